Source: an optimization exercise on an open RTL-to-GDS flow (aim: small area). Production flows keep margins and buffers that such runs may drop. At most, simulation tests tie the RTL to the original design; equivalence was not proved. Runs are listed by start time; runs that overlapped did not see each other's results, and the first one shown may already differ from the original design. Not every run is shown, and edits may drop behaviour that the tests do not exercise. For runs 11 and 12, only the layout was checked, not whether the RTL still works. Power figures rest on the tool's default switching activity, not on a simulated workload.

**config.mk**
```make
export PLATFORM = sky130hd
export DESIGN_NAME = ws_systolic_array
export DESIGN_NICKNAME = ws_systolic_array
export VERILOG_FILES = /design/flow/design.v
export SDC_FILE = /design/flow/constraint.sdc
export NUM_CORES = 4
export LEC_CHECK = 0
export CAP_MARGIN = 20
export CORE_MARGIN = 2
export CORE_UTILIZATION = 40
export SLEW_MARGIN = 20
```
**constraint.sdc**
```tcl
create_clock -name core_clock -period 7.5 [get_ports {clk}]
set_input_delay 1.5000 -clock core_clock [delete_from_list [all_inputs] [get_ports {clk}]]
set_output_delay 1.5000 -clock core_clock [all_outputs]
set_load 0.01 [all_outputs]
```
**design.v**
```verilog
module processing_element # (
    parameter DATA_WIDTH = 8
)
(
    input                               clk     ,
    input                               rstn    ,
    input       [2*DATA_WIDTH-1 : 0]    i_psum  ,    
    input         [DATA_WIDTH-1 : 0]    i_fmap  ,    
    input         [DATA_WIDTH-1 : 0]    i_weight,    
    input                               i_load  ,    
    output      [2*DATA_WIDTH-1 : 0]    o_psum  ,    
    output        [DATA_WIDTH-1 : 0]    o_fmap  ,    
    output        [DATA_WIDTH-1 : 0]    o_weight     
);
    reg         [2*DATA_WIDTH-1 : 0]    r_psum;      
    reg           [DATA_WIDTH-1 : 0]    r_fmap;      
    reg           [DATA_WIDTH-1 : 0]    r_weight;    
    always @ (posedge clk) begin
        if      (!rstn)     r_psum <= 'h0;  
        else if (!i_load)   r_psum <= i_fmap * r_weight + i_psum;
        else if (i_load)    r_psum <= 'h0;
    end
    always @ (posedge clk) begin
        if      (!rstn)     r_fmap <= 'h0;
        else if (!i_load)   r_fmap <= i_fmap;
    end
    always @ (posedge clk) begin
        if      (!rstn)     r_weight <= 'h0;
        else if (i_load)    r_weight <= i_weight;
    end
    assign o_psum   = r_psum;
    assign o_fmap   = r_fmap;
    assign o_weight = r_weight;
endmodule
module ws_systolic_array # (
    parameter DATA_WIDTH = 8
)
(
    input                           clk         ,
    input                           rstn        ,
    input                           i_start     ,
    input       [DATA_WIDTH-1 : 0]  i_w_col_1   ,    
    input       [DATA_WIDTH-1 : 0]  i_w_col_2   ,    
    input       [DATA_WIDTH-1 : 0]  i_w_col_3   ,    
    input       [DATA_WIDTH-1 : 0]  i_w_col_4   ,    
    input       [DATA_WIDTH-1 : 0]  i_f_row_1   ,    
    input       [DATA_WIDTH-1 : 0]  i_f_row_2   ,    
    input       [DATA_WIDTH-1 : 0]  i_f_row_3   ,    
    input       [DATA_WIDTH-1 : 0]  i_f_row_4   ,    
    output    [2*DATA_WIDTH-1 : 0]  o_p_col_1   ,    
    output    [2*DATA_WIDTH-1 : 0]  o_p_col_2   ,    
    output    [2*DATA_WIDTH-1 : 0]  o_p_col_3   ,    
    output    [2*DATA_WIDTH-1 : 0]  o_p_col_4        
);
    parameter              [1 : 0]  ST_IDLE = 2'b00,     
                                    ST_LOAD = 2'b01,     
                                    ST_OPER = 2'b10;     
    wire        [DATA_WIDTH-1 : 0]  w_f_row_11, w_f_row_12, w_f_row_13;                  
    wire        [DATA_WIDTH-1 : 0]  w_f_row_21, w_f_row_22, w_f_row_23;                  
    wire        [DATA_WIDTH-1 : 0]  w_f_row_31, w_f_row_32, w_f_row_33;                  
    wire        [DATA_WIDTH-1 : 0]  w_f_row_41, w_f_row_42, w_f_row_43;                  
    wire        [DATA_WIDTH-1 : 0]  w_w_col_11, w_w_col_12, w_w_col_13, w_w_col_14;      
    wire        [DATA_WIDTH-1 : 0]  w_w_col_21, w_w_col_22, w_w_col_23, w_w_col_24;      
    wire        [DATA_WIDTH-1 : 0]  w_w_col_31, w_w_col_32, w_w_col_33, w_w_col_34;      
    wire      [2*DATA_WIDTH-1 : 0]  w_p_col_11, w_p_col_12, w_p_col_13, w_p_col_14;      
    wire      [2*DATA_WIDTH-1 : 0]  w_p_col_21, w_p_col_22, w_p_col_23, w_p_col_24;      
    wire      [2*DATA_WIDTH-1 : 0]  w_p_col_31, w_p_col_32, w_p_col_33, w_p_col_34;      
    reg                   [15 : 0]  pre_load;                    
    reg                    [1 : 0]  r_cnt;                       
    reg                    [1 : 0]  curr_state, next_state;      
    always @ (posedge clk) begin
        if (!rstn)  curr_state <= ST_IDLE;
        else        curr_state <= next_state;
    end
    always @ (posedge clk) begin
        if  (!rstn) 
            r_cnt <= 'h0;
        else if (curr_state == ST_LOAD)  
            r_cnt <= r_cnt + 1'b1;
        else                             
            r_cnt <= 'h0;
    end
    always @ (*) begin
        next_state  = ST_IDLE;
        pre_load    = 16'h00;
        case (curr_state)
            ST_IDLE :   next_state = (i_start) ? ST_LOAD : ST_IDLE;
            ST_LOAD :   begin
                            pre_load = 16'hFFFF;     
                            next_state = (r_cnt == 2'd3) ? ST_OPER : ST_LOAD;
                        end 
            ST_OPER :   begin
                            pre_load = 16'h0000;     
                            next_state = (i_start) ? ST_LOAD : ST_OPER;
                        end 
        endcase
    end
    processing_element # (.DATA_WIDTH(DATA_WIDTH)) PE_11 (
        .clk        (clk                    ),
        .rstn       (rstn                   ),
        .i_psum     ({ 2*DATA_WIDTH{1'b0} } ),
        .i_fmap     (i_f_row_1              ),
        .i_weight   (i_w_col_1              ),
        .i_load     (pre_load[0]            ),
        .o_psum     (w_p_col_11             ),
        .o_fmap     (w_f_row_11             ),
        .o_weight   (w_w_col_11             )
    );
    processing_element # (.DATA_WIDTH(DATA_WIDTH)) PE_12 (
        .clk        (clk                    ),
        .rstn       (rstn                   ),
        .i_psum     ({ 2*DATA_WIDTH{1'b0} } ),
        .i_fmap     (w_f_row_11             ),
        .i_weight   (i_w_col_2              ),
        .i_load     (pre_load[1]            ),
        .o_psum     (w_p_col_12             ),
        .o_fmap     (w_f_row_12             ),
        .o_weight   (w_w_col_12             )
    );
    processing_element # (.DATA_WIDTH(DATA_WIDTH)) PE_13 (
        .clk        (clk                    ),
        .rstn       (rstn                   ),
        .i_psum     ({ 2*DATA_WIDTH{1'b0} } ),
        .i_fmap     (w_f_row_12             ),
        .i_weight   (i_w_col_3              ),
        .i_load     (pre_load[2]            ),
        .o_psum     (w_p_col_13             ),
        .o_fmap     (w_f_row_13             ),
        .o_weight   (w_w_col_13             )
    );
    processing_element # (.DATA_WIDTH(DATA_WIDTH)) PE_14 (
        .clk        (clk                    ),
        .rstn       (rstn                   ),
        .i_psum     ({ 2*DATA_WIDTH{1'b0} } ),
        .i_fmap     (w_f_row_13             ),
        .i_weight   (i_w_col_4              ),
        .i_load     (pre_load[3]            ),
        .o_psum     (w_p_col_14             ),
        .o_fmap     (                       ),
        .o_weight   (w_w_col_14             )
    );
    processing_element # (.DATA_WIDTH(DATA_WIDTH)) PE_21 (
        .clk        (clk                    ),
        .rstn       (rstn                   ),
        .i_psum     (w_p_col_11             ),
        .i_fmap     (i_f_row_2              ),
        .i_weight   (w_w_col_11             ),
        .i_load     (pre_load[4]            ),
        .o_psum     (w_p_col_21             ),
        .o_fmap     (w_f_row_21             ),
        .o_weight   (w_w_col_21             )
    );
    processing_element # (.DATA_WIDTH(DATA_WIDTH)) PE_22 (
        .clk        (clk         ),
        .rstn       (rstn        ),
        .i_psum     (w_p_col_12  ),
        .i_fmap     (w_f_row_21  ),
        .i_weight   (w_w_col_12  ),
        .i_load     (pre_load[5] ),
        .o_psum     (w_p_col_22  ),
        .o_fmap     (w_f_row_22  ),
        .o_weight   (w_w_col_22  )
    );
    processing_element # (.DATA_WIDTH(DATA_WIDTH)) PE_23 (
        .clk        (clk         ),
        .rstn       (rstn        ),
        .i_psum     (w_p_col_13  ),
        .i_fmap     (w_f_row_22  ),
        .i_weight   (w_w_col_13  ),
        .i_load     (pre_load[6] ),
        .o_psum     (w_p_col_23  ),
        .o_fmap     (w_f_row_23  ),
        .o_weight   (w_w_col_23  )
    );
    processing_element # (.DATA_WIDTH(DATA_WIDTH)) PE_24 (
        .clk        (clk         ),
        .rstn       (rstn        ),
        .i_psum     (w_p_col_14  ),
        .i_fmap     (w_f_row_23  ),
        .i_weight   (w_w_col_14  ),
        .i_load     (pre_load[7] ),
        .o_psum     (w_p_col_24  ),
        .o_fmap     (            ),
        .o_weight   (w_w_col_24  )
    );
    processing_element # (.DATA_WIDTH(DATA_WIDTH)) PE_31 (
        .clk        (clk         ),
        .rstn       (rstn        ),
        .i_psum     (w_p_col_21  ),
        .i_fmap     (i_f_row_3   ),
        .i_weight   (w_w_col_21  ),
        .i_load     (pre_load[8] ),
        .o_psum     (w_p_col_31  ),
        .o_fmap     (w_f_row_31  ),
        .o_weight   (w_w_col_31  )
    );
    processing_element # (.DATA_WIDTH(DATA_WIDTH)) PE_32 (
        .clk        (clk         ),
        .rstn       (rstn        ),
        .i_psum     (w_p_col_22  ),
        .i_fmap     (w_f_row_31  ),
        .i_weight   (w_w_col_22  ),
        .i_load     (pre_load[9] ),
        .o_psum     (w_p_col_32  ),
        .o_fmap     (w_f_row_32  ),
        .o_weight   (w_w_col_32  )
    );
    processing_element # (.DATA_WIDTH(DATA_WIDTH)) PE_33 (
        .clk        (clk         ),
        .rstn       (rstn        ),
        .i_psum     (w_p_col_23  ),
        .i_fmap     (w_f_row_32  ),
        .i_weight   (w_w_col_23  ),
        .i_load     (pre_load[10]),
        .o_psum     (w_p_col_33  ),
        .o_fmap     (w_f_row_33  ),
        .o_weight   (w_w_col_33  )
    );
    processing_element # (.DATA_WIDTH(DATA_WIDTH)) PE_34 (
        .clk        (clk         ),
        .rstn       (rstn        ),
        .i_psum     (w_p_col_24  ),
        .i_fmap     (w_f_row_33  ),
        .i_weight   (w_w_col_24  ),
        .i_load     (pre_load[11]),
        .o_psum     (w_p_col_34  ),
        .o_fmap     (            ),
        .o_weight   (w_w_col_34  )
    );
    processing_element # (.DATA_WIDTH(DATA_WIDTH)) PE_41 (
        .clk        (clk         ),
        .rstn       (rstn        ),
        .i_psum     (w_p_col_31  ),
        .i_fmap     (i_f_row_4   ),
        .i_weight   (w_w_col_31  ),
        .i_load     (pre_load[12]),
        .o_psum     (o_p_col_1   ),
        .o_fmap     (w_f_row_41  ),
        .o_weight   (            )
    );
    processing_element # (.DATA_WIDTH(DATA_WIDTH)) PE_42 (
        .clk        (clk         ),
        .rstn       (rstn        ),
        .i_psum     (w_p_col_32  ),
        .i_fmap     (w_f_row_41  ),
        .i_weight   (w_w_col_32  ),
        .i_load     (pre_load[13]),
        .o_psum     (o_p_col_2   ),
        .o_fmap     (w_f_row_42  ),
        .o_weight   (            )
    );
    processing_element # (.DATA_WIDTH(DATA_WIDTH)) PE_43 (
        .clk        (clk         ),
        .rstn       (rstn        ),
        .i_psum     (w_p_col_33  ),
        .i_fmap     (w_f_row_42  ),
        .i_weight   (w_w_col_33  ),
        .i_load     (pre_load[14]),
        .o_psum     (o_p_col_3   ),
        .o_fmap     (w_f_row_43  ),
        .o_weight   (            )
    );
    processing_element # (.DATA_WIDTH(DATA_WIDTH)) PE_44 (
        .clk        (clk         ),
        .rstn       (rstn        ),
        .i_psum     (w_p_col_34  ),
        .i_fmap     (w_f_row_43  ),
        .i_weight   (w_w_col_34  ),
        .i_load     (pre_load[15]),
        .o_psum     (o_p_col_4   ),
        .o_fmap     (            ),
        .o_weight   (            )
    );
endmodule
```
**run.sh**
```bash
#!/bin/bash
# synth_recipe.tcl (not shown) runs the flow's synth.tcl, then flattens the netlist and writes it again
# the make line also repeats each setting of config.mk as NAME=value (left out here)
make -C /OpenROAD-flow-scripts/flow DESIGN_CONFIG=/design/flow/config.mk WORK_HOME=/design/flow/orfs CLKGATE_MAP_FILE= SYNTH_SCRIPT=/design/flow/synth_recipe.tcl finish
```
==> flow_metrics.py, run 1 <==
metrics = {
    "run_status": {
        "status": "no timing/DRC/antenna violations",
    },
    "setup_path": {
        "reg2reg_depth": 15,
        "regToRegStartpoint": "PE_32.r_fmap[6]$_SDFFE_PN0N_",
        "cp.required_ps": 8100,
        "worstPathArrival_ps": 6090,
        "endpoint_kind": "flop",
        "endpoint": "PE_41.r_psum[15]$_SDFF_PP0_",
        "worstSetupPathType": "primary input to flop",
        "r2r-end": "PE_33.r_psum[14]$_SDFF_PP0_",
        "start_kind": "primary input",
        "critPathMaxFanout": 9,
        "crit_start": "i_f_row_4[6]",
        "r2r_slack_ps": 2820,
    },
    "synthesis": {
        "syn_avg_cell_area_um2": 8.933,
        "synth_cell_types": 58,
        "synth_area_um2": 52100,
        "async_flop_share": 0,
        "yosysSeqAreaShare": 0.1860,
        "ys_warn_count": 2,
        "synth-edff-count": 0,
        "synth_area_leaders": "fa_1 29%, dfxtp_1 19%, ha_1 14%",
        "ys_ff_latch": 484,
        "synth_top_cell_by_area": "fa_1",
        "synth_top_cell_area_share": 0.2859,
        "syn_inst": 5832,
        "synth_top_flop_cell": "dfxtp_1",
    },
    "global_routing": {
        "grt_overflow": 0,
        "grt_max_degree": 179,
        "grt_util_all_layers": 0.1659,
        "antenna_found_initial": 0,
        "grt_pass1_vias": 37170,
        "grt_pass1_wl_um": 185200,
    },
    "cells_and_area": {
        "areaGrowthSynthToFinish_pct": 8.831,
        "final_nets": 7144,
        "final_area_um2": 56700,
        "drive_gt1_frac": 0.02166,
    },
    "detailed_routing": {
        "vias_per_cell": 4.701,
        "wl_per_cell_um": 14.19,
        "drtIter0Drc": 1477,
        "antenna_left": 0,
        "drtPass1Iterations": 5,
        "num_vias": 35540,
        "post-route-drc-count": 0,
        "wl_um": 107300,
    },
    "timing": {
        "post-route-period-util": 0.7330,
        "setup_viol": 0,
        "fin_crit_ps": 5498,
        "tightestPinTransition_ps": 960.6,
        "final_max_slew_viol_count": 0,
        "final.setup.tns_ps": 0,
        "skew_ps": 17.73,
        "slew-limit-headroom": 0.3596,
        "max_freq_mhz": 181.9,
        "hold_violations": 0,
        "rsz0062_at_grt": "false",
    },
    "place": {
        "hpwl_um": 85330,
        "gp_congestion": 0.8334,
        "place_area_um2": 54660,
        "io_buffers": 130,
    },
    "power_and_ir_drop": {
        "leakagePower_uw": 0.02884,
        "power_density_nw_per_um2": 114.4,
        "vdd_ir_drop_max_mv": 0.1903,
    },
    "cts": {
        "cts.clk_slew.worst_paths_ps": 60,
        "insertion_delay_ps": 680,
        "cts_setup_buffers": 0,
        "tritoncts": "done",
        "clock-sinks": 484,
        "root_buffer": "clkbuf_16",
        "htree_levels": 2,
        "ctsResizeCount": 0,
        "cts-hold-fix-buffers": 0,
        "clockBufferDepth": 3,
        "cts_made_buffers": 58,
    },
    "die": {
        "fp-row-count": 132,
        "core_um2": 129300,
        "die_area_um2": 133100,
        "start_util": 0.4029,
        "chipHeight_um": 364.9,
        "ioPinCount": 131,
        "die_w_um": 364.9,
    },
    "job": {
        "max-cap-violations": 0,
    },
    "worst_hold_path": {
        "hp-class": "flop to flop",
    },
}
==> critical path: stages <==
cell	delay (ps)
clkdlybuf4s50_1	740
nand2_1	140
fa_1	520
inv_1	50
fa_1	500
inv_1	60
fa_1	490
fa_1	490
inv_1	40
ha_1	310
o21a_1	200
o31a_1	130
o221ai_1	280
a31oi_1	150
or3_1	350
a21oi_1	140
==> cell usage after synthesis (7+ instances only) <==
cell / n
o21ai_0: 115
nor3_1: 63
xnor2_1: 81
mux2i_1: 10
a22o_1: 224
and3_1: 82
a21oi_1: 84
a31oi_1: 21
dfxtp_1: 484
nor2b_1: 42
and2_1: 600
nand2_1: 501
inv_1: 1379
fa_1: 744
o22ai_1: 7
o31ai_1: 11
xor2_1: 48
nand4_1: 8
o21a_1: 51
o31a_1: 10
a21o_1: 46
clkbuf_1: 222
buf_2: 34
o21bai_1: 13
nor2_1: 204
nand3_1: 24
o211ai_1: 7
a211oi_1: 51
nand2b_1: 23
ha_1: 565
==> sequential cells by signal, indices dropped and copies added (netlist names), 16 cells and up <==
name          cells
PE_41.r_psum     16
PE_44.r_psum     16
PE_12.r_psum     16
PE_42.r_psum     16
PE_11.r_psum     16
PE_13.r_psum     16
PE_23.r_psum     16
PE_43.r_psum     16
PE_33.r_psum     16
PE_34.r_psum     16
PE_14.r_psum     16
PE_24.r_psum     16
PE_21.r_psum     16
PE_31.r_psum     16
PE_22.r_psum     16
PE_32.r_psum     16
==> where the power goes <==
group / switching, uW / total [uW] / internal [uW] / leakage (uW)
clock: 1220 / 3010 / 1780 / 0.000993
sequential: 151 / 2800 / 2650 / 0.00392
combinational: 402 / 682 / 280 / 0.0239
total: 1780 / 6490 / 4710 / 0.0288
==> cells in the final DEF (no fill, tap or decap), types with 6 or more instances in the layout <==
cell	count
o21ai_0	115
nor2b_1	42
xor2_1	48
clkdlybuf4s50_1	129
or3_1	6
clkinvlp_4	6
a21o_1	46
ha_1	565
a211oi_1	51
and2_1	598
dfxtp_1	484
nand2_1	500
o211ai_1	7
clkinv_2	14
mux2i_1	10
o311ai_0	6
a21oi_1	84
o31a_1	10
a22o_1	224
nand4_1	8
and4_1	6
o31ai_1	11
bufinv_16	8
clkbuf_1	7
and3_1	82
nor3b_1	6
inv_1	1379
fa_1	744
o21bai_1	13
nand3_1	24
o21a_1	51
xnor2_1	81
o22ai_1	7
a31oi_1	21
nand2b_1	22
nor3_1	63
clkbuf_16	58
clkbuf_8	8
nor2_1	204
==> how the worst min path moves through the flow <==
stage | from | to | slack, ps | cells after the start
6_report | r_cnt[0]$_SDFF_PN0_ | r_cnt[0]$_SDFF_PN0_ | 440 | 1
3_3_place_gp | r_cnt[0]$_SDFF_PN0_ | r_cnt[0]$_SDFF_PN0_ | 410 | 1
3_5_place_dp | r_cnt[0]$_SDFF_PN0_ | r_cnt[0]$_SDFF_PN0_ | 430 | 1
2_1_floorplan | r_cnt[0]$_SDFF_PN0_ | r_cnt[0]$_SDFF_PN0_ | 400 | 1
4_1_cts | r_cnt[0]$_SDFF_PN0_ | r_cnt[0]$_SDFF_PN0_ | 440 | 1
5_1_grt | r_cnt[0]$_SDFF_PN0_ | r_cnt[0]$_SDFF_PN0_ | 460 | 1
==> through the flow <==
step	utilization	worst slack (ps)	total power (uW)	std cells	hold WS (ps)
final	0.4384	2002	6488	7559	437.3
after global routing	0.4384	1812	6820	7558	463.5
after detailed placement	0.4227	1276	3548	7450	430.4
after global placement	0.4227	1367	3535	7450	410.7
after floorplan	-	2106	3301	5832	398.4
after CTS	0.4384	2002	6602	7558	439.1
==> cells by family (layout without fill, tap and decap cells) <==
group                      count (synthesis)  after routing  share of synthesized area
AOI/OAI and AO/OA                        677            677                    0.09453
buffers and inverters                   1640           1624                     0.1190
xor gates and xnor gates                 129            129                    0.02169
adders and majority gates               1309           1309                     0.4216
other                                      0              1                          0
and+or+nand+nor                         1583           1583                     0.1553
muxes                                     10             10                   0.001921
DFF                                      484            484                     0.1860
==> routing by layer <==
metal | part of all wire | up-vias | wire length, um | track usage
met5 | 0 | - | 0 | 0
met3 | 0.030 | 108 | 3235 | 0.02147
li1 | - | 17790 | - | -
met1 | 0.49 | 17300 | 52980 | 0.2264
met4 | 0.015 | 0 | 1599 | 0.03273
met2 | 0.46 | 337 | 49440 | 0.2818
==> layout make-up <==
cell class / instances / area, um2
Multi-Input combinational cell: 3708 / 36230
Antenna cell: 1 / 2.502
Sequential cell: 484 / 9689
Tap cell: 1742 / 2180
Fill cell: 12630 / 72620
Timing Repair Buffer: 137 / 1386
Clock buffer: 73 / 1588
Clock inverter: 35 / 446.7
Inverter: 1379 / 5176
==> inputs of run 2 (changes only) <==
==> design.v (replaced) <==
module processing_element # (
    parameter DATA_WIDTH = 8
)
(
    input       [4*DATA_WIDTH-1 : 0]    i_fmap  ,    
    input       [4*DATA_WIDTH-1 : 0]    i_weight,    
    input                   [3 : 0]     i_en    ,    
    output reg  [2*DATA_WIDTH-1 : 0]    o_sum
);
    integer r, i;
    reg [DATA_WIDTH-1 : 0] f, w;
    always @ (*) begin
        o_sum = 'h0;
        for (r = 0; r < 4; r = r + 1) begin
            f = i_fmap[r*DATA_WIDTH +: DATA_WIDTH] & {DATA_WIDTH{i_en[r]}};
            w = i_weight[r*DATA_WIDTH +: DATA_WIDTH];
            for (i = 0; i < DATA_WIDTH; i = i + 1)
                o_sum = o_sum + ({{DATA_WIDTH{1'b0}}, w & {DATA_WIDTH{f[i]}}} << i);
        end
    end
endmodule
module ws_systolic_array # (
    parameter DATA_WIDTH = 8
)
(
    input                           clk         ,
    input                           rstn        ,
    input                           i_start     ,
    input       [DATA_WIDTH-1 : 0]  i_w_col_1   ,    
    input       [DATA_WIDTH-1 : 0]  i_w_col_2   ,    
    input       [DATA_WIDTH-1 : 0]  i_w_col_3   ,    
    input       [DATA_WIDTH-1 : 0]  i_w_col_4   ,    
    input       [DATA_WIDTH-1 : 0]  i_f_row_1   ,    
    input       [DATA_WIDTH-1 : 0]  i_f_row_2   ,    
    input       [DATA_WIDTH-1 : 0]  i_f_row_3   ,    
    input       [DATA_WIDTH-1 : 0]  i_f_row_4   ,    
    output    [2*DATA_WIDTH-1 : 0]  o_p_col_1   ,    
    output    [2*DATA_WIDTH-1 : 0]  o_p_col_2   ,    
    output    [2*DATA_WIDTH-1 : 0]  o_p_col_3   ,    
    output    [2*DATA_WIDTH-1 : 0]  o_p_col_4        
);
    localparam DW = DATA_WIDTH;
    reg                 r_load;
    reg     [1 : 0]     r_cnt;
    always @ (posedge clk) begin
        if (!rstn) begin
            r_load <= 1'b0;
            r_cnt  <= 2'd0;
        end else if (r_load) begin
            r_cnt  <= r_cnt + 1'b1;
            if (r_cnt == 2'd3) r_load <= 1'b0;
        end else if (i_start) begin
            r_load <= 1'b1;
        end
    end
    wire z = r_load | ~rstn;     
    reg     [2 : 0]     r_clr;
    always @ (posedge clk)
        r_clr <= {r_clr[1:0], 1'b1} & {3{~z}};
    reg     [5 : 0]     r_shf;
    always @ (posedge clk) begin
        if (!rstn)          r_shf <= 6'd0;
        else if (!r_load)   r_shf <= {r_shf[4:0], 1'b1};
    end
    reg                 r_wok;
    always @ (posedge clk) begin
        if (!rstn)          r_wok <= 1'b0;
        else if (r_load)    r_wok <= 1'b1;
    end
    reg     [DW-1 : 0]  r_w [1:4][1:4];      
    wire    [DW-1 : 0]  w_in [1:4];
    assign w_in[1] = i_w_col_1;
    assign w_in[2] = i_w_col_2;
    assign w_in[3] = i_w_col_3;
    assign w_in[4] = i_w_col_4;
    integer r, c;
    always @ (posedge clk) begin
        if (r_load) begin
            for (c = 1; c <= 4; c = c + 1) begin
                r_w[1][c] <= w_in[c];
                for (r = 2; r <= 4; r = r + 1)
                    r_w[r][c] <= r_w[r-1][c];
            end
        end
    end
    reg     [DW-1 : 0]  r_f1 [1:6];
    reg     [DW-1 : 0]  r_f2 [1:5];
    reg     [DW-1 : 0]  r_f3 [1:4];
    reg     [DW-1 : 0]  r_f4 [1:3];
    always @ (posedge clk) begin
        if (!r_load) begin
            r_f1[1] <= i_f_row_1;  r_f1[2] <= r_f1[1];  r_f1[3] <= r_f1[2];
            r_f2[1] <= i_f_row_2;  r_f2[2] <= r_f2[1];  r_f2[3] <= r_f2[2];
            r_f3[1] <= i_f_row_3;  r_f3[2] <= r_f3[1];  r_f3[3] <= r_f3[2];
            r_f4[1] <= i_f_row_4;  r_f4[2] <= r_f4[1];  r_f4[3] <= r_f4[2];
        end
        r_f1[4] <= r_f1[3];  r_f1[5] <= r_f1[4];  r_f1[6] <= r_f1[5];
        r_f2[4] <= r_f2[3];  r_f2[5] <= r_f2[4];
        r_f3[4] <= r_f3[3];
    end
    wire    [5 : 0]     shf = r_shf;
    wire    [3 : 0]     live_row;                
    assign live_row[3] = ~z & r_wok;             
    assign live_row[2] = ~z & r_wok & r_clr[0];  
    assign live_row[1] = ~z & r_wok & r_clr[1];  
    assign live_row[0] = ~z & r_wok & r_clr[2];  
    wire    [DW-1 : 0]  tap [1:4][1:4];          
    wire    [3 : 0]     en  [1:4];               
    wire  [2*DW-1 : 0]  sum [1:4];
    assign tap[4][1] = i_f_row_4;
    assign tap[4][2] = r_f4[1];
    assign tap[4][3] = r_f4[2];
    assign tap[4][4] = r_f4[3];
    assign tap[3][1] = r_f3[1];
    assign tap[3][2] = r_f3[2];
    assign tap[3][3] = r_f3[3];
    assign tap[3][4] = r_f3[4];
    assign tap[2][1] = r_f2[2];
    assign tap[2][2] = r_f2[3];
    assign tap[2][3] = r_f2[4];
    assign tap[2][4] = r_f2[5];
    assign tap[1][1] = r_f1[3];
    assign tap[1][2] = r_f1[4];
    assign tap[1][3] = r_f1[5];
    assign tap[1][4] = r_f1[6];
    assign en[1] = live_row;
    assign en[2] = live_row & {shf[0], shf[1], shf[2], shf[3]};
    assign en[3] = live_row & {shf[1], shf[2], shf[3], shf[4]};
    assign en[4] = live_row & {shf[2], shf[3], shf[4], shf[5]};
    genvar gc;
    generate for (gc = 1; gc <= 4; gc = gc + 1) begin : g_col
        processing_element # (.DATA_WIDTH(DW)) u_mac (
            .i_fmap   ({tap[4][gc], tap[3][gc], tap[2][gc], tap[1][gc]}),
            .i_weight ({r_w[4][gc], r_w[3][gc], r_w[2][gc], r_w[1][gc]}),
            .i_en     (en[gc]),
            .o_sum    (sum[gc])
        );
    end endgenerate
    reg   [2*DW-1 : 0]  r_p [1:4];
    always @ (posedge clk) begin
        for (c = 1; c <= 4; c = c + 1)
            r_p[c] <= sum[c];
    end
    assign o_p_col_1 = r_p[1];
    assign o_p_col_2 = r_p[2];
    assign o_p_col_3 = r_p[3];
    assign o_p_col_4 = r_p[4];
endmodule
==> flow_metrics.py, run 2 <==
metrics = {
    "run_status": {
        "status": "failed layout checks",
        "violations": "setup timing",
    },
    "cells_and_area": {
        "final_nets": 5495,
        "drive_gt1_frac": 0.1414,
        "fin_cells": 5740,
        "reg.largest.list": "r_w (128), r_p (64), r_f1 (48)",
        "layout_commonest_cell": "inv_1",
        "final_area_um2": 48940,
        "largest_register_ff_count": 128,
        "areaGrowthSynthToFinish_pct": 18.68,
        "final_cell_mix": "925 x inv_1, 849 x fa_1, 527 x nand2_1, 359 x buf_4, 314 x and3_1",
        "regMostFlops": "r_w",
    },
    "setup_path": {
        "worst_path_most_repeated_cell": "fa_1",
        "r2r_slack_ps": -410,
        "start_kind": "primary input",
        "r2r-end": "r_p[3][14]$_DFF_P_",
        "worstPathArrival_ps": 9050,
        "worstSetupPathType": "primary input to flop",
        "cpMaxStageDelayCell": "fa_1",
        "endpoint": "r_p[3][14]$_DFF_P_",
        "endpoint_kind": "flop",
        "cp.required_ps": 7990,
        "reg2reg_depth": 29,
        "regToRegStartpoint": "r_load$_SDFF_PN0_",
        "cpPeakStageDelay_ps": 570,
        "critPathMaxFanout": 4,
        "crit_start": "rstn",
    },
    "place": {
        "io_buffers": 130,
        "gp_congestion": 0.9220,
        "place_area_um2": 46490,
        "hpwl_um": 93120,
        "placed_cells": 5626,
    },
    "power_and_ir_drop": {
        "power_density_nw_per_um2": 110.5,
        "p_seq_frac": 0.459,
        "power_frac_comb": 0.088,
        "intPower_uw": 3911,
        "vdd_ir_drop_max_mv": 0.1688,
        "p_total_uw": 5406,
        "swShare": 0.2765,
        "p_clk_frac": 0.453,
        "leakagePower_uw": 0.02277,
        "switchingPower_uw": 1495,
    },
    "global_routing": {
        "grt_overflow": 0,
        "antenna_found_initial": 4,
        "grt_pass1_wl_um": 176700,
        "grt_util_all_layers": 0.2172,
        "grt_pass1_vias": 30330,
        "grt_max_degree": 85,
    },
    "die": {
        "ioPinCount": 131,
        "die_area_um2": 105700,
        "start_util": 0.4042,
        "chipHeight_um": 325.1,
        "fp-row-count": 117,
        "core_um2": 102000,
        "die_w_um": 325.1,
    },
    "detailed_routing": {
        "vias_per_cell": 4.885,
        "drtPass1Iterations": 6,
        "num_vias": 28040,
        "wl_um": 111000,
        "wl_per_cell_um": 19.33,
        "antenna_left": 0,
        "post-route-drc-count": 0,
        "drtIter0Drc": 1937,
    },
    "synthesis": {
        "synthTopCellsByCount": "943 x inv_1, 880 x fa_1, 528 x nand2_1",
        "synth_most_common_cell": "inv_1",
        "synth_top_cell_by_area": "fa_1",
        "syn_avg_cell_area_um2": 10.49,
        "async_flop_share": 0,
        "synth_cell_types": 40,
        "synth_top_cell_area_share": 0.4272,
        "ys_warn_count": 14,
        "synth_top_flop_cell": "edfxtp_1",
        "syn_inst": 3931,
        "synth-edff-count": 224,
        "synth_area_leaders": "fa_1 43%, edfxtp_1 16%, inv_1 8.6%",
        "synth_area_um2": 41240,
        "ys_ff_latch": 349,
        "yosysSeqAreaShare": 0.2238,
    },
    "timing": {
        "skew_ps": 66.17,
        "fin_crit_ps": 8557,
        "slew-limit-headroom": 0.4413,
        "max_freq_mhz": 116.9,
        "setup_viol": 32,
        "hold_violations": 0,
        "final.setup.tns_ps": -20630,
        "tightestPinTransition_ps": 838.1,
        "rsz0062_at_grt": "true",
        "layout_setup_ws_ps": -1057,
        "final_max_slew_viol_count": 0,
        "post-route-period-util": 1.141,
    },
    "cts": {
        "tritoncts": "done",
        "cts_made_buffers": 45,
        "root_buffer": "clkbuf_16",
        "htree_levels": 2,
        "clockBufferDepth": 3,
        "cts.clk_slew.worst_paths_ps": 60,
        "insertion_delay_ps": 660,
        "clock-sinks": 349,
    },
    "worst_hold_path": {
        "hp-class": "flop to flop",
    },
    "job": {
        "max-cap-violations": 0,
    },
}
[run 2: metrics by stage]
stage | setup WS (ps) | utilization | hold WS (ps)
6_report | -1057 | 0.4797 | 374.4
5_1_grt | -1408 | 0.4797 | 374.4
4_1_cts | -1216 | 0.4769 | 377.3
3_5_place_dp | -2224 | 0.4556 | 361.6
3_3_place_gp | -2119 | 0.4556 | 349.7
2_1_floorplan | -1253 | - | 323.0
[run 2: area by class of cell]
| class | count | area (um2) |
|---|---|---|
| Multi-Input combinational cell | 2480 | 28400 |
| Inverter | 943 | 3542 |
| Fill cell | 9538 | 53090 |
| Clock inverter | 26 | 425.4 |
| Antenna cell | 1 | 2.502 |
| Sequential cell | 349 | 9233 |
| Timing Repair Buffer | 516 | 4393 |
| Tap cell | 1368 | 1712 |
| Clock buffer | 57 | 1241 |
[run 2: cells by family after synthesis]
| kind of cell | count (synthesis) | share of synthesized area |
|---|---|---|
| xor gates and xnor gates | 80 | 0.01699 |
| AOI/OAI and AO/OA | 74 | 0.01138 |
| buffers and inverters | 1102 | 0.1053 |
| muxes | 6 | 0.001456 |
| and+or+nand+nor | 1227 | 0.1493 |
| adders and majority gates | 1093 | 0.4918 |
| DFF | 349 | 0.2238 |
[run 2: worst max-delay path: cells and delay by family]
family                   cells  cell delay [ps]
AND/OR/NAND/NOR              5             1200
adder cells (fa/ha/maj)     10             4410
XOR/XNOR                     2              330
buffers and inverters        6              540
AO/OA/AOI/OAI                7             1060
[run 2: timing repair]
action | in CTS | in global routing
endpoints found under the setup margin | 36 | 36
buffers inserted | 25 | 11
gates resized for setup | 74 | 63
hold buffers | 0 | 0
pin swaps | 64 | 54
[run 2: metal layers]
layer / wire [um] / GRT usage / share of wire / vias up
met1: 47500 / 0.3023 / 0.43 / 14470
li1: - / - / - / 12550
met4: 2660 / 0.05364 / 0.024 / 0
met2: 53620 / 0.3584 / 0.48 / 873
met5: 0 / 0 / 0 / -
met3: 7194 / 0.03061 / 0.065 / 148
[run 2: power groups by stage]
stage                     clock [uW]  combinational, uW  sequential [uW]
after floorplan                    0                203             2380
after global placement             0                452             2520
after detailed placement           0                454             2520
after CTS                       2520                472             2480
after global routing            2590                519             2500
final                           2450                474             2480
[run 2: how the worst min path moves through the flow]
stage | start | end | slack, ps | cells after the start
2_1_floorplan | r_f2[4][2]$_DFF_P_ | r_f2[5][2]$_DFF_P_ | 320 | 0
3_3_place_gp | r_f2[3][2]$_DFFE_PN_ | r_f2[4][2]$_DFF_P_ | 350 | 0
3_5_place_dp | r_f2[3][2]$_DFFE_PN_ | r_f2[4][2]$_DFF_P_ | 360 | 0
4_1_cts | r_f2[4][1]$_DFF_P_ | r_f2[5][1]$_DFF_P_ | 380 | 0
5_1_grt | r_f2[4][1]$_DFF_P_ | r_f2[5][1]$_DFF_P_ | 370 | 0
6_report | r_f2[4][1]$_DFF_P_ | r_f2[5][1]$_DFF_P_ | 370 | 0
==> inputs of run 3 (changes only) <==
--- a/design.v
+++ b/design.v
@@ -1 +1,11 @@
+module fa_cell (
+    input   a,
+    input   b,
+    input   c,
+    output  s,
+    output  co
+);
+    assign s  = a ^ b ^ c;
+    assign co = (a & b) | (a & c) | (b & c);
+endmodule
 module processing_element # (
@@ -7,15 +17,785 @@
     input                   [3 : 0]     i_en    ,    
-    output reg  [2*DATA_WIDTH-1 : 0]    o_sum
+    input                               i_clr   ,    
+    output      [2*DATA_WIDTH-1 : 0]    o_sum
 );
-    integer r, i;
-    reg [DATA_WIDTH-1 : 0] f, w;
-    always @ (*) begin
-        o_sum = 'h0;
-        for (r = 0; r < 4; r = r + 1) begin
-            f = i_fmap[r*DATA_WIDTH +: DATA_WIDTH] & {DATA_WIDTH{i_en[r]}};
-            w = i_weight[r*DATA_WIDTH +: DATA_WIDTH];
-            for (i = 0; i < DATA_WIDTH; i = i + 1)
-                o_sum = o_sum + ({{DATA_WIDTH{1'b0}}, w & {DATA_WIDTH{f[i]}}} << i);
+    wire [255:0] pp;
+    wire [31:0]  fg = i_fmap & {{8{i_en[3]}}, {8{i_en[2]}}, {8{i_en[1]}}, {8{i_en[0]}}};
+    genvar gr, gi, gj;
+    generate for (gr = 0; gr < 4; gr = gr + 1) begin : g_r
+        for (gi = 0; gi < 8; gi = gi + 1) begin : g_i
+            for (gj = 0; gj < 8; gj = gj + 1) begin : g_j
+                assign pp[gr*64 + gi*8 + gj] = ~(fg[gr*8 + gi] & i_weight[gr*8 + gj]);
+            end
         end
-    end
+    end endgenerate
+    wire t0;
+    wire t1;
+    fa_cell u2 (.a(pp[0]), .b(pp[64]), .c(pp[128]), .s(t0), .co(t1));
+    wire t3;
+    wire t4;
+    assign t3 = t0 ^ pp[192];
+    assign t4 = t0 | pp[192];
+    wire t5;
+    wire t6;
+    fa_cell u7 (.a(pp[1]), .b(pp[8]), .c(pp[65]), .s(t5), .co(t6));
+    wire t8;
+    wire t9;
+    fa_cell u10 (.a(pp[72]), .b(pp[129]), .c(pp[136]), .s(t8), .co(t9));
+    wire t11;
+    wire t12;
+    fa_cell u13 (.a(t1), .b(t5), .c(t8), .s(t11), .co(t12));
+    wire t14;
+    wire t15;
+    fa_cell u16 (.a(t11), .b(pp[193]), .c(pp[200]), .s(t14), .co(t15));
+    wire t17;
+    wire t18;
+    assign t17 = t4 ^ t14;
+    assign t18 = t4 | t14;
+    wire t19;
+    wire t20;
+    fa_cell u21 (.a(pp[2]), .b(pp[9]), .c(pp[16]), .s(t19), .co(t20));
+    wire t22;
+    wire t23;
+    fa_cell u24 (.a(pp[66]), .b(pp[73]), .c(pp[80]), .s(t22), .co(t23));
+    wire t25;
+    wire t26;
+    fa_cell u27 (.a(pp[130]), .b(pp[137]), .c(pp[144]), .s(t25), .co(t26));
+    wire t28;
+    wire t29;
+    fa_cell u30 (.a(t6), .b(t9), .c(t19), .s(t28), .co(t29));
+    wire t31;
+    wire t32;
+    fa_cell u33 (.a(t22), .b(t25), .c(t12), .s(t31), .co(t32));
+    wire t34;
+    wire t35;
+    fa_cell u36 (.a(t28), .b(pp[194]), .c(pp[201]), .s(t34), .co(t35));
+    wire t37;
+    wire t38;
+    fa_cell u39 (.a(pp[208]), .b(t31), .c(t15), .s(t37), .co(t38));
+    wire t40;
+    wire t41;
+    fa_cell u42 (.a(t34), .b(t18), .c(t37), .s(t40), .co(t41));
+    wire t43;
+    wire t44;
+    fa_cell u45 (.a(pp[3]), .b(pp[10]), .c(pp[17]), .s(t43), .co(t44));
+    wire t46;
+    wire t47;
+    fa_cell u48 (.a(pp[24]), .b(pp[67]), .c(pp[74]), .s(t46), .co(t47));
+    wire t49;
+    wire t50;
+    fa_cell u51 (.a(pp[81]), .b(pp[88]), .c(pp[131]), .s(t49), .co(t50));
+    wire t52;
+    wire t53;
+    fa_cell u54 (.a(pp[138]), .b(pp[145]), .c(pp[152]), .s(t52), .co(t53));
+    wire t55;
+    wire t56;
+    fa_cell u57 (.a(t20), .b(t23), .c(t26), .s(t55), .co(t56));
+    wire t58;
+    wire t59;
+    fa_cell u60 (.a(t43), .b(t46), .c(t49), .s(t58), .co(t59));
+    wire t61;
+    wire t62;
+    fa_cell u63 (.a(t52), .b(t29), .c(t55), .s(t61), .co(t62));
+    wire t64;
+    wire t65;
+    fa_cell u66 (.a(t58), .b(pp[195]), .c(pp[202]), .s(t64), .co(t65));
+    wire t67;
+    wire t68;
+    fa_cell u69 (.a(pp[209]), .b(pp[216]), .c(t32), .s(t67), .co(t68));
+    wire t70;
+    wire t71;
+    fa_cell u72 (.a(t61), .b(t35), .c(t64), .s(t70), .co(t71));
+    wire t73;
+    wire t74;
+    fa_cell u75 (.a(t67), .b(t38), .c(t70), .s(t73), .co(t74));
+    wire t76;
+    wire t77;
+    assign t76 = t41 ^ t73;
+    assign t77 = t41 | t73;
+    wire t78;
+    wire t79;
+    fa_cell u80 (.a(pp[4]), .b(pp[11]), .c(pp[18]), .s(t78), .co(t79));
+    wire t81;
+    wire t82;
+    fa_cell u83 (.a(pp[25]), .b(pp[32]), .c(pp[68]), .s(t81), .co(t82));
+    wire t84;
+    wire t85;
+    fa_cell u86 (.a(pp[75]), .b(pp[82]), .c(pp[89]), .s(t84), .co(t85));
+    wire t87;
+    wire t88;
+    fa_cell u89 (.a(pp[96]), .b(pp[132]), .c(pp[139]), .s(t87), .co(t88));
+    wire t90;
+    wire t91;
+    fa_cell u92 (.a(pp[146]), .b(pp[153]), .c(pp[160]), .s(t90), .co(t91));
+    wire t93;
+    wire t94;
+    fa_cell u95 (.a(t44), .b(t47), .c(t50), .s(t93), .co(t94));
+    wire t96;
+    wire t97;
+    fa_cell u98 (.a(t53), .b(t78), .c(t81), .s(t96), .co(t97));
+    wire t99;
+    wire t100;
+    fa_cell u101 (.a(t84), .b(t87), .c(t90), .s(t99), .co(t100));
+    wire t102;
+    wire t103;
+    fa_cell u104 (.a(t56), .b(t59), .c(t93), .s(t102), .co(t103));
+    wire t105;
+    wire t106;
+    fa_cell u107 (.a(t96), .b(t99), .c(pp[196]), .s(t105), .co(t106));
+    wire t108;
+    wire t109;
+    fa_cell u110 (.a(pp[203]), .b(pp[210]), .c(pp[217]), .s(t108), .co(t109));
+    wire t111;
+    wire t112;
+    fa_cell u113 (.a(pp[224]), .b(t62), .c(t102), .s(t111), .co(t112));
+    wire t114;
+    wire t115;
+    fa_cell u116 (.a(t65), .b(t68), .c(t105), .s(t114), .co(t115));
+    wire t117;
+    wire t118;
+    fa_cell u119 (.a(t108), .b(t111), .c(t71), .s(t117), .co(t118));
+    wire t120;
+    wire t121;
+    fa_cell u122 (.a(t114), .b(t74), .c(t117), .s(t120), .co(t121));
+    wire t123;
+    wire t124;
+    assign t123 = t77 ^ t120;
+    assign t124 = t77 | t120;
+    wire t125;
+    wire t126;
+    fa_cell u127 (.a(pp[5]), .b(pp[12]), .c(pp[19]), .s(t125), .co(t126));
+    wire t128;
+    wire t129;
+    fa_cell u130 (.a(pp[26]), .b(pp[33]), .c(pp[40]), .s(t128), .co(t129));
+    wire t131;
+    wire t132;
+    fa_cell u133 (.a(pp[69]), .b(pp[76]), .c(pp[83]), .s(t131), .co(t132));
+    wire t134;
+    wire t135;
+    fa_cell u136 (.a(pp[90]), .b(pp[97]), .c(pp[104]), .s(t134), .co(t135));
+    wire t137;
+    wire t138;
+    fa_cell u139 (.a(pp[133]), .b(pp[140]), .c(pp[147]), .s(t137), .co(t138));
+    wire t140;
+    wire t141;
+    fa_cell u142 (.a(pp[154]), .b(pp[161]), .c(pp[168]), .s(t140), .co(t141));
+    wire t143;
+    wire t144;
+    fa_cell u145 (.a(t79), .b(t82), .c(t85), .s(t143), .co(t144));
+    wire t146;
+    wire t147;
+    fa_cell u148 (.a(t88), .b(t91), .c(t125), .s(t146), .co(t147));
+    wire t149;
+    wire t150;
+    fa_cell u151 (.a(t128), .b(t131), .c(t134), .s(t149), .co(t150));
+    wire t152;
+    wire t153;
+    fa_cell u154 (.a(t137), .b(t140), .c(t94), .s(t152), .co(t153));
+    wire t155;
+    wire t156;
+    fa_cell u157 (.a(t97), .b(t100), .c(t143), .s(t155), .co(t156));
+    wire t158;
+    wire t159;
+    fa_cell u160 (.a(t146), .b(t149), .c(pp[197]), .s(t158), .co(t159));
+    wire t161;
+    wire t162;
+    fa_cell u163 (.a(pp[204]), .b(pp[211]), .c(pp[218]), .s(t161), .co(t162));
+    wire t164;
+    wire t165;
+    fa_cell u166 (.a(pp[225]), .b(pp[232]), .c(t103), .s(t164), .co(t165));
+    wire t167;
+    wire t168;
+    fa_cell u169 (.a(t152), .b(t155), .c(t106), .s(t167), .co(t168));
+    wire t170;
+    wire t171;
+    fa_cell u172 (.a(t109), .b(t158), .c(t161), .s(t170), .co(t171));
+    wire t173;
+    wire t174;
+    fa_cell u175 (.a(t112), .b(t164), .c(t115), .s(t173), .co(t174));
+    wire t176;
+    wire t177;
+    fa_cell u178 (.a(t167), .b(t170), .c(t118), .s(t176), .co(t177));
+    wire t179;
+    wire t180;
+    fa_cell u181 (.a(t173), .b(t121), .c(t176), .s(t179), .co(t180));
+    wire t182;
+    wire t183;
+    assign t182 = t124 ^ t179;
+    assign t183 = t124 | t179;
+    wire t184;
+    wire t185;
+    fa_cell u186 (.a(pp[6]), .b(pp[13]), .c(pp[20]), .s(t184), .co(t185));
+    wire t187;
+    wire t188;
+    fa_cell u189 (.a(pp[27]), .b(pp[34]), .c(pp[41]), .s(t187), .co(t188));
+    wire t190;
+    wire t191;
+    fa_cell u192 (.a(pp[48]), .b(pp[70]), .c(pp[77]), .s(t190), .co(t191));
+    wire t193;
+    wire t194;
+    fa_cell u195 (.a(pp[84]), .b(pp[91]), .c(pp[98]), .s(t193), .co(t194));
+    wire t196;
+    wire t197;
+    fa_cell u198 (.a(pp[105]), .b(pp[112]), .c(pp[134]), .s(t196), .co(t197));
+    wire t199;
+    wire t200;
+    fa_cell u201 (.a(pp[141]), .b(pp[148]), .c(pp[155]), .s(t199), .co(t200));
+    wire t202;
+    wire t203;
+    fa_cell u204 (.a(pp[162]), .b(pp[169]), .c(pp[176]), .s(t202), .co(t203));
+    wire t205;
+    wire t206;
+    fa_cell u207 (.a(t126), .b(t129), .c(t132), .s(t205), .co(t206));
+    wire t208;
+    wire t209;
+    fa_cell u210 (.a(t135), .b(t138), .c(t141), .s(t208), .co(t209));
+    wire t211;
+    wire t212;
+    fa_cell u213 (.a(t184), .b(t187), .c(t190), .s(t211), .co(t212));
+    wire t214;
+    wire t215;
+    fa_cell u216 (.a(t193), .b(t196), .c(t199), .s(t214), .co(t215));
+    wire t217;
+    wire t218;
+    fa_cell u219 (.a(t202), .b(t144), .c(t147), .s(t217), .co(t218));
+    wire t220;
+    wire t221;
+    fa_cell u222 (.a(t150), .b(t205), .c(t208), .s(t220), .co(t221));
+    wire t223;
+    wire t224;
+    fa_cell u225 (.a(t211), .b(t214), .c(pp[198]), .s(t223), .co(t224));
+    wire t226;
+    wire t227;
+    fa_cell u228 (.a(pp[205]), .b(pp[212]), .c(pp[219]), .s(t226), .co(t227));
+    wire t229;
+    wire t230;
+    fa_cell u231 (.a(pp[226]), .b(pp[233]), .c(pp[240]), .s(t229), .co(t230));
+    wire t232;
+    wire t233;
+    fa_cell u234 (.a(t153), .b(t156), .c(t217), .s(t232), .co(t233));
+    wire t235;
+    wire t236;
+    fa_cell u237 (.a(t220), .b(t159), .c(t162), .s(t235), .co(t236));
+    wire t238;
+    wire t239;
+    fa_cell u240 (.a(t165), .b(t223), .c(t226), .s(t238), .co(t239));
+    wire t241;
+    wire t242;
+    fa_cell u243 (.a(t229), .b(t232), .c(t168), .s(t241), .co(t242));
+    wire t244;
+    wire t245;
+    fa_cell u246 (.a(t171), .b(t235), .c(t238), .s(t244), .co(t245));
+    wire t247;
+    wire t248;
+    fa_cell u249 (.a(t174), .b(t241), .c(t244), .s(t247), .co(t248));
+    wire t250;
+    wire t251;
+    fa_cell u252 (.a(t177), .b(t247), .c(t180), .s(t250), .co(t251));
+    wire t253;
+    wire t254;
+    assign t253 = t183 ^ t250;
+    assign t254 = t183 | t250;
+    wire t255;
+    wire t256;
+    fa_cell u257 (.a(pp[7]), .b(pp[14]), .c(pp[21]), .s(t255), .co(t256));
+    wire t258;
+    wire t259;
+    fa_cell u260 (.a(pp[28]), .b(pp[35]), .c(pp[42]), .s(t258), .co(t259));
+    wire t261;
+    wire t262;
+    fa_cell u263 (.a(pp[49]), .b(pp[56]), .c(pp[71]), .s(t261), .co(t262));
+    wire t264;
+    wire t265;
+    fa_cell u266 (.a(pp[78]), .b(pp[85]), .c(pp[92]), .s(t264), .co(t265));
+    wire t267;
+    wire t268;
+    fa_cell u269 (.a(pp[99]), .b(pp[106]), .c(pp[113]), .s(t267), .co(t268));
+    wire t270;
+    wire t271;
+    fa_cell u272 (.a(pp[120]), .b(pp[135]), .c(pp[142]), .s(t270), .co(t271));
+    wire t273;
+    wire t274;
+    fa_cell u275 (.a(pp[149]), .b(pp[156]), .c(pp[163]), .s(t273), .co(t274));
+    wire t276;
+    wire t277;
+    fa_cell u278 (.a(pp[170]), .b(pp[177]), .c(pp[184]), .s(t276), .co(t277));
+    wire t279;
+    wire t280;
+    fa_cell u281 (.a(t185), .b(t188), .c(t191), .s(t279), .co(t280));
+    wire t282;
+    wire t283;
+    fa_cell u284 (.a(t194), .b(t197), .c(t200), .s(t282), .co(t283));
+    wire t285;
+    wire t286;
+    fa_cell u287 (.a(t203), .b(t255), .c(t258), .s(t285), .co(t286));
+    wire t288;
+    wire t289;
+    fa_cell u290 (.a(t261), .b(t264), .c(t267), .s(t288), .co(t289));
+    wire t291;
+    wire t292;
+    fa_cell u293 (.a(t270), .b(t273), .c(t276), .s(t291), .co(t292));
+    wire t294;
+    wire t295;
+    fa_cell u296 (.a(t206), .b(t209), .c(t212), .s(t294), .co(t295));
+    wire t297;
+    wire t298;
+    fa_cell u299 (.a(t215), .b(t279), .c(t282), .s(t297), .co(t298));
+    wire t300;
+    wire t301;
+    fa_cell u302 (.a(t285), .b(t288), .c(t291), .s(t300), .co(t301));
+    wire t303;
+    wire t304;
+    fa_cell u305 (.a(pp[199]), .b(pp[206]), .c(pp[213]), .s(t303), .co(t304));
+    wire t306;
+    wire t307;
+    fa_cell u308 (.a(pp[220]), .b(pp[227]), .c(pp[234]), .s(t306), .co(t307));
+    wire t309;
+    wire t310;
+    fa_cell u311 (.a(pp[241]), .b(pp[248]), .c(t218), .s(t309), .co(t310));
+    wire t312;
+    wire t313;
+    fa_cell u314 (.a(t221), .b(t294), .c(t297), .s(t312), .co(t313));
+    wire t315;
+    wire t316;
+    fa_cell u317 (.a(t300), .b(t224), .c(t227), .s(t315), .co(t316));
+    wire t318;
+    wire t319;
+    fa_cell u320 (.a(t230), .b(t303), .c(t306), .s(t318), .co(t319));
+    wire t321;
+    wire t322;
+    fa_cell u323 (.a(t233), .b(t309), .c(t312), .s(t321), .co(t322));
+    wire t324;
+    wire t325;
+    fa_cell u326 (.a(t236), .b(t239), .c(t315), .s(t324), .co(t325));
+    wire t327;
+    wire t328;
+    fa_cell u329 (.a(t318), .b(t321), .c(t242), .s(t327), .co(t328));
+    wire t330;
+    wire t331;
+    fa_cell u332 (.a(t245), .b(t324), .c(t327), .s(t330), .co(t331));
+    wire t333;
+    wire t334;
+    fa_cell u335 (.a(t248), .b(t330), .c(t251), .s(t333), .co(t334));
+    wire t336;
+    wire t337;
+    assign t336 = t254 ^ t333;
+    assign t337 = t254 | t333;
+    wire t338;
+    wire t339;
+    fa_cell u340 (.a(pp[15]), .b(pp[22]), .c(pp[29]), .s(t338), .co(t339));
+    wire t341;
+    wire t342;
+    fa_cell u343 (.a(pp[36]), .b(pp[43]), .c(pp[50]), .s(t341), .co(t342));
+    wire t344;
+    wire t345;
+    fa_cell u346 (.a(pp[57]), .b(pp[79]), .c(pp[86]), .s(t344), .co(t345));
+    wire t347;
+    wire t348;
+    fa_cell u349 (.a(pp[93]), .b(pp[100]), .c(pp[107]), .s(t347), .co(t348));
+    wire t350;
+    wire t351;
+    fa_cell u352 (.a(pp[114]), .b(pp[121]), .c(pp[143]), .s(t350), .co(t351));
+    wire t353;
+    wire t354;
+    fa_cell u355 (.a(pp[150]), .b(pp[157]), .c(pp[164]), .s(t353), .co(t354));
+    wire t356;
+    wire t357;
+    fa_cell u358 (.a(pp[171]), .b(pp[178]), .c(pp[185]), .s(t356), .co(t357));
+    wire t359;
+    wire t360;
+    fa_cell u361 (.a(t256), .b(t259), .c(t262), .s(t359), .co(t360));
+    wire t362;
+    wire t363;
+    fa_cell u364 (.a(t265), .b(t268), .c(t271), .s(t362), .co(t363));
+    wire t365;
+    wire t366;
+    fa_cell u367 (.a(t274), .b(t277), .c(t338), .s(t365), .co(t366));
+    wire t368;
+    wire t369;
+    fa_cell u370 (.a(t341), .b(t344), .c(t347), .s(t368), .co(t369));
+    wire t371;
+    wire t372;
+    fa_cell u373 (.a(t350), .b(t353), .c(t356), .s(t371), .co(t372));
+    wire t374;
+    wire t375;
+    fa_cell u376 (.a(t280), .b(t283), .c(t286), .s(t374), .co(t375));
+    wire t377;
+    wire t378;
+    fa_cell u379 (.a(t289), .b(t292), .c(t359), .s(t377), .co(t378));
+    wire t380;
+    wire t381;
+    fa_cell u382 (.a(t362), .b(t365), .c(t368), .s(t380), .co(t381));
+    wire t383;
+    wire t384;
+    fa_cell u385 (.a(t371), .b(pp[207]), .c(pp[214]), .s(t383), .co(t384));
+    wire t386;
+    wire t387;
+    fa_cell u388 (.a(pp[221]), .b(pp[228]), .c(pp[235]), .s(t386), .co(t387));
+    wire t389;
+    wire t390;
+    fa_cell u391 (.a(pp[242]), .b(pp[249]), .c(t295), .s(t389), .co(t390));
+    wire t392;
+    wire t393;
+    fa_cell u394 (.a(t298), .b(t301), .c(t374), .s(t392), .co(t393));
+    wire t395;
+    wire t396;
+    fa_cell u397 (.a(t377), .b(t380), .c(t304), .s(t395), .co(t396));
+    wire t398;
+    wire t399;
+    fa_cell u400 (.a(t307), .b(t310), .c(t383), .s(t398), .co(t399));
+    wire t401;
+    wire t402;
+    fa_cell u403 (.a(t386), .b(t313), .c(t389), .s(t401), .co(t402));
+    wire t404;
+    wire t405;
+    fa_cell u406 (.a(t392), .b(t316), .c(t319), .s(t404), .co(t405));
+    wire t407;
+    wire t408;
+    fa_cell u409 (.a(t395), .b(t398), .c(t322), .s(t407), .co(t408));
+    wire t410;
+    wire t411;
+    fa_cell u412 (.a(t401), .b(t325), .c(t404), .s(t410), .co(t411));
+    wire t413;
+    wire t414;
+    fa_cell u415 (.a(t407), .b(t328), .c(t410), .s(t413), .co(t414));
+    wire t416;
+    wire t417;
+    fa_cell u418 (.a(t331), .b(t413), .c(t334), .s(t416), .co(t417));
+    wire t419;
+    wire t420;
+    assign t419 = t337 ^ t416;
+    assign t420 = t337 | t416;
+    wire t421;
+    wire t422;
+    fa_cell u423 (.a(pp[23]), .b(pp[30]), .c(pp[37]), .s(t421), .co(t422));
+    wire t424;
+    wire t425;
+    fa_cell u426 (.a(pp[44]), .b(pp[51]), .c(pp[58]), .s(t424), .co(t425));
+    wire t427;
+    wire t428;
+    fa_cell u429 (.a(pp[87]), .b(pp[94]), .c(pp[101]), .s(t427), .co(t428));
+    wire t430;
+    wire t431;
+    fa_cell u432 (.a(pp[108]), .b(pp[115]), .c(pp[122]), .s(t430), .co(t431));
+    wire t433;
+    wire t434;
+    fa_cell u435 (.a(pp[151]), .b(pp[158]), .c(pp[165]), .s(t433), .co(t434));
+    wire t436;
+    wire t437;
+    fa_cell u438 (.a(pp[172]), .b(pp[179]), .c(pp[186]), .s(t436), .co(t437));
+    wire t439;
+    wire t440;
+    fa_cell u441 (.a(t339), .b(t342), .c(t345), .s(t439), .co(t440));
+    wire t442;
+    wire t443;
+    fa_cell u444 (.a(t348), .b(t351), .c(t354), .s(t442), .co(t443));
+    wire t445;
+    wire t446;
+    fa_cell u447 (.a(t357), .b(t421), .c(t424), .s(t445), .co(t446));
+    wire t448;
+    wire t449;
+    fa_cell u450 (.a(t427), .b(t430), .c(t433), .s(t448), .co(t449));
+    wire t451;
+    wire t452;
+    fa_cell u453 (.a(t436), .b(t360), .c(t363), .s(t451), .co(t452));
+    wire t454;
+    wire t455;
+    fa_cell u456 (.a(t366), .b(t369), .c(t372), .s(t454), .co(t455));
+    wire t457;
+    wire t458;
+    fa_cell u459 (.a(t439), .b(t442), .c(t445), .s(t457), .co(t458));
+    wire t460;
+    wire t461;
+    fa_cell u462 (.a(t448), .b(pp[215]), .c(pp[222]), .s(t460), .co(t461));
+    wire t463;
+    wire t464;
+    fa_cell u465 (.a(pp[229]), .b(pp[236]), .c(pp[243]), .s(t463), .co(t464));
+    wire t466;
+    wire t467;
+    fa_cell u468 (.a(pp[250]), .b(t375), .c(t378), .s(t466), .co(t467));
+    wire t469;
+    wire t470;
+    fa_cell u471 (.a(t451), .b(t381), .c(t454), .s(t469), .co(t470));
+    wire t472;
+    wire t473;
+    fa_cell u474 (.a(t457), .b(t384), .c(t387), .s(t472), .co(t473));
+    wire t475;
+    wire t476;
+    fa_cell u477 (.a(t390), .b(t460), .c(t463), .s(t475), .co(t476));
+    wire t478;
+    wire t479;
+    fa_cell u480 (.a(t393), .b(t466), .c(t469), .s(t478), .co(t479));
+    wire t481;
+    wire t482;
+    fa_cell u483 (.a(t396), .b(t399), .c(t472), .s(t481), .co(t482));
+    wire t484;
+    wire t485;
+    fa_cell u486 (.a(t402), .b(t475), .c(t478), .s(t484), .co(t485));
+    wire t487;
+    wire t488;
+    fa_cell u489 (.a(t405), .b(t481), .c(t408), .s(t487), .co(t488));
+    wire t490;
+    wire t491;
+    fa_cell u492 (.a(t484), .b(t411), .c(t487), .s(t490), .co(t491));
+    wire t493;
+    wire t494;
+    fa_cell u495 (.a(t414), .b(t490), .c(t417), .s(t493), .co(t494));
+    wire t496;
+    wire t497;
+    assign t496 = t420 ^ t493;
+    assign t497 = t420 | t493;
+    wire t498;
+    wire t499;
+    fa_cell u500 (.a(pp[31]), .b(pp[38]), .c(pp[45]), .s(t498), .co(t499));
+    wire t501;
+    wire t502;
+    fa_cell u503 (.a(pp[52]), .b(pp[59]), .c(pp[95]), .s(t501), .co(t502));
+    wire t504;
+    wire t505;
+    fa_cell u506 (.a(pp[102]), .b(pp[109]), .c(pp[116]), .s(t504), .co(t505));
+    wire t507;
+    wire t508;
+    fa_cell u509 (.a(pp[123]), .b(pp[159]), .c(pp[166]), .s(t507), .co(t508));
+    wire t510;
+    wire t511;
+    fa_cell u512 (.a(pp[173]), .b(pp[180]), .c(pp[187]), .s(t510), .co(t511));
+    wire t513;
+    wire t514;
+    fa_cell u515 (.a(t422), .b(t425), .c(t428), .s(t513), .co(t514));
+    wire t516;
+    wire t517;
+    fa_cell u518 (.a(t431), .b(t434), .c(t437), .s(t516), .co(t517));
+    wire t519;
+    wire t520;
+    fa_cell u521 (.a(t498), .b(t501), .c(t504), .s(t519), .co(t520));
+    wire t522;
+    wire t523;
+    fa_cell u524 (.a(t507), .b(t510), .c(t440), .s(t522), .co(t523));
+    wire t525;
+    wire t526;
+    fa_cell u527 (.a(t443), .b(t446), .c(t449), .s(t525), .co(t526));
+    wire t528;
+    wire t529;
+    fa_cell u530 (.a(t513), .b(t516), .c(t519), .s(t528), .co(t529));
+    wire t531;
+    wire t532;
+    fa_cell u533 (.a(pp[223]), .b(pp[230]), .c(pp[237]), .s(t531), .co(t532));
+    wire t534;
+    wire t535;
+    fa_cell u536 (.a(pp[244]), .b(pp[251]), .c(t452), .s(t534), .co(t535));
+    wire t537;
+    wire t538;
+    fa_cell u539 (.a(t455), .b(t522), .c(t458), .s(t537), .co(t538));
+    wire t540;
+    wire t541;
+    fa_cell u542 (.a(t525), .b(t528), .c(t461), .s(t540), .co(t541));
+    wire t543;
+    wire t544;
+    fa_cell u545 (.a(t464), .b(t467), .c(t531), .s(t543), .co(t544));
+    wire t546;
+    wire t547;
+    fa_cell u548 (.a(t534), .b(t470), .c(t537), .s(t546), .co(t547));
+    wire t549;
+    wire t550;
+    fa_cell u551 (.a(t473), .b(t476), .c(t540), .s(t549), .co(t550));
+    wire t552;
+    wire t553;
+    fa_cell u554 (.a(t543), .b(t479), .c(t546), .s(t552), .co(t553));
+    wire t555;
+    wire t556;
+    fa_cell u557 (.a(t482), .b(t549), .c(t485), .s(t555), .co(t556));
+    wire t558;
+    wire t559;
+    fa_cell u560 (.a(t552), .b(t488), .c(t555), .s(t558), .co(t559));
+    wire t561;
+    wire t562;
+    fa_cell u563 (.a(t491), .b(t558), .c(t494), .s(t561), .co(t562));
+    wire t564;
+    wire t565;
+    assign t564 = t497 ^ t561;
+    assign t565 = t497 | t561;
+    wire t566;
+    wire t567;
+    fa_cell u568 (.a(pp[39]), .b(pp[46]), .c(pp[53]), .s(t566), .co(t567));
+    wire t569;
+    wire t570;
+    fa_cell u571 (.a(pp[60]), .b(pp[103]), .c(pp[110]), .s(t569), .co(t570));
+    wire t572;
+    wire t573;
+    fa_cell u574 (.a(pp[117]), .b(pp[124]), .c(pp[167]), .s(t572), .co(t573));
+    wire t575;
+    wire t576;
+    fa_cell u577 (.a(pp[174]), .b(pp[181]), .c(pp[188]), .s(t575), .co(t576));
+    wire t578;
+    wire t579;
+    fa_cell u580 (.a(t499), .b(t502), .c(t505), .s(t578), .co(t579));
+    wire t581;
+    wire t582;
+    fa_cell u583 (.a(t508), .b(t511), .c(t566), .s(t581), .co(t582));
+    wire t584;
+    wire t585;
+    fa_cell u586 (.a(t569), .b(t572), .c(t575), .s(t584), .co(t585));
+    wire t587;
+    wire t588;
+    fa_cell u589 (.a(t514), .b(t517), .c(t520), .s(t587), .co(t588));
+    wire t590;
+    wire t591;
+    fa_cell u592 (.a(t578), .b(t581), .c(t584), .s(t590), .co(t591));
+    wire t593;
+    wire t594;
+    fa_cell u595 (.a(pp[231]), .b(pp[238]), .c(pp[245]), .s(t593), .co(t594));
+    wire t596;
+    wire t597;
+    fa_cell u598 (.a(pp[252]), .b(t523), .c(t526), .s(t596), .co(t597));
+    wire t599;
+    wire t600;
+    fa_cell u601 (.a(t529), .b(t587), .c(t590), .s(t599), .co(t600));
+    wire t602;
+    wire t603;
+    fa_cell u604 (.a(t532), .b(t535), .c(t593), .s(t602), .co(t603));
+    wire t605;
+    wire t606;
+    fa_cell u607 (.a(t538), .b(t596), .c(t599), .s(t605), .co(t606));
+    wire t608;
+    wire t609;
+    fa_cell u610 (.a(t541), .b(t544), .c(t602), .s(t608), .co(t609));
+    wire t611;
+    wire t612;
+    fa_cell u613 (.a(t547), .b(t605), .c(t550), .s(t611), .co(t612));
+    wire t614;
+    wire t615;
+    fa_cell u616 (.a(t608), .b(t553), .c(t611), .s(t614), .co(t615));
+    wire t617;
+    wire t618;
+    fa_cell u619 (.a(t556), .b(t614), .c(t559), .s(t617), .co(t618));
+    wire t620;
+    wire t621;
+    fa_cell u622 (.a(t617), .b(t562), .c(t565), .s(t620), .co(t621));
+    wire t623;
+    wire t624;
+    fa_cell u625 (.a(pp[47]), .b(pp[54]), .c(pp[61]), .s(t623), .co(t624));
+    wire t626;
+    wire t627;
+    fa_cell u628 (.a(pp[111]), .b(pp[118]), .c(pp[125]), .s(t626), .co(t627));
+    wire t629;
+    wire t630;
+    fa_cell u631 (.a(pp[175]), .b(pp[182]), .c(pp[189]), .s(t629), .co(t630));
+    wire t632;
+    wire t633;
+    fa_cell u634 (.a(t567), .b(t570), .c(t573), .s(t632), .co(t633));
+    wire t635;
+    wire t636;
+    fa_cell u637 (.a(t576), .b(t623), .c(t626), .s(t635), .co(t636));
+    wire t638;
+    wire t639;
+    fa_cell u640 (.a(t629), .b(t579), .c(t582), .s(t638), .co(t639));
+    wire t641;
+    wire t642;
+    fa_cell u643 (.a(t585), .b(t632), .c(t635), .s(t641), .co(t642));
+    wire t644;
+    wire t645;
+    fa_cell u646 (.a(pp[239]), .b(pp[246]), .c(pp[253]), .s(t644), .co(t645));
+    wire t647;
+    wire t648;
+    fa_cell u649 (.a(t588), .b(t591), .c(t638), .s(t647), .co(t648));
+    wire t650;
+    wire t651;
+    fa_cell u652 (.a(t641), .b(t594), .c(t597), .s(t650), .co(t651));
+    wire t653;
+    wire t654;
+    fa_cell u655 (.a(t644), .b(t600), .c(t647), .s(t653), .co(t654));
+    wire t656;
+    wire t657;
+    fa_cell u658 (.a(t603), .b(t650), .c(t606), .s(t656), .co(t657));
+    wire t659;
+    wire t660;
+    fa_cell u661 (.a(t653), .b(t609), .c(t656), .s(t659), .co(t660));
+    wire t662;
+    wire t663;
+    fa_cell u664 (.a(t612), .b(t659), .c(t615), .s(t662), .co(t663));
+    wire t665;
+    wire t666;
+    fa_cell u667 (.a(t662), .b(t618), .c(t621), .s(t665), .co(t666));
+    wire t668;
+    wire t669;
+    fa_cell u670 (.a(pp[55]), .b(pp[62]), .c(pp[119]), .s(t668), .co(t669));
+    wire t671;
+    wire t672;
+    fa_cell u673 (.a(pp[126]), .b(pp[183]), .c(pp[190]), .s(t671), .co(t672));
+    wire t674;
+    wire t675;
+    fa_cell u676 (.a(t624), .b(t627), .c(t630), .s(t674), .co(t675));
+    wire t677;
+    wire t678;
+    fa_cell u679 (.a(t668), .b(t671), .c(t633), .s(t677), .co(t678));
+    wire t680;
+    wire t681;
+    fa_cell u682 (.a(t636), .b(t674), .c(pp[247]), .s(t680), .co(t681));
+    wire t683;
+    wire t684;
+    fa_cell u685 (.a(pp[254]), .b(t639), .c(t677), .s(t683), .co(t684));
+    wire t686;
+    wire t687;
+    fa_cell u688 (.a(t642), .b(t645), .c(t680), .s(t686), .co(t687));
+    wire t689;
+    wire t690;
+    fa_cell u691 (.a(t648), .b(t683), .c(t651), .s(t689), .co(t690));
+    wire t692;
+    wire t693;
+    fa_cell u694 (.a(t686), .b(t654), .c(t689), .s(t692), .co(t693));
+    wire t695;
+    wire t696;
+    fa_cell u697 (.a(t657), .b(t692), .c(t660), .s(t695), .co(t696));
+    wire t698;
+    wire t699;
+    fa_cell u700 (.a(t695), .b(t663), .c(t666), .s(t698), .co(t699));
+    wire t701;
+    wire t702;
+    fa_cell u703 (.a(pp[63]), .b(pp[127]), .c(pp[191]), .s(t701), .co(t702));
+    wire t704;
+    wire t705;
+    fa_cell u706 (.a(t669), .b(t672), .c(t701), .s(t704), .co(t705));
+    wire t707;
+    wire t708;
+    fa_cell u709 (.a(t675), .b(t704), .c(pp[255]), .s(t707), .co(t708));
+    wire t710;
+    wire t711;
+    fa_cell u712 (.a(t678), .b(t681), .c(t684), .s(t710), .co(t711));
+    wire t713;
+    wire t714;
+    fa_cell u715 (.a(t707), .b(t687), .c(t710), .s(t713), .co(t714));
+    wire t716;
+    wire t717;
+    fa_cell u718 (.a(t690), .b(t713), .c(t693), .s(t716), .co(t717));
+    wire t719;
+    wire t720;
+    fa_cell u721 (.a(t716), .b(t696), .c(t699), .s(t719), .co(t720));
+    wire t722;
+    assign t722 = t702 ^ t705;
+    wire t723;
+    assign t723 = t722 ^ t708;
+    wire t724;
+    assign t724 = t723 ^ t711;
+    wire t725;
+    assign t725 = t724 ^ t714;
+    wire t726;
+    assign t726 = t725 ^ t717;
+    wire t727;
+    assign t727 = t726 ^ t720;
+    assign o_sum[0] = ~i_clr & t3;
+    assign o_sum[1] = ~i_clr & t17;
+    assign o_sum[2] = ~i_clr & ~t40;
+    assign o_sum[3] = ~i_clr & t76;
+    assign o_sum[4] = ~i_clr & t123;
+    assign o_sum[5] = ~i_clr & t182;
+    assign o_sum[6] = ~i_clr & t253;
+    assign o_sum[7] = ~i_clr & t336;
+    assign o_sum[8] = ~i_clr & t419;
+    assign o_sum[9] = ~i_clr & t496;
+    assign o_sum[10] = ~i_clr & t564;
+    assign o_sum[11] = ~i_clr & ~t620;
+    assign o_sum[12] = ~i_clr & ~t665;
+    assign o_sum[13] = ~i_clr & ~t698;
+    assign o_sum[14] = ~i_clr & ~t719;
+    assign o_sum[15] = ~i_clr & ~t727;
 endmodule
@@ -102,6 +882,6 @@
     wire    [3 : 0]     live_row;                
-    assign live_row[3] = ~z & r_wok;             
-    assign live_row[2] = ~z & r_wok & r_clr[0];  
-    assign live_row[1] = ~z & r_wok & r_clr[1];  
-    assign live_row[0] = ~z & r_wok & r_clr[2];  
+    assign live_row[3] = r_wok;                  
+    assign live_row[2] = r_wok & r_clr[0];       
+    assign live_row[1] = r_wok & r_clr[1];       
+    assign live_row[0] = r_wok & r_clr[2];       
     wire    [DW-1 : 0]  tap [1:4][1:4];          
@@ -135,2 +915,3 @@
             .i_en     (en[gc]),
+            .i_clr    (z),
             .o_sum    (sum[gc])
--- a/config.mk
+++ b/config.mk
@@ -11 +11,3 @@
 export SLEW_MARGIN = 20
+export SYNTH_HIERARCHICAL = 1
+export SYNTH_MINIMUM_KEEP_SIZE = 0
==> flow_metrics.py, run 3 <==
metrics = {
    "run_status": {
        "status": "failed layout checks",
        "violations": "setup timing",
    },
    "setup_path": {
        "worstSetupPathType": "flop to flop",
        "cpPeakStageDelay_ps": 590,
        "worstPathArrival_ps": 8850,
        "endpoint_kind": "flop",
        "critPathMaxFanout": 8,
        "worst_path_most_repeated_cell": "fa_2",
        "cpMaxStageDelayCell": "fa_2",
        "start_kind": "flop",
        "cp.required_ps": 8020,
    },
    "cts": {
        "insertion_delay_ps": 620,
        "tritoncts": "done",
        "clockBufferDepth": 3,
        "root_buffer": "clkbuf_16",
        "cts-hold-fix-buffers": 0,
        "cts_made_buffers": 45,
        "clock-sinks": 349,
        "htree_levels": 2,
        "cts.clk_slew.worst_paths_ps": 60,
    },
    "detailed_routing": {
        "wl_um": 92700,
        "num_vias": 22000,
        "post-route-drc-count": 0,
        "drtIter0Drc": 1428,
        "vias_per_cell": 4.979,
        "antenna_left": 0,
        "wl_per_cell_um": 20.98,
        "drtPass1Iterations": 7,
    },
    "place": {
        "placed_cells": 4311,
        "hpwl_um": 78370,
        "gp_congestion": 0.9122,
        "io_buffers": 130,
        "post-place-ws_ps": -1397,
    },
    "power_and_ir_drop": {
        "power_density_nw_per_um2": 128.0,
        "vdd_ir_drop_max_mv": 0.1704,
        "p_total_uw": 5445,
        "leakagePower_uw": 0.01053,
    },
    "die": {
        "ioPinCount": 131,
        "fp-row-count": 108,
        "core_um2": 87020,
        "die_w_um": 301.0,
        "start_util": 0.4054,
        "die_area_um2": 90600,
        "chipHeight_um": 301.0,
    },
    "synthesis": {
        "yosysSeqAreaShare": 0.2616,
        "synthTopCellsByCount": "1020 x nand2_1, 936 x fa_1, 224 x edfxtp_1",
        "syn_avg_cell_area_um2": 12.12,
        "synth_area_leaders": "fa_1 53%, edfxtp_1 19%, nand2_1 11%",
        "synth_area_um2": 35280,
        "synth_top_cell_by_area": "fa_1",
        "ys_warn_count": 19,
        "synth_top_flop_cell": "edfxtp_1",
        "synth_most_common_cell": "nand2_1",
        "synth_cell_types": 24,
        "async_flop_share": 0,
        "synth_top_cell_area_share": 0.5311,
        "synth-edff-count": 224,
        "syn_inst": 2912,
        "ys_ff_latch": 349,
    },
    "cells_and_area": {
        "areaGrowthSynthToFinish_pct": 20.55,
        "final_cell_mix": "1002 x nand2_1, 799 x fa_1, 371 x buf_4, 224 x edfxtp_1, 137 x fa_2",
        "largest_register_ff_count": 128,
        "reg.largest.list": "r_w (128), r_p (64), r_f1 (48)",
        "fin_cells": 4419,
        "diodes": 0,
        "drive_gt1_frac": 0.2230,
        "num-fill-cells": 7807,
        "layout_commonest_cell": "nand2_1",
        "final_nets": 4272,
        "regMostFlops": "r_w",
    },
    "global_routing": {
        "grt_pass1_wl_um": 149000,
        "grt_overflow": 0,
        "grt_util_all_layers": 0.2175,
        "grt_max_degree": 88,
        "antenna_found_initial": 0,
        "grt_pass1_vias": 25460,
    },
    "timing": {
        "setup_viol": 12,
        "final.setup.tns_ps": -6434,
        "skew_ps": 38.23,
        "post-route-period-util": 1.110,
        "fin_crit_ps": 8327,
        "slew-limit-headroom": 0.3182,
        "rsz0062_at_grt": "true",
        "hold_violations": 0,
        "max_freq_mhz": 120.1,
        "whs_ps": 349.7,
        "layout_setup_ws_ps": -826.9,
        "tightestPinTransition_ps": 1023,
        "final_max_slew_viol_count": 0,
    },
    "job": {
        "max-cap-violations": 0,
    },
    "worst_hold_path": {
        "hp-class": "flop to flop",
    },
}
## run 3: changes by cell type in the layout (fill, tap and decap cells not counted), moves of 59 or more
cell     delta
inv_1     -876
and3_1    -310
fa_2      +106
and2_1    -124
xnor2_1    -59
ha_1      -156
nand2_1   +475
nand3_1    -95
## run 3: layout make-up
type | instances | area (um2) | share of cell area
Clock inverter | 24 | 265.3 | 0.006236
Inverter | 54 | 205.2 | 0.004824
Tap cell | 1155 | 1445 | 0.03398
Clock buffer | 59 | 1294 | 0.03042
Sequential cell | 349 | 9240 | 0.2172
Timing Repair Buffer | 532 | 4646 | 0.1092
Multi-Input combinational cell | 2246 | 25440 | 0.5981
## run 3: cells by family after synthesis
kind of cell	after synthesis	synth area share
buffers and inverters	317	0.03497
flip-flops	349	0.2616
XOR/XNOR	17	0.009043
adder cells (fa/ha/maj)	977	0.5456
multiplexers	6	0.001702
AO/OA/AOI/OAI	3	0.0006383
AND/OR/NAND/NOR	1243	0.1465
## run 3: what timing repair did
item | CTS | global route
setup buffers | 21 | 9
setup endpoints to repair | 16 | 16
gates resized for setup | 134 | 45
pin swaps | 90 | 84
## run 3: layer usage
layer | global-route usage | vias to the layer above | wire length (um)
met4 | 0.06373 | 0 | 2907
met1 | 0.2984 | 11630 | 38710
met2 | 0.3575 | 810 | 44630
li1 | - | 9407 | -
met5 | 0 | - | 0
met3 | 0.03694 | 154 | 6443
## run 3: critical path: cells and delay by family, from the launching register on
kind	cells	cell delay [ps]
buf+inv	5	440
fa+ha+maj	16	6400
simple gates	4	600
xor+xnor	2	400
flops	1	380
## run 3: power by group
group          total [uW]  internal [uW]  switching [uW]
Clock                2300           1370             937
Sequential           2390           2230             153
Combinational         757            367             390
Total                5440           3960            1480
## run 3: worst paths after layout
kind / startpoint / end / slack (ps) / cells past startpoint
worst min register to register: r_f1[5][4]$_DFF_P_ / r_f1[6][4]$_DFF_P_ / 350 / 0
worst min-delay path: r_f1[5][4]$_DFF_P_ / r_f1[6][4]$_DFF_P_ / 350 / 0
worst max register to register: r_wok$_SDFFE_PN0P_ / r_p[4][15]$_DFF_P_ / -830 / 27
worst max-delay path: r_wok$_SDFFE_PN0P_ / r_p[4][15]$_DFF_P_ / -830 / 27
## run 3: Yosys stat by module, one instance, submodules excluded, excerpt
module	cell area [um2]	flops+latches	cells	copies in the design
ws_systolic_array	9533	349	392	1
fa_cell	20.02	0	1	936
## run 3: through the flow
| step | utilization | cell area, um2 |
|---|---|---|
| 2_1_floorplan | - | 35770 |
| 3_3_place_gp | 0.4643 | 40400 |
| 3_5_place_dp | 0.4643 | 40400 |
| 4_1_cts | 0.4867 | 42350 |
| 5_1_grt | 0.4888 | 42530 |
| 6_report | 0.4888 | 42530 |
==> inputs of run 4 (changes only) <==
==> design.v (replaced) <==
module fa_cell (
    input   a,
    input   b,
    input   c,
    output  s,
    output  co
);
    assign s  = a ^ b ^ c;
    assign co = (a & b) | (a & c) | (b & c);
endmodule
module processing_element # (
    parameter DATA_WIDTH = 8
)
(
    input       [4*DATA_WIDTH-1 : 0]    i_fmap  ,    
    input       [4*DATA_WIDTH-1 : 0]    i_weight,    
    input                   [3 : 0]     i_en    ,    
    input                               i_clr   ,    
    output      [2*DATA_WIDTH-1 : 0]    o_sum
);
    wire [255:0] pp;
    wire [31:0]  fg = i_fmap & {{8{i_en[3]}}, {8{i_en[2]}}, {8{i_en[1]}}, {8{i_en[0]}}};
    genvar gr, gi, gj;
    generate for (gr = 0; gr < 4; gr = gr + 1) begin : g_r
        for (gi = 0; gi < 8; gi = gi + 1) begin : g_i
            for (gj = 0; gj < 8; gj = gj + 1) begin : g_j
                assign pp[gr*64 + gi*8 + gj] = ~(fg[gr*8 + gi] & i_weight[gr*8 + gj]);
            end
        end
    end endgenerate
    wire t0;
    wire t1;
    fa_cell u2 (.a(pp[0]), .b(pp[64]), .c(pp[128]), .s(t0), .co(t1));
    wire t3;
    wire t4;
    fa_cell u5 (.a(pp[1]), .b(pp[8]), .c(pp[65]), .s(t3), .co(t4));
    wire t6;
    wire t7;
    fa_cell u8 (.a(pp[72]), .b(pp[129]), .c(pp[136]), .s(t6), .co(t7));
    wire t9;
    wire t10;
    fa_cell u11 (.a(t1), .b(t3), .c(t6), .s(t9), .co(t10));
    wire t12;
    wire t13;
    fa_cell u14 (.a(pp[193]), .b(pp[200]), .c(t9), .s(t12), .co(t13));
    wire t15;
    wire t16;
    fa_cell u17 (.a(pp[2]), .b(pp[9]), .c(pp[16]), .s(t15), .co(t16));
    wire t18;
    wire t19;
    fa_cell u20 (.a(pp[66]), .b(pp[73]), .c(pp[80]), .s(t18), .co(t19));
    wire t21;
    wire t22;
    fa_cell u23 (.a(pp[130]), .b(pp[137]), .c(pp[144]), .s(t21), .co(t22));
    wire t24;
    wire t25;
    fa_cell u26 (.a(t4), .b(t7), .c(t15), .s(t24), .co(t25));
    wire t27;
    wire t28;
    fa_cell u29 (.a(t18), .b(t21), .c(pp[194]), .s(t27), .co(t28));
    wire t30;
    wire t31;
    fa_cell u32 (.a(pp[201]), .b(pp[208]), .c(t10), .s(t30), .co(t31));
    wire t33;
    wire t34;
    fa_cell u35 (.a(t24), .b(t27), .c(t30), .s(t33), .co(t34));
    wire t36;
    wire t37;
    fa_cell u38 (.a(pp[3]), .b(pp[10]), .c(pp[17]), .s(t36), .co(t37));
    wire t39;
    wire t40;
    fa_cell u41 (.a(pp[24]), .b(pp[67]), .c(pp[74]), .s(t39), .co(t40));
    wire t42;
    wire t43;
    fa_cell u44 (.a(pp[81]), .b(pp[88]), .c(pp[131]), .s(t42), .co(t43));
    wire t45;
    wire t46;
    fa_cell u47 (.a(pp[138]), .b(pp[145]), .c(pp[152]), .s(t45), .co(t46));
    wire t48;
    wire t49;
    fa_cell u50 (.a(t16), .b(t19), .c(t22), .s(t48), .co(t49));
    wire t51;
    wire t52;
    fa_cell u53 (.a(t36), .b(t39), .c(t42), .s(t51), .co(t52));
    wire t54;
    wire t55;
    fa_cell u56 (.a(t45), .b(pp[195]), .c(pp[202]), .s(t54), .co(t55));
    wire t57;
    wire t58;
    fa_cell u59 (.a(pp[209]), .b(pp[216]), .c(t25), .s(t57), .co(t58));
    wire t60;
    wire t61;
    fa_cell u62 (.a(t48), .b(t28), .c(t51), .s(t60), .co(t61));
    wire t63;
    wire t64;
    fa_cell u65 (.a(t54), .b(t31), .c(t57), .s(t63), .co(t64));
    wire t66;
    wire t67;
    fa_cell u68 (.a(t60), .b(t34), .c(t63), .s(t66), .co(t67));
    wire t69;
    wire t70;
    fa_cell u71 (.a(pp[4]), .b(pp[11]), .c(pp[18]), .s(t69), .co(t70));
    wire t72;
    wire t73;
    fa_cell u74 (.a(pp[25]), .b(pp[32]), .c(pp[68]), .s(t72), .co(t73));
    wire t75;
    wire t76;
    fa_cell u77 (.a(pp[75]), .b(pp[82]), .c(pp[89]), .s(t75), .co(t76));
    wire t78;
    wire t79;
    fa_cell u80 (.a(pp[96]), .b(pp[132]), .c(pp[139]), .s(t78), .co(t79));
    wire t81;
    wire t82;
    fa_cell u83 (.a(pp[146]), .b(pp[153]), .c(pp[160]), .s(t81), .co(t82));
    wire t84;
    wire t85;
    fa_cell u86 (.a(t37), .b(t40), .c(t43), .s(t84), .co(t85));
    wire t87;
    wire t88;
    fa_cell u89 (.a(t46), .b(t69), .c(t72), .s(t87), .co(t88));
    wire t90;
    wire t91;
    fa_cell u92 (.a(t75), .b(t78), .c(t81), .s(t90), .co(t91));
    wire t93;
    wire t94;
    fa_cell u95 (.a(pp[196]), .b(pp[203]), .c(pp[210]), .s(t93), .co(t94));
    wire t96;
    wire t97;
    fa_cell u98 (.a(pp[217]), .b(pp[224]), .c(t49), .s(t96), .co(t97));
    wire t99;
    wire t100;
    fa_cell u101 (.a(t52), .b(t84), .c(t55), .s(t99), .co(t100));
    wire t102;
    wire t103;
    fa_cell u104 (.a(t87), .b(t90), .c(t93), .s(t102), .co(t103));
    wire t105;
    wire t106;
    fa_cell u107 (.a(t58), .b(t96), .c(t61), .s(t105), .co(t106));
    wire t108;
    wire t109;
    fa_cell u110 (.a(t99), .b(t102), .c(t64), .s(t108), .co(t109));
    wire t111;
    wire t112;
    fa_cell u113 (.a(t105), .b(t67), .c(t108), .s(t111), .co(t112));
    wire t114;
    wire t115;
    fa_cell u116 (.a(pp[5]), .b(pp[12]), .c(pp[19]), .s(t114), .co(t115));
    wire t117;
    wire t118;
    fa_cell u119 (.a(pp[26]), .b(pp[33]), .c(pp[40]), .s(t117), .co(t118));
    wire t120;
    wire t121;
    fa_cell u122 (.a(pp[69]), .b(pp[76]), .c(pp[83]), .s(t120), .co(t121));
    wire t123;
    wire t124;
    fa_cell u125 (.a(pp[90]), .b(pp[97]), .c(pp[104]), .s(t123), .co(t124));
    wire t126;
    wire t127;
    fa_cell u128 (.a(pp[133]), .b(pp[140]), .c(pp[147]), .s(t126), .co(t127));
    wire t129;
    wire t130;
    fa_cell u131 (.a(pp[154]), .b(pp[161]), .c(pp[168]), .s(t129), .co(t130));
    wire t132;
    wire t133;
    fa_cell u134 (.a(t70), .b(t73), .c(t76), .s(t132), .co(t133));
    wire t135;
    wire t136;
    fa_cell u137 (.a(t79), .b(t82), .c(t114), .s(t135), .co(t136));
    wire t138;
    wire t139;
    fa_cell u140 (.a(t117), .b(t120), .c(t123), .s(t138), .co(t139));
    wire t141;
    wire t142;
    fa_cell u143 (.a(t126), .b(t129), .c(pp[197]), .s(t141), .co(t142));
    wire t144;
    wire t145;
    fa_cell u146 (.a(pp[204]), .b(pp[211]), .c(pp[218]), .s(t144), .co(t145));
    wire t147;
    wire t148;
    fa_cell u149 (.a(pp[225]), .b(pp[232]), .c(t85), .s(t147), .co(t148));
    wire t150;
    wire t151;
    fa_cell u152 (.a(t88), .b(t91), .c(t132), .s(t150), .co(t151));
    wire t153;
    wire t154;
    fa_cell u155 (.a(t135), .b(t94), .c(t138), .s(t153), .co(t154));
    wire t156;
    wire t157;
    fa_cell u158 (.a(t141), .b(t97), .c(t144), .s(t156), .co(t157));
    wire t159;
    wire t160;
    fa_cell u161 (.a(t147), .b(t100), .c(t150), .s(t159), .co(t160));
    wire t162;
    wire t163;
    fa_cell u164 (.a(t103), .b(t153), .c(t156), .s(t162), .co(t163));
    wire t165;
    wire t166;
    fa_cell u167 (.a(t106), .b(t159), .c(t109), .s(t165), .co(t166));
    wire t168;
    wire t169;
    fa_cell u170 (.a(t162), .b(t165), .c(t112), .s(t168), .co(t169));
    wire t171;
    wire t172;
    fa_cell u173 (.a(pp[6]), .b(pp[13]), .c(pp[20]), .s(t171), .co(t172));
    wire t174;
    wire t175;
    fa_cell u176 (.a(pp[27]), .b(pp[34]), .c(pp[41]), .s(t174), .co(t175));
    wire t177;
    wire t178;
    fa_cell u179 (.a(pp[48]), .b(pp[70]), .c(pp[77]), .s(t177), .co(t178));
    wire t180;
    wire t181;
    fa_cell u182 (.a(pp[84]), .b(pp[91]), .c(pp[98]), .s(t180), .co(t181));
    wire t183;
    wire t184;
    fa_cell u185 (.a(pp[105]), .b(pp[112]), .c(pp[134]), .s(t183), .co(t184));
    wire t186;
    wire t187;
    fa_cell u188 (.a(pp[141]), .b(pp[148]), .c(pp[155]), .s(t186), .co(t187));
    wire t189;
    wire t190;
    fa_cell u191 (.a(pp[162]), .b(pp[169]), .c(pp[176]), .s(t189), .co(t190));
    wire t192;
    wire t193;
    fa_cell u194 (.a(t115), .b(t118), .c(t121), .s(t192), .co(t193));
    wire t195;
    wire t196;
    fa_cell u197 (.a(t124), .b(t127), .c(t130), .s(t195), .co(t196));
    wire t198;
    wire t199;
    fa_cell u200 (.a(t171), .b(t174), .c(t177), .s(t198), .co(t199));
    wire t201;
    wire t202;
    fa_cell u203 (.a(t180), .b(t183), .c(t186), .s(t201), .co(t202));
    wire t204;
    wire t205;
    fa_cell u206 (.a(t189), .b(pp[198]), .c(pp[205]), .s(t204), .co(t205));
    wire t207;
    wire t208;
    fa_cell u209 (.a(pp[212]), .b(pp[219]), .c(pp[226]), .s(t207), .co(t208));
    wire t210;
    wire t211;
    fa_cell u212 (.a(pp[233]), .b(pp[240]), .c(t133), .s(t210), .co(t211));
    wire t213;
    wire t214;
    fa_cell u215 (.a(t136), .b(t139), .c(t192), .s(t213), .co(t214));
    wire t216;
    wire t217;
    fa_cell u218 (.a(t195), .b(t142), .c(t145), .s(t216), .co(t217));
    wire t219;
    wire t220;
    fa_cell u221 (.a(t198), .b(t201), .c(t148), .s(t219), .co(t220));
    wire t222;
    wire t223;
    fa_cell u224 (.a(t204), .b(t207), .c(t210), .s(t222), .co(t223));
    wire t225;
    wire t226;
    fa_cell u227 (.a(t151), .b(t154), .c(t213), .s(t225), .co(t226));
    wire t228;
    wire t229;
    fa_cell u230 (.a(t216), .b(t157), .c(t219), .s(t228), .co(t229));
    wire t231;
    wire t232;
    fa_cell u233 (.a(t222), .b(t160), .c(t225), .s(t231), .co(t232));
    wire t234;
    wire t235;
    fa_cell u236 (.a(t163), .b(t228), .c(t166), .s(t234), .co(t235));
    wire t237;
    wire t238;
    fa_cell u239 (.a(t231), .b(t234), .c(t169), .s(t237), .co(t238));
    wire t240;
    wire t241;
    fa_cell u242 (.a(pp[7]), .b(pp[14]), .c(pp[21]), .s(t240), .co(t241));
    wire t243;
    wire t244;
    fa_cell u245 (.a(pp[28]), .b(pp[35]), .c(pp[42]), .s(t243), .co(t244));
    wire t246;
    wire t247;
    fa_cell u248 (.a(pp[49]), .b(pp[56]), .c(pp[71]), .s(t246), .co(t247));
    wire t249;
    wire t250;
    fa_cell u251 (.a(pp[78]), .b(pp[85]), .c(pp[92]), .s(t249), .co(t250));
    wire t252;
    wire t253;
    fa_cell u254 (.a(pp[99]), .b(pp[106]), .c(pp[113]), .s(t252), .co(t253));
    wire t255;
    wire t256;
    fa_cell u257 (.a(pp[120]), .b(pp[135]), .c(pp[142]), .s(t255), .co(t256));
    wire t258;
    wire t259;
    fa_cell u260 (.a(pp[149]), .b(pp[156]), .c(pp[163]), .s(t258), .co(t259));
    wire t261;
    wire t262;
    fa_cell u263 (.a(pp[170]), .b(pp[177]), .c(pp[184]), .s(t261), .co(t262));
    wire t264;
    wire t265;
    fa_cell u266 (.a(t172), .b(t175), .c(t178), .s(t264), .co(t265));
    wire t267;
    wire t268;
    fa_cell u269 (.a(t181), .b(t184), .c(t187), .s(t267), .co(t268));
    wire t270;
    wire t271;
    fa_cell u272 (.a(t190), .b(t240), .c(t243), .s(t270), .co(t271));
    wire t273;
    wire t274;
    fa_cell u275 (.a(t246), .b(t249), .c(t252), .s(t273), .co(t274));
    wire t276;
    wire t277;
    fa_cell u278 (.a(t255), .b(t258), .c(t261), .s(t276), .co(t277));
    wire t279;
    wire t280;
    fa_cell u281 (.a(pp[199]), .b(pp[206]), .c(pp[213]), .s(t279), .co(t280));
    wire t282;
    wire t283;
    fa_cell u284 (.a(pp[220]), .b(pp[227]), .c(pp[234]), .s(t282), .co(t283));
    wire t285;
    wire t286;
    fa_cell u287 (.a(pp[241]), .b(pp[248]), .c(t193), .s(t285), .co(t286));
    wire t288;
    wire t289;
    fa_cell u290 (.a(t196), .b(t199), .c(t202), .s(t288), .co(t289));
    wire t291;
    wire t292;
    fa_cell u293 (.a(t264), .b(t267), .c(t205), .s(t291), .co(t292));
    wire t294;
    wire t295;
    fa_cell u296 (.a(t208), .b(t270), .c(t273), .s(t294), .co(t295));
    wire t297;
    wire t298;
    fa_cell u299 (.a(t276), .b(t211), .c(t279), .s(t297), .co(t298));
    wire t300;
    wire t301;
    fa_cell u302 (.a(t282), .b(t285), .c(t214), .s(t300), .co(t301));
    wire t303;
    wire t304;
    fa_cell u305 (.a(t217), .b(t220), .c(t288), .s(t303), .co(t304));
    wire t306;
    wire t307;
    fa_cell u308 (.a(t291), .b(t223), .c(t294), .s(t306), .co(t307));
    wire t309;
    wire t310;
    fa_cell u311 (.a(t297), .b(t300), .c(t226), .s(t309), .co(t310));
    wire t312;
    wire t313;
    fa_cell u314 (.a(t229), .b(t303), .c(t306), .s(t312), .co(t313));
    wire t315;
    wire t316;
    fa_cell u317 (.a(t232), .b(t309), .c(t312), .s(t315), .co(t316));
    wire t318;
    wire t319;
    fa_cell u320 (.a(t235), .b(t315), .c(t238), .s(t318), .co(t319));
    wire t321;
    wire t322;
    fa_cell u323 (.a(pp[15]), .b(pp[22]), .c(pp[29]), .s(t321), .co(t322));
    wire t324;
    wire t325;
    fa_cell u326 (.a(pp[36]), .b(pp[43]), .c(pp[50]), .s(t324), .co(t325));
    wire t327;
    wire t328;
    fa_cell u329 (.a(pp[57]), .b(pp[79]), .c(pp[86]), .s(t327), .co(t328));
    wire t330;
    wire t331;
    fa_cell u332 (.a(pp[93]), .b(pp[100]), .c(pp[107]), .s(t330), .co(t331));
    wire t333;
    wire t334;
    fa_cell u335 (.a(pp[114]), .b(pp[121]), .c(pp[143]), .s(t333), .co(t334));
    wire t336;
    wire t337;
    fa_cell u338 (.a(pp[150]), .b(pp[157]), .c(pp[164]), .s(t336), .co(t337));
    wire t339;
    wire t340;
    fa_cell u341 (.a(pp[171]), .b(pp[178]), .c(pp[185]), .s(t339), .co(t340));
    wire t342;
    wire t343;
    fa_cell u344 (.a(t241), .b(t244), .c(t247), .s(t342), .co(t343));
    wire t345;
    wire t346;
    fa_cell u347 (.a(t250), .b(t253), .c(t256), .s(t345), .co(t346));
    wire t348;
    wire t349;
    fa_cell u350 (.a(t259), .b(t262), .c(t321), .s(t348), .co(t349));
    wire t351;
    wire t352;
    fa_cell u353 (.a(t324), .b(t327), .c(t330), .s(t351), .co(t352));
    wire t354;
    wire t355;
    fa_cell u356 (.a(t333), .b(t336), .c(t339), .s(t354), .co(t355));
    wire t357;
    wire t358;
    fa_cell u359 (.a(pp[207]), .b(pp[214]), .c(pp[221]), .s(t357), .co(t358));
    wire t360;
    wire t361;
    fa_cell u362 (.a(pp[228]), .b(pp[235]), .c(pp[242]), .s(t360), .co(t361));
    wire t363;
    wire t364;
    fa_cell u365 (.a(pp[249]), .b(t265), .c(t268), .s(t363), .co(t364));
    wire t366;
    wire t367;
    fa_cell u368 (.a(t271), .b(t274), .c(t277), .s(t366), .co(t367));
    wire t369;
    wire t370;
    fa_cell u371 (.a(t342), .b(t345), .c(t348), .s(t369), .co(t370));
    wire t372;
    wire t373;
    fa_cell u374 (.a(t280), .b(t283), .c(t351), .s(t372), .co(t373));
    wire t375;
    wire t376;
    fa_cell u377 (.a(t354), .b(t286), .c(t357), .s(t375), .co(t376));
    wire t378;
    wire t379;
    fa_cell u380 (.a(t360), .b(t289), .c(t363), .s(t378), .co(t379));
    wire t381;
    wire t382;
    fa_cell u383 (.a(t292), .b(t295), .c(t366), .s(t381), .co(t382));
    wire t384;
    wire t385;
    fa_cell u386 (.a(t369), .b(t298), .c(t372), .s(t384), .co(t385));
    wire t387;
    wire t388;
    fa_cell u389 (.a(t301), .b(t375), .c(t304), .s(t387), .co(t388));
    wire t390;
    wire t391;
    fa_cell u392 (.a(t378), .b(t307), .c(t381), .s(t390), .co(t391));
    wire t393;
    wire t394;
    fa_cell u395 (.a(t384), .b(t310), .c(t387), .s(t393), .co(t394));
    wire t396;
    wire t397;
    fa_cell u398 (.a(t313), .b(t390), .c(t393), .s(t396), .co(t397));
    wire t399;
    wire t400;
    fa_cell u401 (.a(t316), .b(t396), .c(t319), .s(t399), .co(t400));
    wire t402;
    wire t403;
    fa_cell u404 (.a(pp[23]), .b(pp[30]), .c(pp[37]), .s(t402), .co(t403));
    wire t405;
    wire t406;
    fa_cell u407 (.a(pp[44]), .b(pp[51]), .c(pp[58]), .s(t405), .co(t406));
    wire t408;
    wire t409;
    fa_cell u410 (.a(pp[87]), .b(pp[94]), .c(pp[101]), .s(t408), .co(t409));
    wire t411;
    wire t412;
    fa_cell u413 (.a(pp[108]), .b(pp[115]), .c(pp[122]), .s(t411), .co(t412));
    wire t414;
    wire t415;
    fa_cell u416 (.a(pp[151]), .b(pp[158]), .c(pp[165]), .s(t414), .co(t415));
    wire t417;
    wire t418;
    fa_cell u419 (.a(pp[172]), .b(pp[179]), .c(pp[186]), .s(t417), .co(t418));
    wire t420;
    wire t421;
    fa_cell u422 (.a(t322), .b(t325), .c(t328), .s(t420), .co(t421));
    wire t423;
    wire t424;
    fa_cell u425 (.a(t331), .b(t334), .c(t337), .s(t423), .co(t424));
    wire t426;
    wire t427;
    fa_cell u428 (.a(t340), .b(t402), .c(t405), .s(t426), .co(t427));
    wire t429;
    wire t430;
    fa_cell u431 (.a(t408), .b(t411), .c(t414), .s(t429), .co(t430));
    wire t432;
    wire t433;
    fa_cell u434 (.a(t417), .b(pp[215]), .c(pp[222]), .s(t432), .co(t433));
    wire t435;
    wire t436;
    fa_cell u437 (.a(pp[229]), .b(pp[236]), .c(pp[243]), .s(t435), .co(t436));
    wire t438;
    wire t439;
    fa_cell u440 (.a(pp[250]), .b(t343), .c(t346), .s(t438), .co(t439));
    wire t441;
    wire t442;
    fa_cell u443 (.a(t349), .b(t352), .c(t355), .s(t441), .co(t442));
    wire t444;
    wire t445;
    fa_cell u446 (.a(t420), .b(t423), .c(t358), .s(t444), .co(t445));
    wire t447;
    wire t448;
    fa_cell u449 (.a(t361), .b(t426), .c(t429), .s(t447), .co(t448));
    wire t450;
    wire t451;
    fa_cell u452 (.a(t364), .b(t432), .c(t435), .s(t450), .co(t451));
    wire t453;
    wire t454;
    fa_cell u455 (.a(t367), .b(t438), .c(t370), .s(t453), .co(t454));
    wire t456;
    wire t457;
    fa_cell u458 (.a(t373), .b(t441), .c(t444), .s(t456), .co(t457));
    wire t459;
    wire t460;
    fa_cell u461 (.a(t376), .b(t447), .c(t379), .s(t459), .co(t460));
    wire t462;
    wire t463;
    fa_cell u464 (.a(t450), .b(t382), .c(t453), .s(t462), .co(t463));
    wire t465;
    wire t466;
    fa_cell u467 (.a(t385), .b(t456), .c(t459), .s(t465), .co(t466));
    wire t468;
    wire t469;
    fa_cell u470 (.a(t388), .b(t391), .c(t462), .s(t468), .co(t469));
    wire t471;
    wire t472;
    fa_cell u473 (.a(t465), .b(t394), .c(t468), .s(t471), .co(t472));
    wire t474;
    wire t475;
    fa_cell u476 (.a(t397), .b(t471), .c(t400), .s(t474), .co(t475));
    wire t477;
    wire t478;
    fa_cell u479 (.a(pp[31]), .b(pp[38]), .c(pp[45]), .s(t477), .co(t478));
    wire t480;
    wire t481;
    fa_cell u482 (.a(pp[52]), .b(pp[59]), .c(pp[95]), .s(t480), .co(t481));
    wire t483;
    wire t484;
    fa_cell u485 (.a(pp[102]), .b(pp[109]), .c(pp[116]), .s(t483), .co(t484));
    wire t486;
    wire t487;
    fa_cell u488 (.a(pp[123]), .b(pp[159]), .c(pp[166]), .s(t486), .co(t487));
    wire t489;
    wire t490;
    fa_cell u491 (.a(pp[173]), .b(pp[180]), .c(pp[187]), .s(t489), .co(t490));
    wire t492;
    wire t493;
    fa_cell u494 (.a(t403), .b(t406), .c(t409), .s(t492), .co(t493));
    wire t495;
    wire t496;
    fa_cell u497 (.a(t412), .b(t415), .c(t418), .s(t495), .co(t496));
    wire t498;
    wire t499;
    fa_cell u500 (.a(t477), .b(t480), .c(t483), .s(t498), .co(t499));
    wire t501;
    wire t502;
    fa_cell u503 (.a(t486), .b(t489), .c(pp[223]), .s(t501), .co(t502));
    wire t504;
    wire t505;
    fa_cell u506 (.a(pp[230]), .b(pp[237]), .c(pp[244]), .s(t504), .co(t505));
    wire t507;
    wire t508;
    fa_cell u509 (.a(pp[251]), .b(t421), .c(t424), .s(t507), .co(t508));
    wire t510;
    wire t511;
    fa_cell u512 (.a(t427), .b(t430), .c(t492), .s(t510), .co(t511));
    wire t513;
    wire t514;
    fa_cell u515 (.a(t495), .b(t433), .c(t436), .s(t513), .co(t514));
    wire t516;
    wire t517;
    fa_cell u518 (.a(t498), .b(t501), .c(t439), .s(t516), .co(t517));
    wire t519;
    wire t520;
    fa_cell u521 (.a(t504), .b(t442), .c(t507), .s(t519), .co(t520));
    wire t522;
    wire t523;
    fa_cell u524 (.a(t445), .b(t448), .c(t510), .s(t522), .co(t523));
    wire t525;
    wire t526;
    fa_cell u527 (.a(t451), .b(t513), .c(t516), .s(t525), .co(t526));
    wire t528;
    wire t529;
    fa_cell u530 (.a(t454), .b(t457), .c(t519), .s(t528), .co(t529));
    wire t531;
    wire t532;
    fa_cell u533 (.a(t522), .b(t460), .c(t525), .s(t531), .co(t532));
    wire t534;
    wire t535;
    fa_cell u536 (.a(t463), .b(t528), .c(t466), .s(t534), .co(t535));
    wire t537;
    wire t538;
    fa_cell u539 (.a(t531), .b(t469), .c(t534), .s(t537), .co(t538));
    wire t540;
    wire t541;
    fa_cell u542 (.a(t472), .b(t537), .c(t475), .s(t540), .co(t541));
    wire t543;
    wire t544;
    fa_cell u545 (.a(pp[39]), .b(pp[46]), .c(pp[53]), .s(t543), .co(t544));
    wire t546;
    wire t547;
    fa_cell u548 (.a(pp[60]), .b(pp[103]), .c(pp[110]), .s(t546), .co(t547));
    wire t549;
    wire t550;
    fa_cell u551 (.a(pp[117]), .b(pp[124]), .c(pp[167]), .s(t549), .co(t550));
    wire t552;
    wire t553;
    fa_cell u554 (.a(pp[174]), .b(pp[181]), .c(pp[188]), .s(t552), .co(t553));
    wire t555;
    wire t556;
    fa_cell u557 (.a(t478), .b(t481), .c(t484), .s(t555), .co(t556));
    wire t558;
    wire t559;
    fa_cell u560 (.a(t487), .b(t490), .c(t543), .s(t558), .co(t559));
    wire t561;
    wire t562;
    fa_cell u563 (.a(t546), .b(t549), .c(t552), .s(t561), .co(t562));
    wire t564;
    wire t565;
    fa_cell u566 (.a(pp[231]), .b(pp[238]), .c(pp[245]), .s(t564), .co(t565));
    wire t567;
    wire t568;
    fa_cell u569 (.a(pp[252]), .b(t493), .c(t496), .s(t567), .co(t568));
    wire t570;
    wire t571;
    fa_cell u572 (.a(t499), .b(t555), .c(t502), .s(t570), .co(t571));
    wire t573;
    wire t574;
    fa_cell u575 (.a(t558), .b(t505), .c(t561), .s(t573), .co(t574));
    wire t576;
    wire t577;
    fa_cell u578 (.a(t508), .b(t564), .c(t511), .s(t576), .co(t577));
    wire t579;
    wire t580;
    fa_cell u581 (.a(t567), .b(t514), .c(t570), .s(t579), .co(t580));
    wire t582;
    wire t583;
    fa_cell u584 (.a(t517), .b(t573), .c(t520), .s(t582), .co(t583));
    wire t585;
    wire t586;
    fa_cell u587 (.a(t576), .b(t523), .c(t579), .s(t585), .co(t586));
    wire t588;
    wire t589;
    fa_cell u590 (.a(t526), .b(t582), .c(t529), .s(t588), .co(t589));
    wire t591;
    wire t592;
    fa_cell u593 (.a(t585), .b(t532), .c(t588), .s(t591), .co(t592));
    wire t594;
    wire t595;
    fa_cell u596 (.a(t535), .b(t591), .c(t538), .s(t594), .co(t595));
    wire t597;
    wire t598;
    fa_cell u599 (.a(pp[47]), .b(pp[54]), .c(pp[61]), .s(t597), .co(t598));
    wire t600;
    wire t601;
    fa_cell u602 (.a(pp[111]), .b(pp[118]), .c(pp[125]), .s(t600), .co(t601));
    wire t603;
    wire t604;
    fa_cell u605 (.a(pp[175]), .b(pp[182]), .c(pp[189]), .s(t603), .co(t604));
    wire t606;
    wire t607;
    fa_cell u608 (.a(t544), .b(t547), .c(t550), .s(t606), .co(t607));
    wire t609;
    wire t610;
    fa_cell u611 (.a(t553), .b(t597), .c(t600), .s(t609), .co(t610));
    wire t612;
    wire t613;
    fa_cell u614 (.a(t603), .b(pp[239]), .c(pp[246]), .s(t612), .co(t613));
    wire t615;
    wire t616;
    fa_cell u617 (.a(pp[253]), .b(t556), .c(t559), .s(t615), .co(t616));
    wire t618;
    wire t619;
    fa_cell u620 (.a(t562), .b(t606), .c(t565), .s(t618), .co(t619));
    wire t621;
    wire t622;
    fa_cell u623 (.a(t609), .b(t568), .c(t612), .s(t621), .co(t622));
    wire t624;
    wire t625;
    fa_cell u626 (.a(t571), .b(t615), .c(t574), .s(t624), .co(t625));
    wire t627;
    wire t628;
    fa_cell u629 (.a(t618), .b(t577), .c(t621), .s(t627), .co(t628));
    wire t630;
    wire t631;
    fa_cell u632 (.a(t580), .b(t624), .c(t583), .s(t630), .co(t631));
    wire t633;
    wire t634;
    fa_cell u635 (.a(t627), .b(t586), .c(t630), .s(t633), .co(t634));
    wire t636;
    wire t637;
    fa_cell u638 (.a(t589), .b(t633), .c(t592), .s(t636), .co(t637));
    wire t639;
    wire t640;
    fa_cell u641 (.a(pp[55]), .b(pp[62]), .c(pp[119]), .s(t639), .co(t640));
    wire t642;
    wire t643;
    fa_cell u644 (.a(pp[126]), .b(pp[183]), .c(pp[190]), .s(t642), .co(t643));
    wire t645;
    wire t646;
    fa_cell u647 (.a(t598), .b(t601), .c(t604), .s(t645), .co(t646));
    wire t648;
    wire t649;
    fa_cell u650 (.a(t639), .b(t642), .c(pp[247]), .s(t648), .co(t649));
    wire t651;
    wire t652;
    fa_cell u653 (.a(pp[254]), .b(t607), .c(t610), .s(t651), .co(t652));
    wire t654;
    wire t655;
    fa_cell u656 (.a(t645), .b(t613), .c(t648), .s(t654), .co(t655));
    wire t657;
    wire t658;
    fa_cell u659 (.a(t616), .b(t651), .c(t619), .s(t657), .co(t658));
    wire t660;
    wire t661;
    fa_cell u662 (.a(t622), .b(t654), .c(t625), .s(t660), .co(t661));
    wire t663;
    wire t664;
    fa_cell u665 (.a(t657), .b(t628), .c(t660), .s(t663), .co(t664));
    wire t666;
    wire t667;
    fa_cell u668 (.a(t631), .b(t663), .c(t634), .s(t666), .co(t667));
    wire t669;
    wire t670;
    fa_cell u671 (.a(pp[63]), .b(pp[127]), .c(pp[191]), .s(t669), .co(t670));
    wire t672;
    wire t673;
    fa_cell u674 (.a(t640), .b(t643), .c(t669), .s(t672), .co(t673));
    wire t675;
    wire t676;
    fa_cell u677 (.a(pp[255]), .b(t646), .c(t649), .s(t675), .co(t676));
    wire t678;
    wire t679;
    fa_cell u680 (.a(t672), .b(t652), .c(t655), .s(t678), .co(t679));
    wire t681;
    wire t682;
    fa_cell u683 (.a(t675), .b(t658), .c(t678), .s(t681), .co(t682));
    wire t684;
    wire t685;
    fa_cell u686 (.a(t661), .b(t681), .c(t664), .s(t684), .co(t685));
    wire t687;
    assign t687 = ~t0 ^ ~pp[192];
    wire t688;
    assign t688 = t0 | pp[192];
    wire t689;
    assign t689 = ~t12 ^ ~t688;
    wire t690;
    assign t690 = t12 | t688;
    wire t691;
    wire t692;
    fa_cell u693 (.a(t13), .b(t33), .c(t690), .s(t691), .co(t692));
    wire t694;
    assign t694 = ~t66 ^ ~t692;
    wire t695;
    assign t695 = t66 | t692;
    wire t696;
    assign t696 = ~t111 ^ ~t695;
    wire t697;
    assign t697 = t111 | t695;
    wire t698;
    assign t698 = ~t168 ^ ~t697;
    wire t699;
    assign t699 = t168 | t697;
    wire t700;
    assign t700 = ~t237 ^ ~t699;
    wire t701;
    assign t701 = t237 | t699;
    wire t702;
    assign t702 = ~t318 ^ ~t701;
    wire t703;
    assign t703 = t318 | t701;
    wire t704;
    assign t704 = ~t399 ^ ~t703;
    wire t705;
    assign t705 = t399 | t703;
    wire t706;
    assign t706 = ~t474 ^ ~t705;
    wire t707;
    assign t707 = t474 | t705;
    wire t708;
    assign t708 = ~t540 ^ ~t707;
    wire t709;
    assign t709 = t540 | t707;
    wire t710;
    wire t711;
    fa_cell u712 (.a(t594), .b(t541), .c(t709), .s(t710), .co(t711));
    wire t713;
    assign t713 = ~t636 ^ ~t595;
    wire t714;
    assign t714 = t636 | t595;
    wire t715;
    wire t716;
    fa_cell u717 (.a(t666), .b(t637), .c(t714), .s(t715), .co(t716));
    wire t718;
    wire t719;
    fa_cell u720 (.a(t684), .b(t667), .c(t716), .s(t718), .co(t719));
    wire t721;
    assign t721 = t670 ^ t673;
    wire t722;
    assign t722 = t721 ^ t676;
    wire t723;
    assign t723 = t722 ^ t679;
    wire t724;
    assign t724 = t723 ^ t682;
    wire t725;
    assign t725 = t724 ^ t685;
    wire t726;
    assign t726 = t725 ^ t719;
    wire t727;
    assign t727 = ~t636 ^ ~t595;
    wire t728;
    assign t728 = t636 & t595;
    wire t729;
    wire t730;
    fa_cell u731 (.a(t666), .b(t637), .c(t728), .s(t729), .co(t730));
    wire t732;
    wire t733;
    fa_cell u734 (.a(t684), .b(t667), .c(t730), .s(t732), .co(t733));
    wire t735;
    assign t735 = t670 ^ t673;
    wire t736;
    assign t736 = t735 ^ t676;
    wire t737;
    assign t737 = t736 ^ t679;
    wire t738;
    assign t738 = t737 ^ t682;
    wire t739;
    assign t739 = t738 ^ t685;
    wire t740;
    assign t740 = t739 ^ t733;
    wire t741;
    assign t741 = ~t711 ? ~t727 : t713;
    wire t742;
    assign t742 = ~t711 ? ~t729 : ~t715;
    wire t743;
    assign t743 = ~t711 ? ~t732 : ~t718;
    wire t744;
    assign t744 = ~t711 ? ~t740 : ~t726;
    assign o_sum[0] = ~i_clr & t687;
    assign o_sum[1] = ~i_clr & t689;
    assign o_sum[2] = ~i_clr & ~t691;
    assign o_sum[3] = ~i_clr & t694;
    assign o_sum[4] = ~i_clr & t696;
    assign o_sum[5] = ~i_clr & t698;
    assign o_sum[6] = ~i_clr & t700;
    assign o_sum[7] = ~i_clr & t702;
    assign o_sum[8] = ~i_clr & t704;
    assign o_sum[9] = ~i_clr & t706;
    assign o_sum[10] = ~i_clr & t708;
    assign o_sum[11] = ~i_clr & ~t710;
    assign o_sum[12] = ~i_clr & t741;
    assign o_sum[13] = ~i_clr & t742;
    assign o_sum[14] = ~i_clr & t743;
    assign o_sum[15] = ~i_clr & t744;
endmodule
module ws_systolic_array # (
    parameter DATA_WIDTH = 8
)
(
    input                           clk         ,
    input                           rstn        ,
    input                           i_start     ,
    input       [DATA_WIDTH-1 : 0]  i_w_col_1   ,    
    input       [DATA_WIDTH-1 : 0]  i_w_col_2   ,    
    input       [DATA_WIDTH-1 : 0]  i_w_col_3   ,    
    input       [DATA_WIDTH-1 : 0]  i_w_col_4   ,    
    input       [DATA_WIDTH-1 : 0]  i_f_row_1   ,    
    input       [DATA_WIDTH-1 : 0]  i_f_row_2   ,    
    input       [DATA_WIDTH-1 : 0]  i_f_row_3   ,    
    input       [DATA_WIDTH-1 : 0]  i_f_row_4   ,    
    output    [2*DATA_WIDTH-1 : 0]  o_p_col_1   ,    
    output    [2*DATA_WIDTH-1 : 0]  o_p_col_2   ,    
    output    [2*DATA_WIDTH-1 : 0]  o_p_col_3   ,    
    output    [2*DATA_WIDTH-1 : 0]  o_p_col_4        
);
    localparam DW = DATA_WIDTH;
    reg                 r_load;
    reg     [1 : 0]     r_cnt;
    always @ (posedge clk) begin
        if (!rstn) begin
            r_load <= 1'b0;
            r_cnt  <= 2'd0;
        end else if (r_load) begin
            r_cnt  <= r_cnt + 1'b1;
            if (r_cnt == 2'd3) r_load <= 1'b0;
        end else if (i_start) begin
            r_load <= 1'b1;
        end
    end
    wire z = r_load | ~rstn;     
    reg     [2 : 0]     r_clr;
    reg     [5 : 0]     r_shf;
    reg                 r_wok;
    wire    [2 : 0]     clr_nx = {r_clr[1:0], 1'b1} & {3{~z}};
    wire    [5 : 0]     shf_nx = !rstn ? 6'd0 : (r_load ? r_shf : {r_shf[4:0], 1'b1});
    wire                wok_nx = rstn & (r_wok | r_load);
    always @ (posedge clk) begin
        r_clr <= clr_nx;
        r_shf <= shf_nx;
        r_wok <= wok_nx;
    end
    reg     [DW-1 : 0]  r_w [1:4][1:4];      
    wire    [DW-1 : 0]  w_in [1:4];
    assign w_in[1] = i_w_col_1;
    assign w_in[2] = i_w_col_2;
    assign w_in[3] = i_w_col_3;
    assign w_in[4] = i_w_col_4;
    integer r, c;
    always @ (posedge clk) begin
        if (r_load) begin
            for (c = 1; c <= 4; c = c + 1) begin
                r_w[1][c] <= w_in[c];
                for (r = 2; r <= 4; r = r + 1)
                    r_w[r][c] <= r_w[r-1][c];
            end
        end
    end
    reg     [DW-1 : 0]  r_f1 [1:6];
    reg     [DW-1 : 0]  r_f2 [1:5];
    reg     [DW-1 : 0]  r_f3 [1:4];
    reg     [DW-1 : 0]  r_f4 [1:3];
    always @ (posedge clk) begin
        if (!r_load) begin
            r_f1[1] <= i_f_row_1;  r_f1[2] <= r_f1[1];  r_f1[3] <= r_f1[2];
            r_f2[1] <= i_f_row_2;  r_f2[2] <= r_f2[1];  r_f2[3] <= r_f2[2];
            r_f3[1] <= i_f_row_3;  r_f3[2] <= r_f3[1];  r_f3[3] <= r_f3[2];
            r_f4[1] <= i_f_row_4;  r_f4[2] <= r_f4[1];  r_f4[3] <= r_f4[2];
        end
        r_f1[4] <= r_f1[3];  r_f1[5] <= r_f1[4];  r_f1[6] <= r_f1[5];
        r_f2[4] <= r_f2[3];  r_f2[5] <= r_f2[4];
        r_f3[4] <= r_f3[3];
    end
    wire    [3 : 0]     live_nx;                 
    assign live_nx[3] = wok_nx;                  
    assign live_nx[2] = wok_nx & clr_nx[0];      
    assign live_nx[1] = wok_nx & clr_nx[1];      
    assign live_nx[0] = wok_nx & clr_nx[2];      
    wire    [DW-1 : 0]  tap [1:4][1:4];          
    wire  [2*DW-1 : 0]  sum [1:4];
    assign tap[4][1] = i_f_row_4;
    assign tap[4][2] = r_f4[1];
    assign tap[4][3] = r_f4[2];
    assign tap[4][4] = r_f4[3];
    assign tap[3][1] = r_f3[1];
    assign tap[3][2] = r_f3[2];
    assign tap[3][3] = r_f3[3];
    assign tap[3][4] = r_f3[4];
    assign tap[2][1] = r_f2[2];
    assign tap[2][2] = r_f2[3];
    assign tap[2][3] = r_f2[4];
    assign tap[2][4] = r_f2[5];
    assign tap[1][1] = r_f1[3];
    assign tap[1][2] = r_f1[4];
    assign tap[1][3] = r_f1[5];
    assign tap[1][4] = r_f1[6];
    reg     [3 : 0]     r_en [1:4];              
    always @ (posedge clk) begin
        r_en[1] <= live_nx;
        r_en[2] <= live_nx & {shf_nx[0], shf_nx[1], shf_nx[2], shf_nx[3]};
        r_en[3] <= live_nx & {shf_nx[1], shf_nx[2], shf_nx[3], shf_nx[4]};
        r_en[4] <= live_nx & {shf_nx[2], shf_nx[3], shf_nx[4], shf_nx[5]};
    end
    genvar gc;
    generate for (gc = 1; gc <= 4; gc = gc + 1) begin : g_col
        processing_element # (.DATA_WIDTH(DW)) u_mac (
            .i_fmap   ({tap[4][gc], tap[3][gc], tap[2][gc], tap[1][gc]}),
            .i_weight ({r_w[4][gc], r_w[3][gc], r_w[2][gc], r_w[1][gc]}),
            .i_en     (r_en[gc]),
            .i_clr    (z),
            .o_sum    (sum[gc])
        );
    end endgenerate
    reg   [2*DW-1 : 0]  r_p [1:4];
    always @ (posedge clk) begin
        for (c = 1; c <= 4; c = c + 1)
            r_p[c] <= sum[c];
    end
    assign o_p_col_1 = r_p[1];
    assign o_p_col_2 = r_p[2];
    assign o_p_col_3 = r_p[3];
    assign o_p_col_4 = r_p[4];
endmodule
==> flow_metrics.py, run 4 <==
metrics = {
    "cells_and_area": {
        "final_area_um2": 40540,
        "regArea_um2": 9500,
        "areaGrowthSynthToFinish_pct": 13.18,
        "drive_gt1_frac": 0.09597,
        "reg.largest.list": "r_w (128), r_p (64), r_f1 (48)",
        "num-fill-cells": 7984,
        "largest_register_ff_count": 128,
        "multi_input_area_um2": 25120,
        "fin_cells": 4270,
        "final_cell_mix": "1020 x nand2_1, 930 x fa_1, 224 x edfxtp_1, 180 x buf_4, 133 x dfxtp_1",
        "final_nets": 4124,
        "layout_commonest_cell": "nand2_1",
        "diodes": 0,
        "regMostFlops": "r_w",
    },
    "timing": {
        "whs_ps": 345.4,
        "final.setup.tns_ps": 0,
        "setup_viol": 0,
        "skew_ps": 29.16,
        "hold_violations": 0,
        "post-route-period-util": 0.9749,
        "fin_crit_ps": 7312,
        "final_max_slew_viol_count": 0,
        "max_freq_mhz": 136.8,
        "slew-limit-headroom": 0.3907,
        "tightestPinTransition_ps": 913.9,
    },
    "cts": {
        "cts_made_buffers": 46,
        "cts-hold-fix-buffers": 0,
        "htree_levels": 2,
        "clockBufferDepth": 3,
        "cts.clk_slew.worst_paths_ps": 60,
        "root_buffer": "clkbuf_16",
        "clock-sinks": 362,
        "cts_setup_buffers": 0,
        "insertion_delay_ps": 620,
        "tritoncts": "done",
    },
    "setup_path": {
        "endpoint_kind": "flop",
        "r2r-end": "r_p[1][15]$_DFF_P_",
        "start_kind": "primary input",
        "regToRegStartpoint": "r_f3[1][0]$_DFFE_PN_",
        "cp.required_ps": 7950,
        "critPathMaxFanout": 4,
        "worstPathArrival_ps": 7770,
        "r2r_slack_ps": 250,
        "reg2reg_depth": 22,
        "worstSetupPathType": "primary input to flop",
    },
    "synthesis": {
        "synth_top_cell_by_area": "fa_1",
        "ys_warn_count": 21,
        "synth_top_cell_area_share": 0.5254,
        "synth_most_common_cell": "nand2_1",
        "synth-simple-area-share": 0.1447,
        "synth_compound_area_frac": 0.002865,
        "synth_top_family_by_area": "adder cells",
        "synth_area_um2": 35820,
        "ys_ff_latch": 362,
        "async_flop_share": 0,
        "yosysSeqAreaShare": 0.2649,
        "synthMuxAreaShare": 0.002795,
        "synth-xor-area-share": 0.007092,
        "synth-edff-count": 224,
        "synthTopCellsByCount": "1020 x nand2_1, 940 x fa_1, 224 x edfxtp_1",
        "synth-adder-area-share": 0.5425,
        "synth_top_flop_cell": "edfxtp_1",
        "syn_inst": 2972,
        "synth_area_leaders": "fa_1 53%, edfxtp_1 19%, nand2_1 11%",
        "synth_cell_types": 24,
        "syn_avg_cell_area_um2": 12.05,
    },
    "die": {
        "start_util": 0.4046,
        "die_w_um": 303.2,
        "fp-row-count": 109,
        "core_um2": 88510,
        "chipHeight_um": 303.2,
        "die_area_um2": 91950,
        "ioPinCount": 131,
    },
    "place": {
        "io_buffers": 130,
        "placed_cells": 4185,
        "hpwl_um": 80950,
        "place_area_um2": 38960,
        "gp_congestion": 0.9228,
    },
    "power_and_ir_drop": {
        "switchingPower_uw": 1527,
        "p_clk_frac": 0.409,
        "intPower_uw": 3928,
        "p_seq_frac": 0.458,
        "swShare": 0.2800,
        "vdd_ir_drop_max_mv": 0.1375,
        "power_density_nw_per_um2": 134.6,
        "leakagePower_uw": 0.009281,
        "power_frac_comb": 0.133,
    },
    "worst_hold_path": {
        "hp-start": "r_f1[4][4]$_DFF_P_",
        "hp-class": "flop to flop",
        "hold_path_depth": 0,
        "whs_endpoint": "r_f1[5][4]$_DFF_P_",
    },
    "job": {
        "max-cap-violations": 0,
    },
    "global_routing": {
        "grt_pass1_vias": 24620,
        "grt_pass1_wl_um": 148100,
        "use_met3": 0.03313,
        "antenna_found_initial": 1,
        "grt_util_all_layers": 0.2173,
        "grt_most_used_layer": "met2",
        "grt_max_degree": 68,
        "use_met1": 0.3013,
        "grt_use_met2": 0.3562,
        "grt_overflow": 0,
    },
    "detailed_routing": {
        "vias_per_cell": 5.102,
        "wl_um": 94520,
        "antenna_left": 0,
        "num_vias": 21790,
        "post-route-drc-count": 0,
        "wl_per_cell_um": 22.14,
        "drtPass1Iterations": 6,
        "drtIter0Drc": 1744,
    },
    "run_status": {
        "status": "no timing/DRC/antenna violations",
    },
}
## run 4: changes by cell type after synthesis, sizes merged, moves of 12 or more
cell    before  now
buf        153  127
clkbuf     110  137
dfxtp      125  138
inv         54   66
xnor2        8   20
## run 4: cell families (layout without fill, tap and decap cells)
kind of cell             after synthesis  count (layout)
AND/OR/NAND/NOR                     1239            1239
adder cells (fa/ha/maj)              989             989
flip-flops                           362             362
buffers and inverters                330             463
XOR/XNOR                              29              29
AO/OA/AOI/OAI                         13              13
multiplexers                          10              10
## run 4: worst max-delay path by stage
stage	from	to	slack, ps	cells after the start
detailed placement	i_f_row_4[2]	r_p[1][15]$_DFF_P_	-770	21
floorplan	i_f_row_4[0]	r_p[1][15]$_DFF_P_	80	21
global placement	i_f_row_4[1]	r_p[1][15]$_DFF_P_	-770	22
global route	r_en[3][2]$_DFF_P_	r_p[3][15]$_DFF_P_	-6	22
finish	i_f_row_4[4]	r_p[1][15]$_DFF_P_	190	20
CTS	i_f_row_4[4]	r_p[1][15]$_DFF_P_	20	20
## run 4: routing by layer
metal,share of wire,vias up
met5,0,-
met4,0.034,0
met3,0.072,177
met2,0.48,906
met1,0.41,11530
li1,-,9171
## run 4: repair_timing
action                                  CTS  global route
endpoints found under the setup margin    3            10
pin swaps                                 0             3
gates resized for setup                   7            28
## run 4: through the flow
stage                 util  power, uW  setup WS (ps)
detailed placement  0.4402       3280         -774.3
global route        0.4580       5714         -6.213
floorplan                -       2894          83.18
finish              0.4580       5455          188.5
CTS                 0.4574       5547          16.20
global placement    0.4402       3274         -766.4
## run 4: area by class of cell
cell class	count	area share
inverter	66	0.006173
clock inverter	24	0.005556
multi-input combinational	2280	0.6198
tap	1165	0.03596
clock buffer	61	0.03182
timing repair buffer	312	0.06633
sequential	362	0.2344
## run 4: power by group through the flow
stage / sequential [uW] / combinational [uW] / clock, uW
6_report: 2500 / 727 / 2230
5_1_grt: 2510 / 825 / 2380
4_1_cts: 2500 / 747 / 2300
3_5_place_dp: 2540 / 743 / 0
3_3_place_gp: 2540 / 737 / 0
2_1_floorplan: 2420 / 473 / 0
## run 4: worst max-delay path, cell delays in order
cell,delay [ps]
clkdlybuf4s50_1,620
and2_2,300
nand2_1,110
fa_1,480
fa_1,470
fa_1,400
fa_1,570
fa_1,440
fa_1,420
fa_1,390
fa_1,400
fa_1,430
inv_1,70
ha_1,130
inv_1,60
fa_2,430
mux2i_1,210
xnor2_1,160
xnor2_1,130
nor2_1,50
## run 4: modules after synthesis, one instance, submodules excluded, excerpt
| module | area (um2) | copies in the design |
|---|---|---|
| fa_cell | 20.02 | 940 |
| ws_systolic_array | 9801 | 1 |
==> inputs of run 5 (changes only) <==
--- a/config.mk
+++ b/config.mk
@@ -10,2 +10,3 @@
 export CORE_UTILIZATION = 40
+export GPL_TIMING_DRIVEN = 0
 export SLEW_MARGIN = 20
==> flow_metrics.py, run 5 <==
metrics = {
    "power_and_ir_drop": {
        "p_clk_frac": 0.407,
        "p_seq_frac": 0.447,
        "intPower_uw": 3924,
        "vdd_ir_drop_max_mv": 0.1521,
        "power_frac_comb": 0.146,
        "leakagePower_uw": 0.008900,
        "swShare": 0.2742,
        "switchingPower_uw": 1483,
        "power_density_nw_per_um2": 134.3,
    },
    "synthesis": {
        "synth-edff-count": 224,
        "synth_top_cell_by_area": "fa_1",
        "synth_area_um2": 35820,
        "synth_top_flop_cell": "edfxtp_1",
        "synth_most_common_cell": "nand2_1",
        "ys_ff_latch": 362,
        "synthTopCellsByCount": "1020 x nand2_1, 940 x fa_1, 224 x edfxtp_1",
        "synth_top_cell_area_share": 0.5254,
        "syn_avg_cell_area_um2": 12.05,
        "synth_area_leaders": "fa_1 53%, edfxtp_1 19%, nand2_1 11%",
        "async_flop_share": 0,
        "synth_cell_types": 24,
        "yosysSeqAreaShare": 0.2649,
        "ys_warn_count": 21,
        "syn_inst": 2972,
    },
    "cells_and_area": {
        "multi_input_area_um2": 25260,
        "areaGrowthSynthToFinish_pct": 12.43,
        "regArea_um2": 9522,
        "final_area_um2": 40270,
        "final_nets": 4139,
        "regMostFlops": "r_w",
        "largest_register_ff_count": 128,
        "reg.largest.list": "r_w (128), r_p (64), r_f1 (48)",
        "drive_gt1_frac": 0.08021,
        "num-fill-cells": 8161,
        "final_cell_mix": "1020 x nand2_1, 918 x fa_1, 224 x edfxtp_1, 124 x clkdlybuf4s50_1, 122 x dfxtp_1",
        "layout_commonest_cell": "nand2_1",
        "fin_cells": 4283,
    },
    "detailed_routing": {
        "num_vias": 21600,
        "antenna_left": 0,
        "wl_um": 94390,
        "met1_length_um": 39130,
        "wl_met2_um": 46490,
        "post-route-drc-count": 0,
        "drtIter0Drc": 1460,
        "drtPass1Iterations": 5,
        "wl_per_cell_um": 22.04,
        "vias_per_cell": 5.042,
        "top_layer": "met5",
        "dr_wl_met3_um": 6296,
    },
    "place": {
        "gp_congestion": 0.9187,
        "hpwl_um": 78370,
        "io_buffers": 130,
        "place_area_um2": 38710,
        "placed_cells": 4272,
    },
    "timing": {
        "fin_crit_ps": 7262,
        "hold_violations": 0,
        "final_max_slew_viol_count": 0,
        "post-route-period-util": 0.9683,
        "slew-limit-headroom": 0.4849,
        "max_freq_mhz": 137.7,
        "rsz0062_at_grt": "false",
        "tightestPinTransition_ps": 772.7,
        "skew_ps": 18.63,
        "setup_viol": 0,
    },
    "setup_path": {
        "cp.required_ps": 7950,
        "endpoint_kind": "flop",
        "cpLargestDelayFamily": "adder cells",
        "critPathMaxFanout": 8,
        "worstPathArrival_ps": 7710,
        "regToRegStartpoint": "r_f1[3][5]$_DFFE_PN_",
        "worst_path_most_repeated_cell": "fa_1",
        "cpMaxStageDelayCell": "fa_1",
        "crit_buf_inv": 3,
        "r2r_slack_ps": 240,
        "cpPeakStageDelay_ps": 550,
        "r2r-end": "r_p[1][15]$_DFF_P_",
        "start_kind": "flop",
        "worstPathCellList": "and2_1 -> clkbuf_1 -> nand2_1 -> fa_1 -> fa_1 -> fa_1 -> fa_1 -> fa_1 -> fa_1 -> fa_1 -> fa_1 -> fa_2 -> fa_1 -> inv_1 -> ha_1 -> inv_1 -> fa_2 -> mux2i_1 -> xnor2_1 -> xnor2_1 -> nor2_1",
        "reg2reg_depth": 21,
        "worstSetupPathType": "flop to flop",
    },
    "cts": {
        "htree_levels": 2,
        "clockBufferDepth": 3,
        "tritoncts": "done",
        "cts_made_buffers": 43,
        "cts-hold-fix-buffers": 0,
        "root_buffer": "clkbuf_16",
        "insertion_delay_ps": 590,
        "clock-sinks": 362,
        "cts.clk_slew.worst_paths_ps": 60,
    },
    "die": {
        "ioPinCount": 131,
        "chipHeight_um": 303.2,
        "die_w_um": 303.2,
        "start_util": 0.4046,
        "die_area_um2": 91950,
        "core_um2": 88510,
        "fp-row-count": 109,
    },
    "global_routing": {
        "grt_pass1_wl_um": 149300,
        "antenna_found_initial": 1,
        "grt_pass1_vias": 24940,
        "grt_overflow": 0,
        "grt_util_all_layers": 0.2171,
        "grt_max_degree": 84,
    },
    "worst_hold_path": {
        "hp-start": "r_f1[4][0]$_DFF_P_",
        "hp-class": "flop to flop",
        "whs_endpoint": "r_f1[5][0]$_DFF_P_",
        "hold_path_depth": 0,
    },
    "run_status": {
        "status": "no timing/DRC/antenna violations",
    },
    "job": {
        "max-cap-violations": 0,
    },
}
## run 5: changes by cell type in the layout (fill, tap and decap cells not counted), moves of 8 or more
cell	delta
fa_1	-12
and2_4	+35
clkbuf_1	+62
buf_1	+71
and2_2	+12
clkbuf_2	+32
fa_2	+12
and2_1	-47
dfxtp_1	-11
buf_4	-160
dfxtp_2	+8
## run 5: logic make-up (layout without fill, tap and decap cells)
logic type | after synthesis | in the layout | share of synthesized area
AND/OR/NAND/NOR | 1239 | 1239 | 0.1447
adder cells (fa/ha/maj) | 989 | 989 | 0.5425
flip-flops | 362 | 362 | 0.2649
buffers and inverters | 330 | 475 | 0.03511
XOR/XNOR | 29 | 29 | 0.007092
AO/OA/AOI/OAI | 13 | 13 | 0.002865
multiplexers | 10 | 10 | 0.002795
other | 0 | 1 | 0
## run 5: final cells by class
type	count	area share
antenna	1	0.00006215
tap	1165	0.03620
multi-input combinational	2280	0.6274
inverter	66	0.006277
sequential	362	0.2365
clock buffer	56	0.03027
timing repair buffer	153	0.03834
clock inverter	23	0.006215
buffer	177	0.01874
## run 5: per-module statistics from Yosys (local to each module, per instance), a selection
module,cells inside,flip-flops and latches,copies in the design
ws_systolic_array,404,362,1
fa_cell,1,0,940
## run 5: worst max path at each step
stage	startpoint	endpoint	slack, ps	depth (start not counted)
finish	r_f1[3][5]$_DFFE_PN_	r_p[1][15]$_DFF_P_	240	21
global route	r_w[2][1]$_DFFE_PP_	r_p[3][15]$_DFF_P_	2	22
CTS	r_en[1][1]$_DFF_P_	r_p[1][15]$_DFF_P_	-40	22
detailed placement	i_f_row_4[1]	r_p[1][15]$_DFF_P_	-1350	22
global placement	i_f_row_4[1]	r_p[1][15]$_DFF_P_	-1270	22
floorplan	i_f_row_4[0]	r_p[1][15]$_DFF_P_	80	21
## run 5: routing by layer
metal,global-route usage,vias up
li1,-,9194
met1,0.2899,11520
met2,0.3657,723
met3,0.04119,158
met4,0.05747,2
met5,0,-
## run 5: repair_timing
action | in CTS | in global routing
setup endpoints to repair | 15 | 10
buffers inserted | 0 | 18
pin swaps | 0 | 18
gates resized for setup | 74 | 135
## run 5: power groups by stage
stage               Sequential (uW)  Combinational [uW]  Clock [uW]
finish                         2420                 792        2200
floorplan                      2420                 473           0
detailed placement             2450                 809           0
CTS                            2410                 811        2280
global placement               2480                 764           0
global route                   2430                 898        2340
## run 5: per-stage QoR
| stage | utilization | power (uW) | TNS, ps | hold slack [ps] | setup WS, ps |
|---|---|---|---|---|---|
| 2_1_floorplan | - | 2894 | 0 | 323.0 | 83.18 |
| 3_3_place_gp | 0.4358 | 3245 | -47380 | 332.2 | -1269 |
| 3_5_place_dp | 0.4373 | 3256 | -7568 | 331.4 | -1348 |
| 4_1_cts | 0.4523 | 5495 | -37.13 | 347.8 | -37.13 |
| 5_1_grt | 0.4549 | 5672 | 0 | 354.4 | 2.136 |
| 6_report | 0.4549 | 5407 | 0 | 348.2 | 237.6 |
==> inputs of run 6 (changes only) <==
==> design.v (replaced) <==
module fa_cell (
    input   a,
    input   b,
    input   c,
    output  s,
    output  co
);
    assign s  = a ^ b ^ c;
    assign co = (a & b) | (a & c) | (b & c);
endmodule
module processing_element # (
    parameter DATA_WIDTH = 8
)
(
    input       [4*DATA_WIDTH-1 : 0]    i_fmap  ,    
    input       [4*DATA_WIDTH-1 : 0]    i_weight,    
    input                   [3 : 0]     i_en    ,    
    input                               i_clr   ,    
    output      [2*DATA_WIDTH-1 : 0]    o_sum
);
    wire [255:0] pp;
    wire [31:0]  fg = i_fmap & {{8{i_en[3]}}, {8{i_en[2]}}, {8{i_en[1]}}, {8{i_en[0]}}};
    genvar gr, gi, gj;
    generate for (gr = 0; gr < 4; gr = gr + 1) begin : g_r
        for (gi = 0; gi < 8; gi = gi + 1) begin : g_i
            for (gj = 0; gj < 8; gj = gj + 1) begin : g_j
                assign pp[gr*64 + gi*8 + gj] = ~(fg[gr*8 + gi] & i_weight[gr*8 + gj]);
            end
        end
    end endgenerate
    wire t0;
    wire t1;
    fa_cell u2 (.a(pp[0]), .b(pp[64]), .c(pp[128]), .s(t0), .co(t1));
    wire t3;
    wire t4;
    fa_cell u5 (.a(pp[1]), .b(pp[8]), .c(pp[65]), .s(t3), .co(t4));
    wire t6;
    wire t7;
    fa_cell u8 (.a(pp[72]), .b(pp[129]), .c(pp[136]), .s(t6), .co(t7));
    wire t9;
    wire t10;
    fa_cell u11 (.a(t1), .b(t3), .c(t6), .s(t9), .co(t10));
    wire t12;
    assign t12 = ~(~pp[193] ^ ~pp[200]);
    wire t13;
    assign t13 = ~(~pp[193] & ~pp[200]);
    wire t14;
    wire t15;
    fa_cell u16 (.a(pp[2]), .b(pp[9]), .c(pp[16]), .s(t14), .co(t15));
    wire t17;
    wire t18;
    fa_cell u19 (.a(pp[66]), .b(pp[73]), .c(pp[80]), .s(t17), .co(t18));
    wire t20;
    wire t21;
    fa_cell u22 (.a(pp[130]), .b(pp[137]), .c(pp[144]), .s(t20), .co(t21));
    wire t23;
    wire t24;
    fa_cell u25 (.a(t4), .b(t7), .c(t14), .s(t23), .co(t24));
    wire t26;
    wire t27;
    fa_cell u28 (.a(t17), .b(t20), .c(pp[194]), .s(t26), .co(t27));
    wire t29;
    wire t30;
    fa_cell u31 (.a(pp[201]), .b(pp[208]), .c(t10), .s(t29), .co(t30));
    wire t32;
    wire t33;
    fa_cell u34 (.a(t13), .b(t23), .c(t26), .s(t32), .co(t33));
    wire t35;
    wire t36;
    fa_cell u37 (.a(pp[3]), .b(pp[10]), .c(pp[17]), .s(t35), .co(t36));
    wire t38;
    wire t39;
    fa_cell u40 (.a(pp[24]), .b(pp[67]), .c(pp[74]), .s(t38), .co(t39));
    wire t41;
    wire t42;
    fa_cell u43 (.a(pp[81]), .b(pp[88]), .c(pp[131]), .s(t41), .co(t42));
    wire t44;
    wire t45;
    fa_cell u46 (.a(pp[138]), .b(pp[145]), .c(pp[152]), .s(t44), .co(t45));
    wire t47;
    wire t48;
    fa_cell u49 (.a(t15), .b(t18), .c(t21), .s(t47), .co(t48));
    wire t50;
    wire t51;
    fa_cell u52 (.a(t35), .b(t38), .c(t41), .s(t50), .co(t51));
    wire t53;
    wire t54;
    fa_cell u55 (.a(t44), .b(pp[195]), .c(pp[202]), .s(t53), .co(t54));
    wire t56;
    wire t57;
    fa_cell u58 (.a(pp[209]), .b(pp[216]), .c(t24), .s(t56), .co(t57));
    wire t59;
    wire t60;
    fa_cell u61 (.a(t47), .b(t27), .c(t50), .s(t59), .co(t60));
    wire t62;
    wire t63;
    fa_cell u64 (.a(t53), .b(t30), .c(t56), .s(t62), .co(t63));
    wire t65;
    assign t65 = ~(~t33 ^ ~t59);
    wire t66;
    assign t66 = ~(~t33 & ~t59);
    wire t67;
    wire t68;
    fa_cell u69 (.a(pp[4]), .b(pp[11]), .c(pp[18]), .s(t67), .co(t68));
    wire t70;
    wire t71;
    fa_cell u72 (.a(pp[25]), .b(pp[32]), .c(pp[68]), .s(t70), .co(t71));
    wire t73;
    wire t74;
    fa_cell u75 (.a(pp[75]), .b(pp[82]), .c(pp[89]), .s(t73), .co(t74));
    wire t76;
    wire t77;
    fa_cell u78 (.a(pp[96]), .b(pp[132]), .c(pp[139]), .s(t76), .co(t77));
    wire t79;
    wire t80;
    fa_cell u81 (.a(pp[146]), .b(pp[153]), .c(pp[160]), .s(t79), .co(t80));
    wire t82;
    wire t83;
    fa_cell u84 (.a(t36), .b(t39), .c(t42), .s(t82), .co(t83));
    wire t85;
    wire t86;
    fa_cell u87 (.a(t45), .b(t67), .c(t70), .s(t85), .co(t86));
    wire t88;
    wire t89;
    fa_cell u90 (.a(t73), .b(t76), .c(t79), .s(t88), .co(t89));
    wire t91;
    wire t92;
    fa_cell u93 (.a(pp[196]), .b(pp[203]), .c(pp[210]), .s(t91), .co(t92));
    wire t94;
    wire t95;
    fa_cell u96 (.a(pp[217]), .b(pp[224]), .c(t48), .s(t94), .co(t95));
    wire t97;
    wire t98;
    fa_cell u99 (.a(t51), .b(t82), .c(t85), .s(t97), .co(t98));
    wire t100;
    wire t101;
    fa_cell u102 (.a(t88), .b(t54), .c(t91), .s(t100), .co(t101));
    wire t103;
    wire t104;
    fa_cell u105 (.a(t94), .b(t57), .c(t60), .s(t103), .co(t104));
    wire t106;
    wire t107;
    fa_cell u108 (.a(t97), .b(t100), .c(t63), .s(t106), .co(t107));
    wire t109;
    assign t109 = ~(~t66 ^ ~t103);
    wire t110;
    assign t110 = ~(~t66 & ~t103);
    wire t111;
    wire t112;
    fa_cell u113 (.a(pp[5]), .b(pp[12]), .c(pp[19]), .s(t111), .co(t112));
    wire t114;
    wire t115;
    fa_cell u116 (.a(pp[26]), .b(pp[33]), .c(pp[40]), .s(t114), .co(t115));
    wire t117;
    wire t118;
    fa_cell u119 (.a(pp[69]), .b(pp[76]), .c(pp[83]), .s(t117), .co(t118));
    wire t120;
    wire t121;
    fa_cell u122 (.a(pp[90]), .b(pp[97]), .c(pp[104]), .s(t120), .co(t121));
    wire t123;
    wire t124;
    fa_cell u125 (.a(pp[133]), .b(pp[140]), .c(pp[147]), .s(t123), .co(t124));
    wire t126;
    wire t127;
    fa_cell u128 (.a(pp[154]), .b(pp[161]), .c(pp[168]), .s(t126), .co(t127));
    wire t129;
    wire t130;
    fa_cell u131 (.a(t68), .b(t71), .c(t74), .s(t129), .co(t130));
    wire t132;
    wire t133;
    fa_cell u134 (.a(t77), .b(t80), .c(t111), .s(t132), .co(t133));
    wire t135;
    wire t136;
    fa_cell u137 (.a(t114), .b(t117), .c(t120), .s(t135), .co(t136));
    wire t138;
    wire t139;
    fa_cell u140 (.a(t123), .b(t126), .c(pp[197]), .s(t138), .co(t139));
    wire t141;
    wire t142;
    fa_cell u143 (.a(pp[204]), .b(pp[211]), .c(pp[218]), .s(t141), .co(t142));
    wire t144;
    wire t145;
    fa_cell u146 (.a(pp[225]), .b(pp[232]), .c(t83), .s(t144), .co(t145));
    wire t147;
    wire t148;
    fa_cell u149 (.a(t86), .b(t89), .c(t129), .s(t147), .co(t148));
    wire t150;
    wire t151;
    fa_cell u152 (.a(t132), .b(t135), .c(t92), .s(t150), .co(t151));
    wire t153;
    wire t154;
    fa_cell u155 (.a(t138), .b(t141), .c(t95), .s(t153), .co(t154));
    wire t156;
    wire t157;
    fa_cell u158 (.a(t144), .b(t98), .c(t147), .s(t156), .co(t157));
    wire t159;
    wire t160;
    fa_cell u161 (.a(t150), .b(t101), .c(t153), .s(t159), .co(t160));
    wire t162;
    wire t163;
    fa_cell u164 (.a(t104), .b(t156), .c(t159), .s(t162), .co(t163));
    wire t165;
    assign t165 = ~(~t107 ^ ~t110);
    wire t166;
    assign t166 = ~(~t107 & ~t110);
    wire t167;
    wire t168;
    fa_cell u169 (.a(pp[6]), .b(pp[13]), .c(pp[20]), .s(t167), .co(t168));
    wire t170;
    wire t171;
    fa_cell u172 (.a(pp[27]), .b(pp[34]), .c(pp[41]), .s(t170), .co(t171));
    wire t173;
    wire t174;
    fa_cell u175 (.a(pp[48]), .b(pp[70]), .c(pp[77]), .s(t173), .co(t174));
    wire t176;
    wire t177;
    fa_cell u178 (.a(pp[84]), .b(pp[91]), .c(pp[98]), .s(t176), .co(t177));
    wire t179;
    wire t180;
    fa_cell u181 (.a(pp[105]), .b(pp[112]), .c(pp[134]), .s(t179), .co(t180));
    wire t182;
    wire t183;
    fa_cell u184 (.a(pp[141]), .b(pp[148]), .c(pp[155]), .s(t182), .co(t183));
    wire t185;
    wire t186;
    fa_cell u187 (.a(pp[162]), .b(pp[169]), .c(pp[176]), .s(t185), .co(t186));
    wire t188;
    wire t189;
    fa_cell u190 (.a(t112), .b(t115), .c(t118), .s(t188), .co(t189));
    wire t191;
    wire t192;
    fa_cell u193 (.a(t121), .b(t124), .c(t127), .s(t191), .co(t192));
    wire t194;
    wire t195;
    fa_cell u196 (.a(t167), .b(t170), .c(t173), .s(t194), .co(t195));
    wire t197;
    wire t198;
    fa_cell u199 (.a(t176), .b(t179), .c(t182), .s(t197), .co(t198));
    wire t200;
    wire t201;
    fa_cell u202 (.a(t185), .b(pp[198]), .c(pp[205]), .s(t200), .co(t201));
    wire t203;
    wire t204;
    fa_cell u205 (.a(pp[212]), .b(pp[219]), .c(pp[226]), .s(t203), .co(t204));
    wire t206;
    wire t207;
    fa_cell u208 (.a(pp[233]), .b(pp[240]), .c(t130), .s(t206), .co(t207));
    wire t209;
    wire t210;
    fa_cell u211 (.a(t133), .b(t136), .c(t188), .s(t209), .co(t210));
    wire t212;
    wire t213;
    fa_cell u214 (.a(t191), .b(t139), .c(t194), .s(t212), .co(t213));
    wire t215;
    wire t216;
    fa_cell u217 (.a(t197), .b(t142), .c(t200), .s(t215), .co(t216));
    wire t218;
    wire t219;
    fa_cell u220 (.a(t203), .b(t145), .c(t206), .s(t218), .co(t219));
    wire t221;
    wire t222;
    fa_cell u223 (.a(t148), .b(t209), .c(t151), .s(t221), .co(t222));
    wire t224;
    wire t225;
    fa_cell u226 (.a(t212), .b(t215), .c(t154), .s(t224), .co(t225));
    wire t227;
    wire t228;
    fa_cell u229 (.a(t218), .b(t157), .c(t221), .s(t227), .co(t228));
    wire t230;
    wire t231;
    fa_cell u232 (.a(t160), .b(t224), .c(t227), .s(t230), .co(t231));
    wire t233;
    assign t233 = ~(~t166 ^ ~t163);
    wire t234;
    assign t234 = ~(~t166 & ~t163);
    wire t235;
    wire t236;
    fa_cell u237 (.a(pp[7]), .b(pp[14]), .c(pp[21]), .s(t235), .co(t236));
    wire t238;
    wire t239;
    fa_cell u240 (.a(pp[28]), .b(pp[35]), .c(pp[42]), .s(t238), .co(t239));
    wire t241;
    wire t242;
    fa_cell u243 (.a(pp[49]), .b(pp[56]), .c(pp[71]), .s(t241), .co(t242));
    wire t244;
    wire t245;
    fa_cell u246 (.a(pp[78]), .b(pp[85]), .c(pp[92]), .s(t244), .co(t245));
    wire t247;
    wire t248;
    fa_cell u249 (.a(pp[99]), .b(pp[106]), .c(pp[113]), .s(t247), .co(t248));
    wire t250;
    wire t251;
    fa_cell u252 (.a(pp[120]), .b(pp[135]), .c(pp[142]), .s(t250), .co(t251));
    wire t253;
    wire t254;
    fa_cell u255 (.a(pp[149]), .b(pp[156]), .c(pp[163]), .s(t253), .co(t254));
    wire t256;
    wire t257;
    fa_cell u258 (.a(pp[170]), .b(pp[177]), .c(pp[184]), .s(t256), .co(t257));
    wire t259;
    wire t260;
    fa_cell u261 (.a(t168), .b(t171), .c(t174), .s(t259), .co(t260));
    wire t262;
    wire t263;
    fa_cell u264 (.a(t177), .b(t180), .c(t183), .s(t262), .co(t263));
    wire t265;
    wire t266;
    fa_cell u267 (.a(t186), .b(t235), .c(t238), .s(t265), .co(t266));
    wire t268;
    wire t269;
    fa_cell u270 (.a(t241), .b(t244), .c(t247), .s(t268), .co(t269));
    wire t271;
    wire t272;
    fa_cell u273 (.a(t250), .b(t253), .c(t256), .s(t271), .co(t272));
    wire t274;
    wire t275;
    fa_cell u276 (.a(pp[199]), .b(pp[206]), .c(pp[213]), .s(t274), .co(t275));
    wire t277;
    wire t278;
    fa_cell u279 (.a(pp[220]), .b(pp[227]), .c(pp[234]), .s(t277), .co(t278));
    wire t280;
    wire t281;
    fa_cell u282 (.a(pp[241]), .b(pp[248]), .c(t189), .s(t280), .co(t281));
    wire t283;
    wire t284;
    fa_cell u285 (.a(t192), .b(t195), .c(t198), .s(t283), .co(t284));
    wire t286;
    wire t287;
    fa_cell u288 (.a(t259), .b(t262), .c(t265), .s(t286), .co(t287));
    wire t289;
    wire t290;
    fa_cell u291 (.a(t268), .b(t271), .c(t201), .s(t289), .co(t290));
    wire t292;
    wire t293;
    fa_cell u294 (.a(t204), .b(t274), .c(t277), .s(t292), .co(t293));
    wire t295;
    wire t296;
    fa_cell u297 (.a(t207), .b(t280), .c(t210), .s(t295), .co(t296));
    wire t298;
    wire t299;
    fa_cell u300 (.a(t283), .b(t213), .c(t286), .s(t298), .co(t299));
    wire t301;
    wire t302;
    fa_cell u303 (.a(t216), .b(t289), .c(t292), .s(t301), .co(t302));
    wire t304;
    wire t305;
    fa_cell u306 (.a(t219), .b(t295), .c(t222), .s(t304), .co(t305));
    wire t307;
    wire t308;
    fa_cell u309 (.a(t298), .b(t225), .c(t301), .s(t307), .co(t308));
    wire t310;
    wire t311;
    fa_cell u312 (.a(t304), .b(t228), .c(t307), .s(t310), .co(t311));
    wire t313;
    assign t313 = ~(~t231 ^ ~t234);
    wire t314;
    assign t314 = ~(~t231 & ~t234);
    wire t315;
    wire t316;
    fa_cell u317 (.a(pp[15]), .b(pp[22]), .c(pp[29]), .s(t315), .co(t316));
    wire t318;
    wire t319;
    fa_cell u320 (.a(pp[36]), .b(pp[43]), .c(pp[50]), .s(t318), .co(t319));
    wire t321;
    wire t322;
    fa_cell u323 (.a(pp[57]), .b(pp[79]), .c(pp[86]), .s(t321), .co(t322));
    wire t324;
    wire t325;
    fa_cell u326 (.a(pp[93]), .b(pp[100]), .c(pp[107]), .s(t324), .co(t325));
    wire t327;
    wire t328;
    fa_cell u329 (.a(pp[114]), .b(pp[121]), .c(pp[143]), .s(t327), .co(t328));
    wire t330;
    wire t331;
    fa_cell u332 (.a(pp[150]), .b(pp[157]), .c(pp[164]), .s(t330), .co(t331));
    wire t333;
    wire t334;
    fa_cell u335 (.a(pp[171]), .b(pp[178]), .c(pp[185]), .s(t333), .co(t334));
    wire t336;
    wire t337;
    fa_cell u338 (.a(t236), .b(t239), .c(t242), .s(t336), .co(t337));
    wire t339;
    wire t340;
    fa_cell u341 (.a(t245), .b(t248), .c(t251), .s(t339), .co(t340));
    wire t342;
    wire t343;
    fa_cell u344 (.a(t254), .b(t257), .c(t315), .s(t342), .co(t343));
    wire t345;
    wire t346;
    fa_cell u347 (.a(t318), .b(t321), .c(t324), .s(t345), .co(t346));
    wire t348;
    wire t349;
    fa_cell u350 (.a(t327), .b(t330), .c(t333), .s(t348), .co(t349));
    wire t351;
    wire t352;
    fa_cell u353 (.a(pp[207]), .b(pp[214]), .c(pp[221]), .s(t351), .co(t352));
    wire t354;
    wire t355;
    fa_cell u356 (.a(pp[228]), .b(pp[235]), .c(pp[242]), .s(t354), .co(t355));
    wire t357;
    wire t358;
    fa_cell u359 (.a(pp[249]), .b(t260), .c(t263), .s(t357), .co(t358));
    wire t360;
    wire t361;
    fa_cell u362 (.a(t266), .b(t269), .c(t272), .s(t360), .co(t361));
    wire t363;
    wire t364;
    fa_cell u365 (.a(t336), .b(t339), .c(t342), .s(t363), .co(t364));
    wire t366;
    wire t367;
    fa_cell u368 (.a(t345), .b(t348), .c(t275), .s(t366), .co(t367));
    wire t369;
    wire t370;
    fa_cell u371 (.a(t278), .b(t351), .c(t354), .s(t369), .co(t370));
    wire t372;
    wire t373;
    fa_cell u374 (.a(t281), .b(t357), .c(t284), .s(t372), .co(t373));
    wire t375;
    wire t376;
    fa_cell u377 (.a(t287), .b(t360), .c(t290), .s(t375), .co(t376));
    wire t378;
    wire t379;
    fa_cell u380 (.a(t363), .b(t366), .c(t293), .s(t378), .co(t379));
    wire t381;
    wire t382;
    fa_cell u383 (.a(t369), .b(t296), .c(t372), .s(t381), .co(t382));
    wire t384;
    wire t385;
    fa_cell u386 (.a(t299), .b(t375), .c(t302), .s(t384), .co(t385));
    wire t387;
    wire t388;
    fa_cell u389 (.a(t378), .b(t305), .c(t381), .s(t387), .co(t388));
    wire t390;
    wire t391;
    fa_cell u392 (.a(t308), .b(t384), .c(t387), .s(t390), .co(t391));
    wire t393;
    wire t394;
    fa_cell u395 (.a(t311), .b(t314), .c(t390), .s(t393), .co(t394));
    wire t396;
    wire t397;
    fa_cell u398 (.a(pp[23]), .b(pp[30]), .c(pp[37]), .s(t396), .co(t397));
    wire t399;
    wire t400;
    fa_cell u401 (.a(pp[44]), .b(pp[51]), .c(pp[58]), .s(t399), .co(t400));
    wire t402;
    wire t403;
    fa_cell u404 (.a(pp[87]), .b(pp[94]), .c(pp[101]), .s(t402), .co(t403));
    wire t405;
    wire t406;
    fa_cell u407 (.a(pp[108]), .b(pp[115]), .c(pp[122]), .s(t405), .co(t406));
    wire t408;
    wire t409;
    fa_cell u410 (.a(pp[151]), .b(pp[158]), .c(pp[165]), .s(t408), .co(t409));
    wire t411;
    wire t412;
    fa_cell u413 (.a(pp[172]), .b(pp[179]), .c(pp[186]), .s(t411), .co(t412));
    wire t414;
    wire t415;
    fa_cell u416 (.a(t316), .b(t319), .c(t322), .s(t414), .co(t415));
    wire t417;
    wire t418;
    fa_cell u419 (.a(t325), .b(t328), .c(t331), .s(t417), .co(t418));
    wire t420;
    wire t421;
    fa_cell u422 (.a(t334), .b(t396), .c(t399), .s(t420), .co(t421));
    wire t423;
    wire t424;
    fa_cell u425 (.a(t402), .b(t405), .c(t408), .s(t423), .co(t424));
    wire t426;
    wire t427;
    fa_cell u428 (.a(t411), .b(pp[215]), .c(pp[222]), .s(t426), .co(t427));
    wire t429;
    wire t430;
    fa_cell u431 (.a(pp[229]), .b(pp[236]), .c(pp[243]), .s(t429), .co(t430));
    wire t432;
    wire t433;
    fa_cell u434 (.a(pp[250]), .b(t337), .c(t340), .s(t432), .co(t433));
    wire t435;
    wire t436;
    fa_cell u437 (.a(t343), .b(t346), .c(t349), .s(t435), .co(t436));
    wire t438;
    wire t439;
    fa_cell u440 (.a(t414), .b(t417), .c(t420), .s(t438), .co(t439));
    wire t441;
    wire t442;
    fa_cell u443 (.a(t423), .b(t352), .c(t355), .s(t441), .co(t442));
    wire t444;
    wire t445;
    fa_cell u446 (.a(t426), .b(t429), .c(t358), .s(t444), .co(t445));
    wire t447;
    wire t448;
    fa_cell u449 (.a(t432), .b(t361), .c(t364), .s(t447), .co(t448));
    wire t450;
    wire t451;
    fa_cell u452 (.a(t435), .b(t367), .c(t438), .s(t450), .co(t451));
    wire t453;
    wire t454;
    fa_cell u455 (.a(t441), .b(t370), .c(t444), .s(t453), .co(t454));
    wire t456;
    wire t457;
    fa_cell u458 (.a(t373), .b(t447), .c(t376), .s(t456), .co(t457));
    wire t459;
    wire t460;
    fa_cell u461 (.a(t450), .b(t379), .c(t453), .s(t459), .co(t460));
    wire t462;
    wire t463;
    fa_cell u464 (.a(t382), .b(t456), .c(t385), .s(t462), .co(t463));
    wire t465;
    wire t466;
    fa_cell u467 (.a(t459), .b(t388), .c(t462), .s(t465), .co(t466));
    wire t468;
    wire t469;
    fa_cell u470 (.a(t391), .b(t465), .c(t394), .s(t468), .co(t469));
    wire t471;
    wire t472;
    fa_cell u473 (.a(pp[31]), .b(pp[38]), .c(pp[45]), .s(t471), .co(t472));
    wire t474;
    wire t475;
    fa_cell u476 (.a(pp[52]), .b(pp[59]), .c(pp[95]), .s(t474), .co(t475));
    wire t477;
    wire t478;
    fa_cell u479 (.a(pp[102]), .b(pp[109]), .c(pp[116]), .s(t477), .co(t478));
    wire t480;
    wire t481;
    fa_cell u482 (.a(pp[123]), .b(pp[159]), .c(pp[166]), .s(t480), .co(t481));
    wire t483;
    wire t484;
    fa_cell u485 (.a(pp[173]), .b(pp[180]), .c(pp[187]), .s(t483), .co(t484));
    wire t486;
    wire t487;
    fa_cell u488 (.a(t397), .b(t400), .c(t403), .s(t486), .co(t487));
    wire t489;
    wire t490;
    fa_cell u491 (.a(t406), .b(t409), .c(t412), .s(t489), .co(t490));
    wire t492;
    wire t493;
    fa_cell u494 (.a(t471), .b(t474), .c(t477), .s(t492), .co(t493));
    wire t495;
    wire t496;
    fa_cell u497 (.a(t480), .b(t483), .c(pp[223]), .s(t495), .co(t496));
    wire t498;
    wire t499;
    fa_cell u500 (.a(pp[230]), .b(pp[237]), .c(pp[244]), .s(t498), .co(t499));
    wire t501;
    wire t502;
    fa_cell u503 (.a(pp[251]), .b(t415), .c(t418), .s(t501), .co(t502));
    wire t504;
    wire t505;
    fa_cell u506 (.a(t421), .b(t424), .c(t486), .s(t504), .co(t505));
    wire t507;
    wire t508;
    fa_cell u509 (.a(t489), .b(t492), .c(t427), .s(t507), .co(t508));
    wire t510;
    wire t511;
    fa_cell u512 (.a(t430), .b(t495), .c(t498), .s(t510), .co(t511));
    wire t513;
    wire t514;
    fa_cell u515 (.a(t433), .b(t501), .c(t436), .s(t513), .co(t514));
    wire t516;
    wire t517;
    fa_cell u518 (.a(t439), .b(t504), .c(t442), .s(t516), .co(t517));
    wire t519;
    wire t520;
    fa_cell u521 (.a(t507), .b(t510), .c(t445), .s(t519), .co(t520));
    wire t522;
    wire t523;
    fa_cell u524 (.a(t448), .b(t513), .c(t451), .s(t522), .co(t523));
    wire t525;
    wire t526;
    fa_cell u527 (.a(t516), .b(t454), .c(t519), .s(t525), .co(t526));
    wire t528;
    wire t529;
    fa_cell u530 (.a(t457), .b(t522), .c(t460), .s(t528), .co(t529));
    wire t531;
    wire t532;
    fa_cell u533 (.a(t525), .b(t463), .c(t528), .s(t531), .co(t532));
    wire t534;
    wire t535;
    fa_cell u536 (.a(t466), .b(t531), .c(t469), .s(t534), .co(t535));
    wire t537;
    wire t538;
    fa_cell u539 (.a(pp[39]), .b(pp[46]), .c(pp[53]), .s(t537), .co(t538));
    wire t540;
    wire t541;
    fa_cell u542 (.a(pp[60]), .b(pp[103]), .c(pp[110]), .s(t540), .co(t541));
    wire t543;
    wire t544;
    fa_cell u545 (.a(pp[117]), .b(pp[124]), .c(pp[167]), .s(t543), .co(t544));
    wire t546;
    wire t547;
    fa_cell u548 (.a(pp[174]), .b(pp[181]), .c(pp[188]), .s(t546), .co(t547));
    wire t549;
    wire t550;
    fa_cell u551 (.a(t472), .b(t475), .c(t478), .s(t549), .co(t550));
    wire t552;
    wire t553;
    fa_cell u554 (.a(t481), .b(t484), .c(t537), .s(t552), .co(t553));
    wire t555;
    wire t556;
    fa_cell u557 (.a(t540), .b(t543), .c(t546), .s(t555), .co(t556));
    wire t558;
    wire t559;
    fa_cell u560 (.a(pp[231]), .b(pp[238]), .c(pp[245]), .s(t558), .co(t559));
    wire t561;
    wire t562;
    fa_cell u563 (.a(pp[252]), .b(t487), .c(t490), .s(t561), .co(t562));
    wire t564;
    wire t565;
    fa_cell u566 (.a(t493), .b(t549), .c(t552), .s(t564), .co(t565));
    wire t567;
    wire t568;
    fa_cell u569 (.a(t496), .b(t555), .c(t499), .s(t567), .co(t568));
    wire t570;
    wire t571;
    fa_cell u572 (.a(t558), .b(t502), .c(t561), .s(t570), .co(t571));
    wire t573;
    wire t574;
    fa_cell u575 (.a(t505), .b(t508), .c(t564), .s(t573), .co(t574));
    wire t576;
    wire t577;
    fa_cell u578 (.a(t511), .b(t567), .c(t514), .s(t576), .co(t577));
    wire t579;
    wire t580;
    fa_cell u581 (.a(t570), .b(t517), .c(t573), .s(t579), .co(t580));
    wire t582;
    wire t583;
    fa_cell u584 (.a(t520), .b(t576), .c(t523), .s(t582), .co(t583));
    wire t585;
    wire t586;
    fa_cell u587 (.a(t579), .b(t526), .c(t582), .s(t585), .co(t586));
    wire t588;
    wire t589;
    fa_cell u590 (.a(t529), .b(t585), .c(t532), .s(t588), .co(t589));
    wire t591;
    wire t592;
    fa_cell u593 (.a(pp[47]), .b(pp[54]), .c(pp[61]), .s(t591), .co(t592));
    wire t594;
    wire t595;
    fa_cell u596 (.a(pp[111]), .b(pp[118]), .c(pp[125]), .s(t594), .co(t595));
    wire t597;
    wire t598;
    fa_cell u599 (.a(pp[175]), .b(pp[182]), .c(pp[189]), .s(t597), .co(t598));
    wire t600;
    wire t601;
    fa_cell u602 (.a(t538), .b(t541), .c(t544), .s(t600), .co(t601));
    wire t603;
    wire t604;
    fa_cell u605 (.a(t547), .b(t591), .c(t594), .s(t603), .co(t604));
    wire t606;
    wire t607;
    fa_cell u608 (.a(t597), .b(pp[239]), .c(pp[246]), .s(t606), .co(t607));
    wire t609;
    wire t610;
    fa_cell u611 (.a(pp[253]), .b(t550), .c(t553), .s(t609), .co(t610));
    wire t612;
    wire t613;
    fa_cell u614 (.a(t556), .b(t600), .c(t603), .s(t612), .co(t613));
    wire t615;
    wire t616;
    fa_cell u617 (.a(t559), .b(t606), .c(t562), .s(t615), .co(t616));
    wire t618;
    wire t619;
    fa_cell u620 (.a(t565), .b(t609), .c(t568), .s(t618), .co(t619));
    wire t621;
    wire t622;
    fa_cell u623 (.a(t612), .b(t615), .c(t571), .s(t621), .co(t622));
    wire t624;
    wire t625;
    fa_cell u626 (.a(t574), .b(t618), .c(t577), .s(t624), .co(t625));
    wire t627;
    wire t628;
    fa_cell u629 (.a(t621), .b(t580), .c(t624), .s(t627), .co(t628));
    wire t630;
    wire t631;
    fa_cell u632 (.a(t583), .b(t627), .c(t586), .s(t630), .co(t631));
    wire t633;
    wire t634;
    fa_cell u635 (.a(pp[55]), .b(pp[62]), .c(pp[119]), .s(t633), .co(t634));
    wire t636;
    wire t637;
    fa_cell u638 (.a(pp[126]), .b(pp[183]), .c(pp[190]), .s(t636), .co(t637));
    wire t639;
    wire t640;
    fa_cell u641 (.a(t592), .b(t595), .c(t598), .s(t639), .co(t640));
    wire t642;
    wire t643;
    fa_cell u644 (.a(t633), .b(t636), .c(pp[247]), .s(t642), .co(t643));
    wire t645;
    wire t646;
    fa_cell u647 (.a(pp[254]), .b(t601), .c(t604), .s(t645), .co(t646));
    wire t648;
    wire t649;
    fa_cell u650 (.a(t639), .b(t607), .c(t642), .s(t648), .co(t649));
    wire t651;
    wire t652;
    fa_cell u653 (.a(t610), .b(t645), .c(t613), .s(t651), .co(t652));
    wire t654;
    wire t655;
    fa_cell u656 (.a(t648), .b(t616), .c(t619), .s(t654), .co(t655));
    wire t657;
    wire t658;
    fa_cell u659 (.a(t651), .b(t622), .c(t654), .s(t657), .co(t658));
    wire t660;
    wire t661;
    fa_cell u662 (.a(t625), .b(t657), .c(t628), .s(t660), .co(t661));
    wire t663;
    wire t664;
    fa_cell u665 (.a(pp[63]), .b(pp[127]), .c(pp[191]), .s(t663), .co(t664));
    wire t666;
    wire t667;
    fa_cell u668 (.a(t634), .b(t637), .c(t663), .s(t666), .co(t667));
    wire t669;
    wire t670;
    fa_cell u671 (.a(pp[255]), .b(t640), .c(t666), .s(t669), .co(t670));
    wire t672;
    wire t673;
    fa_cell u674 (.a(t643), .b(t646), .c(t669), .s(t672), .co(t673));
    wire t675;
    wire t676;
    fa_cell u677 (.a(t649), .b(t652), .c(t672), .s(t675), .co(t676));
    wire t678;
    wire t679;
    fa_cell u680 (.a(t655), .b(t675), .c(t658), .s(t678), .co(t679));
    wire t681;
    assign t681 = ~(~t0 ^ ~pp[192]);
    wire t682;
    assign t682 = ~(~t0 & ~pp[192]);
    wire t683;
    wire t684;
    fa_cell u685 (.a(t12), .b(t682), .c(t9), .s(t683), .co(t684));
    wire t686;
    wire t687;
    fa_cell u688 (.a(t29), .b(t684), .c(t32), .s(t686), .co(t687));
    wire t689;
    wire t690;
    fa_cell u691 (.a(t62), .b(t65), .c(t687), .s(t689), .co(t690));
    wire t692;
    wire t693;
    fa_cell u694 (.a(t109), .b(t106), .c(t690), .s(t692), .co(t693));
    wire t695;
    wire t696;
    fa_cell u697 (.a(t165), .b(t162), .c(t693), .s(t695), .co(t696));
    wire t698;
    wire t699;
    fa_cell u700 (.a(t233), .b(t230), .c(t696), .s(t698), .co(t699));
    wire t701;
    wire t702;
    fa_cell u703 (.a(t310), .b(t313), .c(t699), .s(t701), .co(t702));
    wire t704;
    assign t704 = ~(~t393 ^ ~t702);
    wire t705;
    assign t705 = ~(~t393 & ~t702);
    wire t706;
    assign t706 = ~(~t468 ^ ~t705);
    wire t707;
    assign t707 = ~(~t468 & ~t705);
    wire t708;
    assign t708 = ~(~t534 ^ ~t707);
    wire t709;
    assign t709 = ~(~t534 & ~t707);
    wire t710;
    wire t711;
    fa_cell u712 (.a(t588), .b(t535), .c(t709), .s(t710), .co(t711));
    wire t713;
    assign t713 = ~(~t630 ^ ~t589);
    wire t714;
    assign t714 = ~(~t630 & ~t589);
    wire t715;
    wire t716;
    fa_cell u717 (.a(t660), .b(t631), .c(t714), .s(t715), .co(t716));
    wire t718;
    wire t719;
    fa_cell u720 (.a(t678), .b(t661), .c(t716), .s(t718), .co(t719));
    wire t721;
    assign t721 = t664 ^ t667;
    wire t722;
    assign t722 = t721 ^ t670;
    wire t723;
    assign t723 = t722 ^ t673;
    wire t724;
    assign t724 = t723 ^ t676;
    wire t725;
    assign t725 = t724 ^ t679;
    wire t726;
    assign t726 = t725 ^ t719;
    wire t727;
    assign t727 = (~t630 ^ ~t589);
    wire t728;
    assign t728 = ~(~t630 | ~t589);
    wire t729;
    wire t730;
    fa_cell u731 (.a(t660), .b(t631), .c(t728), .s(t729), .co(t730));
    wire t732;
    wire t733;
    fa_cell u734 (.a(t678), .b(t661), .c(t730), .s(t732), .co(t733));
    wire t735;
    assign t735 = t664 ^ t667;
    wire t736;
    assign t736 = t735 ^ t670;
    wire t737;
    assign t737 = t736 ^ t673;
    wire t738;
    assign t738 = t737 ^ t676;
    wire t739;
    assign t739 = t738 ^ t679;
    wire t740;
    assign t740 = t739 ^ t733;
    wire t741;
    assign t741 = ~t711 ? ~t727 : ~t713;
    wire t742;
    assign t742 = ~t711 ? ~t729 : ~t715;
    wire t743;
    assign t743 = ~t711 ? ~t732 : ~t718;
    wire t744;
    assign t744 = ~t711 ? ~t740 : ~t726;
    assign o_sum[0] = ~i_clr & ~t681;
    assign o_sum[1] = ~i_clr & ~t683;
    assign o_sum[2] = ~i_clr & ~t686;
    assign o_sum[3] = ~i_clr & ~t689;
    assign o_sum[4] = ~i_clr & ~t692;
    assign o_sum[5] = ~i_clr & ~t695;
    assign o_sum[6] = ~i_clr & ~t698;
    assign o_sum[7] = ~i_clr & ~t701;
    assign o_sum[8] = ~i_clr & ~t704;
    assign o_sum[9] = ~i_clr & ~t706;
    assign o_sum[10] = ~i_clr & ~t708;
    assign o_sum[11] = ~i_clr & ~t710;
    assign o_sum[12] = ~i_clr & t741;
    assign o_sum[13] = ~i_clr & t742;
    assign o_sum[14] = ~i_clr & t743;
    assign o_sum[15] = ~i_clr & t744;
endmodule
module ws_systolic_array # (
    parameter DATA_WIDTH = 8
)
(
    input                           clk         ,
    input                           rstn        ,
    input                           i_start     ,
    input       [DATA_WIDTH-1 : 0]  i_w_col_1   ,    
    input       [DATA_WIDTH-1 : 0]  i_w_col_2   ,    
    input       [DATA_WIDTH-1 : 0]  i_w_col_3   ,    
    input       [DATA_WIDTH-1 : 0]  i_w_col_4   ,    
    input       [DATA_WIDTH-1 : 0]  i_f_row_1   ,    
    input       [DATA_WIDTH-1 : 0]  i_f_row_2   ,    
    input       [DATA_WIDTH-1 : 0]  i_f_row_3   ,    
    input       [DATA_WIDTH-1 : 0]  i_f_row_4   ,    
    output    [2*DATA_WIDTH-1 : 0]  o_p_col_1   ,    
    output    [2*DATA_WIDTH-1 : 0]  o_p_col_2   ,    
    output    [2*DATA_WIDTH-1 : 0]  o_p_col_3   ,    
    output    [2*DATA_WIDTH-1 : 0]  o_p_col_4        
);
    localparam DW = DATA_WIDTH;
    reg                 r_load;
    reg     [1 : 0]     r_cnt;
    always @ (posedge clk) begin
        if (!rstn) begin
            r_load <= 1'b0;
            r_cnt  <= 2'd0;
        end else if (r_load) begin
            r_cnt  <= r_cnt + 1'b1;
            if (r_cnt == 2'd3) r_load <= 1'b0;
        end else if (i_start) begin
            r_load <= 1'b1;
        end
    end
    wire z = r_load | ~rstn;     
    reg     [2 : 0]     r_clr;
    reg     [5 : 0]     r_shf;
    reg                 r_wok;
    wire    [2 : 0]     clr_nx = {r_clr[1:0], 1'b1} & {3{~z}};
    wire    [5 : 0]     shf_nx = !rstn ? 6'd0 : (r_load ? r_shf : {r_shf[4:0], 1'b1});
    wire                wok_nx = rstn & (r_wok | r_load);
    always @ (posedge clk) begin
        r_clr <= clr_nx;
        r_shf <= shf_nx;
        r_wok <= wok_nx;
    end
    reg     [DW-1 : 0]  r_w [1:4][1:4];      
    wire    [DW-1 : 0]  w_in [1:4];
    assign w_in[1] = i_w_col_1;
    assign w_in[2] = i_w_col_2;
    assign w_in[3] = i_w_col_3;
    assign w_in[4] = i_w_col_4;
    integer r, c;
    always @ (posedge clk) begin
        if (r_load) begin
            for (c = 1; c <= 4; c = c + 1) begin
                r_w[1][c] <= w_in[c];
                for (r = 2; r <= 4; r = r + 1)
                    r_w[r][c] <= r_w[r-1][c];
            end
        end
    end
    reg     [DW-1 : 0]  r_f1 [1:6];
    reg     [DW-1 : 0]  r_f2 [1:5];
    reg     [DW-1 : 0]  r_f3 [1:4];
    reg     [DW-1 : 0]  r_f4 [1:3];
    always @ (posedge clk) begin
        if (!r_load) begin
            r_f1[1] <= i_f_row_1;  r_f1[2] <= r_f1[1];  r_f1[3] <= r_f1[2];
            r_f2[1] <= i_f_row_2;  r_f2[2] <= r_f2[1];  r_f2[3] <= r_f2[2];
            r_f3[1] <= i_f_row_3;  r_f3[2] <= r_f3[1];  r_f3[3] <= r_f3[2];
            r_f4[1] <= i_f_row_4;  r_f4[2] <= r_f4[1];  r_f4[3] <= r_f4[2];
        end
        r_f1[4] <= r_f1[3];  r_f1[5] <= r_f1[4];  r_f1[6] <= r_f1[5];
        r_f2[4] <= r_f2[3];  r_f2[5] <= r_f2[4];
        r_f3[4] <= r_f3[3];
    end
    wire    [3 : 0]     live_nx;                 
    assign live_nx[3] = wok_nx;                  
    assign live_nx[2] = wok_nx & clr_nx[0];      
    assign live_nx[1] = wok_nx & clr_nx[1];      
    assign live_nx[0] = wok_nx & clr_nx[2];      
    wire    [DW-1 : 0]  tap [1:4][1:4];          
    wire  [2*DW-1 : 0]  sum [1:4];
    assign tap[4][1] = i_f_row_4;
    assign tap[4][2] = r_f4[1];
    assign tap[4][3] = r_f4[2];
    assign tap[4][4] = r_f4[3];
    assign tap[3][1] = r_f3[1];
    assign tap[3][2] = r_f3[2];
    assign tap[3][3] = r_f3[3];
    assign tap[3][4] = r_f3[4];
    assign tap[2][1] = r_f2[2];
    assign tap[2][2] = r_f2[3];
    assign tap[2][3] = r_f2[4];
    assign tap[2][4] = r_f2[5];
    assign tap[1][1] = r_f1[3];
    assign tap[1][2] = r_f1[4];
    assign tap[1][3] = r_f1[5];
    assign tap[1][4] = r_f1[6];
    reg     [3 : 0]     r_en [1:4];              
    always @ (posedge clk) begin
        r_en[1] <= live_nx;
        r_en[2] <= live_nx & {shf_nx[0], shf_nx[1], shf_nx[2], shf_nx[3]};
        r_en[3] <= live_nx & {shf_nx[1], shf_nx[2], shf_nx[3], shf_nx[4]};
        r_en[4] <= live_nx & {shf_nx[2], shf_nx[3], shf_nx[4], shf_nx[5]};
    end
    genvar gc;
    generate for (gc = 1; gc <= 4; gc = gc + 1) begin : g_col
        processing_element # (.DATA_WIDTH(DW)) u_mac (
            .i_fmap   ({tap[4][gc], tap[3][gc], tap[2][gc], tap[1][gc]}),
            .i_weight ({r_w[4][gc], r_w[3][gc], r_w[2][gc], r_w[1][gc]}),
            .i_en     (r_en[gc]),
            .i_clr    (z),
            .o_sum    (sum[gc])
        );
    end endgenerate
    reg   [2*DW-1 : 0]  r_p [1:4];
    always @ (posedge clk) begin
        for (c = 1; c <= 4; c = c + 1)
            r_p[c] <= sum[c];
    end
    assign o_p_col_1 = r_p[1];
    assign o_p_col_2 = r_p[2];
    assign o_p_col_3 = r_p[3];
    assign o_p_col_4 = r_p[4];
endmodule
==> flow_metrics.py, run 6 <==
metrics = {
    "detailed_routing": {
        "post-route-drc-count": 0,
        "wl_um": 91690,
        "drtPass1Iterations": 7,
        "drtIter0Drc": 1514,
        "antenna_left": 0,
        "vias_per_cell": 5.014,
        "wl_per_cell_um": 21.18,
        "num_vias": 21710,
    },
    "place": {
        "placed_cells": 4304,
        "post-place-ws_ps": -849.3,
        "gp_congestion": 0.9104,
        "io_buffers": 130,
        "hpwl_um": 77290,
    },
    "global_routing": {
        "grt_util_all_layers": 0.2068,
        "antenna_found_initial": 2,
        "grt_pass1_vias": 24850,
        "grt_max_degree": 66,
        "grt_pass1_wl_um": 145500,
        "grt_overflow": 0,
    },
    "setup_path": {
        "cpPeakStageDelay_ps": 750,
        "critPathMaxFanout": 8,
        "cp.required_ps": 7930,
        "cpMaxStageDelayCell": "clkdlybuf4s50_1",
        "worst_path_most_repeated_cell": "fa_1",
        "endpoint_kind": "flop",
        "worstSetupPathType": "primary input to flop",
        "worstPathArrival_ps": 7850,
        "worstPathCellList": "clkdlybuf4s50_1 -> and2_2 -> nand2_1 -> fa_1 -> fa_1 -> fa_1 -> fa_1 -> fa_1 -> fa_1 -> fa_1 -> fa_1 -> inv_1 -> ha_1 -> inv_1 -> fa_2 -> and2b_2 -> a211oi_1",
        "start_kind": "primary input",
        "r2r_slack_ps": 180,
    },
    "synthesis": {
        "syn_avg_cell_area_um2": 11.96,
        "synth_most_common_cell": "nand2_1",
        "synth_top_cell_area_share": 0.5239,
        "synth_area_um2": 35920,
        "synth_top_cell_by_area": "fa_1",
        "ys_warn_count": 21,
        "syn_inst": 3004,
        "yosysSeqAreaShare": 0.2642,
        "ys_ff_latch": 362,
        "async_flop_share": 0,
        "synth-edff-count": 224,
        "synthTopCellsByCount": "1012 x nand2_1, 940 x fa_1, 224 x edfxtp_1",
        "synth_cell_types": 25,
        "synth_area_leaders": "fa_1 52%, edfxtp_1 19%, nand2_1 11%",
        "synth_top_flop_cell": "edfxtp_1",
    },
    "cells_and_area": {
        "final_cell_mix": "1012 x nand2_1, 939 x fa_1, 224 x edfxtp_1, 137 x dfxtp_1, 129 x and2_1",
        "num-fill-cells": 8193,
        "drive_gt1_frac": 0.03635,
        "largest_register_ff_count": 128,
        "layout_commonest_cell": "nand2_1",
        "final_nets": 4186,
        "regArea_um2": 9493,
        "reg.largest.list": "r_w (128), r_p (64), r_f1 (48)",
        "regMostFlops": "r_w",
        "fin_cells": 4330,
        "areaGrowthSynthToFinish_pct": 11.37,
        "multi_input_area_um2": 25040,
    },
    "power_and_ir_drop": {
        "power_density_nw_per_um2": 132.4,
        "p_total_uw": 5298,
        "p_seq_frac": 0.455,
        "power_frac_comb": 0.148,
        "leakagePower_uw": 0.008812,
        "switchingPower_uw": 1490,
        "vdd_ir_drop_max_mv": 0.1295,
        "p_clk_frac": 0.397,
        "swShare": 0.2813,
        "intPower_uw": 3807,
    },
    "worst_hold_path": {
        "hp-class": "flop to flop",
    },
    "die": {
        "ioPinCount": 131,
        "die_area_um2": 92220,
        "core_um2": 88650,
        "fp-row-count": 109,
        "chipHeight_um": 303.7,
        "start_util": 0.4052,
        "die_w_um": 303.7,
    },
    "job": {
        "max-cap-violations": 0,
    },
    "cts": {
        "cts_made_buffers": 42,
        "clock-sinks": 362,
        "htree_levels": 2,
        "cts_setup_buffers": 0,
        "tritoncts": "done",
        "cts.clk_slew.worst_paths_ps": 60,
        "root_buffer": "clkbuf_16",
        "clockBufferDepth": 3,
        "insertion_delay_ps": 610,
    },
    "timing": {
        "layout_setup_ws_ps": 77.99,
        "setup_viol": 0,
        "max_freq_mhz": 134.7,
        "hold_violations": 0,
        "final_max_slew_viol_count": 0,
        "post-route-period-util": 0.9896,
        "skew_ps": 39.84,
        "rsz0062_at_grt": "true",
        "slew-limit-headroom": 0.4315,
        "fin_crit_ps": 7422,
        "tightestPinTransition_ps": 852.7,
    },
    "run_status": {
        "status": "no timing/DRC/antenna violations",
    },
}
run 6: cell count changes after synthesis, sizes merged:
cell    before   now
nor2        16    40
nand2     1020  1012
buf        127   143
inv         66    98
and3        10    18
nor2b       47    23
clkbuf     137   121
run 6: worst paths after layout:
check                        from            endpoint  cells past startpoint
max                  i_f_row_4[7]  r_p[1][13]$_DFF_P_                     17
min            r_f1[4][5]$_DFF_P_  r_f1[5][5]$_DFF_P_                      0
max reg2reg  r_f2[2][0]$_DFFE_PN_  r_p[1][13]$_DFF_P_                     19
min reg2reg    r_f1[4][5]$_DFF_P_  r_f1[5][5]$_DFF_P_                      0
run 6: worst max-delay path, delay by kind of cell:
kind | cells | cell delay [ps]
simple gates | 3 | 770
buf+inv | 3 | 860
compound gates | 1 | 450
fa+ha+maj | 10 | 4260
run 6: cells by family (layout without fill, tap and decap cells):
family                     after synthesis  after routing  synth area share
and+or+nand+nor                       1239           1239            0.1431
adders and majority gates              989            989            0.5409
DFF                                    362            362            0.2642
buffers and inverters                  362            522           0.03905
xor gates and xnor gates                29             29          0.007071
AOI/OAI and AO/OA                       13             13          0.002856
muxes                                   10             10          0.002787
other                                    0              1                 0
run 6: final cells by class:
class / count / area share
clock inverters: 29 / 0.007538
plain buffers: 211 / 0.02089
multi-input cells: 2280 / 0.6259
flip-flops and latches: 362 / 0.2373
inverters: 98 / 0.009321
well taps: 1165 / 0.03644
diodes: 1 / 0.00006255
clock buffers: 49 / 0.02693
repair buffers: 135 / 0.03559
run 6: what timing repair did:
action / in CTS / in global routing
setup endpoints to repair: 3 / 5
hold buffers: 0 / 0
resized for setup: 1 / 9
run 6: routing by layer:
metal	vias to the layer above	wire, um	GRT usage
met3	131	6357	0.03993
met2	744	44070	0.3416
met4	0	2689	0.06121
li1	9294	-	-
met1	11540	38580	0.2786
met5	-	0	0
run 6: power groups by stage:
stage	Sequential [uW]	Combinational [uW]	Clock (uW)
5_1_grt	2420	884	2250
3_5_place_dp	2450	801	0
2_1_floorplan	2420	465	0
3_3_place_gp	2480	759	0
6_report	2410	784	2100
4_1_cts	2410	803	2180
run 6: per-stage QoR:
| step | hold slack [ps] | setup TNS, ps | area (um2) | utilization |
|---|---|---|---|---|
| floorplan | 323.0 | 0 | 35920 | - |
| global placement | 333.5 | -44930 | 38680 | 0.4363 |
| detailed placement | 332.8 | -3169 | 38800 | 0.4377 |
| CTS | 349.3 | 0 | 40170 | 0.4532 |
| global route | 357.2 | -71.95 | 40000 | 0.4512 |
| finish | 348.2 | 0 | 40000 | 0.4513 |
run 6: modules after synthesis, one instance, submodules excluded, a selection:
module | copies in the design | area [um2] | flops+latches
fa_cell | 940 | 20.02 | 0
ws_systolic_array | 1 | 9801 | 362
==> inputs of run 7 (changes only) <==
--- a/config.mk
+++ b/config.mk
@@ -10,2 +10,5 @@
 export CORE_UTILIZATION = 40
+export CTS_BUF_LIST = sky130_fd_sc_hd__clkbuf_8
+export CTS_CLUSTER_DIAMETER = 40
+export CTS_CLUSTER_SIZE = 20
 export GPL_TIMING_DRIVEN = 0
==> flow_metrics.py, run 7 <==
metrics = {
    "synthesis": {
        "synth-edff-count": 224,
        "synth_top_flop_cell": "edfxtp_1",
        "ys_ff_latch": 362,
        "synth_area_leaders": "fa_1 52%, edfxtp_1 19%, nand2_1 11%",
        "ys_warn_count": 21,
        "synth_most_common_cell": "nand2_1",
        "synthTopCellsByCount": "1012 x nand2_1, 940 x fa_1, 224 x edfxtp_1",
        "synth_area_um2": 35920,
        "yosysSeqAreaShare": 0.2642,
        "synth_top_cell_area_share": 0.5239,
        "synth_top_cell_by_area": "fa_1",
        "syn_avg_cell_area_um2": 11.96,
        "async_flop_share": 0,
        "synth_cell_types": 25,
        "syn_inst": 3004,
    },
    "cells_and_area": {
        "largest_register_ff_count": 128,
        "drive_gt1_frac": 0.05066,
        "reg.largest.list": "r_w (128), r_p (64), r_f1 (48)",
        "final_cell_mix": "1012 x nand2_1, 939 x fa_1, 224 x edfxtp_1, 137 x dfxtp_1, 130 x clkdlybuf4s50_1",
        "final_nets": 4202,
        "final_area_um2": 39980,
        "layout_commonest_cell": "nand2_1",
        "areaGrowthSynthToFinish_pct": 11.30,
        "regMostFlops": "r_w",
    },
    "detailed_routing": {
        "antenna_left": 0,
        "drtPass1Iterations": 7,
        "vias_per_cell": 5.003,
        "drtIter0Drc": 1310,
        "num_vias": 21830,
        "wl_um": 91590,
        "post-route-drc-count": 0,
        "wl_per_cell_um": 20.99,
    },
    "job": {
        "max-cap-violations": 0,
    },
    "cts": {
        "insertion_delay_ps": 740,
        "htree_levels": 2,
        "cts_setup_buffers": 0,
        "cts_made_buffers": 61,
        "cts.clk_slew.worst_paths_ps": 80,
        "clock-sinks": 362,
        "tritoncts": "done",
        "root_buffer": "clkbuf_8",
        "cts-hold-fix-buffers": 0,
        "clockBufferDepth": 3,
    },
    "die": {
        "ioPinCount": 131,
        "die_area_um2": 92220,
        "chipHeight_um": 303.7,
        "core_um2": 88650,
        "start_util": 0.4052,
        "fp-row-count": 109,
        "die_w_um": 303.7,
    },
    "setup_path": {
        "start_kind": "primary input",
        "reg2reg_depth": 21,
        "critPathMaxFanout": 8,
        "r2r_slack_ps": 220,
        "worstSetupPathType": "primary input to flop",
        "worstPathArrival_ps": 7900,
        "r2r-end": "r_p[1][15]$_DFF_P_",
        "regToRegStartpoint": "r_f2[2][0]$_DFFE_PN_",
        "cp.required_ps": 8070,
        "endpoint_kind": "flop",
    },
    "global_routing": {
        "grt_max_degree": 66,
        "grt_pass1_wl_um": 145400,
        "grt_overflow": 0,
        "grt_util_all_layers": 0.2071,
        "antenna_found_initial": 4,
        "grt_pass1_vias": 25050,
    },
    "timing": {
        "layout_setup_ws_ps": 174.3,
        "setup_viol": 0,
        "post-route-period-util": 0.9768,
        "hold_violations": 0,
        "slew-limit-headroom": 0.4362,
        "fin_crit_ps": 7326,
        "skew_ps": 46.09,
        "max_freq_mhz": 136.5,
        "final_max_slew_viol_count": 0,
        "tightestPinTransition_ps": 845.7,
    },
    "place": {
        "post-place-ws_ps": -849.3,
        "gp_congestion": 0.9104,
        "place_area_um2": 38800,
        "hpwl_um": 77290,
        "io_buffers": 130,
    },
    "worst_hold_path": {
        "hp-start": "r_f1[4][5]$_DFF_P_",
        "hold_path_depth": 0,
        "hp-class": "flop to flop",
        "whs_endpoint": "r_f1[5][5]$_DFF_P_",
    },
    "power_and_ir_drop": {
        "vdd_ir_drop_max_mv": 0.1474,
        "power_density_nw_per_um2": 128.7,
        "leakagePower_uw": 0.008804,
    },
    "run_status": {
        "status": "no timing/DRC/antenna violations",
    },
}
==> run 7: cell count changes in the layout (fill, tap and decap cells not counted), moves of 6 or more <==
cell	previous run	this run
clkbuf_16	42	0
clkinv_4	2	10
clkbuf_1	75	65
inv_8	2	9
and2_2	6	12
and2_1	129	123
clkbuf_8	0	65
==> run 7: routing by layer <==
metal,up-vias,part of all wire,global-route usage
met5,-,0.00028,0
met2,747,0.48,0.3381
li1,9335,-,-
met4,4,0.034,0.07081
met1,11590,0.42,0.2760
met3,157,0.071,0.04398
==> run 7: per-module statistics from Yosys, one instance, submodules excluded, excerpt <==
module             flip-flops and latches  times used
fa_cell                                 0         940
ws_systolic_array                     362           1
==> run 7: worst max-delay path by stage <==
stage	startpoint	end
final	i_f_row_4[7]	r_p[1][15]$_DFF_P_
after global placement	i_f_row_4[7]	r_p[1][15]$_DFF_P_
after detailed placement	i_f_row_4[7]	r_p[1][15]$_DFF_P_
after global routing	i_f_row_4[7]	r_p[1][15]$_DFF_P_
after floorplan	i_f_row_4[0]	r_p[1][15]$_DFF_P_
after CTS	i_f_row_4[1]	r_p[1][15]$_DFF_P_
==> run 7: worst max-delay path, cell delays in order <==
cell and delay (ps):
clkdlybuf4s50_1 700, and2_1 500, nand2_1 160, fa_1 520
fa_1 550, fa_1 430, fa_1 510, fa_1 430
fa_1 390, fa_1 430, fa_1 500, inv_1 40
ha_1 190, inv_1 70, fa_2 330, mux2i_1 260
xnor2_1 160, xnor2_1 130, nor2_1 70
==> run 7: repair_timing <==
action                                  4_1_cts  5_1_grt
cloned                                        0        0
endpoints found under the setup margin        2        5
resized for setup                             0       14
pin swaps                                     0        0
==> run 7: cell families (layout without fill, tap and decap cells) <==
group,Yosys count,count (layout),synth area share
and+or+nand+nor,1239,1239,0.1431
adders and majority gates,989,989,0.5409
DFF,362,362,0.2642
buffers and inverters,362,556,0.03905
xor gates and xnor gates,29,29,0.007071
AOI/OAI and AO/OA,13,13,0.002856
muxes,10,10,0.002787
other,0,1,0
==> run 7: per-stage QoR <==
step / power [uW] / instances / setup TNS, ps / util / hold slack, ps
after detailed placement: 3251 / 4304 / -3169 / 0.4377 / 332.8
after CTS: 5242 / 4418 / 0 / 0.4531 / 349.3
after global routing: 5418 / 4364 / -2.372 / 0.4510 / 354.8
after global placement: 3241 / 4299 / -44930 / 0.4363 / 333.5
final: 5148 / 4364 / 0 / 0.4510 / 350.3
after floorplan: 2887 / 3004 / 0 / - / 323.0
==> run 7: area by class of cell <==
class | count | area [um2]
multi-input combinational | 2280 | 25050
clock buffer | 65 | 894.6
timing repair buffer | 135 | 1416
sequential | 362 | 9493
inverter | 98 | 372.9
tap | 1165 | 1458
buffer | 208 | 824.5
antenna | 1 | 2.502
fill | 8215 | 48670
clock inverter | 50 | 467.9
==> run 7: power by group <==
part | internal [uW] | switching (uW)
logic | 317 | 468
clock network | 946 | 1010
registers | 2300 | 106
total | 3560 | 1580
==> inputs of run 8 (changes only) <==
==> design.v (replaced) <==
module fa_cell (
    input   a,
    input   b,
    input   c,
    output  s,
    output  co
);
    assign s  = a ^ b ^ c;
    assign co = (a & b) | (a & c) | (b & c);
endmodule
module pp_cell (
    input   a,
    input   b,
    output  y
);
    assign y = ~(a & b);
endmodule
module xnor_cell (
    input   a,
    input   b,
    output  y
);
    assign y = ~(a ^ b);
endmodule
module processing_element # (
    parameter DATA_WIDTH = 8
)
(
    input       [4*DATA_WIDTH-1 : 0]    i_fmap  ,    
    input       [4*DATA_WIDTH-1 : 0]    i_weight,    
    input                   [3 : 0]     i_en    ,    
    input                               i_clr   ,    
    output      [2*DATA_WIDTH-1 : 0]    o_sum
);
    wire [255:0] pp;
    wire [31:0]  fg = i_fmap & {{8{i_en[3]}}, {8{i_en[2]}}, {8{i_en[1]}}, {8{i_en[0]}}};
    genvar gr, gi, gj;
    generate for (gr = 0; gr < 4; gr = gr + 1) begin : g_r
        for (gi = 0; gi < 8; gi = gi + 1) begin : g_i
            for (gj = 0; gj < 8; gj = gj + 1) begin : g_j
                pp_cell u_pp (.a(fg[gr*8 + gi]), .b(i_weight[gr*8 + gj]), .y(pp[gr*64 + gi*8 + gj]));
            end
        end
    end endgenerate
    wire t0;
    wire t1;
    fa_cell u2 (.a(pp[0]), .b(pp[64]), .c(pp[128]), .s(t0), .co(t1));
    wire t3;
    wire t4;
    fa_cell u5 (.a(pp[1]), .b(pp[8]), .c(pp[65]), .s(t3), .co(t4));
    wire t6;
    wire t7;
    fa_cell u8 (.a(pp[72]), .b(pp[129]), .c(pp[136]), .s(t6), .co(t7));
    wire t9;
    wire t10;
    fa_cell u11 (.a(t1), .b(t3), .c(t6), .s(t9), .co(t10));
    wire t12;
    xnor_cell u13 (.a(pp[193]), .b(pp[200]), .y(t12));
    wire t14;
    assign t14 = ~(~pp[193] & ~pp[200]);
    wire t15;
    wire t16;
    fa_cell u17 (.a(pp[2]), .b(pp[9]), .c(pp[16]), .s(t15), .co(t16));
    wire t18;
    wire t19;
    fa_cell u20 (.a(pp[66]), .b(pp[73]), .c(pp[80]), .s(t18), .co(t19));
    wire t21;
    wire t22;
    fa_cell u23 (.a(pp[130]), .b(pp[137]), .c(pp[144]), .s(t21), .co(t22));
    wire t24;
    wire t25;
    fa_cell u26 (.a(t4), .b(t7), .c(t15), .s(t24), .co(t25));
    wire t27;
    wire t28;
    fa_cell u29 (.a(t18), .b(t21), .c(pp[194]), .s(t27), .co(t28));
    wire t30;
    wire t31;
    fa_cell u32 (.a(pp[201]), .b(pp[208]), .c(t10), .s(t30), .co(t31));
    wire t33;
    wire t34;
    fa_cell u35 (.a(t14), .b(t24), .c(t27), .s(t33), .co(t34));
    wire t36;
    wire t37;
    fa_cell u38 (.a(pp[3]), .b(pp[10]), .c(pp[17]), .s(t36), .co(t37));
    wire t39;
    wire t40;
    fa_cell u41 (.a(pp[24]), .b(pp[67]), .c(pp[74]), .s(t39), .co(t40));
    wire t42;
    wire t43;
    fa_cell u44 (.a(pp[81]), .b(pp[88]), .c(pp[131]), .s(t42), .co(t43));
    wire t45;
    wire t46;
    fa_cell u47 (.a(pp[138]), .b(pp[145]), .c(pp[152]), .s(t45), .co(t46));
    wire t48;
    wire t49;
    fa_cell u50 (.a(t16), .b(t19), .c(t22), .s(t48), .co(t49));
    wire t51;
    wire t52;
    fa_cell u53 (.a(t36), .b(t39), .c(t42), .s(t51), .co(t52));
    wire t54;
    wire t55;
    fa_cell u56 (.a(t45), .b(pp[195]), .c(pp[202]), .s(t54), .co(t55));
    wire t57;
    wire t58;
    fa_cell u59 (.a(pp[209]), .b(pp[216]), .c(t25), .s(t57), .co(t58));
    wire t60;
    wire t61;
    fa_cell u62 (.a(t48), .b(t28), .c(t51), .s(t60), .co(t61));
    wire t63;
    wire t64;
    fa_cell u65 (.a(t54), .b(t31), .c(t57), .s(t63), .co(t64));
    wire t66;
    xnor_cell u67 (.a(t34), .b(t60), .y(t66));
    wire t68;
    assign t68 = ~(~t34 & ~t60);
    wire t69;
    wire t70;
    fa_cell u71 (.a(pp[4]), .b(pp[11]), .c(pp[18]), .s(t69), .co(t70));
    wire t72;
    wire t73;
    fa_cell u74 (.a(pp[25]), .b(pp[32]), .c(pp[68]), .s(t72), .co(t73));
    wire t75;
    wire t76;
    fa_cell u77 (.a(pp[75]), .b(pp[82]), .c(pp[89]), .s(t75), .co(t76));
    wire t78;
    wire t79;
    fa_cell u80 (.a(pp[96]), .b(pp[132]), .c(pp[139]), .s(t78), .co(t79));
    wire t81;
    wire t82;
    fa_cell u83 (.a(pp[146]), .b(pp[153]), .c(pp[160]), .s(t81), .co(t82));
    wire t84;
    wire t85;
    fa_cell u86 (.a(t37), .b(t40), .c(t43), .s(t84), .co(t85));
    wire t87;
    wire t88;
    fa_cell u89 (.a(t46), .b(t69), .c(t72), .s(t87), .co(t88));
    wire t90;
    wire t91;
    fa_cell u92 (.a(t75), .b(t78), .c(t81), .s(t90), .co(t91));
    wire t93;
    wire t94;
    fa_cell u95 (.a(pp[196]), .b(pp[203]), .c(pp[210]), .s(t93), .co(t94));
    wire t96;
    wire t97;
    fa_cell u98 (.a(pp[217]), .b(pp[224]), .c(t49), .s(t96), .co(t97));
    wire t99;
    wire t100;
    fa_cell u101 (.a(t52), .b(t84), .c(t87), .s(t99), .co(t100));
    wire t102;
    wire t103;
    fa_cell u104 (.a(t90), .b(t55), .c(t93), .s(t102), .co(t103));
    wire t105;
    wire t106;
    fa_cell u107 (.a(t96), .b(t58), .c(t61), .s(t105), .co(t106));
    wire t108;
    wire t109;
    fa_cell u110 (.a(t99), .b(t102), .c(t64), .s(t108), .co(t109));
    wire t111;
    xnor_cell u112 (.a(t68), .b(t105), .y(t111));
    wire t113;
    assign t113 = ~(~t68 & ~t105);
    wire t114;
    wire t115;
    fa_cell u116 (.a(pp[5]), .b(pp[12]), .c(pp[19]), .s(t114), .co(t115));
    wire t117;
    wire t118;
    fa_cell u119 (.a(pp[26]), .b(pp[33]), .c(pp[40]), .s(t117), .co(t118));
    wire t120;
    wire t121;
    fa_cell u122 (.a(pp[69]), .b(pp[76]), .c(pp[83]), .s(t120), .co(t121));
    wire t123;
    wire t124;
    fa_cell u125 (.a(pp[90]), .b(pp[97]), .c(pp[104]), .s(t123), .co(t124));
    wire t126;
    wire t127;
    fa_cell u128 (.a(pp[133]), .b(pp[140]), .c(pp[147]), .s(t126), .co(t127));
    wire t129;
    wire t130;
    fa_cell u131 (.a(pp[154]), .b(pp[161]), .c(pp[168]), .s(t129), .co(t130));
    wire t132;
    wire t133;
    fa_cell u134 (.a(t70), .b(t73), .c(t76), .s(t132), .co(t133));
    wire t135;
    wire t136;
    fa_cell u137 (.a(t79), .b(t82), .c(t114), .s(t135), .co(t136));
    wire t138;
    wire t139;
    fa_cell u140 (.a(t117), .b(t120), .c(t123), .s(t138), .co(t139));
    wire t141;
    wire t142;
    fa_cell u143 (.a(t126), .b(t129), .c(pp[197]), .s(t141), .co(t142));
    wire t144;
    wire t145;
    fa_cell u146 (.a(pp[204]), .b(pp[211]), .c(pp[218]), .s(t144), .co(t145));
    wire t147;
    wire t148;
    fa_cell u149 (.a(pp[225]), .b(pp[232]), .c(t85), .s(t147), .co(t148));
    wire t150;
    wire t151;
    fa_cell u152 (.a(t88), .b(t91), .c(t132), .s(t150), .co(t151));
    wire t153;
    wire t154;
    fa_cell u155 (.a(t135), .b(t138), .c(t94), .s(t153), .co(t154));
    wire t156;
    wire t157;
    fa_cell u158 (.a(t141), .b(t144), .c(t97), .s(t156), .co(t157));
    wire t159;
    wire t160;
    fa_cell u161 (.a(t147), .b(t100), .c(t150), .s(t159), .co(t160));
    wire t162;
    wire t163;
    fa_cell u164 (.a(t153), .b(t103), .c(t156), .s(t162), .co(t163));
    wire t165;
    wire t166;
    fa_cell u167 (.a(t106), .b(t159), .c(t162), .s(t165), .co(t166));
    wire t168;
    xnor_cell u169 (.a(t109), .b(t113), .y(t168));
    wire t170;
    assign t170 = ~(~t109 & ~t113);
    wire t171;
    wire t172;
    fa_cell u173 (.a(pp[6]), .b(pp[13]), .c(pp[20]), .s(t171), .co(t172));
    wire t174;
    wire t175;
    fa_cell u176 (.a(pp[27]), .b(pp[34]), .c(pp[41]), .s(t174), .co(t175));
    wire t177;
    wire t178;
    fa_cell u179 (.a(pp[48]), .b(pp[70]), .c(pp[77]), .s(t177), .co(t178));
    wire t180;
    wire t181;
    fa_cell u182 (.a(pp[84]), .b(pp[91]), .c(pp[98]), .s(t180), .co(t181));
    wire t183;
    wire t184;
    fa_cell u185 (.a(pp[105]), .b(pp[112]), .c(pp[134]), .s(t183), .co(t184));
    wire t186;
    wire t187;
    fa_cell u188 (.a(pp[141]), .b(pp[148]), .c(pp[155]), .s(t186), .co(t187));
    wire t189;
    wire t190;
    fa_cell u191 (.a(pp[162]), .b(pp[169]), .c(pp[176]), .s(t189), .co(t190));
    wire t192;
    wire t193;
    fa_cell u194 (.a(t115), .b(t118), .c(t121), .s(t192), .co(t193));
    wire t195;
    wire t196;
    fa_cell u197 (.a(t124), .b(t127), .c(t130), .s(t195), .co(t196));
    wire t198;
    wire t199;
    fa_cell u200 (.a(t171), .b(t174), .c(t177), .s(t198), .co(t199));
    wire t201;
    wire t202;
    fa_cell u203 (.a(t180), .b(t183), .c(t186), .s(t201), .co(t202));
    wire t204;
    wire t205;
    fa_cell u206 (.a(t189), .b(pp[198]), .c(pp[205]), .s(t204), .co(t205));
    wire t207;
    wire t208;
    fa_cell u209 (.a(pp[212]), .b(pp[219]), .c(pp[226]), .s(t207), .co(t208));
    wire t210;
    wire t211;
    fa_cell u212 (.a(pp[233]), .b(pp[240]), .c(t133), .s(t210), .co(t211));
    wire t213;
    wire t214;
    fa_cell u215 (.a(t136), .b(t139), .c(t192), .s(t213), .co(t214));
    wire t216;
    wire t217;
    fa_cell u218 (.a(t195), .b(t142), .c(t198), .s(t216), .co(t217));
    wire t219;
    wire t220;
    fa_cell u221 (.a(t201), .b(t145), .c(t204), .s(t219), .co(t220));
    wire t222;
    wire t223;
    fa_cell u224 (.a(t207), .b(t148), .c(t210), .s(t222), .co(t223));
    wire t225;
    wire t226;
    fa_cell u227 (.a(t151), .b(t213), .c(t154), .s(t225), .co(t226));
    wire t228;
    wire t229;
    fa_cell u230 (.a(t216), .b(t219), .c(t157), .s(t228), .co(t229));
    wire t231;
    wire t232;
    fa_cell u233 (.a(t222), .b(t160), .c(t225), .s(t231), .co(t232));
    wire t234;
    wire t235;
    fa_cell u236 (.a(t163), .b(t228), .c(t231), .s(t234), .co(t235));
    wire t237;
    xnor_cell u238 (.a(t170), .b(t166), .y(t237));
    wire t239;
    assign t239 = ~(~t170 & ~t166);
    wire t240;
    wire t241;
    fa_cell u242 (.a(pp[7]), .b(pp[14]), .c(pp[21]), .s(t240), .co(t241));
    wire t243;
    wire t244;
    fa_cell u245 (.a(pp[28]), .b(pp[35]), .c(pp[42]), .s(t243), .co(t244));
    wire t246;
    wire t247;
    fa_cell u248 (.a(pp[49]), .b(pp[56]), .c(pp[71]), .s(t246), .co(t247));
    wire t249;
    wire t250;
    fa_cell u251 (.a(pp[78]), .b(pp[85]), .c(pp[92]), .s(t249), .co(t250));
    wire t252;
    wire t253;
    fa_cell u254 (.a(pp[99]), .b(pp[106]), .c(pp[113]), .s(t252), .co(t253));
    wire t255;
    wire t256;
    fa_cell u257 (.a(pp[120]), .b(pp[135]), .c(pp[142]), .s(t255), .co(t256));
    wire t258;
    wire t259;
    fa_cell u260 (.a(pp[149]), .b(pp[156]), .c(pp[163]), .s(t258), .co(t259));
    wire t261;
    wire t262;
    fa_cell u263 (.a(pp[170]), .b(pp[177]), .c(pp[184]), .s(t261), .co(t262));
    wire t264;
    wire t265;
    fa_cell u266 (.a(t172), .b(t175), .c(t178), .s(t264), .co(t265));
    wire t267;
    wire t268;
    fa_cell u269 (.a(t181), .b(t184), .c(t187), .s(t267), .co(t268));
    wire t270;
    wire t271;
    fa_cell u272 (.a(t190), .b(t240), .c(t243), .s(t270), .co(t271));
    wire t273;
    wire t274;
    fa_cell u275 (.a(t246), .b(t249), .c(t252), .s(t273), .co(t274));
    wire t276;
    wire t277;
    fa_cell u278 (.a(t255), .b(t258), .c(t261), .s(t276), .co(t277));
    wire t279;
    wire t280;
    fa_cell u281 (.a(pp[199]), .b(pp[206]), .c(pp[213]), .s(t279), .co(t280));
    wire t282;
    wire t283;
    fa_cell u284 (.a(pp[220]), .b(pp[227]), .c(pp[234]), .s(t282), .co(t283));
    wire t285;
    wire t286;
    fa_cell u287 (.a(pp[241]), .b(pp[248]), .c(t193), .s(t285), .co(t286));
    wire t288;
    wire t289;
    fa_cell u290 (.a(t196), .b(t199), .c(t202), .s(t288), .co(t289));
    wire t291;
    wire t292;
    fa_cell u293 (.a(t264), .b(t267), .c(t270), .s(t291), .co(t292));
    wire t294;
    wire t295;
    fa_cell u296 (.a(t273), .b(t276), .c(t205), .s(t294), .co(t295));
    wire t297;
    wire t298;
    fa_cell u299 (.a(t208), .b(t279), .c(t282), .s(t297), .co(t298));
    wire t300;
    wire t301;
    fa_cell u302 (.a(t211), .b(t285), .c(t214), .s(t300), .co(t301));
    wire t303;
    wire t304;
    fa_cell u305 (.a(t288), .b(t217), .c(t291), .s(t303), .co(t304));
    wire t306;
    wire t307;
    fa_cell u308 (.a(t220), .b(t294), .c(t297), .s(t306), .co(t307));
    wire t309;
    wire t310;
    fa_cell u311 (.a(t223), .b(t300), .c(t226), .s(t309), .co(t310));
    wire t312;
    wire t313;
    fa_cell u314 (.a(t303), .b(t229), .c(t306), .s(t312), .co(t313));
    wire t315;
    wire t316;
    fa_cell u317 (.a(t309), .b(t232), .c(t312), .s(t315), .co(t316));
    wire t318;
    xnor_cell u319 (.a(t235), .b(t239), .y(t318));
    wire t320;
    assign t320 = ~(~t235 & ~t239);
    wire t321;
    wire t322;
    fa_cell u323 (.a(pp[15]), .b(pp[22]), .c(pp[29]), .s(t321), .co(t322));
    wire t324;
    wire t325;
    fa_cell u326 (.a(pp[36]), .b(pp[43]), .c(pp[50]), .s(t324), .co(t325));
    wire t327;
    wire t328;
    fa_cell u329 (.a(pp[57]), .b(pp[79]), .c(pp[86]), .s(t327), .co(t328));
    wire t330;
    wire t331;
    fa_cell u332 (.a(pp[93]), .b(pp[100]), .c(pp[107]), .s(t330), .co(t331));
    wire t333;
    wire t334;
    fa_cell u335 (.a(pp[114]), .b(pp[121]), .c(pp[143]), .s(t333), .co(t334));
    wire t336;
    wire t337;
    fa_cell u338 (.a(pp[150]), .b(pp[157]), .c(pp[164]), .s(t336), .co(t337));
    wire t339;
    wire t340;
    fa_cell u341 (.a(pp[171]), .b(pp[178]), .c(pp[185]), .s(t339), .co(t340));
    wire t342;
    wire t343;
    fa_cell u344 (.a(t241), .b(t244), .c(t247), .s(t342), .co(t343));
    wire t345;
    wire t346;
    fa_cell u347 (.a(t250), .b(t253), .c(t256), .s(t345), .co(t346));
    wire t348;
    wire t349;
    fa_cell u350 (.a(t259), .b(t262), .c(t321), .s(t348), .co(t349));
    wire t351;
    wire t352;
    fa_cell u353 (.a(t324), .b(t327), .c(t330), .s(t351), .co(t352));
    wire t354;
    wire t355;
    fa_cell u356 (.a(t333), .b(t336), .c(t339), .s(t354), .co(t355));
    wire t357;
    wire t358;
    fa_cell u359 (.a(pp[207]), .b(pp[214]), .c(pp[221]), .s(t357), .co(t358));
    wire t360;
    wire t361;
    fa_cell u362 (.a(pp[228]), .b(pp[235]), .c(pp[242]), .s(t360), .co(t361));
    wire t363;
    wire t364;
    fa_cell u365 (.a(pp[249]), .b(t265), .c(t268), .s(t363), .co(t364));
    wire t366;
    wire t367;
    fa_cell u368 (.a(t271), .b(t274), .c(t277), .s(t366), .co(t367));
    wire t369;
    wire t370;
    fa_cell u371 (.a(t342), .b(t345), .c(t348), .s(t369), .co(t370));
    wire t372;
    wire t373;
    fa_cell u374 (.a(t351), .b(t354), .c(t280), .s(t372), .co(t373));
    wire t375;
    wire t376;
    fa_cell u377 (.a(t283), .b(t357), .c(t360), .s(t375), .co(t376));
    wire t378;
    wire t379;
    fa_cell u380 (.a(t286), .b(t363), .c(t289), .s(t378), .co(t379));
    wire t381;
    wire t382;
    fa_cell u383 (.a(t292), .b(t366), .c(t295), .s(t381), .co(t382));
    wire t384;
    wire t385;
    fa_cell u386 (.a(t369), .b(t372), .c(t298), .s(t384), .co(t385));
    wire t387;
    wire t388;
    fa_cell u389 (.a(t375), .b(t301), .c(t378), .s(t387), .co(t388));
    wire t390;
    wire t391;
    fa_cell u392 (.a(t304), .b(t381), .c(t307), .s(t390), .co(t391));
    wire t393;
    wire t394;
    fa_cell u395 (.a(t384), .b(t310), .c(t387), .s(t393), .co(t394));
    wire t396;
    wire t397;
    fa_cell u398 (.a(t313), .b(t390), .c(t393), .s(t396), .co(t397));
    wire t399;
    wire t400;
    fa_cell u401 (.a(t316), .b(t320), .c(t396), .s(t399), .co(t400));
    wire t402;
    wire t403;
    fa_cell u404 (.a(pp[23]), .b(pp[30]), .c(pp[37]), .s(t402), .co(t403));
    wire t405;
    wire t406;
    fa_cell u407 (.a(pp[44]), .b(pp[51]), .c(pp[58]), .s(t405), .co(t406));
    wire t408;
    wire t409;
    fa_cell u410 (.a(pp[87]), .b(pp[94]), .c(pp[101]), .s(t408), .co(t409));
    wire t411;
    wire t412;
    fa_cell u413 (.a(pp[108]), .b(pp[115]), .c(pp[122]), .s(t411), .co(t412));
    wire t414;
    wire t415;
    fa_cell u416 (.a(pp[151]), .b(pp[158]), .c(pp[165]), .s(t414), .co(t415));
    wire t417;
    wire t418;
    fa_cell u419 (.a(pp[172]), .b(pp[179]), .c(pp[186]), .s(t417), .co(t418));
    wire t420;
    wire t421;
    fa_cell u422 (.a(t322), .b(t325), .c(t328), .s(t420), .co(t421));
    wire t423;
    wire t424;
    fa_cell u425 (.a(t331), .b(t334), .c(t337), .s(t423), .co(t424));
    wire t426;
    wire t427;
    fa_cell u428 (.a(t340), .b(t402), .c(t405), .s(t426), .co(t427));
    wire t429;
    wire t430;
    fa_cell u431 (.a(t408), .b(t411), .c(t414), .s(t429), .co(t430));
    wire t432;
    wire t433;
    fa_cell u434 (.a(t417), .b(pp[215]), .c(pp[222]), .s(t432), .co(t433));
    wire t435;
    wire t436;
    fa_cell u437 (.a(pp[229]), .b(pp[236]), .c(pp[243]), .s(t435), .co(t436));
    wire t438;
    wire t439;
    fa_cell u440 (.a(pp[250]), .b(t343), .c(t346), .s(t438), .co(t439));
    wire t441;
    wire t442;
    fa_cell u443 (.a(t349), .b(t352), .c(t355), .s(t441), .co(t442));
    wire t444;
    wire t445;
    fa_cell u446 (.a(t420), .b(t423), .c(t426), .s(t444), .co(t445));
    wire t447;
    wire t448;
    fa_cell u449 (.a(t429), .b(t358), .c(t361), .s(t447), .co(t448));
    wire t450;
    wire t451;
    fa_cell u452 (.a(t432), .b(t435), .c(t364), .s(t450), .co(t451));
    wire t453;
    wire t454;
    fa_cell u455 (.a(t438), .b(t367), .c(t370), .s(t453), .co(t454));
    wire t456;
    wire t457;
    fa_cell u458 (.a(t441), .b(t373), .c(t444), .s(t456), .co(t457));
    wire t459;
    wire t460;
    fa_cell u461 (.a(t447), .b(t376), .c(t450), .s(t459), .co(t460));
    wire t462;
    wire t463;
    fa_cell u464 (.a(t379), .b(t453), .c(t382), .s(t462), .co(t463));
    wire t465;
    wire t466;
    fa_cell u467 (.a(t456), .b(t385), .c(t459), .s(t465), .co(t466));
    wire t468;
    wire t469;
    fa_cell u470 (.a(t388), .b(t462), .c(t391), .s(t468), .co(t469));
    wire t471;
    wire t472;
    fa_cell u473 (.a(t465), .b(t394), .c(t468), .s(t471), .co(t472));
    wire t474;
    wire t475;
    fa_cell u476 (.a(t397), .b(t471), .c(t400), .s(t474), .co(t475));
    wire t477;
    wire t478;
    fa_cell u479 (.a(pp[31]), .b(pp[38]), .c(pp[45]), .s(t477), .co(t478));
    wire t480;
    wire t481;
    fa_cell u482 (.a(pp[52]), .b(pp[59]), .c(pp[95]), .s(t480), .co(t481));
    wire t483;
    wire t484;
    fa_cell u485 (.a(pp[102]), .b(pp[109]), .c(pp[116]), .s(t483), .co(t484));
    wire t486;
    wire t487;
    fa_cell u488 (.a(pp[123]), .b(pp[159]), .c(pp[166]), .s(t486), .co(t487));
    wire t489;
    wire t490;
    fa_cell u491 (.a(pp[173]), .b(pp[180]), .c(pp[187]), .s(t489), .co(t490));
    wire t492;
    wire t493;
    fa_cell u494 (.a(t403), .b(t406), .c(t409), .s(t492), .co(t493));
    wire t495;
    wire t496;
    fa_cell u497 (.a(t412), .b(t415), .c(t418), .s(t495), .co(t496));
    wire t498;
    wire t499;
    fa_cell u500 (.a(t477), .b(t480), .c(t483), .s(t498), .co(t499));
    wire t501;
    wire t502;
    fa_cell u503 (.a(t486), .b(t489), .c(pp[223]), .s(t501), .co(t502));
    wire t504;
    wire t505;
    fa_cell u506 (.a(pp[230]), .b(pp[237]), .c(pp[244]), .s(t504), .co(t505));
    wire t507;
    wire t508;
    fa_cell u509 (.a(pp[251]), .b(t421), .c(t424), .s(t507), .co(t508));
    wire t510;
    wire t511;
    fa_cell u512 (.a(t427), .b(t430), .c(t492), .s(t510), .co(t511));
    wire t513;
    wire t514;
    fa_cell u515 (.a(t495), .b(t498), .c(t433), .s(t513), .co(t514));
    wire t516;
    wire t517;
    fa_cell u518 (.a(t436), .b(t501), .c(t504), .s(t516), .co(t517));
    wire t519;
    wire t520;
    fa_cell u521 (.a(t439), .b(t507), .c(t442), .s(t519), .co(t520));
    wire t522;
    wire t523;
    fa_cell u524 (.a(t445), .b(t510), .c(t448), .s(t522), .co(t523));
    wire t525;
    wire t526;
    fa_cell u527 (.a(t513), .b(t516), .c(t451), .s(t525), .co(t526));
    wire t528;
    wire t529;
    fa_cell u530 (.a(t454), .b(t519), .c(t457), .s(t528), .co(t529));
    wire t531;
    wire t532;
    fa_cell u533 (.a(t522), .b(t460), .c(t525), .s(t531), .co(t532));
    wire t534;
    wire t535;
    fa_cell u536 (.a(t463), .b(t528), .c(t466), .s(t534), .co(t535));
    wire t537;
    wire t538;
    fa_cell u539 (.a(t531), .b(t469), .c(t534), .s(t537), .co(t538));
    wire t540;
    wire t541;
    fa_cell u542 (.a(t472), .b(t537), .c(t475), .s(t540), .co(t541));
    wire t543;
    wire t544;
    fa_cell u545 (.a(pp[39]), .b(pp[46]), .c(pp[53]), .s(t543), .co(t544));
    wire t546;
    wire t547;
    fa_cell u548 (.a(pp[60]), .b(pp[103]), .c(pp[110]), .s(t546), .co(t547));
    wire t549;
    wire t550;
    fa_cell u551 (.a(pp[117]), .b(pp[124]), .c(pp[167]), .s(t549), .co(t550));
    wire t552;
    wire t553;
    fa_cell u554 (.a(pp[174]), .b(pp[181]), .c(pp[188]), .s(t552), .co(t553));
    wire t555;
    wire t556;
    fa_cell u557 (.a(t478), .b(t481), .c(t484), .s(t555), .co(t556));
    wire t558;
    wire t559;
    fa_cell u560 (.a(t487), .b(t490), .c(t543), .s(t558), .co(t559));
    wire t561;
    wire t562;
    fa_cell u563 (.a(t546), .b(t549), .c(t552), .s(t561), .co(t562));
    wire t564;
    wire t565;
    fa_cell u566 (.a(pp[231]), .b(pp[238]), .c(pp[245]), .s(t564), .co(t565));
    wire t567;
    wire t568;
    fa_cell u569 (.a(pp[252]), .b(t493), .c(t496), .s(t567), .co(t568));
    wire t570;
    wire t571;
    fa_cell u572 (.a(t499), .b(t555), .c(t558), .s(t570), .co(t571));
    wire t573;
    wire t574;
    fa_cell u575 (.a(t502), .b(t561), .c(t505), .s(t573), .co(t574));
    wire t576;
    wire t577;
    fa_cell u578 (.a(t564), .b(t508), .c(t567), .s(t576), .co(t577));
    wire t579;
    wire t580;
    fa_cell u581 (.a(t511), .b(t514), .c(t570), .s(t579), .co(t580));
    wire t582;
    wire t583;
    fa_cell u584 (.a(t517), .b(t573), .c(t520), .s(t582), .co(t583));
    wire t585;
    wire t586;
    fa_cell u587 (.a(t576), .b(t523), .c(t579), .s(t585), .co(t586));
    wire t588;
    wire t589;
    fa_cell u590 (.a(t526), .b(t582), .c(t529), .s(t588), .co(t589));
    wire t591;
    wire t592;
    fa_cell u593 (.a(t585), .b(t532), .c(t588), .s(t591), .co(t592));
    wire t594;
    wire t595;
    fa_cell u596 (.a(t535), .b(t591), .c(t538), .s(t594), .co(t595));
    wire t597;
    wire t598;
    fa_cell u599 (.a(pp[47]), .b(pp[54]), .c(pp[61]), .s(t597), .co(t598));
    wire t600;
    wire t601;
    fa_cell u602 (.a(pp[111]), .b(pp[118]), .c(pp[125]), .s(t600), .co(t601));
    wire t603;
    wire t604;
    fa_cell u605 (.a(pp[175]), .b(pp[182]), .c(pp[189]), .s(t603), .co(t604));
    wire t606;
    wire t607;
    fa_cell u608 (.a(t544), .b(t547), .c(t550), .s(t606), .co(t607));
    wire t609;
    wire t610;
    fa_cell u611 (.a(t553), .b(t597), .c(t600), .s(t609), .co(t610));
    wire t612;
    wire t613;
    fa_cell u614 (.a(t603), .b(pp[239]), .c(pp[246]), .s(t612), .co(t613));
    wire t615;
    wire t616;
    fa_cell u617 (.a(pp[253]), .b(t556), .c(t559), .s(t615), .co(t616));
    wire t618;
    wire t619;
    fa_cell u620 (.a(t562), .b(t606), .c(t609), .s(t618), .co(t619));
    wire t621;
    wire t622;
    fa_cell u623 (.a(t565), .b(t612), .c(t568), .s(t621), .co(t622));
    wire t624;
    wire t625;
    fa_cell u626 (.a(t571), .b(t615), .c(t574), .s(t624), .co(t625));
    wire t627;
    wire t628;
    fa_cell u629 (.a(t618), .b(t621), .c(t577), .s(t627), .co(t628));
    wire t630;
    wire t631;
    fa_cell u632 (.a(t580), .b(t624), .c(t583), .s(t630), .co(t631));
    wire t633;
    wire t634;
    fa_cell u635 (.a(t627), .b(t586), .c(t630), .s(t633), .co(t634));
    wire t636;
    wire t637;
    fa_cell u638 (.a(t589), .b(t633), .c(t592), .s(t636), .co(t637));
    wire t639;
    wire t640;
    fa_cell u641 (.a(pp[55]), .b(pp[62]), .c(pp[119]), .s(t639), .co(t640));
    wire t642;
    wire t643;
    fa_cell u644 (.a(pp[126]), .b(pp[183]), .c(pp[190]), .s(t642), .co(t643));
    wire t645;
    wire t646;
    fa_cell u647 (.a(t598), .b(t601), .c(t604), .s(t645), .co(t646));
    wire t648;
    wire t649;
    fa_cell u650 (.a(t639), .b(t642), .c(pp[247]), .s(t648), .co(t649));
    wire t651;
    wire t652;
    fa_cell u653 (.a(pp[254]), .b(t607), .c(t610), .s(t651), .co(t652));
    wire t654;
    wire t655;
    fa_cell u656 (.a(t645), .b(t613), .c(t648), .s(t654), .co(t655));
    wire t657;
    wire t658;
    fa_cell u659 (.a(t616), .b(t651), .c(t619), .s(t657), .co(t658));
    wire t660;
    wire t661;
    fa_cell u662 (.a(t654), .b(t622), .c(t625), .s(t660), .co(t661));
    wire t663;
    wire t664;
    fa_cell u665 (.a(t657), .b(t628), .c(t660), .s(t663), .co(t664));
    wire t666;
    wire t667;
    fa_cell u668 (.a(t631), .b(t663), .c(t634), .s(t666), .co(t667));
    wire t669;
    wire t670;
    fa_cell u671 (.a(pp[63]), .b(pp[127]), .c(pp[191]), .s(t669), .co(t670));
    wire t672;
    wire t673;
    fa_cell u674 (.a(t640), .b(t643), .c(t669), .s(t672), .co(t673));
    wire t675;
    wire t676;
    fa_cell u677 (.a(pp[255]), .b(t646), .c(t672), .s(t675), .co(t676));
    wire t678;
    wire t679;
    fa_cell u680 (.a(t649), .b(t652), .c(t675), .s(t678), .co(t679));
    wire t681;
    wire t682;
    fa_cell u683 (.a(t655), .b(t658), .c(t678), .s(t681), .co(t682));
    wire t684;
    wire t685;
    fa_cell u686 (.a(t661), .b(t681), .c(t664), .s(t684), .co(t685));
    wire t687;
    xnor_cell u688 (.a(t0), .b(pp[192]), .y(t687));
    wire t689;
    assign t689 = ~(~t0 & ~pp[192]);
    wire t690;
    wire t691;
    fa_cell u692 (.a(t12), .b(t689), .c(t9), .s(t690), .co(t691));
    wire t693;
    wire t694;
    fa_cell u695 (.a(t30), .b(t691), .c(t33), .s(t693), .co(t694));
    wire t696;
    wire t697;
    fa_cell u698 (.a(t63), .b(t66), .c(t694), .s(t696), .co(t697));
    wire t699;
    wire t700;
    fa_cell u701 (.a(t111), .b(t108), .c(t697), .s(t699), .co(t700));
    wire t702;
    wire t703;
    fa_cell u704 (.a(t168), .b(t165), .c(t700), .s(t702), .co(t703));
    wire t705;
    wire t706;
    fa_cell u707 (.a(t237), .b(t234), .c(t703), .s(t705), .co(t706));
    wire t708;
    wire t709;
    fa_cell u710 (.a(t315), .b(t318), .c(t706), .s(t708), .co(t709));
    wire t711;
    xnor_cell u712 (.a(t399), .b(t709), .y(t711));
    wire t713;
    assign t713 = ~(~t399 & ~t709);
    wire t714;
    xnor_cell u715 (.a(t474), .b(t713), .y(t714));
    wire t716;
    assign t716 = ~(~t474 & ~t713);
    wire t717;
    xnor_cell u718 (.a(t540), .b(t716), .y(t717));
    wire t719;
    assign t719 = ~(~t540 & ~t716);
    wire t720;
    wire t721;
    fa_cell u722 (.a(t594), .b(t541), .c(t719), .s(t720), .co(t721));
    wire t723;
    xnor_cell u724 (.a(t636), .b(t595), .y(t723));
    wire t725;
    assign t725 = ~(~t636 & ~t595);
    wire t726;
    wire t727;
    fa_cell u728 (.a(t666), .b(t637), .c(t725), .s(t726), .co(t727));
    wire t729;
    wire t730;
    fa_cell u731 (.a(t684), .b(t667), .c(t727), .s(t729), .co(t730));
    wire t732;
    assign t732 = t670 ^ t673;
    wire t733;
    assign t733 = t732 ^ t676;
    wire t734;
    assign t734 = t733 ^ t679;
    wire t735;
    assign t735 = t734 ^ t682;
    wire t736;
    assign t736 = t735 ^ t685;
    wire t737;
    assign t737 = t736 ^ t730;
    wire t738;
    xnor_cell u739 (.a(t636), .b(t595), .y(t738));
    wire t740;
    assign t740 = ~(~t636 | ~t595);
    wire t741;
    wire t742;
    fa_cell u743 (.a(t666), .b(t637), .c(t740), .s(t741), .co(t742));
    wire t744;
    wire t745;
    fa_cell u746 (.a(t684), .b(t667), .c(t742), .s(t744), .co(t745));
    wire t747;
    assign t747 = t670 ^ t673;
    wire t748;
    assign t748 = t747 ^ t676;
    wire t749;
    assign t749 = t748 ^ t679;
    wire t750;
    assign t750 = t749 ^ t682;
    wire t751;
    assign t751 = t750 ^ t685;
    wire t752;
    assign t752 = t751 ^ t745;
    wire t753;
    assign t753 = ~t721 ? t738 : ~t723;
    wire t754;
    assign t754 = ~t721 ? ~t741 : ~t726;
    wire t755;
    assign t755 = ~t721 ? ~t744 : ~t729;
    wire t756;
    assign t756 = ~t721 ? ~t752 : ~t737;
    assign o_sum[0] = ~i_clr & ~t687;
    assign o_sum[1] = ~i_clr & ~t690;
    assign o_sum[2] = ~i_clr & ~t693;
    assign o_sum[3] = ~i_clr & ~t696;
    assign o_sum[4] = ~i_clr & ~t699;
    assign o_sum[5] = ~i_clr & ~t702;
    assign o_sum[6] = ~i_clr & ~t705;
    assign o_sum[7] = ~i_clr & ~t708;
    assign o_sum[8] = ~i_clr & ~t711;
    assign o_sum[9] = ~i_clr & ~t714;
    assign o_sum[10] = ~i_clr & ~t717;
    assign o_sum[11] = ~i_clr & ~t720;
    assign o_sum[12] = ~i_clr & t753;
    assign o_sum[13] = ~i_clr & t754;
    assign o_sum[14] = ~i_clr & t755;
    assign o_sum[15] = ~i_clr & t756;
endmodule
module ws_systolic_array # (
    parameter DATA_WIDTH = 8
)
(
    input                           clk         ,
    input                           rstn        ,
    input                           i_start     ,
    input       [DATA_WIDTH-1 : 0]  i_w_col_1   ,    
    input       [DATA_WIDTH-1 : 0]  i_w_col_2   ,    
    input       [DATA_WIDTH-1 : 0]  i_w_col_3   ,    
    input       [DATA_WIDTH-1 : 0]  i_w_col_4   ,    
    input       [DATA_WIDTH-1 : 0]  i_f_row_1   ,    
    input       [DATA_WIDTH-1 : 0]  i_f_row_2   ,    
    input       [DATA_WIDTH-1 : 0]  i_f_row_3   ,    
    input       [DATA_WIDTH-1 : 0]  i_f_row_4   ,    
    output    [2*DATA_WIDTH-1 : 0]  o_p_col_1   ,    
    output    [2*DATA_WIDTH-1 : 0]  o_p_col_2   ,    
    output    [2*DATA_WIDTH-1 : 0]  o_p_col_3   ,    
    output    [2*DATA_WIDTH-1 : 0]  o_p_col_4        
);
    localparam DW = DATA_WIDTH;
    reg                 r_load;
    reg     [1 : 0]     r_cnt;
    always @ (posedge clk) begin
        if (!rstn) begin
            r_load <= 1'b0;
            r_cnt  <= 2'd0;
        end else if (r_load) begin
            r_cnt  <= r_cnt + 1'b1;
            if (r_cnt == 2'd3) r_load <= 1'b0;
        end else if (i_start) begin
            r_load <= 1'b1;
        end
    end
    wire z = r_load | ~rstn;     
    reg     [2 : 0]     r_clr;
    reg     [5 : 0]     r_shf;
    reg                 r_wok;
    wire    [2 : 0]     clr_nx = {r_clr[1:0], 1'b1} & {3{~z}};
    wire    [5 : 0]     shf_nx = !rstn ? 6'd0 : (r_load ? r_shf : {r_shf[4:0], 1'b1});
    wire                wok_nx = rstn & (r_wok | r_load);
    always @ (posedge clk) begin
        r_clr <= clr_nx;
        r_shf <= shf_nx;
        r_wok <= wok_nx;
    end
    reg     [DW-1 : 0]  r_w [1:4][1:4];      
    wire    [DW-1 : 0]  w_in [1:4];
    assign w_in[1] = i_w_col_1;
    assign w_in[2] = i_w_col_2;
    assign w_in[3] = i_w_col_3;
    assign w_in[4] = i_w_col_4;
    integer r, c;
    always @ (posedge clk) begin
        if (r_load) begin
            for (c = 1; c <= 4; c = c + 1) begin
                r_w[1][c] <= w_in[c];
                for (r = 2; r <= 4; r = r + 1)
                    r_w[r][c] <= r_w[r-1][c];
            end
        end
    end
    reg     [DW-1 : 0]  r_f1 [1:6];
    reg     [DW-1 : 0]  r_f2 [1:5];
    reg     [DW-1 : 0]  r_f3 [1:4];
    reg     [DW-1 : 0]  r_f4 [1:3];
    always @ (posedge clk) begin
        if (!r_load) begin
            r_f1[1] <= i_f_row_1;  r_f1[2] <= r_f1[1];  r_f1[3] <= r_f1[2];
            r_f2[1] <= i_f_row_2;  r_f2[2] <= r_f2[1];  r_f2[3] <= r_f2[2];
            r_f3[1] <= i_f_row_3;  r_f3[2] <= r_f3[1];  r_f3[3] <= r_f3[2];
            r_f4[1] <= i_f_row_4;  r_f4[2] <= r_f4[1];  r_f4[3] <= r_f4[2];
        end
        r_f1[4] <= r_f1[3];  r_f1[5] <= r_f1[4];  r_f1[6] <= r_f1[5];
        r_f2[4] <= r_f2[3];  r_f2[5] <= r_f2[4];
        r_f3[4] <= r_f3[3];
    end
    wire    [3 : 0]     live_nx;                 
    assign live_nx[3] = wok_nx;                  
    assign live_nx[2] = wok_nx & clr_nx[0];      
    assign live_nx[1] = wok_nx & clr_nx[1];      
    assign live_nx[0] = wok_nx & clr_nx[2];      
    wire    [DW-1 : 0]  tap [1:4][1:4];          
    wire  [2*DW-1 : 0]  sum [1:4];
    assign tap[4][1] = i_f_row_4;
    assign tap[4][2] = r_f4[1];
    assign tap[4][3] = r_f4[2];
    assign tap[4][4] = r_f4[3];
    assign tap[3][1] = r_f3[1];
    assign tap[3][2] = r_f3[2];
    assign tap[3][3] = r_f3[3];
    assign tap[3][4] = r_f3[4];
    assign tap[2][1] = r_f2[2];
    assign tap[2][2] = r_f2[3];
    assign tap[2][3] = r_f2[4];
    assign tap[2][4] = r_f2[5];
    assign tap[1][1] = r_f1[3];
    assign tap[1][2] = r_f1[4];
    assign tap[1][3] = r_f1[5];
    assign tap[1][4] = r_f1[6];
    reg     [3 : 0]     r_en [1:4];              
    always @ (posedge clk) begin
        r_en[1] <= live_nx;
        r_en[2] <= live_nx & {shf_nx[0], shf_nx[1], shf_nx[2], shf_nx[3]};
        r_en[3] <= live_nx & {shf_nx[1], shf_nx[2], shf_nx[3], shf_nx[4]};
        r_en[4] <= live_nx & {shf_nx[2], shf_nx[3], shf_nx[4], shf_nx[5]};
    end
    genvar gc;
    generate for (gc = 1; gc <= 4; gc = gc + 1) begin : g_col
        processing_element # (.DATA_WIDTH(DW)) u_mac (
            .i_fmap   ({tap[4][gc], tap[3][gc], tap[2][gc], tap[1][gc]}),
            .i_weight ({r_w[4][gc], r_w[3][gc], r_w[2][gc], r_w[1][gc]}),
            .i_en     (r_en[gc]),
            .i_clr    (z),
            .o_sum    (sum[gc])
        );
    end endgenerate
    reg   [2*DW-1 : 0]  r_p [1:4];
    always @ (posedge clk) begin
        for (c = 1; c <= 4; c = c + 1)
            r_p[c] <= sum[c];
    end
    assign o_p_col_1 = r_p[1];
    assign o_p_col_2 = r_p[2];
    assign o_p_col_3 = r_p[3];
    assign o_p_col_4 = r_p[4];
endmodule
--- a/config.mk
+++ b/config.mk
@@ -10,6 +10,2 @@
 export CORE_UTILIZATION = 40
-export CTS_BUF_LIST = sky130_fd_sc_hd__clkbuf_8
-export CTS_CLUSTER_DIAMETER = 40
-export CTS_CLUSTER_SIZE = 20
-export GPL_TIMING_DRIVEN = 0
 export SLEW_MARGIN = 20
==> flow_metrics.py, run 8 <==
metrics = {
    "die": {
        "start_util": 0.4050,
        "die_area_um2": 88990,
        "die_w_um": 298.3,
        "fp-row-count": 107,
        "chipHeight_um": 298.3,
        "ioPinCount": 131,
        "core_um2": 85550,
    },
    "timing": {
        "hold_violations": 0,
        "post-route-period-util": 0.9560,
        "skew_ps": 20.90,
        "final_max_slew_viol_count": 0,
        "rsz0062_at_grt": "false",
        "fin_crit_ps": 7170,
        "setup_viol": 0,
        "max_freq_mhz": 139.5,
        "layout_setup_ws_ps": 330.2,
        "whs_ps": 364.2,
        "tightestPinTransition_ps": 1068,
        "slew-limit-headroom": 0.2868,
    },
    "global_routing": {
        "grt_pass1_wl_um": 151700,
        "antenna_found_initial": 1,
        "grt_util_all_layers": 0.2249,
        "grt_max_degree": 83,
        "grt_overflow": 0,
        "grt_pass1_vias": 25540,
    },
    "synthesis": {
        "synthTopCellsByCount": "1024 x nand2_1, 940 x fa_1, 224 x edfxtp_1",
        "synth_area_um2": 34650,
        "syn_avg_cell_area_um2": 12.81,
        "synth_top_cell_by_area": "fa_1",
        "syn_inst": 2704,
        "ys_ff_latch": 362,
        "async_flop_share": 0,
        "synth_area_leaders": "fa_1 54%, edfxtp_1 19%, nand2_1 11%",
        "synth-edff-count": 224,
        "synth_top_flop_cell": "edfxtp_1",
        "synth_top_cell_area_share": 0.5431,
        "synth_cell_types": 27,
        "synth_most_common_cell": "nand2_1",
        "ys_warn_count": 21,
        "yosysSeqAreaShare": 0.2739,
    },
    "place": {
        "gp_congestion": 0.9737,
        "io_buffers": 130,
        "hpwl_um": 80500,
        "place_area_um2": 38030,
        "post-place-ws_ps": -336.1,
        "placed_cells": 4057,
    },
    "cells_and_area": {
        "diodes": 0,
        "num-fill-cells": 7721,
        "areaGrowthSynthToFinish_pct": 14.24,
        "regMostFlops": "r_w",
        "drive_gt1_frac": 0.06874,
        "final_nets": 3968,
        "final_cell_mix": "1024 x nand2_1, 940 x fa_1, 224 x edfxtp_1, 137 x and2_1, 137 x dfxtp_1",
        "reg.largest.list": "r_w (128), r_p (64), r_f1 (48)",
        "largest_register_ff_count": 128,
        "final_area_um2": 39580,
        "fin_cells": 4141,
        "layout_commonest_cell": "nand2_1",
    },
    "run_status": {
        "status": "no timing/DRC/antenna violations",
    },
    "cts": {
        "cts.clk_slew.worst_paths_ps": 70,
        "insertion_delay_ps": 610,
        "clock-sinks": 362,
        "root_buffer": "clkbuf_16",
        "cts_made_buffers": 45,
        "clockBufferDepth": 3,
        "tritoncts": "done",
        "cts_setup_buffers": 0,
        "cts-hold-fix-buffers": 0,
        "htree_levels": 2,
    },
    "job": {
        "max-cap-violations": 0,
    },
    "detailed_routing": {
        "drtPass1Iterations": 8,
        "num_vias": 21750,
        "antenna_left": 0,
        "wl_per_cell_um": 23.29,
        "vias_per_cell": 5.252,
        "wl_um": 96440,
        "drtIter0Drc": 1342,
        "post-route-drc-count": 0,
    },
    "worst_hold_path": {
        "hp-class": "flop to flop",
    },
    "setup_path": {
        "cp.required_ps": 7960,
        "worstSetupPathType": "flop to flop",
        "worst_path_most_repeated_cell": "fa_1",
        "cpLargestDelayFamily": "adder cells",
        "worstPathArrival_ps": 7630,
        "worstPathCellList": "and2_1 -> nand2_1 -> fa_1 -> fa_1 -> fa_1 -> fa_1 -> fa_1 -> fa_1 -> fa_1 -> fa_1 -> fa_1 -> fa_1 -> or2_2 -> fa_1 -> mux2i_1 -> xnor2_1 -> xnor2_1 -> nor2_1",
        "critPathMaxFanout": 8,
        "crit_buf_inv": 0,
        "cpPeakStageDelay_ps": 550,
        "start_kind": "flop",
        "cpMaxStageDelayCell": "fa_1",
        "endpoint_kind": "flop",
    },
    "power_and_ir_drop": {
        "vdd_ir_drop_max_mv": 0.1749,
        "leakagePower_uw": 0.007950,
        "p_total_uw": 5515,
        "power_density_nw_per_um2": 139.3,
    },
}
[run 8: cell types whose count changed in the layout (fill, tap and decap cells not counted), sizes merged, moves of 9 or more]
cell / previous run / this run
and3: 18 / 6
buf: 148 / 91
clkbuf: 130 / 63
clkinv: 18 / 9
ha: 49 / 1
inv: 122 / 9
nand2: 1012 / 1024
nor2: 40 / 56
or2: 0 / 28
or3: 0 / 16
xnor2: 20 / 68
[run 8: repair_timing]
item                                   CTS  global route
endpoints found under the hold margin    0             0
resized for setup                        0             2
setup endpoints to repair                0             1
[run 8: cell type report]
cell class / count / area [um2] / area share
well taps: 1144 / 1431 / 0.03616
inverters: 2 / 10.01 / 0.0002529
clock inverters: 21 / 252.7 / 0.006385
clock buffers: 63 / 1296 / 0.03275
repair buffers: 221 / 2009 / 0.05076
flip-flops and latches: 362 / 9493 / 0.2398
multi-input cells: 2328 / 25090 / 0.6339
[run 8: cell families (layout without fill, tap and decap cells)]
logic type               Yosys count  count (layout)  synth area share
adder cells (fa/ha/maj)          941             941            0.5435
buffers and inverters             14             307          0.002058
AO/OA/AOI/OAI                     17              17          0.003828
multiplexers                      10              10          0.002889
flip-flops                       362             362            0.2739
AND/OR/NAND/NOR                 1287            1287            0.1555
XOR/XNOR                          73              73           0.01845
[run 8: worst paths after layout]
path / startpoint / to / slack (ps) / cells past startpoint
worst max-delay path: r_en[2][0]$_DFF_P_ / r_p[2][15]$_DFF_P_ / 330 / 18
worst min-delay path: r_f2[4][7]$_DFF_P_ / r_f2[5][7]$_DFF_P_ / 360 / 0
worst max register to register: r_en[2][0]$_DFF_P_ / r_p[2][15]$_DFF_P_ / 330 / 18
worst min register to register: r_f2[4][7]$_DFF_P_ / r_f2[5][7]$_DFF_P_ / 360 / 0
[run 8: Yosys stat by module (local to each module, per instance), excerpt]
module	copies in the design	cells inside	flops+latches	cell area (um2)
pp_cell	1024	1	0	3.754
xnor_cell	48	1	0	8.758
fa_cell	940	1	0	20.02
ws_systolic_array	1	404	362	9801
[run 8: where the power goes]
part	internal (uW)	switching, uW
Clock	1330	947
Combinational	337	386
Sequential	2310	205
Total	3980	1540
[run 8: stage by stage]
step / TNS, ps / utilization
2_1_floorplan: 0 / -
3_3_place_gp: -291.0 / 0.4446
3_5_place_dp: -620.9 / 0.4446
4_1_cts: 0 / 0.4627
5_1_grt: 0 / 0.4627
6_report: 0 / 0.4627
[run 8: layer usage]
| layer | GRT usage | part of all wire |
|---|---|---|
| met3 | 0.03573 | 0.066 |
| met1 | 0.3026 | 0.41 |
| met2 | 0.3741 | 0.49 |
| met4 | 0.07514 | 0.033 |
| met5 | 0 | 0 |
==> inputs of run 9 (changes only) <==
--- a/config.mk
+++ b/config.mk
@@ -10,2 +10,3 @@
 export CORE_UTILIZATION = 40
+export GPL_TIMING_DRIVEN = 0
 export SLEW_MARGIN = 20
==> flow_metrics.py, run 9 <==
metrics = {
    "run_status": {
        "status": "no timing/DRC/antenna violations",
    },
    "cts": {
        "insertion_delay_ps": 600,
        "htree_levels": 2,
        "cts_setup_buffers": 0,
        "clock-sinks": 362,
        "cts-hold-fix-buffers": 0,
        "cts.clk_slew.worst_paths_ps": 70,
        "root_buffer": "clkbuf_16",
        "tritoncts": "done",
        "clockBufferDepth": 3,
        "cts_made_buffers": 45,
    },
    "cells_and_area": {
        "utilization": 0.4568,
        "layout_commonest_cell": "nand2_1",
        "drive_gt1_frac": 0.04825,
        "areaGrowthSynthToFinish_pct": 12.78,
        "regMostFlops": "r_w",
        "largest_register_ff_count": 128,
        "final_cell_mix": "1024 x nand2_1, 939 x fa_1, 224 x edfxtp_1, 137 x dfxtp_1, 130 x clkdlybuf4s50_1",
        "final_nets": 3893,
        "reg.largest.list": "r_w (128), r_p (64), r_f1 (48)",
    },
    "setup_path": {
        "cpMaxStageDelayCell": "fa_1",
        "endpoint_kind": "flop",
        "critPathMaxFanout": 8,
        "crit_buf_inv": 0,
        "cpLargestDelayFamily": "adder cells",
        "worst_path_most_repeated_cell": "fa_1",
        "cp.required_ps": 7980,
        "cpPeakStageDelay_ps": 530,
        "start_kind": "flop",
        "worstPathCellList": "and2_1 -> nand2_1 -> fa_1 -> fa_1 -> fa_1 -> fa_1 -> fa_1 -> fa_1 -> fa_1 -> fa_1 -> fa_1 -> fa_1 -> or2_2 -> fa_1 -> mux2i_1 -> xnor2_1 -> xnor2_1 -> nor2_1",
        "worstSetupPathType": "flop to flop",
        "worstPathArrival_ps": 7700,
    },
    "synthesis": {
        "synth_top_flop_cell": "edfxtp_1",
        "synth_top_cell_by_area": "fa_1",
        "yosysSeqAreaShare": 0.2739,
        "syn_avg_cell_area_um2": 12.81,
        "synth_top_cell_area_share": 0.5431,
        "ys_warn_count": 21,
        "synth-edff-count": 224,
        "synth_area_leaders": "fa_1 54%, edfxtp_1 19%, nand2_1 11%",
        "synth_most_common_cell": "nand2_1",
        "synthTopCellsByCount": "1024 x nand2_1, 940 x fa_1, 224 x edfxtp_1",
        "syn_inst": 2704,
        "synth_cell_types": 27,
        "async_flop_share": 0,
        "synth_area_um2": 34650,
        "ys_ff_latch": 362,
    },
    "timing": {
        "setup_viol": 0,
        "post-route-period-util": 0.9633,
        "final_max_slew_viol_count": 0,
        "tightestPinTransition_ps": 828.4,
        "hold_violations": 0,
        "max_freq_mhz": 138.4,
        "skew_ps": 19.82,
        "layout_setup_ws_ps": 275.6,
        "rsz0062_at_grt": "false",
        "slew-limit-headroom": 0.4471,
        "fin_crit_ps": 7224,
    },
    "place": {
        "io_buffers": 130,
        "hpwl_um": 78180,
        "gp_congestion": 0.9361,
        "post-place-ws_ps": -584.0,
    },
    "die": {
        "die_w_um": 298.3,
        "core_um2": 85550,
        "fp-row-count": 107,
        "start_util": 0.4050,
        "chipHeight_um": 298.3,
        "die_area_um2": 88990,
        "ioPinCount": 131,
    },
    "power_and_ir_drop": {
        "leakagePower_uw": 0.007588,
        "vdd_ir_drop_max_mv": 0.1491,
        "power_density_nw_per_um2": 140.9,
    },
    "global_routing": {
        "antenna_found_initial": 1,
        "grt_overflow": 0,
        "grt_util_all_layers": 0.2213,
        "grt_pass1_vias": 25420,
        "grt_max_degree": 63,
        "grt_pass1_wl_um": 150100,
    },
    "detailed_routing": {
        "antenna_left": 0,
        "drtIter0Drc": 1587,
        "vias_per_cell": 5.306,
        "num_vias": 21580,
        "wl_per_cell_um": 23.36,
        "drtPass1Iterations": 6,
        "wl_um": 95000,
        "post-route-drc-count": 0,
    },
    "job": {
        "max-cap-violations": 0,
    },
    "worst_hold_path": {
        "hp-class": "flop to flop",
    },
}
[run 9: cell counts after synthesis]
No cell type changed its count.
[run 9: final timing paths]
kind / start / to / depth (start not counted) / slack [ps]
worst max register to register: r_en[3][0]$_DFF_P_ / r_p[3][15]$_DFF_P_ / 18 / 280
worst min register to register: r_f2[4][4]$_DFF_P_ / r_f2[5][4]$_DFF_P_ / 0 / 350
worst max-delay path: r_en[3][0]$_DFF_P_ / r_p[3][15]$_DFF_P_ / 18 / 280
worst min-delay path: r_f2[4][4]$_DFF_P_ / r_f2[5][4]$_DFF_P_ / 0 / 350
[run 9: cell families after synthesis]
kind of cell / count (synthesis) / share of synthesized area
flops: 362 / 0.2739
buf+inv: 14 / 0.002058
fa+ha+maj: 941 / 0.5435
simple gates: 1287 / 0.1555
xor+xnor: 73 / 0.01845
mux: 10 / 0.002889
compound gates: 17 / 0.003828
[run 9: worst reg2reg max path: stages (launching register included)]
cell and delay, ps:
dfxtp_1 420, and2_1 470, nand2_1 160, fa_1 470
fa_1 490, fa_1 510, fa_1 530, fa_1 430
fa_1 510, fa_1 430, fa_1 390, fa_1 400
fa_1 470, or2_2 320, fa_1 520, mux2i_1 250
xnor2_1 160, xnor2_1 140, nor2_1 50
[run 9: per-layer routing]
layer,routed length [um],global-route usage,vias to the layer above
li1,-,-,8828
met1,38050,0.2921,11600
met4,3043,0.07107,0
met3,6617,0.03850,181
met2,47290,0.3731,973
met5,0,0.001587,-
[run 9: final cells by class]
type	instances	area [um2]
multi-input combinational	2328	25110
timing repair buffer	134	1389
fill	7641	46470
sequential	362	9493
antenna	1	2.502
tap	1144	1431
buffer	12	63.81
inverter	2	10.01
clock buffer	57	1282
clock inverter	27	294.0
[run 9: power by group]
| part | internal [uW] | switching, uW |
|---|---|---|
| Clock | 1340 | 969 |
| Sequential | 2310 | 210 |
| Combinational | 314 | 361 |
[run 9: through the flow]
step	power [uW]	hold WS, ps	cell area, um2	std cells	TNS (ps)
6_report	5504	350.2	39080	4067	0
5_1_grt	5740	350.0	39080	4066	0
4_1_cts	5591	357.3	39050	4066	0
3_5_place_dp	3232	345.5	37480	3982	-1434
3_3_place_gp	3235	342.1	37380	3978	-46290
2_1_floorplan	2882	323.6	34650	2704	0
[run 9: repair_timing]
action	4_1_cts	5_1_grt
setup endpoints to repair	0	3
endpoints found under the hold margin	0	0
gates resized for setup	0	17
[run 9: per-module statistics from Yosys, one instance, submodules excluded, a selection]
| module | cell area [um2] | cells inside | flops+latches | times used |
|---|---|---|---|---|
| fa_cell | 20.02 | 1 | 0 | 940 |
| pp_cell | 3.754 | 1 | 0 | 1024 |
| xnor_cell | 8.758 | 1 | 0 | 48 |
| ws_systolic_array | 9801 | 404 | 362 | 1 |
==> inputs of run 10 (changes only) <==
==> flow/run.sh (new file) <==
#!/bin/bash
# The standard layout (standard.sh, unchanged synthesis), with two changes:
# the port buffers use the smallest buffer cell, and the clock tree is built
# without dummy loads.  make's output goes to standard.log.
set -euo pipefail
cd "$(dirname "$0")/.."
bash standard.sh \
  "BUFFER_PORTS_ARGS=-buffer_cell sky130_fd_sc_hd__buf_1" \
  "CTS_ARGS=-sink_clustering_enable -repair_clock_nets -dont_use_dummy_load" \
  finish > standard.log 2>&1
==> standard.sh (new file) <==
#!/bin/bash
# synth_recipe.tcl (not shown) runs the flow's synth.tcl, then flattens the netlist and writes it again
# the make line also repeats each setting of config.mk as NAME=value (left out here)
make -C /OpenROAD-flow-scripts/flow DESIGN_CONFIG=/design/flow/config.mk WORK_HOME=/design/flow/orfs CLKGATE_MAP_FILE= SYNTH_SCRIPT=/design/flow/synth_recipe.tcl "${@:-finish}"
--- a/config.mk
+++ b/config.mk
@@ -10,3 +10,2 @@
 export CORE_UTILIZATION = 40
-export GPL_TIMING_DRIVEN = 0
 export SLEW_MARGIN = 20
removed: run.sh
==> flow_metrics.py, run 10 <==
metrics = {
    "detailed_routing": {
        "antenna_left": 0,
        "wl_um": 91310,
        "drtPass1Iterations": 7,
        "vias_per_cell": 5.237,
        "wl_per_cell_um": 22.47,
        "num_vias": 21280,
        "post-route-drc-count": 0,
        "drtIter0Drc": 1630,
    },
    "synthesis": {
        "synth_area_um2": 34650,
        "async_flop_share": 0,
        "ys_warn_count": 21,
        "synth_area_leaders": "fa_1 54%, edfxtp_1 19%, nand2_1 11%",
        "synth_top_flop_cell": "edfxtp_1",
        "synth_most_common_cell": "nand2_1",
        "synth_cell_types": 27,
        "synth-adder-area-share": 0.5435,
        "synth_top_cell_by_area": "fa_1",
        "ys_ff_latch": 362,
        "synthTopCellsByCount": "1024 x nand2_1, 940 x fa_1, 224 x edfxtp_1",
        "synth_compound_area_frac": 0.003828,
        "synth_top_family_by_area": "adder cells",
        "synthMuxAreaShare": 0.002889,
        "syn_avg_cell_area_um2": 12.81,
        "syn_inst": 2704,
        "synth_top_cell_area_share": 0.5431,
        "synth-xor-area-share": 0.01845,
        "synth-simple-area-share": 0.1555,
        "yosysSeqAreaShare": 0.2739,
        "synth-edff-count": 224,
    },
    "place": {
        "hpwl_um": 75730,
        "gp_congestion": 0.9358,
        "io_buffers": 130,
    },
    "power_and_ir_drop": {
        "power_density_nw_per_um2": 131.3,
        "leakagePower_uw": 0.007230,
        "vdd_ir_drop_max_mv": 0.1701,
    },
    "job": {
        "max-cap-violations": 0,
    },
    "timing": {
        "hold_violations": 0,
        "tightestPinTransition_ps": 822.4,
        "final.setup.tns_ps": 0,
        "final_max_slew_viol_count": 0,
        "slew-limit-headroom": 0.4517,
        "max_freq_mhz": 138.9,
        "whs_ps": 348.1,
        "fin_crit_ps": 7200,
        "rsz0062_at_grt": "false",
        "post-route-period-util": 0.9599,
        "skew_ps": 58.76,
        "setup_viol": 0,
    },
    "cts": {
        "clock-sinks": 362,
        "tritoncts": "done",
        "cts_made_buffers": 45,
        "ctsResizeCount": 0,
        "cts.clk_slew.worst_paths_ps": 50,
        "htree_levels": 2,
        "root_buffer": "clkbuf_16",
        "cts-hold-fix-buffers": 0,
        "cts_setup_buffers": 0,
        "insertion_delay_ps": 600,
        "clockBufferDepth": 3,
    },
    "cells_and_area": {
        "areaGrowthSynthToFinish_pct": 9.771,
        "regArea_um2": 9493,
        "regMostFlops": "r_w",
        "diodes": 0,
        "reg.largest.list": "r_w (128), r_p (64), r_f1 (48)",
        "drive_gt1_frac": 0.04692,
        "num-fill-cells": 7917,
        "final_nets": 3930,
        "layout_commonest_cell": "nand2_1",
        "largest_register_ff_count": 128,
        "multi_input_area_um2": 25090,
        "final_cell_mix": "1024 x nand2_1, 940 x fa_1, 224 x edfxtp_1, 139 x and2_1, 137 x dfxtp_1",
    },
    "setup_path": {
        "cpLargestDelayFamily": "adder cells",
        "critPathMaxFanout": 8,
        "start_kind": "flop",
        "r2r_slack_ps": 300,
        "cpPeakStageDelay_ps": 540,
        "worst_path_most_repeated_cell": "fa_1",
        "worstSetupPathType": "flop to flop",
        "cpMaxStageDelayCell": "fa_1",
        "worstPathArrival_ps": 7630,
        "worstPathCellList": "and2_1 -> nand2_1 -> fa_1 -> fa_1 -> fa_1 -> fa_1 -> fa_1 -> fa_1 -> fa_1 -> fa_1 -> fa_1 -> fa_1 -> or2_2 -> fa_1 -> mux2i_1 -> xnor2_1 -> xnor2_1 -> nor2_1",
        "crit_buf_inv": 0,
        "endpoint_kind": "flop",
        "cp.required_ps": 7930,
    },
    "die": {
        "core_um2": 85550,
        "start_util": 0.4050,
        "die_area_um2": 88990,
        "die_w_um": 298.3,
        "fp-row-count": 107,
        "chipHeight_um": 298.3,
        "ioPinCount": 131,
    },
    "global_routing": {
        "grt_overflow": 0,
        "grt_pass1_wl_um": 143800,
        "grt_pass1_vias": 24050,
        "antenna_found_initial": 1,
        "grt_util_all_layers": 0.2136,
        "grt_max_degree": 58,
    },
    "worst_hold_path": {
        "hp-class": "flop to flop",
    },
    "run_status": {
        "status": "no timing/DRC/antenna violations",
    },
}
==> run 10: final timing paths <==
kind / cells after the start / start / endpoint
worst min-delay path: 0 / r_f2[4][7]$_DFF_P_ / r_f2[5][7]$_DFF_P_
worst max register to register: 18 / r_en[2][0]$_DFF_P_ / r_p[2][15]$_DFF_P_
worst max-delay path: 18 / r_en[2][0]$_DFF_P_ / r_p[2][15]$_DFF_P_
worst min register to register: 0 / r_f2[4][7]$_DFF_P_ / r_f2[5][7]$_DFF_P_
==> run 10: layer usage <==
layer	GRT usage	share of wire	wire length, um	up-vias
li1	-	-	-	8861
met1	0.2958	0.41	37300	11320
met2	0.3453	0.48	43740	960
met3	0.03384	0.077	7049	145
met4	0.07286	0.035	3219	0
met5	0	0	0	-
==> run 10: modules after synthesis (local to each module, per instance), excerpt <==
module | copies in the design | flip-flops and latches | cell area, um2 | cells inside
xnor_cell | 48 | 0 | 8.758 | 1
pp_cell | 1024 | 0 | 3.754 | 1
fa_cell | 940 | 0 | 20.02 | 1
ws_systolic_array | 1 | 362 | 9801 | 404
==> run 10: final cells by class <==
type / instances / area share
clock buffer: 45 / 0.02961
inverter: 2 / 0.0002632
multi-input combinational: 2328 / 0.6596
sequential: 362 / 0.2496
tap: 1144 / 0.03763
timing repair buffer: 183 / 0.02329
==> run 10: logic make-up after synthesis <==
logic type / Yosys count
AO/OA/AOI/OAI: 17
XOR/XNOR: 73
adder cells (fa/ha/maj): 941
buffers and inverters: 14
flip-flops: 362
multiplexers: 10
AND/OR/NAND/NOR: 1287
==> run 10: through the flow <==
stage / cells / area (um2) / setup slack [ps] / power [uW] / util
2_1_floorplan: 2704 / 34650 / 511.8 / 2882 / -
3_3_place_gp: 4019 / 36910 / 189.0 / 3179 / 0.4314
3_5_place_dp: 4019 / 36910 / 165.2 / 3178 / 0.4314
4_1_cts: 4064 / 38040 / 307.5 / 5073 / 0.4446
5_1_grt: 4064 / 38040 / 6.350 / 5225 / 0.4446
6_report: 4064 / 38040 / 300.4 / 4994 / 0.4446
==> run 10: report_power, final <==
group	internal [uW]	switching, uW	leakage, uW
Clock	1040	812	0.000555
Combinational	253	364	0.00336
Sequential	2310	211	0.00332
Total	3610	1390	0.00723
==> inputs of run 11 (changes only) <==
--- a/design.v
+++ b/design.v
@@ -28,5 +28,5 @@
 (
-    input       [4*DATA_WIDTH-1 : 0]    i_fmap  ,    
+    input       [4*DATA_WIDTH-1 : 0]    i_fmap_n,    
     input       [4*DATA_WIDTH-1 : 0]    i_weight,    
-    input                   [3 : 0]     i_en    ,    
+    input                   [3 : 0]     i_en_n  ,    
     input                               i_clr   ,    
@@ -35,3 +35,3 @@
     wire [255:0] pp;
-    wire [31:0]  fg = i_fmap & {{8{i_en[3]}}, {8{i_en[2]}}, {8{i_en[1]}}, {8{i_en[0]}}};
+    wire [31:0]  fg = ~(i_fmap_n | {{8{i_en_n[3]}}, {8{i_en_n[2]}}, {8{i_en_n[1]}}, {8{i_en_n[0]}}});
     genvar gr, gi, gj;
@@ -914,6 +914,6 @@
         if (!r_load) begin
-            r_f1[1] <= i_f_row_1;  r_f1[2] <= r_f1[1];  r_f1[3] <= r_f1[2];
-            r_f2[1] <= i_f_row_2;  r_f2[2] <= r_f2[1];  r_f2[3] <= r_f2[2];
-            r_f3[1] <= i_f_row_3;  r_f3[2] <= r_f3[1];  r_f3[3] <= r_f3[2];
-            r_f4[1] <= i_f_row_4;  r_f4[2] <= r_f4[1];  r_f4[3] <= r_f4[2];
+            r_f1[1] <= ~i_f_row_1;  r_f1[2] <= r_f1[1];  r_f1[3] <= r_f1[2];
+            r_f2[1] <= ~i_f_row_2;  r_f2[2] <= r_f2[1];  r_f2[3] <= r_f2[2];
+            r_f3[1] <= ~i_f_row_3;  r_f3[2] <= r_f3[1];  r_f3[3] <= r_f3[2];
+            r_f4[1] <= ~i_f_row_4;  r_f4[2] <= r_f4[1];  r_f4[3] <= r_f4[2];
         end
@@ -930,3 +930,3 @@
     wire  [2*DW-1 : 0]  sum [1:4];
-    assign tap[4][1] = i_f_row_4;
+    assign tap[4][1] = ~i_f_row_4;
     assign tap[4][2] = r_f4[1];
@@ -946,8 +946,8 @@
     assign tap[1][4] = r_f1[6];
-    reg     [3 : 0]     r_en [1:4];              
+    reg     [3 : 0]     r_en_n [1:4];            
     always @ (posedge clk) begin
-        r_en[1] <= live_nx;
-        r_en[2] <= live_nx & {shf_nx[0], shf_nx[1], shf_nx[2], shf_nx[3]};
-        r_en[3] <= live_nx & {shf_nx[1], shf_nx[2], shf_nx[3], shf_nx[4]};
-        r_en[4] <= live_nx & {shf_nx[2], shf_nx[3], shf_nx[4], shf_nx[5]};
+        r_en_n[1] <= ~live_nx;
+        r_en_n[2] <= ~(live_nx & {shf_nx[0], shf_nx[1], shf_nx[2], shf_nx[3]});
+        r_en_n[3] <= ~(live_nx & {shf_nx[1], shf_nx[2], shf_nx[3], shf_nx[4]});
+        r_en_n[4] <= ~(live_nx & {shf_nx[2], shf_nx[3], shf_nx[4], shf_nx[5]});
     end
@@ -956,5 +956,5 @@
         processing_element # (.DATA_WIDTH(DW)) u_mac (
-            .i_fmap   ({tap[4][gc], tap[3][gc], tap[2][gc], tap[1][gc]}),
+            .i_fmap_n ({tap[4][gc], tap[3][gc], tap[2][gc], tap[1][gc]}),
             .i_weight ({r_w[4][gc], r_w[3][gc], r_w[2][gc], r_w[1][gc]}),
-            .i_en     (r_en[gc]),
+            .i_en_n   (r_en_n[gc]),
             .i_clr    (z),
--- a/config.mk
+++ b/config.mk
@@ -10,2 +10,3 @@
 export CORE_UTILIZATION = 40
+export GPL_TIMING_DRIVEN = 0
 export SLEW_MARGIN = 20
==> flow_metrics.py, run 11 <==
metrics = {
    "cts": {
        "cts_made_buffers": 44,
        "root_buffer": "clkbuf_16",
        "cts.clk_slew.worst_paths_ps": 60,
        "htree_levels": 2,
        "clock-sinks": 363,
        "tritoncts": "done",
        "cts-hold-fix-buffers": 0,
        "clockBufferDepth": 3,
        "insertion_delay_ps": 630,
    },
    "timing": {
        "final_max_slew_viol_count": 0,
        "setup_viol": 0,
        "max_freq_mhz": 138.3,
        "skew_ps": 90.08,
        "slew-limit-headroom": 0.3038,
        "hold_violations": 0,
        "tightestPinTransition_ps": 1041,
        "fin_crit_ps": 7229,
        "post-route-period-util": 0.9639,
    },
    "worst_hold_path": {
        "hp-class": "flop to flop",
        "hp-start": "r_shf[4]$_DFF_P_",
        "hold_path_depth": 1,
        "whs_endpoint": "r_en_n[4][0]$_DFF_P_",
    },
    "synthesis": {
        "synth_cell_types": 29,
        "ys_ff_latch": 363,
        "async_flop_share": 0,
        "synthTopCellsByCount": "1029 x nand2_1, 940 x fa_1, 224 x edfxtp_1",
        "synth_top_flop_cell": "edfxtp_1",
        "synth_top_cell_area_share": 0.5449,
        "syn_inst": 2755,
        "synth-edff-count": 224,
        "yosysSeqAreaShare": 0.2754,
        "ys_warn_count": 21,
        "synth_area_leaders": "fa_1 54%, edfxtp_1 19%, nand2_1 11%",
        "synth_most_common_cell": "nand2_1",
        "syn_avg_cell_area_um2": 12.53,
        "synth_area_um2": 34530,
        "synth_top_cell_by_area": "fa_1",
    },
    "setup_path": {
        "worstSetupPathType": "primary input to flop",
        "reg2reg_depth": 18,
        "start_kind": "primary input",
        "cp.required_ps": 7980,
        "r2r_slack_ps": 280,
        "r2r-end": "r_p[1][15]$_DFF_P_",
        "critPathMaxFanout": 8,
        "worstPathArrival_ps": 7710,
        "endpoint_kind": "flop",
        "regToRegStartpoint": "r_en_n[1][0]$_DFF_P_",
    },
    "detailed_routing": {
        "num_vias": 21290,
        "post-route-drc-count": 0,
        "wl_per_cell_um": 22.00,
        "antenna_left": 0,
        "drtPass1Iterations": 6,
        "drtIter0Drc": 1473,
        "vias_per_cell": 5.211,
        "wl_um": 89870,
    },
    "power_and_ir_drop": {
        "p_seq_frac": 0.510,
        "switchingPower_uw": 1409,
        "power_frac_comb": 0.125,
        "vdd_ir_drop_max_mv": 0.1608,
        "leakagePower_uw": 0.007081,
        "p_total_uw": 5001,
        "swShare": 0.2817,
        "intPower_uw": 3592,
        "power_density_nw_per_um2": 130.3,
        "p_clk_frac": 0.365,
    },
    "run_status": {
        "status": "no timing/DRC/antenna violations",
    },
    "place": {
        "hpwl_um": 73840,
        "gp_congestion": 0.8988,
        "io_buffers": 130,
        "place_area_um2": 36540,
    },
    "global_routing": {
        "antenna_found_initial": 1,
        "grt_use_met2": 0.3492,
        "use_met3": 0.02990,
        "grt_pass1_wl_um": 142900,
        "grt_pass1_vias": 24310,
        "grt_most_used_layer": "met2",
        "grt_util_all_layers": 0.2107,
        "grt_overflow": 0,
        "use_met1": 0.2915,
        "grt_max_degree": 67,
    },
    "cells_and_area": {
        "areaGrowthSynthToFinish_pct": 11.11,
        "layout_commonest_cell": "nand2_1",
        "largest_register_ff_count": 128,
        "final_area_um2": 38370,
        "regMostFlops": "r_w",
        "drive_gt1_frac": 0.07279,
        "final_cell_mix": "1029 x nand2_1, 940 x fa_1, 224 x edfxtp_1, 132 x dfxtp_1, 130 x buf_1",
        "num-fill-cells": 7917,
        "reg.largest.list": "r_w (128), r_p (64), r_f1 (48)",
        "final_nets": 3950,
    },
    "die": {
        "die_w_um": 297.8,
        "core_um2": 85410,
        "chipHeight_um": 297.8,
        "ioPinCount": 131,
        "die_area_um2": 88700,
        "start_util": 0.4043,
        "fp-row-count": 107,
    },
    "job": {
        "max-cap-violations": 0,
    },
}
-- run 11: cell count changes in the layout (fill, tap and decap cells not counted), moves of 3 or more --
cell,previous run,this run
nand3_1,0,5
and2_1,139,6
nor2_2,0,25
buf_16,0,3
and3_1,6,0
nand2_1,1024,1029
dfxtp_2,0,6
nor2_4,0,73
inv_1,0,35
buf_4,53,20
buf_6,0,3
nor2_1,56,86
clkbuf_1,0,13
dfxtp_1,137,132
-- run 11: worst max-delay path by stage --
stage,end,cells past startpoint,start
floorplan,r_p[1][15]$_DFF_P_,18,i_f_row_4[0]
global placement,r_p[1][15]$_DFF_P_,19,i_f_row_4[0]
detailed placement,r_p[1][15]$_DFF_P_,19,i_f_row_4[0]
CTS,r_p[4][15]$_DFF_P_,19,r_en_n[4][2]$_DFF_P_
global route,r_p[2][15]$_DFF_P_,18,r_en_n[2][1]$_DFF_P_
finish,r_p[1][15]$_DFF_P_,18,i_f_row_4[3]
-- run 11: area by class of cell --
type | instances | area (um2) | share of cell area
Timing Repair Buffer | 153 | 720.7 | 0.01878
Buffer | 16 | 82.58 | 0.002152
Sequential cell | 363 | 9520 | 0.2481
Inverter | 36 | 140.1 | 0.003652
Clock buffer | 44 | 1101 | 0.02870
Antenna cell | 1 | 2.502 | 0.00006522
Multi-Input combinational cell | 2328 | 25370 | 0.6612
Tap cell | 1144 | 1431 | 0.03731
-- run 11: power by group through the flow --
stage | Sequential, uW | Clock (uW) | Combinational (uW)
final | 2550 | 1820 | 625
after CTS | 2530 | 1890 | 639
after floorplan | 2490 | 0 | 413
after global routing | 2570 | 1960 | 709
after global placement | 2590 | 0 | 601
after detailed placement | 2560 | 0 | 636
-- run 11: stage by stage --
| stage | std cells | TNS, ps | setup WS, ps | util | hold slack, ps |
|---|---|---|---|---|---|
| after CTS | 4075 | 0 | 1.024 | 0.4425 | 369.1 |
| after global routing | 4084 | -6.233 | -3.570 | 0.4492 | 382.5 |
| after floorplan | 2755 | 0 | 392.8 | - | 331.7 |
| final | 4085 | 0 | 270.6 | 0.4492 | 372.0 |
| after global placement | 4029 | -46210 | -500.7 | 0.4268 | 343.5 |
| after detailed placement | 4032 | -1067 | -516.4 | 0.4278 | 350.3 |
-- run 11: logic make-up (layout without fill, tap and decap cells) --
logic type | after synthesis | in the layout | synth area share
AOI/OAI and AO/OA | 17 | 17 | 0.003986
buffers and inverters | 64 | 249 | 0.007609
muxes | 10 | 10 | 0.003044
and+or+nand+nor | 1287 | 1287 | 0.1462
other | 0 | 1 | 0
adders and majority gates | 941 | 941 | 0.5453
DFF | 363 | 363 | 0.2754
xor gates and xnor gates | 73 | 73 | 0.01852
-- run 11: what timing repair did --
item,in CTS,in global routing
setup buffers,0,20
cloned,0,0
gates resized for setup,56,121
setup endpoints to repair,6,8
pin swaps,0,18
-- run 11: critical path: stages --
cell and delay [ps]:
buf_1 70, inv_1 100, nor2_1 580, nand2_1 190
fa_1 480, fa_1 590, fa_1 590, fa_1 430
fa_1 460, fa_1 380, fa_1 390, fa_1 470
or2_2 320, fa_1 550, mux2i_1 250, xnor2_1 160
xnor2_1 140, nor2_1 50
-- run 11: per-layer routing --
metal,part of all wire,wire length [um]
met1,0.42,37410
met2,0.49,43750
met3,0.069,6238
met4,0.028,2476
met5,0,0
-- run 11: Yosys stat by module (local to each module, per instance), excerpt --
module / cell area [um2] / times used / flip-flops and latches / cells
pp_cell: 3.754 / 1024 / 0 / 1
fa_cell: 20.02 / 940 / 0 / 1
ws_systolic_array: 9943 / 1 / 363 / 439
xnor_cell: 8.758 / 48 / 0 / 1
==> inputs of run 12 (changes only) <==
--- a/flow/run.sh
+++ b/flow/run.sh
@@ -8,3 +8,3 @@
   "BUFFER_PORTS_ARGS=-buffer_cell sky130_fd_sc_hd__buf_1" \
-  "CTS_ARGS=-sink_clustering_enable -repair_clock_nets -dont_use_dummy_load" \
+  "CTS_ARGS=-sink_clustering_enable -repair_clock_nets -dont_use_dummy_load -sink_clustering_size 30 -sink_clustering_max_diameter 100" \
   finish > standard.log 2>&1
==> flow_metrics.py, run 12 <==
metrics = {
    "cts": {
        "clock-sinks": 363,
        "cts_made_buffers": 23,
        "tritoncts": "done",
        "htree_levels": 1,
        "clockBufferDepth": 3,
        "cts-hold-fix-buffers": 0,
        "root_buffer": "clkbuf_16",
        "insertion_delay_ps": 620,
        "cts.clk_slew.worst_paths_ps": 110,
    },
    "cells_and_area": {
        "final_cell_mix": "1029 x nand2_1, 939 x fa_1, 224 x edfxtp_1, 130 x buf_1, 130 x dfxtp_1",
        "final_area_um2": 37910,
        "regMostFlops": "r_w",
        "fin_cells": 4067,
        "final_nets": 3933,
        "num-fill-cells": 7975,
        "diodes": 0,
        "reg.largest.list": "r_w (128), r_p (64), r_f1 (48)",
        "areaGrowthSynthToFinish_pct": 9.787,
        "drive_gt1_frac": 0.06876,
        "largest_register_ff_count": 128,
        "layout_commonest_cell": "nand2_1",
        "utilization": 0.4439,
    },
    "die": {
        "chipHeight_um": 297.8,
        "start_util": 0.4043,
        "ioPinCount": 131,
        "fp-row-count": 107,
        "core_um2": 85410,
        "die_area_um2": 88700,
        "die_w_um": 297.8,
    },
    "timing": {
        "final_max_slew_viol_count": 0,
        "slew-limit-headroom": 0.3052,
        "fin_crit_ps": 7209,
        "post-route-period-util": 0.9612,
        "setup_viol": 0,
        "hold_violations": 0,
        "whs_ps": 342.7,
        "rsz0062_at_grt": "false",
        "tightestPinTransition_ps": 1038,
        "skew_ps": 74.36,
        "max_freq_mhz": 138.7,
    },
    "synthesis": {
        "syn_inst": 2755,
        "async_flop_share": 0,
        "synth_area_leaders": "fa_1 54%, edfxtp_1 19%, nand2_1 11%",
        "synthTopCellsByCount": "1029 x nand2_1, 940 x fa_1, 224 x edfxtp_1",
        "synth_area_um2": 34530,
        "synth_top_cell_by_area": "fa_1",
        "synth_top_flop_cell": "edfxtp_1",
        "yosysSeqAreaShare": 0.2754,
        "ys_ff_latch": 363,
        "synth_cell_types": 29,
        "syn_avg_cell_area_um2": 12.53,
        "ys_warn_count": 21,
        "synth-edff-count": 224,
        "synth_most_common_cell": "nand2_1",
        "synth_top_cell_area_share": 0.5449,
    },
    "place": {
        "io_buffers": 130,
        "hpwl_um": 73840,
        "place_area_um2": 36540,
        "placed_cells": 4032,
        "gp_congestion": 0.8988,
    },
    "power_and_ir_drop": {
        "leakagePower_uw": 0.006849,
        "vdd_ir_drop_max_mv": 0.1776,
        "p_total_uw": 4397,
        "power_density_nw_per_um2": 116.0,
    },
    "detailed_routing": {
        "drtPass1Iterations": 5,
        "wl_um": 89230,
        "post-route-drc-count": 0,
        "num_vias": 21090,
        "drtIter0Drc": 1634,
        "vias_per_cell": 5.185,
        "antenna_left": 0,
        "wl_per_cell_um": 21.94,
    },
    "setup_path": {
        "worstSetupPathType": "flop to flop",
        "worstPathArrival_ps": 7620,
        "critPathMaxFanout": 8,
        "cp.required_ps": 7910,
        "start_kind": "flop",
        "endpoint_kind": "flop",
    },
    "global_routing": {
        "grt_pass1_vias": 24170,
        "antenna_found_initial": 1,
        "grt_util_all_layers": 0.2081,
        "grt_pass1_wl_um": 141800,
        "grt_overflow": 0,
        "grt_max_degree": 67,
    },
    "worst_hold_path": {
        "hp-class": "flop to flop",
    },
    "run_status": {
        "status": "no timing/DRC/antenna violations",
    },
    "job": {
        "max-cap-violations": 0,
    },
}
## run 12: cell types whose count changed in the layout (fill, tap and decap cells not counted)
cell / delta
fa_1: -1
nor2_1: -1
nor2_2: -3
buf_12: +1
nor2_4: +4
dfxtp_2: +2
dfxtp_1: -2
diode_2: -1
buf_4: +3
fa_2: +1
clkbuf_16: -21
## run 12: final timing paths
path,startpoint,to,slack (ps),cells after the start
worst max-delay path,r_en_n[3][2]$_DFF_P_,r_p[3][15]$_DFF_P_,290,18
worst min-delay path,r_f1[2][4]$_DFFE_PN_,r_f1[3][4]$_DFFE_PN_,340,0
worst max register to register,r_en_n[3][2]$_DFF_P_,r_p[3][15]$_DFF_P_,290,18
worst min register to register,r_f1[2][4]$_DFFE_PN_,r_f1[3][4]$_DFFE_PN_,340,0
## run 12: where the power goes
part           total, uW  leakage (uW)  switching [uW]  internal [uW]
clock               1220      0.000283             681            542
sequential          2550       0.00332             238           2310
combinational        625       0.00324             367            257
## run 12: repair_timing
action                     4_1_cts  5_1_grt
gates cloned                     0        0
resized for setup               78      107
pin swaps                        0       20
setup endpoints to repair        7        8
buffers inserted                 0       24
## run 12: layer usage
metal / track usage / vias up / wire length, um
li1: - / 8860 / -
met1: 0.2894 / 11350 / 37700
met2: 0.3498 / 772 / 43830
met3: 0.02458 / 111 / 5326
met4: 0.05324 / 0 / 2378
met5: 0 / - / 0
## run 12: logic make-up (layout without fill, tap and decap cells)
logic type,after synthesis,after routing,share of synthesized area
buffers and inverters,64,232,0.007609
flip-flops,363,363,0.2754
AND/OR/NAND/NOR,1287,1287,0.1462
multiplexers,10,10,0.003044
XOR/XNOR,73,73,0.01852
adder cells (fa/ha/maj),941,941,0.5453
AO/OA/AOI/OAI,17,17,0.003986
## run 12: metrics by stage
step | TNS, ps | worst slack (ps)
after CTS | 0 | 7.904
after detailed placement | -1067 | -516.4
after floorplan | 0 | 392.8
after global routing | 0 | 19.31
after global placement | -46210 | -500.7
final | 0 | 291.3
## run 12: per-module statistics from Yosys, one instance, submodules excluded, excerpt
| module | cell area, um2 | flip-flops and latches |
|---|---|---|
| ws_systolic_array | 9943 | 363 |
| pp_cell | 3.754 | 0 |
| xnor_cell | 8.758 | 0 |
| fa_cell | 20.02 | 0 |
## run 12: critical path: stages (launching register included)
cell and delay [ps]:
dfxtp_1 520, nor2_4 360, nand2_1 130, fa_1 440
fa_1 450, fa_1 540, fa_1 570, fa_1 430
fa_1 420, or3_1 410, fa_1 420, fa_1 400
fa_1 480, or2_2 320, fa_1 500, mux2i_1 220
xnor2_1 150, xnor2_1 150, nor2_1 90
## run 12: final cells by class
class / instances / area [um2] / share of cell area
Timing Repair Buffer: 157 / 763.2 / 0.02013
Buffer: 16 / 82.58 / 0.002178
Tap cell: 1144 / 1431 / 0.03776
Clock buffer: 23 / 575.6 / 0.01518
Multi-Input combinational cell: 2328 / 25400 / 0.6699
Inverter: 36 / 140.1 / 0.003696
Sequential cell: 363 / 9523 / 0.2512
==> inputs of run 13 (changes only) <==
==> design.v: back to that of run 8 <==
==> flow_metrics.py, run 13 <==
metrics = {
    "run_status": {
        "status": "no timing/DRC/antenna violations",
    },
    "cells_and_area": {
        "fin_cells": 4010,
        "regArea_um2": 9494,
        "final_cell_mix": "1024 x nand2_1, 940 x fa_1, 224 x edfxtp_1, 136 x dfxtp_1, 130 x buf_1",
        "regMostFlops": "r_w",
        "multi_input_area_um2": 25130,
        "areaGrowthSynthToFinish_pct": 7.959,
        "largest_register_ff_count": 128,
        "num-fill-cells": 7844,
        "layout_commonest_cell": "nand2_1",
        "reg.largest.list": "r_w (128), r_p (64), r_f1 (48)",
        "diodes": 0,
        "drive_gt1_frac": 0.03594,
        "final_nets": 3876,
    },
    "setup_path": {
        "worstPathCellList": "and2_1 -> nand2_1 -> fa_1 -> fa_1 -> fa_1 -> fa_1 -> fa_1 -> fa_1 -> fa_1 -> fa_1 -> fa_1 -> fa_1 -> or2_2 -> fa_1 -> mux2i_1 -> xnor2_1 -> xnor2_1 -> nor2_1",
        "cpPeakStageDelay_ps": 560,
        "endpoint_kind": "flop",
        "cpMaxStageDelayCell": "fa_1",
        "critPathMaxFanout": 8,
        "crit_buf_inv": 0,
        "worstSetupPathType": "flop to flop",
        "cp.required_ps": 7980,
        "cpLargestDelayFamily": "adder cells",
        "worstPathArrival_ps": 7740,
        "start_kind": "flop",
        "worst_path_most_repeated_cell": "fa_1",
    },
    "power_and_ir_drop": {
        "leakagePower_uw": 0.006839,
        "vdd_ir_drop_max_mv": 0.1493,
        "power_density_nw_per_um2": 120.2,
    },
    "timing": {
        "skew_ps": 69.79,
        "fin_crit_ps": 7262,
        "slew-limit-headroom": 0.4403,
        "hold_violations": 0,
        "final.setup.tns_ps": 0,
        "final_max_slew_viol_count": 0,
        "layout_setup_ws_ps": 237.7,
        "post-route-period-util": 0.9683,
        "max_freq_mhz": 137.7,
        "setup_viol": 0,
        "whs_ps": 330.4,
        "tightestPinTransition_ps": 838.7,
    },
    "synthesis": {
        "synth_area_leaders": "fa_1 54%, edfxtp_1 19%, nand2_1 11%",
        "synthMuxAreaShare": 0.002889,
        "syn_avg_cell_area_um2": 12.81,
        "synth-xor-area-share": 0.01845,
        "synth_top_flop_cell": "edfxtp_1",
        "synth_cell_types": 27,
        "ys_ff_latch": 362,
        "synth_top_family_by_area": "adder cells",
        "synth_compound_area_frac": 0.003828,
        "synth-adder-area-share": 0.5435,
        "yosysSeqAreaShare": 0.2739,
        "synthTopCellsByCount": "1024 x nand2_1, 940 x fa_1, 224 x edfxtp_1",
        "async_flop_share": 0,
        "synth_area_um2": 34650,
        "synth_most_common_cell": "nand2_1",
        "synth-simple-area-share": 0.1555,
        "synth_top_cell_by_area": "fa_1",
        "synth-edff-count": 224,
        "synth_top_cell_area_share": 0.5431,
        "syn_inst": 2704,
        "ys_warn_count": 21,
    },
    "die": {
        "chipHeight_um": 298.3,
        "core_um2": 85550,
        "start_util": 0.4050,
        "fp-row-count": 107,
        "die_w_um": 298.3,
        "die_area_um2": 88990,
        "ioPinCount": 131,
    },
    "detailed_routing": {
        "antenna_left": 0,
        "vias_per_cell": 5.231,
        "post-route-drc-count": 0,
        "wl_um": 89890,
        "drtIter0Drc": 1508,
        "drtPass1Iterations": 7,
        "num_vias": 20980,
        "wl_per_cell_um": 22.42,
    },
    "global_routing": {
        "grt_pass1_vias": 24040,
        "grt_use_met2": 0.3446,
        "grt_most_used_layer": "met2",
        "use_met3": 0.03041,
        "grt_overflow": 0,
        "grt_pass1_wl_um": 143500,
        "grt_util_all_layers": 0.2104,
        "grt_max_degree": 52,
        "antenna_found_initial": 1,
        "use_met1": 0.2933,
    },
    "place": {
        "hpwl_um": 74610,
        "gp_congestion": 0.8980,
        "post-place-ws_ps": -257.4,
        "placed_cells": 3982,
        "io_buffers": 130,
    },
    "cts": {
        "cts_setup_buffers": 0,
        "clock-sinks": 362,
        "htree_levels": 1,
        "cts.clk_slew.worst_paths_ps": 110,
        "root_buffer": "clkbuf_16",
        "cts-hold-fix-buffers": 0,
        "clockBufferDepth": 3,
        "tritoncts": "done",
        "insertion_delay_ps": 630,
        "cts_made_buffers": 28,
    },
    "worst_hold_path": {
        "hp-class": "flop to flop",
    },
    "job": {
        "max-cap-violations": 0,
    },
}
## run 13: power by group
group / switching (uW) / internal, uW / leakage, uW
sequential: 207 / 2300 / 0.00332
clock: 720 / 652 / 0.000345
combinational: 357 / 256 / 0.00318
## run 13: modules after synthesis (local to each module, per instance), excerpt
module,area [um2],flops+latches,cells,times used
ws_systolic_array,9801,362,404,1
pp_cell,3.754,0,1,1024
xnor_cell,8.758,0,1,48
fa_cell,20.02,0,1,940
## run 13: layout make-up
type | count | share of cell area
Timing Repair Buffer | 134 | 0.01539
Clock buffer | 28 | 0.01873
Tap cell | 1144 | 0.03826
Inverter | 2 | 0.0003345
Multi-Input combinational cell | 2328 | 0.6718
Buffer | 12 | 0.001706
Sequential cell | 362 | 0.2538
## run 13: logic make-up after synthesis
logic type | Yosys count
buffers and inverters | 14
AO/OA/AOI/OAI | 17
flip-flops | 362
XOR/XNOR | 73
AND/OR/NAND/NOR | 1287
adder cells (fa/ha/maj) | 941
multiplexers | 10
## run 13: path summary, 6_finish.rpt
check / start / slack [ps] / cells after the start / end
worst min-delay path: r_f1[5][2]$_DFF_P_ / 330 / 0 / r_f1[6][2]$_DFF_P_
worst max register to register: r_en[3][0]$_DFF_P_ / 240 / 18 / r_p[3][15]$_DFF_P_
worst min register to register: r_f1[5][2]$_DFF_P_ / 330 / 0 / r_f1[6][2]$_DFF_P_
worst max-delay path: r_en[3][0]$_DFF_P_ / 240 / 18 / r_p[3][15]$_DFF_P_
## run 13: what timing repair did
action	in CTS	in global routing
gates resized for setup	0	33
endpoints found under the hold margin	0	0
endpoints found under the setup margin	0	3
## run 13: stage by stage
stage	instance area, um2	utilization	total power, uW
final	37410	0.4373	4496
after global placement	36570	0.4275	3174
after detailed placement	36670	0.4286	3168
after CTS	37370	0.4368	4578
after floorplan	34650	-	2882
after global routing	37410	0.4373	4726
## run 13: worst register-to-register path, delay by kind of cell (launching register included)
family	cells	cell delay, ps
XOR/XNOR	2	290
flip-flops	1	440
adder cells (fa/ha/maj)	11	5160
AND/OR/NAND/NOR	4	970
multiplexers	1	250
## run 13: layer usage
metal	part of all wire	wire (um)	up-vias
met5	0	0	-
met4	0.032	2895	0
met3	0.063	5633	129
met2	0.49	44030	827
met1	0.42	37330	11280
li1	-	-	8740
==> inputs of run 14 (changes only) <==
--- a/flow/run.sh
+++ b/flow/run.sh
@@ -8,3 +8,3 @@
   "BUFFER_PORTS_ARGS=-buffer_cell sky130_fd_sc_hd__buf_1" \
-  "CTS_ARGS=-sink_clustering_enable -repair_clock_nets -dont_use_dummy_load -sink_clustering_size 30 -sink_clustering_max_diameter 100" \
+  "CTS_ARGS=-sink_clustering_enable -repair_clock_nets -dont_use_dummy_load -buf_list sky130_fd_sc_hd__clkbuf_8 -sink_clustering_size 16 -sink_clustering_max_diameter 60" \
   finish > standard.log 2>&1
==> flow_metrics.py, run 14 <==
metrics = {
    "cts": {
        "cts-hold-fix-buffers": 0,
        "clock-sinks": 362,
        "tritoncts": "done",
        "cts_made_buffers": 47,
        "htree_levels": 2,
        "insertion_delay_ps": 690,
        "clockBufferDepth": 3,
        "cts.clk_slew.worst_paths_ps": 100,
        "root_buffer": "clkbuf_8",
    },
    "synthesis": {
        "synth_area_leaders": "fa_1 54%, edfxtp_1 19%, nand2_1 11%",
        "async_flop_share": 0,
        "synth_top_cell_by_area": "fa_1",
        "ys_warn_count": 21,
        "syn_inst": 2704,
        "ys_ff_latch": 362,
        "synthTopCellsByCount": "1024 x nand2_1, 940 x fa_1, 224 x edfxtp_1",
        "synth_top_flop_cell": "edfxtp_1",
        "synth_top_cell_area_share": 0.5431,
        "synth_cell_types": 27,
        "yosysSeqAreaShare": 0.2739,
        "synth-edff-count": 224,
        "synth_most_common_cell": "nand2_1",
        "synth_area_um2": 34650,
        "syn_avg_cell_area_um2": 12.81,
    },
    "die": {
        "ioPinCount": 131,
        "fp-row-count": 107,
        "core_um2": 85550,
        "chipHeight_um": 298.3,
        "die_area_um2": 88990,
        "start_util": 0.4050,
        "die_w_um": 298.3,
    },
    "run_status": {
        "status": "no timing/DRC/antenna violations",
    },
    "timing": {
        "fin_crit_ps": 7267,
        "setup_viol": 0,
        "post-route-period-util": 0.9689,
        "layout_setup_ws_ps": 233.2,
        "max_freq_mhz": 137.6,
        "tightestPinTransition_ps": 812.8,
        "final_max_slew_viol_count": 0,
        "slew-limit-headroom": 0.4575,
        "skew_ps": 70.08,
        "hold_violations": 0,
    },
    "power_and_ir_drop": {
        "intPower_uw": 3110,
        "power_frac_comb": 0.139,
        "p_clk_frac": 0.291,
        "switchingPower_uw": 1294,
        "leakagePower_uw": 0.006820,
        "swShare": 0.2938,
        "power_density_nw_per_um2": 117.9,
        "vdd_ir_drop_max_mv": 0.1352,
        "p_seq_frac": 0.570,
    },
    "cells_and_area": {
        "reg.largest.list": "r_w (128), r_p (64), r_f1 (48)",
        "drive_gt1_frac": 0.03744,
        "final_nets": 3895,
        "largest_register_ff_count": 128,
        "areaGrowthSynthToFinish_pct": 7.757,
        "fin_cells": 4031,
        "regMostFlops": "r_w",
        "utilization": 0.4364,
        "final_cell_mix": "1024 x nand2_1, 940 x fa_1, 224 x edfxtp_1, 137 x dfxtp_1, 130 x buf_1",
        "final_area_um2": 37340,
        "layout_commonest_cell": "nand2_1",
    },
    "setup_path": {
        "cpMaxStageDelayCell": "fa_1",
        "critPathMaxFanout": 8,
        "worst_path_most_repeated_cell": "fa_1",
        "endpoint_kind": "flop",
        "worstPathCellList": "and2_1 -> nand2_1 -> fa_1 -> fa_1 -> fa_1 -> fa_1 -> fa_1 -> fa_1 -> fa_1 -> fa_1 -> fa_1 -> fa_1 -> or2_2 -> fa_1 -> mux2i_1 -> xnor2_1 -> xnor2_1 -> nor2_1",
        "r2r_slack_ps": 230,
        "worstPathArrival_ps": 7810,
        "cp.required_ps": 8040,
        "cpPeakStageDelay_ps": 560,
        "start_kind": "flop",
        "worstSetupPathType": "flop to flop",
    },
    "job": {
        "max-cap-violations": 0,
    },
    "global_routing": {
        "grt_pass1_wl_um": 143600,
        "antenna_found_initial": 2,
        "grt_util_all_layers": 0.2115,
        "grt_pass1_vias": 24150,
        "grt_overflow": 0,
        "grt_max_degree": 52,
    },
    "detailed_routing": {
        "antenna_left": 0,
        "vias_per_cell": 5.239,
        "wl_um": 89900,
        "num_vias": 21120,
        "post-route-drc-count": 0,
        "drtPass1Iterations": 5,
        "wl_per_cell_um": 22.30,
        "drtIter0Drc": 1343,
    },
    "place": {
        "hpwl_um": 74610,
        "gp_congestion": 0.8980,
        "place_area_um2": 36670,
        "placed_cells": 3982,
        "post-place-ws_ps": -257.4,
        "io_buffers": 130,
    },
    "worst_hold_path": {
        "hp-class": "flop to flop",
    },
}
==> run 14: through the flow <==
step	power (uW)	hold slack [ps]	setup TNS (ps)
after floorplan	2882	323.6	0
after global placement	3174	350.2	-62760
after detailed placement	3168	351.3	-404.0
after CTS	4486	331.0	0
after global routing	4646	354.5	-4.574
final	4403	345.5	0
==> run 14: power by group through the flow <==
stage | combinational, uW | clock [uW] | sequential (uW)
2_1_floorplan | 406 | 0 | 2480
3_3_place_gp | 586 | 0 | 2590
3_5_place_dp | 617 | 0 | 2550
4_1_cts | 629 | 1350 | 2510
5_1_grt | 700 | 1410 | 2530
6_report | 611 | 1280 | 2510
==> run 14: worst max-delay path, delay by kind of cell (launching register included) <==
kind	cells	cell delay [ps]
and+or+nand+nor	4	990
muxes	1	250
xor gates and xnor gates	2	290
DFF	1	440
adders and majority gates	11	5170
==> run 14: final timing paths <==
| kind | to | cells past startpoint | start |
|---|---|---|---|
| worst max-delay path | r_p[3][15]$_DFF_P_ | 18 | r_en[3][0]$_DFF_P_ |
| worst min-delay path | r_f1[6][0]$_DFF_P_ | 0 | r_f1[5][0]$_DFF_P_ |
| worst max register to register | r_p[3][15]$_DFF_P_ | 18 | r_en[3][0]$_DFF_P_ |
| worst min register to register | r_f1[6][0]$_DFF_P_ | 0 | r_f1[5][0]$_DFF_P_ |
==> run 14: layout make-up <==
cell class                      instances  area [um2]
Sequential cell                       362        9493
Fill cell                            7849       48210
Antenna cell                            2       5.005
Clock buffer                           47       646.9
Buffer                                 12       63.81
Multi-Input combinational cell       2328       25110
Timing Repair Buffer                  134       575.6
Tap cell                             1144        1431
Inverter                                2       12.51
==> run 14: per-module statistics from Yosys (local to each module, per instance), a selection <==
module             times used  cells inside  cell area [um2]  flip-flops and latches
fa_cell                   940             1            20.02                       0
pp_cell                  1024             1            3.754                       0
ws_systolic_array           1           404             9801                     362
xnor_cell                  48             1            8.758                       0
==> run 14: timing repair <==
| item | CTS | global route |
|---|---|---|
| gates resized for setup | 0 | 16 |
| setup endpoints to repair | 0 | 3 |
| buffers inserted | 0 | 0 |
==> run 14: cell families after synthesis <==
logic type | count (synthesis) | share of synthesized area
buffers and inverters | 14 | 0.002058
XOR/XNOR | 73 | 0.01845
AO/OA/AOI/OAI | 17 | 0.003828
AND/OR/NAND/NOR | 1287 | 0.1555
adder cells (fa/ha/maj) | 941 | 0.5435
multiplexers | 10 | 0.002889
flip-flops | 362 | 0.2739
==> run 14: routing by layer <==
metal,share of wire,wire length (um),global-route usage,vias up
met4,0.031,2742,0.06628,0
li1,-,-,-,8772
met5,0,0,0,-
met2,0.49,44060,0.3452,832
met1,0.41,36630,0.2911,11370
met3,0.072,6472,0.03551,147
==> inputs of run 15 (changes only) <==
--- a/flow/run.sh
+++ b/flow/run.sh
@@ -8,3 +8,3 @@
   "BUFFER_PORTS_ARGS=-buffer_cell sky130_fd_sc_hd__buf_1" \
-  "CTS_ARGS=-sink_clustering_enable -repair_clock_nets -dont_use_dummy_load -buf_list sky130_fd_sc_hd__clkbuf_8 -sink_clustering_size 16 -sink_clustering_max_diameter 60" \
+  "CTS_ARGS=-sink_clustering_enable -repair_clock_nets -dont_use_dummy_load -buf_list sky130_fd_sc_hd__clkbuf_4 -sink_clustering_size 10 -sink_clustering_max_diameter 50" \
   finish > standard.log 2>&1
==> flow_metrics.py, run 15 <==
metrics = {
    "power_and_ir_drop": {
        "power_density_nw_per_um2": 112.8,
        "leakagePower_uw": 0.006767,
        "p_total_uw": 4192,
        "vdd_ir_drop_max_mv": 0.1387,
    },
    "die": {
        "die_area_um2": 88990,
        "ioPinCount": 131,
        "die_w_um": 298.3,
        "chipHeight_um": 298.3,
        "start_util": 0.4050,
        "core_um2": 85550,
        "fp-row-count": 107,
    },
    "place": {
        "hpwl_um": 74610,
        "gp_congestion": 0.8980,
        "io_buffers": 130,
        "place_area_um2": 36670,
    },
    "cells_and_area": {
        "drive_gt1_frac": 0.04415,
        "reg.largest.list": "r_w (128), r_p (64), r_f1 (48)",
        "regMostFlops": "r_w",
        "utilization": 0.4343,
        "largest_register_ff_count": 128,
        "final_nets": 3909,
        "final_cell_mix": "1024 x nand2_1, 940 x fa_1, 224 x edfxtp_1, 137 x dfxtp_1, 130 x buf_1",
        "final_area_um2": 37160,
        "layout_commonest_cell": "nand2_1",
        "areaGrowthSynthToFinish_pct": 7.233,
    },
    "global_routing": {
        "grt_overflow": 0,
        "grt_util_all_layers": 0.2115,
        "grt_pass1_wl_um": 143800,
        "antenna_found_initial": 3,
        "grt_max_degree": 52,
        "grt_pass1_vias": 24290,
    },
    "setup_path": {
        "worst_path_most_repeated_cell": "fa_1",
        "r2r_slack_ps": 270,
        "critPathMaxFanout": 8,
        "start_kind": "flop",
        "cpLargestDelayFamily": "adder cells",
        "regToRegStartpoint": "r_en[3][0]$_DFF_P_",
        "r2r-end": "r_p[3][15]$_DFF_P_",
        "cpPeakStageDelay_ps": 560,
        "crit_buf_inv": 0,
        "endpoint_kind": "flop",
        "cp.required_ps": 8230,
        "worstSetupPathType": "flop to flop",
        "reg2reg_depth": 18,
        "worstPathArrival_ps": 7960,
        "worstPathCellList": "and2_1 -> nand2_1 -> fa_1 -> fa_1 -> fa_1 -> fa_1 -> fa_1 -> fa_1 -> fa_1 -> fa_1 -> fa_1 -> fa_1 -> or2_2 -> fa_1 -> mux2i_1 -> xnor2_1 -> xnor2_1 -> nor2_1",
        "cpMaxStageDelayCell": "fa_1",
    },
    "synthesis": {
        "synth_cell_types": 27,
        "synth_area_leaders": "fa_1 54%, edfxtp_1 19%, nand2_1 11%",
        "yosysSeqAreaShare": 0.2739,
        "syn_inst": 2704,
        "ys_warn_count": 21,
        "synth_most_common_cell": "nand2_1",
        "synth-edff-count": 224,
        "syn_avg_cell_area_um2": 12.81,
        "synth_top_cell_area_share": 0.5431,
        "synth_top_cell_by_area": "fa_1",
        "synth_area_um2": 34650,
        "synthTopCellsByCount": "1024 x nand2_1, 940 x fa_1, 224 x edfxtp_1",
        "ys_ff_latch": 362,
        "synth_top_flop_cell": "edfxtp_1",
        "async_flop_share": 0,
    },
    "timing": {
        "slew-limit-headroom": 0.4347,
        "whs_ps": 358.3,
        "setup_viol": 0,
        "rsz0062_at_grt": "false",
        "skew_ps": 98.89,
        "fin_crit_ps": 7235,
        "final.setup.tns_ps": 0,
        "hold_violations": 0,
        "max_freq_mhz": 138.2,
        "post-route-period-util": 0.9646,
        "final_max_slew_viol_count": 0,
        "tightestPinTransition_ps": 847.0,
    },
    "cts": {
        "clock-sinks": 362,
        "cts_made_buffers": 61,
        "cts.clk_slew.worst_paths_ps": 100,
        "htree_levels": 2,
        "tritoncts": "done",
        "clockBufferDepth": 3,
        "cts_setup_buffers": 0,
        "root_buffer": "clkbuf_4",
        "insertion_delay_ps": 890,
        "ctsResizeCount": 0,
        "cts-hold-fix-buffers": 0,
    },
    "detailed_routing": {
        "wl_um": 89900,
        "drtIter0Drc": 1490,
        "antenna_left": 0,
        "num_vias": 21140,
        "post-route-drc-count": 0,
        "wl_per_cell_um": 22.22,
        "vias_per_cell": 5.225,
        "drtPass1Iterations": 5,
    },
    "worst_hold_path": {
        "hp-start": "r_f2[4][4]$_DFF_P_",
        "whs_endpoint": "r_f2[5][4]$_DFF_P_",
        "hp-class": "flop to flop",
        "hold_path_depth": 0,
    },
    "job": {
        "max-cap-violations": 0,
    },
    "run_status": {
        "status": "no timing/DRC/antenna violations",
    },
}
## run 15: cell counts after synthesis
Identical to the previous run, type by type.
## run 15: kinds of logic (layout without fill, tap and decap cells)
kind of cell             after synthesis  count (layout)  synth area share
XOR/XNOR                              73              73           0.01845
AO/OA/AOI/OAI                         17              17          0.003828
adder cells (fa/ha/maj)              941             941            0.5435
flip-flops                           362             362            0.2739
other                                  0               2                 0
AND/OR/NAND/NOR                     1287            1287            0.1555
multiplexers                          10              10          0.002889
buffers and inverters                 14             209          0.002058
## run 15: final cells by class
type,count,area [um2]
Fill cell,7903,48390
Multi-Input combinational cell,2328,25120
Sequential cell,362,9493
Tap cell,1144,1431
Timing Repair Buffer,134,575.6
Clock buffer,61,457.9
Buffer,12,63.81
Inverter,2,12.51
Antenna cell,2,5.005
## run 15: Yosys stat by module, one instance, submodules excluded, excerpt
| module | cells | flip-flops and latches | cell area [um2] | times used |
|---|---|---|---|---|
| ws_systolic_array | 404 | 362 | 9801 | 1 |
| fa_cell | 1 | 0 | 20.02 | 940 |
| xnor_cell | 1 | 0 | 8.758 | 48 |
| pp_cell | 1 | 0 | 3.754 | 1024 |
## run 15: per-stage QoR
| step | setup WS, ps | instances |
|---|---|---|
| after detailed placement | -257.4 | 3982 |
| after global placement | -656.4 | 3978 |
| after floorplan | 511.8 | 2704 |
| final | 265.3 | 4045 |
| after CTS | 171.9 | 4043 |
| after global routing | 3.241 | 4044 |
## run 15: worst max path at each step
stage / start / end / slack, ps / cells after the start
after floorplan: i_f_row_4[0] / r_p[1][15]$_DFF_P_ / 510 / 17
after global placement: r_load$_SDFF_PN0_ / r_f2[1][4]$_DFFE_PN_ / -660 / 3
after detailed placement: i_f_row_4[0] / r_p[1][15]$_DFF_P_ / -260 / 18
after CTS: r_en[1][1]$_DFF_P_ / r_p[1][15]$_DFF_P_ / 170 / 18
after global routing: r_en[1][0]$_DFF_P_ / r_p[1][15]$_DFF_P_ / 3 / 18
final: r_en[3][0]$_DFF_P_ / r_p[3][15]$_DFF_P_ / 270 / 18
## run 15: layer usage
layer | vias to the layer above | track usage | wire, um
met5 | - | 0 | 13
met4 | 2 | 0.06640 | 2815
met3 | 167 | 0.03544 | 6376
met2 | 821 | 0.3454 | 44130
met1 | 11330 | 0.2907 | 36560
li1 | 8818 | - | -
## run 15: report_power, final
group | switching (uW) | leakage, uW | internal [uW]
registers | 205 | 0.00332 | 2300
logic | 357 | 0.00317 | 256
clock network | 704 | 0.000281 | 366
total | 1270 | 0.00677 | 2930
==> inputs of run 16 (changes only) <==
--- a/design.v
+++ b/design.v
@@ -31,2 +31,3 @@
     input                   [3 : 0]     i_en    ,    
+    input                   [3 : 0]     i_sh    ,    
     input                               i_clr   ,    
@@ -35,3 +36,4 @@
     wire [255:0] pp;
-    wire [31:0]  fg = i_fmap & {{8{i_en[3]}}, {8{i_en[2]}}, {8{i_en[1]}}, {8{i_en[0]}}};
+    wire [3:0]   en = i_en & i_sh;
+    wire [31:0]  fg = i_fmap & {{8{en[3]}}, {8{en[2]}}, {8{en[1]}}, {8{en[0]}}};
     genvar gr, gi, gj;
@@ -946,9 +948,10 @@
     assign tap[1][4] = r_f1[6];
-    reg     [3 : 0]     r_en [1:4];              
-    always @ (posedge clk) begin
-        r_en[1] <= live_nx;
-        r_en[2] <= live_nx & {shf_nx[0], shf_nx[1], shf_nx[2], shf_nx[3]};
-        r_en[3] <= live_nx & {shf_nx[1], shf_nx[2], shf_nx[3], shf_nx[4]};
-        r_en[4] <= live_nx & {shf_nx[2], shf_nx[3], shf_nx[4], shf_nx[5]};
-    end
+    reg     [3 : 0]     r_live;                  
+    always @ (posedge clk)
+        r_live <= live_nx;
+    wire    [3 : 0]     sh [1:4];                
+    assign sh[1] = 4'b1111;
+    assign sh[2] = {r_shf[0], r_shf[1], r_shf[2], r_shf[3]};
+    assign sh[3] = {r_shf[1], r_shf[2], r_shf[3], r_shf[4]};
+    assign sh[4] = {r_shf[2], r_shf[3], r_shf[4], r_shf[5]};
     genvar gc;
@@ -958,3 +961,4 @@
             .i_weight ({r_w[4][gc], r_w[3][gc], r_w[2][gc], r_w[1][gc]}),
-            .i_en     (r_en[gc]),
+            .i_en     (r_live),
+            .i_sh     (sh[gc]),
             .i_clr    (z),
--- a/flow/run.sh
+++ b/flow/run.sh
@@ -8,3 +8,3 @@
   "BUFFER_PORTS_ARGS=-buffer_cell sky130_fd_sc_hd__buf_1" \
-  "CTS_ARGS=-sink_clustering_enable -repair_clock_nets -dont_use_dummy_load -buf_list sky130_fd_sc_hd__clkbuf_4 -sink_clustering_size 10 -sink_clustering_max_diameter 50" \
+  "CTS_ARGS=-sink_clustering_enable -repair_clock_nets -dont_use_dummy_load -sink_clustering_size 30 -sink_clustering_max_diameter 100" \
   finish > standard.log 2>&1
==> flow_metrics.py, run 16 <==
metrics = {
    "cells_and_area": {
        "num-fill-cells": 7980,
        "utilization": 0.4373,
        "fin_cells": 4017,
        "largest_register_ff_count": 128,
        "final_cell_mix": "1025 x nand2_1, 938 x fa_1, 224 x edfxtp_1, 130 x buf_1, 118 x dfxtp_1",
        "reg.largest.list": "r_w (128), r_p (64), r_f1 (48)",
        "drive_gt1_frac": 0.05118,
        "regArea_um2": 9295,
        "final_nets": 3882,
        "areaGrowthSynthToFinish_pct": 8.459,
        "layout_commonest_cell": "nand2_1",
        "regMostFlops": "r_w",
        "multi_input_area_um2": 25250,
    },
    "synthesis": {
        "syn_inst": 2680,
        "yosysSeqAreaShare": 0.2700,
        "synth_area_um2": 34330,
        "synth_area_leaders": "fa_1 55%, edfxtp_1 20%, nand2_1 11%",
        "synth_most_common_cell": "nand2_1",
        "synth_cell_types": 24,
        "ys_ff_latch": 351,
        "synth_top_cell_area_share": 0.5482,
        "synthTopCellsByCount": "1025 x nand2_1, 940 x fa_1, 224 x edfxtp_1",
        "synth_top_flop_cell": "edfxtp_1",
        "ys_warn_count": 19,
        "syn_avg_cell_area_um2": 12.81,
        "async_flop_share": 0,
        "synth-edff-count": 224,
        "synth_top_cell_by_area": "fa_1",
    },
    "power_and_ir_drop": {
        "switchingPower_uw": 1071,
        "intPower_uw": 2878,
        "swShare": 0.2712,
        "p_seq_frac": 0.604,
        "power_density_nw_per_um2": 106.1,
        "power_frac_comb": 0.087,
        "p_total_uw": 3949,
        "vdd_ir_drop_max_mv": 0.1619,
        "leakagePower_uw": 0.006935,
        "p_clk_frac": 0.310,
    },
    "setup_path": {
        "worstPathCellList": "and3_1 -> nand2_1 -> fa_1 -> fa_1 -> fa_1 -> fa_1 -> fa_1 -> fa_1 -> fa_1 -> fa_1 -> fa_1 -> fa_1 -> or2_2 -> fa_1 -> mux2i_1 -> xnor2_1 -> xnor2_1 -> nor2_1",
        "worstSetupPathType": "flop to flop",
        "worstPathArrival_ps": 7700,
        "cpLargestDelayFamily": "adder cells",
        "worst_path_most_repeated_cell": "fa_1",
        "critPathMaxFanout": 26,
        "endpoint_kind": "flop",
        "start_kind": "flop",
        "cpPeakStageDelay_ps": 530,
        "cp.required_ps": 7960,
        "cpMaxStageDelayCell": "fa_1",
        "crit_buf_inv": 0,
    },
    "cts": {
        "clockBufferDepth": 3,
        "root_buffer": "clkbuf_16",
        "insertion_delay_ps": 640,
        "htree_levels": 1,
        "clock-sinks": 351,
        "tritoncts": "done",
        "cts.clk_slew.worst_paths_ps": 120,
        "cts_made_buffers": 23,
        "cts-hold-fix-buffers": 0,
    },
    "job": {
        "max-cap-violations": 0,
    },
    "detailed_routing": {
        "post-route-drc-count": 0,
        "drtPass1Iterations": 5,
        "drtIter0Drc": 1474,
        "antenna_left": 0,
        "wl_um": 91610,
        "num_vias": 21180,
        "vias_per_cell": 5.273,
        "wl_per_cell_um": 22.80,
    },
    "timing": {
        "rsz0062_at_grt": "false",
        "setup_viol": 0,
        "max_freq_mhz": 138.2,
        "fin_crit_ps": 7235,
        "final_max_slew_viol_count": 0,
        "hold_violations": 0,
        "slew-limit-headroom": 0.5071,
        "skew_ps": 103.5,
        "tightestPinTransition_ps": 739.4,
        "post-route-period-util": 0.9647,
    },
    "place": {
        "placed_cells": 3989,
        "io_buffers": 130,
        "gp_congestion": 0.9154,
        "hpwl_um": 75020,
    },
    "global_routing": {
        "antenna_found_initial": 4,
        "grt_overflow": 0,
        "grt_max_degree": 79,
        "grt_pass1_wl_um": 143400,
        "grt_util_all_layers": 0.2141,
        "grt_pass1_vias": 24270,
    },
    "die": {
        "die_area_um2": 88180,
        "die_w_um": 297.0,
        "core_um2": 85150,
        "start_util": 0.4032,
        "ioPinCount": 131,
        "chipHeight_um": 297.0,
        "fp-row-count": 107,
    },
    "worst_hold_path": {
        "hp-class": "flop to flop",
    },
    "run_status": {
        "status": "no timing/DRC/antenna violations",
    },
}
-- run 16: changes by cell type in the layout (fill, tap and decap cells not counted), moves of 3 or more --
cell | before | now
and2_1 | 117 | 7
dfxtp_1 | 137 | 118
and3_4 | 0 | 11
clkbuf_4 | 61 | 0
dfxtp_2 | 0 | 3
and3_1 | 6 | 63
dfxtp_4 | 1 | 6
and2_2 | 22 | 0
conb_1 | 0 | 32
and3_2 | 0 | 56
clkbuf_16 | 0 | 23
-- run 16: what timing repair did --
item | CTS | global route
pin swaps | 0 | 0
endpoints found under the setup margin | 13 | 7
buffers inserted | 0 | 4
gates resized for setup | 29 | 64
-- run 16: power by group through the flow --
stage | Combinational [uW] | Clock, uW | Sequential [uW]
after floorplan | 216 | 0 | 2350
after global placement | 318 | 0 | 2450
after detailed placement | 350 | 0 | 2420
after CTS | 351 | 1280 | 2380
after global routing | 389 | 1330 | 2400
final | 343 | 1220 | 2380
-- run 16: Yosys stat by module, one instance, submodules excluded, excerpt --
| module | copies in the design | cell area [um2] | cells |
|---|---|---|---|
| fa_cell | 940 | 20.02 | 1 |
| pp_cell | 1024 | 3.754 | 1 |
| ws_systolic_array | 1 | 9480 | 380 |
| xnor_cell | 48 | 8.758 | 1 |
-- run 16: cell type report --
class / count / share of cell area
antenna: 1 / 0.00006721
buffer: 10 / 0.001210
clock buffer: 23 / 0.01546
inverter: 2 / 0.0003360
multi-input combinational: 2348 / 0.6783
sequential: 351 / 0.2496
tap: 1144 / 0.03844
timing repair buffer: 138 / 0.01657
-- run 16: final timing paths --
check | cells after the start | startpoint | end | slack, ps
max | 18 | r_shf[3]$_SDFFE_PN0N_ | r_p[2][15]$_DFF_P_ | 270
min | 0 | r_f1[4][6]$_DFF_P_ | r_f1[5][6]$_DFF_P_ | 350
max reg2reg | 18 | r_shf[3]$_SDFFE_PN0N_ | r_p[2][15]$_DFF_P_ | 270
min reg2reg | 0 | r_f1[4][6]$_DFF_P_ | r_f1[5][6]$_DFF_P_ | 350
-- run 16: logic make-up (layout without fill, tap and decap cells) --
family	after synthesis	after routing	synth area share
buf+inv	12	173	0.001531
xor+xnor	73	73	0.01862
flops	351	351	0.2700
simple gates	1277	1277	0.1549
other cells	1	33	0.0001092
compound gates	15	15	0.003353
mux	10	10	0.002916
fa+ha+maj	941	941	0.5485
-- run 16: metrics by stage --
stage / TNS [ps] / setup slack, ps / cell area (um2) / hold slack, ps
global route: 0 / 2.237 / 37230 / 363.1
detailed placement: -2700 / -556.0 / 36470 / 332.3
CTS: 0 / 0.4921 / 37080 / 356.0
floorplan: 0 / 473.7 / 34450 / 324.2
global placement: -77330 / -655.5 / 36360 / 331.9
finish: 0 / 265.1 / 37230 / 350.1
-- run 16: metal layers --
layer | track usage | vias up | wire length, um
li1 | - | 8818 | -
met1 | 0.2844 | 11360 | 36630
met2 | 0.3584 | 846 | 45070
met3 | 0.03562 | 153 | 6302
met4 | 0.07275 | 0 | 3598
met5 | 0 | - | 0
==> inputs of run 17 (changes only) <==
--- a/flow/run.sh
+++ b/flow/run.sh
@@ -8,3 +8,3 @@
   "BUFFER_PORTS_ARGS=-buffer_cell sky130_fd_sc_hd__buf_1" \
-  "CTS_ARGS=-sink_clustering_enable -repair_clock_nets -dont_use_dummy_load -sink_clustering_size 30 -sink_clustering_max_diameter 100" \
+  "CTS_ARGS=-sink_clustering_enable -repair_clock_nets -dont_use_dummy_load -buf_list sky130_fd_sc_hd__clkbuf_8 -sink_clustering_size 16 -sink_clustering_max_diameter 60" \
   finish > standard.log 2>&1
==> flow_metrics.py, run 17 <==
metrics = {
    "cts": {
        "cts_made_buffers": 44,
        "tritoncts": "done",
        "cts.clk_slew.worst_paths_ps": 100,
        "insertion_delay_ps": 700,
        "htree_levels": 2,
        "clock-sinks": 351,
        "root_buffer": "clkbuf_8",
        "clockBufferDepth": 3,
    },
    "setup_path": {
        "cpLargestDelayFamily": "adder cells",
        "start_kind": "flop",
        "worst_path_most_repeated_cell": "fa_1",
        "worstSetupPathType": "flop to flop",
        "cp_num_cells": 19,
        "endpoint_kind": "flop",
        "worstPathArrival_ps": 7770,
        "regToRegStartpoint": "r_live[1]$_DFF_P_",
        "cpMaxStageDelayCell": "fa_1",
        "cp.required_ps": 8020,
        "crit_buf_inv": 1,
        "reg2reg_depth": 19,
        "critPathMaxFanout": 16,
        "cpPeakStageDelay_ps": 580,
        "crit_start": "r_live[1]$_DFF_P_",
        "r2r_slack_ps": 250,
        "worstPathCellList": "buf_6 -> and3_4 -> nand2_1 -> fa_1 -> fa_1 -> fa_1 -> fa_1 -> fa_1 -> fa_1 -> or3_1 -> fa_1 -> fa_1 -> fa_1 -> or2_2 -> fa_2 -> mux2i_1 -> xnor2_1 -> xnor2_1 -> nor2_1",
    },
    "synthesis": {
        "synthMuxAreaShare": 0.002916,
        "synth-xor-area-share": 0.01862,
        "syn_inst": 2680,
        "synth-adder-area-share": 0.5485,
        "synth_area_um2": 34330,
        "synth-edff-count": 224,
        "synth_top_cell_area_share": 0.5482,
        "syn_avg_cell_area_um2": 12.81,
        "synth_compound_area_frac": 0.003353,
        "synth_cell_types": 24,
        "synthTopCellsByCount": "1025 x nand2_1, 940 x fa_1, 224 x edfxtp_1",
        "async_flop_share": 0,
        "synth_most_common_cell": "nand2_1",
        "synth_top_cell_by_area": "fa_1",
        "synth-simple-area-share": 0.1549,
        "ys_ff_latch": 351,
        "ys_warn_count": 19,
        "synth_top_flop_cell": "edfxtp_1",
        "synth_area_leaders": "fa_1 55%, edfxtp_1 20%, nand2_1 11%",
        "yosysSeqAreaShare": 0.2700,
        "synth_top_family_by_area": "adder cells",
    },
    "detailed_routing": {
        "drtPass1Iterations": 5,
        "wl_per_cell_um": 22.83,
        "post-route-drc-count": 0,
        "drtIter0Drc": 1662,
        "wl_um": 92290,
        "vias_per_cell": 5.278,
        "antenna_left": 0,
        "num_vias": 21330,
    },
    "timing": {
        "hold_violations": 0,
        "skew_ps": 131.9,
        "setup_viol": 0,
        "layout_setup_ws_ps": 245.8,
        "rsz0062_at_grt": "true",
        "slew-limit-headroom": 0.5012,
        "max_freq_mhz": 137.9,
        "tightestPinTransition_ps": 748.3,
        "final_max_slew_viol_count": 0,
        "fin_crit_ps": 7254,
        "whs_ps": 318.3,
        "post-route-period-util": 0.9672,
    },
    "die": {
        "chipHeight_um": 297.0,
        "die_w_um": 297.0,
        "die_area_um2": 88180,
        "start_util": 0.4032,
        "core_um2": 85150,
        "ioPinCount": 131,
        "fp-row-count": 107,
    },
    "power_and_ir_drop": {
        "leakagePower_uw": 0.006971,
        "swShare": 0.2780,
        "switchingPower_uw": 1099,
        "vdd_ir_drop_max_mv": 0.1572,
        "power_frac_comb": 0.087,
        "p_seq_frac": 0.604,
        "p_clk_frac": 0.309,
        "power_density_nw_per_um2": 105.8,
        "intPower_uw": 2853,
    },
    "cells_and_area": {
        "regMostFlops": "r_w",
        "layout_commonest_cell": "nand2_1",
        "areaGrowthSynthToFinish_pct": 8.787,
        "largest_register_ff_count": 128,
        "utilization": 0.4386,
        "reg.largest.list": "r_w (128), r_p (64), r_f1 (48)",
        "num-fill-cells": 7980,
        "final_cell_mix": "1025 x nand2_1, 938 x fa_1, 224 x edfxtp_1, 130 x buf_1, 118 x dfxtp_1",
        "final_nets": 3906,
        "drive_gt1_frac": 0.06008,
    },
    "global_routing": {
        "grt_pass1_vias": 24410,
        "grt_max_degree": 79,
        "grt_util_all_layers": 0.2163,
        "antenna_found_initial": 4,
        "grt_pass1_wl_um": 144500,
        "grt_overflow": 0,
    },
    "worst_hold_path": {
        "hold_path_depth": 0,
        "hp-class": "flop to flop",
        "hp-start": "r_f2[4][0]$_DFF_P_",
    },
    "place": {
        "gp_congestion": 0.9154,
        "io_buffers": 130,
        "hpwl_um": 75020,
        "post-place-ws_ps": -556.0,
    },
    "job": {
        "max-cap-violations": 0,
    },
    "run_status": {
        "status": "no timing/DRC/antenna violations",
    },
}
[run 17: layout make-up]
type,instances,area (um2),area share
Tap cell,1144,1431,0.03833
Buffer,10,45.04,0.001206
Antenna cell,2,5.005,0.0001340
Inverter,2,12.51,0.0003350
Sequential cell,351,9295,0.2489
Clock buffer,44,605.6,0.01622
Multi-Input combinational cell,2348,25300,0.6773
Timing Repair Buffer,141,655.6,0.01756
[run 17: power groups by stage]
stage	clock [uW]	combinational (uW)	sequential [uW]
floorplan	0	216	2350
global placement	0	318	2450
detailed placement	0	350	2420
CTS	1290	351	2380
global route	1350	391	2400
finish	1220	345	2390
[run 17: per-layer routing]
metal | GRT usage | routed length [um] | vias up
met5 | 0 | 0 | -
met4 | 0.07407 | 3299 | 0
met2 | 0.3604 | 45380 | 884
met1 | 0.2867 | 36900 | 11430
met3 | 0.03855 | 6711 | 160
li1 | - | - | 8864
[run 17: kinds of logic (layout without fill, tap and decap cells)]
family	Yosys count	after routing
buffers and inverters	12	197
muxes	10	10
DFF	351	351
xor gates and xnor gates	73	73
AOI/OAI and AO/OA	15	15
other	1	34
adders and majority gates	941	941
and+or+nand+nor	1277	1277
[run 17: Yosys stat by module, one instance, submodules excluded, a selection]
module / copies in the design / cells inside
ws_systolic_array: 1 / 380
fa_cell: 940 / 1
xnor_cell: 48 / 1
pp_cell: 1024 / 1
[run 17: worst paths after layout]
path                        end
max          r_p[1][15]$_DFF_P_
min          r_f2[5][0]$_DFF_P_
max reg2reg  r_p[1][15]$_DFF_P_
min reg2reg  r_f2[5][0]$_DFF_P_
[run 17: worst reg2reg max path, cell delays in order (launching register included)]
cell and delay, ps:
dfxtp_4 440, buf_6 210, and3_4 350, nand2_1 110, fa_1 550, fa_1 490
fa_1 450, fa_1 580, fa_1 440, fa_1 410, or3_1 390, fa_1 420
fa_1 390, fa_1 470, or2_2 320, fa_2 440, mux2i_1 220, xnor2_1 160
xnor2_1 130, nor2_1 70
[run 17: timing repair]
action,4_1_cts,5_1_grt
hold buffers,0,0
gates cloned,0,0
resized for setup,29,77
setup endpoints to repair,17,8
pin swaps,0,1
buffers inserted,0,7
[run 17: stage by stage]
stage | total power [uW] | TNS (ps) | std cells | cell area, um2
after floorplan | 2566 | 0 | 2711 | 34450
after global placement | 2771 | -77330 | 3985 | 36360
after detailed placement | 2773 | -2700 | 3989 | 36470
after CTS | 4018 | 0 | 4033 | 37110
after global routing | 4137 | -63.19 | 4041 | 37340
final | 3952 | 0 | 4042 | 37350
==> inputs of run 18 (changes only) <==
--- a/flow/run.sh
+++ b/flow/run.sh
@@ -8,3 +8,3 @@
   "BUFFER_PORTS_ARGS=-buffer_cell sky130_fd_sc_hd__buf_1" \
-  "CTS_ARGS=-sink_clustering_enable -repair_clock_nets -dont_use_dummy_load -buf_list sky130_fd_sc_hd__clkbuf_8 -sink_clustering_size 16 -sink_clustering_max_diameter 60" \
+  "CTS_ARGS=-sink_clustering_enable -repair_clock_nets -dont_use_dummy_load -buf_list sky130_fd_sc_hd__clkbuf_4 -sink_clustering_size 9 -sink_clustering_max_diameter 45" \
   finish > standard.log 2>&1
==> flow_metrics.py, run 18 <==
metrics = {
    "timing": {
        "post-route-period-util": 0.9637,
        "layout_setup_ws_ps": 272.1,
        "final_max_slew_viol_count": 0,
        "max_freq_mhz": 138.4,
        "skew_ps": 168.3,
        "fin_crit_ps": 7228,
        "hold_violations": 0,
        "whs_ps": 354.6,
        "setup_viol": 0,
        "rsz0062_at_grt": "true",
        "tightestPinTransition_ps": 739.2,
        "slew-limit-headroom": 0.5072,
    },
    "setup_path": {
        "r2r_slack_ps": 270,
        "endpoint_kind": "flop",
        "endpoint": "r_p[2][15]$_DFF_P_",
        "reg2reg_depth": 19,
        "crit_start": "r_live[0]$_DFF_P_",
        "r2r-end": "r_p[2][15]$_DFF_P_",
        "worstPathArrival_ps": 7950,
        "worstSetupPathType": "flop to flop",
        "cp.required_ps": 8230,
        "start_kind": "flop",
        "regToRegStartpoint": "r_live[0]$_DFF_P_",
        "critPathMaxFanout": 16,
    },
    "place": {
        "post-place-ws_ps": -556.0,
        "gp_congestion": 0.9154,
        "placed_cells": 3989,
        "hpwl_um": 75020,
        "io_buffers": 130,
    },
    "detailed_routing": {
        "wl_per_cell_um": 22.69,
        "antenna_left": 0,
        "num_vias": 21470,
        "post-route-drc-count": 0,
        "drtIter0Drc": 1520,
        "vias_per_cell": 5.274,
        "wl_um": 92340,
        "drtPass1Iterations": 5,
    },
    "cts": {
        "root_buffer": "clkbuf_4",
        "tritoncts": "done",
        "htree_levels": 3,
        "cts_made_buffers": 68,
        "insertion_delay_ps": 890,
        "clock-sinks": 351,
        "cts-hold-fix-buffers": 0,
        "cts.clk_slew.worst_paths_ps": 110,
        "clockBufferDepth": 3,
    },
    "global_routing": {
        "grt_overflow": 0,
        "antenna_found_initial": 8,
        "grt_pass1_vias": 24660,
        "grt_pass1_wl_um": 144500,
        "grt_util_all_layers": 0.2174,
        "grt_max_degree": 79,
    },
    "synthesis": {
        "yosysSeqAreaShare": 0.2700,
        "synth_top_cell_by_area": "fa_1",
        "syn_inst": 2680,
        "ys_warn_count": 19,
        "synth_top_cell_area_share": 0.5482,
        "synth_area_um2": 34330,
        "syn_avg_cell_area_um2": 12.81,
        "synth_area_leaders": "fa_1 55%, edfxtp_1 20%, nand2_1 11%",
        "ys_ff_latch": 351,
        "synth_cell_types": 24,
        "synthTopCellsByCount": "1025 x nand2_1, 940 x fa_1, 224 x edfxtp_1",
        "synth_top_flop_cell": "edfxtp_1",
        "async_flop_share": 0,
        "synth_most_common_cell": "nand2_1",
        "synth-edff-count": 224,
    },
    "cells_and_area": {
        "utilization": 0.4368,
        "reg.largest.list": "r_w (128), r_p (64), r_f1 (48)",
        "layout_commonest_cell": "nand2_1",
        "drive_gt1_frac": 0.06717,
        "regMostFlops": "r_w",
        "final_cell_mix": "1025 x nand2_1, 937 x fa_1, 224 x edfxtp_1, 130 x buf_1, 118 x dfxtp_1",
        "largest_register_ff_count": 128,
        "final_nets": 3928,
        "areaGrowthSynthToFinish_pct": 8.343,
        "fin_cells": 4070,
    },
    "die": {
        "die_area_um2": 88180,
        "start_util": 0.4032,
        "ioPinCount": 131,
        "die_w_um": 297.0,
        "fp-row-count": 107,
        "chipHeight_um": 297.0,
        "core_um2": 85150,
    },
    "job": {
        "max-cap-violations": 0,
    },
    "run_status": {
        "status": "no timing/DRC/antenna violations",
    },
    "power_and_ir_drop": {
        "power_density_nw_per_um2": 103.8,
        "vdd_ir_drop_max_mv": 0.1567,
        "leakagePower_uw": 0.006975,
    },
    "worst_hold_path": {
        "hp-class": "flop to flop",
    },
}
-- run 18: cell count changes in the layout (fill, tap and decap cells not counted) --
cell      previous run  this run
clkbuf_4             0        68
clkbuf_8            44         1
and3_4              21         8
and3_2              49        61
diode_2              2         8
and3_1              60        61
buf_12               3         2
buf_4                4         3
buf_6                3         2
fa_1               938       937
fa_2                 2         3
-- run 18: final cells by class --
cell class	instances	area, um2
inverters	2	12.51
fillers	8015	47950
well taps	1144	1431
multi-input cells	2348	25250
plain buffers	10	45.04
repair buffers	139	630.6
diodes	8	20.02
clock buffers	68	510.5
flip-flops and latches	351	9295
-- run 18: stage by stage --
step / instance area [um2] / total power [uW] / TNS (ps)
2_1_floorplan: 34450 / 2566 / 0
3_3_place_gp: 36360 / 2771 / -77330
3_5_place_dp: 36470 / 2773 / -2700
4_1_cts: 37020 / 3929 / 0
5_1_grt: 37190 / 4059 / -3.995
6_report: 37190 / 3860 / 0
-- run 18: logic make-up after synthesis --
kind of cell             Yosys count  share of synthesized area
AND/OR/NAND/NOR                 1277                     0.1549
adder cells (fa/ha/maj)          941                     0.5485
flip-flops                       351                     0.2700
XOR/XNOR                          73                    0.01862
AO/OA/AOI/OAI                     15                   0.003353
buffers and inverters             12                   0.001531
multiplexers                      10                   0.002916
other                              1                  0.0001092
-- run 18: per-layer routing --
metal  part of all wire  vias up  track usage
li1                   -     8940            -
met1               0.40    11450       0.2825
met2               0.48      856       0.3570
met3              0.073      216      0.04762
met4              0.046        2      0.08562
met5            0.00018        -            0
-- run 18: per-module statistics from Yosys, one instance, submodules excluded, excerpt --
module,flops+latches,cells
ws_systolic_array,351,380
pp_cell,0,1
xnor_cell,0,1
fa_cell,0,1
-- run 18: power by group --
part	total [uW]	internal (uW)	switching, uW
combinational	343	138	206
sequential	2380	2200	185
clock	1130	411	721
total	3860	2750	1110
-- run 18: worst max-delay path, cell delays in order, from the launching register on --
cell and delay, ps:
dfxtp_4 450, buf_6 210, and3_2 330, nand2_1 110, fa_1 470, fa_1 510, fa_1 500, fa_1 540
fa_1 420, fa_1 520, fa_1 440, fa_1 390, fa_1 390, fa_1 470, or2_2 330, fa_2 420
mux2i_1 210, xnor2_1 160, xnor2_1 140, nor2_1 50
-- run 18: worst min-delay path by stage --
stage	startpoint	to	slack, ps	cells past startpoint
floorplan	r_f1[4][0]$_DFF_P_	r_f1[5][0]$_DFF_P_	320	0
global placement	r_f1[4][7]$_DFF_P_	r_f1[5][7]$_DFF_P_	330	0
detailed placement	r_f2[4][0]$_DFF_P_	r_f2[5][0]$_DFF_P_	330	0
CTS	r_f1[4][5]$_DFF_P_	r_f1[5][5]$_DFF_P_	350	0
global route	r_f1[4][4]$_DFF_P_	r_f1[5][4]$_DFF_P_	360	0
finish	r_f1[4][5]$_DFF_P_	r_f1[5][5]$_DFF_P_	350	0
-- run 18: repair_timing --
item                       CTS  global route
buffers inserted             0             5
cloned                       0             0
gates resized for setup     28            65
setup endpoints to repair   13             9
==> inputs of run 19 (changes only) <==
--- a/config.mk
+++ b/config.mk
@@ -7,3 +7,3 @@
 export LEC_CHECK = 0
-export CAP_MARGIN = 20
+export CAP_MARGIN = 0
 export CORE_MARGIN = 2
@@ -11,3 +11,3 @@
 export GPL_TIMING_DRIVEN = 0
-export SLEW_MARGIN = 20
+export SLEW_MARGIN = 0
 export SYNTH_HIERARCHICAL = 1
==> flow_metrics.py, run 19 <==
metrics = {
    "cts": {
        "insertion_delay_ps": 910,
        "root_buffer": "clkbuf_4",
        "clockBufferDepth": 3,
        "clock-sinks": 351,
        "tritoncts": "done",
        "cts.clk_slew.worst_paths_ps": 100,
        "htree_levels": 3,
        "cts_made_buffers": 69,
        "cts-hold-fix-buffers": 0,
    },
    "run_status": {
        "status": "no timing/DRC/antenna violations",
    },
    "cells_and_area": {
        "num-fill-cells": 8001,
        "regMostFlops": "r_w",
        "fin_cells": 4066,
        "layout_commonest_cell": "nand2_1",
        "multi_input_area_um2": 25260,
        "utilization": 0.4363,
        "final_nets": 3923,
        "final_cell_mix": "1025 x nand2_1, 939 x fa_1, 224 x edfxtp_1, 130 x buf_1, 118 x dfxtp_1",
        "reg.largest.list": "r_w (128), r_p (64), r_f1 (48)",
        "areaGrowthSynthToFinish_pct": 8.219,
        "final_area_um2": 37150,
        "drive_gt1_frac": 0.06419,
        "regArea_um2": 9298,
        "largest_register_ff_count": 128,
    },
    "detailed_routing": {
        "drtPass1Iterations": 5,
        "wl_um": 92160,
        "post-route-drc-count": 0,
        "vias_per_cell": 5.284,
        "num_vias": 21480,
        "drtIter0Drc": 1518,
        "antenna_left": 0,
        "wl_per_cell_um": 22.67,
    },
    "timing": {
        "final_max_slew_viol_count": 0,
        "slew-limit-headroom": 0.5152,
        "setup_viol": 0,
        "rsz0062_at_grt": "true",
        "max_freq_mhz": 137.3,
        "hold_violations": 0,
        "fin_crit_ps": 7286,
        "post-route-period-util": 0.9715,
        "skew_ps": 141.0,
        "tightestPinTransition_ps": 727.2,
    },
    "synthesis": {
        "ys_ff_latch": 351,
        "synth-xor-area-share": 0.01862,
        "synthTopCellsByCount": "1025 x nand2_1, 940 x fa_1, 224 x edfxtp_1",
        "synth_top_cell_area_share": 0.5482,
        "synth-adder-area-share": 0.5485,
        "yosysSeqAreaShare": 0.2700,
        "syn_inst": 2680,
        "async_flop_share": 0,
        "synth_compound_area_frac": 0.003353,
        "synth_area_leaders": "fa_1 55%, edfxtp_1 20%, nand2_1 11%",
        "synth-edff-count": 224,
        "synth_cell_types": 24,
        "synth_top_flop_cell": "edfxtp_1",
        "synth_top_cell_by_area": "fa_1",
        "synthMuxAreaShare": 0.002916,
        "synth_top_family_by_area": "adder cells",
        "synth_area_um2": 34330,
        "synth-simple-area-share": 0.1549,
        "synth_most_common_cell": "nand2_1",
        "ys_warn_count": 19,
        "syn_avg_cell_area_um2": 12.81,
    },
    "setup_path": {
        "worstPathCellList": "and3_1 -> nand2_1 -> fa_1 -> fa_1 -> fa_1 -> fa_1 -> fa_1 -> fa_1 -> or3_1 -> fa_1 -> fa_1 -> fa_1 -> or2_2 -> fa_1 -> mux2i_1 -> xnor2_1 -> xnor2_1 -> nor2_1",
        "cpPeakStageDelay_ps": 610,
        "reg2reg_depth": 18,
        "critPathMaxFanout": 26,
        "worstPathArrival_ps": 8010,
        "worstSetupPathType": "flop to flop",
        "endpoint_kind": "flop",
        "start_kind": "flop",
        "cpMaxStageDelayCell": "fa_1",
        "cp.required_ps": 8220,
        "r2r_slack_ps": 210,
        "r2r-end": "r_p[4][15]$_DFF_P_",
        "worst_path_most_repeated_cell": "fa_1",
        "regToRegStartpoint": "r_shf[3]$_SDFFE_PN0N_",
    },
    "die": {
        "die_area_um2": 88180,
        "chipHeight_um": 297.0,
        "die_w_um": 297.0,
        "ioPinCount": 131,
        "core_um2": 85150,
        "fp-row-count": 107,
        "start_util": 0.4032,
    },
    "place": {
        "placed_cells": 3988,
        "place_area_um2": 36450,
        "gp_congestion": 0.9154,
        "hpwl_um": 74950,
        "io_buffers": 130,
    },
    "power_and_ir_drop": {
        "p_total_uw": 3865,
        "leakagePower_uw": 0.006938,
        "vdd_ir_drop_max_mv": 0.1363,
        "power_density_nw_per_um2": 104.0,
    },
    "worst_hold_path": {
        "hp-start": "r_f1[4][6]$_DFF_P_",
        "hold_path_depth": 0,
        "whs_endpoint": "r_f1[5][6]$_DFF_P_",
        "hp-class": "flop to flop",
    },
    "global_routing": {
        "grt_overflow": 0,
        "grt_util_all_layers": 0.2183,
        "antenna_found_initial": 7,
        "grt_max_degree": 78,
        "grt_pass1_wl_um": 145100,
        "grt_pass1_vias": 24880,
    },
    "job": {
        "max-cap-violations": 0,
    },
}
run 19: cell types whose count changed in the layout (fill, tap and decap cells not counted), sizes merged:
cell   change
diode      +1
buf        -5
run 19: area by class of cell:
type,instances,area share
antenna,9,0.0006062
buffer,10,0.001212
clock buffer,69,0.01394
inverter,2,0.0002694
multi-input combinational,2348,0.6798
sequential,351,0.2503
tap,1144,0.03853
timing repair buffer,133,0.01536
run 19: worst max path at each step:
stage                     startpoint                    to  slack, ps  cells past startpoint
2_1_floorplan           i_f_row_4[0]    r_p[1][15]$_DFF_P_        470                     17
3_3_place_gp       r_load$_SDFF_PN0_  r_f1[1][2]$_DFFE_PN_       -660                      2
3_5_place_dp       r_live[1]$_DFF_P_    r_p[1][15]$_DFF_P_       -560                     18
4_1_cts            r_live[2]$_DFF_P_    r_p[1][15]$_DFF_P_          3                     18
5_1_grt            r_live[0]$_DFF_P_    r_p[1][15]$_DFF_P_        -90                     18
6_report       r_shf[3]$_SDFFE_PN0N_    r_p[4][15]$_DFF_P_        210                     18
run 19: critical path, delay by kind of cell, from the launching register on:
family | cells | cell delay [ps]
AND/OR/NAND/NOR | 5 | 1390
XOR/XNOR | 2 | 280
adder cells (fa/ha/maj) | 10 | 4660
flip-flops | 1 | 520
multiplexers | 1 | 230
run 19: routing by layer:
layer  wire length [um]  part of all wire  track usage
met3               7157             0.078      0.05054
met4               3795             0.041      0.08273
met5                 13           0.00014            0
met2              45010              0.49       0.3591
met1              36180              0.39       0.2823
run 19: per-module statistics from Yosys (local to each module, per instance), excerpt:
module / cell area, um2 / cells inside / copies in the design / flops+latches
pp_cell: 3.754 / 1 / 1024 / 0
xnor_cell: 8.758 / 1 / 48 / 0
ws_systolic_array: 9480 / 380 / 1 / 351
fa_cell: 20.02 / 1 / 940 / 0
run 19: per-stage QoR:
step                worst slack (ps)  TNS (ps)  hold slack, ps
CTS                            2.688         0           353.4
finish                         214.0         0           351.5
global route                  -88.06    -166.1           360.4
floorplan                      473.7         0           324.2
global placement              -655.5    -77330           331.9
detailed placement            -557.3     -2858           332.3
run 19: logic make-up (layout without fill, tap and decap cells):
| logic type | count (synthesis) | after routing |
|---|---|---|
| other | 1 | 41 |
| adders and majority gates | 941 | 941 |
| buffers and inverters | 12 | 214 |
| DFF | 351 | 351 |
| AOI/OAI and AO/OA | 15 | 15 |
| and+or+nand+nor | 1277 | 1277 |
| xor gates and xnor gates | 73 | 73 |
| muxes | 10 | 10 |
run 19: report_power, final:
part	internal, uW	switching (uW)	total (uW)
clock	416	724	1140
combinational	136	202	339
sequential	2200	187	2390
total	2750	1110	3870
run 19: what timing repair did:
| item | in CTS | in global routing |
|---|---|---|
| buffers inserted | 0 | 0 |
| resized for setup | 33 | 61 |
| hold endpoints to repair | 0 | 0 |
| setup endpoints to repair | 13 | 10 |
| cloned | 0 | 0 |
==> inputs of run 20 (changes only) <==
--- a/config.mk
+++ b/config.mk
@@ -7,7 +7,7 @@
 export LEC_CHECK = 0
-export CAP_MARGIN = 0
+export CAP_MARGIN = 20
 export CORE_MARGIN = 2
-export CORE_UTILIZATION = 40
+export CORE_UTILIZATION = 55
 export GPL_TIMING_DRIVEN = 0
-export SLEW_MARGIN = 0
+export SLEW_MARGIN = 20
 export SYNTH_HIERARCHICAL = 1
==> flow_metrics.py, run 20 <==
metrics = {
    "synthesis": {
        "synth_most_common_cell": "nand2_1",
        "syn_avg_cell_area_um2": 12.81,
        "synthMuxAreaShare": 0.002916,
        "synth_top_cell_area_share": 0.5482,
        "ys_warn_count": 19,
        "synth_cell_types": 24,
        "synth-adder-area-share": 0.5485,
        "ys_ff_latch": 351,
        "syn_inst": 2680,
        "synth-simple-area-share": 0.1549,
        "async_flop_share": 0,
        "yosysSeqAreaShare": 0.2700,
        "synth_top_family_by_area": "adder cells",
        "synth-xor-area-share": 0.01862,
        "synth_area_leaders": "fa_1 55%, edfxtp_1 20%, nand2_1 11%",
        "synth_area_um2": 34330,
        "synth_top_cell_by_area": "fa_1",
        "synthTopCellsByCount": "1025 x nand2_1, 940 x fa_1, 224 x edfxtp_1",
        "synth-edff-count": 224,
        "synth_top_flop_cell": "edfxtp_1",
        "synth_compound_area_frac": 0.003353,
    },
    "cts": {
        "cts_made_buffers": 59,
        "cts.clk_slew.worst_paths_ps": 100,
        "insertion_delay_ps": 860,
        "tritoncts": "done",
        "clockBufferDepth": 3,
        "root_buffer": "clkbuf_4",
        "cts-hold-fix-buffers": 0,
        "htree_levels": 2,
        "clock-sinks": 351,
    },
    "timing": {
        "fin_crit_ps": 7395,
        "slew-limit-headroom": 0.4846,
        "final_max_slew_viol_count": 0,
        "setup_viol": 0,
        "tightestPinTransition_ps": 772.3,
        "skew_ps": 82.78,
        "hold_violations": 0,
        "rsz0062_at_grt": "true",
        "post-route-period-util": 0.9859,
        "max_freq_mhz": 135.2,
    },
    "run_status": {
        "status": "no timing/DRC/antenna violations",
    },
    "global_routing": {
        "antenna_found_initial": 4,
        "grt_pass1_wl_um": 141700,
        "grt_overflow": 0,
        "grt_util_all_layers": 0.2977,
        "grt_max_degree": 66,
        "grt_pass1_vias": 24730,
    },
    "worst_hold_path": {
        "hp-class": "flop to flop",
        "hold_path_depth": 0,
        "hp-start": "r_f2[3][4]$_DFFE_PN_",
        "whs_endpoint": "r_f2[4][4]$_DFF_P_",
    },
    "job": {
        "max-cap-violations": 0,
    },
    "setup_path": {
        "reg2reg_depth": 18,
        "r2r-end": "r_p[1][15]$_DFF_P_",
        "endpoint_kind": "flop",
        "regToRegStartpoint": "r_live[1]$_DFF_P_",
        "critPathMaxFanout": 32,
        "start_kind": "flop",
        "cp.required_ps": 8160,
        "worstSetupPathType": "flop to flop",
        "r2r_slack_ps": 110,
        "worstPathArrival_ps": 8050,
    },
    "detailed_routing": {
        "post-route-drc-count": 0,
        "wl_per_cell_um": 24.12,
        "drtIter0Drc": 1521,
        "antenna_left": 0,
        "wl_um": 90350,
        "num_vias": 21440,
        "drtPass1Iterations": 5,
        "vias_per_cell": 5.723,
    },
    "die": {
        "ioPinCount": 131,
        "chipHeight_um": 253.8,
        "core_um2": 61710,
        "die_w_um": 253.8,
        "fp-row-count": 91,
        "start_util": 0.5563,
        "die_area_um2": 64430,
    },
    "power_and_ir_drop": {
        "leakagePower_uw": 0.006901,
        "p_total_uw": 3737,
        "power_density_nw_per_um2": 101.7,
        "vdd_ir_drop_max_mv": 0.1396,
    },
    "cells_and_area": {
        "final_nets": 3916,
        "areaGrowthSynthToFinish_pct": 7.009,
        "final_cell_mix": "1025 x nand2_1, 938 x fa_1, 224 x edfxtp_1, 130 x buf_1, 118 x dfxtp_1",
        "num-fill-cells": 5134,
        "drive_gt1_frac": 0.06366,
        "largest_register_ff_count": 128,
        "layout_commonest_cell": "nand2_1",
        "fin_cells": 3746,
        "regMostFlops": "r_w",
        "reg.largest.list": "r_w (128), r_p (64), r_f1 (48)",
    },
    "place": {
        "placed_cells": 3682,
        "gp_congestion": 0.9337,
        "hpwl_um": 73380,
        "io_buffers": 130,
    },
}
-- run 20: routing by layer --
layer	routed length, um	vias up	GRT usage
met5	0	-	0
met4	3673	0	0.1126
met3	6506	189	0.05234
met2	43900	943	0.4835
met1	36270	11410	0.4068
li1	-	8900	-
-- run 20: how the worst max path moves through the flow --
| stage | from | end | depth (start not counted) |
|---|---|---|---|
| floorplan | i_f_row_4[0] | r_p[1][15]$_DFF_P_ | 17 |
| global placement | r_live[2]$_DFF_P_ | r_p[1][15]$_DFF_P_ | 18 |
| detailed placement | r_live[2]$_DFF_P_ | r_p[1][15]$_DFF_P_ | 18 |
| CTS | r_shf[4]$_SDFFE_PN0N_ | r_p[3][15]$_DFF_P_ | 18 |
| global route | r_live[1]$_DFF_P_ | r_p[1][15]$_DFF_P_ | 18 |
| finish | r_live[1]$_DFF_P_ | r_p[1][15]$_DFF_P_ | 18 |
-- run 20: what timing repair did --
item	4_1_cts	5_1_grt
pin swaps	0	0
hold endpoints to repair	0	0
setup endpoints to repair	16	4
setup buffers	0	2
gates cloned	0	0
gates resized for setup	21	81
-- run 20: per-stage QoR --
stage / hold slack [ps] / utilization / TNS, ps / area [um2] / setup slack, ps
final: 325.6 / 0.5953 / 0 / 36740 / 105.5
after global routing: 310.9 / 0.5952 / -93.73 / 36730 / -93.31
after CTS: 318.0 / 0.5924 / 0 / 36560 / 6.714
after detailed placement: 343.8 / 0.5847 / -2166 / 36080 / -487.7
after global placement: 335.8 / 0.5830 / -27550 / 35980 / -449.1
after floorplan: 324.2 / - / 0 / 34450 / 473.7
-- run 20: critical path: stages, from the launching register on --
cell and delay [ps]:
dfxtp_4 550, and3_2 390, nand2_1 110, fa_1 450
fa_1 480, fa_1 470, fa_1 540, fa_1 430
fa_1 510, fa_1 430, fa_1 390, fa_1 380
fa_1 470, or2_2 330, fa_1 510, mux2i_1 270
xnor2_1 110, xnor2_1 260, nor2_1 100
-- run 20: cell type report --
type	count	area (um2)	area share
Inverter	2	10.01	0.0002725
Buffer	10	45.04	0.001226
Multi-Input combinational cell	2348	25280	0.6882
Sequential cell	351	9295	0.2530
Antenna cell	3	7.507	0.0002044
Tap cell	837	1047	0.02851
Timing Repair Buffer	136	605.6	0.01649
Clock buffer	59	442.9	0.01206
-- run 20: kinds of logic (layout without fill, tap and decap cells) --
family	Yosys count	in the layout
buf+inv	12	207
other cells	1	35
flops	351	351
compound gates	15	15
fa+ha+maj	941	941
mux	10	10
xor+xnor	73	73
simple gates	1277	1277
-- run 20: per-module statistics from Yosys (local to each module, per instance), a selection --
module	cells inside	times used	flops+latches	area [um2]
ws_systolic_array	380	1	351	9480
pp_cell	1	1024	0	3.754
fa_cell	1	940	0	20.02
xnor_cell	1	48	0	8.758
-- run 20: power breakdown --
group	switching [uW]	leakage (uW)	total (uW)	internal (uW)
Sequential	184	0.00323	2380	2200
Clock	665	0.000271	1020	355
Combinational	199	0.00340	334	135
Total	1050	0.00690	3740	2690
==> inputs of run 21 (changes only) <==
--- a/config.mk
+++ b/config.mk
@@ -7,3 +7,3 @@
 export LEC_CHECK = 0
-export CAP_MARGIN = 20
+export CAP_MARGIN = 0
 export CORE_MARGIN = 2
@@ -11,3 +11,3 @@
 export GPL_TIMING_DRIVEN = 0
-export SLEW_MARGIN = 20
+export SLEW_MARGIN = 0
 export SYNTH_HIERARCHICAL = 1
==> flow_metrics.py, run 21 <==
metrics = {
    "die": {
        "core_um2": 61710,
        "start_util": 0.5563,
        "ioPinCount": 131,
        "die_w_um": 253.8,
        "chipHeight_um": 253.8,
        "die_area_um2": 64430,
        "fp-row-count": 91,
    },
    "power_and_ir_drop": {
        "power_density_nw_per_um2": 103.3,
        "swShare": 0.2811,
        "p_seq_frac": 0.626,
        "leakagePower_uw": 0.006968,
        "p_clk_frac": 0.286,
        "intPower_uw": 2737,
        "power_frac_comb": 0.088,
        "switchingPower_uw": 1070,
        "vdd_ir_drop_max_mv": 0.1175,
    },
    "place": {
        "placed_cells": 3681,
        "hpwl_um": 73340,
        "gp_congestion": 0.9337,
        "io_buffers": 130,
        "place_area_um2": 36070,
    },
    "cts": {
        "cts_made_buffers": 66,
        "tritoncts": "done",
        "clockBufferDepth": 3,
        "htree_levels": 3,
        "root_buffer": "clkbuf_4",
        "clock-sinks": 351,
        "cts.clk_slew.worst_paths_ps": 90,
        "insertion_delay_ps": 830,
    },
    "timing": {
        "final.setup.tns_ps": 0,
        "skew_ps": 88.85,
        "hold_violations": 0,
        "slew-limit-headroom": 0.4783,
        "whs_ps": 330.3,
        "final_max_slew_viol_count": 0,
        "rsz0062_at_grt": "true",
        "fin_crit_ps": 7301,
        "tightestPinTransition_ps": 781.6,
        "max_freq_mhz": 137.0,
        "post-route-period-util": 0.9735,
        "setup_viol": 0,
    },
    "setup_path": {
        "worstPathArrival_ps": 7970,
        "worstPathCellList": "buf_6 -> and3_2 -> nand2_1 -> fa_1 -> fa_1 -> fa_1 -> fa_1 -> fa_1 -> fa_1 -> fa_1 -> fa_1 -> fa_1 -> fa_1 -> or2_2 -> fa_1 -> mux2i_1 -> xnor2_1 -> xnor2_1 -> nor2_1",
        "critPathMaxFanout": 17,
        "cpMaxStageDelayCell": "fa_1",
        "crit_start": "r_live[2]$_DFF_P_",
        "start_kind": "flop",
        "worst_path_most_repeated_cell": "fa_1",
        "worstSetupPathType": "flop to flop",
        "endpoint_kind": "flop",
        "cp.required_ps": 8170,
        "regToRegStartpoint": "r_live[2]$_DFF_P_",
        "cpPeakStageDelay_ps": 530,
    },
    "worst_hold_path": {
        "hp-class": "flop to flop",
        "hp-start": "r_f2[3][4]$_DFFE_PN_",
    },
    "synthesis": {
        "synthTopCellsByCount": "1025 x nand2_1, 940 x fa_1, 224 x edfxtp_1",
        "synth_most_common_cell": "nand2_1",
        "syn_avg_cell_area_um2": 12.81,
        "ys_ff_latch": 351,
        "ys_warn_count": 19,
        "synth_top_flop_cell": "edfxtp_1",
        "synth_cell_types": 24,
        "async_flop_share": 0,
        "synth_top_cell_by_area": "fa_1",
        "syn_inst": 2680,
        "synth_area_leaders": "fa_1 55%, edfxtp_1 20%, nand2_1 11%",
        "synth-edff-count": 224,
        "synth_top_cell_area_share": 0.5482,
        "synth_area_um2": 34330,
        "yosysSeqAreaShare": 0.2700,
    },
    "cells_and_area": {
        "areaGrowthSynthToFinish_pct": 7.359,
        "reg.largest.list": "r_w (128), r_p (64), r_f1 (48)",
        "layout_commonest_cell": "nand2_1",
        "fin_cells": 3757,
        "final_cell_mix": "1025 x nand2_1, 940 x fa_1, 224 x edfxtp_1, 130 x buf_1, 118 x dfxtp_1",
        "regMostFlops": "r_w",
        "utilization": 0.5972,
        "final_area_um2": 36860,
        "final_nets": 3928,
        "largest_register_ff_count": 128,
        "drive_gt1_frac": 0.06854,
    },
    "detailed_routing": {
        "drtIter0Drc": 1447,
        "wl_um": 90670,
        "antenna_left": 0,
        "num_vias": 21570,
        "vias_per_cell": 5.742,
        "post-route-drc-count": 0,
        "drtPass1Iterations": 7,
        "wl_per_cell_um": 24.13,
    },
    "global_routing": {
        "grt_pass1_vias": 24890,
        "grt_pass1_wl_um": 142200,
        "grt_util_all_layers": 0.2997,
        "antenna_found_initial": 2,
        "grt_overflow": 0,
        "grt_max_degree": 76,
    },
    "run_status": {
        "status": "no timing/DRC/antenna violations",
    },
    "job": {
        "max-cap-violations": 0,
    },
}
-- run 21: area by class of cell --
class	count	area [um2]
Buffer	10	45.04
Tap cell	837	1047
Clock buffer	66	495.5
Multi-Input combinational cell	2348	25280
Antenna cell	2	5.005
Timing Repair Buffer	141	681.9
Inverter	2	10.01
Fill cell	5147	24860
Sequential cell	351	9295
-- run 21: final timing paths --
kind,end,slack (ps),cells after the start
worst min register to register,r_f2[4][4]$_DFF_P_,330,0
worst min-delay path,r_f2[4][4]$_DFF_P_,330,0
worst max-delay path,r_p[4][15]$_DFF_P_,200,19
worst max register to register,r_p[4][15]$_DFF_P_,200,19
-- run 21: power by group through the flow --
stage	combinational (uW)	clock, uW	sequential [uW]
floorplan	216	0	2350
global placement	303	0	2450
detailed placement	336	0	2420
CTS	337	1150	2380
global route	380	1230	2400
finish	335	1090	2380
-- run 21: worst max-delay path, delay by kind of cell, from the launching register on --
family                   cells  cell delay [ps]
adder cells (fa/ha/maj)     11             5140
flip-flops                   1              500
buffers and inverters        1              230
multiplexers                 1              220
XOR/XNOR                     2              290
AND/OR/NAND/NOR              4              820
-- run 21: metal layers --
layer  vias to the layer above  track usage  share of wire
met5                         -            0              0
met4                         0       0.1339          0.046
met3                       228      0.05255          0.073
met2                       951       0.4795           0.48
met1                     11470       0.4076           0.40
li1                       8918            -              -
-- run 21: modules after synthesis (local to each module, per instance), a selection --
| module | flops+latches | cell area [um2] |
|---|---|---|
| ws_systolic_array | 351 | 9480 |
| pp_cell | 0 | 3.754 |
| xnor_cell | 0 | 8.758 |
| fa_cell | 0 | 20.02 |
-- run 21: kinds of logic after synthesis --
logic type	Yosys count	synth area share
adders and majority gates	941	0.5485
other	1	0.0001092
xor gates and xnor gates	73	0.01862
muxes	10	0.002916
and+or+nand+nor	1277	0.1549
DFF	351	0.2700
buffers and inverters	12	0.001531
AOI/OAI and AO/OA	15	0.003353
-- run 21: timing repair --
item,CTS,global route
setup buffers,0,8
hold buffers,0,0
endpoints found under the setup margin,12,4
gates resized for setup,26,78
endpoints found under the hold margin,0,0
-- run 21: stage by stage --
step                      worst slack [ps]  total power (uW)
after floorplan                      473.7              2566
after global placement              -449.1              2752
after detailed placement            -476.2              2759
after CTS                            12.24              3864
after global routing                -64.72              4004
final                                198.7              3807
==> inputs of run 22 (changes only) <==
--- a/config.mk
+++ b/config.mk
@@ -9,3 +9,3 @@
 export CORE_MARGIN = 2
-export CORE_UTILIZATION = 55
+export CORE_UTILIZATION = 50
 export GPL_TIMING_DRIVEN = 0
==> flow_metrics.py, run 22 <==
metrics = {
    "cells_and_area": {
        "reg.largest.list": "r_w (128), r_p (64), r_f1 (48)",
        "layout_commonest_cell": "nand2_1",
        "largest_register_ff_count": 128,
        "regMostFlops": "r_w",
        "final_cell_mix": "1025 x nand2_1, 936 x fa_1, 224 x edfxtp_1, 130 x buf_1, 118 x dfxtp_1",
        "num-fill-cells": 5837,
        "drive_gt1_frac": 0.06623,
        "areaGrowthSynthToFinish_pct": 7.326,
        "final_nets": 3924,
        "fin_cells": 3798,
    },
    "die": {
        "die_area_um2": 70770,
        "chipHeight_um": 266.0,
        "fp-row-count": 96,
        "start_util": 0.5032,
        "core_um2": 68230,
        "ioPinCount": 131,
        "die_w_um": 266.0,
    },
    "global_routing": {
        "grt_util_all_layers": 0.2730,
        "grt_max_degree": 79,
        "grt_overflow": 0,
        "antenna_found_initial": 3,
        "grt_pass1_vias": 25440,
        "grt_pass1_wl_um": 144500,
    },
    "cts": {
        "insertion_delay_ps": 890,
        "htree_levels": 3,
        "cts-hold-fix-buffers": 0,
        "tritoncts": "done",
        "cts_made_buffers": 67,
        "root_buffer": "clkbuf_4",
        "clockBufferDepth": 3,
        "cts.clk_slew.worst_paths_ps": 90,
        "clock-sinks": 351,
    },
    "power_and_ir_drop": {
        "swShare": 0.2859,
        "intPower_uw": 2742,
        "vdd_ir_drop_max_mv": 0.1476,
        "switchingPower_uw": 1097,
        "leakagePower_uw": 0.006939,
        "p_clk_frac": 0.291,
        "power_frac_comb": 0.088,
        "power_density_nw_per_um2": 104.2,
        "p_seq_frac": 0.621,
    },
    "setup_path": {
        "r2r-end": "r_p[4][15]$_DFF_P_",
        "cpMaxStageDelayCell": "fa_1",
        "endpoint_kind": "flop",
        "cpPeakStageDelay_ps": 540,
        "crit_start": "r_live[2]$_DFF_P_",
        "crit_buf_inv": 1,
        "endpoint": "r_p[4][15]$_DFF_P_",
        "start_kind": "flop",
        "worstPathArrival_ps": 7960,
        "critPathMaxFanout": 17,
        "cp.required_ps": 8190,
        "r2r_slack_ps": 230,
        "worst_path_most_repeated_cell": "fa_1",
        "reg2reg_depth": 19,
        "cpLargestDelayFamily": "adder cells",
        "worstSetupPathType": "flop to flop",
        "regToRegStartpoint": "r_live[2]$_DFF_P_",
        "cp_num_cells": 19,
        "worstPathCellList": "buf_4 -> and3_2 -> nand2_1 -> fa_1 -> fa_1 -> fa_1 -> fa_1 -> fa_1 -> fa_1 -> fa_1 -> fa_1 -> fa_1 -> fa_1 -> or2_2 -> fa_2 -> mux2i_1 -> xnor2_1 -> xnor2_1 -> nor2_1",
    },
    "job": {
        "max-cap-violations": 0,
    },
    "timing": {
        "setup_viol": 0,
        "post-route-period-util": 0.9695,
        "rsz0062_at_grt": "true",
        "slew-limit-headroom": 0.5177,
        "max_freq_mhz": 137.5,
        "final_max_slew_viol_count": 0,
        "tightestPinTransition_ps": 723.5,
        "whs_ps": 345.0,
        "skew_ps": 117.1,
        "hold_violations": 0,
        "fin_crit_ps": 7271,
    },
    "detailed_routing": {
        "post-route-drc-count": 0,
        "wl_per_cell_um": 24.19,
        "num_vias": 21810,
        "vias_per_cell": 5.741,
        "drtPass1Iterations": 5,
        "antenna_left": 0,
        "wl_um": 91890,
        "drtIter0Drc": 1865,
    },
    "synthesis": {
        "synth_most_common_cell": "nand2_1",
        "synth_area_leaders": "fa_1 55%, edfxtp_1 20%, nand2_1 11%",
        "synth_top_flop_cell": "edfxtp_1",
        "yosysSeqAreaShare": 0.2700,
        "synth_top_cell_by_area": "fa_1",
        "synth_cell_types": 24,
        "syn_inst": 2680,
        "syn_avg_cell_area_um2": 12.81,
        "synth_area_um2": 34330,
        "synthTopCellsByCount": "1025 x nand2_1, 940 x fa_1, 224 x edfxtp_1",
        "synth_top_cell_area_share": 0.5482,
        "ys_ff_latch": 351,
        "synth-edff-count": 224,
        "async_flop_share": 0,
        "ys_warn_count": 19,
    },
    "place": {
        "io_buffers": 130,
        "hpwl_um": 73730,
        "placed_cells": 3726,
        "gp_congestion": 0.9277,
    },
    "run_status": {
        "status": "no timing/DRC/antenna violations",
    },
    "worst_hold_path": {
        "hp-class": "flop to flop",
    },
}
## run 22: cell counts after synthesis
Identical to the previous run, type by type.
## run 22: cell families after synthesis
kind of cell	after synthesis	share of synthesized area
AO/OA/AOI/OAI	15	0.003353
buffers and inverters	12	0.001531
multiplexers	10	0.002916
flip-flops	351	0.2700
XOR/XNOR	73	0.01862
AND/OR/NAND/NOR	1277	0.1549
adder cells (fa/ha/maj)	941	0.5485
other	1	0.0001092
## run 22: worst min path at each step
stage | to | slack (ps) | start | cells after the start
finish | r_f2[4][1]$_DFF_P_ | 340 | r_f2[3][1]$_DFFE_PN_ | 0
global route | r_f2[4][1]$_DFF_P_ | 360 | r_f2[3][1]$_DFFE_PN_ | 0
CTS | r_f2[4][1]$_DFF_P_ | 330 | r_f2[3][1]$_DFFE_PN_ | 0
detailed placement | r_f1[5][7]$_DFF_P_ | 350 | r_f1[4][7]$_DFF_P_ | 0
global placement | r_f1[5][6]$_DFF_P_ | 340 | r_f1[4][6]$_DFF_P_ | 0
floorplan | r_f1[5][0]$_DFF_P_ | 320 | r_f1[4][0]$_DFF_P_ | 0
## run 22: area by class of cell
type                            count  area, um2  area share
Inverter                            2      10.01   0.0002717
Timing Repair Buffer              136      596.8     0.01620
Clock buffer                       67      503.0     0.01365
Buffer                             10      45.04    0.001223
Antenna cell                        2      5.005   0.0001358
Multi-Input combinational cell   2348      25290      0.6864
Tap cell                          882       1104     0.02995
Sequential cell                   351       9293      0.2522
## run 22: metrics by stage
step	instance area, um2	util	setup slack [ps]	setup TNS [ps]	total power [uW]
global placement	36040	0.5282	-375.3	-31490	2756
finish	36840	0.5400	228.6	0	3839
detailed placement	36130	0.5295	-448.9	-2418	2761
global route	36840	0.5400	-32.55	-49.83	4027
floorplan	34450	-	473.7	0	2566
CTS	36680	0.5376	3.795	0	3902
## run 22: timing repair
action | in CTS | in global routing
buffers inserted | 0 | 3
setup endpoints to repair | 13 | 4
pin swaps | 0 | 0
resized for setup | 36 | 67
gates cloned | 0 | 0
## run 22: power groups by stage
stage	sequential, uW	clock, uW	combinational (uW)
4_1_cts	2380	1180	340
3_3_place_gp	2450	0	307
5_1_grt	2400	1250	383
2_1_floorplan	2350	0	216
3_5_place_dp	2420	0	339
6_report	2390	1120	336
## run 22: Yosys stat by module (local to each module, per instance), excerpt
| module | cells | times used | cell area (um2) |
|---|---|---|---|
| ws_systolic_array | 380 | 1 | 9480 |
| fa_cell | 1 | 940 | 20.02 |
| xnor_cell | 1 | 48 | 8.758 |
| pp_cell | 1 | 1024 | 3.754 |
## run 22: per-layer routing
metal / global-route usage / wire, um / share of wire
met1: 0.3570 / 35520 / 0.39
met5: 0 / 0 / 0
met4: 0.1159 / 4350 / 0.047
met3: 0.04760 / 6298 / 0.069
met2: 0.4548 / 45720 / 0.50
==> inputs of run 23 (changes only) <==
--- a/design.v
+++ b/design.v
@@ -25,3 +25,4 @@
 module processing_element # (
-    parameter DATA_WIDTH = 8
+    parameter DATA_WIDTH = 8,
+    parameter USE_SH     = 1         
 )
@@ -36,3 +37,3 @@
     wire [255:0] pp;
-    wire [3:0]   en = i_en & i_sh;
+    wire [3:0]   en = USE_SH ? (i_en & i_sh) : i_en;
     wire [31:0]  fg = i_fmap & {{8{en[3]}}, {8{en[2]}}, {8{en[1]}}, {8{en[0]}}};
@@ -952,3 +953,3 @@
     wire    [3 : 0]     sh [1:4];                
-    assign sh[1] = 4'b1111;
+    assign sh[1] = 4'b1111;                  
     assign sh[2] = {r_shf[0], r_shf[1], r_shf[2], r_shf[3]};
@@ -958,3 +959,3 @@
     generate for (gc = 1; gc <= 4; gc = gc + 1) begin : g_col
-        processing_element # (.DATA_WIDTH(DW)) u_mac (
+        processing_element # (.DATA_WIDTH(DW), .USE_SH(gc > 1)) u_mac (
             .i_fmap   ({tap[4][gc], tap[3][gc], tap[2][gc], tap[1][gc]}),
--- a/flow/run.sh
+++ b/flow/run.sh
@@ -8,3 +8,3 @@
   "BUFFER_PORTS_ARGS=-buffer_cell sky130_fd_sc_hd__buf_1" \
-  "CTS_ARGS=-sink_clustering_enable -repair_clock_nets -dont_use_dummy_load -buf_list sky130_fd_sc_hd__clkbuf_4 -sink_clustering_size 9 -sink_clustering_max_diameter 45" \
+  "CTS_ARGS=-sink_clustering_enable -repair_clock_nets -dont_use_dummy_load -buf_list {sky130_fd_sc_hd__clkbuf_2 sky130_fd_sc_hd__clkbuf_4} -sink_clustering_size 6 -sink_clustering_max_diameter 30" \
   finish > standard.log 2>&1
--- a/config.mk
+++ b/config.mk
@@ -9,3 +9,3 @@
 export CORE_MARGIN = 2
-export CORE_UTILIZATION = 50
+export CORE_UTILIZATION = 55
 export GPL_TIMING_DRIVEN = 0
==> flow_metrics.py, run 23 <==
metrics = {
    "run_status": {
        "status": "no timing/DRC/antenna violations",
    },
    "setup_path": {
        "cp.required_ps": 8200,
        "r2r_slack_ps": 200,
        "regToRegStartpoint": "r_live[1]$_DFF_P_",
        "reg2reg_depth": 18,
        "critPathMaxFanout": 32,
        "worstSetupPathType": "flop to flop",
        "endpoint_kind": "flop",
        "cpPeakStageDelay_ps": 550,
        "cpMaxStageDelayCell": "dfxtp_4",
        "r2r-end": "r_p[3][15]$_DFF_P_",
        "worstPathArrival_ps": 8000,
        "start_kind": "flop",
        "worst_path_most_repeated_cell": "fa_1",
        "worstPathCellList": "and3_2 -> nand2_1 -> fa_1 -> fa_1 -> fa_1 -> fa_1 -> fa_1 -> fa_1 -> fa_1 -> fa_1 -> fa_1 -> fa_1 -> or2_2 -> fa_1 -> mux2i_1 -> xnor2_1 -> xnor2_1 -> nor2_1",
    },
    "detailed_routing": {
        "wl_met2_um": 43720,
        "wl_per_cell_um": 23.89,
        "drtIter0Drc": 1707,
        "top_layer": "met5",
        "dr_wl_met3_um": 6534,
        "wl_um": 89430,
        "drtPass1Iterations": 6,
        "antenna_left": 0,
        "met1_length_um": 35280,
        "post-route-drc-count": 0,
        "vias_per_cell": 5.815,
        "num_vias": 21770,
    },
    "die": {
        "die_area_um2": 64450,
        "die_w_um": 253.9,
        "chipHeight_um": 253.9,
        "ioPinCount": 131,
        "fp-row-count": 91,
        "start_util": 0.5564,
        "core_um2": 61710,
    },
    "timing": {
        "hold_violations": 0,
        "slew-limit-headroom": 0.4808,
        "final_max_slew_viol_count": 0,
        "tightestPinTransition_ps": 777.9,
        "setup_viol": 0,
        "final.setup.tns_ps": 0,
        "post-route-period-util": 0.9730,
        "rsz0062_at_grt": "true",
        "skew_ps": 97.55,
        "fin_crit_ps": 7297,
        "max_freq_mhz": 137.0,
    },
    "global_routing": {
        "grt_overflow": 0,
        "grt_util_all_layers": 0.2974,
        "grt_max_degree": 78,
        "antenna_found_initial": 3,
        "grt_pass1_wl_um": 141700,
        "grt_pass1_vias": 25160,
    },
    "worst_hold_path": {
        "hp-class": "flop to flop",
        "hp-start": "r_f2[4][4]$_DFF_P_",
        "hold_path_depth": 0,
        "whs_endpoint": "r_f2[5][4]$_DFF_P_",
    },
    "power_and_ir_drop": {
        "p_clk_frac": 0.306,
        "leakagePower_uw": 0.006941,
        "vdd_ir_drop_max_mv": 0.1163,
        "power_frac_comb": 0.116,
        "intPower_uw": 3002,
        "power_density_nw_per_um2": 115.0,
        "swShare": 0.2902,
        "p_seq_frac": 0.578,
        "p_total_uw": 4229,
        "switchingPower_uw": 1228,
    },
    "place": {
        "place_area_um2": 35960,
        "placed_cells": 3650,
        "hpwl_um": 72310,
        "io_buffers": 130,
        "gp_congestion": 0.9236,
    },
    "synthesis": {
        "syn_inst": 2680,
        "syn_avg_cell_area_um2": 12.81,
        "synth_area_um2": 34340,
        "ys_warn_count": 19,
    },
    "cts": {
        "cts_made_buffers": 93,
        "cts.clk_slew.worst_paths_ps": 70,
        "insertion_delay_ps": 870,
        "clockBufferDepth": 3,
        "cts-hold-fix-buffers": 0,
        "clock-sinks": 351,
        "tritoncts": "done",
        "htree_levels": 3,
        "root_buffer": "clkbuf_4",
    },
    "cells_and_area": {
        "num-fill-cells": 5139,
        "areaGrowthSynthToFinish_pct": 7.084,
        "final_area_um2": 36770,
        "reg.largest.list": "r_w (128), r_p (64), r_f1 (48)",
        "final_nets": 3916,
        "largest_register_ff_count": 128,
        "final_cell_mix": "1024 x nand2_1, 940 x fa_1, 224 x edfxtp_1, 130 x buf_1, 118 x dfxtp_1",
        "drive_gt1_frac": 0.06986,
        "layout_commonest_cell": "nand2_1",
        "regMostFlops": "r_w",
        "regArea_um2": 9295,
        "fin_cells": 3744,
        "multi_input_area_um2": 25100,
    },
    "job": {
        "max-cap-violations": 0,
    },
}
==> run 23: worst max-delay path: cells and delay by family, from the launching register on <==
family,cells,cell delay (ps)
multiplexers,1,260
adder cells (fa/ha/maj),11,5160
AND/OR/NAND/NOR,4,890
XOR/XNOR,2,290
flip-flops,1,550
==> run 23: per-stage QoR <==
stage | utilization | worst slack, ps | hold WS, ps
after floorplan | - | 511.4 | 324.2
after global placement | 0.5813 | -434.1 | 336.9
after detailed placement | 0.5827 | -511.9 | 335.3
after CTS | 0.5946 | 0.2087 | 299.4
after global routing | 0.5958 | -63.14 | 328.7
final | 0.5958 | 202.7 | 307.4
==> run 23: cell type report <==
class	instances	area share
multi-input combinational	2317	0.6827
sequential	351	0.2528
tap	837	0.02848
clock buffer	93	0.01899
timing repair buffer	133	0.01552
buffer	10	0.001225
inverter	2	0.0002722
antenna	1	0.00006805
==> run 23: power groups by stage <==
stage                     clock, uW  combinational [uW]  sequential [uW]
final                          1290                 490             2450
after global routing           1430                 560             2460
after CTS                      1350                 503             2440
after detailed placement          0                 501             2480
after global placement            0                 458             2510
after floorplan                   0                 334             2410
==> run 23: worst max-delay path by stage <==
| stage | slack (ps) | startpoint | endpoint | cells past startpoint |
|---|---|---|---|---|
| detailed placement | -510 | r_live[0]$_DFF_P_ | r_p[3][15]$_DFF_P_ | 18 |
| global placement | -430 | r_live[0]$_DFF_P_ | r_p[3][15]$_DFF_P_ | 18 |
| global route | -60 | r_live[0]$_DFF_P_ | r_p[3][15]$_DFF_P_ | 18 |
| CTS | 0.2 | r_live[1]$_DFF_P_ | r_p[3][15]$_DFF_P_ | 18 |
| finish | 200 | r_live[1]$_DFF_P_ | r_p[3][15]$_DFF_P_ | 18 |
| floorplan | 510 | i_f_row_4[0] | r_p[1][15]$_DFF_P_ | 17 |
==> run 23: repair_timing <==
| item | 4_1_cts | 5_1_grt |
|---|---|---|
| gates resized for setup | 27 | 46 |
| setup endpoints to repair | 10 | 4 |
| buffers inserted | 0 | 0 |
| gates cloned | 0 | 0 |
==> run 23: metal layers <==
| layer | up-vias | GRT usage |
|---|---|---|
| li1 | 8902 | - |
| met1 | 11680 | 0.4003 |
| met2 | 981 | 0.4806 |
| met3 | 209 | 0.05203 |
| met4 | 2 | 0.1331 |
| met5 | - | 0 |
==> inputs of run 24 (changes only) <==
--- a/flow/run.sh
+++ b/flow/run.sh
@@ -8,3 +8,3 @@
   "BUFFER_PORTS_ARGS=-buffer_cell sky130_fd_sc_hd__buf_1" \
-  "CTS_ARGS=-sink_clustering_enable -repair_clock_nets -dont_use_dummy_load -buf_list {sky130_fd_sc_hd__clkbuf_2 sky130_fd_sc_hd__clkbuf_4} -sink_clustering_size 6 -sink_clustering_max_diameter 30" \
+  "CTS_ARGS=-sink_clustering_enable -repair_clock_nets -dont_use_dummy_load -buf_list sky130_fd_sc_hd__clkbuf_4 -sink_clustering_size 9 -sink_clustering_max_diameter 45" \
   finish > standard.log 2>&1
==> flow_metrics.py, run 24 <==
metrics = {
    "run_status": {
        "status": "no timing/DRC/antenna violations",
    },
    "detailed_routing": {
        "wl_um": 89450,
        "wl_per_cell_um": 24.07,
        "num_vias": 21660,
        "post-route-drc-count": 0,
        "drtIter0Drc": 1690,
        "antenna_left": 0,
        "drtPass1Iterations": 6,
        "vias_per_cell": 5.828,
    },
    "setup_path": {
        "worstPathCellList": "buf_6 -> and3_2 -> nand2_1 -> fa_1 -> fa_1 -> fa_1 -> fa_1 -> fa_1 -> fa_1 -> fa_1 -> fa_1 -> fa_1 -> fa_1 -> or2_2 -> fa_2 -> mux2i_2 -> xnor2_1 -> xnor2_1 -> nor2_1",
        "critPathMaxFanout": 17,
        "cpMaxStageDelayCell": "fa_1",
        "worstSetupPathType": "flop to flop",
        "start_kind": "flop",
        "worstPathArrival_ps": 8020,
        "cp.required_ps": 8270,
        "cpPeakStageDelay_ps": 540,
        "worst_path_most_repeated_cell": "fa_1",
        "endpoint_kind": "flop",
    },
    "place": {
        "hpwl_um": 72310,
        "io_buffers": 130,
        "gp_congestion": 0.9236,
        "place_area_um2": 35960,
    },
    "timing": {
        "final_max_slew_viol_count": 0,
        "setup_viol": 0,
        "post-route-period-util": 0.9674,
        "fin_crit_ps": 7255,
        "tightestPinTransition_ps": 765.3,
        "max_freq_mhz": 137.8,
        "hold_violations": 0,
        "skew_ps": 96.09,
        "rsz0062_at_grt": "false",
        "slew-limit-headroom": 0.4893,
    },
    "cts": {
        "cts.clk_slew.worst_paths_ps": 90,
        "root_buffer": "clkbuf_4",
        "cts-hold-fix-buffers": 0,
        "tritoncts": "done",
        "clockBufferDepth": 3,
        "cts_made_buffers": 60,
        "insertion_delay_ps": 890,
        "htree_levels": 2,
        "clock-sinks": 351,
    },
    "synthesis": {
        "syn_inst": 2680,
        "syn_avg_cell_area_um2": 12.81,
        "ys_warn_count": 19,
        "synth_area_um2": 34340,
    },
    "power_and_ir_drop": {
        "power_density_nw_per_um2": 108.6,
        "leakagePower_uw": 0.006805,
        "vdd_ir_drop_max_mv": 0.1479,
        "p_total_uw": 3980,
    },
    "cells_and_area": {
        "largest_register_ff_count": 128,
        "final_area_um2": 36640,
        "final_nets": 3886,
        "num-fill-cells": 5126,
        "drive_gt1_frac": 0.06780,
        "final_cell_mix": "1024 x nand2_1, 935 x fa_1, 224 x edfxtp_1, 130 x buf_1, 118 x dfxtp_1",
        "reg.largest.list": "r_w (128), r_p (64), r_f1 (48)",
        "regMostFlops": "r_w",
        "layout_commonest_cell": "nand2_1",
        "areaGrowthSynthToFinish_pct": 6.716,
    },
    "global_routing": {
        "grt_util_all_layers": 0.2959,
        "grt_pass1_vias": 24880,
        "grt_max_degree": 78,
        "grt_pass1_wl_um": 141300,
        "grt_overflow": 0,
        "antenna_found_initial": 3,
    },
    "die": {
        "chipHeight_um": 253.9,
        "die_w_um": 253.9,
        "fp-row-count": 91,
        "start_util": 0.5564,
        "die_area_um2": 64450,
        "ioPinCount": 131,
        "core_um2": 61710,
    },
    "job": {
        "max-cap-violations": 0,
    },
    "worst_hold_path": {
        "hp-class": "flop to flop",
    },
}
## run 24: critical path, delay by kind of cell, from the launching register on
family / cells / cell delay (ps)
and+or+nand+nor: 4 / 840
muxes: 1 / 250
buffers and inverters: 1 / 210
adders and majority gates: 11 / 5080
DFF: 1 / 500
xor gates and xnor gates: 2 / 290
## run 24: worst paths after layout
path | from | endpoint | slack (ps) | cells past startpoint
worst max-delay path | r_live[1]$_DFF_P_ | r_p[3][15]$_DFF_P_ | 240 | 19
worst min-delay path | r_f1[5][1]$_DFF_P_ | r_f1[6][1]$_DFF_P_ | 310 | 0
worst max register to register | r_live[1]$_DFF_P_ | r_p[3][15]$_DFF_P_ | 240 | 19
worst min register to register | r_f1[5][1]$_DFF_P_ | r_f1[6][1]$_DFF_P_ | 310 | 0
## run 24: where the power goes
part | leakage [uW] | total [uW] | internal (uW) | switching, uW
sequential | 0.00323 | 2440 | 2240 | 203
combinational | 0.00330 | 495 | 207 | 287
clock | 0.000276 | 1050 | 361 | 684
total | 0.00681 | 3980 | 2810 | 1170
## run 24: routing by layer
| layer | routed length (um) | GRT usage |
|---|---|---|
| met3 | 6600 | 0.04660 |
| met2 | 43440 | 0.4775 |
| met1 | 35250 | 0.4044 |
| met4 | 4147 | 0.1281 |
| met5 | 13 | 0 |
## run 24: area by class of cell
| class | instances | area (um2) | share of cell area |
|---|---|---|---|
| multi-input cells | 2317 | 25180 | 0.6873 |
| flip-flops and latches | 351 | 9295 | 0.2537 |
| well taps | 837 | 1047 | 0.02858 |
| repair buffers | 136 | 604.3 | 0.01649 |
| clock buffers | 60 | 450.4 | 0.01229 |
| plain buffers | 10 | 45.04 | 0.001229 |
| inverters | 2 | 10.01 | 0.0002732 |
| diodes | 3 | 7.507 | 0.0002049 |
## run 24: timing repair
item,4_1_cts,5_1_grt
pin swaps,0,0
setup buffers,0,3
resized for setup,22,86
endpoints found under the setup margin,16,4
## run 24: metrics by stage
stage	utilization	hold WS [ps]	setup WS, ps	TNS, ps	cells
6_report	0.5938	312.6	244.8	0	3716
5_1_grt	0.5938	286.8	8.631	0	3715
4_1_cts	0.5905	307.4	20.07	0	3710
3_5_place_dp	0.5827	335.3	-511.9	-2117	3650
3_3_place_gp	0.5813	336.9	-434.1	-43250	3647
2_1_floorplan	-	324.2	511.4	0	2680
==> inputs of run 25 (changes only) <==
--- a/config.mk
+++ b/config.mk
@@ -11,2 +11,3 @@
 export GPL_TIMING_DRIVEN = 0
+export SETUP_SLACK_MARGIN = -0.25
 export SLEW_MARGIN = 0
==> flow_metrics.py, run 25 <==
metrics = {
    "setup_path": {
        "worstSetupPathType": "flop to flop",
        "critPathMaxFanout": 26,
        "cpPeakStageDelay_ps": 620,
        "cpMaxStageDelayCell": "dfxtp_2",
        "start_kind": "flop",
        "worst_path_most_repeated_cell": "fa_1",
        "worstPathArrival_ps": 8310,
        "cp.required_ps": 8270,
        "endpoint_kind": "flop",
        "worstPathCellList": "and3_1 -> nand2_1 -> fa_1 -> fa_1 -> fa_1 -> fa_1 -> fa_1 -> fa_1 -> fa_1 -> fa_1 -> fa_1 -> fa_1 -> or2_2 -> fa_1 -> mux2i_1 -> xnor2_1 -> xnor2_1 -> nor2_1",
    },
    "worst_hold_path": {
        "hp-class": "flop to flop",
    },
    "die": {
        "core_um2": 61710,
        "ioPinCount": 131,
        "start_util": 0.5564,
        "die_w_um": 253.9,
        "die_area_um2": 64450,
        "chipHeight_um": 253.9,
        "fp-row-count": 91,
    },
    "timing": {
        "hold_violations": 0,
        "layout_setup_ws_ps": -34.54,
        "final_max_slew_viol_count": 0,
        "skew_ps": 103.8,
        "slew-limit-headroom": 0.2357,
        "whs_ps": 306.1,
        "final.setup.tns_ps": -34.54,
        "setup_viol": 1,
        "max_freq_mhz": 132.7,
        "post-route-period-util": 1.005,
        "tightestPinTransition_ps": 1145,
        "fin_crit_ps": 7535,
    },
    "run_status": {
        "violations": "setup timing",
        "status": "failed layout checks",
    },
    "global_routing": {
        "grt_util_all_layers": 0.2959,
        "antenna_found_initial": 3,
        "grt_overflow": 0,
        "grt_pass1_vias": 24870,
        "grt_max_degree": 78,
        "grt_pass1_wl_um": 141300,
    },
    "power_and_ir_drop": {
        "power_density_nw_per_um2": 109.0,
        "vdd_ir_drop_max_mv": 0.1481,
        "leakagePower_uw": 0.006817,
    },
    "detailed_routing": {
        "vias_per_cell": 5.815,
        "post-route-drc-count": 0,
        "drtPass1Iterations": 7,
        "wl_per_cell_um": 23.99,
        "num_vias": 21590,
        "drtIter0Drc": 1651,
        "antenna_left": 0,
        "wl_um": 89070,
    },
    "synthesis": {
        "synth_area_um2": 34340,
        "syn_avg_cell_area_um2": 12.81,
        "ys_warn_count": 19,
        "syn_inst": 2680,
    },
    "cts": {
        "clock-sinks": 351,
        "htree_levels": 2,
        "insertion_delay_ps": 890,
        "tritoncts": "done",
        "clockBufferDepth": 3,
        "cts_made_buffers": 60,
        "cts.clk_slew.worst_paths_ps": 90,
        "root_buffer": "clkbuf_4",
    },
    "place": {
        "io_buffers": 130,
        "place_area_um2": 35960,
        "post-place-ws_ps": -511.9,
        "gp_congestion": 0.9236,
        "hpwl_um": 72310,
    },
    "cells_and_area": {
        "regArea_um2": 9289,
        "reg.largest.list": "r_w (128), r_p (64), r_f1 (48)",
        "final_area_um2": 36450,
        "areaGrowthSynthToFinish_pct": 6.162,
        "largest_register_ff_count": 128,
        "layout_commonest_cell": "nand2_1",
        "drive_gt1_frac": 0.04420,
        "num-fill-cells": 5143,
        "final_nets": 3883,
        "multi_input_area_um2": 25030,
        "regMostFlops": "r_w",
        "final_cell_mix": "1024 x nand2_1, 940 x fa_1, 224 x edfxtp_1, 130 x buf_1, 119 x dfxtp_1",
    },
    "job": {
        "max-cap-violations": 0,
    },
}
-- run 25: cell count changes in the layout (fill, tap and decap cells not counted), moves of 5 or more --
cell,before,now
and2_2,20,3
fa_2,5,0
and3_1,43,83
fa_1,935,940
and3_4,16,0
and3_2,39,15
and2_1,18,36
-- run 25: report_power, final --
group / switching [uW] / internal, uW / leakage (uW)
combinational: 285 / 205 / 0.00331
sequential: 202 / 2240 / 0.00323
clock: 684 / 361 / 0.000276
-- run 25: path summary, 6_finish.rpt --
path	start	to	slack, ps	depth (start not counted)
hold reg to reg	r_f1[5][1]$_DFF_P_	r_f1[6][1]$_DFF_P_	310	0
hold / removal	r_f1[5][1]$_DFF_P_	r_f1[6][1]$_DFF_P_	310	0
setup / recovery	r_shf[2]$_SDFFE_PN0N_	r_p[3][15]$_DFF_P_	-30	18
setup reg to reg	r_shf[2]$_SDFFE_PN0N_	r_p[3][15]$_DFF_P_	-30	18
-- run 25: area by class of cell --
class	count	share of cell area
flip-flops and latches	351	0.2548
diodes	3	0.0002059
plain buffers	10	0.001236
inverters	2	0.0002746
well taps	837	0.02873
clock buffers	60	0.01236
repair buffers	133	0.01565
multi-input cells	2317	0.6867
-- run 25: critical path, delay by kind of cell (launching register included) --
family	cells	cell delay, ps
xor+xnor	2	300
fa+ha+maj	11	5090
flops	1	620
mux	1	270
simple gates	4	1120
-- run 25: what timing repair did --
item                       in CTS  in global routing
setup endpoints to repair       4                  4
resized for setup               5                 19
gates cloned                    0                  0
hold buffers                    0                  0
setup buffers                   0                  0
-- run 25: layer usage --
layer  up-vias  share of wire  global-route usage
li1       8834              -                   -
met1     11610           0.40              0.4040
met2       925           0.49              0.4778
met3       217          0.071             0.04660
met4         2          0.046              0.1281
met5         -        0.00015                   0
-- run 25: metrics by stage --
step,util,instances,power (uW)
2_1_floorplan,-,2680,2744
3_3_place_gp,0.5813,3647,2969
3_5_place_dp,0.5827,3650,2981
4_1_cts,0.5901,3710,4037
5_1_grt,0.5907,3712,4180
6_report,0.5907,3713,3975
==> inputs of run 26 (changes only) <==
--- a/config.mk
+++ b/config.mk
@@ -11,3 +11,3 @@
 export GPL_TIMING_DRIVEN = 0
-export SETUP_SLACK_MARGIN = -0.25
+export SETUP_SLACK_MARGIN = -0.1
 export SLEW_MARGIN = 0
==> flow_metrics.py, run 26 <==
metrics = {
    "die": {
        "start_util": 0.5564,
        "chipHeight_um": 253.9,
        "die_area_um2": 64450,
        "ioPinCount": 131,
        "core_um2": 61710,
        "fp-row-count": 91,
        "die_w_um": 253.9,
    },
    "global_routing": {
        "grt_pass1_vias": 24880,
        "grt_overflow": 0,
        "antenna_found_initial": 3,
        "grt_pass1_wl_um": 141300,
        "grt_util_all_layers": 0.2959,
        "grt_max_degree": 78,
    },
    "synthesis": {
        "syn_avg_cell_area_um2": 12.81,
        "synth_area_um2": 34340,
        "syn_inst": 2680,
        "ys_warn_count": 19,
    },
    "cells_and_area": {
        "drive_gt1_frac": 0.05639,
        "layout_commonest_cell": "nand2_1",
        "final_cell_mix": "1024 x nand2_1, 940 x fa_1, 224 x edfxtp_1, 130 x buf_1, 118 x dfxtp_1",
        "regMostFlops": "r_w",
        "fin_cells": 3712,
        "areaGrowthSynthToFinish_pct": 6.308,
        "final_nets": 3883,
        "reg.largest.list": "r_w (128), r_p (64), r_f1 (48)",
        "utilization": 0.5915,
        "largest_register_ff_count": 128,
    },
    "cts": {
        "cts_setup_buffers": 0,
        "htree_levels": 2,
        "cts.clk_slew.worst_paths_ps": 90,
        "insertion_delay_ps": 890,
        "clockBufferDepth": 3,
        "cts-hold-fix-buffers": 0,
        "tritoncts": "done",
        "cts_made_buffers": 60,
        "clock-sinks": 351,
        "root_buffer": "clkbuf_4",
    },
    "place": {
        "placed_cells": 3650,
        "hpwl_um": 72310,
        "gp_congestion": 0.9236,
        "io_buffers": 130,
    },
    "timing": {
        "final_max_slew_viol_count": 0,
        "setup_viol": 0,
        "tightestPinTransition_ps": 809.9,
        "skew_ps": 103.4,
        "hold_violations": 0,
        "fin_crit_ps": 7317,
        "max_freq_mhz": 136.7,
        "rsz0062_at_grt": "true",
        "slew-limit-headroom": 0.4595,
        "post-route-period-util": 0.9756,
        "final.setup.tns_ps": 0,
    },
    "setup_path": {
        "worstPathArrival_ps": 8080,
        "cp.required_ps": 8270,
        "cpMaxStageDelayCell": "dfxtp_4",
        "worst_path_most_repeated_cell": "fa_1",
        "worstSetupPathType": "flop to flop",
        "cpPeakStageDelay_ps": 550,
        "start_kind": "flop",
        "critPathMaxFanout": 32,
        "endpoint_kind": "flop",
        "worstPathCellList": "and3_1 -> nand2_1 -> fa_1 -> fa_1 -> fa_1 -> fa_1 -> fa_1 -> fa_1 -> fa_1 -> fa_1 -> fa_1 -> fa_1 -> or2_2 -> fa_1 -> mux2i_1 -> xnor2_1 -> xnor2_1 -> nor2_1",
    },
    "detailed_routing": {
        "num_vias": 21570,
        "wl_per_cell_um": 23.98,
        "top_layer": "met5",
        "vias_per_cell": 5.810,
        "post-route-drc-count": 0,
        "drtPass1Iterations": 6,
        "wl_um": 89020,
        "dr_wl_met3_um": 6633,
        "antenna_left": 0,
        "met1_length_um": 34870,
        "wl_met2_um": 43260,
        "drtIter0Drc": 1639,
    },
    "power_and_ir_drop": {
        "leakagePower_uw": 0.006804,
        "vdd_ir_drop_max_mv": 0.1482,
        "power_density_nw_per_um2": 108.9,
    },
    "job": {
        "max-cap-violations": 0,
    },
    "run_status": {
        "status": "no timing/DRC/antenna violations",
    },
    "worst_hold_path": {
        "hp-class": "flop to flop",
    },
}
## run 26: path summary, 6_finish.rpt
check                startpoint                  to  slack (ps)  depth (start not counted)
max           r_live[1]$_DFF_P_  r_p[3][15]$_DFF_P_         180                         18
min          r_f1[5][1]$_DFF_P_  r_f1[6][1]$_DFF_P_         310                          0
max reg2reg   r_live[1]$_DFF_P_  r_p[3][15]$_DFF_P_         180                         18
min reg2reg  r_f1[5][1]$_DFF_P_  r_f1[6][1]$_DFF_P_         310                          0
## run 26: critical path: cells and delay by family (launching register included)
| family | cells | cell delay [ps] |
|---|---|---|
| fa+ha+maj | 11 | 5160 |
| xor+xnor | 2 | 300 |
| mux | 1 | 270 |
| simple gates | 4 | 990 |
| flops | 1 | 550 |
## run 26: power breakdown
group          internal, uW  leakage (uW)  switching (uW)
Sequential             2240       0.00323             203
Clock                   361      0.000276             684
Combinational           205       0.00330             285
Total                  2800       0.00680            1170
## run 26: cell type report
type                       count  area, um2
fill                        5145      25210
multi-input combinational   2317      25080
sequential                   351       9295
tap                          837       1047
timing repair buffer         133      570.5
clock buffer                  60      450.4
buffer                        10      45.04
inverter                       2      10.01
antenna                        2      5.005
## run 26: routing by layer
| layer | vias up | global-route usage |
|---|---|---|
| met5 | - | 0 |
| met4 | 2 | 0.1281 |
| met3 | 215 | 0.04660 |
| met2 | 1006 | 0.4777 |
| met1 | 11510 | 0.4042 |
| li1 | 8833 | - |
## run 26: what timing repair did
action                     4_1_cts  5_1_grt
setup endpoints to repair       10        4
resized for setup               10       52
hold endpoints to repair         0        0
## run 26: metrics by stage
stage | power, uW | setup slack, ps | cell area [um2] | hold WS [ps]
detailed placement | 2981 | -511.9 | 35960 | 335.3
global placement | 2969 | -434.1 | 35870 | 336.9
floorplan | 2744 | 511.4 | 34340 | 324.2
CTS | 4037 | -99.66 | 36430 | 307.4
global route | 4179 | -105.1 | 36500 | 287.1
finish | 3975 | 183.3 | 36500 | 305.6
==> inputs of run 27 (changes only) <==
--- a/flow/run.sh
+++ b/flow/run.sh
@@ -8,3 +8,3 @@
   "BUFFER_PORTS_ARGS=-buffer_cell sky130_fd_sc_hd__buf_1" \
-  "CTS_ARGS=-sink_clustering_enable -repair_clock_nets -dont_use_dummy_load -buf_list sky130_fd_sc_hd__clkbuf_4 -sink_clustering_size 9 -sink_clustering_max_diameter 45" \
+  "CTS_ARGS=-sink_clustering_enable -repair_clock_nets -dont_use_dummy_load -buf_list sky130_fd_sc_hd__clkbuf_4 -sink_clustering_size 11 -sink_clustering_max_diameter 45" \
   finish > standard.log 2>&1
==> flow_metrics.py, run 27 <==
metrics = {
    "cts": {
        "htree_levels": 2,
        "cts_made_buffers": 56,
        "clock-sinks": 351,
        "cts-hold-fix-buffers": 0,
        "tritoncts": "done",
        "cts_setup_buffers": 0,
        "clockBufferDepth": 3,
        "insertion_delay_ps": 920,
        "root_buffer": "clkbuf_4",
        "cts.clk_slew.worst_paths_ps": 110,
    },
    "setup_path": {
        "start_kind": "flop",
        "critPathMaxFanout": 18,
        "reg2reg_depth": 18,
        "worstSetupPathType": "flop to flop",
        "endpoint_kind": "flop",
        "cp.required_ps": 8250,
        "worstPathArrival_ps": 8130,
    },
    "place": {
        "placed_cells": 3650,
        "place_area_um2": 35960,
        "gp_congestion": 0.9236,
        "hpwl_um": 72310,
        "io_buffers": 130,
    },
    "die": {
        "chipHeight_um": 253.9,
        "core_um2": 61710,
        "start_util": 0.5564,
        "ioPinCount": 131,
        "fp-row-count": 91,
        "die_w_um": 253.9,
        "die_area_um2": 64450,
    },
    "cells_and_area": {
        "regArea_um2": 9295,
        "regMostFlops": "r_w",
        "fin_cells": 3710,
        "drive_gt1_frac": 0.05681,
        "num-fill-cells": 5146,
        "final_nets": 3879,
        "areaGrowthSynthToFinish_pct": 6.275,
        "final_cell_mix": "1024 x nand2_1, 940 x fa_1, 224 x edfxtp_1, 130 x buf_1, 118 x dfxtp_1",
        "final_area_um2": 36490,
        "multi_input_area_um2": 25090,
        "layout_commonest_cell": "nand2_1",
        "largest_register_ff_count": 128,
        "reg.largest.list": "r_w (128), r_p (64), r_f1 (48)",
    },
    "detailed_routing": {
        "vias_per_cell": 5.814,
        "drtPass1Iterations": 8,
        "post-route-drc-count": 0,
        "wl_per_cell_um": 23.99,
        "antenna_left": 0,
        "num_vias": 21570,
        "wl_um": 88990,
        "drtIter0Drc": 1695,
    },
    "worst_hold_path": {
        "hold_path_depth": 0,
        "hp-class": "flop to flop",
    },
    "global_routing": {
        "grt_max_degree": 78,
        "grt_overflow": 0,
        "antenna_found_initial": 5,
        "grt_pass1_wl_um": 141200,
        "grt_pass1_vias": 24860,
        "grt_util_all_layers": 0.2962,
    },
    "timing": {
        "fin_crit_ps": 7381,
        "hold_violations": 0,
        "tightestPinTransition_ps": 781.8,
        "final.setup.tns_ps": 0,
        "setup_viol": 0,
        "slew-limit-headroom": 0.4782,
        "final_max_slew_viol_count": 0,
        "skew_ps": 128.5,
        "max_freq_mhz": 135.5,
        "post-route-period-util": 0.9841,
    },
    "job": {
        "max-cap-violations": 0,
    },
    "synthesis": {
        "ys_warn_count": 19,
        "syn_avg_cell_area_um2": 12.81,
        "syn_inst": 2680,
        "synth_area_um2": 34340,
    },
    "power_and_ir_drop": {
        "vdd_ir_drop_max_mv": 0.1211,
        "power_density_nw_per_um2": 108.2,
        "leakagePower_uw": 0.006784,
    },
    "run_status": {
        "status": "no timing/DRC/antenna violations",
    },
}
==> run 27: final cells by class <==
cell class | instances | area share
Multi-Input combinational cell | 2317 | 0.6877
Sequential cell | 351 | 0.2547
Antenna cell | 4 | 0.0002743
Inverter | 2 | 0.0002743
Timing Repair Buffer | 133 | 0.01563
Buffer | 10 | 0.001234
Tap cell | 837 | 0.02870
Clock buffer | 56 | 0.01152
==> run 27: worst paths after layout <==
check | startpoint | endpoint | slack, ps
worst max register to register | r_shf[4]$_SDFFE_PN0N_ | r_p[3][15]$_DFF_P_ | 120
worst min-delay path | r_f2[3][2]$_DFFE_PN_ | r_f2[4][2]$_DFF_P_ | 300
worst min register to register | r_f2[3][2]$_DFFE_PN_ | r_f2[4][2]$_DFF_P_ | 300
worst max-delay path | r_shf[4]$_SDFFE_PN0N_ | r_p[3][15]$_DFF_P_ | 120
==> run 27: through the flow <==
stage          worst slack [ps]  hold slack [ps]  utilization  total power, uW
2_1_floorplan             511.4            324.2            -             2744
3_3_place_gp             -434.1            336.9       0.5813             2969
3_5_place_dp             -511.9            335.3       0.5827             2981
4_1_cts                  -86.02            325.8       0.5898             4010
5_1_grt                  -101.5            315.1       0.5913             4160
6_report                  119.1            300.5       0.5913             3949
==> run 27: repair_timing <==
item,CTS,global route
cloned,0,0
setup endpoints to repair,7,5
gates resized for setup,11,58
==> run 27: worst max-delay path: stages, from the launching register on <==
cell and delay [ps]:
dfxtp_2 510, and3_1 460, nand2_1 130, fa_1 500, fa_1 470, fa_1 460, fa_1 500, fa_1 480
fa_1 540, fa_1 420, fa_1 390, fa_1 420, fa_1 470, or2_2 320, fa_1 510, mux2i_1 270
xnor2_1 170, xnor2_1 130, nor2_1 50
==> run 27: per-layer routing <==
layer / global-route usage / wire [um] / vias up / share of wire
met5: 0 / 13 / - / 0.00015
met2: 0.4779 / 43310 / 999 / 0.49
li1: - / - / 8827 / -
met4: 0.1242 / 4039 / 2 / 0.045
met1: 0.4031 / 34960 / 11530 / 0.39
met3: 0.05152 / 6665 / 209 / 0.075
==> run 27: report_power, final <==
group	switching, uW	internal, uW
clock	682	337
combinational	285	205
sequential	203	2240
total	1170	2780
==> inputs of run 28 (changes only) <==
--- a/flow/run.sh
+++ b/flow/run.sh
@@ -8,3 +8,3 @@
   "BUFFER_PORTS_ARGS=-buffer_cell sky130_fd_sc_hd__buf_1" \
-  "CTS_ARGS=-sink_clustering_enable -repair_clock_nets -dont_use_dummy_load -buf_list sky130_fd_sc_hd__clkbuf_4 -sink_clustering_size 11 -sink_clustering_max_diameter 45" \
+  "CTS_ARGS=-sink_clustering_enable -repair_clock_nets -dont_use_dummy_load -buf_list sky130_fd_sc_hd__clkbuf_4 -sink_clustering_size 9 -sink_clustering_max_diameter 45" \
   finish > standard.log 2>&1
--- a/config.mk
+++ b/config.mk
@@ -9,4 +9,5 @@
 export CORE_MARGIN = 2
-export CORE_UTILIZATION = 55
+export CORE_UTILIZATION = 60
 export GPL_TIMING_DRIVEN = 0
+export PLACE_DENSITY = 0.7
 export SETUP_SLACK_MARGIN = -0.1
==> flow_metrics.py, run 28 <==
metrics = {
    "run_status": {
        "status": "no timing/DRC/antenna violations",
    },
    "cts": {
        "cts_made_buffers": 61,
        "cts-hold-fix-buffers": 0,
        "cts_setup_buffers": 0,
        "htree_levels": 2,
        "tritoncts": "done",
        "insertion_delay_ps": 880,
        "clock-sinks": 351,
        "clockBufferDepth": 3,
        "root_buffer": "clkbuf_4",
        "cts.clk_slew.worst_paths_ps": 100,
    },
    "global_routing": {
        "grt_util_all_layers": 0.3124,
        "grt_max_degree": 72,
        "grt_pass1_vias": 25240,
        "grt_pass1_wl_um": 139500,
        "grt_overflow": 0,
        "antenna_found_initial": 2,
    },
    "synthesis": {
        "syn_avg_cell_area_um2": 12.81,
        "synth_area_um2": 34340,
        "ys_warn_count": 19,
        "syn_inst": 2680,
    },
    "cells_and_area": {
        "drive_gt1_frac": 0.05637,
        "areaGrowthSynthToFinish_pct": 6.082,
        "largest_register_ff_count": 128,
        "regMostFlops": "r_w",
        "final_nets": 3884,
        "fin_cells": 3633,
        "final_cell_mix": "1024 x nand2_1, 940 x fa_1, 224 x edfxtp_1, 130 x buf_1, 118 x dfxtp_1",
        "reg.largest.list": "r_w (128), r_p (64), r_f1 (48)",
        "layout_commonest_cell": "nand2_1",
    },
    "die": {
        "die_w_um": 243.2,
        "chipHeight_um": 243.2,
        "start_util": 0.6078,
        "ioPinCount": 131,
        "die_area_um2": 59160,
        "fp-row-count": 87,
        "core_um2": 56500,
    },
    "place": {
        "placed_cells": 3569,
        "gp_congestion": 0.9643,
        "io_buffers": 130,
        "hpwl_um": 71260,
    },
    "power_and_ir_drop": {
        "leakagePower_uw": 0.006797,
        "vdd_ir_drop_max_mv": 0.1422,
        "power_density_nw_per_um2": 109.1,
        "p_seq_frac": 0.615,
        "power_frac_comb": 0.124,
        "p_clk_frac": 0.261,
        "swShare": 0.2931,
        "switchingPower_uw": 1165,
        "intPower_uw": 2809,
    },
    "setup_path": {
        "worst_path_most_repeated_cell": "fa_1",
        "start_kind": "flop",
        "cpLargestDelayFamily": "adder cells",
        "critPathMaxFanout": 32,
        "worstPathCellList": "and3_1 -> nand2_1 -> fa_1 -> fa_1 -> fa_1 -> fa_1 -> fa_1 -> fa_1 -> or3_1 -> fa_1 -> fa_1 -> fa_1 -> or2_2 -> fa_1 -> mux2i_1 -> xnor2_1 -> xnor2_1 -> nor2_1",
        "worstSetupPathType": "flop to flop",
        "r2r-end": "r_p[4][15]$_DFF_P_",
        "cpPeakStageDelay_ps": 570,
        "r2r_slack_ps": 120,
        "cpMaxStageDelayCell": "fa_1",
        "cp.required_ps": 8180,
        "worstPathArrival_ps": 8070,
        "reg2reg_depth": 18,
        "crit_buf_inv": 0,
        "regToRegStartpoint": "r_live[2]$_DFF_P_",
        "endpoint_kind": "flop",
    },
    "timing": {
        "tightestPinTransition_ps": 796.9,
        "final_max_slew_viol_count": 0,
        "skew_ps": 91.86,
        "post-route-period-util": 0.9843,
        "hold_violations": 0,
        "fin_crit_ps": 7382,
        "slew-limit-headroom": 0.4681,
        "whs_ps": 339.5,
        "max_freq_mhz": 135.5,
        "setup_viol": 0,
        "rsz0062_at_grt": "true",
    },
    "detailed_routing": {
        "drtIter0Drc": 1694,
        "drtPass1Iterations": 5,
        "vias_per_cell": 6.061,
        "wl_per_cell_um": 24.16,
        "post-route-drc-count": 0,
        "wl_um": 87780,
        "num_vias": 22020,
        "antenna_left": 0,
    },
    "worst_hold_path": {
        "hold_path_depth": 0,
        "hp-start": "r_f1[3][7]$_DFFE_PN_",
        "whs_endpoint": "r_f1[4][7]$_DFF_P_",
        "hp-class": "flop to flop",
    },
    "job": {
        "max-cap-violations": 0,
    },
}
## run 28: area by class of cell
type / count / area, um2
multi-input cells: 2317 / 25090
fillers: 4430 / 20070
flip-flops and latches: 351 / 9295
well taps: 756 / 945.9
repair buffers: 133 / 570.5
clock buffers: 61 / 457.9
plain buffers: 10 / 45.04
inverters: 2 / 10.01
diodes: 3 / 7.507
## run 28: routing by layer
metal	global-route usage	wire length, um	vias up
li1	-	-	8833
met1	0.4117	32530	11690
met2	0.5122	43490	1221
met3	0.05661	7086	273
met4	0.1436	4676	0
met5	0	0	-
## run 28: worst max path at each step
stage / from / to / slack, ps / cells past startpoint
floorplan: i_f_row_4[0] / r_p[1][15]$_DFF_P_ / 510 / 17
global placement: r_live[1]$_DFF_P_ / r_p[4][15]$_DFF_P_ / -360 / 18
detailed placement: r_live[1]$_DFF_P_ / r_p[4][15]$_DFF_P_ / -420 / 18
CTS: r_live[2]$_DFF_P_ / r_p[3][15]$_DFF_P_ / -70 / 18
global route: r_live[0]$_DFF_P_ / r_p[4][15]$_DFF_P_ / -120 / 18
finish: r_live[2]$_DFF_P_ / r_p[4][15]$_DFF_P_ / 120 / 18
## run 28: timing repair
| item | in CTS | in global routing |
|---|---|---|
| endpoints found under the hold margin | 0 | 0 |
| gates cloned | 0 | 0 |
| gates resized for setup | 22 | 43 |
| setup endpoints to repair | 9 | 4 |
## run 28: power groups by stage
| stage | Sequential (uW) | Combinational (uW) | Clock (uW) |
|---|---|---|---|
| 5_1_grt | 2460 | 556 | 1160 |
| 4_1_cts | 2430 | 501 | 1080 |
| 3_5_place_dp | 2480 | 500 | 0 |
| 2_1_floorplan | 2410 | 334 | 0 |
| 3_3_place_gp | 2510 | 455 | 0 |
| 6_report | 2440 | 492 | 1040 |
## run 28: per-stage QoR
step           setup TNS [ps]  cell area, um2  total power (uW)  setup WS, ps    util
2_1_floorplan               0           34340              2744         511.4       -
3_3_place_gp           -16170           35770              2963        -362.7  0.6332
3_5_place_dp            -1682           35860              2979        -418.1  0.6348
4_1_cts                -189.2           36350              4012        -69.45  0.6434
5_1_grt                -418.8           36430              4172        -116.0  0.6448
6_report                    0           36430              3973         117.8  0.6448
==> inputs of run 29 (changes only) <==
--- a/design.v
+++ b/design.v
@@ -884,13 +884,6 @@
     wire z = r_load | ~rstn;     
-    reg     [2 : 0]     r_clr;
     reg     [5 : 0]     r_shf;
-    reg                 r_wok;
-    wire    [2 : 0]     clr_nx = {r_clr[1:0], 1'b1} & {3{~z}};
     wire    [5 : 0]     shf_nx = !rstn ? 6'd0 : (r_load ? r_shf : {r_shf[4:0], 1'b1});
-    wire                wok_nx = rstn & (r_wok | r_load);
-    always @ (posedge clk) begin
-        r_clr <= clr_nx;
+    always @ (posedge clk)
         r_shf <= shf_nx;
-        r_wok <= wok_nx;
-    end
     reg     [DW-1 : 0]  r_w [1:4][1:4];      
@@ -926,7 +919,10 @@
     end
-    wire    [3 : 0]     live_nx;                 
-    assign live_nx[3] = wok_nx;                  
-    assign live_nx[2] = wok_nx & clr_nx[0];      
-    assign live_nx[1] = wok_nx & clr_nx[1];      
-    assign live_nx[0] = wok_nx & clr_nx[2];      
+    reg     [3 : 0]     r_live;                  
+    wire    [3 : 0]     live_nx;
+    assign live_nx[3] = rstn & (r_live[3] | r_load);     
+    assign live_nx[2] = ~z & r_live[3];                  
+    assign live_nx[1] = ~z & r_live[2];                  
+    assign live_nx[0] = ~z & r_live[1];                  
+    always @ (posedge clk)
+        r_live <= live_nx;
     wire    [DW-1 : 0]  tap [1:4][1:4];          
@@ -949,5 +945,2 @@
     assign tap[1][4] = r_f1[6];
-    reg     [3 : 0]     r_live;                  
-    always @ (posedge clk)
-        r_live <= live_nx;
     wire    [3 : 0]     sh [1:4];                
--- a/flow/run.sh
+++ b/flow/run.sh
@@ -2,4 +2,5 @@
 # The standard layout (standard.sh, unchanged synthesis), with two changes:
-# the port buffers use the smallest buffer cell, and the clock tree is built
-# without dummy loads.  make's output goes to standard.log.
+# the port buffers use the smallest buffer cell (buf_1), and the clock tree
+# is built from clkbuf_4 with small sink clusters and without dummy loads.
+# make's output goes to standard.log.
 set -euo pipefail
--- a/config.mk
+++ b/config.mk
@@ -9,5 +9,4 @@
 export CORE_MARGIN = 2
-export CORE_UTILIZATION = 60
+export CORE_UTILIZATION = 55
 export GPL_TIMING_DRIVEN = 0
-export PLACE_DENSITY = 0.7
 export SETUP_SLACK_MARGIN = -0.1
==> flow_metrics.py, run 29 <==
metrics = {
    "setup_path": {
        "cp.required_ps": 8270,
        "worstPathArrival_ps": 8120,
        "cpLargestDelayFamily": "adder cells",
        "worstPathCellList": "and3_1 -> nand2_1 -> fa_1 -> fa_1 -> fa_1 -> fa_1 -> fa_1 -> fa_1 -> fa_1 -> fa_1 -> fa_1 -> fa_1 -> or2_2 -> fa_1 -> mux2i_1 -> xnor2_1 -> xnor2_1 -> nor2_1",
        "endpoint_kind": "flop",
        "worst_path_most_repeated_cell": "fa_1",
        "worstSetupPathType": "flop to flop",
        "critPathMaxFanout": 26,
        "cp_num_cells": 18,
        "start_kind": "flop",
        "cpPeakStageDelay_ps": 600,
        "cpMaxStageDelayCell": "dfxtp_2",
        "crit_buf_inv": 0,
        "reg2reg_depth": 18,
    },
    "power_and_ir_drop": {
        "vdd_ir_drop_max_mv": 0.1297,
        "power_density_nw_per_um2": 108.9,
        "leakagePower_uw": 0.006779,
        "p_total_uw": 3972,
    },
    "cts": {
        "tritoncts": "done",
        "clock-sinks": 349,
        "clockBufferDepth": 3,
        "root_buffer": "clkbuf_4",
        "htree_levels": 2,
        "cts_made_buffers": 61,
        "insertion_delay_ps": 900,
        "cts-hold-fix-buffers": 0,
        "cts.clk_slew.worst_paths_ps": 100,
    },
    "worst_hold_path": {
        "hp-class": "flop to flop",
        "hold_path_depth": 0,
    },
    "detailed_routing": {
        "post-route-drc-count": 0,
        "drtIter0Drc": 1537,
        "drtPass1Iterations": 7,
        "antenna_left": 0,
        "num_vias": 21480,
        "wl_per_cell_um": 23.67,
        "wl_um": 87900,
        "vias_per_cell": 5.784,
    },
    "global_routing": {
        "grt_pass1_wl_um": 139700,
        "use_met3": 0.04783,
        "grt_overflow": 0,
        "grt_max_degree": 62,
        "grt_most_used_layer": "met2",
        "use_met1": 0.4009,
        "grt_use_met2": 0.4795,
        "grt_pass1_vias": 24460,
        "antenna_found_initial": 4,
        "grt_util_all_layers": 0.2915,
    },
    "place": {
        "gp_congestion": 0.9347,
        "hpwl_um": 71680,
        "post-place-ws_ps": -436.3,
        "place_area_um2": 35910,
        "io_buffers": 130,
        "placed_cells": 3647,
    },
    "timing": {
        "slew-limit-headroom": 0.5145,
        "max_freq_mhz": 136.0,
        "final_max_slew_viol_count": 0,
        "setup_viol": 0,
        "fin_crit_ps": 7354,
        "layout_setup_ws_ps": 146.0,
        "rsz0062_at_grt": "true",
        "tightestPinTransition_ps": 727.4,
        "hold_violations": 0,
        "whs_ps": 341.5,
        "post-route-period-util": 0.9805,
        "skew_ps": 71.63,
    },
    "die": {
        "die_area_um2": 64360,
        "chipHeight_um": 253.7,
        "ioPinCount": 131,
        "core_um2": 61710,
        "die_w_um": 253.7,
        "start_util": 0.5556,
        "fp-row-count": 91,
    },
    "synthesis": {
        "synth_area_um2": 34290,
        "syn_avg_cell_area_um2": 12.81,
        "ys_warn_count": 19,
        "syn_inst": 2677,
    },
    "cells_and_area": {
        "fin_cells": 3713,
        "layout_commonest_cell": "nand2_1",
        "num-fill-cells": 5161,
        "final_cell_mix": "1024 x nand2_1, 939 x fa_1, 224 x edfxtp_1, 130 x buf_1, 116 x dfxtp_1",
        "reg.largest.list": "r_w (128), r_p (64), r_f1 (48)",
        "regMostFlops": "r_w",
        "drive_gt1_frac": 0.05712,
        "final_nets": 3881,
        "final_area_um2": 36490,
        "areaGrowthSynthToFinish_pct": 6.404,
        "largest_register_ff_count": 128,
    },
    "run_status": {
        "status": "no timing/DRC/antenna violations",
    },
    "job": {
        "max-cap-violations": 0,
    },
}
## run 29: worst paths after layout
check                        startpoint            endpoint  slack (ps)
setup / recovery  r_shf[3]$_SDFFE_PN0N_  r_p[2][15]$_DFF_P_         150
hold / removal       r_f1[5][7]$_DFF_P_  r_f1[6][7]$_DFF_P_         340
setup reg to reg  r_shf[3]$_SDFFE_PN0N_  r_p[2][15]$_DFF_P_         150
hold reg to reg      r_f1[5][7]$_DFF_P_  r_f1[6][7]$_DFF_P_         340
## run 29: worst register-to-register path, stage by stage, from the launching register on
cell and delay (ps):
dfxtp_2 600, and3_1 450, nand2_1 140, fa_1 440, fa_1 520, fa_1 510
fa_1 540, fa_1 430, fa_1 520, fa_1 430, fa_1 390, fa_1 400
fa_1 480, or2_2 330, fa_1 500, mux2i_1 220, xnor2_1 150, xnor2_1 140
nor2_1 50
## run 29: final cells by class
cell class              count  area (um2)  share of cell area
multi-input cells        2316       25090              0.6877
flip-flops and latches    349        9253              0.2536
diodes                      5       12.51           0.0003429
well taps                 837        1047             0.02870
repair buffers            133       570.5             0.01564
inverters                   2       10.01           0.0002743
plain buffers              10       45.04            0.001235
clock buffers              61       457.9             0.01255
## run 29: layer usage
metal	part of all wire	vias up
met5	0	-
li1	-	8825
met3	0.073	192
met2	0.49	951
met1	0.40	11510
met4	0.039	0
## run 29: repair_timing
action | in CTS | in global routing
resized for setup | 9 | 59
cloned | 0 | 0
setup endpoints to repair | 6 | 5
buffers inserted | 0 | 0
endpoints found under the hold margin | 0 | 0
## run 29: power by group
| part | switching [uW] | internal (uW) |
|---|---|---|
| Combinational | 281 | 205 |
| Clock | 687 | 366 |
| Sequential | 206 | 2230 |
## run 29: per-stage QoR
stage / utilization / TNS (ps)
after floorplan: - / 0
after global placement: 0.5805 / -24490
after detailed placement: 0.5820 / -1521
after CTS: 0.5896 / -180.6
after global routing: 0.5911 / -310.5
final: 0.5912 / 0

port drivers added, routing unchanged:
Ports are ideal in the flow. The routed layouts listed here were re-timed in OpenROAD. Step 1 (the two cells are an assumption about what drives the block):
set clk [get_ports {clk}]
set_driving_cell -lib_cell sky130_fd_sc_hd__clkbuf_16 $clk
set_driving_cell -lib_cell sky130_fd_sc_hd__buf_2 [delete_from_list [all_inputs] $clk]
Step 2 times the ports against the registers' clock, not the clock port: input delays grow and output delays shrink by t, the midpoint of the rising clock arrivals with the driver on. Three values: no drivers, after step 1, after step 2; two values: the first two.
run	shift t [ns]	setup slack, ns	clock arrival spread, ns	pins driven straight from the clock port
run 1	0.738	2.002 / 1.972 / 1.234	0.020 / 0.021	1
run 2	0.701	-1.057 / -1.057 / -1.758	0.066 / 0.066	1
run 3	0.661	-0.827 / -0.827 / -1.295	0.041 / 0.042	1
run 4	0.670	0.188 / 0.232 / -0.438	0.033 / 0.034	1
run 5	0.643	0.238 / 0.238 / -0.359	0.023 / 0.023	1
run 6	0.662	0.078 / 0.114 / -0.548	0.040 / 0.040	1
run 7	0.786	0.174 / 0.206 / -0.581	0.049 / 0.049	1
run 8	0.660	0.330 / 0.330 / -0.281	0.024 / 0.024	1
run 9	0.652	0.276 / 0.276 / -0.360	0.020 / 0.020	1
run 10	0.627	0.300 / 0.300 / 0.207	0.059 / 0.059	1
run 11	0.647	0.271 / 0.282 / -0.341	0.092 / 0.092	1
run 12	0.645	0.291 / 0.291 / -0.270	0.077 / 0.077	1
run 13	0.662	0.238 / 0.238 / -0.267	0.091 / 0.091	1
run 14	0.715	0.233 / 0.233 / -0.260	0.086 / 0.086	1
run 15	0.900	0.265 / 0.265 / -0.217	0.107 / 0.107	1
run 16	0.653	0.265 / 0.265 / -0.274	0.103 / 0.103	1
run 17	0.703	0.246 / 0.246 / -0.248	0.136 / 0.137	1
run 18	0.870	0.272 / 0.272 / -0.164	0.168 / 0.168	1
run 19	0.908	0.214 / 0.214 / -0.300	0.148 / 0.148	1
run 20	0.875	0.105 / 0.105 / -0.428	0.084 / 0.083	1
run 21	0.849	0.199 / 0.199 / -0.410	0.089 / 0.089	1
run 22	0.882	0.229 / 0.229 / -0.278	0.141 / 0.140	1
run 23	0.883	0.203 / 0.203 / -0.102	0.102 / 0.102	1
run 24	0.901	0.245 / 0.245 / -0.080	0.107 / 0.106	1
run 25	0.901	-0.035 / -0.035 / -0.194	0.115 / 0.115	1
run 26	0.898	0.183 / 0.183 / -0.193	0.115 / 0.114	1
run 27	0.910	0.119 / 0.119 / -0.201	0.135 / 0.135	1
run 28	0.892	0.118 / 0.118 / -0.241	0.103 / 0.103	1
run 29	0.928	0.146 / 0.146 / -0.093	0.075 / 0.075	1
With both steps, setup timing fails in 24 of these runs, where it was met with ideal ports. The setup slack of run 1, which loses most, moves by -0.030 ns with the drivers and by -0.768 ns with both steps.
